This design comes from an exercise in tuning for small area and a short achievable clock period on the open sky130 flow, not from production work. Where RTL was checked, it was by simulation tests only, not by an equivalence proof against the original. Order is by start time. A run may have started before the one above it ended, and the first run may already hold edits. The series may have gaps, and a smaller design here may also do less where the tests do not look. For runs 2 to 4, 11 to 19, 25 and 26, only the layout was checked, not whether the RTL still works.

===== flow/constraint.sdc =====
create_clock -name core_clock -period 8.5 [get_ports {PCLK}]
set_input_delay 1.7000 -clock core_clock [delete_from_list [all_inputs] [get_ports {PCLK}]]
set_output_delay 1.7000 -clock core_clock [all_outputs]
set_load 0.01 [all_outputs]

===== flow/config.mk =====
export PLATFORM = sky130hd
export DESIGN_NAME = APB_Square
export DESIGN_NICKNAME = APB_Square
export VERILOG_FILES = /design/flow/design.v
export SDC_FILE = /design/flow/constraint.sdc
export NUM_CORES = 4
export LEC_CHECK = 0
export CAP_MARGIN = 20
export CORE_MARGIN = 2
export CORE_UTILIZATION = 40
export SLEW_MARGIN = 20

===== flow/design.v =====
module APB_Square
#(parameter storona_a_ADDR = 4'h0,   
  parameter storona_b_ADDR = 4'h4,   
  parameter output_reg_ADDR = 4'h8)  
(
    input wire PWRITE,             
    input wire PCLK,               
    input wire PSEL,               
    input wire [31:0] PADDR,       
    input wire [31:0] PWDATA,      
    output reg [31:0] PRDATA,      
    input wire PENABLE,            
    output reg PREADY,             
	  input PRESET                   
);
reg  [31:0] storona_a;    
reg  [31:0] storona_b;    
reg  [31:0] output_reg;   
always @(posedge PCLK) 
begin
    if(PRESET)  
	  begin
	    storona_a <= 0;
      storona_b <= 0;
      PRDATA    <= 0;
      PREADY    <= 0;
	  end
    else if (PSEL && !PWRITE && PENABLE)  
     begin
        case(PADDR)
         storona_a_ADDR  : PRDATA <= storona_a;
         storona_b_ADDR  : PRDATA <= storona_b;
         output_reg_ADDR : PRDATA <= output_reg;
        endcase
        PREADY <= 1'd1;
     end
     else if(PSEL && PWRITE && PENABLE)  
     begin
      case(PADDR)
         storona_a_ADDR : storona_a <= PWDATA;
         storona_b_ADDR : storona_b <= PWDATA;
      endcase
        PREADY <= 1'd1;
     end
   if (PREADY)  
    begin
      PREADY <= !PREADY;
    end
  end
always @(*) begin  
    if(PRESET)
	  begin
	    output_reg = 0;
	  end
    else begin
      output_reg = storona_a * storona_b;
    end
end
endmodule

===== flow/run.sh =====
#!/bin/bash
# synth_recipe.tcl (not shown) runs the flow's synth.tcl, then flattens the netlist and writes it again
# the make line also repeats each setting of config.mk as NAME=value (left out here)
make -C /OpenROAD-flow-scripts/flow DESIGN_CONFIG=/design/flow/config.mk WORK_HOME=/design/flow/orfs CLKGATE_MAP_FILE= SYNTH_SCRIPT=/design/flow/synth_recipe.tcl finish

==> reports/metrics.cfg, run 1 <==
[critical_path]
critPathCaptureType = register
critPathMostFrequentCell = fa_1
startpoint_type = register
r2r_cells = 20
path_cells = and2_1, fa_1, fa_1, inv_1, fa_1, fa_1, inv_1, fa_1, fa_1, fa_1, fa_1, ha_1, and3_1, and3_1, a211o_1, a221oi_1, o21ai_1, xnor2_1, nand2_1, a211oi_1
crit_fanout = 18
critPathKind = reg -> reg
worst_ep_arrival_time_ps = 7890
timing.rr.end = PRDATA[31]
crit_required_ps = 8780
worst_path_max_delay_cell = dfxtp_1
cp_slowest_stage_delay_ps = 1060
worstReg2RegStart = storona_a[10]
reg2reg_setup_slack_ps = 890

[layout]
syn_to_final_growth_pct = 10.3
diodes = 0
final_common_cell = fa_1
layout_common_cells = 408 x fa_1, 385 x inv_1, 369 x nand2_1
postLayoutCoreUtil_pct = 44.5
fillers = 4830
nNetsFinal = 2867
drive_gt1_share_pct = 3.61
instances_no_fill = 2935

[synth]
synth_area_per_cell_um2 = 8.79
synth_edf_count = 0
ys_ff_latch = 97
synth_top_flop_cell = dfxtp_1
synth_warnings = 1
synth_cell_types = 58
syn_area_um2 = 19700
synthArstFlopShare_pct = 0
syn-instance-count = 2240
ys_seq_area_share_pct = 9.86

[cts]
cts_hold_buf = 0
path_clk_slew_ps = 80
max-clock-path-buffers = 2
clock-root-buffer = clkbuf_16
h-tree-depth = 3
cts-resized-gates = 0
insertion_delay_ps = 360
cts_sinks = 97
postCtsSetupBuffers = 0
cts_buffers = 9
tritoncts = yes

[floorplan]
ios = 102
placementRows = 81
core_region_area_um2 = 48700
start_util_pct = 40.4
die_h_um = 226
die_w_um = 226
die-area_um2 = 51000

[min_path]
min_path_cells = 1
worstHoldPathType = reg -> reg
min_to = PREADY
hp-start = PREADY

[sta]
tightestPinTransition_ps = 1130
drv_slew = 0
fin_crit_sh_pct = 89.5
finalClockSkew_ps = 12.9
grt_setup_unrepaired = false
period_needed_ps = 7610
setup_violations = 0
fin_hold_ws_ps = 425
tns_ps = 0
final_hold_viol_count = 0
fmax_mhz = 131
slew_headroom_pct = 24.8

[placed_design]
place.gp.congestion = 0.908
placed_cells = 2920
port_buffers = 101
place_hpwl_mm = 47.3

[global_route]
antenna_found_initial = 2
grt_pass1_wl_mm = 96.2
globalRouteTotalUtil_pct = 25.1
grt_overflow_total = 0
grt_max_degree = 82
grt_pass1_vias = 16700

[routing]
vias = 15400
drtAntennaViolNets = 0
vias_per_cell = 5.25
wl_per_cell_um = 20.7
drc = 0
first_iter_violations = 1087
wl_mm = 60.7
dr.pass1.iters = 5

[job]
cap_violations = 0

[run_status]
status = no timing/DRC/antenna violations

## cell usage after synthesis, drive strengths merged (3+ instances only)
cell type	instances	area [um^2]
buf	13	70.1
a221oi	10	93.8
a211o	3	26.3
nor3	25	125
and3	6	37.5
ha	123	1540
xnor2	60	526
nand3	6	30.0
o21bai	4	30.0
a21o	15	113
nor4	11	75.1
clkbuf	127	477
dfxtp	97	1940
inv	386	1450
o21ai	19	95.1
fa	408	8170
a21oi	108	541
and2	309	1930
a211oi	7	57.6
o211ai	4	30.0
nor2	48	180
nor3b	3	56.3
xor2	20	175
o21a	3	22.5
nand2b	5	31.3
nand3b	3	22.5
nand2	369	1390
a311oi	3	26.3
a221o	17	170
## layout make-up
type                            count  area [um^2]  share of cell area, %
Clock inverter                      6         62.6                  0.288
Clock buffer                        9          225                   1.04
Inverter                          386         1450                   6.67
Timing Repair Buffer              156         1440                   6.65
Sequential cell                    97         1940                   8.95
Tap cell                          664          831                   3.83
Multi-Input combinational cell   1617        15800                   72.6
## registers in the layout, summed over array words and instances (netlist names)
name       count
PRDATA        32
PREADY         1
storona_a     32
storona_b     32
## metal layers
metal	global-route usage, %	routed length [um]	vias up
met3	4.31	4280	134
met1	33.1	25200	7928
met5	0	10	-
li1	-	-	6794
met2	41.5	28700	551
met4	8.74	2470	2
## metrics by stage
step           area, um^2  setup slack, ps
4_1_cts             21700              960
2_1_floorplan       19700             1670
5_1_grt             21700              578
6_report            21700              894
3_5_place_dp        21400              984
3_3_place_gp        21400             1000
## worst max path at each step
| stage | startpoint | end | slack (ps) | depth (start not counted) |
|---|---|---|---|---|
| detailed placement | storona_a[10] | PRDATA[31] | 980 | 20 |
| global placement | storona_a[10] | PRDATA[31] | 1000 | 20 |
| global route | storona_a[10] | PRDATA[31] | 580 | 20 |
| floorplan | storona_b[3] | PRDATA[31] | 1670 | 23 |
| finish | storona_a[10] | PRDATA[31] | 890 | 20 |
| CTS | storona_a[10] | PRDATA[31] | 960 | 20 |
## kinds of logic (layout without fill, tap and decap cells)
logic type	after synthesis	in the layout	share of synthesized area (%)
compound gates	209	209	6.88
xor+xnor	81	81	3.67
fa+ha+maj	531	531	49.3
buf+inv	526	557	10.1
flops	97	97	9.86
simple gates	796	796	20.1
## worst max-delay path: cells and delay by family, from the launching register on
family | cells | cell delay [ps]
compound gates | 4 | 1130
fa+ha+maj | 9 | 4280
buf+inv | 2 | 100
xor+xnor | 1 | 160
flops | 1 | 1060
simple gates | 4 | 770
Power of run 1 is not shown: the default activity estimate is doubtful for this run.
==> inputs of run 2 (changes only) <==
==> flow/design.v (replaced) <==
module APB_Square
(
    input wire PWRITE,
    input wire PCLK,
    input wire PSEL,
    input wire [31:0] PADDR,
    input wire [31:0] PWDATA,
    output reg [31:0] PRDATA,
    input wire PENABLE,
    output reg PREADY,
    input PRESET
);
  reg [31:0] a;
  reg [31:0] b;
  reg        rst_d;    
  wire acc   = PSEL & PENABLE;
  wire hi0   = (PADDR[31:4] == 28'd0) & (PADDR[1:0] == 2'd0);
  wire sel0  = hi0 & (PADDR[3:2] == 2'd0);
  wire sel4  = hi0 & (PADDR[3:2] == 2'd1);
  wire sel8  = hi0 & (PADDR[3:2] == 2'd2);
  always @(posedge PCLK) rst_d <= PRESET;
  always @(posedge PCLK) begin
    if (PRESET) begin
      a      <= 32'd0;
      b      <= 32'd0;
      PRDATA <= 32'd0;
      PREADY <= 1'b0;
    end else begin
      PREADY <= acc & ~PREADY;
      if (acc & PWRITE & sel0) a <= PWDATA;
      if (acc & PWRITE & sel4) b <= PWDATA;
      if (acc & ~PWRITE) begin
        if (sel0)      PRDATA <= a;
        else if (sel4) PRDATA <= b;
        else if (sel8) PRDATA <= rst_d ? 32'd0 : prod;
      end
    end
  end
  wire one0 = b[0] ^ 1'b0;
  wire two0 = (b[1] & ~b[0] & ~1'b0) | (~b[1] & b[0] & 1'b0);
  wire neg0 = b[1];
  wire pp0_0;
  apb_bsel u_pp0_0 (.one(one0), .two(two0), .neg(neg0), .x(1'b0), .y(a[0]), .p(pp0_0));
  wire pp0_1;
  apb_bsel u_pp0_1 (.one(one0), .two(two0), .neg(neg0), .x(a[0]), .y(a[1]), .p(pp0_1));
  wire pp0_2;
  apb_bsel u_pp0_2 (.one(one0), .two(two0), .neg(neg0), .x(a[1]), .y(a[2]), .p(pp0_2));
  wire pp0_3;
  apb_bsel u_pp0_3 (.one(one0), .two(two0), .neg(neg0), .x(a[2]), .y(a[3]), .p(pp0_3));
  wire pp0_4;
  apb_bsel u_pp0_4 (.one(one0), .two(two0), .neg(neg0), .x(a[3]), .y(a[4]), .p(pp0_4));
  wire pp0_5;
  apb_bsel u_pp0_5 (.one(one0), .two(two0), .neg(neg0), .x(a[4]), .y(a[5]), .p(pp0_5));
  wire pp0_6;
  apb_bsel u_pp0_6 (.one(one0), .two(two0), .neg(neg0), .x(a[5]), .y(a[6]), .p(pp0_6));
  wire pp0_7;
  apb_bsel u_pp0_7 (.one(one0), .two(two0), .neg(neg0), .x(a[6]), .y(a[7]), .p(pp0_7));
  wire pp0_8;
  apb_bsel u_pp0_8 (.one(one0), .two(two0), .neg(neg0), .x(a[7]), .y(a[8]), .p(pp0_8));
  wire pp0_9;
  apb_bsel u_pp0_9 (.one(one0), .two(two0), .neg(neg0), .x(a[8]), .y(a[9]), .p(pp0_9));
  wire pp0_10;
  apb_bsel u_pp0_10 (.one(one0), .two(two0), .neg(neg0), .x(a[9]), .y(a[10]), .p(pp0_10));
  wire pp0_11;
  apb_bsel u_pp0_11 (.one(one0), .two(two0), .neg(neg0), .x(a[10]), .y(a[11]), .p(pp0_11));
  wire pp0_12;
  apb_bsel u_pp0_12 (.one(one0), .two(two0), .neg(neg0), .x(a[11]), .y(a[12]), .p(pp0_12));
  wire pp0_13;
  apb_bsel u_pp0_13 (.one(one0), .two(two0), .neg(neg0), .x(a[12]), .y(a[13]), .p(pp0_13));
  wire pp0_14;
  apb_bsel u_pp0_14 (.one(one0), .two(two0), .neg(neg0), .x(a[13]), .y(a[14]), .p(pp0_14));
  wire pp0_15;
  apb_bsel u_pp0_15 (.one(one0), .two(two0), .neg(neg0), .x(a[14]), .y(a[15]), .p(pp0_15));
  wire pp0_16;
  apb_bsel u_pp0_16 (.one(one0), .two(two0), .neg(neg0), .x(a[15]), .y(a[16]), .p(pp0_16));
  wire pp0_17;
  apb_bsel u_pp0_17 (.one(one0), .two(two0), .neg(neg0), .x(a[16]), .y(a[17]), .p(pp0_17));
  wire pp0_18;
  apb_bsel u_pp0_18 (.one(one0), .two(two0), .neg(neg0), .x(a[17]), .y(a[18]), .p(pp0_18));
  wire pp0_19;
  apb_bsel u_pp0_19 (.one(one0), .two(two0), .neg(neg0), .x(a[18]), .y(a[19]), .p(pp0_19));
  wire pp0_20;
  apb_bsel u_pp0_20 (.one(one0), .two(two0), .neg(neg0), .x(a[19]), .y(a[20]), .p(pp0_20));
  wire pp0_21;
  apb_bsel u_pp0_21 (.one(one0), .two(two0), .neg(neg0), .x(a[20]), .y(a[21]), .p(pp0_21));
  wire pp0_22;
  apb_bsel u_pp0_22 (.one(one0), .two(two0), .neg(neg0), .x(a[21]), .y(a[22]), .p(pp0_22));
  wire pp0_23;
  apb_bsel u_pp0_23 (.one(one0), .two(two0), .neg(neg0), .x(a[22]), .y(a[23]), .p(pp0_23));
  wire pp0_24;
  apb_bsel u_pp0_24 (.one(one0), .two(two0), .neg(neg0), .x(a[23]), .y(a[24]), .p(pp0_24));
  wire pp0_25;
  apb_bsel u_pp0_25 (.one(one0), .two(two0), .neg(neg0), .x(a[24]), .y(a[25]), .p(pp0_25));
  wire pp0_26;
  apb_bsel u_pp0_26 (.one(one0), .two(two0), .neg(neg0), .x(a[25]), .y(a[26]), .p(pp0_26));
  wire pp0_27;
  apb_bsel u_pp0_27 (.one(one0), .two(two0), .neg(neg0), .x(a[26]), .y(a[27]), .p(pp0_27));
  wire pp0_28;
  apb_bsel u_pp0_28 (.one(one0), .two(two0), .neg(neg0), .x(a[27]), .y(a[28]), .p(pp0_28));
  wire pp0_29;
  apb_bsel u_pp0_29 (.one(one0), .two(two0), .neg(neg0), .x(a[28]), .y(a[29]), .p(pp0_29));
  wire pp0_30;
  apb_bsel u_pp0_30 (.one(one0), .two(two0), .neg(neg0), .x(a[29]), .y(a[30]), .p(pp0_30));
  wire pp0_31;
  apb_bsel u_pp0_31 (.one(one0), .two(two0), .neg(neg0), .x(a[30]), .y(a[31]), .p(pp0_31));
  wire one1 = b[2] ^ b[1];
  wire two1 = (b[3] & ~b[2] & ~b[1]) | (~b[3] & b[2] & b[1]);
  wire neg1 = b[3];
  wire pp1_0;
  apb_bsel u_pp1_0 (.one(one1), .two(two1), .neg(neg1), .x(1'b0), .y(a[0]), .p(pp1_0));
  wire pp1_1;
  apb_bsel u_pp1_1 (.one(one1), .two(two1), .neg(neg1), .x(a[0]), .y(a[1]), .p(pp1_1));
  wire pp1_2;
  apb_bsel u_pp1_2 (.one(one1), .two(two1), .neg(neg1), .x(a[1]), .y(a[2]), .p(pp1_2));
  wire pp1_3;
  apb_bsel u_pp1_3 (.one(one1), .two(two1), .neg(neg1), .x(a[2]), .y(a[3]), .p(pp1_3));
  wire pp1_4;
  apb_bsel u_pp1_4 (.one(one1), .two(two1), .neg(neg1), .x(a[3]), .y(a[4]), .p(pp1_4));
  wire pp1_5;
  apb_bsel u_pp1_5 (.one(one1), .two(two1), .neg(neg1), .x(a[4]), .y(a[5]), .p(pp1_5));
  wire pp1_6;
  apb_bsel u_pp1_6 (.one(one1), .two(two1), .neg(neg1), .x(a[5]), .y(a[6]), .p(pp1_6));
  wire pp1_7;
  apb_bsel u_pp1_7 (.one(one1), .two(two1), .neg(neg1), .x(a[6]), .y(a[7]), .p(pp1_7));
  wire pp1_8;
  apb_bsel u_pp1_8 (.one(one1), .two(two1), .neg(neg1), .x(a[7]), .y(a[8]), .p(pp1_8));
  wire pp1_9;
  apb_bsel u_pp1_9 (.one(one1), .two(two1), .neg(neg1), .x(a[8]), .y(a[9]), .p(pp1_9));
  wire pp1_10;
  apb_bsel u_pp1_10 (.one(one1), .two(two1), .neg(neg1), .x(a[9]), .y(a[10]), .p(pp1_10));
  wire pp1_11;
  apb_bsel u_pp1_11 (.one(one1), .two(two1), .neg(neg1), .x(a[10]), .y(a[11]), .p(pp1_11));
  wire pp1_12;
  apb_bsel u_pp1_12 (.one(one1), .two(two1), .neg(neg1), .x(a[11]), .y(a[12]), .p(pp1_12));
  wire pp1_13;
  apb_bsel u_pp1_13 (.one(one1), .two(two1), .neg(neg1), .x(a[12]), .y(a[13]), .p(pp1_13));
  wire pp1_14;
  apb_bsel u_pp1_14 (.one(one1), .two(two1), .neg(neg1), .x(a[13]), .y(a[14]), .p(pp1_14));
  wire pp1_15;
  apb_bsel u_pp1_15 (.one(one1), .two(two1), .neg(neg1), .x(a[14]), .y(a[15]), .p(pp1_15));
  wire pp1_16;
  apb_bsel u_pp1_16 (.one(one1), .two(two1), .neg(neg1), .x(a[15]), .y(a[16]), .p(pp1_16));
  wire pp1_17;
  apb_bsel u_pp1_17 (.one(one1), .two(two1), .neg(neg1), .x(a[16]), .y(a[17]), .p(pp1_17));
  wire pp1_18;
  apb_bsel u_pp1_18 (.one(one1), .two(two1), .neg(neg1), .x(a[17]), .y(a[18]), .p(pp1_18));
  wire pp1_19;
  apb_bsel u_pp1_19 (.one(one1), .two(two1), .neg(neg1), .x(a[18]), .y(a[19]), .p(pp1_19));
  wire pp1_20;
  apb_bsel u_pp1_20 (.one(one1), .two(two1), .neg(neg1), .x(a[19]), .y(a[20]), .p(pp1_20));
  wire pp1_21;
  apb_bsel u_pp1_21 (.one(one1), .two(two1), .neg(neg1), .x(a[20]), .y(a[21]), .p(pp1_21));
  wire pp1_22;
  apb_bsel u_pp1_22 (.one(one1), .two(two1), .neg(neg1), .x(a[21]), .y(a[22]), .p(pp1_22));
  wire pp1_23;
  apb_bsel u_pp1_23 (.one(one1), .two(two1), .neg(neg1), .x(a[22]), .y(a[23]), .p(pp1_23));
  wire pp1_24;
  apb_bsel u_pp1_24 (.one(one1), .two(two1), .neg(neg1), .x(a[23]), .y(a[24]), .p(pp1_24));
  wire pp1_25;
  apb_bsel u_pp1_25 (.one(one1), .two(two1), .neg(neg1), .x(a[24]), .y(a[25]), .p(pp1_25));
  wire pp1_26;
  apb_bsel u_pp1_26 (.one(one1), .two(two1), .neg(neg1), .x(a[25]), .y(a[26]), .p(pp1_26));
  wire pp1_27;
  apb_bsel u_pp1_27 (.one(one1), .two(two1), .neg(neg1), .x(a[26]), .y(a[27]), .p(pp1_27));
  wire pp1_28;
  apb_bsel u_pp1_28 (.one(one1), .two(two1), .neg(neg1), .x(a[27]), .y(a[28]), .p(pp1_28));
  wire pp1_29;
  apb_bsel u_pp1_29 (.one(one1), .two(two1), .neg(neg1), .x(a[28]), .y(a[29]), .p(pp1_29));
  wire one2 = b[4] ^ b[3];
  wire two2 = (b[5] & ~b[4] & ~b[3]) | (~b[5] & b[4] & b[3]);
  wire neg2 = b[5];
  wire pp2_0;
  apb_bsel u_pp2_0 (.one(one2), .two(two2), .neg(neg2), .x(1'b0), .y(a[0]), .p(pp2_0));
  wire pp2_1;
  apb_bsel u_pp2_1 (.one(one2), .two(two2), .neg(neg2), .x(a[0]), .y(a[1]), .p(pp2_1));
  wire pp2_2;
  apb_bsel u_pp2_2 (.one(one2), .two(two2), .neg(neg2), .x(a[1]), .y(a[2]), .p(pp2_2));
  wire pp2_3;
  apb_bsel u_pp2_3 (.one(one2), .two(two2), .neg(neg2), .x(a[2]), .y(a[3]), .p(pp2_3));
  wire pp2_4;
  apb_bsel u_pp2_4 (.one(one2), .two(two2), .neg(neg2), .x(a[3]), .y(a[4]), .p(pp2_4));
  wire pp2_5;
  apb_bsel u_pp2_5 (.one(one2), .two(two2), .neg(neg2), .x(a[4]), .y(a[5]), .p(pp2_5));
  wire pp2_6;
  apb_bsel u_pp2_6 (.one(one2), .two(two2), .neg(neg2), .x(a[5]), .y(a[6]), .p(pp2_6));
  wire pp2_7;
  apb_bsel u_pp2_7 (.one(one2), .two(two2), .neg(neg2), .x(a[6]), .y(a[7]), .p(pp2_7));
  wire pp2_8;
  apb_bsel u_pp2_8 (.one(one2), .two(two2), .neg(neg2), .x(a[7]), .y(a[8]), .p(pp2_8));
  wire pp2_9;
  apb_bsel u_pp2_9 (.one(one2), .two(two2), .neg(neg2), .x(a[8]), .y(a[9]), .p(pp2_9));
  wire pp2_10;
  apb_bsel u_pp2_10 (.one(one2), .two(two2), .neg(neg2), .x(a[9]), .y(a[10]), .p(pp2_10));
  wire pp2_11;
  apb_bsel u_pp2_11 (.one(one2), .two(two2), .neg(neg2), .x(a[10]), .y(a[11]), .p(pp2_11));
  wire pp2_12;
  apb_bsel u_pp2_12 (.one(one2), .two(two2), .neg(neg2), .x(a[11]), .y(a[12]), .p(pp2_12));
  wire pp2_13;
  apb_bsel u_pp2_13 (.one(one2), .two(two2), .neg(neg2), .x(a[12]), .y(a[13]), .p(pp2_13));
  wire pp2_14;
  apb_bsel u_pp2_14 (.one(one2), .two(two2), .neg(neg2), .x(a[13]), .y(a[14]), .p(pp2_14));
  wire pp2_15;
  apb_bsel u_pp2_15 (.one(one2), .two(two2), .neg(neg2), .x(a[14]), .y(a[15]), .p(pp2_15));
  wire pp2_16;
  apb_bsel u_pp2_16 (.one(one2), .two(two2), .neg(neg2), .x(a[15]), .y(a[16]), .p(pp2_16));
  wire pp2_17;
  apb_bsel u_pp2_17 (.one(one2), .two(two2), .neg(neg2), .x(a[16]), .y(a[17]), .p(pp2_17));
  wire pp2_18;
  apb_bsel u_pp2_18 (.one(one2), .two(two2), .neg(neg2), .x(a[17]), .y(a[18]), .p(pp2_18));
  wire pp2_19;
  apb_bsel u_pp2_19 (.one(one2), .two(two2), .neg(neg2), .x(a[18]), .y(a[19]), .p(pp2_19));
  wire pp2_20;
  apb_bsel u_pp2_20 (.one(one2), .two(two2), .neg(neg2), .x(a[19]), .y(a[20]), .p(pp2_20));
  wire pp2_21;
  apb_bsel u_pp2_21 (.one(one2), .two(two2), .neg(neg2), .x(a[20]), .y(a[21]), .p(pp2_21));
  wire pp2_22;
  apb_bsel u_pp2_22 (.one(one2), .two(two2), .neg(neg2), .x(a[21]), .y(a[22]), .p(pp2_22));
  wire pp2_23;
  apb_bsel u_pp2_23 (.one(one2), .two(two2), .neg(neg2), .x(a[22]), .y(a[23]), .p(pp2_23));
  wire pp2_24;
  apb_bsel u_pp2_24 (.one(one2), .two(two2), .neg(neg2), .x(a[23]), .y(a[24]), .p(pp2_24));
  wire pp2_25;
  apb_bsel u_pp2_25 (.one(one2), .two(two2), .neg(neg2), .x(a[24]), .y(a[25]), .p(pp2_25));
  wire pp2_26;
  apb_bsel u_pp2_26 (.one(one2), .two(two2), .neg(neg2), .x(a[25]), .y(a[26]), .p(pp2_26));
  wire pp2_27;
  apb_bsel u_pp2_27 (.one(one2), .two(two2), .neg(neg2), .x(a[26]), .y(a[27]), .p(pp2_27));
  wire one3 = b[6] ^ b[5];
  wire two3 = (b[7] & ~b[6] & ~b[5]) | (~b[7] & b[6] & b[5]);
  wire neg3 = b[7];
  wire pp3_0;
  apb_bsel u_pp3_0 (.one(one3), .two(two3), .neg(neg3), .x(1'b0), .y(a[0]), .p(pp3_0));
  wire pp3_1;
  apb_bsel u_pp3_1 (.one(one3), .two(two3), .neg(neg3), .x(a[0]), .y(a[1]), .p(pp3_1));
  wire pp3_2;
  apb_bsel u_pp3_2 (.one(one3), .two(two3), .neg(neg3), .x(a[1]), .y(a[2]), .p(pp3_2));
  wire pp3_3;
  apb_bsel u_pp3_3 (.one(one3), .two(two3), .neg(neg3), .x(a[2]), .y(a[3]), .p(pp3_3));
  wire pp3_4;
  apb_bsel u_pp3_4 (.one(one3), .two(two3), .neg(neg3), .x(a[3]), .y(a[4]), .p(pp3_4));
  wire pp3_5;
  apb_bsel u_pp3_5 (.one(one3), .two(two3), .neg(neg3), .x(a[4]), .y(a[5]), .p(pp3_5));
  wire pp3_6;
  apb_bsel u_pp3_6 (.one(one3), .two(two3), .neg(neg3), .x(a[5]), .y(a[6]), .p(pp3_6));
  wire pp3_7;
  apb_bsel u_pp3_7 (.one(one3), .two(two3), .neg(neg3), .x(a[6]), .y(a[7]), .p(pp3_7));
  wire pp3_8;
  apb_bsel u_pp3_8 (.one(one3), .two(two3), .neg(neg3), .x(a[7]), .y(a[8]), .p(pp3_8));
  wire pp3_9;
  apb_bsel u_pp3_9 (.one(one3), .two(two3), .neg(neg3), .x(a[8]), .y(a[9]), .p(pp3_9));
  wire pp3_10;
  apb_bsel u_pp3_10 (.one(one3), .two(two3), .neg(neg3), .x(a[9]), .y(a[10]), .p(pp3_10));
  wire pp3_11;
  apb_bsel u_pp3_11 (.one(one3), .two(two3), .neg(neg3), .x(a[10]), .y(a[11]), .p(pp3_11));
  wire pp3_12;
  apb_bsel u_pp3_12 (.one(one3), .two(two3), .neg(neg3), .x(a[11]), .y(a[12]), .p(pp3_12));
  wire pp3_13;
  apb_bsel u_pp3_13 (.one(one3), .two(two3), .neg(neg3), .x(a[12]), .y(a[13]), .p(pp3_13));
  wire pp3_14;
  apb_bsel u_pp3_14 (.one(one3), .two(two3), .neg(neg3), .x(a[13]), .y(a[14]), .p(pp3_14));
  wire pp3_15;
  apb_bsel u_pp3_15 (.one(one3), .two(two3), .neg(neg3), .x(a[14]), .y(a[15]), .p(pp3_15));
  wire pp3_16;
  apb_bsel u_pp3_16 (.one(one3), .two(two3), .neg(neg3), .x(a[15]), .y(a[16]), .p(pp3_16));
  wire pp3_17;
  apb_bsel u_pp3_17 (.one(one3), .two(two3), .neg(neg3), .x(a[16]), .y(a[17]), .p(pp3_17));
  wire pp3_18;
  apb_bsel u_pp3_18 (.one(one3), .two(two3), .neg(neg3), .x(a[17]), .y(a[18]), .p(pp3_18));
  wire pp3_19;
  apb_bsel u_pp3_19 (.one(one3), .two(two3), .neg(neg3), .x(a[18]), .y(a[19]), .p(pp3_19));
  wire pp3_20;
  apb_bsel u_pp3_20 (.one(one3), .two(two3), .neg(neg3), .x(a[19]), .y(a[20]), .p(pp3_20));
  wire pp3_21;
  apb_bsel u_pp3_21 (.one(one3), .two(two3), .neg(neg3), .x(a[20]), .y(a[21]), .p(pp3_21));
  wire pp3_22;
  apb_bsel u_pp3_22 (.one(one3), .two(two3), .neg(neg3), .x(a[21]), .y(a[22]), .p(pp3_22));
  wire pp3_23;
  apb_bsel u_pp3_23 (.one(one3), .two(two3), .neg(neg3), .x(a[22]), .y(a[23]), .p(pp3_23));
  wire pp3_24;
  apb_bsel u_pp3_24 (.one(one3), .two(two3), .neg(neg3), .x(a[23]), .y(a[24]), .p(pp3_24));
  wire pp3_25;
  apb_bsel u_pp3_25 (.one(one3), .two(two3), .neg(neg3), .x(a[24]), .y(a[25]), .p(pp3_25));
  wire one4 = b[8] ^ b[7];
  wire two4 = (b[9] & ~b[8] & ~b[7]) | (~b[9] & b[8] & b[7]);
  wire neg4 = b[9];
  wire pp4_0;
  apb_bsel u_pp4_0 (.one(one4), .two(two4), .neg(neg4), .x(1'b0), .y(a[0]), .p(pp4_0));
  wire pp4_1;
  apb_bsel u_pp4_1 (.one(one4), .two(two4), .neg(neg4), .x(a[0]), .y(a[1]), .p(pp4_1));
  wire pp4_2;
  apb_bsel u_pp4_2 (.one(one4), .two(two4), .neg(neg4), .x(a[1]), .y(a[2]), .p(pp4_2));
  wire pp4_3;
  apb_bsel u_pp4_3 (.one(one4), .two(two4), .neg(neg4), .x(a[2]), .y(a[3]), .p(pp4_3));
  wire pp4_4;
  apb_bsel u_pp4_4 (.one(one4), .two(two4), .neg(neg4), .x(a[3]), .y(a[4]), .p(pp4_4));
  wire pp4_5;
  apb_bsel u_pp4_5 (.one(one4), .two(two4), .neg(neg4), .x(a[4]), .y(a[5]), .p(pp4_5));
  wire pp4_6;
  apb_bsel u_pp4_6 (.one(one4), .two(two4), .neg(neg4), .x(a[5]), .y(a[6]), .p(pp4_6));
  wire pp4_7;
  apb_bsel u_pp4_7 (.one(one4), .two(two4), .neg(neg4), .x(a[6]), .y(a[7]), .p(pp4_7));
  wire pp4_8;
  apb_bsel u_pp4_8 (.one(one4), .two(two4), .neg(neg4), .x(a[7]), .y(a[8]), .p(pp4_8));
  wire pp4_9;
  apb_bsel u_pp4_9 (.one(one4), .two(two4), .neg(neg4), .x(a[8]), .y(a[9]), .p(pp4_9));
  wire pp4_10;
  apb_bsel u_pp4_10 (.one(one4), .two(two4), .neg(neg4), .x(a[9]), .y(a[10]), .p(pp4_10));
  wire pp4_11;
  apb_bsel u_pp4_11 (.one(one4), .two(two4), .neg(neg4), .x(a[10]), .y(a[11]), .p(pp4_11));
  wire pp4_12;
  apb_bsel u_pp4_12 (.one(one4), .two(two4), .neg(neg4), .x(a[11]), .y(a[12]), .p(pp4_12));
  wire pp4_13;
  apb_bsel u_pp4_13 (.one(one4), .two(two4), .neg(neg4), .x(a[12]), .y(a[13]), .p(pp4_13));
  wire pp4_14;
  apb_bsel u_pp4_14 (.one(one4), .two(two4), .neg(neg4), .x(a[13]), .y(a[14]), .p(pp4_14));
  wire pp4_15;
  apb_bsel u_pp4_15 (.one(one4), .two(two4), .neg(neg4), .x(a[14]), .y(a[15]), .p(pp4_15));
  wire pp4_16;
  apb_bsel u_pp4_16 (.one(one4), .two(two4), .neg(neg4), .x(a[15]), .y(a[16]), .p(pp4_16));
  wire pp4_17;
  apb_bsel u_pp4_17 (.one(one4), .two(two4), .neg(neg4), .x(a[16]), .y(a[17]), .p(pp4_17));
  wire pp4_18;
  apb_bsel u_pp4_18 (.one(one4), .two(two4), .neg(neg4), .x(a[17]), .y(a[18]), .p(pp4_18));
  wire pp4_19;
  apb_bsel u_pp4_19 (.one(one4), .two(two4), .neg(neg4), .x(a[18]), .y(a[19]), .p(pp4_19));
  wire pp4_20;
  apb_bsel u_pp4_20 (.one(one4), .two(two4), .neg(neg4), .x(a[19]), .y(a[20]), .p(pp4_20));
  wire pp4_21;
  apb_bsel u_pp4_21 (.one(one4), .two(two4), .neg(neg4), .x(a[20]), .y(a[21]), .p(pp4_21));
  wire pp4_22;
  apb_bsel u_pp4_22 (.one(one4), .two(two4), .neg(neg4), .x(a[21]), .y(a[22]), .p(pp4_22));
  wire pp4_23;
  apb_bsel u_pp4_23 (.one(one4), .two(two4), .neg(neg4), .x(a[22]), .y(a[23]), .p(pp4_23));
  wire one5 = b[10] ^ b[9];
  wire two5 = (b[11] & ~b[10] & ~b[9]) | (~b[11] & b[10] & b[9]);
  wire neg5 = b[11];
  wire pp5_0;
  apb_bsel u_pp5_0 (.one(one5), .two(two5), .neg(neg5), .x(1'b0), .y(a[0]), .p(pp5_0));
  wire pp5_1;
  apb_bsel u_pp5_1 (.one(one5), .two(two5), .neg(neg5), .x(a[0]), .y(a[1]), .p(pp5_1));
  wire pp5_2;
  apb_bsel u_pp5_2 (.one(one5), .two(two5), .neg(neg5), .x(a[1]), .y(a[2]), .p(pp5_2));
  wire pp5_3;
  apb_bsel u_pp5_3 (.one(one5), .two(two5), .neg(neg5), .x(a[2]), .y(a[3]), .p(pp5_3));
  wire pp5_4;
  apb_bsel u_pp5_4 (.one(one5), .two(two5), .neg(neg5), .x(a[3]), .y(a[4]), .p(pp5_4));
  wire pp5_5;
  apb_bsel u_pp5_5 (.one(one5), .two(two5), .neg(neg5), .x(a[4]), .y(a[5]), .p(pp5_5));
  wire pp5_6;
  apb_bsel u_pp5_6 (.one(one5), .two(two5), .neg(neg5), .x(a[5]), .y(a[6]), .p(pp5_6));
  wire pp5_7;
  apb_bsel u_pp5_7 (.one(one5), .two(two5), .neg(neg5), .x(a[6]), .y(a[7]), .p(pp5_7));
  wire pp5_8;
  apb_bsel u_pp5_8 (.one(one5), .two(two5), .neg(neg5), .x(a[7]), .y(a[8]), .p(pp5_8));
  wire pp5_9;
  apb_bsel u_pp5_9 (.one(one5), .two(two5), .neg(neg5), .x(a[8]), .y(a[9]), .p(pp5_9));
  wire pp5_10;
  apb_bsel u_pp5_10 (.one(one5), .two(two5), .neg(neg5), .x(a[9]), .y(a[10]), .p(pp5_10));
  wire pp5_11;
  apb_bsel u_pp5_11 (.one(one5), .two(two5), .neg(neg5), .x(a[10]), .y(a[11]), .p(pp5_11));
  wire pp5_12;
  apb_bsel u_pp5_12 (.one(one5), .two(two5), .neg(neg5), .x(a[11]), .y(a[12]), .p(pp5_12));
  wire pp5_13;
  apb_bsel u_pp5_13 (.one(one5), .two(two5), .neg(neg5), .x(a[12]), .y(a[13]), .p(pp5_13));
  wire pp5_14;
  apb_bsel u_pp5_14 (.one(one5), .two(two5), .neg(neg5), .x(a[13]), .y(a[14]), .p(pp5_14));
  wire pp5_15;
  apb_bsel u_pp5_15 (.one(one5), .two(two5), .neg(neg5), .x(a[14]), .y(a[15]), .p(pp5_15));
  wire pp5_16;
  apb_bsel u_pp5_16 (.one(one5), .two(two5), .neg(neg5), .x(a[15]), .y(a[16]), .p(pp5_16));
  wire pp5_17;
  apb_bsel u_pp5_17 (.one(one5), .two(two5), .neg(neg5), .x(a[16]), .y(a[17]), .p(pp5_17));
  wire pp5_18;
  apb_bsel u_pp5_18 (.one(one5), .two(two5), .neg(neg5), .x(a[17]), .y(a[18]), .p(pp5_18));
  wire pp5_19;
  apb_bsel u_pp5_19 (.one(one5), .two(two5), .neg(neg5), .x(a[18]), .y(a[19]), .p(pp5_19));
  wire pp5_20;
  apb_bsel u_pp5_20 (.one(one5), .two(two5), .neg(neg5), .x(a[19]), .y(a[20]), .p(pp5_20));
  wire pp5_21;
  apb_bsel u_pp5_21 (.one(one5), .two(two5), .neg(neg5), .x(a[20]), .y(a[21]), .p(pp5_21));
  wire one6 = b[12] ^ b[11];
  wire two6 = (b[13] & ~b[12] & ~b[11]) | (~b[13] & b[12] & b[11]);
  wire neg6 = b[13];
  wire pp6_0;
  apb_bsel u_pp6_0 (.one(one6), .two(two6), .neg(neg6), .x(1'b0), .y(a[0]), .p(pp6_0));
  wire pp6_1;
  apb_bsel u_pp6_1 (.one(one6), .two(two6), .neg(neg6), .x(a[0]), .y(a[1]), .p(pp6_1));
  wire pp6_2;
  apb_bsel u_pp6_2 (.one(one6), .two(two6), .neg(neg6), .x(a[1]), .y(a[2]), .p(pp6_2));
  wire pp6_3;
  apb_bsel u_pp6_3 (.one(one6), .two(two6), .neg(neg6), .x(a[2]), .y(a[3]), .p(pp6_3));
  wire pp6_4;
  apb_bsel u_pp6_4 (.one(one6), .two(two6), .neg(neg6), .x(a[3]), .y(a[4]), .p(pp6_4));
  wire pp6_5;
  apb_bsel u_pp6_5 (.one(one6), .two(two6), .neg(neg6), .x(a[4]), .y(a[5]), .p(pp6_5));
  wire pp6_6;
  apb_bsel u_pp6_6 (.one(one6), .two(two6), .neg(neg6), .x(a[5]), .y(a[6]), .p(pp6_6));
  wire pp6_7;
  apb_bsel u_pp6_7 (.one(one6), .two(two6), .neg(neg6), .x(a[6]), .y(a[7]), .p(pp6_7));
  wire pp6_8;
  apb_bsel u_pp6_8 (.one(one6), .two(two6), .neg(neg6), .x(a[7]), .y(a[8]), .p(pp6_8));
  wire pp6_9;
  apb_bsel u_pp6_9 (.one(one6), .two(two6), .neg(neg6), .x(a[8]), .y(a[9]), .p(pp6_9));
  wire pp6_10;
  apb_bsel u_pp6_10 (.one(one6), .two(two6), .neg(neg6), .x(a[9]), .y(a[10]), .p(pp6_10));
  wire pp6_11;
  apb_bsel u_pp6_11 (.one(one6), .two(two6), .neg(neg6), .x(a[10]), .y(a[11]), .p(pp6_11));
  wire pp6_12;
  apb_bsel u_pp6_12 (.one(one6), .two(two6), .neg(neg6), .x(a[11]), .y(a[12]), .p(pp6_12));
  wire pp6_13;
  apb_bsel u_pp6_13 (.one(one6), .two(two6), .neg(neg6), .x(a[12]), .y(a[13]), .p(pp6_13));
  wire pp6_14;
  apb_bsel u_pp6_14 (.one(one6), .two(two6), .neg(neg6), .x(a[13]), .y(a[14]), .p(pp6_14));
  wire pp6_15;
  apb_bsel u_pp6_15 (.one(one6), .two(two6), .neg(neg6), .x(a[14]), .y(a[15]), .p(pp6_15));
  wire pp6_16;
  apb_bsel u_pp6_16 (.one(one6), .two(two6), .neg(neg6), .x(a[15]), .y(a[16]), .p(pp6_16));
  wire pp6_17;
  apb_bsel u_pp6_17 (.one(one6), .two(two6), .neg(neg6), .x(a[16]), .y(a[17]), .p(pp6_17));
  wire pp6_18;
  apb_bsel u_pp6_18 (.one(one6), .two(two6), .neg(neg6), .x(a[17]), .y(a[18]), .p(pp6_18));
  wire pp6_19;
  apb_bsel u_pp6_19 (.one(one6), .two(two6), .neg(neg6), .x(a[18]), .y(a[19]), .p(pp6_19));
  wire one7 = b[14] ^ b[13];
  wire two7 = (b[15] & ~b[14] & ~b[13]) | (~b[15] & b[14] & b[13]);
  wire neg7 = b[15];
  wire pp7_0;
  apb_bsel u_pp7_0 (.one(one7), .two(two7), .neg(neg7), .x(1'b0), .y(a[0]), .p(pp7_0));
  wire pp7_1;
  apb_bsel u_pp7_1 (.one(one7), .two(two7), .neg(neg7), .x(a[0]), .y(a[1]), .p(pp7_1));
  wire pp7_2;
  apb_bsel u_pp7_2 (.one(one7), .two(two7), .neg(neg7), .x(a[1]), .y(a[2]), .p(pp7_2));
  wire pp7_3;
  apb_bsel u_pp7_3 (.one(one7), .two(two7), .neg(neg7), .x(a[2]), .y(a[3]), .p(pp7_3));
  wire pp7_4;
  apb_bsel u_pp7_4 (.one(one7), .two(two7), .neg(neg7), .x(a[3]), .y(a[4]), .p(pp7_4));
  wire pp7_5;
  apb_bsel u_pp7_5 (.one(one7), .two(two7), .neg(neg7), .x(a[4]), .y(a[5]), .p(pp7_5));
  wire pp7_6;
  apb_bsel u_pp7_6 (.one(one7), .two(two7), .neg(neg7), .x(a[5]), .y(a[6]), .p(pp7_6));
  wire pp7_7;
  apb_bsel u_pp7_7 (.one(one7), .two(two7), .neg(neg7), .x(a[6]), .y(a[7]), .p(pp7_7));
  wire pp7_8;
  apb_bsel u_pp7_8 (.one(one7), .two(two7), .neg(neg7), .x(a[7]), .y(a[8]), .p(pp7_8));
  wire pp7_9;
  apb_bsel u_pp7_9 (.one(one7), .two(two7), .neg(neg7), .x(a[8]), .y(a[9]), .p(pp7_9));
  wire pp7_10;
  apb_bsel u_pp7_10 (.one(one7), .two(two7), .neg(neg7), .x(a[9]), .y(a[10]), .p(pp7_10));
  wire pp7_11;
  apb_bsel u_pp7_11 (.one(one7), .two(two7), .neg(neg7), .x(a[10]), .y(a[11]), .p(pp7_11));
  wire pp7_12;
  apb_bsel u_pp7_12 (.one(one7), .two(two7), .neg(neg7), .x(a[11]), .y(a[12]), .p(pp7_12));
  wire pp7_13;
  apb_bsel u_pp7_13 (.one(one7), .two(two7), .neg(neg7), .x(a[12]), .y(a[13]), .p(pp7_13));
  wire pp7_14;
  apb_bsel u_pp7_14 (.one(one7), .two(two7), .neg(neg7), .x(a[13]), .y(a[14]), .p(pp7_14));
  wire pp7_15;
  apb_bsel u_pp7_15 (.one(one7), .two(two7), .neg(neg7), .x(a[14]), .y(a[15]), .p(pp7_15));
  wire pp7_16;
  apb_bsel u_pp7_16 (.one(one7), .two(two7), .neg(neg7), .x(a[15]), .y(a[16]), .p(pp7_16));
  wire pp7_17;
  apb_bsel u_pp7_17 (.one(one7), .two(two7), .neg(neg7), .x(a[16]), .y(a[17]), .p(pp7_17));
  wire one8 = b[16] ^ b[15];
  wire two8 = (b[17] & ~b[16] & ~b[15]) | (~b[17] & b[16] & b[15]);
  wire neg8 = b[17];
  wire pp8_0;
  apb_bsel u_pp8_0 (.one(one8), .two(two8), .neg(neg8), .x(1'b0), .y(a[0]), .p(pp8_0));
  wire pp8_1;
  apb_bsel u_pp8_1 (.one(one8), .two(two8), .neg(neg8), .x(a[0]), .y(a[1]), .p(pp8_1));
  wire pp8_2;
  apb_bsel u_pp8_2 (.one(one8), .two(two8), .neg(neg8), .x(a[1]), .y(a[2]), .p(pp8_2));
  wire pp8_3;
  apb_bsel u_pp8_3 (.one(one8), .two(two8), .neg(neg8), .x(a[2]), .y(a[3]), .p(pp8_3));
  wire pp8_4;
  apb_bsel u_pp8_4 (.one(one8), .two(two8), .neg(neg8), .x(a[3]), .y(a[4]), .p(pp8_4));
  wire pp8_5;
  apb_bsel u_pp8_5 (.one(one8), .two(two8), .neg(neg8), .x(a[4]), .y(a[5]), .p(pp8_5));
  wire pp8_6;
  apb_bsel u_pp8_6 (.one(one8), .two(two8), .neg(neg8), .x(a[5]), .y(a[6]), .p(pp8_6));
  wire pp8_7;
  apb_bsel u_pp8_7 (.one(one8), .two(two8), .neg(neg8), .x(a[6]), .y(a[7]), .p(pp8_7));
  wire pp8_8;
  apb_bsel u_pp8_8 (.one(one8), .two(two8), .neg(neg8), .x(a[7]), .y(a[8]), .p(pp8_8));
  wire pp8_9;
  apb_bsel u_pp8_9 (.one(one8), .two(two8), .neg(neg8), .x(a[8]), .y(a[9]), .p(pp8_9));
  wire pp8_10;
  apb_bsel u_pp8_10 (.one(one8), .two(two8), .neg(neg8), .x(a[9]), .y(a[10]), .p(pp8_10));
  wire pp8_11;
  apb_bsel u_pp8_11 (.one(one8), .two(two8), .neg(neg8), .x(a[10]), .y(a[11]), .p(pp8_11));
  wire pp8_12;
  apb_bsel u_pp8_12 (.one(one8), .two(two8), .neg(neg8), .x(a[11]), .y(a[12]), .p(pp8_12));
  wire pp8_13;
  apb_bsel u_pp8_13 (.one(one8), .two(two8), .neg(neg8), .x(a[12]), .y(a[13]), .p(pp8_13));
  wire pp8_14;
  apb_bsel u_pp8_14 (.one(one8), .two(two8), .neg(neg8), .x(a[13]), .y(a[14]), .p(pp8_14));
  wire pp8_15;
  apb_bsel u_pp8_15 (.one(one8), .two(two8), .neg(neg8), .x(a[14]), .y(a[15]), .p(pp8_15));
  wire one9 = b[18] ^ b[17];
  wire two9 = (b[19] & ~b[18] & ~b[17]) | (~b[19] & b[18] & b[17]);
  wire neg9 = b[19];
  wire pp9_0;
  apb_bsel u_pp9_0 (.one(one9), .two(two9), .neg(neg9), .x(1'b0), .y(a[0]), .p(pp9_0));
  wire pp9_1;
  apb_bsel u_pp9_1 (.one(one9), .two(two9), .neg(neg9), .x(a[0]), .y(a[1]), .p(pp9_1));
  wire pp9_2;
  apb_bsel u_pp9_2 (.one(one9), .two(two9), .neg(neg9), .x(a[1]), .y(a[2]), .p(pp9_2));
  wire pp9_3;
  apb_bsel u_pp9_3 (.one(one9), .two(two9), .neg(neg9), .x(a[2]), .y(a[3]), .p(pp9_3));
  wire pp9_4;
  apb_bsel u_pp9_4 (.one(one9), .two(two9), .neg(neg9), .x(a[3]), .y(a[4]), .p(pp9_4));
  wire pp9_5;
  apb_bsel u_pp9_5 (.one(one9), .two(two9), .neg(neg9), .x(a[4]), .y(a[5]), .p(pp9_5));
  wire pp9_6;
  apb_bsel u_pp9_6 (.one(one9), .two(two9), .neg(neg9), .x(a[5]), .y(a[6]), .p(pp9_6));
  wire pp9_7;
  apb_bsel u_pp9_7 (.one(one9), .two(two9), .neg(neg9), .x(a[6]), .y(a[7]), .p(pp9_7));
  wire pp9_8;
  apb_bsel u_pp9_8 (.one(one9), .two(two9), .neg(neg9), .x(a[7]), .y(a[8]), .p(pp9_8));
  wire pp9_9;
  apb_bsel u_pp9_9 (.one(one9), .two(two9), .neg(neg9), .x(a[8]), .y(a[9]), .p(pp9_9));
  wire pp9_10;
  apb_bsel u_pp9_10 (.one(one9), .two(two9), .neg(neg9), .x(a[9]), .y(a[10]), .p(pp9_10));
  wire pp9_11;
  apb_bsel u_pp9_11 (.one(one9), .two(two9), .neg(neg9), .x(a[10]), .y(a[11]), .p(pp9_11));
  wire pp9_12;
  apb_bsel u_pp9_12 (.one(one9), .two(two9), .neg(neg9), .x(a[11]), .y(a[12]), .p(pp9_12));
  wire pp9_13;
  apb_bsel u_pp9_13 (.one(one9), .two(two9), .neg(neg9), .x(a[12]), .y(a[13]), .p(pp9_13));
  wire one10 = b[20] ^ b[19];
  wire two10 = (b[21] & ~b[20] & ~b[19]) | (~b[21] & b[20] & b[19]);
  wire neg10 = b[21];
  wire pp10_0;
  apb_bsel u_pp10_0 (.one(one10), .two(two10), .neg(neg10), .x(1'b0), .y(a[0]), .p(pp10_0));
  wire pp10_1;
  apb_bsel u_pp10_1 (.one(one10), .two(two10), .neg(neg10), .x(a[0]), .y(a[1]), .p(pp10_1));
  wire pp10_2;
  apb_bsel u_pp10_2 (.one(one10), .two(two10), .neg(neg10), .x(a[1]), .y(a[2]), .p(pp10_2));
  wire pp10_3;
  apb_bsel u_pp10_3 (.one(one10), .two(two10), .neg(neg10), .x(a[2]), .y(a[3]), .p(pp10_3));
  wire pp10_4;
  apb_bsel u_pp10_4 (.one(one10), .two(two10), .neg(neg10), .x(a[3]), .y(a[4]), .p(pp10_4));
  wire pp10_5;
  apb_bsel u_pp10_5 (.one(one10), .two(two10), .neg(neg10), .x(a[4]), .y(a[5]), .p(pp10_5));
  wire pp10_6;
  apb_bsel u_pp10_6 (.one(one10), .two(two10), .neg(neg10), .x(a[5]), .y(a[6]), .p(pp10_6));
  wire pp10_7;
  apb_bsel u_pp10_7 (.one(one10), .two(two10), .neg(neg10), .x(a[6]), .y(a[7]), .p(pp10_7));
  wire pp10_8;
  apb_bsel u_pp10_8 (.one(one10), .two(two10), .neg(neg10), .x(a[7]), .y(a[8]), .p(pp10_8));
  wire pp10_9;
  apb_bsel u_pp10_9 (.one(one10), .two(two10), .neg(neg10), .x(a[8]), .y(a[9]), .p(pp10_9));
  wire pp10_10;
  apb_bsel u_pp10_10 (.one(one10), .two(two10), .neg(neg10), .x(a[9]), .y(a[10]), .p(pp10_10));
  wire pp10_11;
  apb_bsel u_pp10_11 (.one(one10), .two(two10), .neg(neg10), .x(a[10]), .y(a[11]), .p(pp10_11));
  wire one11 = b[22] ^ b[21];
  wire two11 = (b[23] & ~b[22] & ~b[21]) | (~b[23] & b[22] & b[21]);
  wire neg11 = b[23];
  wire pp11_0;
  apb_bsel u_pp11_0 (.one(one11), .two(two11), .neg(neg11), .x(1'b0), .y(a[0]), .p(pp11_0));
  wire pp11_1;
  apb_bsel u_pp11_1 (.one(one11), .two(two11), .neg(neg11), .x(a[0]), .y(a[1]), .p(pp11_1));
  wire pp11_2;
  apb_bsel u_pp11_2 (.one(one11), .two(two11), .neg(neg11), .x(a[1]), .y(a[2]), .p(pp11_2));
  wire pp11_3;
  apb_bsel u_pp11_3 (.one(one11), .two(two11), .neg(neg11), .x(a[2]), .y(a[3]), .p(pp11_3));
  wire pp11_4;
  apb_bsel u_pp11_4 (.one(one11), .two(two11), .neg(neg11), .x(a[3]), .y(a[4]), .p(pp11_4));
  wire pp11_5;
  apb_bsel u_pp11_5 (.one(one11), .two(two11), .neg(neg11), .x(a[4]), .y(a[5]), .p(pp11_5));
  wire pp11_6;
  apb_bsel u_pp11_6 (.one(one11), .two(two11), .neg(neg11), .x(a[5]), .y(a[6]), .p(pp11_6));
  wire pp11_7;
  apb_bsel u_pp11_7 (.one(one11), .two(two11), .neg(neg11), .x(a[6]), .y(a[7]), .p(pp11_7));
  wire pp11_8;
  apb_bsel u_pp11_8 (.one(one11), .two(two11), .neg(neg11), .x(a[7]), .y(a[8]), .p(pp11_8));
  wire pp11_9;
  apb_bsel u_pp11_9 (.one(one11), .two(two11), .neg(neg11), .x(a[8]), .y(a[9]), .p(pp11_9));
  wire one12 = b[24] ^ b[23];
  wire two12 = (b[25] & ~b[24] & ~b[23]) | (~b[25] & b[24] & b[23]);
  wire neg12 = b[25];
  wire pp12_0;
  apb_bsel u_pp12_0 (.one(one12), .two(two12), .neg(neg12), .x(1'b0), .y(a[0]), .p(pp12_0));
  wire pp12_1;
  apb_bsel u_pp12_1 (.one(one12), .two(two12), .neg(neg12), .x(a[0]), .y(a[1]), .p(pp12_1));
  wire pp12_2;
  apb_bsel u_pp12_2 (.one(one12), .two(two12), .neg(neg12), .x(a[1]), .y(a[2]), .p(pp12_2));
  wire pp12_3;
  apb_bsel u_pp12_3 (.one(one12), .two(two12), .neg(neg12), .x(a[2]), .y(a[3]), .p(pp12_3));
  wire pp12_4;
  apb_bsel u_pp12_4 (.one(one12), .two(two12), .neg(neg12), .x(a[3]), .y(a[4]), .p(pp12_4));
  wire pp12_5;
  apb_bsel u_pp12_5 (.one(one12), .two(two12), .neg(neg12), .x(a[4]), .y(a[5]), .p(pp12_5));
  wire pp12_6;
  apb_bsel u_pp12_6 (.one(one12), .two(two12), .neg(neg12), .x(a[5]), .y(a[6]), .p(pp12_6));
  wire pp12_7;
  apb_bsel u_pp12_7 (.one(one12), .two(two12), .neg(neg12), .x(a[6]), .y(a[7]), .p(pp12_7));
  wire one13 = b[26] ^ b[25];
  wire two13 = (b[27] & ~b[26] & ~b[25]) | (~b[27] & b[26] & b[25]);
  wire neg13 = b[27];
  wire pp13_0;
  apb_bsel u_pp13_0 (.one(one13), .two(two13), .neg(neg13), .x(1'b0), .y(a[0]), .p(pp13_0));
  wire pp13_1;
  apb_bsel u_pp13_1 (.one(one13), .two(two13), .neg(neg13), .x(a[0]), .y(a[1]), .p(pp13_1));
  wire pp13_2;
  apb_bsel u_pp13_2 (.one(one13), .two(two13), .neg(neg13), .x(a[1]), .y(a[2]), .p(pp13_2));
  wire pp13_3;
  apb_bsel u_pp13_3 (.one(one13), .two(two13), .neg(neg13), .x(a[2]), .y(a[3]), .p(pp13_3));
  wire pp13_4;
  apb_bsel u_pp13_4 (.one(one13), .two(two13), .neg(neg13), .x(a[3]), .y(a[4]), .p(pp13_4));
  wire pp13_5;
  apb_bsel u_pp13_5 (.one(one13), .two(two13), .neg(neg13), .x(a[4]), .y(a[5]), .p(pp13_5));
  wire one14 = b[28] ^ b[27];
  wire two14 = (b[29] & ~b[28] & ~b[27]) | (~b[29] & b[28] & b[27]);
  wire neg14 = b[29];
  wire pp14_0;
  apb_bsel u_pp14_0 (.one(one14), .two(two14), .neg(neg14), .x(1'b0), .y(a[0]), .p(pp14_0));
  wire pp14_1;
  apb_bsel u_pp14_1 (.one(one14), .two(two14), .neg(neg14), .x(a[0]), .y(a[1]), .p(pp14_1));
  wire pp14_2;
  apb_bsel u_pp14_2 (.one(one14), .two(two14), .neg(neg14), .x(a[1]), .y(a[2]), .p(pp14_2));
  wire pp14_3;
  apb_bsel u_pp14_3 (.one(one14), .two(two14), .neg(neg14), .x(a[2]), .y(a[3]), .p(pp14_3));
  wire one15 = b[30] ^ b[29];
  wire two15 = (b[31] & ~b[30] & ~b[29]) | (~b[31] & b[30] & b[29]);
  wire neg15 = b[31];
  wire pp15_0;
  apb_bsel u_pp15_0 (.one(one15), .two(two15), .neg(neg15), .x(1'b0), .y(a[0]), .p(pp15_0));
  wire pp15_1;
  apb_bsel u_pp15_1 (.one(one15), .two(two15), .neg(neg15), .x(a[0]), .y(a[1]), .p(pp15_1));
  wire s1, k2;
  apb_ha u_s1 (.x(pp0_24), .y(pp1_22), .s(s1), .c(k2));
  wire s3, k4;
  apb_ha u_s3 (.x(pp0_25), .y(pp1_23), .s(s3), .c(k4));
  wire s5, k6;
  apb_fa u_s5 (.x(pp0_26), .y(pp1_24), .z(pp2_22), .s(s5), .c(k6));
  wire s7, k8;
  apb_ha u_s7 (.x(pp3_20), .y(pp4_18), .s(s7), .c(k8));
  wire s9, k10;
  apb_fa u_s9 (.x(pp0_27), .y(pp1_25), .z(pp2_23), .s(s9), .c(k10));
  wire s11, k12;
  apb_ha u_s11 (.x(pp3_21), .y(pp4_19), .s(s11), .c(k12));
  wire s13, k14;
  apb_fa u_s13 (.x(pp0_28), .y(pp1_26), .z(pp2_24), .s(s13), .c(k14));
  wire s15, k16;
  apb_fa u_s15 (.x(pp3_22), .y(pp4_20), .z(pp5_18), .s(s15), .c(k16));
  wire s17, k18;
  apb_ha u_s17 (.x(pp6_16), .y(pp7_14), .s(s17), .c(k18));
  wire s19, k20;
  apb_fa u_s19 (.x(pp0_29), .y(pp1_27), .z(pp2_25), .s(s19), .c(k20));
  wire s21, k22;
  apb_fa u_s21 (.x(pp3_23), .y(pp4_21), .z(pp5_19), .s(s21), .c(k22));
  wire s23, k24;
  apb_ha u_s23 (.x(pp6_17), .y(pp7_15), .s(s23), .c(k24));
  wire s25, k26;
  apb_fa u_s25 (.x(pp0_30), .y(pp1_28), .z(pp2_26), .s(s25), .c(k26));
  wire s27, k28;
  apb_fa u_s27 (.x(pp3_24), .y(pp4_22), .z(pp5_20), .s(s27), .c(k28));
  wire s29, k30;
  apb_fa u_s29 (.x(pp6_18), .y(pp7_16), .z(pp8_14), .s(s29), .c(k30));
  wire s31, k32;
  apb_ha u_s31 (.x(pp9_12), .y(pp10_10), .s(s31), .c(k32));
  wire s33 = pp0_31 ^ pp1_29;
  wire s34 = pp2_27 ^ pp3_25;
  wire s35 = pp4_23 ^ pp5_21;
  wire s36 = pp6_19 ^ pp7_17;
  wire s37 = pp8_15 ^ pp9_13;
  wire s38 = pp10_11 ^ pp11_9;
  wire s39 = pp12_7 ^ pp13_5;
  wire s40, k41;
  apb_ha u_s40 (.x(pp0_16), .y(pp1_14), .s(s40), .c(k41));
  wire s42, k43;
  apb_ha u_s42 (.x(pp0_17), .y(pp1_15), .s(s42), .c(k43));
  wire s44, k45;
  apb_fa u_s44 (.x(pp0_18), .y(pp1_16), .z(pp2_14), .s(s44), .c(k45));
  wire s46, k47;
  apb_ha u_s46 (.x(pp3_12), .y(pp4_10), .s(s46), .c(k47));
  wire s48, k49;
  apb_fa u_s48 (.x(pp0_19), .y(pp1_17), .z(pp2_15), .s(s48), .c(k49));
  wire s50, k51;
  apb_ha u_s50 (.x(pp3_13), .y(pp4_11), .s(s50), .c(k51));
  wire s52, k53;
  apb_fa u_s52 (.x(pp0_20), .y(pp1_18), .z(pp2_16), .s(s52), .c(k53));
  wire s54, k55;
  apb_fa u_s54 (.x(pp3_14), .y(pp4_12), .z(pp5_10), .s(s54), .c(k55));
  wire s56, k57;
  apb_ha u_s56 (.x(pp6_8), .y(pp7_6), .s(s56), .c(k57));
  wire s58, k59;
  apb_fa u_s58 (.x(pp0_21), .y(pp1_19), .z(pp2_17), .s(s58), .c(k59));
  wire s60, k61;
  apb_fa u_s60 (.x(pp3_15), .y(pp4_13), .z(pp5_11), .s(s60), .c(k61));
  wire s62, k63;
  apb_ha u_s62 (.x(pp6_9), .y(pp7_7), .s(s62), .c(k63));
  wire s64, k65;
  apb_fa u_s64 (.x(pp0_22), .y(pp1_20), .z(pp2_18), .s(s64), .c(k65));
  wire s66, k67;
  apb_fa u_s66 (.x(pp3_16), .y(pp4_14), .z(pp5_12), .s(s66), .c(k67));
  wire s68, k69;
  apb_fa u_s68 (.x(pp6_10), .y(pp7_8), .z(pp8_6), .s(s68), .c(k69));
  wire s70, k71;
  apb_ha u_s70 (.x(pp9_4), .y(pp10_2), .s(s70), .c(k71));
  wire s72, k73;
  apb_fa u_s72 (.x(pp0_23), .y(pp1_21), .z(pp2_19), .s(s72), .c(k73));
  wire s74, k75;
  apb_fa u_s74 (.x(pp3_17), .y(pp4_15), .z(pp5_13), .s(s74), .c(k75));
  wire s76, k77;
  apb_fa u_s76 (.x(pp6_11), .y(pp7_9), .z(pp8_7), .s(s76), .c(k77));
  wire s78, k79;
  apb_ha u_s78 (.x(pp9_5), .y(pp10_3), .s(s78), .c(k79));
  wire s80, k81;
  apb_fa u_s80 (.x(pp2_20), .y(pp3_18), .z(pp4_16), .s(s80), .c(k81));
  wire s82, k83;
  apb_fa u_s82 (.x(pp5_14), .y(pp6_12), .z(pp7_10), .s(s82), .c(k83));
  wire s84, k85;
  apb_fa u_s84 (.x(pp8_8), .y(pp9_6), .z(pp10_4), .s(s84), .c(k85));
  wire s86, k87;
  apb_fa u_s86 (.x(pp11_2), .y(pp12_0), .z(neg12), .s(s86), .c(k87));
  wire s88, k89;
  apb_fa u_s88 (.x(pp2_21), .y(pp3_19), .z(pp4_17), .s(s88), .c(k89));
  wire s90, k91;
  apb_fa u_s90 (.x(pp5_15), .y(pp6_13), .z(pp7_11), .s(s90), .c(k91));
  wire s92, k93;
  apb_fa u_s92 (.x(pp8_9), .y(pp9_7), .z(pp10_5), .s(s92), .c(k93));
  wire s94, k95;
  apb_fa u_s94 (.x(pp11_3), .y(pp12_1), .z(s3), .s(s94), .c(k95));
  wire s96, k97;
  apb_fa u_s96 (.x(pp5_16), .y(pp6_14), .z(pp7_12), .s(s96), .c(k97));
  wire s98, k99;
  apb_fa u_s98 (.x(pp8_10), .y(pp9_8), .z(pp10_6), .s(s98), .c(k99));
  wire s100, k101;
  apb_fa u_s100 (.x(pp11_4), .y(pp12_2), .z(pp13_0), .s(s100), .c(k101));
  wire s102, k103;
  apb_fa u_s102 (.x(neg13), .y(s5), .z(s7), .s(s102), .c(k103));
  wire s104, k105;
  apb_fa u_s104 (.x(pp5_17), .y(pp6_15), .z(pp7_13), .s(s104), .c(k105));
  wire s106, k107;
  apb_fa u_s106 (.x(pp8_11), .y(pp9_9), .z(pp10_7), .s(s106), .c(k107));
  wire s108, k109;
  apb_fa u_s108 (.x(pp11_5), .y(pp12_3), .z(pp13_1), .s(s108), .c(k109));
  wire s110, k111;
  apb_fa u_s110 (.x(s9), .y(s11), .z(k6), .s(s110), .c(k111));
  wire s112, k113;
  apb_fa u_s112 (.x(pp8_12), .y(pp9_10), .z(pp10_8), .s(s112), .c(k113));
  wire s114, k115;
  apb_fa u_s114 (.x(pp11_6), .y(pp12_4), .z(pp13_2), .s(s114), .c(k115));
  wire s116, k117;
  apb_fa u_s116 (.x(pp14_0), .y(neg14), .z(s13), .s(s116), .c(k117));
  wire s118, k119;
  apb_fa u_s118 (.x(s15), .y(s17), .z(k10), .s(s118), .c(k119));
  wire s120, k121;
  apb_fa u_s120 (.x(pp8_13), .y(pp9_11), .z(pp10_9), .s(s120), .c(k121));
  wire s122, k123;
  apb_fa u_s122 (.x(pp11_7), .y(pp12_5), .z(pp13_3), .s(s122), .c(k123));
  wire s124, k125;
  apb_fa u_s124 (.x(pp14_1), .y(s19), .z(s21), .s(s124), .c(k125));
  wire s126, k127;
  apb_fa u_s126 (.x(s23), .y(k14), .z(k16), .s(s126), .c(k127));
  wire s128, k129;
  apb_fa u_s128 (.x(pp11_8), .y(pp12_6), .z(pp13_4), .s(s128), .c(k129));
  wire s130, k131;
  apb_fa u_s130 (.x(pp14_2), .y(pp15_0), .z(neg15), .s(s130), .c(k131));
  wire s132, k133;
  apb_fa u_s132 (.x(s25), .y(s27), .z(s29), .s(s132), .c(k133));
  wire s134, k135;
  apb_fa u_s134 (.x(s31), .y(k20), .z(k22), .s(s134), .c(k135));
  wire s136 = pp14_3 ^ pp15_1;
  wire s137 = s33 ^ s34;
  wire s138 = s35 ^ s36;
  wire s139 = s37 ^ s38;
  wire s140 = s39 ^ k26;
  wire s141 = k28 ^ k30;
  wire s142 = k32 ^ s136;
  wire s143 = s137 ^ s138;
  wire s144, k145;
  apb_ha u_s144 (.x(pp0_10), .y(pp1_8), .s(s144), .c(k145));
  wire s146, k147;
  apb_ha u_s146 (.x(pp0_11), .y(pp1_9), .s(s146), .c(k147));
  wire s148, k149;
  apb_fa u_s148 (.x(pp0_12), .y(pp1_10), .z(pp2_8), .s(s148), .c(k149));
  wire s150, k151;
  apb_ha u_s150 (.x(pp3_6), .y(pp4_4), .s(s150), .c(k151));
  wire s152, k153;
  apb_fa u_s152 (.x(pp0_13), .y(pp1_11), .z(pp2_9), .s(s152), .c(k153));
  wire s154, k155;
  apb_ha u_s154 (.x(pp3_7), .y(pp4_5), .s(s154), .c(k155));
  wire s156, k157;
  apb_fa u_s156 (.x(pp0_14), .y(pp1_12), .z(pp2_10), .s(s156), .c(k157));
  wire s158, k159;
  apb_fa u_s158 (.x(pp3_8), .y(pp4_6), .z(pp5_4), .s(s158), .c(k159));
  wire s160, k161;
  apb_ha u_s160 (.x(pp6_2), .y(pp7_0), .s(s160), .c(k161));
  wire s162, k163;
  apb_fa u_s162 (.x(pp0_15), .y(pp1_13), .z(pp2_11), .s(s162), .c(k163));
  wire s164, k165;
  apb_fa u_s164 (.x(pp3_9), .y(pp4_7), .z(pp5_5), .s(s164), .c(k165));
  wire s166, k167;
  apb_ha u_s166 (.x(pp6_3), .y(pp7_1), .s(s166), .c(k167));
  wire s168, k169;
  apb_fa u_s168 (.x(pp2_12), .y(pp3_10), .z(pp4_8), .s(s168), .c(k169));
  wire s170, k171;
  apb_fa u_s170 (.x(pp5_6), .y(pp6_4), .z(pp7_2), .s(s170), .c(k171));
  wire s172, k173;
  apb_fa u_s172 (.x(pp8_0), .y(neg8), .z(s40), .s(s172), .c(k173));
  wire s174, k175;
  apb_fa u_s174 (.x(pp2_13), .y(pp3_11), .z(pp4_9), .s(s174), .c(k175));
  wire s176, k177;
  apb_fa u_s176 (.x(pp5_7), .y(pp6_5), .z(pp7_3), .s(s176), .c(k177));
  wire s178, k179;
  apb_fa u_s178 (.x(pp8_1), .y(s42), .z(k41), .s(s178), .c(k179));
  wire s180, k181;
  apb_fa u_s180 (.x(pp5_8), .y(pp6_6), .z(pp7_4), .s(s180), .c(k181));
  wire s182, k183;
  apb_fa u_s182 (.x(pp8_2), .y(pp9_0), .z(neg9), .s(s182), .c(k183));
  wire s184, k185;
  apb_fa u_s184 (.x(s44), .y(s46), .z(k43), .s(s184), .c(k185));
  wire s186, k187;
  apb_fa u_s186 (.x(pp5_9), .y(pp6_7), .z(pp7_5), .s(s186), .c(k187));
  wire s188, k189;
  apb_fa u_s188 (.x(pp8_3), .y(pp9_1), .z(s48), .s(s188), .c(k189));
  wire s190, k191;
  apb_fa u_s190 (.x(s50), .y(k45), .z(k47), .s(s190), .c(k191));
  wire s192, k193;
  apb_fa u_s192 (.x(pp8_4), .y(pp9_2), .z(pp10_0), .s(s192), .c(k193));
  wire s194, k195;
  apb_fa u_s194 (.x(neg10), .y(s52), .z(s54), .s(s194), .c(k195));
  wire s196, k197;
  apb_fa u_s196 (.x(s56), .y(k49), .z(k51), .s(s196), .c(k197));
  wire s198, k199;
  apb_fa u_s198 (.x(pp8_5), .y(pp9_3), .z(pp10_1), .s(s198), .c(k199));
  wire s200, k201;
  apb_fa u_s200 (.x(s58), .y(s60), .z(s62), .s(s200), .c(k201));
  wire s202, k203;
  apb_fa u_s202 (.x(k53), .y(k55), .z(k57), .s(s202), .c(k203));
  wire s204, k205;
  apb_fa u_s204 (.x(pp11_0), .y(neg11), .z(s64), .s(s204), .c(k205));
  wire s206, k207;
  apb_fa u_s206 (.x(s66), .y(s68), .z(s70), .s(s206), .c(k207));
  wire s208, k209;
  apb_fa u_s208 (.x(k59), .y(k61), .z(k63), .s(s208), .c(k209));
  wire s210, k211;
  apb_fa u_s210 (.x(pp11_1), .y(s72), .z(s74), .s(s210), .c(k211));
  wire s212, k213;
  apb_fa u_s212 (.x(s76), .y(s78), .z(k65), .s(s212), .c(k213));
  wire s214, k215;
  apb_fa u_s214 (.x(k67), .y(k69), .z(k71), .s(s214), .c(k215));
  wire s216, k217;
  apb_fa u_s216 (.x(s1), .y(s80), .z(s82), .s(s216), .c(k217));
  wire s218, k219;
  apb_fa u_s218 (.x(s84), .y(s86), .z(k73), .s(s218), .c(k219));
  wire s220, k221;
  apb_fa u_s220 (.x(k75), .y(k77), .z(k79), .s(s220), .c(k221));
  wire s222, k223;
  apb_fa u_s222 (.x(k2), .y(s88), .z(s90), .s(s222), .c(k223));
  wire s224, k225;
  apb_fa u_s224 (.x(s92), .y(s94), .z(k81), .s(s224), .c(k225));
  wire s226, k227;
  apb_fa u_s226 (.x(k83), .y(k85), .z(k87), .s(s226), .c(k227));
  wire s228, k229;
  apb_fa u_s228 (.x(k4), .y(s96), .z(s98), .s(s228), .c(k229));
  wire s230, k231;
  apb_fa u_s230 (.x(s100), .y(s102), .z(k89), .s(s230), .c(k231));
  wire s232, k233;
  apb_fa u_s232 (.x(k91), .y(k93), .z(k95), .s(s232), .c(k233));
  wire s234, k235;
  apb_fa u_s234 (.x(k8), .y(s104), .z(s106), .s(s234), .c(k235));
  wire s236, k237;
  apb_fa u_s236 (.x(s108), .y(s110), .z(k97), .s(s236), .c(k237));
  wire s238, k239;
  apb_fa u_s238 (.x(k99), .y(k101), .z(k103), .s(s238), .c(k239));
  wire s240, k241;
  apb_fa u_s240 (.x(k12), .y(s112), .z(s114), .s(s240), .c(k241));
  wire s242, k243;
  apb_fa u_s242 (.x(s116), .y(s118), .z(k105), .s(s242), .c(k243));
  wire s244, k245;
  apb_fa u_s244 (.x(k107), .y(k109), .z(k111), .s(s244), .c(k245));
  wire s246, k247;
  apb_fa u_s246 (.x(k18), .y(s120), .z(s122), .s(s246), .c(k247));
  wire s248, k249;
  apb_fa u_s248 (.x(s124), .y(s126), .z(k113), .s(s248), .c(k249));
  wire s250, k251;
  apb_fa u_s250 (.x(k115), .y(k117), .z(k119), .s(s250), .c(k251));
  wire s252, k253;
  apb_fa u_s252 (.x(k24), .y(s128), .z(s130), .s(s252), .c(k253));
  wire s254, k255;
  apb_fa u_s254 (.x(s132), .y(s134), .z(k121), .s(s254), .c(k255));
  wire s256, k257;
  apb_fa u_s256 (.x(k123), .y(k125), .z(k127), .s(s256), .c(k257));
  wire s258 = s139 ^ s140;
  wire s259 = s141 ^ s142;
  wire s260 = s143 ^ k129;
  wire s261 = k131 ^ k133;
  wire s262 = k135 ^ s258;
  wire s263 = s259 ^ s260;
  wire s264, k265;
  apb_ha u_s264 (.x(pp0_6), .y(pp1_4), .s(s264), .c(k265));
  wire s266, k267;
  apb_ha u_s266 (.x(pp0_7), .y(pp1_5), .s(s266), .c(k267));
  wire s268, k269;
  apb_fa u_s268 (.x(pp0_8), .y(pp1_6), .z(pp2_4), .s(s268), .c(k269));
  wire s270, k271;
  apb_ha u_s270 (.x(pp3_2), .y(pp4_0), .s(s270), .c(k271));
  wire s272, k273;
  apb_fa u_s272 (.x(pp0_9), .y(pp1_7), .z(pp2_5), .s(s272), .c(k273));
  wire s274, k275;
  apb_ha u_s274 (.x(pp3_3), .y(pp4_1), .s(s274), .c(k275));
  wire s276, k277;
  apb_fa u_s276 (.x(pp2_6), .y(pp3_4), .z(pp4_2), .s(s276), .c(k277));
  wire s278, k279;
  apb_fa u_s278 (.x(pp5_0), .y(neg5), .z(s144), .s(s278), .c(k279));
  wire s280, k281;
  apb_fa u_s280 (.x(pp2_7), .y(pp3_5), .z(pp4_3), .s(s280), .c(k281));
  wire s282, k283;
  apb_fa u_s282 (.x(pp5_1), .y(s146), .z(k145), .s(s282), .c(k283));
  wire s284, k285;
  apb_fa u_s284 (.x(pp5_2), .y(pp6_0), .z(neg6), .s(s284), .c(k285));
  wire s286, k287;
  apb_fa u_s286 (.x(s148), .y(s150), .z(k147), .s(s286), .c(k287));
  wire s288, k289;
  apb_fa u_s288 (.x(pp5_3), .y(pp6_1), .z(s152), .s(s288), .c(k289));
  wire s290, k291;
  apb_fa u_s290 (.x(s154), .y(k149), .z(k151), .s(s290), .c(k291));
  wire s292, k293;
  apb_fa u_s292 (.x(neg7), .y(s156), .z(s158), .s(s292), .c(k293));
  wire s294, k295;
  apb_fa u_s294 (.x(s160), .y(k153), .z(k155), .s(s294), .c(k295));
  wire s296, k297;
  apb_fa u_s296 (.x(s162), .y(s164), .z(s166), .s(s296), .c(k297));
  wire s298, k299;
  apb_fa u_s298 (.x(k157), .y(k159), .z(k161), .s(s298), .c(k299));
  wire s300, k301;
  apb_fa u_s300 (.x(s168), .y(s170), .z(s172), .s(s300), .c(k301));
  wire s302, k303;
  apb_fa u_s302 (.x(k163), .y(k165), .z(k167), .s(s302), .c(k303));
  wire s304, k305;
  apb_fa u_s304 (.x(s174), .y(s176), .z(s178), .s(s304), .c(k305));
  wire s306, k307;
  apb_fa u_s306 (.x(k169), .y(k171), .z(k173), .s(s306), .c(k307));
  wire s308, k309;
  apb_fa u_s308 (.x(s180), .y(s182), .z(s184), .s(s308), .c(k309));
  wire s310, k311;
  apb_fa u_s310 (.x(k175), .y(k177), .z(k179), .s(s310), .c(k311));
  wire s312, k313;
  apb_fa u_s312 (.x(s186), .y(s188), .z(s190), .s(s312), .c(k313));
  wire s314, k315;
  apb_fa u_s314 (.x(k181), .y(k183), .z(k185), .s(s314), .c(k315));
  wire s316, k317;
  apb_fa u_s316 (.x(s192), .y(s194), .z(s196), .s(s316), .c(k317));
  wire s318, k319;
  apb_fa u_s318 (.x(k187), .y(k189), .z(k191), .s(s318), .c(k319));
  wire s320, k321;
  apb_fa u_s320 (.x(s198), .y(s200), .z(s202), .s(s320), .c(k321));
  wire s322, k323;
  apb_fa u_s322 (.x(k193), .y(k195), .z(k197), .s(s322), .c(k323));
  wire s324, k325;
  apb_fa u_s324 (.x(s204), .y(s206), .z(s208), .s(s324), .c(k325));
  wire s326, k327;
  apb_fa u_s326 (.x(k199), .y(k201), .z(k203), .s(s326), .c(k327));
  wire s328, k329;
  apb_fa u_s328 (.x(s210), .y(s212), .z(s214), .s(s328), .c(k329));
  wire s330, k331;
  apb_fa u_s330 (.x(k205), .y(k207), .z(k209), .s(s330), .c(k331));
  wire s332, k333;
  apb_fa u_s332 (.x(s216), .y(s218), .z(s220), .s(s332), .c(k333));
  wire s334, k335;
  apb_fa u_s334 (.x(k211), .y(k213), .z(k215), .s(s334), .c(k335));
  wire s336, k337;
  apb_fa u_s336 (.x(s222), .y(s224), .z(s226), .s(s336), .c(k337));
  wire s338, k339;
  apb_fa u_s338 (.x(k217), .y(k219), .z(k221), .s(s338), .c(k339));
  wire s340, k341;
  apb_fa u_s340 (.x(s228), .y(s230), .z(s232), .s(s340), .c(k341));
  wire s342, k343;
  apb_fa u_s342 (.x(k223), .y(k225), .z(k227), .s(s342), .c(k343));
  wire s344, k345;
  apb_fa u_s344 (.x(s234), .y(s236), .z(s238), .s(s344), .c(k345));
  wire s346, k347;
  apb_fa u_s346 (.x(k229), .y(k231), .z(k233), .s(s346), .c(k347));
  wire s348, k349;
  apb_fa u_s348 (.x(s240), .y(s242), .z(s244), .s(s348), .c(k349));
  wire s350, k351;
  apb_fa u_s350 (.x(k235), .y(k237), .z(k239), .s(s350), .c(k351));
  wire s352, k353;
  apb_fa u_s352 (.x(s246), .y(s248), .z(s250), .s(s352), .c(k353));
  wire s354, k355;
  apb_fa u_s354 (.x(k241), .y(k243), .z(k245), .s(s354), .c(k355));
  wire s356, k357;
  apb_fa u_s356 (.x(s252), .y(s254), .z(s256), .s(s356), .c(k357));
  wire s358, k359;
  apb_fa u_s358 (.x(k247), .y(k249), .z(k251), .s(s358), .c(k359));
  wire s360 = s261 ^ s262;
  wire s361 = s263 ^ k253;
  wire s362 = k255 ^ k257;
  wire s363 = s360 ^ s361;
  wire s364, k365;
  apb_ha u_s364 (.x(pp0_4), .y(pp1_2), .s(s364), .c(k365));
  wire s366, k367;
  apb_ha u_s366 (.x(pp0_5), .y(pp1_3), .s(s366), .c(k367));
  wire s368, k369;
  apb_fa u_s368 (.x(pp2_2), .y(pp3_0), .z(neg3), .s(s368), .c(k369));
  wire s370, k371;
  apb_fa u_s370 (.x(pp2_3), .y(pp3_1), .z(s266), .s(s370), .c(k371));
  wire s372, k373;
  apb_fa u_s372 (.x(neg4), .y(s268), .z(s270), .s(s372), .c(k373));
  wire s374, k375;
  apb_fa u_s374 (.x(s272), .y(s274), .z(k269), .s(s374), .c(k375));
  wire s376, k377;
  apb_fa u_s376 (.x(s276), .y(s278), .z(k273), .s(s376), .c(k377));
  wire s378, k379;
  apb_fa u_s378 (.x(s280), .y(s282), .z(k277), .s(s378), .c(k379));
  wire s380, k381;
  apb_fa u_s380 (.x(s284), .y(s286), .z(k281), .s(s380), .c(k381));
  wire s382, k383;
  apb_fa u_s382 (.x(s288), .y(s290), .z(k285), .s(s382), .c(k383));
  wire s384, k385;
  apb_fa u_s384 (.x(s292), .y(s294), .z(k289), .s(s384), .c(k385));
  wire s386, k387;
  apb_fa u_s386 (.x(s296), .y(s298), .z(k293), .s(s386), .c(k387));
  wire s388, k389;
  apb_fa u_s388 (.x(s300), .y(s302), .z(k297), .s(s388), .c(k389));
  wire s390, k391;
  apb_fa u_s390 (.x(s304), .y(s306), .z(k301), .s(s390), .c(k391));
  wire s392, k393;
  apb_fa u_s392 (.x(s308), .y(s310), .z(k305), .s(s392), .c(k393));
  wire s394, k395;
  apb_fa u_s394 (.x(s312), .y(s314), .z(k309), .s(s394), .c(k395));
  wire s396, k397;
  apb_fa u_s396 (.x(s316), .y(s318), .z(k313), .s(s396), .c(k397));
  wire s398, k399;
  apb_fa u_s398 (.x(s320), .y(s322), .z(k317), .s(s398), .c(k399));
  wire s400, k401;
  apb_fa u_s400 (.x(s324), .y(s326), .z(k321), .s(s400), .c(k401));
  wire s402, k403;
  apb_fa u_s402 (.x(s328), .y(s330), .z(k325), .s(s402), .c(k403));
  wire s404, k405;
  apb_fa u_s404 (.x(s332), .y(s334), .z(k329), .s(s404), .c(k405));
  wire s406, k407;
  apb_fa u_s406 (.x(s336), .y(s338), .z(k333), .s(s406), .c(k407));
  wire s408, k409;
  apb_fa u_s408 (.x(s340), .y(s342), .z(k337), .s(s408), .c(k409));
  wire s410, k411;
  apb_fa u_s410 (.x(s344), .y(s346), .z(k341), .s(s410), .c(k411));
  wire s412, k413;
  apb_fa u_s412 (.x(s348), .y(s350), .z(k345), .s(s412), .c(k413));
  wire s414, k415;
  apb_fa u_s414 (.x(s352), .y(s354), .z(k349), .s(s414), .c(k415));
  wire s416, k417;
  apb_fa u_s416 (.x(s356), .y(s358), .z(k353), .s(s416), .c(k417));
  wire s418 = s362 ^ s363;
  wire s419 = k357 ^ k359;
  wire s420, k421;
  apb_ha u_s420 (.x(pp0_2), .y(pp1_0), .s(s420), .c(k421));
  wire s422, k423;
  apb_ha u_s422 (.x(pp0_3), .y(pp1_1), .s(s422), .c(k423));
  wire s424, k425;
  apb_fa u_s424 (.x(pp2_0), .y(neg2), .z(s364), .s(s424), .c(k425));
  wire s426, k427;
  apb_fa u_s426 (.x(pp2_1), .y(s366), .z(k365), .s(s426), .c(k427));
  wire s428, k429;
  apb_fa u_s428 (.x(s264), .y(s368), .z(k367), .s(s428), .c(k429));
  wire s430, k431;
  apb_fa u_s430 (.x(k265), .y(s370), .z(k369), .s(s430), .c(k431));
  wire s432, k433;
  apb_fa u_s432 (.x(k267), .y(s372), .z(k371), .s(s432), .c(k433));
  wire s434, k435;
  apb_fa u_s434 (.x(k271), .y(s374), .z(k373), .s(s434), .c(k435));
  wire s436, k437;
  apb_fa u_s436 (.x(k275), .y(s376), .z(k375), .s(s436), .c(k437));
  wire s438, k439;
  apb_fa u_s438 (.x(k279), .y(s378), .z(k377), .s(s438), .c(k439));
  wire s440, k441;
  apb_fa u_s440 (.x(k283), .y(s380), .z(k379), .s(s440), .c(k441));
  wire s442, k443;
  apb_fa u_s442 (.x(k287), .y(s382), .z(k381), .s(s442), .c(k443));
  wire s444, k445;
  apb_fa u_s444 (.x(k291), .y(s384), .z(k383), .s(s444), .c(k445));
  wire s446, k447;
  apb_fa u_s446 (.x(k295), .y(s386), .z(k385), .s(s446), .c(k447));
  wire s448, k449;
  apb_fa u_s448 (.x(k299), .y(s388), .z(k387), .s(s448), .c(k449));
  wire s450, k451;
  apb_fa u_s450 (.x(k303), .y(s390), .z(k389), .s(s450), .c(k451));
  wire s452, k453;
  apb_fa u_s452 (.x(k307), .y(s392), .z(k391), .s(s452), .c(k453));
  wire s454, k455;
  apb_fa u_s454 (.x(k311), .y(s394), .z(k393), .s(s454), .c(k455));
  wire s456, k457;
  apb_fa u_s456 (.x(k315), .y(s396), .z(k395), .s(s456), .c(k457));
  wire s458, k459;
  apb_fa u_s458 (.x(k319), .y(s398), .z(k397), .s(s458), .c(k459));
  wire s460, k461;
  apb_fa u_s460 (.x(k323), .y(s400), .z(k399), .s(s460), .c(k461));
  wire s462, k463;
  apb_fa u_s462 (.x(k327), .y(s402), .z(k401), .s(s462), .c(k463));
  wire s464, k465;
  apb_fa u_s464 (.x(k331), .y(s404), .z(k403), .s(s464), .c(k465));
  wire s466, k467;
  apb_fa u_s466 (.x(k335), .y(s406), .z(k405), .s(s466), .c(k467));
  wire s468, k469;
  apb_fa u_s468 (.x(k339), .y(s408), .z(k407), .s(s468), .c(k469));
  wire s470, k471;
  apb_fa u_s470 (.x(k343), .y(s410), .z(k409), .s(s470), .c(k471));
  wire s472, k473;
  apb_fa u_s472 (.x(k347), .y(s412), .z(k411), .s(s472), .c(k473));
  wire s474, k475;
  apb_fa u_s474 (.x(k351), .y(s414), .z(k413), .s(s474), .c(k475));
  wire s476, k477;
  apb_fa u_s476 (.x(k355), .y(s416), .z(k415), .s(s476), .c(k477));
  wire s478 = s418 ^ s419;
  wire s479 = k417 ^ s478;
  reg [62:0] cs_r;
  always @(posedge PCLK) begin
    cs_r[0] <= pp0_0;
    cs_r[1] <= neg0;
    cs_r[2] <= pp0_1;
    cs_r[3] <= neg1;
    cs_r[4] <= s420;
    cs_r[5] <= s422;
    cs_r[6] <= k421;
    cs_r[7] <= s424;
    cs_r[8] <= k423;
    cs_r[9] <= s426;
    cs_r[10] <= k425;
    cs_r[11] <= s428;
    cs_r[12] <= k427;
    cs_r[13] <= s430;
    cs_r[14] <= k429;
    cs_r[15] <= s432;
    cs_r[16] <= k431;
    cs_r[17] <= s434;
    cs_r[18] <= k433;
    cs_r[19] <= s436;
    cs_r[20] <= k435;
    cs_r[21] <= s438;
    cs_r[22] <= k437;
    cs_r[23] <= s440;
    cs_r[24] <= k439;
    cs_r[25] <= s442;
    cs_r[26] <= k441;
    cs_r[27] <= s444;
    cs_r[28] <= k443;
    cs_r[29] <= s446;
    cs_r[30] <= k445;
    cs_r[31] <= s448;
    cs_r[32] <= k447;
    cs_r[33] <= s450;
    cs_r[34] <= k449;
    cs_r[35] <= s452;
    cs_r[36] <= k451;
    cs_r[37] <= s454;
    cs_r[38] <= k453;
    cs_r[39] <= s456;
    cs_r[40] <= k455;
    cs_r[41] <= s458;
    cs_r[42] <= k457;
    cs_r[43] <= s460;
    cs_r[44] <= k459;
    cs_r[45] <= s462;
    cs_r[46] <= k461;
    cs_r[47] <= s464;
    cs_r[48] <= k463;
    cs_r[49] <= s466;
    cs_r[50] <= k465;
    cs_r[51] <= s468;
    cs_r[52] <= k467;
    cs_r[53] <= s470;
    cs_r[54] <= k469;
    cs_r[55] <= s472;
    cs_r[56] <= k471;
    cs_r[57] <= s474;
    cs_r[58] <= k473;
    cs_r[59] <= s476;
    cs_r[60] <= k475;
    cs_r[61] <= s479;
    cs_r[62] <= k477;
  end
  wire [31:0] prod = {cs_r[61], cs_r[59], cs_r[57], cs_r[55], cs_r[53], cs_r[51], cs_r[49], cs_r[47], cs_r[45], cs_r[43], cs_r[41], cs_r[39], cs_r[37], cs_r[35], cs_r[33], cs_r[31], cs_r[29], cs_r[27], cs_r[25], cs_r[23], cs_r[21], cs_r[19], cs_r[17], cs_r[15], cs_r[13], cs_r[11], cs_r[9], cs_r[7], cs_r[5], cs_r[3], cs_r[2], cs_r[0]} + {cs_r[62], cs_r[60], cs_r[58], cs_r[56], cs_r[54], cs_r[52], cs_r[50], cs_r[48], cs_r[46], cs_r[44], cs_r[42], cs_r[40], cs_r[38], cs_r[36], cs_r[34], cs_r[32], cs_r[30], cs_r[28], cs_r[26], cs_r[24], cs_r[22], cs_r[20], cs_r[18], cs_r[16], cs_r[14], cs_r[12], cs_r[10], cs_r[8], cs_r[6], cs_r[4], 1'b0, cs_r[1]};
endmodule
module apb_fa (input wire x, input wire y, input wire z, output wire s, output wire c);
  assign s = x ^ y ^ z;
  assign c = (x & y) | (x & z) | (y & z);
endmodule
module apb_ha (input wire x, input wire y, output wire s, output wire c);
  assign s = x ^ y;
  assign c = x & y;
endmodule
module apb_bsel (input wire one, input wire two, input wire neg, input wire x, input wire y, output wire p);
  assign p = ((one & y) | (two & x)) ^ neg;
endmodule
--- a/flow/config.mk
+++ b/flow/config.mk
@@ -10,2 +10,4 @@
 export CORE_UTILIZATION = 40
+export SETUP_SLACK_MARGIN = 5
 export SLEW_MARGIN = 20
+export SYNTH_HIERARCHICAL = 1
==> run 2 against run 1 <==
Against the previous run:
- still clean on timing, DRC and antenna
- via count rose by 1.7%
- clock skew rose by 2.8 ps
- highest routed layer unchanged
- non-clock buffer count rose by 143
- critical endpoint is now cs_r[61]
- largest cell class unchanged
- critical path depth fell by 5
- synthesized cell count fell by 23%
- critical path type unchanged
- sequential cell count rose by 64
==> reports/metrics.cfg, run 2 <==
[routing]
first_iter_violations = 1499  ; +38%
dr.pass1.iters = 5  ; unchanged
vias = 15700  ; +1.7%
wl_mm = 70.1  ; +15%
wl_per_cell_um = 26.9  ; +30%
drtAntennaViolNets = 0  ; unchanged
vias_per_cell = 6.00  ; +14%
drc = 0  ; unchanged

[placed_design]
place.gp.congestion = 0.894  ; -1.6%
port_buffers = 101  ; unchanged
place_hpwl_mm = 45.7  ; -3.3%

[synth]
synthArstFlopShare_pct = 0  ; unchanged
synth_cell_types = 69  ; +19%
synth_area_per_cell_um2 = 10.4  ; +19%
synth_top_flop_cell = dfxtp_1
synth_warnings = 7  ; +6
ys_ff_latch = 161  ; +66%
syn_area_um2 = 18000  ; -8.7%
synth_most_common_cell = xnor2_1
synth_area_leaders = fa_1 22%, a22oi_2 19%, dfxtp_1 18%
synth_top_area_share_pct = 21.8  ; -20 points
syn-instance-count = 1721  ; -23%
synth_edf_count = 0  ; unchanged
ys_seq_area_share_pct = 17.9  ; +8.1 points
ys_top_cells_by_count = 312 x xnor2_1, 272 x a22oi_2, 197 x nand2_1
synth_top_cell_by_area = fa_1

[sta]
period_needed_ps = 4470  ; -3140 ps
grt_setup_unrepaired = true
slew_headroom_pct = 46.4  ; +22 points
finalClockSkew_ps = 15.6  ; +2.75 ps
drv_slew = 0  ; unchanged
tns_ps = 0  ; unchanged
fin_crit_sh_pct = 52.5  ; -37 points
final_hold_viol_count = 0  ; unchanged
setup_violations = 0  ; unchanged
tightestPinTransition_ps = 802  ; -324 ps
fmax_mhz = 224  ; +70%

[cts]
clock-root-buffer = clkbuf_16
insertion_delay_ps = 480  ; +120 ps
h-tree-depth = 4  ; +1
cts_sinks = 161  ; +66%
cts_buffers = 17  ; +8
path_clk_slew_ps = 80  ; about the same
max-clock-path-buffers = 2  ; unchanged
tritoncts = yes

[job]
cap_violations = 0  ; unchanged

[min_path]
worstHoldPathType = reg -> reg
min_to = PREADY
min_path_cells = 1  ; unchanged
hp-start = PREADY

[layout]
drive_gt1_share_pct = 35.0  ; +31 points
layout_common_cells = 284 x xnor2_1, 272 x a22oi_2, 189 x nand2_1
top_register = cs_r
final_common_cell = xnor2_1
syn_to_final_growth_pct = 30.8
fillers = 3867  ; -20%
largest_reg_flops = 63
diodes = 0  ; unchanged
nNetsFinal = 2331  ; -19%

[floorplan]
start_util_pct = 40.6  ; +0.17 points
die_w_um = 216  ; -4.4%
ios = 102  ; unchanged
core_region_area_um2 = 44300  ; -9.1%
die-area_um2 = 46600  ; -8.5%
die_h_um = 216  ; -4.4%
placementRows = 77  ; -4.9%

[critical_path]
critPathCaptureType = register
crit_fanout = 6  ; -12
timing.rr.end = cs_r[61]
critPathKind = reg -> reg
worst_ep_arrival_time_ps = 4830  ; -3060 ps
reg2reg_setup_slack_ps = 4030  ; +3140 ps
crit_required_ps = 8860  ; +80 ps
worstReg2RegStart = b[12]
r2r_cells = 15  ; -25%
startpoint_type = register

[global_route]
grt_overflow_total = 0  ; unchanged
grt_max_degree = 54  ; -34%
globalRouteTotalUtil_pct = 30.2  ; +5.1 points
antenna_found_initial = 1  ; -1
grt_pass1_vias = 16100  ; -3.7%
grt_pass1_wl_mm = 105  ; +8.8%

[run_status]
status = no timing/DRC/antenna violations

[run 2: logic make-up (layout without fill, tap and decap cells)]
family | Yosys count | in the layout | share of synthesized area [%]
other cells | 1 | 16 | 0.0209
mux | 32 | 32 | 1.84
fa+ha+maj | 256 | 256 | 26.0
xor+xnor | 336 | 338 | 16.4
simple gates | 343 | 346 | 8.43
buf+inv | 69 | 344 | 1.61
flops | 161 | 161 | 17.9
compound gates | 523 | 525 | 27.8
[run 2: layout make-up]
type | count | area [um^2] | area share (%)
repair buffers | 299 | 3310 | 14.1
clock buffers | 17 | 425 | 1.81
clock inverters | 14 | 170 | 0.724
well taps | 592 | 741 | 3.15
flip-flops and latches | 161 | 3320 | 14.1
inverters | 14 | 52.6 | 0.223
multi-input cells | 1513 | 15500 | 65.9
[run 2: critical path: stages (launching register included)]
cell and delay (ps):
dfxtp_4 470, nor2_1 60, nand2_1 210, o21ai_4 100
a22oi_2 210, xnor2_2 160, fa_2 520, fa_1 580
fa_1 460, fa_1 470, fa_2 370, xor2_2 170
xnor2_2 150, xnor2_1 150, xnor2_1 200, xnor2_1 90
[run 2: worst max path at each step]
stage	startpoint	endpoint	slack [ps]	depth (start not counted)
6_report	b[12]	cs_r[61]	4030	15
5_1_grt	b[3]	cs_r[61]	3920	16
4_1_cts	b[1]	cs_r[61]	4100	15
3_5_place_dp	b[13]	cs_r[61]	3050	14
3_3_place_gp	b[1]	cs_r[61]	3060	14
2_1_floorplan	b[3]	cs_r[61]	3490	14
[run 2: what timing repair did]
action | in CTS | in global routing
cloned | 17 | 1
buffers inserted | 139 | 7
hold buffers | 0 | 0
setup endpoints to repair | 145 | 126
gates resized for setup | 167 | 83
pin swaps | 67 | 67
[run 2: modules after synthesis (local to each module, per instance)]
module	flops+latches	copies in the design	area, um^2
apb_ha	0	29	12.5
apb_fa	0	196	20.0
APB_Square	161	1	7900
apb_bsel	0	272	21.3
[run 2: stage by stage]
stage	area [um^2]	worst slack [ps]	utilization [%]	std cells	hold WS, ps
after floorplan	18500	3490	-	1736	456
after global placement	20300	3060	45.8	2415	419
after detailed placement	20300	3050	45.8	2415	409
after CTS	23100	4100	52.2	2602	428
after global routing	23500	3920	53.1	2610	446
final	23500	4030	53.1	2610	428
[run 2: per-layer routing]
layer	vias to the layer above	share of wire (%)	GRT usage, %
li1	6791	-	-
met1	7886	41	40.1
met2	818	46	47.5
met3	176	9.6	7.50
met4	2	3.8	11.1
met5	-	0.017	0
Power of run 2 is not shown: the default activity estimate is doubtful for this run.
==> inputs of run 3 (changes only) <==
--- a/flow/config.mk
+++ b/flow/config.mk
@@ -10,3 +10,2 @@
 export CORE_UTILIZATION = 40
-export SETUP_SLACK_MARGIN = 5
 export SLEW_MARGIN = 20
==> run 3 against run 2 <==
Against the previous run:
- wire length shrank 11%
- cell count shrank 5.4%
- core utilization shrank 6.2 points
- register-to-register slack lost 980 ps
- die area is the same
- sequential cell count is the same
- worst hold slack gained 6.9 ps
- setup slack lost 980 ps
- clock-buffer cell count grew 1
- global-route usage shrank 3.0 points
- via count shrank 7.0%
- critical path depth is the same
- largest cell class unchanged
- highest routed layer is now met4
==> reports/metrics.cfg, run 3 <==
[cts]
path_clk_slew_ps = 80  ; about the same
clock-root-buffer = clkbuf_16
cts_buffers = 17  ; unchanged
cts_sinks = 161  ; unchanged
h-tree-depth = 4  ; unchanged
insertion_delay_ps = 480  ; about the same
tritoncts = yes
cts_hold_buf = 0  ; unchanged
max-clock-path-buffers = 2  ; unchanged
postCtsSetupBuffers = 0  ; -100%
cts-resized-gates = 0  ; -100%

[min_path]
worstHoldPathType = reg -> reg
min_to = PREADY
min_path_cells = 1  ; unchanged
hp-start = PREADY

[layout]
register_area_um2 = 3240  ; -2.4%
fillers = 4188  ; +8.3%
nNetsFinal = 2189  ; -6.1%
diodes = 0  ; unchanged
top_register = cs_r
largest_reg_flops = 63  ; unchanged
layout_common_cells = 312 x xnor2_1, 272 x a22oi_2, 197 x nand2_1
multi_input_area_um2 = 14700  ; -5.2%
final_common_cell = xnor2_1
syn_to_final_growth_pct = 15.6
drive_gt1_share_pct = 22.7  ; -12 points

[routing]
vias = 14600  ; -7.0%
vias_per_cell = 5.90  ; -1.7%
drtAntennaViolNets = 0  ; unchanged
wl_mm = 62.7  ; -11%
first_iter_violations = 1347  ; -10%
dr.pass1.iters = 5  ; unchanged
drc = 0  ; unchanged
wl_per_cell_um = 25.4  ; -5.5%

[synth]
synth_edf_count = 0  ; unchanged
synth_area_leaders = fa_1 22%, a22oi_2 19%, dfxtp_1 18%
ys_ff_latch = 161  ; unchanged
syn-instance-count = 1721  ; unchanged
synth_top_flop_cell = dfxtp_1
synth_warnings = 7  ; unchanged
synthArstFlopShare_pct = 0  ; unchanged
syn_area_um2 = 18000  ; unchanged
synth_top_area_share_pct = 21.8  ; unchanged
synth_top_cell_by_area = fa_1
synth_area_per_cell_um2 = 10.4  ; unchanged
ys_seq_area_share_pct = 17.9  ; unchanged
ys_top_cells_by_count = 312 x xnor2_1, 272 x a22oi_2, 197 x nand2_1
synth_cell_types = 69  ; unchanged
synth_most_common_cell = xnor2_1

[critical_path]
worstReg2RegStart = b[1]
crit_required_ps = 8860  ; about the same
r2r_cells = 15  ; unchanged
worst_path_max_delay_cell = dfxtp_2
startpoint_type = register
cp_slowest_stage_delay_ps = 690  ; +110 ps
worst_ep_arrival_time_ps = 5810  ; +980 ps
critPathCaptureType = register
path_cells = buf_4, nor2b_4, buf_4, a22oi_2, xnor2_1, fa_1, fa_1, fa_1, fa_1, fa_1, xor2_1, xnor2_1, xnor2_1, xnor2_1, xnor2_1
path_delay_family = adder cells
critPathKind = reg -> reg
worst-path-buf-inv = 2  ; +2
reg2reg_setup_slack_ps = 3050  ; -980 ps
timing.rr.end = cs_r[61]
crit_fanout = 32  ; +26

[placed_design]
port_buffers = 101  ; unchanged
place.gp.congestion = 0.914  ; +2.2%
place_hpwl_mm = 45.6  ; -0.29%

[sta]
finalClockSkew_ps = 14.0  ; -1.65 ps
tightestPinTransition_ps = 1150  ; +347 ps
period_needed_ps = 5450  ; +984 ps
setup_violations = 0  ; unchanged
grt_setup_unrepaired = false
fin_crit_sh_pct = 64.1  ; +12 points
final_hold_viol_count = 0  ; unchanged
fmax_mhz = 184  ; -18%
tns_ps = 0  ; unchanged
drv_slew = 0  ; unchanged
slew_headroom_pct = 23.2  ; -23 points

[floorplan]
die-area_um2 = 46600  ; unchanged
die_h_um = 216  ; unchanged
start_util_pct = 40.6  ; unchanged
ios = 102  ; unchanged
core_region_area_um2 = 44300  ; unchanged
placementRows = 77  ; unchanged
die_w_um = 216  ; unchanged

[global_route]
grt_overflow_total = 0  ; unchanged
grt_pass1_vias = 14900  ; -7.5%
grt_max_degree = 60  ; +11%
grt_pass1_wl_mm = 95.2  ; -9.0%
globalRouteTotalUtil_pct = 27.2  ; -3.0 points
antenna_found_initial = 0  ; -1

[run_status]
status = no timing/DRC/antenna violations

[job]
cap_violations = 0  ; unchanged

## run 3: cell type report
class                   instances  area share (%)
multi-input cells            1506            70.7
flip-flops and latches        161            15.6
repair buffers                164            7.09
well taps                     592            3.57
clock buffers                  18            2.07
clock inverters                14           0.681
inverters                      14           0.253
## run 3: logic make-up after synthesis
family / count (synthesis) / synth area share, %
xor gates and xnor gates: 336 / 16.4
buffers and inverters: 69 / 1.61
DFF: 161 / 17.9
AOI/OAI and AO/OA: 523 / 27.8
adders and majority gates: 256 / 26.0
other: 1 / 0.0209
and+or+nand+nor: 343 / 8.43
muxes: 32 / 1.84
## run 3: how the worst max path moves through the flow
| stage | slack, ps | startpoint | depth (start not counted) | endpoint |
|---|---|---|---|---|
| after global routing | 2830 | b[1] | 15 | cs_r[61] |
| final | 3050 | b[1] | 15 | cs_r[61] |
| after global placement | 3140 | b[1] | 14 | cs_r[61] |
| after detailed placement | 3080 | b[1] | 14 | cs_r[61] |
| after floorplan | 540 | b[1] | 14 | cs_r[61] |
| after CTS | 3060 | b[1] | 14 | cs_r[61] |
## run 3: stage by stage
| stage | setup slack (ps) | util, % | hold slack [ps] | area, um^2 | instances |
|---|---|---|---|---|---|
| after CTS | 3060 | 46.9 | 435 | 20800 | 2469 |
| after floorplan | 543 | - | 456 | 18000 | 1736 |
| after global placement | 3140 | 45.5 | 413 | 20200 | 2437 |
| after global routing | 2830 | 46.9 | 466 | 20800 | 2469 |
| final | 3050 | 46.9 | 435 | 20800 | 2469 |
| after detailed placement | 3080 | 45.6 | 416 | 20200 | 2437 |
## run 3: Yosys stat by module, one instance, submodules excluded
module      area, um^2  cells  times used
apb_bsel          21.3      2         272
apb_fa            20.0      1         196
APB_Square        7900    952           1
apb_ha            12.5      1          29
## run 3: routing by layer
metal,share of wire (%),up-vias,track usage (%)
li1,-,6473,-
met1,43,7402,36.9
met2,46,602,44.1
met3,7.9,99,5.61
met4,2.4,0,7.31
met5,0,-,0
Power of run 3 is not shown: the default activity estimate is doubtful for this run.
## Run 4: large edit since run 3, in outline
flow/design.v: 1188 -> 1437 lines; modules unchanged: 2
  APB_Square: edited, 1177 -> 1423 lines, shown in part
  apb_sel: new, 3 lines
  apb_xor: new, 3 lines
  removed: apb_bsel
==> module APB_Square as of run 4, first 56 of 1423 lines <==
module APB_Square
(
    input wire PWRITE,
    input wire PCLK,
    input wire PSEL,
    input wire [31:0] PADDR,
    input wire [31:0] PWDATA,
    output reg [31:0] PRDATA,
    input wire PENABLE,
    output reg PREADY,
    input PRESET
);
  reg [31:0] a;
  reg [31:0] b;
  reg        rst_d;    
  wire acc   = PSEL & PENABLE;
  wire hi0   = (PADDR[31:4] == 28'd0) & (PADDR[1:0] == 2'd0);
  wire sel0  = hi0 & (PADDR[3:2] == 2'd0);
  wire sel4  = hi0 & (PADDR[3:2] == 2'd1);
  wire sel8  = hi0 & (PADDR[3:2] == 2'd2);
  always @(posedge PCLK) rst_d <= PRESET;
  always @(posedge PCLK) begin
    if (PRESET) begin
      a      <= 32'd0;
      b      <= 32'd0;
      PRDATA <= 32'd0;
      PREADY <= 1'b0;
    end else begin
      PREADY <= acc & ~PREADY;
      if (acc & PWRITE & sel0) a <= PWDATA;
      if (acc & PWRITE & sel4) b <= PWDATA;
      if (acc & ~PWRITE) begin
        if (sel0)      PRDATA <= a;
        else if (sel4) PRDATA <= b;
        else if (sel8) PRDATA <= rst_d ? 32'd0 : prod;
      end
    end
  end
  wire [31:0] na = ~a;
  wire one0 = b[0] ^ 1'b0;
  wire two0 = (b[1] & ~b[0] & ~1'b0) | (~b[1] & b[0] & 1'b0);
  wire none0 = ~one0;
  wire ntwo0 = ~two0;
  wire neg0 = b[1];
  wire pp0_0 = one0 & a[0];
  wire nc0 = neg0 & ~pp0_0;
  wire t0_1, pp0_1;
  apb_sel u_t0_1 (.none(none0), .ntwo(ntwo0), .nx(na[0]), .ny(na[1]), .t(t0_1));
  apb_xor u_pp0_1 (.t(t0_1), .neg(neg0), .p(pp0_1));
  wire t0_2, pp0_2;
  apb_sel u_t0_2 (.none(none0), .ntwo(ntwo0), .nx(na[1]), .ny(na[2]), .t(t0_2));
  apb_xor u_pp0_2 (.t(t0_2), .neg(neg0), .p(pp0_2));
  wire t0_3, pp0_3;
  apb_sel u_t0_3 (.none(none0), .ntwo(ntwo0), .nx(na[2]), .ny(na[3]), .t(t0_3));
  apb_xor u_pp0_3 (.t(t0_3), .neg(neg0), .p(pp0_3));
  wire t0_4, pp0_4;
==> module apb_sel as of run 4 <==
module apb_sel (input wire none, input wire ntwo, input wire nx, input wire ny, output wire t);
  assign t = ~((none | ny) & (ntwo | nx));
endmodule
==> module apb_xor as of run 4 <==
module apb_xor (input wire t, input wire neg, output wire p);
  assign p = t ^ neg;
endmodule
--- a/flow/config.mk
+++ b/flow/config.mk
@@ -10,2 +10,3 @@
 export CORE_UTILIZATION = 40
+export SETUP_SLACK_MARGIN = 4
 export SLEW_MARGIN = 20
==> run 4 against run 3 <==
Against the previous run:
- still clean on timing, DRC and antenna
- via count shrank 0.61%
- die area decreased by 12%
- clock-buffer cell count grew 1
- cell area is 6.7% lower
- first-iteration DRC count is 25% higher
- critical path depth rose by 1
- sequential cell count stayed put
- clock skew hardly changed
- synthesized cell count grew 0.76%
- core utilization grew 3.1 points
- fmax is 19% higher
- critical path type unchanged
==> reports/metrics.cfg, run 4 <==
[run_status]
status = no timing/DRC/antenna violations

[floorplan]
placementRows = 72  ; -6.5%
die_h_um = 202  ; -6.3%
start_util_pct = 40.6  ; +0.060 points
die-area_um2 = 40900  ; -12%
die_w_um = 202  ; -6.3%
core_region_area_um2 = 38700  ; -13%
ios = 102  ; unchanged

[layout]
drive_gt1_share_pct = 12.9  ; -9.8 points
syn_to_final_growth_pct = 23.2
final_common_cell = xor2_1
layout_common_cells = 276 x xor2_1, 255 x o22ai_1, 192 x nand2_1
nNetsFinal = 2223  ; +1.6%
diodes = 0  ; unchanged
postLayoutCoreUtil_pct = 50.0  ; +3.1 points
largest_reg_flops = 63  ; unchanged
fillers = 3619  ; -14%
top_register = cs_r

[sta]
slew_headroom_pct = 22.4  ; -0.87 points
finalClockSkew_ps = 14.4  ; +0.489 ps
fin_crit_sh_pct = 53.7  ; -10 points
tightestPinTransition_ps = 1160  ; +10.7 ps
setup_violations = 0  ; unchanged
period_needed_ps = 4570  ; -882 ps
fmax_mhz = 219  ; +19%
grt_setup_unrepaired = true
tns_ps = 0  ; unchanged
drv_slew = 0  ; unchanged
final_hold_viol_count = 0  ; unchanged

[global_route]
globalRouteTotalUtil_pct = 28.3  ; +1.1 points
grt_pass1_wl_mm = 88.0  ; -7.6%
antenna_found_initial = 1  ; +1
grt_overflow_total = 0  ; unchanged
grt_pass1_vias = 14500  ; -2.4%
grt_max_degree = 64  ; +6.7%

[routing]
vias = 14500  ; -0.61%
drc = 0  ; unchanged
vias_per_cell = 5.93  ; +0.41%
dr.pass1.iters = 6  ; +1
wl_per_cell_um = 23.5  ; -7.6%
wl_mm = 57.3  ; -8.5%
drtAntennaViolNets = 0  ; unchanged
first_iter_violations = 1685  ; +25%

[cts]
cts_sinks = 161  ; unchanged
insertion_delay_ps = 470  ; about the same
path_clk_slew_ps = 70  ; about the same
clock-root-buffer = clkbuf_16
cts_buffers = 17  ; unchanged
max-clock-path-buffers = 2  ; unchanged
h-tree-depth = 4  ; unchanged
cts_hold_buf = 0  ; unchanged
tritoncts = yes

[critical_path]
worstReg2RegStart = b[13]
critPathKind = reg -> reg
critPathCaptureType = register
startpoint_type = register
worst_ep_arrival_time_ps = 4960  ; -850 ps
critPathLaunch = b[13]
crit_required_ps = 8900  ; +40 ps
crit_fanout = 19  ; -41%

[synth]
synth_top_flop_cell = dfxtp_1
synth_edf_count = 0  ; unchanged
synth_area_leaders = fa_1 25%, dfxtp_1 20%, xor2_1 16%
ys_ff_latch = 161  ; unchanged
synth_cell_types = 48  ; -30%
syn-instance-count = 1734  ; +0.76%
ys_top_cells_by_count = 286 x xor2_1, 267 x o22ai_1, 197 x fa_1
synth_area_per_cell_um2 = 9.07  ; -13%
synth_top_cell_by_area = fa_1
ys_seq_area_share_pct = 20.5  ; +2.6 points
syn_area_um2 = 15700  ; -12%
synth_top_area_share_pct = 25.1  ; +3.2 points
synth_most_common_cell = xor2_1
synthArstFlopShare_pct = 0  ; unchanged
synth_warnings = 7  ; unchanged

[placed_design]
place.gp.congestion = 0.883  ; -3.4%
place_hpwl_mm = 39.5  ; -13%
port_buffers = 101  ; unchanged

[job]
cap_violations = 0  ; unchanged

[min_path]
worstHoldPathType = reg -> reg
hp-start = PREADY

run 4: cell count changes after synthesis, sizes merged, moves of 10 or more:
| cell | before | now |
|---|---|---|
| o22ai | 1 | 267 |
| a22oi | 273 | 0 |
| nand3 | 18 | 7 |
| ha | 60 | 44 |
| buf | 13 | 3 |
| nor2 | 65 | 100 |
| xnor2 | 312 | 39 |
| a21oi | 109 | 131 |
| mux2i | 24 | 6 |
| xor2 | 24 | 286 |
| nor2b | 3 | 15 |
| clkbuf | 42 | 58 |
| nor3 | 14 | 25 |
| inv | 14 | 54 |
run 4: kinds of logic (layout without fill, tap and decap cells):
kind of cell,after synthesis,in the layout,synth area share [%]
buf+inv,116,304,2.78
xor+xnor,325,325,18.1
compound gates,510,514,19.6
mux,6,6,0.382
fa+ha+maj,241,241,28.6
flops,161,161,20.5
simple gates,375,375,10.1
run 4: critical path: stages (launching register included):
cell and delay (ps):
dfxtp_4 390, buf_4 150, a21oi_4 120, buf_8 190, o22ai_2 90, xor2_1 190, fa_1 600, fa_1 450
fa_1 570, fa_1 440, fa_2 370, xor2_2 170, xnor2_2 140, xnor2_1 170, xnor2_1 150, xnor2_1 160
xnor2_1 140
run 4: through the flow:
stage | setup slack [ps] | cells | cell area, um^2 | hold WS (ps)
after CTS | 3870 | 2417 | 18900 | 435
after global routing | 3730 | 2444 | 19400 | 447
final | 3930 | 2444 | 19400 | 434
after floorplan | 3630 | 1734 | 15900 | 432
after detailed placement | 3090 | 2323 | 17600 | 416
after global placement | 3190 | 2323 | 17600 | 411
run 4: path summary, 6_finish.rpt:
| check | endpoint | slack, ps | cells past startpoint |
|---|---|---|---|
| setup / recovery | cs_r[61] | 3930 | 16 |
| hold / removal | PREADY | 430 | 1 |
| setup reg to reg | cs_r[61] | 3930 | 16 |
| hold reg to reg | PREADY | 430 | 1 |
run 4: routing by layer:
layer  vias to the layer above  part of all wire (%)  track usage, %
met1                      7169                    41            37.5
met2                       683                    46            45.2
met4                         0                   4.8            12.8
met3                       151                   7.6            4.71
li1                       6484                     -               -
met5                         -                     0               0
run 4: cell type report:
cell class / instances / area (um^2) / share of cell area [%]
inverter: 55 / 249 / 1.29
tap: 518 / 648 / 3.35
sequential: 161 / 3280 / 16.9
clock inverter: 13 / 118 / 0.607
multi-input combinational: 1461 / 12600 / 64.8
timing repair inverter: 5 / 25.0 / 0.129
timing repair buffer: 212 / 2050 / 10.6
clock buffer: 19 / 443 / 2.29
run 4: what timing repair did:
item	4_1_cts	5_1_grt
resized for setup	47	51
buffers inserted	54	25
endpoints found under the hold margin	0	0
gates cloned	8	2
setup endpoints to repair	61	25
pin swaps	7	35
run 4: modules after synthesis (local to each module, per instance):
| module | area (um^2) | cells | copies in the design | flip-flops and latches |
|---|---|---|---|---|
| apb_ha | 12.5 | 1 | 14 | 0 |
| apb_sel | 6.26 | 1 | 256 | 0 |
| APB_Square | 7790 | 1012 | 1 | 161 |
| apb_fa | 20.0 | 1 | 196 | 0 |
| apb_xor | 8.76 | 1 | 256 | 0 |
Power of run 4 is not shown: the default activity estimate is doubtful for this run.
==> inputs of run 5 (changes only) <==
--- a/flow/design.v
+++ b/flow/design.v
@@ -1244,180 +1244,236 @@
   wire s325 = k224 ^ k226 ^ k228;
+  reg [118:0] cs_r;
+  always @(posedge PCLK) begin
+    cs_r[0] <= pp0_0;
+    cs_r[1] <= nc0;
+    cs_r[2] <= pp0_1;
+    cs_r[3] <= pp0_2;
+    cs_r[4] <= pp1_0;
+    cs_r[5] <= pp0_3;
+    cs_r[6] <= nc1;
+    cs_r[7] <= pp1_1;
+    cs_r[8] <= pp0_4;
+    cs_r[9] <= pp1_2;
+    cs_r[10] <= pp2_0;
+    cs_r[11] <= pp0_5;
+    cs_r[12] <= pp1_3;
+    cs_r[13] <= nc2;
+    cs_r[14] <= pp2_1;
+    cs_r[15] <= pp0_6;
+    cs_r[16] <= pp1_4;
+    cs_r[17] <= pp2_2;
+    cs_r[18] <= pp3_0;
+    cs_r[19] <= pp2_3;
+    cs_r[20] <= nc3;
+    cs_r[21] <= pp3_1;
+    cs_r[22] <= s232;
+    cs_r[23] <= pp3_2;
+    cs_r[24] <= pp4_0;
+    cs_r[25] <= s234;
+    cs_r[26] <= k233;
+    cs_r[27] <= pp4_1;
+    cs_r[28] <= s236;
+    cs_r[29] <= s238;
+    cs_r[30] <= k235;
+    cs_r[31] <= s240;
+    cs_r[32] <= s242;
+    cs_r[33] <= k237;
+    cs_r[34] <= k239;
+    cs_r[35] <= s244;
+    cs_r[36] <= s246;
+    cs_r[37] <= k241;
+    cs_r[38] <= k243;
+    cs_r[39] <= s248;
+    cs_r[40] <= s250;
+    cs_r[41] <= k245;
+    cs_r[42] <= k247;
+    cs_r[43] <= s252;
+    cs_r[44] <= s254;
+    cs_r[45] <= k249;
+    cs_r[46] <= k251;
+    cs_r[47] <= s256;
+    cs_r[48] <= s258;
+    cs_r[49] <= k253;
+    cs_r[50] <= k255;
+    cs_r[51] <= s260;
+    cs_r[52] <= s262;
+    cs_r[53] <= k257;
+    cs_r[54] <= k259;
+    cs_r[55] <= s264;
+    cs_r[56] <= s266;
+    cs_r[57] <= k261;
+    cs_r[58] <= k263;
+    cs_r[59] <= s268;
+    cs_r[60] <= s270;
+    cs_r[61] <= k265;
+    cs_r[62] <= k267;
+    cs_r[63] <= s272;
+    cs_r[64] <= s274;
+    cs_r[65] <= k269;
+    cs_r[66] <= k271;
+    cs_r[67] <= s276;
+    cs_r[68] <= s278;
+    cs_r[69] <= k273;
+    cs_r[70] <= k275;
+    cs_r[71] <= s280;
+    cs_r[72] <= s282;
+    cs_r[73] <= k277;
+    cs_r[74] <= k279;
+    cs_r[75] <= s284;
+    cs_r[76] <= s286;
+    cs_r[77] <= k281;
+    cs_r[78] <= k283;
+    cs_r[79] <= s288;
+    cs_r[80] <= s290;
+    cs_r[81] <= k285;
+    cs_r[82] <= k287;
+    cs_r[83] <= s292;
+    cs_r[84] <= s294;
+    cs_r[85] <= k289;
+    cs_r[86] <= k291;
+    cs_r[87] <= s296;
+    cs_r[88] <= s298;
+    cs_r[89] <= k293;
+    cs_r[90] <= k295;
+    cs_r[91] <= s300;
+    cs_r[92] <= s302;
+    cs_r[93] <= k297;
+    cs_r[94] <= k299;
+    cs_r[95] <= s304;
+    cs_r[96] <= s306;
+    cs_r[97] <= k301;
+    cs_r[98] <= k303;
+    cs_r[99] <= s308;
+    cs_r[100] <= s310;
+    cs_r[101] <= k305;
+    cs_r[102] <= k307;
+    cs_r[103] <= s312;
+    cs_r[104] <= s314;
+    cs_r[105] <= k309;
+    cs_r[106] <= k311;
+    cs_r[107] <= s316;
+    cs_r[108] <= s318;
+    cs_r[109] <= k313;
+    cs_r[110] <= k315;
+    cs_r[111] <= s320;
+    cs_r[112] <= s322;
+    cs_r[113] <= k317;
+    cs_r[114] <= k319;
+    cs_r[115] <= s324;
+    cs_r[116] <= s325;
+    cs_r[117] <= k321;
+    cs_r[118] <= k323;
+  end
   wire s326, k327;
-  apb_ha u_s326 (.x(pp0_5), .y(pp1_3), .s(s326), .c(k327));
+  apb_ha u_s326 (.x(cs_r[11]), .y(cs_r[12]), .s(s326), .c(k327));
   wire s328, k329;
-  apb_fa u_s328 (.x(pp0_6), .y(pp1_4), .z(pp2_2), .s(s328), .c(k329));
+  apb_fa u_s328 (.x(cs_r[15]), .y(cs_r[16]), .z(cs_r[17]), .s(s328), .c(k329));
   wire s330, k331;
-  apb_fa u_s330 (.x(pp2_3), .y(nc3), .z(pp3_1), .s(s330), .c(k331));
+  apb_fa u_s330 (.x(cs_r[19]), .y(cs_r[20]), .z(cs_r[21]), .s(s330), .c(k331));
   wire s332, k333;
-  apb_fa u_s332 (.x(pp3_2), .y(pp4_0), .z(s234), .s(s332), .c(k333));
+  apb_fa u_s332 (.x(cs_r[23]), .y(cs_r[24]), .z(cs_r[25]), .s(s332), .c(k333));
   wire s334, k335;
-  apb_fa u_s334 (.x(pp4_1), .y(s236), .z(s238), .s(s334), .c(k335));
+  apb_fa u_s334 (.x(cs_r[27]), .y(cs_r[28]), .z(cs_r[29]), .s(s334), .c(k335));
   wire s336, k337;
-  apb_fa u_s336 (.x(s240), .y(s242), .z(k237), .s(s336), .c(k337));
+  apb_fa u_s336 (.x(cs_r[31]), .y(cs_r[32]), .z(cs_r[33]), .s(s336), .c(k337));
   wire s338, k339;
-  apb_fa u_s338 (.x(s244), .y(s246), .z(k241), .s(s338), .c(k339));
+  apb_fa u_s338 (.x(cs_r[35]), .y(cs_r[36]), .z(cs_r[37]), .s(s338), .c(k339));
   wire s340, k341;
-  apb_fa u_s340 (.x(s248), .y(s250), .z(k245), .s(s340), .c(k341));
+  apb_fa u_s340 (.x(cs_r[39]), .y(cs_r[40]), .z(cs_r[41]), .s(s340), .c(k341));
   wire s342, k343;
-  apb_fa u_s342 (.x(s252), .y(s254), .z(k249), .s(s342), .c(k343));
+  apb_fa u_s342 (.x(cs_r[43]), .y(cs_r[44]), .z(cs_r[45]), .s(s342), .c(k343));
   wire s344, k345;
-  apb_fa u_s344 (.x(s256), .y(s258), .z(k253), .s(s344), .c(k345));
+  apb_fa u_s344 (.x(cs_r[47]), .y(cs_r[48]), .z(cs_r[49]), .s(s344), .c(k345));
   wire s346, k347;
-  apb_fa u_s346 (.x(s260), .y(s262), .z(k257), .s(s346), .c(k347));
+  apb_fa u_s346 (.x(cs_r[51]), .y(cs_r[52]), .z(cs_r[53]), .s(s346), .c(k347));
   wire s348, k349;
-  apb_fa u_s348 (.x(s264), .y(s266), .z(k261), .s(s348), .c(k349));
+  apb_fa u_s348 (.x(cs_r[55]), .y(cs_r[56]), .z(cs_r[57]), .s(s348), .c(k349));
   wire s350, k351;
-  apb_fa u_s350 (.x(s268), .y(s270), .z(k265), .s(s350), .c(k351));
+  apb_fa u_s350 (.x(cs_r[59]), .y(cs_r[60]), .z(cs_r[61]), .s(s350), .c(k351));
   wire s352, k353;
-  apb_fa u_s352 (.x(s272), .y(s274), .z(k269), .s(s352), .c(k353));
+  apb_fa u_s352 (.x(cs_r[63]), .y(cs_r[64]), .z(cs_r[65]), .s(s352), .c(k353));
   wire s354, k355;
-  apb_fa u_s354 (.x(s276), .y(s278), .z(k273), .s(s354), .c(k355));
+  apb_fa u_s354 (.x(cs_r[67]), .y(cs_r[68]), .z(cs_r[69]), .s(s354), .c(k355));
   wire s356, k357;
-  apb_fa u_s356 (.x(s280), .y(s282), .z(k277), .s(s356), .c(k357));
+  apb_fa u_s356 (.x(cs_r[71]), .y(cs_r[72]), .z(cs_r[73]), .s(s356), .c(k357));
   wire s358, k359;
-  apb_fa u_s358 (.x(s284), .y(s286), .z(k281), .s(s358), .c(k359));
+  apb_fa u_s358 (.x(cs_r[75]), .y(cs_r[76]), .z(cs_r[77]), .s(s358), .c(k359));
   wire s360, k361;
-  apb_fa u_s360 (.x(s288), .y(s290), .z(k285), .s(s360), .c(k361));
+  apb_fa u_s360 (.x(cs_r[79]), .y(cs_r[80]), .z(cs_r[81]), .s(s360), .c(k361));
   wire s362, k363;
-  apb_fa u_s362 (.x(s292), .y(s294), .z(k289), .s(s362), .c(k363));
+  apb_fa u_s362 (.x(cs_r[83]), .y(cs_r[84]), .z(cs_r[85]), .s(s362), .c(k363));
   wire s364, k365;
-  apb_fa u_s364 (.x(s296), .y(s298), .z(k293), .s(s364), .c(k365));
+  apb_fa u_s364 (.x(cs_r[87]), .y(cs_r[88]), .z(cs_r[89]), .s(s364), .c(k365));
   wire s366, k367;
-  apb_fa u_s366 (.x(s300), .y(s302), .z(k297), .s(s366), .c(k367));
+  apb_fa u_s366 (.x(cs_r[91]), .y(cs_r[92]), .z(cs_r[93]), .s(s366), .c(k367));
   wire s368, k369;
-  apb_fa u_s368 (.x(s304), .y(s306), .z(k301), .s(s368), .c(k369));
+  apb_fa u_s368 (.x(cs_r[95]), .y(cs_r[96]), .z(cs_r[97]), .s(s368), .c(k369));
   wire s370, k371;
-  apb_fa u_s370 (.x(s308), .y(s310), .z(k305), .s(s370), .c(k371));
+  apb_fa u_s370 (.x(cs_r[99]), .y(cs_r[100]), .z(cs_r[101]), .s(s370), .c(k371));
   wire s372, k373;
-  apb_fa u_s372 (.x(s312), .y(s314), .z(k309), .s(s372), .c(k373));
+  apb_fa u_s372 (.x(cs_r[103]), .y(cs_r[104]), .z(cs_r[105]), .s(s372), .c(k373));
   wire s374, k375;
-  apb_fa u_s374 (.x(s316), .y(s318), .z(k313), .s(s374), .c(k375));
+  apb_fa u_s374 (.x(cs_r[107]), .y(cs_r[108]), .z(cs_r[109]), .s(s374), .c(k375));
   wire s376, k377;
-  apb_fa u_s376 (.x(s320), .y(s322), .z(k317), .s(s376), .c(k377));
-  wire s378 = s324 ^ s325 ^ k321;
+  apb_fa u_s376 (.x(cs_r[111]), .y(cs_r[112]), .z(cs_r[113]), .s(s376), .c(k377));
+  wire s378 = cs_r[115] ^ cs_r[116] ^ cs_r[117];
   wire s379, k380;
-  apb_ha u_s379 (.x(pp0_3), .y(nc1), .s(s379), .c(k380));
+  apb_ha u_s379 (.x(cs_r[5]), .y(cs_r[6]), .s(s379), .c(k380));
   wire s381, k382;
-  apb_fa u_s381 (.x(pp0_4), .y(pp1_2), .z(pp2_0), .s(s381), .c(k382));
+  apb_fa u_s381 (.x(cs_r[8]), .y(cs_r[9]), .z(cs_r[10]), .s(s381), .c(k382));
   wire s383, k384;
-  apb_fa u_s383 (.x(nc2), .y(pp2_1), .z(s326), .s(s383), .c(k384));
+  apb_fa u_s383 (.x(cs_r[13]), .y(cs_r[14]), .z(s326), .s(s383), .c(k384));
   wire s385, k386;
-  apb_fa u_s385 (.x(pp3_0), .y(s328), .z(k327), .s(s385), .c(k386));
+  apb_fa u_s385 (.x(cs_r[18]), .y(s328), .z(k327), .s(s385), .c(k386));
   wire s387, k388;
-  apb_fa u_s387 (.x(s232), .y(s330), .z(k329), .s(s387), .c(k388));
+  apb_fa u_s387 (.x(cs_r[22]), .y(s330), .z(k329), .s(s387), .c(k388));
   wire s389, k390;
-  apb_fa u_s389 (.x(k233), .y(s332), .z(k331), .s(s389), .c(k390));
+  apb_fa u_s389 (.x(cs_r[26]), .y(s332), .z(k331), .s(s389), .c(k390));
   wire s391, k392;
-  apb_fa u_s391 (.x(k235), .y(s334), .z(k333), .s(s391), .c(k392));
+  apb_fa u_s391 (.x(cs_r[30]), .y(s334), .z(k333), .s(s391), .c(k392));
   wire s393, k394;
-  apb_fa u_s393 (.x(k239), .y(s336), .z(k335), .s(s393), .c(k394));
+  apb_fa u_s393 (.x(cs_r[34]), .y(s336), .z(k335), .s(s393), .c(k394));
   wire s395, k396;
-  apb_fa u_s395 (.x(k243), .y(s338), .z(k337), .s(s395), .c(k396));
+  apb_fa u_s395 (.x(cs_r[38]), .y(s338), .z(k337), .s(s395), .c(k396));
   wire s397, k398;
-  apb_fa u_s397 (.x(k247), .y(s340), .z(k339), .s(s397), .c(k398));
+  apb_fa u_s397 (.x(cs_r[42]), .y(s340), .z(k339), .s(s397), .c(k398));
   wire s399, k400;
-  apb_fa u_s399 (.x(k251), .y(s342), .z(k341), .s(s399), .c(k400));
+  apb_fa u_s399 (.x(cs_r[46]), .y(s342), .z(k341), .s(s399), .c(k400));
   wire s401, k402;
-  apb_fa u_s401 (.x(k255), .y(s344), .z(k343), .s(s401), .c(k402));
+  apb_fa u_s401 (.x(cs_r[50]), .y(s344), .z(k343), .s(s401), .c(k402));
   wire s403, k404;
-  apb_fa u_s403 (.x(k259), .y(s346), .z(k345), .s(s403), .c(k404));
+  apb_fa u_s403 (.x(cs_r[54]), .y(s346), .z(k345), .s(s403), .c(k404));
   wire s405, k406;
-  apb_fa u_s405 (.x(k263), .y(s348), .z(k347), .s(s405), .c(k406));
+  apb_fa u_s405 (.x(cs_r[58]), .y(s348), .z(k347), .s(s405), .c(k406));
   wire s407, k408;
-  apb_fa u_s407 (.x(k267), .y(s350), .z(k349), .s(s407), .c(k408));
+  apb_fa u_s407 (.x(cs_r[62]), .y(s350), .z(k349), .s(s407), .c(k408));
   wire s409, k410;
-  apb_fa u_s409 (.x(k271), .y(s352), .z(k351), .s(s409), .c(k410));
+  apb_fa u_s409 (.x(cs_r[66]), .y(s352), .z(k351), .s(s409), .c(k410));
   wire s411, k412;
-  apb_fa u_s411 (.x(k275), .y(s354), .z(k353), .s(s411), .c(k412));
+  apb_fa u_s411 (.x(cs_r[70]), .y(s354), .z(k353), .s(s411), .c(k412));
   wire s413, k414;
-  apb_fa u_s413 (.x(k279), .y(s356), .z(k355), .s(s413), .c(k414));
+  apb_fa u_s413 (.x(cs_r[74]), .y(s356), .z(k355), .s(s413), .c(k414));
   wire s415, k416;
-  apb_fa u_s415 (.x(k283), .y(s358), .z(k357), .s(s415), .c(k416));
+  apb_fa u_s415 (.x(cs_r[78]), .y(s358), .z(k357), .s(s415), .c(k416));
   wire s417, k418;
-  apb_fa u_s417 (.x(k287), .y(s360), .z(k359), .s(s417), .c(k418));
+  apb_fa u_s417 (.x(cs_r[82]), .y(s360), .z(k359), .s(s417), .c(k418));
   wire s419, k420;
-  apb_fa u_s419 (.x(k291), .y(s362), .z(k361), .s(s419), .c(k420));
+  apb_fa u_s419 (.x(cs_r[86]), .y(s362), .z(k361), .s(s419), .c(k420));
   wire s421, k422;
-  apb_fa u_s421 (.x(k295), .y(s364), .z(k363), .s(s421), .c(k422));
+  apb_fa u_s421 (.x(cs_r[90]), .y(s364), .z(k363), .s(s421), .c(k422));
   wire s423, k424;
-  apb_fa u_s423 (.x(k299), .y(s366), .z(k365), .s(s423), .c(k424));
+  apb_fa u_s423 (.x(cs_r[94]), .y(s366), .z(k365), .s(s423), .c(k424));
   wire s425, k426;
-  apb_fa u_s425 (.x(k303), .y(s368), .z(k367), .s(s425), .c(k426));
+  apb_fa u_s425 (.x(cs_r[98]), .y(s368), .z(k367), .s(s425), .c(k426));
   wire s427, k428;
-  apb_fa u_s427 (.x(k307), .y(s370), .z(k369), .s(s427), .c(k428));
+  apb_fa u_s427 (.x(cs_r[102]), .y(s370), .z(k369), .s(s427), .c(k428));
   wire s429, k430;
-  apb_fa u_s429 (.x(k311), .y(s372), .z(k371), .s(s429), .c(k430));
+  apb_fa u_s429 (.x(cs_r[106]), .y(s372), .z(k371), .s(s429), .c(k430));
   wire s431, k432;
-  apb_fa u_s431 (.x(k315), .y(s374), .z(k373), .s(s431), .c(k432));
+  apb_fa u_s431 (.x(cs_r[110]), .y(s374), .z(k373), .s(s431), .c(k432));
   wire s433, k434;
-  apb_fa u_s433 (.x(k319), .y(s376), .z(k375), .s(s433), .c(k434));
-  wire s435 = k323 ^ s378 ^ k377;
-  reg [62:0] cs_r;
-  always @(posedge PCLK) begin
-    cs_r[0] <= pp0_0;
-    cs_r[1] <= nc0;
-    cs_r[2] <= pp0_1;
-    cs_r[3] <= pp0_2;
-    cs_r[4] <= pp1_0;
-    cs_r[5] <= pp1_1;
-    cs_r[6] <= s379;
-    cs_r[7] <= s381;
-    cs_r[8] <= k380;
-    cs_r[9] <= s383;
-    cs_r[10] <= k382;
-    cs_r[11] <= s385;
-    cs_r[12] <= k384;
-    cs_r[13] <= s387;
-    cs_r[14] <= k386;
-    cs_r[15] <= s389;
-    cs_r[16] <= k388;
-    cs_r[17] <= s391;
-    cs_r[18] <= k390;
-    cs_r[19] <= s393;
-    cs_r[20] <= k392;
-    cs_r[21] <= s395;
-    cs_r[22] <= k394;
-    cs_r[23] <= s397;
-    cs_r[24] <= k396;
-    cs_r[25] <= s399;
-    cs_r[26] <= k398;
-    cs_r[27] <= s401;
-    cs_r[28] <= k400;
-    cs_r[29] <= s403;
-    cs_r[30] <= k402;
-    cs_r[31] <= s405;
-    cs_r[32] <= k404;
-    cs_r[33] <= s407;
-    cs_r[34] <= k406;
-    cs_r[35] <= s409;
-    cs_r[36] <= k408;
-    cs_r[37] <= s411;
-    cs_r[38] <= k410;
-    cs_r[39] <= s413;
-    cs_r[40] <= k412;
-    cs_r[41] <= s415;
-    cs_r[42] <= k414;
-    cs_r[43] <= s417;
-    cs_r[44] <= k416;
-    cs_r[45] <= s419;
-    cs_r[46] <= k418;
-    cs_r[47] <= s421;
-    cs_r[48] <= k420;
-    cs_r[49] <= s423;
-    cs_r[50] <= k422;
-    cs_r[51] <= s425;
-    cs_r[52] <= k424;
-    cs_r[53] <= s427;
-    cs_r[54] <= k426;
-    cs_r[55] <= s429;
-    cs_r[56] <= k428;
-    cs_r[57] <= s431;
-    cs_r[58] <= k430;
-    cs_r[59] <= s433;
-    cs_r[60] <= k432;
-    cs_r[61] <= s435;
-    cs_r[62] <= k434;
-  end
-  wire s436 = cs_r[61] ^ cs_r[62];
-  wire [31:0] prod = {s436, cs_r[59], cs_r[57], cs_r[55], cs_r[53], cs_r[51], cs_r[49], cs_r[47], cs_r[45], cs_r[43], cs_r[41], cs_r[39], cs_r[37], cs_r[35], cs_r[33], cs_r[31], cs_r[29], cs_r[27], cs_r[25], cs_r[23], cs_r[21], cs_r[19], cs_r[17], cs_r[15], cs_r[13], cs_r[11], cs_r[9], cs_r[7], cs_r[5], cs_r[3], cs_r[1], cs_r[0]} + {1'b0, cs_r[60], cs_r[58], cs_r[56], cs_r[54], cs_r[52], cs_r[50], cs_r[48], cs_r[46], cs_r[44], cs_r[42], cs_r[40], cs_r[38], cs_r[36], cs_r[34], cs_r[32], cs_r[30], cs_r[28], cs_r[26], cs_r[24], cs_r[22], cs_r[20], cs_r[18], cs_r[16], cs_r[14], cs_r[12], cs_r[10], cs_r[8], cs_r[6], cs_r[4], cs_r[2], 1'b0};
+  apb_fa u_s433 (.x(cs_r[114]), .y(s376), .z(k375), .s(s433), .c(k434));
+  wire s435 = cs_r[118] ^ s378 ^ k377;
+  wire s436 = s435 ^ k434;
+  wire [31:0] prod = {s436, s433, s431, s429, s427, s425, s423, s421, s419, s417, s415, s413, s411, s409, s407, s405, s403, s401, s399, s397, s395, s393, s391, s389, s387, s385, s383, s381, cs_r[7], cs_r[3], cs_r[1], cs_r[0]} + {1'b0, k432, k430, k428, k426, k424, k422, k420, k418, k416, k414, k412, k410, k408, k406, k404, k402, k400, k398, k396, k394, k392, k390, k388, k386, k384, k382, k380, s379, cs_r[4], cs_r[2], 1'b0};
 endmodule
--- a/flow/config.mk
+++ b/flow/config.mk
@@ -10,3 +10,3 @@
 export CORE_UTILIZATION = 40
-export SETUP_SLACK_MARGIN = 4
+export SETUP_SLACK_MARGIN = 5
 export SLEW_MARGIN = 20
==> run 5 against run 4 <==
Against the previous run:
- clock skew decreased by 3.6 ps
- via count increased by 7.9%
- clock-buffer cell count increased by 18
- core utilization increased by 1.6 points
- synthesized area increased by 7.6%
- non-clock buffer count increased by 12
- sequential cell count increased by 56
- die area increased by 7.5%
- cell count increased by 3.7%
- global-route usage increased by 0.92 points
- wire length increased by 14%
- largest cell class unchanged
- critical endpoint is now cs_r[111]
- register-to-register slack improved by 1000 ps
==> reports/metrics.cfg, run 5 <==
[synth]
ys_ff_latch = 217  ; +35%
synth_most_common_cell = xor2_1
synth_top_area_share_pct = 25.7  ; +0.59 points
syn_area_um2 = 16900  ; +7.6%
synth_top_flop_cell = dfxtp_1
synth_edf_count = 0  ; unchanged
synth_warnings = 7  ; unchanged
synth_area_leaders = dfxtp_1 26%, fa_1 23%, xor2_1 15%
synthArstFlopShare_pct = 0  ; unchanged
ys_top_cells_by_count = 287 x xor2_1, 258 x o22ai_1, 217 x dfxtp_1
synth_cell_types = 59  ; +23%
synth_top_cell_by_area = dfxtp_1
syn-instance-count = 1773  ; +2.2%
synth_area_per_cell_um2 = 9.55  ; +5.3%
ys_seq_area_share_pct = 25.7  ; +5.2 points

[routing]
drtAntennaViolNets = 0  ; unchanged
wl_mm = 65.5  ; +14%
wl_per_cell_um = 25.8  ; +10%
first_iter_violations = 1952  ; +16%
dr.pass1.iters = 6  ; unchanged
vias_per_cell = 6.17  ; +4.1%
drc = 0  ; unchanged
vias = 15600  ; +7.9%

[cts]
cts_buffers = 25  ; +8
path_clk_slew_ps = 60  ; about the same
cts_sinks = 217  ; +35%
h-tree-depth = 1  ; -3
cts_hold_buf = 0  ; unchanged
clock-root-buffer = clkbuf_16
max-clock-path-buffers = 3  ; +1
insertion_delay_ps = 570  ; +100 ps
tritoncts = yes

[placed_design]
port_buffers = 101  ; unchanged
place.gp.congestion = 0.914  ; +3.5%
place_hpwl_mm = 40.3  ; +2.1%

[floorplan]
start_util_pct = 40.5  ; -0.16 points
die_h_um = 210  ; +3.7%
ios = 102  ; unchanged
core_region_area_um2 = 41900  ; +8.0%
die-area_um2 = 44000  ; +7.5%
placementRows = 75  ; +4.2%
die_w_um = 210  ; +3.7%

[sta]
drv_slew = 0  ; unchanged
period_needed_ps = 3520  ; -1050 ps
fmax_mhz = 284  ; +30%
finalClockSkew_ps = 10.8  ; -3.61 ps
fin_crit_sh_pct = 41.4  ; -12 points
slew_headroom_pct = 26.4  ; +4.1 points
tightestPinTransition_ps = 1100  ; -57.0 ps
final_hold_viol_count = 0  ; unchanged
tns_ps = 0  ; unchanged
grt_setup_unrepaired = true
setup_violations = 0  ; unchanged

[global_route]
grt_overflow_total = 0  ; unchanged
globalRouteTotalUtil_pct = 29.2  ; +0.92 points
antenna_found_initial = 0  ; -1
grt_pass1_vias = 15600  ; +7.9%
grt_pass1_wl_mm = 96.9  ; +10%
grt_max_degree = 59  ; -7.8%

[layout]
layout_common_cells = 276 x xor2_1, 249 x o22ai_1, 196 x dfxtp_1
final_common_cell = xor2_1
largest_reg_flops = 119  ; +89%
nNetsFinal = 2286  ; +2.8%
top_register = cs_r
fillers = 3747  ; +3.5%
drive_gt1_share_pct = 17.1  ; +4.2 points
syn_to_final_growth_pct = 27.7
diodes = 0  ; unchanged

[critical_path]
startpoint_type = register
crit_required_ps = 8920  ; +20 ps
cp_slowest_stage_delay_ps = 600  ; about the same
critPathKind = reg -> reg
reg2reg_setup_slack_ps = 4980  ; +1050 ps
worst_path_max_delay_cell = fa_1
worst_ep_arrival_time_ps = 3940  ; -1020 ps
path_cells = inv_1, o22ai_1, xor2_1, fa_1, fa_1, fa_1, fa_1
crit_fanout = 17  ; -2
critPathCaptureType = register
critPathMostFrequentCell = fa_1

[run_status]
status = no timing/DRC/antenna violations

[min_path]
worstHoldPathType = reg -> reg

[job]
cap_violations = 0  ; unchanged

==> run 5: changes by cell type after synthesis, moves of 9 or more <==
cell	previous run	this run
a211oi_1	16	2
a221oi_1	10	0
buf_2	1	13
clkbuf_1	58	40
dfxtp_1	161	217
mux2i_1	6	21
nand2_1	193	182
nand3_1	6	15
nor3_1	25	16
o22ai_1	267	258
==> run 5: per-stage QoR <==
| stage | hold WS [ps] | utilization (%) | cells | setup slack (ps) | instance area (um^2) |
|---|---|---|---|---|---|
| floorplan | 432 | - | 1773 | 4830 | 17200 |
| global placement | 420 | 44.9 | 2382 | 3560 | 18800 |
| detailed placement | 421 | 45.0 | 2383 | 3610 | 18800 |
| CTS | 430 | 50.3 | 2505 | 4980 | 21000 |
| global route | 471 | 51.7 | 2534 | 4930 | 21600 |
| finish | 425 | 51.7 | 2534 | 4980 | 21600 |
==> run 5: final timing paths <==
check          from   endpoint  cells past startpoint
min reg2reg  PREADY     PREADY                      1
min          PREADY     PREADY                      1
max           a[15]  cs_r[111]                      7
max reg2reg   a[15]  cs_r[111]                      7
==> run 5: layer usage <==
metal | global-route usage [%] | up-vias | share of wire (%)
li1 | - | 6656 | -
met3 | 6.34 | 214 | 11
met5 | 0 | - | 0
met4 | 13.6 | 0 | 5.2
met1 | 37.9 | 7711 | 39
met2 | 46.5 | 1052 | 45
==> run 5: final cells by class <==
class	count	area, um^2	share of cell area [%]
inverter	55	241	1.12
sequential	217	4400	20.3
clock buffer	37	741	3.43
tap	539	674	3.12
timing repair buffer	224	2250	10.4
multi-input combinational	1452	13200	61.0
timing repair inverter	1	5.00	0.0231
clock inverter	9	111	0.515
==> run 5: worst max-delay path, delay by kind of cell, from the launching register on <==
family | cells | cell delay (ps)
adder cells (fa/ha/maj) | 4 | 2110
buffers and inverters | 1 | 490
flip-flops | 1 | 320
AO/OA/AOI/OAI | 1 | 230
XOR/XNOR | 1 | 210
==> run 5: kinds of logic (layout without fill, tap and decap cells) <==
kind of cell | Yosys count | count (layout) | share of synthesized area, %
AOI/OAI and AO/OA | 496 | 499 | 17.9
and+or+nand+nor | 358 | 364 | 9.06
xor gates and xnor gates | 327 | 327 | 16.9
adders and majority gates | 241 | 241 | 26.5
DFF | 217 | 217 | 25.7
buffers and inverters | 113 | 326 | 2.65
muxes | 21 | 21 | 1.24
==> run 5: modules after synthesis (local to each module, per instance) <==
module,cells,cell area (um^2),flip-flops and latches
apb_ha,1,12.5,0
APB_Square,1051,8990,217
apb_sel,1,6.26,0
apb_fa,1,20.0,0
apb_xor,1,8.76,0
==> run 5: repair_timing <==
action	CTS	global route
buffers inserted	67	26
pin swaps	51	60
gates resized for setup	152	78
gates cloned	9	3
setup endpoints to repair	147	122
Power of run 5 is not shown: the default activity estimate is doubtful for this run.
==> inputs of run 6 (changes only) <==
==> flow/flow/run.sh (new file) <==
#!/bin/bash
# The standard layout (standard.sh: standard synthesis through finish), with the
# port buffers that buffer_ports inserts made the smallest buffer cell.
set -euo pipefail
export BUFFER_PORTS_ARGS="-buffer_cell sky130_fd_sc_hd__buf_1"
bash standard.sh > standard.log 2>&1
==> flow/standard.sh (new file) <==
#!/bin/bash
# synth_recipe.tcl (not shown) runs the flow's synth.tcl, then flattens the netlist and writes it again
# the make line also repeats each setting of config.mk as NAME=value (left out here)
make -C /OpenROAD-flow-scripts/flow DESIGN_CONFIG=/design/flow/config.mk WORK_HOME=/design/flow/orfs CLKGATE_MAP_FILE= SYNTH_SCRIPT=/design/flow/synth_recipe.tcl "${@:-finish}"
removed: flow/run.sh
==> run 6 against run 5 <==
Against the previous run:
- global-route usage fell by 0.72 points
- clock-buffer cell count fell by 6
- synthesized area did not move
- cell area fell by 4.7%
- worst hold slack improved by 4.2 ps
- cell count fell by 0.91%
- critical endpoint is now PRDATA[29]
- fmax rose by 0.81%
- still clean on timing, DRC and antenna
- wire length fell by 3.3%
- sequential cell count did not move
- sequential share of layout area rose by 0.97 points
- first-iteration DRC count fell by 13%
==> reports/metrics.cfg, run 6 <==
[critical_path]
r2r_cells = 11  ; +4
reg2reg_setup_slack_ps = 5050  ; +70 ps
worst_ep_arrival_time_ps = 3980  ; +40 ps
path_delay_family = simple AND/OR/NAND/NOR gates
crit_fanout = 36  ; +19
critPathCaptureType = register
cp_slowest_stage_delay_ps = 590  ; about the same
crit_required_ps = 8990  ; +70 ps
critPathKind = in -> reg
worstReg2RegStart = cs_r[51]
startpoint_type = primary input
worst-path-buf-inv = 2  ; +1
timing.rr.end = PRDATA[24]
path_cells = buf_1, nor4_4, nand4_1, or3_1, buf_4, or4_4, nor2_2, a21oi_1, o21ai_0
worst_path_max_delay_cell = or4_4

[cts]
tritoncts = yes
h-tree-depth = 1  ; unchanged
clock-root-buffer = clkbuf_16
max-clock-path-buffers = 3  ; unchanged
insertion_delay_ps = 580  ; about the same
path_clk_slew_ps = 60  ; about the same
cts_hold_buf = 0  ; unchanged
cts_buffers = 26  ; +4.0%
cts_sinks = 217  ; unchanged

[routing]
drc = 0  ; unchanged
dr.pass1.iters = 5  ; -1
vias_per_cell = 6.15  ; -0.36%
first_iter_violations = 1691  ; -13%
wl_per_cell_um = 25.2  ; -2.4%
wl_mm = 63.4  ; -3.3%
drtAntennaViolNets = 0  ; unchanged
vias = 15400  ; -1.3%

[sta]
tightestPinTransition_ps = 971  ; -131 ps
period_needed_ps = 3490  ; -28.3 ps
setup_slack_ps = 5010  ; +28.3 ps
setup_violations = 0  ; unchanged
drv_slew = 0  ; unchanged
fmax_mhz = 286  ; +0.81%
fin_crit_sh_pct = 41.1  ; -0.33 points
final_hold_viol_count = 0  ; unchanged
slew_headroom_pct = 35.2  ; +8.8 points
finalClockSkew_ps = 23.1  ; +12.2 ps
tns_ps = 0  ; unchanged
grt_setup_unrepaired = true

[synth]
synth_top_area_share_pct = 25.7  ; unchanged
synth_area_per_cell_um2 = 9.55  ; unchanged
synth_warnings = 7  ; unchanged
ys_ff_latch = 217  ; unchanged
synth_cell_types = 59  ; unchanged
ys_top_cells_by_count = 287 x xor2_1, 258 x o22ai_1, 217 x dfxtp_1
syn-instance-count = 1773  ; unchanged
synth_top_cell_by_area = dfxtp_1
synth_most_common_cell = xor2_1
synth_area_leaders = dfxtp_1 26%, fa_1 23%, xor2_1 15%
synth_edf_count = 0  ; unchanged
ys_seq_area_share_pct = 25.7  ; unchanged
syn_area_um2 = 16900  ; unchanged
synthArstFlopShare_pct = 0  ; unchanged
synth_top_flop_cell = dfxtp_1

[job]
cap_violations = 0  ; unchanged

[global_route]
antenna_found_initial = 0  ; unchanged
globalRouteTotalUtil_pct = 28.4  ; -0.72 points
grt_overflow_total = 0  ; unchanged
grt_pass1_wl_mm = 94.6  ; -2.4%
grt_max_degree = 85  ; +44%
grt_pass1_vias = 15400  ; -1.4%

[floorplan]
placementRows = 75  ; unchanged
die_h_um = 210  ; unchanged
ios = 102  ; unchanged
core_region_area_um2 = 41900  ; unchanged
die-area_um2 = 44000  ; unchanged
die_w_um = 210  ; unchanged
start_util_pct = 40.5  ; unchanged

[min_path]
min_path_cells = 1  ; unchanged
min_to = PREADY
worstHoldPathType = reg -> reg
hp-start = PREADY

[layout]
final_common_cell = xor2_1
diodes = 0  ; unchanged
final_area_um2 = 20600  ; -4.7%
top_register = cs_r
layout_common_cells = 276 x xor2_1, 248 x o22ai_1, 202 x dfxtp_1
largest_reg_flops = 119  ; unchanged
postLayoutCoreUtil_pct = 49.3  ; -2.4 points
drive_gt1_share_pct = 14.4  ; -2.7 points
syn_to_final_growth_pct = 21.7
nNetsFinal = 2262  ; -1.0%
fillers = 3881  ; +3.6%

[placed_design]
place_hpwl_mm = 39.5  ; -1.9%
dpl_worst_slack_ps = 3450  ; -155 ps
port_buffers = 101  ; unchanged
place.gp.congestion = 0.893  ; -2.3%
placed_area_um2 = 18200  ; -3.4%

[run_status]
status = no timing/DRC/antenna violations

==> run 6: cell counts after synthesis <==
Identical to the previous run, type by type.
==> run 6: worst max path at each step <==
stage	start	cells past startpoint	end	slack, ps
3_5_place_dp	PADDR[15]	10	b[5]	3450
5_1_grt	cs_r[51]	11	PRDATA[24]	4890
2_1_floorplan	b[3]	9	cs_r[107]	4830
4_1_cts	cs_r[52]	12	PRDATA[30]	4960
6_report	PADDR[15]	9	PRDATA[29]	5010
3_3_place_gp	PADDR[15]	10	b[5]	3530
==> run 6: cell families after synthesis <==
| kind of cell | after synthesis | share of synthesized area [%] |
|---|---|---|
| adders and majority gates | 241 | 26.5 |
| xor gates and xnor gates | 327 | 16.9 |
| DFF | 217 | 25.7 |
| and+or+nand+nor | 358 | 9.06 |
| buffers and inverters | 113 | 2.65 |
| muxes | 21 | 1.24 |
| AOI/OAI and AO/OA | 496 | 17.9 |
==> run 6: metrics by stage <==
step | instances | hold WS, ps
2_1_floorplan | 1773 | 432
3_3_place_gp | 2384 | 411
3_5_place_dp | 2384 | 419
4_1_cts | 2494 | 428
5_1_grt | 2511 | 450
6_report | 2511 | 429
==> run 6: per-module statistics from Yosys (local to each module, per instance) <==
module,flops+latches,cells,times used,area [um^2]
APB_Square,217,1051,1,8990
apb_fa,0,1,196,20.0
apb_ha,0,1,14,12.5
apb_sel,0,1,256,6.26
apb_xor,0,1,256,8.76
==> run 6: area by class of cell <==
cell class	instances	area, um^2	share of cell area (%)
Timing Repair inverter	1	5.00	0.0243
Tap cell	539	674	3.27
Clock inverter	17	163	0.789
Inverter	55	253	1.23
Sequential cell	217	4390	21.3
Clock buffer	31	689	3.34
Multi-Input combinational cell	1450	13000	63.2
Timing Repair Buffer	201	1410	6.85
==> run 6: layer usage <==
| metal | global-route usage [%] | up-vias | share of wire, % |
|---|---|---|---|
| met1 | 37.9 | 7693 | 40 |
| li1 | - | 6588 | - |
| met3 | 5.49 | 177 | 10 |
| met5 | 0 | - | 0 |
| met2 | 45.1 | 978 | 46 |
| met4 | 12.6 | 0 | 4.3 |
==> run 6: timing repair <==
item / 4_1_cts / 5_1_grt
endpoints found under the hold margin: 0 / 0
buffers inserted: 55 / 15
resized for setup: 95 / 54
endpoints found under the setup margin: 148 / 102
pin swaps: 31 / 33
cloned: 7 / 1
Power of run 6 is not shown: the default activity estimate is doubtful for this run.
==> inputs of run 7 (changes only) <==
--- a/flow/flow/run.sh
+++ b/flow/flow/run.sh
@@ -5,2 +5,3 @@
 export BUFFER_PORTS_ARGS="-buffer_cell sky130_fd_sc_hd__buf_1"
+export SETUP_SLACK_MARGIN=6
 bash standard.sh > standard.log 2>&1
--- a/flow/config.mk
+++ b/flow/config.mk
@@ -10,3 +10,2 @@
 export CORE_UTILIZATION = 40
-export SETUP_SLACK_MARGIN = 5
 export SLEW_MARGIN = 20
==> run 7 against run 6 <==
Against the previous run:
- core utilization grew 12 points
- via count grew 15%
- largest cell class unchanged
- non-clock buffer count grew 165
- fmax shrank 5.2%
==> reports/metrics.cfg, run 7 <==
[synth]
synth_edf_count = 0  ; unchanged
synthArstFlopShare_pct = 0  ; unchanged
synth_area_leaders = dfxtp_1 26%, fa_1 23%, xor2_1 15%
ys_top_cells_by_count = 287 x xor2_1, 258 x o22ai_1, 217 x dfxtp_1
synth_warnings = 7  ; unchanged
synth_top_area_share_pct = 25.7  ; unchanged
synth_area_per_cell_um2 = 9.55  ; unchanged
syn_area_um2 = 16900  ; unchanged
syn-instance-count = 1773  ; unchanged
synth_top_cell_by_area = dfxtp_1
synth_cell_types = 59  ; unchanged
synth_top_flop_cell = dfxtp_1
ys_ff_latch = 217  ; unchanged
ys_seq_area_share_pct = 25.7  ; unchanged
synth_most_common_cell = xor2_1

[global_route]
grt_pass1_wl_mm = 106  ; +12%
grt_pass1_vias = 17000  ; +10%
grt_max_degree = 96  ; +13%
globalRouteTotalUtil_pct = 32.1  ; +3.6 points
antenna_found_initial = 1  ; +1
grt_overflow_total = 0  ; unchanged

[sta]
fmax_mhz = 272  ; -5.2%
tns_ps = 0  ; unchanged
period_needed_ps = 3680  ; +191 ps
finalClockSkew_ps = 16.2  ; -6.83 ps
tightestPinTransition_ps = 1370  ; +394 ps
fin_crit_sh_pct = 43.3  ; +2.2 points
fin_hold_ws_ps = 480  ; +50.7 ps
grt_setup_unrepaired = true
drv_slew = 0  ; unchanged
slew_headroom_pct = 8.63  ; -27 points
final_hold_viol_count = 0  ; unchanged
setup_violations = 0  ; unchanged

[layout]
drive_gt1_share_pct = 43.5  ; +29 points
largest_reg_flops = 119  ; unchanged
top_register = cs_r
layout_common_cells = 251 x xor2_1, 203 x o22ai_1, 149 x dfxtp_1
nNetsFinal = 2431  ; +7.5%
fillers = 3062  ; -21%
instances_no_fill = 2679  ; +6.7%
syn_to_final_growth_pct = 50.5
final_area_um2 = 25500  ; +24%
final_common_cell = xor2_1

[critical_path]
startpoint_type = register
r2r_cells = 12  ; +1
path_delay_family = adder cells
crit_fanout = 4  ; -89%
worstReg2RegStart = cs_r[23]
worst-path-buf-inv = 1  ; -1
critPathKind = reg -> reg
worst_path_max_delay_cell = fa_1
crit_required_ps = 8960  ; -30 ps
cp_slowest_stage_delay_ps = 610  ; +20 ps
critPathCaptureType = register
worst_ep_arrival_time_ps = 4140  ; +160 ps
path_cells = fa_1, fa_1, ha_4, and3_4, nand2_2, a211oi_4, o211ai_1, buf_4, nand3b_1, a21oi_2, xor2_2, o221ai_2
critPathMostFrequentCell = fa_1
reg2reg_setup_slack_ps = 4820  ; -230 ps
timing.rr.end = PRDATA[24]

[floorplan]
die_w_um = 210  ; unchanged
placementRows = 75  ; unchanged
ios = 102  ; unchanged
start_util_pct = 40.5  ; unchanged
core_region_area_um2 = 41900  ; unchanged
die-area_um2 = 44000  ; unchanged
die_h_um = 210  ; unchanged

[routing]
wl_per_cell_um = 29.6  ; +17%
wl_mm = 79.2  ; +25%
dr.pass1.iters = 7  ; +2
drc = 0  ; unchanged
drtAntennaViolNets = 0  ; unchanged
vias = 17800  ; +15%
vias_per_cell = 6.63  ; +7.8%
first_iter_violations = 2801  ; +66%

[cts]
cts_buffers = 25  ; -3.8%
cts_sinks = 217  ; unchanged
h-tree-depth = 1  ; unchanged
tritoncts = yes
insertion_delay_ps = 590  ; about the same
path_clk_slew_ps = 70  ; about the same
max-clock-path-buffers = 3  ; unchanged
clock-root-buffer = clkbuf_16

[min_path]
min_to = a[3]
worstHoldPathType = reg -> reg
min_path_cells = 2  ; +1
hp-start = a[3]

[placed_design]
placed_area_um2 = 18300  ; +0.61%
placed_cells = 2380  ; -0.17%
place_hpwl_mm = 39.2  ; -0.84%
place.gp.congestion = 0.894  ; about the same
port_buffers = 101  ; unchanged

[job]
cap_violations = 0  ; unchanged

[run_status]
status = no timing/DRC/antenna violations

## run 7: cell count changes in the layout (fill, tap and decap cells not counted), sizes merged
cell / change
clkinv: -8
clkbuf: +12
bufinv: -2
nor2b: +1
diode: +2
or4: +1
bufbuf: +1
buf: +159
a21oi: -1
clkinvlp: +12
inv: -9
## run 7: per-module statistics from Yosys (local to each module, per instance)
module	copies in the design	area [um^2]	flip-flops and latches
apb_sel	256	6.26	0
apb_xor	256	8.76	0
apb_ha	14	12.5	0
apb_fa	196	20.0	0
APB_Square	1	8990	217
## run 7: worst max-delay path by stage
stage,startpoint,endpoint,cells past startpoint
global placement,PADDR[28],PRDATA[23],8
CTS,cs_r[59],PRDATA[30],11
finish,cs_r[23],PRDATA[24],12
global route,cs_r[23],PRDATA[24],12
floorplan,b[3],cs_r[107],9
detailed placement,PADDR[28],PRDATA[22],8
## run 7: cell families (layout without fill, tap and decap cells)
logic type | after synthesis | count (layout) | synth area share [%]
AOI/OAI and AO/OA | 496 | 498 | 17.9
xor gates and xnor gates | 327 | 327 | 16.9
adders and majority gates | 241 | 241 | 26.5
buffers and inverters | 113 | 470 | 2.65
DFF | 217 | 217 | 25.7
muxes | 21 | 21 | 1.24
other | 0 | 2 | 0
and+or+nand+nor | 358 | 364 | 9.06
## run 7: timing repair
item                       in CTS  in global routing
setup endpoints to repair     218                202
pin swaps                     144                177
hold buffers                    0                  0
resized for setup             512                381
gates cloned                   29                  5
buffers inserted              157                 61
## run 7: worst min-delay path, delay by kind of cell (launching register included)
family          cells  cell delay (ps)
flops               1              310
compound gates      1               50
simple gates        1               80
## run 7: through the flow
stage                     worst slack [ps]  utilization (%)
final                                 4820             60.9
after global routing                  4750             60.9
after CTS                             5030             55.5
after detailed placement              3960             43.7
after global placement                3960             43.7
after floorplan                       4830                -
## run 7: cell type report
| cell class | count | area [um^2] | share of cell area, % |
|---|---|---|---|
| timing repair inverter | 5 | 37.5 | 0.147 |
| clock inverter | 6 | 95.1 | 0.373 |
| timing repair buffer | 366 | 3840 | 15.1 |
| clock buffer | 38 | 756 | 2.97 |
| inverter | 55 | 295 | 1.16 |
| sequential | 217 | 4500 | 17.7 |
| tap | 539 | 674 | 2.65 |
| antenna | 2 | 5.00 | 0.0196 |
| multi-input combinational | 1451 | 15300 | 60.0 |
## run 7: metal layers
metal,vias up,wire length (um),GRT usage [%]
li1,6956,-,-
met1,8562,27600,39.5
met2,1658,34400,50.8
met3,576,10100,8.38
met4,0,7130,18.9
met5,-,0,0
Power of run 7 is not shown: the default activity estimate is doubtful for this run.
==> inputs of run 8 (changes only) <==
--- a/flow/flow/run.sh
+++ b/flow/flow/run.sh
@@ -5,3 +5,3 @@
 export BUFFER_PORTS_ARGS="-buffer_cell sky130_fd_sc_hd__buf_1"
-export SETUP_SLACK_MARGIN=6
+export SETUP_SLACK_MARGIN=5.3
 bash standard.sh > standard.log 2>&1
--- a/flow/config.mk
+++ b/flow/config.mk
@@ -9,3 +9,4 @@
 export CORE_MARGIN = 2
-export CORE_UTILIZATION = 40
+export CORE_UTILIZATION = 60
+export CTS_BUF_LIST = sky130_fd_sc_hd__clkbuf_4
 export SLEW_MARGIN = 20
==> run 8 against run 7 <==
Against the previous run:
- still clean
- clock skew is 31 ps higher
- global-route usage is 12 points higher
- die area is 33% lower
- sequential cell count stayed put
- core utilization is 16 points higher
- critical path depth is 1 lower
- synthesized area stayed put
- non-clock buffer count is 115 lower
- worst hold slack worse by 51 ps
- via count is 7.6% lower
- first-iteration DRC count is 16% lower
- wire length is 17% lower
- critical path type unchanged
- highest routed layer unchanged
==> reports/metrics.cfg, run 8 <==
[critical_path]
path_cells = buf_6, nor2_4, a21oi_4, buf_12, buf_12, o22ai_4, xor2_2, fa_2, fa_2, fa_2, fa_2
worst_path_max_delay_cell = fa_2
critPathCaptureType = register
critPathLaunch = b[3]
worst_ep_arrival_time_ps = 4050  ; -90 ps
worstReg2RegStart = b[3]
crit_required_ps = 9110  ; +150 ps
critPathKind = reg -> reg
cp_slowest_stage_delay_ps = 560  ; -50 ps
startpoint_type = register
critPathMostFrequentCell = fa_2
crit_fanout = 6  ; +2

[sta]
setup_violations = 0  ; unchanged
slew_headroom_pct = 30.4  ; +22 points
fmax_mhz = 290  ; +6.9%
tightestPinTransition_ps = 1040  ; -321 ps
period_needed_ps = 3440  ; -238 ps
grt_setup_unrepaired = true
fin_crit_sh_pct = 40.5  ; -2.8 points
drv_slew = 0  ; unchanged
tns_ps = 0  ; unchanged
final_hold_viol_count = 0  ; unchanged
finalClockSkew_ps = 46.9  ; +30.7 ps

[routing]
vias_per_cell = 6.68  ; +0.84%
drtAntennaViolNets = 0  ; unchanged
vias = 16400  ; -7.6%
wl_per_cell_um = 26.9  ; -9.0%
drc = 0  ; unchanged
dr.pass1.iters = 9  ; +2
wl_mm = 66.0  ; -17%
first_iter_violations = 2358  ; -16%

[placed_design]
place_hpwl_mm = 37.1  ; -5.2%
place.gp.congestion = 0.900  ; +0.72%
placed_cells = 2217  ; -6.8%
port_buffers = 101  ; unchanged

[cts]
clock-root-buffer = clkbuf_4
cts_hold_buf = 0  ; unchanged
tritoncts = yes
cts_sinks = 217  ; unchanged
path_clk_slew_ps = 70  ; about the same
h-tree-depth = 2  ; +1
insertion_delay_ps = 760  ; +170 ps
cts_buffers = 57  ; +130%
max-clock-path-buffers = 3  ; unchanged

[synth]
syn_area_um2 = 16900  ; unchanged
synth_most_common_cell = xor2_1
synth_top_flop_cell = dfxtp_1
synth_warnings = 7  ; unchanged
ys_top_cells_by_count = 287 x xor2_1, 258 x o22ai_1, 217 x dfxtp_1
ys_ff_latch = 217  ; unchanged
synth_xor_area_share_pct = 16.9  ; unchanged
synth_top_area_share_pct = 25.7  ; unchanged
synth_compound_area_share_pct = 17.9  ; unchanged
synth_area_per_cell_um2 = 9.55  ; unchanged
synth_mux_area_share_pct = 1.24  ; unchanged
synth_cell_types = 59  ; unchanged
synth_edf_count = 0  ; unchanged
ys_seq_area_share_pct = 25.7  ; unchanged
synthSimpleGateAreaFrac_pct = 9.06  ; unchanged
synthArstFlopShare_pct = 0  ; unchanged
syn-instance-count = 1773  ; unchanged
synth_top_cell_by_area = dfxtp_1
synth_top_family_by_area = adder cells
synth_area_leaders = dfxtp_1 26%, fa_1 23%, xor2_1 15%
synthAdderAreaFrac_pct = 26.5  ; unchanged

[global_route]
globalRouteTotalUtil_pct = 44.3  ; +12 points
grt_max_degree = 95  ; -1.0%
grt_overflow_total = 0  ; unchanged
antenna_found_initial = 1  ; unchanged
grt_pass1_wl_mm = 97.1  ; -8.3%
grt_pass1_vias = 16300  ; -4.6%

[layout]
postLayoutCoreUtil_pct = 77.4  ; +16 points
instances_no_fill = 2454  ; -8.4%
largest_reg_flops = 119  ; unchanged
final_common_cell = xor2_1
syn_to_final_growth_pct = 27.0
fillers = 1911  ; -38%
top_register = cs_r
nNetsFinal = 2348  ; -3.4%
layout_common_cells = 265 x xor2_1, 228 x o22ai_1, 192 x dfxtp_1
drive_gt1_share_pct = 23.1  ; -20 points

[floorplan]
start_util_pct = 60.9  ; +20 points
placementRows = 61  ; -19%
die-area_um2 = 29600  ; -33%
ios = 102  ; unchanged
die_h_um = 172  ; -18%
core_region_area_um2 = 27800  ; -34%
die_w_um = 172  ; -18%

[min_path]
worstHoldPathType = reg -> reg
hp-start = PREADY

[job]
cap_violations = 0  ; unchanged

[run_status]
status = no timing/DRC/antenna violations

-- run 8: cell counts after synthesis --
No cell type changed its count.
-- run 8: logic make-up (layout without fill, tap and decap cells) --
family | Yosys count | count (layout)
buffers and inverters | 113 | 408
muxes | 21 | 21
xor gates and xnor gates | 327 | 327
AOI/OAI and AO/OA | 496 | 498
DFF | 217 | 217
and+or+nand+nor | 358 | 362
adders and majority gates | 241 | 241
other | 0 | 2
-- run 8: per-layer routing --
layer	vias up	share of wire [%]	global-route usage, %
met3	366	15	15.7
met1	7771	36	56.9
met4	0	7.4	25.9
met2	1451	42	64.6
met5	-	0	0.522
li1	6809	-	-
-- run 8: critical path, delay by kind of cell (launching register included) --
family | cells | cell delay (ps)
AO/OA/AOI/OAI | 2 | 230
XOR/XNOR | 1 | 220
adder cells (fa/ha/maj) | 4 | 1980
buffers and inverters | 3 | 390
flip-flops | 1 | 430
AND/OR/NAND/NOR | 1 | 40
-- run 8: timing repair --
action / CTS / global route
setup buffers: 93 / 28
gates cloned: 15 / 4
pin swaps: 77 / 90
hold endpoints to repair: 0 / 0
gates resized for setup: 189 / 83
endpoints found under the setup margin: 156 / 132
-- run 8: final cells by class --
type,count,area [um^2],area share [%]
multi-input cells,1449,13600,63.2
flip-flops and latches,217,4420,20.6
repair buffers,251,1980,9.22
clock buffers,83,623,2.90
well taps,378,473,2.20
inverters,55,280,1.30
clock inverters,12,83.8,0.390
repair inverters,7,37.5,0.175
diodes,2,5.00,0.0233
-- run 8: worst paths after layout --
kind	depth (start not counted)	slack, ps	to
setup / recovery	11	5060	cs_r[99]
hold / removal	1	430	PREADY
setup reg to reg	11	5060	cs_r[99]
hold reg to reg	1	430	PREADY
-- run 8: through the flow --
| step | setup WS, ps | instance area [um^2] | hold slack [ps] |
|---|---|---|---|
| global route | 5000 | 21500 | 465 |
| global placement | 3980 | 18100 | 416 |
| detailed placement | 3940 | 18100 | 411 |
| finish | 5060 | 21500 | 428 |
| CTS | 5120 | 20800 | 427 |
| floorplan | 4830 | 17400 | 439 |
-- run 8: per-module statistics from Yosys (local to each module, per instance) --
module,flip-flops and latches,cells,area (um^2),times used
APB_Square,217,1051,8990,1
apb_fa,0,1,20.0,196
apb_ha,0,1,12.5,14
apb_xor,0,1,8.76,256
apb_sel,0,1,6.26,256
Power of run 8 is not shown: the default activity estimate is doubtful for this run.
==> inputs of run 9 (changes only) <==
--- a/flow/flow/run.sh
+++ b/flow/flow/run.sh
@@ -5,3 +5,2 @@
 export BUFFER_PORTS_ARGS="-buffer_cell sky130_fd_sc_hd__buf_1"
-export SETUP_SLACK_MARGIN=5.3
 bash standard.sh > standard.log 2>&1
--- a/flow/config.mk
+++ b/flow/config.mk
@@ -11,2 +11,3 @@
 export CTS_BUF_LIST = sky130_fd_sc_hd__clkbuf_4
+export SETUP_SLACK_MARGIN = 5
 export SLEW_MARGIN = 20
==> run 9 against run 8 <==
Against the previous run:
- first-iteration DRC count shrank 22%
- worst hold slack gained 9.1 ps
- synthesized cell count unchanged
- clock skew up 15 ps
- critical path type unchanged
==> reports/metrics.cfg, run 9 <==
[synth]
synth_top_area_share_pct = 25.7  ; unchanged
ys_ff_latch = 217  ; unchanged
synth_edf_count = 0  ; unchanged
syn_area_um2 = 16900  ; unchanged
synth_most_common_cell = xor2_1
synth_top_flop_cell = dfxtp_1
ys_top_cells_by_count = 287 x xor2_1, 258 x o22ai_1, 217 x dfxtp_1
syn-instance-count = 1773  ; unchanged
synth_area_per_cell_um2 = 9.55  ; unchanged
synth_area_leaders = dfxtp_1 26%, fa_1 23%, xor2_1 15%
synthArstFlopShare_pct = 0  ; unchanged
synth_top_cell_by_area = dfxtp_1
ys_seq_area_share_pct = 25.7  ; unchanged
synth_cell_types = 59  ; unchanged
synth_warnings = 7  ; unchanged

[min_path]
hp-start = PREADY
worstHoldPathType = reg -> reg

[cts]
h-tree-depth = 2  ; unchanged
cts_hold_buf = 0  ; unchanged
path_clk_slew_ps = 70  ; about the same
insertion_delay_ps = 770  ; about the same
cts_buffers = 57  ; unchanged
clock-root-buffer = clkbuf_4
max-clock-path-buffers = 3  ; unchanged
cts_sinks = 217  ; unchanged
tritoncts = yes

[sta]
fin_crit_sh_pct = 40.8  ; +0.30 points
finalClockSkew_ps = 62.2  ; +15.3 ps
setup_slack_ps = 5030  ; -25.9 ps
slew_headroom_pct = 29.9  ; -0.45 points
setup_violations = 0  ; unchanged
final_hold_viol_count = 0  ; unchanged
period_needed_ps = 3470  ; +25.9 ps
fmax_mhz = 288  ; -0.75%
grt_setup_unrepaired = true
tightestPinTransition_ps = 1050  ; +6.74 ps
tns_ps = 0  ; unchanged
drv_slew = 0  ; unchanged

[critical_path]
worst_ep_arrival_time_ps = 4120  ; +70 ps
critPathLaunch = cs_r[40]
reg2reg_setup_slack_ps = 5030  ; -30 ps
crit_fanout = 6  ; unchanged
worstReg2RegStart = cs_r[40]
critPathCaptureType = register
r2r_cells = 11  ; unchanged
startpoint_type = register
crit_required_ps = 9150  ; +40 ps
critPathKind = reg -> reg
endpoint = PRDATA[30]
timing.rr.end = PRDATA[30]

[floorplan]
die_w_um = 172  ; unchanged
die_h_um = 172  ; unchanged
ios = 102  ; unchanged
placementRows = 61  ; unchanged
core_region_area_um2 = 27800  ; unchanged
die-area_um2 = 29600  ; unchanged
start_util_pct = 60.9  ; unchanged

[placed_design]
dpl_worst_slack_ps = 4160  ; +222 ps
port_buffers = 101  ; unchanged
place.gp.congestion = 0.890  ; -1.1%
place_hpwl_mm = 38.0  ; +2.4%

[layout]
drive_gt1_share_pct = 15.9  ; -7.2 points
final_common_cell = xor2_1
largest_reg_flops = 119  ; unchanged
nNetsFinal = 2277  ; -3.0%
register_area_um2 = 4390  ; -0.68%
multi_input_area_um2 = 13000  ; -4.7%
layout_common_cells = 276 x xor2_1, 248 x o22ai_1, 200 x dfxtp_1
top_register = cs_r
fillers = 2208  ; +16%
syn_to_final_growth_pct = 18.4

[job]
cap_violations = 0  ; unchanged

[routing]
drtAntennaViolNets = 0  ; unchanged
drc = 0  ; unchanged
vias_per_cell = 6.51  ; -2.5%
wl_per_cell_um = 25.1  ; -6.6%
dr.pass1.iters = 8  ; -1
vias = 15600  ; -5.1%
first_iter_violations = 1828  ; -22%
wl_mm = 60.1  ; -9.0%

[run_status]
status = no timing/DRC/antenna violations

[global_route]
grt_pass1_wl_mm = 90.0  ; -7.3%
antenna_found_initial = 3  ; +2
grt_max_degree = 95  ; unchanged
globalRouteTotalUtil_pct = 40.8  ; -3.5 points
grt_pass1_vias = 15300  ; -5.7%
grt_overflow_total = 0  ; unchanged

## run 9: cell counts after synthesis
Identical to the previous run, type by type.
## run 9: cells by family (layout without fill, tap and decap cells)
kind of cell	Yosys count	count (layout)	synth area share [%]
other	0	3	0
adders and majority gates	241	241	26.5
AOI/OAI and AO/OA	496	499	17.9
buffers and inverters	113	345	2.65
and+or+nand+nor	358	358	9.06
muxes	21	21	1.24
DFF	217	217	25.7
xor gates and xnor gates	327	327	16.9
## run 9: layer usage
| metal | vias to the layer above | share of wire (%) | GRT usage (%) |
|---|---|---|---|
| li1 | 6666 | - | - |
| met1 | 7521 | 38 | 53.5 |
| met2 | 1126 | 44 | 62.4 |
| met3 | 243 | 12 | 11.9 |
| met4 | 0 | 5.1 | 19.0 |
| met5 | - | 0 | 0 |
## run 9: repair_timing
item,CTS,global route
endpoints found under the setup margin,94,99
pin swaps,14,30
buffers inserted,36,21
gates resized for setup,73,73
cloned,5,1
## run 9: per-module statistics from Yosys, one instance, submodules excluded
module | flip-flops and latches | cells inside | times used | area [um^2]
apb_ha | 0 | 1 | 14 | 12.5
apb_fa | 0 | 1 | 196 | 20.0
apb_xor | 0 | 1 | 256 | 8.76
apb_sel | 0 | 1 | 256 | 6.26
APB_Square | 217 | 1051 | 1 | 8990
## run 9: worst min path at each step
stage	end	cells after the start	slack [ps]
after floorplan	a[14]	2	430
after global placement	PREADY	1	430
after detailed placement	PREADY	1	430
after CTS	PREADY	1	440
after global routing	PREADY	1	460
final	PREADY	1	440
## run 9: worst max-delay path, cell delays in order, from the launching register on
cell and delay [ps]:
dfxtp_1 320, fa_1 540, fa_1 550, ha_4 320, and3_1 220, nand3_2 130
a211oi_4 290, o211ai_1 180, nand2_2 270, a41oi_2 180, xor2_2 310, o21ai_2 70
## run 9: cell type report
type	count	area share, %
timing repair inverter	1	0.0250
antenna	3	0.0375
multi-input combinational	1446	64.7
inverter	55	1.14
timing repair buffer	189	6.34
clock buffer	83	3.11
sequential	217	21.9
clock inverter	17	0.418
tap	378	2.36
## run 9: metrics by stage
stage | util [%] | cell area (um^2) | std cells | hold slack [ps]
5_1_grt | 72.1 | 20000 | 2389 | 463
4_1_cts | 70.2 | 19500 | 2364 | 440
6_report | 72.1 | 20000 | 2389 | 438
3_3_place_gp | 64.7 | 18000 | 2223 | 429
3_5_place_dp | 64.7 | 18000 | 2223 | 430
2_1_floorplan | - | 17200 | 1773 | 432
Power of run 9 is not shown: the default activity estimate is doubtful for this run.
==> inputs of run 10 (changes only) <==
--- a/flow/config.mk
+++ b/flow/config.mk
@@ -14 +14,2 @@
 export SYNTH_HIERARCHICAL = 1
+export TNS_END_PERCENT = 5
==> run 10 against run 9 <==
Against the previous run:
- still clean on timing, DRC and antenna
- clock skew decreased by 5.5 ps
- fmax decreased by 4.6%
- register-to-register slack got worse by 170 ps
- sequential share of layout area increased by 0.27 points
- setup slack got worse by 170 ps
- critical path depth decreased by 4
- core utilization decreased by 0.99 points
- critical path type unchanged
- highest routed layer unchanged
==> reports/metrics.cfg, run 10 <==
[synth]
synth_top_cell_by_area = dfxtp_1
synth_area_leaders = dfxtp_1 26%, fa_1 23%, xor2_1 15%
synth_warnings = 7  ; unchanged
ys_seq_area_share_pct = 25.7  ; unchanged
synth_edf_count = 0  ; unchanged
syn-instance-count = 1773  ; unchanged
synth_top_area_share_pct = 25.7  ; unchanged
syn_area_um2 = 16900  ; unchanged
ys_ff_latch = 217  ; unchanged
synth_area_per_cell_um2 = 9.55  ; unchanged
ys_top_cells_by_count = 287 x xor2_1, 258 x o22ai_1, 217 x dfxtp_1
synthArstFlopShare_pct = 0  ; unchanged
synth_cell_types = 59  ; unchanged
synth_top_flop_cell = dfxtp_1
synth_most_common_cell = xor2_1

[critical_path]
crit_required_ps = 9090  ; -60 ps
startpoint_type = register
r2r_cells = 7  ; -4
worst_ep_arrival_time_ps = 4230  ; +110 ps
critPathKind = reg -> reg
critPathCaptureType = register
crit_fanout = 17  ; +11

[cts]
max-clock-path-buffers = 3  ; unchanged
cts_sinks = 217  ; unchanged
clock-root-buffer = clkbuf_4
tritoncts = yes
path_clk_slew_ps = 70  ; about the same
h-tree-depth = 2  ; unchanged
cts_hold_buf = 0  ; unchanged
cts_buffers = 60  ; +5.3%
insertion_delay_ps = 770  ; about the same

[min_path]
min_path_cells = 1  ; unchanged
worstHoldPathType = reg -> reg

[routing]
dr_wl_met3_mm = 8.04  ; +7.2%
vias_per_cell = 6.50  ; -0.14%
wl_met1_mm = 23.4  ; +1.9%
drtAntennaViolNets = 0  ; unchanged
first_iter_violations = 2067  ; +13%
drc = 0  ; unchanged
vias = 15500  ; -0.39%
wl_mm = 61.5  ; +2.3%
dr.max_layer_used = met4
wl_per_cell_um = 25.8  ; +2.6%
dr.pass1.iters = 8  ; unchanged
wl_met2_mm = 26.7  ; +0.39%

[sta]
finalClockSkew_ps = 56.7  ; -5.49 ps
setup_violations = 0  ; unchanged
fin_crit_sh_pct = 42.8  ; +2.0 points
fmax_mhz = 275  ; -4.6%
grt_setup_unrepaired = true
drv_slew = 0  ; unchanged
tns_ps = 0  ; unchanged
slew_headroom_pct = 25.9  ; -4.1 points
tightestPinTransition_ps = 1110  ; +59.6 ps
final_hold_viol_count = 0  ; unchanged
period_needed_ps = 3640  ; +168 ps

[layout]
syn_to_final_growth_pct = 16.7
largest_reg_flops = 119  ; unchanged
postLayoutCoreUtil_pct = 71.1  ; -0.99 points
layout_common_cells = 280 x xor2_1, 250 x o22ai_1, 202 x dfxtp_1
final_area_um2 = 19800  ; -1.4%
drive_gt1_share_pct = 14.6  ; -1.4 points
top_register = cs_r
multi_input_area_um2 = 12700  ; -1.7%
fillers = 2262  ; +2.4%
nNetsFinal = 2266  ; -0.48%
register_area_um2 = 4390  ; -0.17%
final_common_cell = xor2_1

[global_route]
antenna_found_initial = 1  ; -2
grt_overflow_total = 0  ; unchanged
grt_max_degree = 94  ; -1.1%
grt_pass1_vias = 15400  ; +0.42%
grt_pass1_wl_mm = 91.7  ; +1.9%
globalRouteTotalUtil_pct = 41.8  ; +1.0 points

[floorplan]
die-area_um2 = 29600  ; unchanged
ios = 102  ; unchanged
die_h_um = 172  ; unchanged
placementRows = 61  ; unchanged
core_region_area_um2 = 27800  ; unchanged
start_util_pct = 60.9  ; unchanged
die_w_um = 172  ; unchanged

[job]
cap_violations = 0  ; unchanged

[run_status]
status = no timing/DRC/antenna violations

[placed_design]
place.gp.congestion = 0.926  ; +4.0%
placed_area_um2 = 17900  ; -0.13%
port_buffers = 101  ; unchanged
place_hpwl_mm = 38.2  ; +0.54%

run 10: timing repair:
item | CTS | global route
gates resized for setup | 78 | 19
gates cloned | 4 | 0
buffers inserted | 40 | 7
endpoints found under the setup margin | 104 | 98
pin swaps | 15 | 5
run 10: through the flow:
stage / setup WS, ps / cells / hold slack [ps]
finish: 4860 / 2383 / 425
global route: 4800 / 2382 / 447
CTS: 4870 / 2374 / 429
detailed placement: 4110 / 2221 / 421
global placement: 4130 / 2221 / 415
floorplan: 4830 / 1773 / 432
run 10: cell type report:
cell class              instances  area share [%]
repair inverters                2          0.0506
clock inverters                13           0.443
well taps                     378            2.39
diodes                          2          0.0253
flip-flops and latches        217            22.2
repair buffers                175            5.67
inverters                      55            1.16
multi-input cells            1445            64.4
clock buffers                  96            3.65
run 10: final timing paths:
path / from / endpoint / slack (ps)
worst max-delay path: a[15] / cs_r[111] / 4860
worst min register to register: PREADY / PREADY / 420
worst max register to register: a[15] / cs_r[111] / 4860
worst min-delay path: PREADY / PREADY / 420
run 10: Yosys stat by module (local to each module, per instance):
module	area [um^2]	times used	cells	flops+latches
APB_Square	8990	1	1051	217
apb_ha	12.5	14	1	0
apb_fa	20.0	196	1	0
apb_sel	6.26	256	1	0
apb_xor	8.76	256	1	0
run 10: cells by family after synthesis:
logic type      Yosys count  synth area share, %
buf+inv                 113                 2.65
fa+ha+maj               241                 26.5
simple gates            358                 9.06
mux                      21                 1.24
compound gates          496                 17.9
flops                   217                 25.7
xor+xnor                327                 16.9
run 10: per-layer routing:
layer	vias up	GRT usage [%]
met5	-	0
met4	0	20.5
met3	249	13.5
met2	1206	62.9
met1	7399	54.5
li1	6641	-
run 10: worst max-delay path, cell delays in order (launching register included):
cell and delay (ps):
dfxtp_1 320, inv_1 540, o22ai_1 220, xor2_1 210
fa_1 640, fa_1 470, fa_1 630, fa_1 430
Power of run 10 is not shown: the default activity estimate is doubtful for this run.
==> inputs of run 11 (changes only) <==
--- a/flow/design.v
+++ b/flow/design.v
@@ -920,327 +920,415 @@
   wire s1, k2;
-  apb_ha u_s1 (.x(pp0_25), .y(pp1_23), .s(s1), .c(k2));
+  apb_ha u_s1 (.x(pp0_3), .y(nc1), .s(s1), .c(k2));
   wire s3, k4;
-  apb_fa u_s3 (.x(pp0_26), .y(pp1_24), .z(pp2_22), .s(s3), .c(k4));
+  apb_fa u_s3 (.x(pp0_4), .y(pp1_2), .z(pp2_0), .s(s3), .c(k4));
   wire s5, k6;
-  apb_fa u_s5 (.x(pp0_27), .y(pp1_25), .z(pp2_23), .s(s5), .c(k6));
+  apb_fa u_s5 (.x(pp0_5), .y(pp1_3), .z(nc2), .s(s5), .c(k6));
   wire s7, k8;
-  apb_ha u_s7 (.x(pp3_21), .y(pp4_19), .s(s7), .c(k8));
+  apb_ha u_s7 (.x(pp2_1), .y(k4), .s(s7), .c(k8));
   wire s9, k10;
-  apb_fa u_s9 (.x(pp0_28), .y(pp1_26), .z(pp2_24), .s(s9), .c(k10));
+  apb_fa u_s9 (.x(pp0_6), .y(pp1_4), .z(pp2_2), .s(s9), .c(k10));
   wire s11, k12;
-  apb_fa u_s11 (.x(pp3_22), .y(pp4_20), .z(pp5_18), .s(s11), .c(k12));
+  apb_fa u_s11 (.x(pp3_0), .y(k6), .z(s9), .s(s11), .c(k12));
   wire s13, k14;
-  apb_fa u_s13 (.x(pp0_29), .y(pp1_27), .z(pp2_25), .s(s13), .c(k14));
+  apb_fa u_s13 (.x(pp0_7), .y(pp1_5), .z(pp2_3), .s(s13), .c(k14));
   wire s15, k16;
-  apb_fa u_s15 (.x(pp3_23), .y(pp4_21), .z(pp5_19), .s(s15), .c(k16));
+  apb_fa u_s15 (.x(nc3), .y(pp3_1), .z(k10), .s(s15), .c(k16));
   wire s17, k18;
-  apb_ha u_s17 (.x(pp6_17), .y(pp7_15), .s(s17), .c(k18));
+  apb_ha u_s17 (.x(s13), .y(k12), .s(s17), .c(k18));
   wire s19, k20;
-  apb_fa u_s19 (.x(pp0_30), .y(pp1_28), .z(pp2_26), .s(s19), .c(k20));
+  apb_fa u_s19 (.x(pp0_8), .y(pp1_6), .z(pp2_4), .s(s19), .c(k20));
   wire s21, k22;
-  apb_fa u_s21 (.x(pp3_24), .y(pp4_22), .z(pp5_20), .s(s21), .c(k22));
+  apb_fa u_s21 (.x(pp3_2), .y(pp4_0), .z(k14), .s(s21), .c(k22));
   wire s23, k24;
-  apb_fa u_s23 (.x(pp6_18), .y(pp7_16), .z(pp8_14), .s(s23), .c(k24));
-  wire s25 = pp0_31 ^ pp1_29 ^ pp2_27;
-  wire s26 = pp3_25 ^ pp4_23 ^ pp5_21;
-  wire s27 = pp6_19 ^ pp7_17 ^ pp8_15;
-  wire s28 = pp9_13 ^ pp10_11;
+  apb_fa u_s23 (.x(s19), .y(k16), .z(s21), .s(s23), .c(k24));
+  wire s25, k26;
+  apb_fa u_s25 (.x(pp0_9), .y(pp1_7), .z(pp2_5), .s(s25), .c(k26));
+  wire s27, k28;
+  apb_fa u_s27 (.x(pp3_3), .y(nc4), .z(pp4_1), .s(s27), .c(k28));
   wire s29, k30;
-  apb_ha u_s29 (.x(pp0_17), .y(pp1_15), .s(s29), .c(k30));
+  apb_fa u_s29 (.x(k20), .y(s25), .z(s27), .s(s29), .c(k30));
   wire s31, k32;
-  apb_fa u_s31 (.x(pp0_18), .y(pp1_16), .z(pp2_14), .s(s31), .c(k32));
+  apb_ha u_s31 (.x(k22), .y(s29), .s(s31), .c(k32));
   wire s33, k34;
-  apb_fa u_s33 (.x(pp0_19), .y(pp1_17), .z(pp2_15), .s(s33), .c(k34));
+  apb_fa u_s33 (.x(pp0_10), .y(pp1_8), .z(pp2_6), .s(s33), .c(k34));
   wire s35, k36;
-  apb_ha u_s35 (.x(pp3_13), .y(pp4_11), .s(s35), .c(k36));
+  apb_fa u_s35 (.x(pp3_4), .y(pp4_2), .z(pp5_0), .s(s35), .c(k36));
   wire s37, k38;
-  apb_fa u_s37 (.x(pp0_20), .y(pp1_18), .z(pp2_16), .s(s37), .c(k38));
+  apb_fa u_s37 (.x(k26), .y(k28), .z(s33), .s(s37), .c(k38));
   wire s39, k40;
-  apb_fa u_s39 (.x(pp3_14), .y(pp4_12), .z(pp5_10), .s(s39), .c(k40));
+  apb_fa u_s39 (.x(s35), .y(k30), .z(s37), .s(s39), .c(k40));
   wire s41, k42;
-  apb_fa u_s41 (.x(pp0_21), .y(pp1_19), .z(pp2_17), .s(s41), .c(k42));
+  apb_fa u_s41 (.x(pp0_11), .y(pp1_9), .z(pp2_7), .s(s41), .c(k42));
   wire s43, k44;
-  apb_fa u_s43 (.x(pp3_15), .y(pp4_13), .z(pp5_11), .s(s43), .c(k44));
+  apb_fa u_s43 (.x(pp3_5), .y(pp4_3), .z(nc5), .s(s43), .c(k44));
   wire s45, k46;
-  apb_ha u_s45 (.x(pp6_9), .y(pp7_7), .s(s45), .c(k46));
+  apb_fa u_s45 (.x(pp5_1), .y(k34), .z(k36), .s(s45), .c(k46));
   wire s47, k48;
-  apb_fa u_s47 (.x(pp0_22), .y(pp1_20), .z(pp2_18), .s(s47), .c(k48));
+  apb_fa u_s47 (.x(s41), .y(s43), .z(k38), .s(s47), .c(k48));
   wire s49, k50;
-  apb_fa u_s49 (.x(pp3_16), .y(pp4_14), .z(pp5_12), .s(s49), .c(k50));
+  apb_ha u_s49 (.x(s45), .y(k40), .s(s49), .c(k50));
   wire s51, k52;
-  apb_fa u_s51 (.x(pp6_10), .y(pp7_8), .z(pp8_6), .s(s51), .c(k52));
+  apb_fa u_s51 (.x(pp0_12), .y(pp1_10), .z(pp2_8), .s(s51), .c(k52));
   wire s53, k54;
-  apb_fa u_s53 (.x(pp0_23), .y(pp1_21), .z(pp2_19), .s(s53), .c(k54));
+  apb_fa u_s53 (.x(pp3_6), .y(pp4_4), .z(pp5_2), .s(s53), .c(k54));
   wire s55, k56;
-  apb_fa u_s55 (.x(pp3_17), .y(pp4_15), .z(pp5_13), .s(s55), .c(k56));
+  apb_fa u_s55 (.x(pp6_0), .y(k42), .z(k44), .s(s55), .c(k56));
   wire s57, k58;
-  apb_fa u_s57 (.x(pp6_11), .y(pp7_9), .z(pp8_7), .s(s57), .c(k58));
+  apb_fa u_s57 (.x(s51), .y(s53), .z(k46), .s(s57), .c(k58));
   wire s59, k60;
-  apb_ha u_s59 (.x(pp9_5), .y(pp10_3), .s(s59), .c(k60));
+  apb_fa u_s59 (.x(s55), .y(k48), .z(s57), .s(s59), .c(k60));
   wire s61, k62;
-  apb_fa u_s61 (.x(pp0_24), .y(pp1_22), .z(pp2_20), .s(s61), .c(k62));
+  apb_fa u_s61 (.x(pp0_13), .y(pp1_11), .z(pp2_9), .s(s61), .c(k62));
   wire s63, k64;
-  apb_fa u_s63 (.x(pp3_18), .y(pp4_16), .z(pp5_14), .s(s63), .c(k64));
+  apb_fa u_s63 (.x(pp3_7), .y(pp4_5), .z(pp5_3), .s(s63), .c(k64));
   wire s65, k66;
-  apb_fa u_s65 (.x(pp6_12), .y(pp7_10), .z(pp8_8), .s(s65), .c(k66));
+  apb_fa u_s65 (.x(nc6), .y(pp6_1), .z(k52), .s(s65), .c(k66));
   wire s67, k68;
-  apb_fa u_s67 (.x(pp9_6), .y(pp10_4), .z(pp11_2), .s(s67), .c(k68));
+  apb_fa u_s67 (.x(k54), .y(s61), .z(s63), .s(s67), .c(k68));
   wire s69, k70;
-  apb_fa u_s69 (.x(pp2_21), .y(pp3_19), .z(pp4_17), .s(s69), .c(k70));
+  apb_fa u_s69 (.x(k56), .y(s65), .z(s67), .s(s69), .c(k70));
   wire s71, k72;
-  apb_fa u_s71 (.x(pp5_15), .y(pp6_13), .z(pp7_11), .s(s71), .c(k72));
+  apb_ha u_s71 (.x(k58), .y(s69), .s(s71), .c(k72));
   wire s73, k74;
-  apb_fa u_s73 (.x(pp8_9), .y(pp9_7), .z(pp10_5), .s(s73), .c(k74));
+  apb_fa u_s73 (.x(pp0_14), .y(pp1_12), .z(pp2_10), .s(s73), .c(k74));
   wire s75, k76;
-  apb_fa u_s75 (.x(pp11_3), .y(nc12), .z(pp12_1), .s(s75), .c(k76));
+  apb_fa u_s75 (.x(pp3_8), .y(pp4_6), .z(pp5_4), .s(s75), .c(k76));
   wire s77, k78;
-  apb_fa u_s77 (.x(pp3_20), .y(pp4_18), .z(pp5_16), .s(s77), .c(k78));
+  apb_fa u_s77 (.x(pp6_2), .y(pp7_0), .z(k62), .s(s77), .c(k78));
   wire s79, k80;
-  apb_fa u_s79 (.x(pp6_14), .y(pp7_12), .z(pp8_10), .s(s79), .c(k80));
+  apb_fa u_s79 (.x(k64), .y(s73), .z(s75), .s(s79), .c(k80));
   wire s81, k82;
-  apb_fa u_s81 (.x(pp9_8), .y(pp10_6), .z(pp11_4), .s(s81), .c(k82));
+  apb_fa u_s81 (.x(k66), .y(k68), .z(s77), .s(s81), .c(k82));
   wire s83, k84;
-  apb_fa u_s83 (.x(pp12_2), .y(pp13_0), .z(s3), .s(s83), .c(k84));
+  apb_fa u_s83 (.x(s79), .y(k70), .z(s81), .s(s83), .c(k84));
   wire s85, k86;
-  apb_fa u_s85 (.x(pp5_17), .y(pp6_15), .z(pp7_13), .s(s85), .c(k86));
+  apb_fa u_s85 (.x(pp0_15), .y(pp1_13), .z(pp2_11), .s(s85), .c(k86));
   wire s87, k88;
-  apb_fa u_s87 (.x(pp8_11), .y(pp9_9), .z(pp10_7), .s(s87), .c(k88));
+  apb_fa u_s87 (.x(pp3_9), .y(pp4_7), .z(pp5_5), .s(s87), .c(k88));
   wire s89, k90;
-  apb_fa u_s89 (.x(pp11_5), .y(pp12_3), .z(nc13), .s(s89), .c(k90));
+  apb_fa u_s89 (.x(pp6_3), .y(nc7), .z(pp7_1), .s(s89), .c(k90));
   wire s91, k92;
-  apb_fa u_s91 (.x(pp13_1), .y(s5), .z(s7), .s(s91), .c(k92));
+  apb_fa u_s91 (.x(k74), .y(k76), .z(s85), .s(s91), .c(k92));
   wire s93, k94;
-  apb_fa u_s93 (.x(pp6_16), .y(pp7_14), .z(pp8_12), .s(s93), .c(k94));
+  apb_fa u_s93 (.x(s87), .y(s89), .z(k78), .s(s93), .c(k94));
   wire s95, k96;
-  apb_fa u_s95 (.x(pp9_10), .y(pp10_8), .z(pp11_6), .s(s95), .c(k96));
+  apb_fa u_s95 (.x(k80), .y(s91), .z(k82), .s(s95), .c(k96));
   wire s97, k98;
-  apb_fa u_s97 (.x(pp12_4), .y(pp13_2), .z(pp14_0), .s(s97), .c(k98));
+  apb_fa u_s97 (.x(pp0_16), .y(pp1_14), .z(pp2_12), .s(s97), .c(k98));
   wire s99, k100;
-  apb_fa u_s99 (.x(s9), .y(s11), .z(k6), .s(s99), .c(k100));
+  apb_fa u_s99 (.x(pp3_10), .y(pp4_8), .z(pp5_6), .s(s99), .c(k100));
   wire s101, k102;
-  apb_fa u_s101 (.x(pp8_13), .y(pp9_11), .z(pp10_9), .s(s101), .c(k102));
+  apb_fa u_s101 (.x(pp6_4), .y(pp7_2), .z(pp8_0), .s(s101), .c(k102));
   wire s103, k104;
-  apb_fa u_s103 (.x(pp11_7), .y(pp12_5), .z(pp13_3), .s(s103), .c(k104));
+  apb_fa u_s103 (.x(k86), .y(k88), .z(k90), .s(s103), .c(k104));
   wire s105, k106;
-  apb_fa u_s105 (.x(nc14), .y(pp14_1), .z(s13), .s(s105), .c(k106));
+  apb_fa u_s105 (.x(s97), .y(s99), .z(s101), .s(s105), .c(k106));
   wire s107, k108;
-  apb_fa u_s107 (.x(s15), .y(s17), .z(k10), .s(s107), .c(k108));
+  apb_fa u_s107 (.x(k92), .y(s103), .z(s105), .s(s107), .c(k108));
   wire s109, k110;
-  apb_fa u_s109 (.x(pp9_12), .y(pp10_10), .z(pp11_8), .s(s109), .c(k110));
+  apb_ha u_s109 (.x(k94), .y(s107), .s(s109), .c(k110));
   wire s111, k112;
-  apb_fa u_s111 (.x(pp12_6), .y(pp13_4), .z(pp14_2), .s(s111), .c(k112));
+  apb_fa u_s111 (.x(pp0_17), .y(pp1_15), .z(pp2_13), .s(s111), .c(k112));
   wire s113, k114;
-  apb_fa u_s113 (.x(pp15_0), .y(s19), .z(s21), .s(s113), .c(k114));
+  apb_fa u_s113 (.x(pp3_11), .y(pp4_9), .z(pp5_7), .s(s113), .c(k114));
   wire s115, k116;
-  apb_fa u_s115 (.x(s23), .y(k14), .z(k16), .s(s115), .c(k116));
-  wire s117 = pp11_9 ^ pp12_7 ^ pp13_5;
-  wire s118 = pp14_3 ^ nc15 ^ pp15_1;
-  wire s119 = s25 ^ s26 ^ s27;
-  wire s120 = s28 ^ k20 ^ k22;
+  apb_fa u_s115 (.x(pp6_5), .y(pp7_3), .z(nc8), .s(s115), .c(k116));
+  wire s117, k118;
+  apb_fa u_s117 (.x(pp8_1), .y(k98), .z(k100), .s(s117), .c(k118));
+  wire s119, k120;
+  apb_fa u_s119 (.x(k102), .y(s111), .z(s113), .s(s119), .c(k120));
   wire s121, k122;
-  apb_ha u_s121 (.x(pp0_11), .y(pp1_9), .s(s121), .c(k122));
+  apb_fa u_s121 (.x(s115), .y(k104), .z(k106), .s(s121), .c(k122));
   wire s123, k124;
-  apb_fa u_s123 (.x(pp0_12), .y(pp1_10), .z(pp2_8), .s(s123), .c(k124));
+  apb_fa u_s123 (.x(s117), .y(s119), .z(k108), .s(s123), .c(k124));
   wire s125, k126;
-  apb_fa u_s125 (.x(pp0_13), .y(pp1_11), .z(pp2_9), .s(s125), .c(k126));
+  apb_fa u_s125 (.x(pp0_18), .y(pp1_16), .z(pp2_14), .s(s125), .c(k126));
   wire s127, k128;
-  apb_ha u_s127 (.x(pp3_7), .y(pp4_5), .s(s127), .c(k128));
+  apb_fa u_s127 (.x(pp3_12), .y(pp4_10), .z(pp5_8), .s(s127), .c(k128));
   wire s129, k130;
-  apb_fa u_s129 (.x(pp0_14), .y(pp1_12), .z(pp2_10), .s(s129), .c(k130));
+  apb_fa u_s129 (.x(pp6_6), .y(pp7_4), .z(pp8_2), .s(s129), .c(k130));
   wire s131, k132;
-  apb_fa u_s131 (.x(pp3_8), .y(pp4_6), .z(pp5_4), .s(s131), .c(k132));
+  apb_fa u_s131 (.x(pp9_0), .y(k112), .z(k114), .s(s131), .c(k132));
   wire s133, k134;
-  apb_fa u_s133 (.x(pp0_15), .y(pp1_13), .z(pp2_11), .s(s133), .c(k134));
+  apb_fa u_s133 (.x(k116), .y(s125), .z(s127), .s(s133), .c(k134));
   wire s135, k136;
-  apb_fa u_s135 (.x(pp3_9), .y(pp4_7), .z(pp5_5), .s(s135), .c(k136));
+  apb_fa u_s135 (.x(s129), .y(k118), .z(k120), .s(s135), .c(k136));
   wire s137, k138;
-  apb_ha u_s137 (.x(pp6_3), .y(nc7), .s(s137), .c(k138));
+  apb_fa u_s137 (.x(s131), .y(s133), .z(k122), .s(s137), .c(k138));
   wire s139, k140;
-  apb_fa u_s139 (.x(pp0_16), .y(pp1_14), .z(pp2_12), .s(s139), .c(k140));
+  apb_fa u_s139 (.x(pp0_19), .y(pp1_17), .z(pp2_15), .s(s139), .c(k140));
   wire s141, k142;
-  apb_fa u_s141 (.x(pp3_10), .y(pp4_8), .z(pp5_6), .s(s141), .c(k142));
+  apb_fa u_s141 (.x(pp3_13), .y(pp4_11), .z(pp5_9), .s(s141), .c(k142));
   wire s143, k144;
-  apb_fa u_s143 (.x(pp6_4), .y(pp7_2), .z(pp8_0), .s(s143), .c(k144));
+  apb_fa u_s143 (.x(pp6_7), .y(pp7_5), .z(pp8_3), .s(s143), .c(k144));
   wire s145, k146;
-  apb_fa u_s145 (.x(pp2_13), .y(pp3_11), .z(pp4_9), .s(s145), .c(k146));
+  apb_fa u_s145 (.x(nc9), .y(pp9_1), .z(k126), .s(s145), .c(k146));
   wire s147, k148;
-  apb_fa u_s147 (.x(pp5_7), .y(pp6_5), .z(pp7_3), .s(s147), .c(k148));
+  apb_fa u_s147 (.x(k128), .y(k130), .z(s139), .s(s147), .c(k148));
   wire s149, k150;
-  apb_fa u_s149 (.x(nc8), .y(pp8_1), .z(s29), .s(s149), .c(k150));
+  apb_fa u_s149 (.x(s141), .y(s143), .z(k132), .s(s149), .c(k150));
   wire s151, k152;
-  apb_fa u_s151 (.x(pp3_12), .y(pp4_10), .z(pp5_8), .s(s151), .c(k152));
+  apb_fa u_s151 (.x(k134), .y(s145), .z(s147), .s(s151), .c(k152));
   wire s153, k154;
-  apb_fa u_s153 (.x(pp6_6), .y(pp7_4), .z(pp8_2), .s(s153), .c(k154));
+  apb_fa u_s153 (.x(k136), .y(s149), .z(s151), .s(s153), .c(k154));
   wire s155, k156;
-  apb_fa u_s155 (.x(pp9_0), .y(s31), .z(k30), .s(s155), .c(k156));
+  apb_fa u_s155 (.x(pp0_20), .y(pp1_18), .z(pp2_16), .s(s155), .c(k156));
   wire s157, k158;
-  apb_fa u_s157 (.x(pp5_9), .y(pp6_7), .z(pp7_5), .s(s157), .c(k158));
+  apb_fa u_s157 (.x(pp3_14), .y(pp4_12), .z(pp5_10), .s(s157), .c(k158));
   wire s159, k160;
-  apb_fa u_s159 (.x(pp8_3), .y(nc9), .z(pp9_1), .s(s159), .c(k160));
+  apb_fa u_s159 (.x(pp6_8), .y(pp7_6), .z(pp8_4), .s(s159), .c(k160));
   wire s161, k162;
-  apb_fa u_s161 (.x(s33), .y(s35), .z(k32), .s(s161), .c(k162));
+  apb_fa u_s161 (.x(pp9_2), .y(pp10_0), .z(k140), .s(s161), .c(k162));
   wire s163, k164;
-  apb_fa u_s163 (.x(pp6_8), .y(pp7_6), .z(pp8_4), .s(s163), .c(k164));
+  apb_fa u_s163 (.x(k142), .y(k144), .z(s155), .s(s163), .c(k164));
   wire s165, k166;
-  apb_fa u_s165 (.x(pp9_2), .y(pp10_0), .z(s37), .s(s165), .c(k166));
+  apb_fa u_s165 (.x(s157), .y(s159), .z(k146), .s(s165), .c(k166));
   wire s167, k168;
-  apb_fa u_s167 (.x(s39), .y(k34), .z(k36), .s(s167), .c(k168));
+  apb_fa u_s167 (.x(k148), .y(s161), .z(s163), .s(s167), .c(k168));
   wire s169, k170;
-  apb_fa u_s169 (.x(pp8_5), .y(pp9_3), .z(nc10), .s(s169), .c(k170));
+  apb_fa u_s169 (.x(k150), .y(k152), .z(s165), .s(s169), .c(k170));
   wire s171, k172;
-  apb_fa u_s171 (.x(pp10_1), .y(s41), .z(s43), .s(s171), .c(k172));
+  apb_fa u_s171 (.x(pp0_21), .y(pp1_19), .z(pp2_17), .s(s171), .c(k172));
   wire s173, k174;
-  apb_fa u_s173 (.x(s45), .y(k38), .z(k40), .s(s173), .c(k174));
+  apb_fa u_s173 (.x(pp3_15), .y(pp4_13), .z(pp5_11), .s(s173), .c(k174));
   wire s175, k176;
-  apb_fa u_s175 (.x(pp9_4), .y(pp10_2), .z(pp11_0), .s(s175), .c(k176));
+  apb_fa u_s175 (.x(pp6_9), .y(pp7_7), .z(pp8_5), .s(s175), .c(k176));
   wire s177, k178;
-  apb_fa u_s177 (.x(s47), .y(s49), .z(s51), .s(s177), .c(k178));
+  apb_fa u_s177 (.x(pp9_3), .y(nc10), .z(pp10_1), .s(s177), .c(k178));
   wire s179, k180;
-  apb_fa u_s179 (.x(k42), .y(k44), .z(k46), .s(s179), .c(k180));
+  apb_fa u_s179 (.x(k156), .y(k158), .z(k160), .s(s179), .c(k180));
   wire s181, k182;
-  apb_fa u_s181 (.x(nc11), .y(pp11_1), .z(s53), .s(s181), .c(k182));
+  apb_fa u_s181 (.x(s171), .y(s173), .z(s175), .s(s181), .c(k182));
   wire s183, k184;
-  apb_fa u_s183 (.x(s55), .y(s57), .z(s59), .s(s183), .c(k184));
+  apb_fa u_s183 (.x(s177), .y(k162), .z(k164), .s(s183), .c(k184));
   wire s185, k186;
-  apb_fa u_s185 (.x(k48), .y(k50), .z(k52), .s(s185), .c(k186));
+  apb_fa u_s185 (.x(s179), .y(s181), .z(k166), .s(s185), .c(k186));
   wire s187, k188;
-  apb_fa u_s187 (.x(pp12_0), .y(s61), .z(s63), .s(s187), .c(k188));
+  apb_ha u_s187 (.x(k168), .y(s183), .s(s187), .c(k188));
   wire s189, k190;
-  apb_fa u_s189 (.x(s65), .y(s67), .z(k54), .s(s189), .c(k190));
+  apb_fa u_s189 (.x(pp0_22), .y(pp1_20), .z(pp2_18), .s(s189), .c(k190));
   wire s191, k192;
-  apb_fa u_s191 (.x(k56), .y(k58), .z(k60), .s(s191), .c(k192));
+  apb_fa u_s191 (.x(pp3_16), .y(pp4_14), .z(pp5_12), .s(s191), .c(k192));
   wire s193, k194;
-  apb_fa u_s193 (.x(s1), .y(s69), .z(s71), .s(s193), .c(k194));
+  apb_fa u_s193 (.x(pp6_10), .y(pp7_8), .z(pp8_6), .s(s193), .c(k194));
   wire s195, k196;
-  apb_fa u_s195 (.x(s73), .y(s75), .z(k62), .s(s195), .c(k196));
+  apb_fa u_s195 (.x(pp9_4), .y(pp10_2), .z(pp11_0), .s(s195), .c(k196));
   wire s197, k198;
-  apb_fa u_s197 (.x(k64), .y(k66), .z(k68), .s(s197), .c(k198));
+  apb_fa u_s197 (.x(k172), .y(k174), .z(k176), .s(s197), .c(k198));
   wire s199, k200;
-  apb_fa u_s199 (.x(k2), .y(s77), .z(s79), .s(s199), .c(k200));
+  apb_fa u_s199 (.x(k178), .y(s189), .z(s191), .s(s199), .c(k200));
   wire s201, k202;
-  apb_fa u_s201 (.x(s81), .y(s83), .z(k70), .s(s201), .c(k202));
+  apb_fa u_s201 (.x(s193), .y(s195), .z(k180), .s(s201), .c(k202));
   wire s203, k204;
-  apb_fa u_s203 (.x(k72), .y(k74), .z(k76), .s(s203), .c(k204));
+  apb_fa u_s203 (.x(k182), .y(s197), .z(s199), .s(s203), .c(k204));
   wire s205, k206;
-  apb_fa u_s205 (.x(k4), .y(s85), .z(s87), .s(s205), .c(k206));
+  apb_fa u_s205 (.x(k184), .y(s201), .z(s203), .s(s205), .c(k206));
   wire s207, k208;
-  apb_fa u_s207 (.x(s89), .y(s91), .z(k78), .s(s207), .c(k208));
+  apb_fa u_s207 (.x(pp0_23), .y(pp1_21), .z(pp2_19), .s(s207), .c(k208));
   wire s209, k210;
-  apb_fa u_s209 (.x(k80), .y(k82), .z(k84), .s(s209), .c(k210));
+  apb_fa u_s209 (.x(pp3_17), .y(pp4_15), .z(pp5_13), .s(s209), .c(k210));
   wire s211, k212;
-  apb_fa u_s211 (.x(k8), .y(s93), .z(s95), .s(s211), .c(k212));
+  apb_fa u_s211 (.x(pp6_11), .y(pp7_9), .z(pp8_7), .s(s211), .c(k212));
   wire s213, k214;
-  apb_fa u_s213 (.x(s97), .y(s99), .z(k86), .s(s213), .c(k214));
+  apb_fa u_s213 (.x(pp9_5), .y(pp10_3), .z(nc11), .s(s213), .c(k214));
   wire s215, k216;
-  apb_fa u_s215 (.x(k88), .y(k90), .z(k92), .s(s215), .c(k216));
+  apb_fa u_s215 (.x(pp11_1), .y(k190), .z(k192), .s(s215), .c(k216));
   wire s217, k218;
-  apb_fa u_s217 (.x(k12), .y(s101), .z(s103), .s(s217), .c(k218));
+  apb_fa u_s217 (.x(k194), .y(k196), .z(s207), .s(s217), .c(k218));
   wire s219, k220;
-  apb_fa u_s219 (.x(s105), .y(s107), .z(k94), .s(s219), .c(k220));
+  apb_fa u_s219 (.x(s209), .y(s211), .z(s213), .s(s219), .c(k220));
   wire s221, k222;
-  apb_fa u_s221 (.x(k96), .y(k98), .z(k100), .s(s221), .c(k222));
+  apb_fa u_s221 (.x(k198), .y(k200), .z(s215), .s(s221), .c(k222));
   wire s223, k224;
-  apb_fa u_s223 (.x(k18), .y(s109), .z(s111), .s(s223), .c(k224));
+  apb_fa u_s223 (.x(s217), .y(s219), .z(k202), .s(s223), .c(k224));
   wire s225, k226;
-  apb_fa u_s225 (.x(s113), .y(s115), .z(k102), .s(s225), .c(k226));
+  apb_ha u_s225 (.x(k204), .y(s221), .s(s225), .c(k226));
   wire s227, k228;
-  apb_fa u_s227 (.x(k104), .y(k106), .z(k108), .s(s227), .c(k228));
-  wire s229 = k24 ^ s117 ^ s118;
-  wire s230 = s119 ^ s120 ^ k110;
-  wire s231 = k112 ^ k114 ^ k116;
-  wire s232, k233;
-  apb_ha u_s232 (.x(pp0_7), .y(pp1_5), .s(s232), .c(k233));
-  wire s234, k235;
-  apb_fa u_s234 (.x(pp0_8), .y(pp1_6), .z(pp2_4), .s(s234), .c(k235));
-  wire s236, k237;
-  apb_fa u_s236 (.x(pp0_9), .y(pp1_7), .z(pp2_5), .s(s236), .c(k237));
-  wire s238, k239;
-  apb_ha u_s238 (.x(pp3_3), .y(nc4), .s(s238), .c(k239));
-  wire s240, k241;
-  apb_fa u_s240 (.x(pp0_10), .y(pp1_8), .z(pp2_6), .s(s240), .c(k241));
-  wire s242, k243;
-  apb_fa u_s242 (.x(pp3_4), .y(pp4_2), .z(pp5_0), .s(s242), .c(k243));
-  wire s244, k245;
-  apb_fa u_s244 (.x(pp2_7), .y(pp3_5), .z(pp4_3), .s(s244), .c(k245));
-  wire s246, k247;
-  apb_fa u_s246 (.x(nc5), .y(pp5_1), .z(s121), .s(s246), .c(k247));
-  wire s248, k249;
-  apb_fa u_s248 (.x(pp3_6), .y(pp4_4), .z(pp5_2), .s(s248), .c(k249));
-  wire s250, k251;
-  apb_fa u_s250 (.x(pp6_0), .y(s123), .z(k122), .s(s250), .c(k251));
-  wire s252, k253;
-  apb_fa u_s252 (.x(pp5_3), .y(nc6), .z(pp6_1), .s(s252), .c(k253));
-  wire s254, k255;
-  apb_fa u_s254 (.x(s125), .y(s127), .z(k124), .s(s254), .c(k255));
-  wire s256, k257;
-  apb_fa u_s256 (.x(pp6_2), .y(pp7_0), .z(s129), .s(s256), .c(k257));
-  wire s258, k259;
-  apb_fa u_s258 (.x(s131), .y(k126), .z(k128), .s(s258), .c(k259));
-  wire s260, k261;
-  apb_fa u_s260 (.x(pp7_1), .y(s133), .z(s135), .s(s260), .c(k261));
-  wire s262, k263;
-  apb_fa u_s262 (.x(s137), .y(k130), .z(k132), .s(s262), .c(k263));
-  wire s264, k265;
-  apb_fa u_s264 (.x(s139), .y(s141), .z(s143), .s(s264), .c(k265));
-  wire s266, k267;
-  apb_fa u_s266 (.x(k134), .y(k136), .z(k138), .s(s266), .c(k267));
-  wire s268, k269;
-  apb_fa u_s268 (.x(s145), .y(s147), .z(s149), .s(s268), .c(k269));
-  wire s270, k271;
-  apb_fa u_s270 (.x(k140), .y(k142), .z(k144), .s(s270), .c(k271));
-  wire s272, k273;
-  apb_fa u_s272 (.x(s151), .y(s153), .z(s155), .s(s272), .c(k273));
-  wire s274, k275;
-  apb_fa u_s274 (.x(k146), .y(k148), .z(k150), .s(s274), .c(k275));
-  wire s276, k277;
-  apb_fa u_s276 (.x(s157), .y(s159), .z(s161), .s(s276), .c(k277));
-  wire s278, k279;
-  apb_fa u_s278 (.x(k152), .y(k154), .z(k156), .s(s278), .c(k279));
-  wire s280, k281;
-  apb_fa u_s280 (.x(s163), .y(s165), .z(s167), .s(s280), .c(k281));
-  wire s282, k283;
-  apb_fa u_s282 (.x(k158), .y(k160), .z(k162), .s(s282), .c(k283));
-  wire s284, k285;
-  apb_fa u_s284 (.x(s169), .y(s171), .z(s173), .s(s284), .c(k285));
-  wire s286, k287;
-  apb_fa u_s286 (.x(k164), .y(k166), .z(k168), .s(s286), .c(k287));
-  wire s288, k289;
-  apb_fa u_s288 (.x(s175), .y(s177), .z(s179), .s(s288), .c(k289));
-  wire s290, k291;
-  apb_fa u_s290 (.x(k170), .y(k172), .z(k174), .s(s290), .c(k291));
-  wire s292, k293;
-  apb_fa u_s292 (.x(s181), .y(s183), .z(s185), .s(s292), .c(k293));
-  wire s294, k295;
-  apb_fa u_s294 (.x(k176), .y(k178), .z(k180), .s(s294), .c(k295));
-  wire s296, k297;
-  apb_fa u_s296 (.x(s187), .y(s189), .z(s191), .s(s296), .c(k297));
-  wire s298, k299;
-  apb_fa u_s298 (.x(k182), .y(k184), .z(k186), .s(s298), .c(k299));
-  wire s300, k301;
-  apb_fa u_s300 (.x(s193), .y(s195), .z(s197), .s(s300), .c(k301));
-  wire s302, k303;
-  apb_fa u_s302 (.x(k188), .y(k190), .z(k192), .s(s302), .c(k303));
-  wire s304, k305;
-  apb_fa u_s304 (.x(s199), .y(s201), .z(s203), .s(s304), .c(k305));
-  wire s306, k307;
-  apb_fa u_s306 (.x(k194), .y(k196), .z(k198), .s(s306), .c(k307));
-  wire s308, k309;
-  apb_fa u_s308 (.x(s205), .y(s207), .z(s209), .s(s308), .c(k309));
-  wire s310, k311;
-  apb_fa u_s310 (.x(k200), .y(k202), .z(k204), .s(s310), .c(k311));
-  wire s312, k313;
-  apb_fa u_s312 (.x(s211), .y(s213), .z(s215), .s(s312), .c(k313));
-  wire s314, k315;
-  apb_fa u_s314 (.x(k206), .y(k208), .z(k210), .s(s314), .c(k315));
-  wire s316, k317;
-  apb_fa u_s316 (.x(s217), .y(s219), .z(s221), .s(s316), .c(k317));
-  wire s318, k319;
-  apb_fa u_s318 (.x(k212), .y(k214), .z(k216), .s(s318), .c(k319));
-  wire s320, k321;
-  apb_fa u_s320 (.x(s223), .y(s225), .z(s227), .s(s320), .c(k321));
-  wire s322, k323;
-  apb_fa u_s322 (.x(k218), .y(k220), .z(k222), .s(s322), .c(k323));
-  wire s324 = s229 ^ s230 ^ s231;
-  wire s325 = k224 ^ k226 ^ k228;
-  reg [118:0] cs_r;
+  apb_fa u_s227 (.x(pp0_24), .y(pp1_22), .z(pp2_20), .s(s227), .c(k228));
+  wire s229, k230;
+  apb_fa u_s229 (.x(pp3_18), .y(pp4_16), .z(pp5_14), .s(s229), .c(k230));
+  wire s231, k232;
+  apb_fa u_s231 (.x(pp6_12), .y(pp7_10), .z(pp8_8), .s(s231), .c(k232));
+  wire s233, k234;
+  apb_fa u_s233 (.x(pp9_6), .y(pp10_4), .z(pp11_2), .s(s233), .c(k234));
+  wire s235, k236;
+  apb_fa u_s235 (.x(pp12_0), .y(k208), .z(k210), .s(s235), .c(k236));
+  wire s237, k238;
+  apb_fa u_s237 (.x(k212), .y(k214), .z(s227), .s(s237), .c(k238));
+  wire s239, k240;
+  apb_fa u_s239 (.x(s229), .y(s231), .z(s233), .s(s239), .c(k240));
+  wire s241, k242;
+  apb_fa u_s241 (.x(k216), .y(k218), .z(k220), .s(s241), .c(k242));
+  wire s243, k244;
+  apb_fa u_s243 (.x(s235), .y(s237), .z(s239), .s(s243), .c(k244));
+  wire s245, k246;
+  apb_fa u_s245 (.x(k222), .y(s241), .z(s243), .s(s245), .c(k246));
+  wire s247, k248;
+  apb_fa u_s247 (.x(pp0_25), .y(pp1_23), .z(pp2_21), .s(s247), .c(k248));
+  wire s249, k250;
+  apb_fa u_s249 (.x(pp3_19), .y(pp4_17), .z(pp5_15), .s(s249), .c(k250));
+  wire s251, k252;
+  apb_fa u_s251 (.x(pp6_13), .y(pp7_11), .z(pp8_9), .s(s251), .c(k252));
+  wire s253, k254;
+  apb_fa u_s253 (.x(pp9_7), .y(pp10_5), .z(pp11_3), .s(s253), .c(k254));
+  wire s255, k256;
+  apb_fa u_s255 (.x(nc12), .y(pp12_1), .z(k228), .s(s255), .c(k256));
+  wire s257, k258;
+  apb_fa u_s257 (.x(k230), .y(k232), .z(k234), .s(s257), .c(k258));
+  wire s259, k260;
+  apb_fa u_s259 (.x(s247), .y(s249), .z(s251), .s(s259), .c(k260));
+  wire s261, k262;
+  apb_fa u_s261 (.x(s253), .y(k236), .z(k238), .s(s261), .c(k262));
+  wire s263, k264;
+  apb_fa u_s263 (.x(k240), .y(s255), .z(s257), .s(s263), .c(k264));
+  wire s265, k266;
+  apb_fa u_s265 (.x(s259), .y(k242), .z(k244), .s(s265), .c(k266));
+  wire s267, k268;
+  apb_ha u_s267 (.x(s261), .y(s263), .s(s267), .c(k268));
+  wire s269, k270;
+  apb_fa u_s269 (.x(pp0_26), .y(pp1_24), .z(pp2_22), .s(s269), .c(k270));
+  wire s271, k272;
+  apb_fa u_s271 (.x(pp3_20), .y(pp4_18), .z(pp5_16), .s(s271), .c(k272));
+  wire s273, k274;
+  apb_fa u_s273 (.x(pp6_14), .y(pp7_12), .z(pp8_10), .s(s273), .c(k274));
+  wire s275, k276;
+  apb_fa u_s275 (.x(pp9_8), .y(pp10_6), .z(pp11_4), .s(s275), .c(k276));
+  wire s277, k278;
+  apb_fa u_s277 (.x(pp12_2), .y(pp13_0), .z(k248), .s(s277), .c(k278));
+  wire s279, k280;
+  apb_fa u_s279 (.x(k250), .y(k252), .z(k254), .s(s279), .c(k280));
+  wire s281, k282;
+  apb_fa u_s281 (.x(s269), .y(s271), .z(s273), .s(s281), .c(k282));
+  wire s283, k284;
+  apb_fa u_s283 (.x(s275), .y(k256), .z(k258), .s(s283), .c(k284));
+  wire s285, k286;
+  apb_fa u_s285 (.x(k260), .y(s277), .z(s279), .s(s285), .c(k286));
+  wire s287, k288;
+  apb_fa u_s287 (.x(s281), .y(k262), .z(k264), .s(s287), .c(k288));
+  wire s289, k290;
+  apb_ha u_s289 (.x(s283), .y(s285), .s(s289), .c(k290));
+  wire s291, k292;
+  apb_fa u_s291 (.x(pp0_27), .y(pp1_25), .z(pp2_23), .s(s291), .c(k292));
+  wire s293, k294;
+  apb_fa u_s293 (.x(pp3_21), .y(pp4_19), .z(pp5_17), .s(s293), .c(k294));
+  wire s295, k296;
+  apb_fa u_s295 (.x(pp6_15), .y(pp7_13), .z(pp8_11), .s(s295), .c(k296));
+  wire s297, k298;
+  apb_fa u_s297 (.x(pp9_9), .y(pp10_7), .z(pp11_5), .s(s297), .c(k298));
+  wire s299, k300;
+  apb_fa u_s299 (.x(pp12_3), .y(nc13), .z(pp13_1), .s(s299), .c(k300));
+  wire s301, k302;
+  apb_fa u_s301 (.x(k270), .y(k272), .z(k274), .s(s301), .c(k302));
+  wire s303, k304;
+  apb_fa u_s303 (.x(k276), .y(s291), .z(s293), .s(s303), .c(k304));
+  wire s305, k306;
+  apb_fa u_s305 (.x(s295), .y(s297), .z(s299), .s(s305), .c(k306));
+  wire s307, k308;
+  apb_fa u_s307 (.x(k278), .y(k280), .z(k282), .s(s307), .c(k308));
+  wire s309, k310;
+  apb_fa u_s309 (.x(s301), .y(s303), .z(s305), .s(s309), .c(k310));
+  wire s311, k312;
+  apb_fa u_s311 (.x(k284), .y(k286), .z(s307), .s(s311), .c(k312));
+  wire s313, k314;
+  apb_fa u_s313 (.x(pp0_28), .y(pp1_26), .z(pp2_24), .s(s313), .c(k314));
+  wire s315, k316;
+  apb_fa u_s315 (.x(pp3_22), .y(pp4_20), .z(pp5_18), .s(s315), .c(k316));
+  wire s317, k318;
+  apb_fa u_s317 (.x(pp6_16), .y(pp7_14), .z(pp8_12), .s(s317), .c(k318));
+  wire s319, k320;
+  apb_fa u_s319 (.x(pp9_10), .y(pp10_8), .z(pp11_6), .s(s319), .c(k320));
+  wire s321, k322;
+  apb_fa u_s321 (.x(pp12_4), .y(pp13_2), .z(pp14_0), .s(s321), .c(k322));
+  wire s323, k324;
+  apb_fa u_s323 (.x(k292), .y(k294), .z(k296), .s(s323), .c(k324));
+  wire s325, k326;
+  apb_fa u_s325 (.x(k298), .y(k300), .z(s313), .s(s325), .c(k326));
+  wire s327, k328;
+  apb_fa u_s327 (.x(s315), .y(s317), .z(s319), .s(s327), .c(k328));
+  wire s329, k330;
+  apb_fa u_s329 (.x(s321), .y(k302), .z(k304), .s(s329), .c(k330));
+  wire s331, k332;
+  apb_fa u_s331 (.x(k306), .y(s323), .z(s325), .s(s331), .c(k332));
+  wire s333, k334;
+  apb_fa u_s333 (.x(s327), .y(k308), .z(k310), .s(s333), .c(k334));
+  wire s335, k336;
+  apb_ha u_s335 (.x(s329), .y(s331), .s(s335), .c(k336));
+  wire s337, k338;
+  apb_fa u_s337 (.x(pp0_29), .y(pp1_27), .z(pp2_25), .s(s337), .c(k338));
+  wire s339, k340;
+  apb_fa u_s339 (.x(pp3_23), .y(pp4_21), .z(pp5_19), .s(s339), .c(k340));
+  wire s341, k342;
+  apb_fa u_s341 (.x(pp6_17), .y(pp7_15), .z(pp8_13), .s(s341), .c(k342));
+  wire s343, k344;
+  apb_fa u_s343 (.x(pp9_11), .y(pp10_9), .z(pp11_7), .s(s343), .c(k344));
+  wire s345, k346;
+  apb_fa u_s345 (.x(pp12_5), .y(pp13_3), .z(nc14), .s(s345), .c(k346));
+  wire s347, k348;
+  apb_fa u_s347 (.x(pp14_1), .y(k314), .z(k316), .s(s347), .c(k348));
+  wire s349, k350;
+  apb_fa u_s349 (.x(k318), .y(k320), .z(k322), .s(s349), .c(k350));
+  wire s351, k352;
+  apb_fa u_s351 (.x(s337), .y(s339), .z(s341), .s(s351), .c(k352));
+  wire s353, k354;
+  apb_fa u_s353 (.x(s343), .y(s345), .z(k324), .s(s353), .c(k354));
+  wire s355, k356;
+  apb_fa u_s355 (.x(k326), .y(k328), .z(s347), .s(s355), .c(k356));
+  wire s357, k358;
+  apb_fa u_s357 (.x(s349), .y(s351), .z(k330), .s(s357), .c(k358));
+  wire s359, k360;
+  apb_fa u_s359 (.x(k332), .y(s353), .z(s355), .s(s359), .c(k360));
+  wire s361, k362;
+  apb_fa u_s361 (.x(pp0_30), .y(pp1_28), .z(pp2_26), .s(s361), .c(k362));
+  wire s363, k364;
+  apb_fa u_s363 (.x(pp3_24), .y(pp4_22), .z(pp5_20), .s(s363), .c(k364));
+  wire s365, k366;
+  apb_fa u_s365 (.x(pp6_18), .y(pp7_16), .z(pp8_14), .s(s365), .c(k366));
+  wire s367, k368;
+  apb_fa u_s367 (.x(pp9_12), .y(pp10_10), .z(pp11_8), .s(s367), .c(k368));
+  wire s369, k370;
+  apb_fa u_s369 (.x(pp12_6), .y(pp13_4), .z(pp14_2), .s(s369), .c(k370));
+  wire s371, k372;
+  apb_fa u_s371 (.x(pp15_0), .y(k338), .z(k340), .s(s371), .c(k372));
+  wire s373, k374;
+  apb_fa u_s373 (.x(k342), .y(k344), .z(k346), .s(s373), .c(k374));
+  wire s375, k376;
+  apb_fa u_s375 (.x(s361), .y(s363), .z(s365), .s(s375), .c(k376));
+  wire s377, k378;
+  apb_fa u_s377 (.x(s367), .y(s369), .z(k348), .s(s377), .c(k378));
+  wire s379, k380;
+  apb_fa u_s379 (.x(k350), .y(k352), .z(s371), .s(s379), .c(k380));
+  wire s381, k382;
+  apb_fa u_s381 (.x(s373), .y(s375), .z(k354), .s(s381), .c(k382));
+  wire s383, k384;
+  apb_fa u_s383 (.x(k356), .y(s377), .z(s379), .s(s383), .c(k384));
+  wire s385;
+  apb_x3 u_s385 (.x(pp0_31), .y(pp1_29), .z(pp2_27), .s(s385));
+  wire s386;
+  apb_x3 u_s386 (.x(pp3_25), .y(pp4_23), .z(pp5_21), .s(s386));
+  wire s387;
+  apb_x3 u_s387 (.x(pp6_19), .y(pp7_17), .z(pp8_15), .s(s387));
+  wire s388;
+  apb_x3 u_s388 (.x(pp9_13), .y(pp10_11), .z(pp11_9), .s(s388));
+  wire s389;
+  apb_x3 u_s389 (.x(pp12_7), .y(pp13_5), .z(pp14_3), .s(s389));
+  wire s390;
+  apb_x3 u_s390 (.x(nc15), .y(pp15_1), .z(k362), .s(s390));
+  wire s391;
+  apb_x3 u_s391 (.x(k364), .y(k366), .z(k368), .s(s391));
+  wire s392;
+  apb_x3 u_s392 (.x(k370), .y(s385), .z(s386), .s(s392));
+  wire s393;
+  apb_x3 u_s393 (.x(s387), .y(s388), .z(s389), .s(s393));
+  wire s394;
+  apb_x3 u_s394 (.x(k372), .y(k374), .z(k376), .s(s394));
+  wire s395;
+  apb_x3 u_s395 (.x(s390), .y(s391), .z(s392), .s(s395));
+  wire s396;
+  apb_x3 u_s396 (.x(s393), .y(k378), .z(k380), .s(s396));
+  wire s397;
+  apb_xor u_s397 (.t(s394), .neg(s395), .p(s397));
+  wire s398 = k382 ^ k384;
+  wire s399 = s396 ^ s397;
+  wire s400 = s398 ^ s399;
+  reg [79:0] cs_r;
   always @(posedge PCLK) begin
@@ -1251,229 +1339,125 @@
     cs_r[4] <= pp1_0;
-    cs_r[5] <= pp0_3;
-    cs_r[6] <= nc1;
-    cs_r[7] <= pp1_1;
-    cs_r[8] <= pp0_4;
-    cs_r[9] <= pp1_2;
-    cs_r[10] <= pp2_0;
-    cs_r[11] <= pp0_5;
-    cs_r[12] <= pp1_3;
-    cs_r[13] <= nc2;
-    cs_r[14] <= pp2_1;
-    cs_r[15] <= pp0_6;
-    cs_r[16] <= pp1_4;
-    cs_r[17] <= pp2_2;
-    cs_r[18] <= pp3_0;
-    cs_r[19] <= pp2_3;
-    cs_r[20] <= nc3;
-    cs_r[21] <= pp3_1;
-    cs_r[22] <= s232;
-    cs_r[23] <= pp3_2;
-    cs_r[24] <= pp4_0;
-    cs_r[25] <= s234;
-    cs_r[26] <= k233;
-    cs_r[27] <= pp4_1;
-    cs_r[28] <= s236;
-    cs_r[29] <= s238;
-    cs_r[30] <= k235;
-    cs_r[31] <= s240;
-    cs_r[32] <= s242;
-    cs_r[33] <= k237;
-    cs_r[34] <= k239;
-    cs_r[35] <= s244;
-    cs_r[36] <= s246;
-    cs_r[37] <= k241;
-    cs_r[38] <= k243;
-    cs_r[39] <= s248;
-    cs_r[40] <= s250;
-    cs_r[41] <= k245;
-    cs_r[42] <= k247;
-    cs_r[43] <= s252;
-    cs_r[44] <= s254;
-    cs_r[45] <= k249;
-    cs_r[46] <= k251;
-    cs_r[47] <= s256;
-    cs_r[48] <= s258;
-    cs_r[49] <= k253;
-    cs_r[50] <= k255;
-    cs_r[51] <= s260;
-    cs_r[52] <= s262;
-    cs_r[53] <= k257;
-    cs_r[54] <= k259;
-    cs_r[55] <= s264;
-    cs_r[56] <= s266;
-    cs_r[57] <= k261;
-    cs_r[58] <= k263;
-    cs_r[59] <= s268;
-    cs_r[60] <= s270;
-    cs_r[61] <= k265;
-    cs_r[62] <= k267;
-    cs_r[63] <= s272;
-    cs_r[64] <= s274;
-    cs_r[65] <= k269;
-    cs_r[66] <= k271;
-    cs_r[67] <= s276;
-    cs_r[68] <= s278;
-    cs_r[69] <= k273;
-    cs_r[70] <= k275;
-    cs_r[71] <= s280;
-    cs_r[72] <= s282;
-    cs_r[73] <= k277;
-    cs_r[74] <= k279;
-    cs_r[75] <= s284;
-    cs_r[76] <= s286;
-    cs_r[77] <= k281;
-    cs_r[78] <= k283;
-    cs_r[79] <= s288;
-    cs_r[80] <= s290;
-    cs_r[81] <= k285;
-    cs_r[82] <= k287;
-    cs_r[83] <= s292;
-    cs_r[84] <= s294;
-    cs_r[85] <= k289;
-    cs_r[86] <= k291;
-    cs_r[87] <= s296;
-    cs_r[88] <= s298;
-    cs_r[89] <= k293;
-    cs_r[90] <= k295;
-    cs_r[91] <= s300;
-    cs_r[92] <= s302;
-    cs_r[93] <= k297;
-    cs_r[94] <= k299;
-    cs_r[95] <= s304;
-    cs_r[96] <= s306;
-    cs_r[97] <= k301;
-    cs_r[98] <= k303;
-    cs_r[99] <= s308;
-    cs_r[100] <= s310;
-    cs_r[101] <= k305;
-    cs_r[102] <= k307;
-    cs_r[103] <= s312;
-    cs_r[104] <= s314;
-    cs_r[105] <= k309;
-    cs_r[106] <= k311;
-    cs_r[107] <= s316;
-    cs_r[108] <= s318;
-    cs_r[109] <= k313;
-    cs_r[110] <= k315;
-    cs_r[111] <= s320;
-    cs_r[112] <= s322;
-    cs_r[113] <= k317;
-    cs_r[114] <= k319;
-    cs_r[115] <= s324;
-    cs_r[116] <= s325;
-    cs_r[117] <= k321;
-    cs_r[118] <= k323;
+    cs_r[5] <= pp1_1;
+    cs_r[6] <= s1;
+    cs_r[7] <= k2;
+    cs_r[8] <= s3;
+    cs_r[9] <= s5;
+    cs_r[10] <= s7;
+    cs_r[11] <= k8;
+    cs_r[12] <= s11;
+    cs_r[13] <= s15;
+    cs_r[14] <= s17;
+    cs_r[15] <= k18;
+    cs_r[16] <= s23;
+    cs_r[17] <= k24;
+    cs_r[18] <= s31;
+    cs_r[19] <= k32;
+    cs_r[20] <= s39;
+    cs_r[21] <= s47;
+    cs_r[22] <= s49;
+    cs_r[23] <= k50;
+    cs_r[24] <= s59;
+    cs_r[25] <= k60;
+    cs_r[26] <= s71;
+    cs_r[27] <= k72;
+    cs_r[28] <= s83;
+    cs_r[29] <= s93;
+    cs_r[30] <= k84;
+    cs_r[31] <= s95;
+    cs_r[32] <= k96;
+    cs_r[33] <= s109;
+    cs_r[34] <= s121;
+    cs_r[35] <= k110;
+    cs_r[36] <= s123;
+    cs_r[37] <= s135;
+    cs_r[38] <= k124;
+    cs_r[39] <= s137;
+    cs_r[40] <= k138;
+    cs_r[41] <= s153;
+    cs_r[42] <= s167;
+    cs_r[43] <= k154;
+    cs_r[44] <= s169;
+    cs_r[45] <= k170;
+    cs_r[46] <= s185;
+    cs_r[47] <= s187;
+    cs_r[48] <= k186;
+    cs_r[49] <= k188;
+    cs_r[50] <= s205;
+    cs_r[51] <= k206;
+    cs_r[52] <= s223;
+    cs_r[53] <= s225;
+    cs_r[54] <= k224;
+    cs_r[55] <= k226;
+    cs_r[56] <= s245;
+    cs_r[57] <= k246;
+    cs_r[58] <= s265;
+    cs_r[59] <= s267;
+    cs_r[60] <= k266;
+    cs_r[61] <= k268;
+    cs_r[62] <= s287;
+    cs_r[63] <= s289;
+    cs_r[64] <= s309;
+    cs_r[65] <= k288;
+    cs_r[66] <= k290;
+    cs_r[67] <= s311;
+    cs_r[68] <= k312;
+    cs_r[69] <= s333;
+    cs_r[70] <= s335;
+    cs_r[71] <= k334;
+    cs_r[72] <= k336;
+    cs_r[73] <= s357;
+    cs_r[74] <= s359;
+    cs_r[75] <= k358;
+    cs_r[76] <= k360;
+    cs_r[77] <= s381;
+    cs_r[78] <= s383;
+    cs_r[79] <= s400;
   end
-  wire s326, k327;
-  apb_ha u_s326 (.x(cs_r[11]), .y(cs_r[12]), .s(s326), .c(k327));
-  wire s328, k329;
-  apb_fa u_s328 (.x(cs_r[15]), .y(cs_r[16]), .z(cs_r[17]), .s(s328), .c(k329));
-  wire s330, k331;
-  apb_fa u_s330 (.x(cs_r[19]), .y(cs_r[20]), .z(cs_r[21]), .s(s330), .c(k331));
-  wire s332, k333;
-  apb_fa u_s332 (.x(cs_r[23]), .y(cs_r[24]), .z(cs_r[25]), .s(s332), .c(k333));
-  wire s334, k335;
-  apb_fa u_s334 (.x(cs_r[27]), .y(cs_r[28]), .z(cs_r[29]), .s(s334), .c(k335));
-  wire s336, k337;
-  apb_fa u_s336 (.x(cs_r[31]), .y(cs_r[32]), .z(cs_r[33]), .s(s336), .c(k337));
-  wire s338, k339;
-  apb_fa u_s338 (.x(cs_r[35]), .y(cs_r[36]), .z(cs_r[37]), .s(s338), .c(k339));
-  wire s340, k341;
-  apb_fa u_s340 (.x(cs_r[39]), .y(cs_r[40]), .z(cs_r[41]), .s(s340), .c(k341));
-  wire s342, k343;
-  apb_fa u_s342 (.x(cs_r[43]), .y(cs_r[44]), .z(cs_r[45]), .s(s342), .c(k343));
-  wire s344, k345;
-  apb_fa u_s344 (.x(cs_r[47]), .y(cs_r[48]), .z(cs_r[49]), .s(s344), .c(k345));
-  wire s346, k347;
-  apb_fa u_s346 (.x(cs_r[51]), .y(cs_r[52]), .z(cs_r[53]), .s(s346), .c(k347));
-  wire s348, k349;
-  apb_fa u_s348 (.x(cs_r[55]), .y(cs_r[56]), .z(cs_r[57]), .s(s348), .c(k349));
-  wire s350, k351;
-  apb_fa u_s350 (.x(cs_r[59]), .y(cs_r[60]), .z(cs_r[61]), .s(s350), .c(k351));
-  wire s352, k353;
-  apb_fa u_s352 (.x(cs_r[63]), .y(cs_r[64]), .z(cs_r[65]), .s(s352), .c(k353));
-  wire s354, k355;
-  apb_fa u_s354 (.x(cs_r[67]), .y(cs_r[68]), .z(cs_r[69]), .s(s354), .c(k355));
-  wire s356, k357;
-  apb_fa u_s356 (.x(cs_r[71]), .y(cs_r[72]), .z(cs_r[73]), .s(s356), .c(k357));
-  wire s358, k359;
-  apb_fa u_s358 (.x(cs_r[75]), .y(cs_r[76]), .z(cs_r[77]), .s(s358), .c(k359));
-  wire s360, k361;
-  apb_fa u_s360 (.x(cs_r[79]), .y(cs_r[80]), .z(cs_r[81]), .s(s360), .c(k361));
-  wire s362, k363;
-  apb_fa u_s362 (.x(cs_r[83]), .y(cs_r[84]), .z(cs_r[85]), .s(s362), .c(k363));
-  wire s364, k365;
-  apb_fa u_s364 (.x(cs_r[87]), .y(cs_r[88]), .z(cs_r[89]), .s(s364), .c(k365));
-  wire s366, k367;
-  apb_fa u_s366 (.x(cs_r[91]), .y(cs_r[92]), .z(cs_r[93]), .s(s366), .c(k367));
-  wire s368, k369;
-  apb_fa u_s368 (.x(cs_r[95]), .y(cs_r[96]), .z(cs_r[97]), .s(s368), .c(k369));
-  wire s370, k371;
-  apb_fa u_s370 (.x(cs_r[99]), .y(cs_r[100]), .z(cs_r[101]), .s(s370), .c(k371));
-  wire s372, k373;
-  apb_fa u_s372 (.x(cs_r[103]), .y(cs_r[104]), .z(cs_r[105]), .s(s372), .c(k373));
-  wire s374, k375;
-  apb_fa u_s374 (.x(cs_r[107]), .y(cs_r[108]), .z(cs_r[109]), .s(s374), .c(k375));
-  wire s376, k377;
-  apb_fa u_s376 (.x(cs_r[111]), .y(cs_r[112]), .z(cs_r[113]), .s(s376), .c(k377));
-  wire s378 = cs_r[115] ^ cs_r[116] ^ cs_r[117];
-  wire s379, k380;
-  apb_ha u_s379 (.x(cs_r[5]), .y(cs_r[6]), .s(s379), .c(k380));
-  wire s381, k382;
-  apb_fa u_s381 (.x(cs_r[8]), .y(cs_r[9]), .z(cs_r[10]), .s(s381), .c(k382));
-  wire s383, k384;
-  apb_fa u_s383 (.x(cs_r[13]), .y(cs_r[14]), .z(s326), .s(s383), .c(k384));
-  wire s385, k386;
-  apb_fa u_s385 (.x(cs_r[18]), .y(s328), .z(k327), .s(s385), .c(k386));
-  wire s387, k388;
-  apb_fa u_s387 (.x(cs_r[22]), .y(s330), .z(k329), .s(s387), .c(k388));
-  wire s389, k390;
-  apb_fa u_s389 (.x(cs_r[26]), .y(s332), .z(k331), .s(s389), .c(k390));
-  wire s391, k392;
-  apb_fa u_s391 (.x(cs_r[30]), .y(s334), .z(k333), .s(s391), .c(k392));
-  wire s393, k394;
-  apb_fa u_s393 (.x(cs_r[34]), .y(s336), .z(k335), .s(s393), .c(k394));
-  wire s395, k396;
-  apb_fa u_s395 (.x(cs_r[38]), .y(s338), .z(k337), .s(s395), .c(k396));
-  wire s397, k398;
-  apb_fa u_s397 (.x(cs_r[42]), .y(s340), .z(k339), .s(s397), .c(k398));
-  wire s399, k400;
-  apb_fa u_s399 (.x(cs_r[46]), .y(s342), .z(k341), .s(s399), .c(k400));
   wire s401, k402;
-  apb_fa u_s401 (.x(cs_r[50]), .y(s344), .z(k343), .s(s401), .c(k402));
+  apb_ha u_s401 (.x(cs_r[29]), .y(cs_r[30]), .s(s401), .c(k402));
   wire s403, k404;
-  apb_fa u_s403 (.x(cs_r[54]), .y(s346), .z(k345), .s(s403), .c(k404));
+  apb_ha u_s403 (.x(cs_r[32]), .y(cs_r[33]), .s(s403), .c(k404));
   wire s405, k406;
-  apb_fa u_s405 (.x(cs_r[58]), .y(s348), .z(k347), .s(s405), .c(k406));
+  apb_fa u_s405 (.x(cs_r[34]), .y(cs_r[35]), .z(cs_r[36]), .s(s405), .c(k406));
   wire s407, k408;
-  apb_fa u_s407 (.x(cs_r[62]), .y(s350), .z(k349), .s(s407), .c(k408));
+  apb_fa u_s407 (.x(cs_r[37]), .y(cs_r[38]), .z(cs_r[39]), .s(s407), .c(k408));
   wire s409, k410;
-  apb_fa u_s409 (.x(cs_r[66]), .y(s352), .z(k351), .s(s409), .c(k410));
+  apb_ha u_s409 (.x(cs_r[40]), .y(cs_r[41]), .s(s409), .c(k410));
   wire s411, k412;
-  apb_fa u_s411 (.x(cs_r[70]), .y(s354), .z(k353), .s(s411), .c(k412));
+  apb_fa u_s411 (.x(cs_r[42]), .y(cs_r[43]), .z(cs_r[44]), .s(s411), .c(k412));
   wire s413, k414;
-  apb_fa u_s413 (.x(cs_r[74]), .y(s356), .z(k355), .s(s413), .c(k414));
+  apb_fa u_s413 (.x(cs_r[45]), .y(cs_r[46]), .z(cs_r[47]), .s(s413), .c(k414));
   wire s415, k416;
-  apb_fa u_s415 (.x(cs_r[78]), .y(s358), .z(k357), .s(s415), .c(k416));
+  apb_fa u_s415 (.x(cs_r[48]), .y(cs_r[49]), .z(cs_r[50]), .s(s415), .c(k416));
   wire s417, k418;
-  apb_fa u_s417 (.x(cs_r[82]), .y(s360), .z(k359), .s(s417), .c(k418));
+  apb_fa u_s417 (.x(cs_r[51]), .y(cs_r[52]), .z(cs_r[53]), .s(s417), .c(k418));
   wire s419, k420;
-  apb_fa u_s419 (.x(cs_r[86]), .y(s362), .z(k361), .s(s419), .c(k420));
+  apb_fa u_s419 (.x(cs_r[54]), .y(cs_r[55]), .z(cs_r[56]), .s(s419), .c(k420));
   wire s421, k422;
-  apb_fa u_s421 (.x(cs_r[90]), .y(s364), .z(k363), .s(s421), .c(k422));
+  apb_fa u_s421 (.x(cs_r[57]), .y(cs_r[58]), .z(cs_r[59]), .s(s421), .c(k422));
   wire s423, k424;
-  apb_fa u_s423 (.x(cs_r[94]), .y(s366), .z(k365), .s(s423), .c(k424));
+  apb_fa u_s423 (.x(cs_r[60]), .y(cs_r[61]), .z(cs_r[62]), .s(s423), .c(k424));
   wire s425, k426;
-  apb_fa u_s425 (.x(cs_r[98]), .y(s368), .z(k367), .s(s425), .c(k426));
+  apb_ha u_s425 (.x(cs_r[63]), .y(k422), .s(s425), .c(k426));
   wire s427, k428;
-  apb_fa u_s427 (.x(cs_r[102]), .y(s370), .z(k369), .s(s427), .c(k428));
+  apb_fa u_s427 (.x(cs_r[64]), .y(cs_r[65]), .z(cs_r[66]), .s(s427), .c(k428));
   wire s429, k430;
-  apb_fa u_s429 (.x(cs_r[106]), .y(s372), .z(k371), .s(s429), .c(k430));
+  apb_fa u_s429 (.x(cs_r[67]), .y(k424), .z(s427), .s(s429), .c(k430));
   wire s431, k432;
-  apb_fa u_s431 (.x(cs_r[110]), .y(s374), .z(k373), .s(s431), .c(k432));
+  apb_fa u_s431 (.x(cs_r[68]), .y(cs_r[69]), .z(cs_r[70]), .s(s431), .c(k432));
   wire s433, k434;
-  apb_fa u_s433 (.x(cs_r[114]), .y(s376), .z(k375), .s(s433), .c(k434));
-  wire s435 = cs_r[118] ^ s378 ^ k377;
-  wire s436 = s435 ^ k434;
-  wire [31:0] prod = {s436, s433, s431, s429, s427, s425, s423, s421, s419, s417, s415, s413, s411, s409, s407, s405, s403, s401, s399, s397, s395, s393, s391, s389, s387, s385, s383, s381, cs_r[7], cs_r[3], cs_r[1], cs_r[0]} + {1'b0, k432, k430, k428, k426, k424, k422, k420, k418, k416, k414, k412, k410, k408, k406, k404, k402, k400, k398, k396, k394, k392, k390, k388, k386, k384, k382, k380, s379, cs_r[4], cs_r[2], 1'b0};
+  apb_ha u_s433 (.x(k428), .y(s431), .s(s433), .c(k434));
+  wire s435, k436;
+  apb_fa u_s435 (.x(cs_r[71]), .y(cs_r[72]), .z(cs_r[73]), .s(s435), .c(k436));
+  wire s437, k438;
+  apb_fa u_s437 (.x(cs_r[74]), .y(k432), .z(s435), .s(s437), .c(k438));
+  wire s439, k440;
+  apb_fa u_s439 (.x(cs_r[75]), .y(cs_r[76]), .z(cs_r[77]), .s(s439), .c(k440));
+  wire s441, k442;
+  apb_fa u_s441 (.x(cs_r[78]), .y(k436), .z(s439), .s(s441), .c(k442));
+  wire s443;
+  apb_x3 u_s443 (.x(cs_r[79]), .y(k440), .z(k442), .s(s443));
+  wire [31:0] r0 = {s443, k438, k434, k430, k426, s423, k420, k418, k416, k414, k412, k410, k408, k406, k404, k402, cs_r[31], cs_r[27], cs_r[25], cs_r[23], cs_r[21], cs_r[19], cs_r[17], cs_r[15], cs_r[13], cs_r[11], cs_r[9], cs_r[7], cs_r[5], cs_r[3], cs_r[1], cs_r[0]};
+  wire [31:0] r1 = {1'b0, s441, s437, s433, s429, s425, s421, s419, s417, s415, s413, s411, s409, s407, s405, s403, s401, cs_r[28], cs_r[26], cs_r[24], cs_r[22], cs_r[20], cs_r[18], cs_r[16], cs_r[14], cs_r[12], cs_r[10], cs_r[8], cs_r[6], cs_r[4], cs_r[2], 1'b0};
+  wire [31:0] prod = r0 + r1;
 endmodule
@@ -1490,2 +1474,5 @@
 endmodule
+module apb_x3 (input wire x, input wire y, input wire z, output wire s);
+  assign s = x ^ y ^ z;
+endmodule
 module apb_xor (input wire t, input wire neg, output wire p);
--- a/flow/config.mk
+++ b/flow/config.mk
@@ -9,4 +9,4 @@
 export CORE_MARGIN = 2
-export CORE_UTILIZATION = 60
-export CTS_BUF_LIST = sky130_fd_sc_hd__clkbuf_4
+export CORE_UTILIZATION = 50
+export CTS_BUF_LIST = sky130_fd_sc_hd__clkbuf_8
 export SETUP_SLACK_MARGIN = 5
@@ -14,2 +14 @@
 export SYNTH_HIERARCHICAL = 1
-export TNS_END_PERCENT = 5
==> run 11 against run 10 <==
Against the previous run:
- critical path depth grew 3
- critical endpoint is now cs_r[41]
- cell count grew 1.4%
- non-clock buffer count grew 76
- synthesized area shrank 3.1%
- setup slack gained 82 ps
- highest routed layer unchanged
- core utilization shrank 9.1 points
- via count grew 3.7%
==> reports/metrics.cfg, run 11 <==
[run_status]
status = no timing/DRC/antenna violations

[layout]
layout_common_cells = 267 x xor2_1, 236 x o22ai_1, 174 x nand2_1
diodes = 0  ; -2
largest_reg_flops = 80  ; -33%
final_common_cell = xor2_1
top_register = cs_r
final_area_um2 = 20100  ; +1.9%
nNetsFinal = 2275  ; +0.40%
drive_gt1_share_pct = 18.8  ; +4.2 points
fillers = 2766  ; +22%
syn_to_final_growth_pct = 22.8

[floorplan]
die-area_um2 = 34300  ; +16%
die_w_um = 185  ; +7.6%
die_h_um = 185  ; +7.6%
placementRows = 66  ; +8.2%
ios = 102  ; unchanged
start_util_pct = 50.5  ; -10 points
core_region_area_um2 = 32500  ; +17%

[synth]
syn_area_um2 = 16400  ; -3.1%
synth_edf_count = 0  ; unchanged
syn-instance-count = 1737  ; -2.0%
ys_ff_latch = 178  ; -18%
synth_area_per_cell_um2 = 9.44  ; -1.1%
synth_top_cell_by_area = fa_1
synth_cell_types = 71  ; +20%
synth_top_flop_cell = dfxtp_1
synth_most_common_cell = xor2_1
ys_seq_area_share_pct = 21.7  ; -3.9 points
ys_top_cells_by_count = 279 x xor2_1, 257 x o22ai_1, 197 x fa_1
synth_top_area_share_pct = 24.0  ; -1.6 points
synthArstFlopShare_pct = 0  ; unchanged
synth_area_leaders = fa_1 24%, dfxtp_1 22%, xor2_1 15%
synth_warnings = 7  ; unchanged

[sta]
drv_slew = 0  ; unchanged
finalClockSkew_ps = 21.1  ; -35.7 ps
slew_headroom_pct = 25.5  ; -0.36 points
tns_ps = 0  ; unchanged
period_needed_ps = 3560  ; -82.4 ps
grt_setup_unrepaired = true
fmax_mhz = 281  ; +2.3%
setup_slack_ps = 4940  ; +82.4 ps
tightestPinTransition_ps = 1120  ; +6.56 ps
fin_crit_sh_pct = 41.8  ; -0.97 points
final_hold_viol_count = 0  ; unchanged
setup_violations = 0  ; unchanged

[routing]
drtAntennaViolNets = 0  ; unchanged
vias_per_cell = 6.65  ; +2.2%
drc = 0  ; unchanged
vias = 16100  ; +3.7%
wl_per_cell_um = 27.9  ; +8.0%
wl_mm = 67.3  ; +9.5%
first_iter_violations = 2365  ; +14%
dr.pass1.iters = 12  ; +4

[cts]
cts_sinks = 178  ; -18%
insertion_delay_ps = 550  ; -220 ps
path_clk_slew_ps = 120  ; +50 ps
h-tree-depth = 4  ; +2
clock-root-buffer = clkbuf_8
tritoncts = yes
max-clock-path-buffers = 2  ; -1
cts_buffers = 17  ; -72%

[critical_path]
timing.rr.end = cs_r[41]
endpoint = cs_r[41]
critPathCaptureType = register
worst_ep_arrival_time_ps = 3980  ; -250 ps
r2r_cells = 10  ; +3
critPathMostFrequentCell = fa_1
startpoint_type = register
worstReg2RegStart = b[4]
path_cells = nand2_1, nor2_4, a21oi_4, buf_12, o22ai_1, xor2_1, fa_1, fa_1, fa_1, fa_1
worst_path_max_delay_cell = fa_1
critPathKind = reg -> reg
reg2reg_setup_slack_ps = 4940  ; +80 ps
crit_fanout = 14  ; -3
crit_required_ps = 8920  ; -170 ps
cp.depth = 10  ; +3
path_delay_family = adder cells
worst-path-buf-inv = 1  ; unchanged
critPathLaunch = b[4]
cp_slowest_stage_delay_ps = 520  ; -120 ps

[global_route]
grt_max_degree = 100  ; +6.4%
grt_overflow_total = 0  ; unchanged
antenna_found_initial = 0  ; -1
globalRouteTotalUtil_pct = 38.7  ; -3.1 points
grt_pass1_wl_mm = 96.7  ; +5.4%
grt_pass1_vias = 15500  ; +0.90%

[placed_design]
placed_area_um2 = 17500  ; -2.8%
place_hpwl_mm = 38.5  ; +0.62%
port_buffers = 101  ; unchanged
place.gp.congestion = 0.949  ; +2.5%
dpl_worst_slack_ps = 4020  ; -91.4 ps

[job]
cap_violations = 0  ; unchanged

[min_path]
worstHoldPathType = reg -> reg

==> run 11: changes by cell type in the layout (fill, tap and decap cells not counted), moves of 25 or more <==
cell      before  now
buf_4         58  101
dfxtp_1      202  152
fa_2           4   37
fa_1         193  160
buf_12         6   31
clkbuf_4      97    1
==> run 11: worst min path at each step <==
stage | start | end | cells after the start
global placement | PREADY | PREADY | 1
global route | PREADY | PREADY | 1
finish | PREADY | PREADY | 1
CTS | PREADY | PREADY | 1
detailed placement | PREADY | PREADY | 1
floorplan | a[20] | a[20] | 2
==> run 11: Yosys stat by module (local to each module, per instance) <==
| module | area [um^2] | cells | flops+latches |
|---|---|---|---|
| APB_Square | 8110 | 998 | 178 |
| apb_x3 | 23.8 | 1 | 0 |
| apb_fa | 20.0 | 1 | 0 |
| apb_ha | 12.5 | 1 | 0 |
| apb_xor | 8.76 | 1 | 0 |
| apb_sel | 6.26 | 1 | 0 |
==> run 11: what timing repair did <==
| action | in CTS | in global routing |
|---|---|---|
| buffers inserted | 94 | 36 |
| hold endpoints to repair | 0 | 0 |
| gates resized for setup | 82 | 97 |
| setup endpoints to repair | 145 | 125 |
| pin swaps | 18 | 60 |
| gates cloned | 12 | 3 |
| hold buffers | 0 | 0 |
==> run 11: layer usage <==
layer | global-route usage, % | share of wire (%) | up-vias
met1 | 49.1 | 37 | 7782
met3 | 10.6 | 12 | 381
li1 | - | - | 6620
met2 | 58.8 | 43 | 1279
met5 | 0 | 0 | -
met4 | 24.1 | 7.9 | 0
==> run 11: per-stage QoR <==
step,util [%],instances,hold WS (ps)
floorplan,-,1737,432
global placement,53.8,2240,404
detailed placement,53.8,2240,412
CTS,59.7,2378,429
global route,62.1,2417,456
finish,62.1,2417,429
==> run 11: layout make-up <==
cell class                 count  area (um^2)  area share (%)
multi-input combinational   1447        13100            65.1
sequential                   178         3640            18.1
timing repair buffer         251         2030            10.1
tap                          442          553            2.74
inverter                      60          319            1.58
clock buffer                  17          234            1.16
clock inverter                15          194           0.963
timing repair inverter         7         52.6           0.261
==> run 11: cell families (layout without fill, tap and decap cells) <==
| group | Yosys count | count (layout) | synth area share [%] |
|---|---|---|---|
| adders and majority gates | 244 | 244 | 27.6 |
| AOI/OAI and AO/OA | 492 | 498 | 18.3 |
| and+or+nand+nor | 367 | 369 | 9.86 |
| xor gates and xnor gates | 308 | 308 | 17.6 |
| DFF | 178 | 178 | 21.7 |
| buffers and inverters | 120 | 350 | 3.10 |
| muxes | 28 | 28 | 1.71 |
Power of run 11 is not shown: the default activity estimate is doubtful for this run.
--- run 12: outline of the changes from run 11 ---
flow/design.v: 1480 -> 1524 lines; modules unchanged: 4
  APB_Square: edited, 1463 -> 1507 lines, shown in part
  apb_xnor: new, 3 lines
  removed: apb_x3
==> module APB_Square, changes in run 12, first 37 of 1755 lines <==
@@ -38,3 +38,2 @@
   end
-  wire [31:0] na = ~a;
   wire one0 = b[0] ^ 1'b0;
@@ -43,98 +42,100 @@
   wire ntwo0 = ~two0;
-  wire neg0 = b[1];
+  wire neg0 = b[1] & ~(b[0] & 1'b0);
+  wire [31:0] ny0;
+  apb_xnor u_ny0_0 (.x(a[0]), .n(neg0), .y(ny0[0]));
+  apb_xnor u_ny0_1 (.x(a[1]), .n(neg0), .y(ny0[1]));
+  apb_xnor u_ny0_2 (.x(a[2]), .n(neg0), .y(ny0[2]));
+  apb_xnor u_ny0_3 (.x(a[3]), .n(neg0), .y(ny0[3]));
+  apb_xnor u_ny0_4 (.x(a[4]), .n(neg0), .y(ny0[4]));
+  apb_xnor u_ny0_5 (.x(a[5]), .n(neg0), .y(ny0[5]));
+  apb_xnor u_ny0_6 (.x(a[6]), .n(neg0), .y(ny0[6]));
+  apb_xnor u_ny0_7 (.x(a[7]), .n(neg0), .y(ny0[7]));
+  apb_xnor u_ny0_8 (.x(a[8]), .n(neg0), .y(ny0[8]));
+  apb_xnor u_ny0_9 (.x(a[9]), .n(neg0), .y(ny0[9]));
+  apb_xnor u_ny0_10 (.x(a[10]), .n(neg0), .y(ny0[10]));
+  apb_xnor u_ny0_11 (.x(a[11]), .n(neg0), .y(ny0[11]));
+  apb_xnor u_ny0_12 (.x(a[12]), .n(neg0), .y(ny0[12]));
+  apb_xnor u_ny0_13 (.x(a[13]), .n(neg0), .y(ny0[13]));
+  apb_xnor u_ny0_14 (.x(a[14]), .n(neg0), .y(ny0[14]));
+  apb_xnor u_ny0_15 (.x(a[15]), .n(neg0), .y(ny0[15]));
+  apb_xnor u_ny0_16 (.x(a[16]), .n(neg0), .y(ny0[16]));
+  apb_xnor u_ny0_17 (.x(a[17]), .n(neg0), .y(ny0[17]));
+  apb_xnor u_ny0_18 (.x(a[18]), .n(neg0), .y(ny0[18]));
+  apb_xnor u_ny0_19 (.x(a[19]), .n(neg0), .y(ny0[19]));
+  apb_xnor u_ny0_20 (.x(a[20]), .n(neg0), .y(ny0[20]));
+  apb_xnor u_ny0_21 (.x(a[21]), .n(neg0), .y(ny0[21]));
+  apb_xnor u_ny0_22 (.x(a[22]), .n(neg0), .y(ny0[22]));
+  apb_xnor u_ny0_23 (.x(a[23]), .n(neg0), .y(ny0[23]));
+  apb_xnor u_ny0_24 (.x(a[24]), .n(neg0), .y(ny0[24]));
+  apb_xnor u_ny0_25 (.x(a[25]), .n(neg0), .y(ny0[25]));
+  apb_xnor u_ny0_26 (.x(a[26]), .n(neg0), .y(ny0[26]));
+  apb_xnor u_ny0_27 (.x(a[27]), .n(neg0), .y(ny0[27]));
==> module apb_xnor as of run 12 <==
module apb_xnor (input wire x, input wire n, output wire y);
  assign y = ~(x ^ n);
endmodule
--- a/flow/config.mk
+++ b/flow/config.mk
@@ -11,2 +11,4 @@
 export CTS_BUF_LIST = sky130_fd_sc_hd__clkbuf_8
+export CTS_CLUSTER_DIAMETER = 50
+export CTS_CLUSTER_SIZE = 16
 export SETUP_SLACK_MARGIN = 5
==> run 12 against run 11 <==
Against the previous run:
- sequential share of layout area is essentially flat
- wire length fell by 8.6%
- global-route usage fell by 2.3 points
- non-clock buffer count is 18 lower
- still clean on timing, DRC and antenna
- critical path type unchanged
- clock skew grew 4.0 ps
- synthesized area is 0.59% higher
- worst hold slack gained 8.8 ps
- critical endpoint is now cs_r[56]
==> reports/metrics.cfg, run 12 <==
[run_status]
status = no timing/DRC/antenna violations

[routing]
vias_per_cell = 6.40  ; -3.7%
wl_mm = 61.5  ; -8.6%
dr_wl_met3_mm = 5.81  ; -31%
first_iter_violations = 1998  ; -16%
drc = 0  ; unchanged
vias = 15400  ; -4.4%
dr.pass1.iters = 6  ; -6
wl_per_cell_um = 25.6  ; -8.0%
wl_met1_mm = 24.0  ; -2.5%
drtAntennaViolNets = 0  ; unchanged
wl_met2_mm = 28.5  ; -1.7%
dr.max_layer_used = met4

[global_route]
antenna_found_initial = 0  ; unchanged
grt_overflow_total = 0  ; unchanged
grt_pass1_vias = 15100  ; -3.1%
grt_pass1_wl_mm = 91.1  ; -5.8%
grt_max_degree = 61  ; -39%
globalRouteTotalUtil_pct = 36.4  ; -2.3 points

[synth]
synth_warnings = 7  ; unchanged
synth_top_flop_cell = dfxtp_1
synthArstFlopShare_pct = 0  ; unchanged
synth_edf_count = 0  ; unchanged
synth_area_per_cell_um2 = 9.51  ; +0.71%
synthSimpleGateAreaFrac_pct = 9.91  ; +0.055 points
syn-instance-count = 1735  ; -0.12%
synth_cell_types = 65  ; -8.5%
ys_top_cells_by_count = 284 x xnor2_1, 258 x o22ai_1, 197 x fa_1
synth_mux_area_share_pct = 1.83  ; +0.12 points
ys_seq_area_share_pct = 21.6  ; -0.13 points
synth_top_area_share_pct = 23.9  ; -0.14 points
synth_top_family_by_area = adder cells
syn_area_um2 = 16500  ; +0.59%
synth_top_cell_by_area = fa_1
synth_compound_area_share_pct = 19.0  ; +0.66 points
synth_area_leaders = fa_1 24%, dfxtp_1 22%, xnor2_1 15%
ys_ff_latch = 178  ; unchanged
synth_xor_area_share_pct = 17.1  ; -0.49 points
synth_most_common_cell = xnor2_1
synthAdderAreaFrac_pct = 28.6  ; +0.97 points

[layout]
nNetsFinal = 2273  ; -0.088%
top_register = cs_r
layout_common_cells = 243 x xnor2_1, 229 x o22ai_1, 181 x nand2_1
largest_reg_flops = 80  ; unchanged
diodes = 0  ; unchanged
final_common_cell = xnor2_1
drive_gt1_share_pct = 18.4  ; -0.40 points
syn_to_final_growth_pct = 21.6

[cts]
cts_sinks = 178  ; unchanged
h-tree-depth = 4  ; unchanged
path_clk_slew_ps = 100  ; -20 ps
insertion_delay_ps = 540  ; about the same
cts_buffers = 17  ; unchanged
clock-root-buffer = clkbuf_8
tritoncts = yes
max-clock-path-buffers = 2  ; unchanged

[critical_path]
critPathKind = reg -> reg
startpoint_type = register
worstReg2RegStart = b[8]
reg2reg_setup_slack_ps = 4980  ; +40 ps
critPathLaunch = b[8]
critPathCaptureType = register
crit_fanout = 5  ; -9
worst_ep_arrival_time_ps = 3920  ; -60 ps
crit_required_ps = 8910  ; about the same

[min_path]
hp-start = PREADY
worstHoldPathType = reg -> reg

[floorplan]
placementRows = 66  ; unchanged
die-area_um2 = 34500  ; +0.58%
core_region_area_um2 = 32500  ; +0.25%
ios = 102  ; unchanged
start_util_pct = 50.7  ; +0.17 points
die_h_um = 186  ; +0.29%
die_w_um = 186  ; +0.29%

[placed_design]
port_buffers = 101  ; unchanged
place_hpwl_mm = 41.3  ; +7.5%
place.gp.congestion = 0.935  ; -1.4%

[sta]
drv_slew = 0  ; unchanged
setup_violations = 0  ; unchanged
final_hold_viol_count = 0  ; unchanged
finalClockSkew_ps = 25.1  ; +4.04 ps
grt_setup_unrepaired = true
fin_crit_sh_pct = 41.4  ; -0.48 points
tns_ps = 0  ; unchanged
tightestPinTransition_ps = 830  ; -287 ps
slew_headroom_pct = 44.6  ; +19 points
period_needed_ps = 3520  ; -40.7 ps
fmax_mhz = 284  ; +1.2%

[job]
cap_violations = 0  ; unchanged

## run 12: cell types whose count changed after synthesis, sizes merged, moves of 11 or more
cell	before	now
nor3	19	8
and2	2	21
xnor2	16	284
clkbuf	47	36
nor2b	19	32
xor2	279	39
inv	59	26
xor3	13	0
nor2	92	68
ha	47	62
## run 12: routing by layer
layer / track usage (%) / vias up
met5: 0 / -
met4: 17.7 / 0
met3: 10.5 / 206
met2: 57.4 / 891
met1: 45.8 / 7574
li1: - / 6682
## run 12: what timing repair did
action / CTS / global route
hold buffers: 0 / 0
pin swaps: 34 / 48
setup endpoints to repair: 120 / 82
setup buffers: 68 / 10
gates resized for setup: 130 / 89
cloned: 12 / 2
## run 12: cell type report
cell class	count	area, um^2
well taps	442	553
multi-input cells	1485	13500
inverters	26	116
clock buffers	18	248
flip-flops and latches	178	3620
fillers	2912	12500
repair buffers	233	1820
clock inverters	14	155
repair inverters	4	27.5
## run 12: worst paths after layout
check / end / cells past startpoint
max reg2reg: cs_r[56] / 12
max: cs_r[56] / 12
min: PREADY / 1
min reg2reg: PREADY / 1
## run 12: cell families after synthesis
family,Yosys count
compound gates,506
mux,30
simple gates,365
fa+ha+maj,259
buf+inv,74
flops,178
xor+xnor,323
## run 12: critical path, cell delays in order (launching register included)
cell,delay (ps)
dfxtp_4,380
ha_4,160
nor2b_4,170
buf_12,130
buf_12,90
buf_16,130
buf_6,110
xnor2_4,120
o22ai_2,100
fa_1,580
fa_1,460
fa_2,560
fa_1,400
## run 12: per-module statistics from Yosys (local to each module, per instance)
module,flops+latches,cell area [um^2],cells inside,copies in the design
APB_Square,178,8140,967,1
apb_fa,0,20.0,1,196
apb_ha,0,12.5,1,17
apb_sel,0,6.26,1,256
apb_xnor,0,8.76,1,272
apb_xor,0,8.76,1,27
## run 12: through the flow
step / area, um^2 / utilization [%] / instances / setup WS [ps] / hold WS, ps
final: 20100 / 61.7 / 2400 / 4980 / 438
after floorplan: 16600 / - / 1735 / 4590 / 457
after CTS: 19400 / 59.8 / 2388 / 5000 / 438
after global routing: 20100 / 61.7 / 2400 / 4910 / 445
after global placement: 17700 / 54.4 / 2276 / 3770 / 415
after detailed placement: 17700 / 54.4 / 2276 / 3650 / 423
Power of run 12 is not shown: the default activity estimate is doubtful for this run.
==> inputs of run 13 (changes only) <==
--- a/flow/config.mk
+++ b/flow/config.mk
@@ -10,5 +10,2 @@
 export CORE_UTILIZATION = 50
-export CTS_BUF_LIST = sky130_fd_sc_hd__clkbuf_8
-export CTS_CLUSTER_DIAMETER = 50
-export CTS_CLUSTER_SIZE = 16
 export SETUP_SLACK_MARGIN = 5
==> run 13 against run 12 <==
Against the previous run:
- critical endpoint is now cs_r[50]
- cell area rose by 1.8%
- clock-buffer cell count grew 1
- critical path type unchanged
- global-route usage is 0.39 points lower
- clock skew shrank 5.7 ps
- sequential cell count unchanged
==> reports/metrics.cfg, run 13 <==
[run_status]
status = no timing/DRC/antenna violations

[synth]
synth_top_flop_cell = dfxtp_1
synth_edf_count = 0  ; unchanged
synth_top_area_share_pct = 23.9  ; unchanged
synth_area_per_cell_um2 = 9.51  ; unchanged
synthArstFlopShare_pct = 0  ; unchanged
synth_top_cell_by_area = fa_1
ys_ff_latch = 178  ; unchanged
syn_area_um2 = 16500  ; unchanged
ys_seq_area_share_pct = 21.6  ; unchanged
syn-instance-count = 1735  ; unchanged
synth_cell_types = 65  ; unchanged
synth_area_leaders = fa_1 24%, dfxtp_1 22%, xnor2_1 15%
synth_warnings = 7  ; unchanged
ys_top_cells_by_count = 284 x xnor2_1, 258 x o22ai_1, 197 x fa_1
synth_most_common_cell = xnor2_1

[routing]
wl_per_cell_um = 25.6  ; about the same
first_iter_violations = 1960  ; -1.9%
dr.pass1.iters = 6  ; unchanged
drc = 0  ; unchanged
wl_mm = 61.8  ; +0.45%
vias = 15300  ; -0.18%
vias_per_cell = 6.36  ; -0.55%
drtAntennaViolNets = 0  ; unchanged

[cts]
path_clk_slew_ps = 70  ; -30 ps
clock-root-buffer = clkbuf_16
h-tree-depth = 4  ; unchanged
insertion_delay_ps = 480  ; -60 ps
cts_sinks = 178  ; unchanged
tritoncts = yes
cts_hold_buf = 0  ; unchanged
max-clock-path-buffers = 2  ; unchanged
cts_buffers = 17  ; unchanged

[floorplan]
die_w_um = 186  ; unchanged
ios = 102  ; unchanged
die_h_um = 186  ; unchanged
placementRows = 66  ; unchanged
core_region_area_um2 = 32500  ; unchanged
start_util_pct = 50.7  ; unchanged
die-area_um2 = 34500  ; unchanged

[layout]
layout_common_cells = 241 x xnor2_1, 225 x o22ai_1, 181 x nand2_1
largest_reg_flops = 80  ; unchanged
syn_to_final_growth_pct = 23.7
postLayoutCoreUtil_pct = 62.8  ; +1.1 points
final_common_cell = xnor2_1
diodes = 0  ; unchanged
top_register = cs_r
nNetsFinal = 2282  ; +0.40%
drive_gt1_share_pct = 18.7  ; +0.27 points

[critical_path]
crit_fanout = 8  ; +3
critPathKind = reg -> reg
worst_ep_arrival_time_ps = 3860  ; -60 ps
critPathCaptureType = register
reg2reg_setup_slack_ps = 4980  ; about the same
startpoint_type = register
crit_required_ps = 8840  ; -70 ps

[global_route]
grt_max_degree = 61  ; unchanged
grt_pass1_wl_mm = 90.3  ; -0.87%
antenna_found_initial = 0  ; unchanged
grt_overflow_total = 0  ; unchanged
globalRouteTotalUtil_pct = 36.0  ; -0.39 points
grt_pass1_vias = 15000  ; -0.55%

[sta]
tightestPinTransition_ps = 780  ; -49.4 ps
setup_violations = 0  ; unchanged
final_hold_viol_count = 0  ; unchanged
drv_slew = 0  ; unchanged
finalClockSkew_ps = 19.4  ; -5.69 ps
period_needed_ps = 3520  ; +5.92 ps
slew_headroom_pct = 47.9  ; +3.3 points
tns_ps = 0  ; unchanged
fmax_mhz = 284  ; -0.17%
fin_crit_sh_pct = 41.4  ; +0.070 points
grt_setup_unrepaired = true

[placed_design]
place.gp.congestion = 0.935  ; unchanged
port_buffers = 101  ; unchanged
place_hpwl_mm = 41.3  ; unchanged

[min_path]
worstHoldPathType = reg -> reg

[job]
cap_violations = 0  ; unchanged

[run 13: cell counts after synthesis]
No cell type changed its count.
[run 13: kinds of logic (layout without fill, tap and decap cells)]
| group | Yosys count | in the layout | share of synthesized area [%] |
|---|---|---|---|
| adder cells (fa/ha/maj) | 259 | 259 | 28.6 |
| buffers and inverters | 74 | 304 | 1.92 |
| AND/OR/NAND/NOR | 365 | 367 | 9.91 |
| multiplexers | 30 | 30 | 1.83 |
| XOR/XNOR | 323 | 323 | 17.1 |
| flip-flops | 178 | 178 | 21.6 |
| AO/OA/AOI/OAI | 506 | 506 | 19.0 |
[run 13: worst max-delay path, stage by stage (launching register included)]
cell and delay [ps]:
dfxtp_4 390, ha_2 200, nor2b_4 180, buf_12 170
buf_6 150, xnor2_1 210, o22ai_2 170, fa_2 520
fa_1 450, fa_1 530, fa_1 400
[run 13: final cells by class]
cell class | count | area [um^2]
timing repair buffer | 242 | 1960
tap | 442 | 553
multi-input combinational | 1485 | 13500
fill | 2832 | 12100
clock inverter | 13 | 151
sequential | 178 | 3620
clock buffer | 19 | 443
timing repair inverter | 4 | 27.5
inverter | 26 | 120
[run 13: final timing paths]
check	endpoint	depth (start not counted)	from
hold / removal	PREADY	1	PREADY
setup reg to reg	cs_r[50]	10	b[5]
setup / recovery	cs_r[50]	10	b[5]
hold reg to reg	PREADY	1	PREADY
[run 13: metal layers]
metal  vias up  share of wire [%]  global-route usage, %
met1      7489                 38                   45.0
met3       209                 10                   10.3
met4         2                4.9                   15.6
met5         -               0.10                   1.33
met2       916                 47                   58.1
li1       6710                  -                      -
[run 13: what timing repair did]
action / 4_1_cts / 5_1_grt
gates resized for setup: 108 / 118
cloned: 11 / 4
setup endpoints to repair: 120 / 89
pin swaps: 32 / 44
buffers inserted: 60 / 26
[run 13: stage by stage]
stage          setup WS [ps]  instances  area, um^2  hold WS, ps
2_1_floorplan           4590       1735       16600          457
3_3_place_gp            3770       2276       17700          415
3_5_place_dp            3650       2276       17700          423
4_1_cts                 4950       2379       19400          434
5_1_grt                 4910       2409       20400          441
6_report                4980       2409       20400          434
[run 13: modules after synthesis, one instance, submodules excluded]
module,flip-flops and latches,copies in the design,cells
apb_fa,0,196,1
APB_Square,178,1,967
apb_ha,0,17,1
apb_sel,0,256,1
apb_xor,0,27,1
apb_xnor,0,272,1
Power of run 13 is not shown: the default activity estimate is doubtful for this run.
==> inputs of run 14 (changes only) <==
==> flow/flow/run.sh (replaced) <==
#!/bin/bash
# The standard layout (standard.sh), in two calls: synthesis, floorplan and placement
# with no setup margin, then clock tree, routing and finish with the repair aiming 5 ns
# below the clock period. buffer_ports uses the smallest buffer cell.
set -euo pipefail
export BUFFER_PORTS_ARGS="-buffer_cell sky130_fd_sc_hd__buf_1"
bash standard.sh synth floorplan place > standard_1.log 2>&1
export SETUP_SLACK_MARGIN=5
bash standard.sh > standard_2.log 2>&1
--- a/flow/config.mk
+++ b/flow/config.mk
@@ -10,3 +10,2 @@
 export CORE_UTILIZATION = 50
-export SETUP_SLACK_MARGIN = 5
 export SLEW_MARGIN = 20
==> run 14 against run 13 <==
Against the previous run:
- wire length up 2.0%
- clock-buffer cell count fell by 1
- non-clock buffer count grew 7
- synthesized area did not move
- die area unchanged
- clock skew decreased by 3.8 ps
- register-to-register slack about the same
- highest routed layer is now met4
==> reports/metrics.cfg, run 14 <==
[critical_path]
critPathLaunch = b[13]
path_cells = ha_1, nor2b_2, buf_12, buf_4, xnor2_1, o22ai_1, fa_1, fa_1, fa_1, fa_1
critPathMostFrequentCell = fa_1
path_delay_family = adder cells
crit_fanout = 17  ; +9
crit_required_ps = 8840  ; about the same
worst_ep_arrival_time_ps = 3860  ; about the same
worst_path_max_delay_cell = fa_1
worstReg2RegStart = b[13]
worst-path-buf-inv = 2  ; unchanged
reg2reg_setup_slack_ps = 4980  ; about the same
critPathCaptureType = register
cp_slowest_stage_delay_ps = 590  ; +60 ps
endpoint = cs_r[50]
r2r_cells = 10  ; unchanged
startpoint_type = register
cp.depth = 10  ; unchanged
timing.rr.end = cs_r[50]
critPathKind = reg -> reg

[floorplan]
die_w_um = 186  ; unchanged
start_util_pct = 50.7  ; unchanged
placementRows = 66  ; unchanged
die_h_um = 186  ; unchanged
die-area_um2 = 34500  ; unchanged
core_region_area_um2 = 32500  ; unchanged
ios = 102  ; unchanged

[synth]
synth_most_common_cell = xnor2_1
synth_area_per_cell_um2 = 9.51  ; unchanged
synthArstFlopShare_pct = 0  ; unchanged
ys_seq_area_share_pct = 21.6  ; unchanged
syn_area_um2 = 16500  ; unchanged
synth_area_leaders = fa_1 24%, dfxtp_1 22%, xnor2_1 15%
ys_top_cells_by_count = 284 x xnor2_1, 258 x o22ai_1, 197 x fa_1
synth_top_area_share_pct = 23.9  ; unchanged
syn-instance-count = 1735  ; unchanged
synth_warnings = 7  ; unchanged
ys_ff_latch = 178  ; unchanged
synth_edf_count = 0  ; unchanged
synth_cell_types = 65  ; unchanged
synth_top_flop_cell = dfxtp_1
synth_top_cell_by_area = fa_1

[job]
cap_violations = 0  ; unchanged

[min_path]
hp-start = PREADY
worstHoldPathType = reg -> reg

[global_route]
grt_pass1_vias = 15200  ; +1.4%
grt_overflow_total = 0  ; unchanged
grt_pass1_wl_mm = 91.5  ; +1.3%
grt_max_degree = 90  ; +48%
antenna_found_initial = 0  ; unchanged
globalRouteTotalUtil_pct = 36.2  ; +0.17 points

[layout]
fillers = 2827  ; -0.18%
multi_input_area_um2 = 13400  ; -0.91%
nNetsFinal = 2287  ; +0.22%
drive_gt1_share_pct = 18.3  ; -0.39 points
syn_to_final_growth_pct = 22.6
register_area_um2 = 3610  ; -0.35%
top_register = cs_r
postLayoutCoreUtil_pct = 62.2  ; -0.60 points
final_common_cell = xnor2_1
instances_no_fill = 2413  ; +0.17%
layout_common_cells = 254 x xnor2_1, 226 x o22ai_1, 183 x nand2_1
largest_reg_flops = 80  ; unchanged
diodes = 0  ; unchanged

[placed_design]
place_hpwl_mm = 42.1  ; +1.9%
placed_cells = 2281  ; +0.22%
place.gp.congestion = 0.917  ; -1.9%
port_buffers = 101  ; unchanged
dpl_worst_slack_ps = 4140  ; +486 ps

[routing]
drc = 0  ; unchanged
wl_per_cell_um = 26.1  ; +1.9%
first_iter_violations = 1841  ; -6.1%
wl_mm = 63.0  ; +2.0%
dr.pass1.iters = 8  ; +2
vias_per_cell = 6.44  ; +1.2%
vias = 15500  ; +1.3%
drtAntennaViolNets = 0  ; unchanged

[cts]
max-clock-path-buffers = 2  ; unchanged
tritoncts = yes
insertion_delay_ps = 460  ; -20 ps
clock-root-buffer = clkbuf_16
h-tree-depth = 4  ; unchanged
cts_buffers = 17  ; unchanged
cts_sinks = 178  ; unchanged
path_clk_slew_ps = 80  ; about the same

[sta]
tns_ps = 0  ; unchanged
setup_slack_ps = 4980  ; +1.62 ps
fmax_mhz = 284  ; about the same
finalClockSkew_ps = 15.7  ; -3.76 ps
tightestPinTransition_ps = 998  ; +217 ps
fin_crit_sh_pct = 41.4  ; about the same
slew_headroom_pct = 33.5  ; -14 points
final_hold_viol_count = 0  ; unchanged
setup_violations = 0  ; unchanged
period_needed_ps = 3520  ; -1.62 ps
drv_slew = 0  ; unchanged
grt_setup_unrepaired = true

[run_status]
status = no timing/DRC/antenna violations

-- run 14: cell counts after synthesis --
No cell type changed its count.
-- run 14: logic make-up after synthesis --
logic type               after synthesis  share of synthesized area (%)
buffers and inverters                 74                           1.92
flip-flops                           178                           21.6
multiplexers                          30                           1.83
AND/OR/NAND/NOR                      365                           9.91
adder cells (fa/ha/maj)              259                           28.6
XOR/XNOR                             323                           17.1
AO/OA/AOI/OAI                        506                           19.0
-- run 14: worst min path at each step --
stage / cells past startpoint / slack (ps) / end
detailed placement: 1 / 420 / PREADY
floorplan: 2 / 460 / b[0]
global route: 1 / 450 / PREADY
CTS: 1 / 430 / PREADY
finish: 1 / 430 / PREADY
global placement: 1 / 410 / PREADY
-- run 14: final cells by class --
| type | count | share of cell area [%] |
|---|---|---|
| Clock buffer | 18 | 2.17 |
| Clock inverter | 13 | 0.681 |
| Inverter | 26 | 0.575 |
| Multi-Input combinational cell | 1486 | 66.4 |
| Sequential cell | 178 | 17.9 |
| Tap cell | 442 | 2.73 |
| Timing Repair Buffer | 249 | 9.58 |
| Timing Repair inverter | 1 | 0.0371 |
-- run 14: timing repair --
action / 4_1_cts / 5_1_grt
setup buffers: 53 / 35
endpoints found under the setup margin: 125 / 105
hold buffers: 0 / 0
pin swaps: 33 / 43
gates resized for setup: 127 / 101
cloned: 10 / 3
-- run 14: modules after synthesis, one instance, submodules excluded --
module / cell area (um^2) / copies in the design
apb_xor: 8.76 / 27
apb_sel: 6.26 / 256
APB_Square: 8140 / 1
apb_ha: 12.5 / 17
apb_fa: 20.0 / 196
apb_xnor: 8.76 / 272
-- run 14: layer usage --
metal / track usage (%) / up-vias / part of all wire, % / wire [um]
met2: 59.8 / 974 / 47 / 29800
li1: - / 6702 / - / -
met3: 8.82 / 166 / 9.7 / 6120
met5: 0 / - / 0 / 0
met4: 14.8 / 0 / 4.5 / 2870
met1: 45.4 / 7690 / 38 / 24200
-- run 14: stage by stage --
stage               hold WS (ps)  area (um^2)
finish                       433        20200
global route                 451        20200
CTS                          432        19400
detailed placement           422        17700
global placement             410        17700
floorplan                    457        16500
Power of run 14 is not shown: the default activity estimate is doubtful for this run.
==> inputs of run 15 (changes only) <==
==> flow/flow/run.sh (replaced) <==
#!/bin/bash
# The standard layout (standard.sh: standard synthesis through finish), with the
# port buffers that buffer_ports inserts made the smallest buffer cell.
set -euo pipefail
export BUFFER_PORTS_ARGS="-buffer_cell sky130_fd_sc_hd__buf_1"
bash standard.sh > standard.log 2>&1
--- a/flow/config.mk
+++ b/flow/config.mk
@@ -10,2 +10,3 @@
 export CORE_UTILIZATION = 50
+export SETUP_SLACK_MARGIN = 4.5
 export SLEW_MARGIN = 20
==> run 15 against run 14 <==
Against the previous run:
- still clean on timing, DRC and antenna
- first-iteration DRC count shrank 6.0%
- synthesized area is the same
- clock-buffer cell count grew 1
- synthesized cell count is the same
- via count shrank 4.7%
- cell area shrank 8.6%
- critical path type unchanged
- largest cell class unchanged
==> reports/metrics.cfg, run 15 <==
[sta]
setup_violations = 0  ; unchanged
tightestPinTransition_ps = 1040  ; +40.2 ps
grt_setup_unrepaired = true
slew_headroom_pct = 30.7  ; -2.8 points
drv_slew = 0  ; unchanged
finalClockSkew_ps = 20.3  ; +4.66 ps
tns_ps = 0  ; unchanged
fin_hold_ws_ps = 436  ; +3.10 ps
period_needed_ps = 3880  ; +358 ps
final_hold_viol_count = 0  ; unchanged
fmax_mhz = 258  ; -9.2%
setup_slack_ps = 4620  ; -358 ps
fin_crit_sh_pct = 45.6  ; +4.2 points

[placed_design]
dpl_worst_slack_ps = 4170  ; +31.6 ps
place_hpwl_mm = 42.6  ; +1.2%
port_buffers = 101  ; unchanged
place.gp.congestion = 0.959  ; +4.5%

[routing]
drtAntennaViolNets = 0  ; unchanged
vias_per_cell = 6.38  ; -0.95%
wl_per_cell_um = 25.1  ; -3.9%
wl_mm = 58.2  ; -7.6%
first_iter_violations = 1731  ; -6.0%
drc = 0  ; unchanged
dr.pass1.iters = 8  ; unchanged
vias = 14800  ; -4.7%

[min_path]
worstHoldPathType = reg -> reg

[synth]
synthArstFlopShare_pct = 0  ; unchanged
synth_mux_area_share_pct = 1.83  ; unchanged
synth_top_family_by_area = adder cells
synth_area_leaders = fa_1 24%, dfxtp_1 22%, xnor2_1 15%
synth_xor_area_share_pct = 17.1  ; unchanged
synth_edf_count = 0  ; unchanged
synth_cell_types = 65  ; unchanged
synth_top_flop_cell = dfxtp_1
ys_ff_latch = 178  ; unchanged
synth_warnings = 7  ; unchanged
syn_area_um2 = 16500  ; unchanged
synth_compound_area_share_pct = 19.0  ; unchanged
synth_most_common_cell = xnor2_1
synthSimpleGateAreaFrac_pct = 9.91  ; unchanged
synth_top_cell_by_area = fa_1
synth_top_area_share_pct = 23.9  ; unchanged
ys_seq_area_share_pct = 21.6  ; unchanged
synth_area_per_cell_um2 = 9.51  ; unchanged
syn-instance-count = 1735  ; unchanged
ys_top_cells_by_count = 284 x xnor2_1, 258 x o22ai_1, 197 x fa_1
synthAdderAreaFrac_pct = 28.6  ; unchanged

[cts]
h-tree-depth = 4  ; unchanged
insertion_delay_ps = 470  ; about the same
clock-root-buffer = clkbuf_16
cts_sinks = 178  ; unchanged
cts_buffers = 17  ; unchanged
max-clock-path-buffers = 2  ; unchanged
tritoncts = yes
path_clk_slew_ps = 80  ; about the same

[critical_path]
crit_fanout = 15  ; -2
crit_required_ps = 8900  ; +60 ps
startpoint_type = register
critPathKind = reg -> reg
critPathCaptureType = register
worst_ep_arrival_time_ps = 4280  ; +420 ps
reg2reg_setup_slack_ps = 4620  ; -360 ps

[global_route]
grt_max_degree = 62  ; -31%
antenna_found_initial = 0  ; unchanged
globalRouteTotalUtil_pct = 34.1  ; -2.1 points
grt_overflow_total = 0  ; unchanged
grt_pass1_vias = 14600  ; -4.0%
grt_pass1_wl_mm = 86.9  ; -5.0%

[floorplan]
ios = 102  ; unchanged
core_region_area_um2 = 32500  ; unchanged
die_h_um = 186  ; unchanged
die_w_um = 186  ; unchanged
placementRows = 66  ; unchanged
start_util_pct = 50.7  ; unchanged
die-area_um2 = 34500  ; unchanged

[layout]
drive_gt1_share_pct = 7.45  ; -11 points
diodes = 0  ; unchanged
top_register = cs_r
layout_common_cells = 281 x xnor2_1, 256 x o22ai_1, 195 x fa_1
largest_reg_flops = 80  ; unchanged
final_common_cell = xnor2_1
nNetsFinal = 2194  ; -4.1%
syn_to_final_growth_pct = 12.0
fillers = 3040  ; +7.5%

[run_status]
status = no timing/DRC/antenna violations

[job]
cap_violations = 0  ; unchanged

==> run 15: changes by cell type in the layout (fill, tap and decap cells not counted), moves of 26 or more <==
cell	change
buf_4	-61
fa_1	+30
fa_2	-30
o22ai_1	+30
o22ai_2	-30
xnor2_1	+27
xnor2_2	-26
==> run 15: per-module statistics from Yosys (local to each module, per instance) <==
module / flops+latches / cells
APB_Square: 178 / 967
apb_fa: 0 / 1
apb_ha: 0 / 1
apb_sel: 0 / 1
apb_xnor: 0 / 1
apb_xor: 0 / 1
==> run 15: repair_timing <==
action	CTS	global route
buffers inserted	1	12
resized for setup	8	22
hold buffers	0	0
setup endpoints to repair	25	39
pin swaps	0	0
gates cloned	1	3
==> run 15: through the flow <==
step / area, um^2 / std cells / util [%]
3_5_place_dp: 17600 / 2272 / 54.2
4_1_cts: 18300 / 2306 / 56.2
2_1_floorplan: 16600 / 1735 / -
5_1_grt: 18500 / 2321 / 56.8
6_report: 18500 / 2321 / 56.8
3_3_place_gp: 17600 / 2272 / 54.2
==> run 15: final timing paths <==
check	from	endpoint	cells after the start
worst min register to register	PREADY	PREADY	1
worst min-delay path	PREADY	PREADY	1
worst max-delay path	b[15]	cs_r[79]	9
worst max register to register	b[15]	cs_r[79]	9
==> run 15: cell families after synthesis <==
| kind of cell | count (synthesis) |
|---|---|
| adders and majority gates | 259 |
| buffers and inverters | 74 |
| AOI/OAI and AO/OA | 506 |
| muxes | 30 |
| xor gates and xnor gates | 323 |
| DFF | 178 |
| and+or+nand+nor | 365 |
==> run 15: routing by layer <==
layer	track usage, %	share of wire [%]	vias up
met1	44.5	40	7313
li1	-	-	6518
met4	15.2	4.7	0
met2	55.4	46	817
met5	0	0	-
met3	6.03	8.7	150
==> run 15: worst max-delay path: stages, from the launching register on <==
cell and delay [ps]:
dfxtp_1 500, ha_1 310, inv_1 470, o22ai_1 220, fa_1 560, fa_1 440, fa_1 540, fa_1 430
xnor2_1 190, xnor2_1 130
==> run 15: area by class of cell <==
type / count / area, um^2 / share of cell area, %
clock buffer: 19 / 443 / 2.40
timing repair inverter: 3 / 22.5 / 0.122
clock inverter: 13 / 135 / 0.731
tap: 442 / 553 / 2.99
timing repair buffer: 156 / 857 / 4.64
inverter: 26 / 116 / 0.630
sequential: 178 / 3570 / 19.3
multi-input combinational: 1484 / 12800 / 69.2
Power of run 15 is not shown: the default activity estimate is doubtful for this run.
==> inputs of run 16 (changes only) <==
--- a/flow/design.v
+++ b/flow/design.v
@@ -38,7 +38,5 @@
   end
-  wire one0 = b[0] ^ 1'b0;
-  wire two0 = (b[1] & ~b[0] & ~1'b0) | (~b[1] & b[0] & 1'b0);
-  wire none0 = ~one0;
-  wire ntwo0 = ~two0;
-  wire neg0 = b[1] & ~(b[0] & 1'b0);
+  wire none0, ntwo0, neg0;
+  apb_xnor u_none0 (.x(b[0]), .n(1'b0), .y(none0));
+  apb_benc u_benc0 (.b2(b[1]), .b1(b[0]), .b0(1'b0), .ntwo(ntwo0), .neg(neg0));
   wire [31:0] ny0;
@@ -76,3 +74,3 @@
   apb_xnor u_ny0_31 (.x(a[31]), .n(neg0), .y(ny0[31]));
-  wire pp0_0 = one0 & a[0];
+  wire pp0_0 = ~none0 & a[0];
   wire nc0 = neg0 & ~pp0_0;
@@ -140,7 +138,5 @@
   apb_sel u_pp0_31 (.none(none0), .ntwo(ntwo0), .nx(ny0[30]), .ny(ny0[31]), .t(pp0_31));
-  wire one1 = b[2] ^ b[1];
-  wire two1 = (b[3] & ~b[2] & ~b[1]) | (~b[3] & b[2] & b[1]);
-  wire none1 = ~one1;
-  wire ntwo1 = ~two1;
-  wire neg1 = b[3] & ~(b[2] & b[1]);
+  wire none1, ntwo1, neg1;
+  apb_xnor u_none1 (.x(b[2]), .n(b[1]), .y(none1));
+  apb_benc u_benc1 (.b2(b[3]), .b1(b[2]), .b0(b[1]), .ntwo(ntwo1), .neg(neg1));
   wire [29:0] ny1;
@@ -176,3 +172,3 @@
   apb_xnor u_ny1_29 (.x(a[29]), .n(neg1), .y(ny1[29]));
-  wire pp1_0 = one1 & a[0];
+  wire pp1_0 = ~none1 & a[0];
   wire nc1 = neg1 & ~pp1_0;
@@ -236,7 +232,5 @@
   apb_sel u_pp1_29 (.none(none1), .ntwo(ntwo1), .nx(ny1[28]), .ny(ny1[29]), .t(pp1_29));
-  wire one2 = b[4] ^ b[3];
-  wire two2 = (b[5] & ~b[4] & ~b[3]) | (~b[5] & b[4] & b[3]);
-  wire none2 = ~one2;
-  wire ntwo2 = ~two2;
-  wire neg2 = b[5] & ~(b[4] & b[3]);
+  wire none2, ntwo2, neg2;
+  apb_xnor u_none2 (.x(b[4]), .n(b[3]), .y(none2));
+  apb_benc u_benc2 (.b2(b[5]), .b1(b[4]), .b0(b[3]), .ntwo(ntwo2), .neg(neg2));
   wire [27:0] ny2;
@@ -270,3 +264,3 @@
   apb_xnor u_ny2_27 (.x(a[27]), .n(neg2), .y(ny2[27]));
-  wire pp2_0 = one2 & a[0];
+  wire pp2_0 = ~none2 & a[0];
   wire nc2 = neg2 & ~pp2_0;
@@ -326,7 +320,5 @@
   apb_sel u_pp2_27 (.none(none2), .ntwo(ntwo2), .nx(ny2[26]), .ny(ny2[27]), .t(pp2_27));
-  wire one3 = b[6] ^ b[5];
-  wire two3 = (b[7] & ~b[6] & ~b[5]) | (~b[7] & b[6] & b[5]);
-  wire none3 = ~one3;
-  wire ntwo3 = ~two3;
-  wire neg3 = b[7] & ~(b[6] & b[5]);
+  wire none3, ntwo3, neg3;
+  apb_xnor u_none3 (.x(b[6]), .n(b[5]), .y(none3));
+  apb_benc u_benc3 (.b2(b[7]), .b1(b[6]), .b0(b[5]), .ntwo(ntwo3), .neg(neg3));
   wire [25:0] ny3;
@@ -358,3 +350,3 @@
   apb_xnor u_ny3_25 (.x(a[25]), .n(neg3), .y(ny3[25]));
-  wire pp3_0 = one3 & a[0];
+  wire pp3_0 = ~none3 & a[0];
   wire nc3 = neg3 & ~pp3_0;
@@ -410,7 +402,5 @@
   apb_sel u_pp3_25 (.none(none3), .ntwo(ntwo3), .nx(ny3[24]), .ny(ny3[25]), .t(pp3_25));
-  wire one4 = b[8] ^ b[7];
-  wire two4 = (b[9] & ~b[8] & ~b[7]) | (~b[9] & b[8] & b[7]);
-  wire none4 = ~one4;
-  wire ntwo4 = ~two4;
-  wire neg4 = b[9] & ~(b[8] & b[7]);
+  wire none4, ntwo4, neg4;
+  apb_xnor u_none4 (.x(b[8]), .n(b[7]), .y(none4));
+  apb_benc u_benc4 (.b2(b[9]), .b1(b[8]), .b0(b[7]), .ntwo(ntwo4), .neg(neg4));
   wire [23:0] ny4;
@@ -440,3 +430,3 @@
   apb_xnor u_ny4_23 (.x(a[23]), .n(neg4), .y(ny4[23]));
-  wire pp4_0 = one4 & a[0];
+  wire pp4_0 = ~none4 & a[0];
   wire nc4 = neg4 & ~pp4_0;
@@ -488,7 +478,5 @@
   apb_sel u_pp4_23 (.none(none4), .ntwo(ntwo4), .nx(ny4[22]), .ny(ny4[23]), .t(pp4_23));
-  wire one5 = b[10] ^ b[9];
-  wire two5 = (b[11] & ~b[10] & ~b[9]) | (~b[11] & b[10] & b[9]);
-  wire none5 = ~one5;
-  wire ntwo5 = ~two5;
-  wire neg5 = b[11] & ~(b[10] & b[9]);
+  wire none5, ntwo5, neg5;
+  apb_xnor u_none5 (.x(b[10]), .n(b[9]), .y(none5));
+  apb_benc u_benc5 (.b2(b[11]), .b1(b[10]), .b0(b[9]), .ntwo(ntwo5), .neg(neg5));
   wire [21:0] ny5;
@@ -516,3 +504,3 @@
   apb_xnor u_ny5_21 (.x(a[21]), .n(neg5), .y(ny5[21]));
-  wire pp5_0 = one5 & a[0];
+  wire pp5_0 = ~none5 & a[0];
   wire nc5 = neg5 & ~pp5_0;
@@ -560,7 +548,5 @@
   apb_sel u_pp5_21 (.none(none5), .ntwo(ntwo5), .nx(ny5[20]), .ny(ny5[21]), .t(pp5_21));
-  wire one6 = b[12] ^ b[11];
-  wire two6 = (b[13] & ~b[12] & ~b[11]) | (~b[13] & b[12] & b[11]);
-  wire none6 = ~one6;
-  wire ntwo6 = ~two6;
-  wire neg6 = b[13] & ~(b[12] & b[11]);
+  wire none6, ntwo6, neg6;
+  apb_xnor u_none6 (.x(b[12]), .n(b[11]), .y(none6));
+  apb_benc u_benc6 (.b2(b[13]), .b1(b[12]), .b0(b[11]), .ntwo(ntwo6), .neg(neg6));
   wire [19:0] ny6;
@@ -586,3 +572,3 @@
   apb_xnor u_ny6_19 (.x(a[19]), .n(neg6), .y(ny6[19]));
-  wire pp6_0 = one6 & a[0];
+  wire pp6_0 = ~none6 & a[0];
   wire nc6 = neg6 & ~pp6_0;
@@ -626,7 +612,5 @@
   apb_sel u_pp6_19 (.none(none6), .ntwo(ntwo6), .nx(ny6[18]), .ny(ny6[19]), .t(pp6_19));
-  wire one7 = b[14] ^ b[13];
-  wire two7 = (b[15] & ~b[14] & ~b[13]) | (~b[15] & b[14] & b[13]);
-  wire none7 = ~one7;
-  wire ntwo7 = ~two7;
-  wire neg7 = b[15] & ~(b[14] & b[13]);
+  wire none7, ntwo7, neg7;
+  apb_xnor u_none7 (.x(b[14]), .n(b[13]), .y(none7));
+  apb_benc u_benc7 (.b2(b[15]), .b1(b[14]), .b0(b[13]), .ntwo(ntwo7), .neg(neg7));
   wire [17:0] ny7;
@@ -650,3 +634,3 @@
   apb_xnor u_ny7_17 (.x(a[17]), .n(neg7), .y(ny7[17]));
-  wire pp7_0 = one7 & a[0];
+  wire pp7_0 = ~none7 & a[0];
   wire nc7 = neg7 & ~pp7_0;
@@ -686,7 +670,5 @@
   apb_sel u_pp7_17 (.none(none7), .ntwo(ntwo7), .nx(ny7[16]), .ny(ny7[17]), .t(pp7_17));
-  wire one8 = b[16] ^ b[15];
-  wire two8 = (b[17] & ~b[16] & ~b[15]) | (~b[17] & b[16] & b[15]);
-  wire none8 = ~one8;
-  wire ntwo8 = ~two8;
-  wire neg8 = b[17] & ~(b[16] & b[15]);
+  wire none8, ntwo8, neg8;
+  apb_xnor u_none8 (.x(b[16]), .n(b[15]), .y(none8));
+  apb_benc u_benc8 (.b2(b[17]), .b1(b[16]), .b0(b[15]), .ntwo(ntwo8), .neg(neg8));
   wire [15:0] ny8;
@@ -708,3 +690,3 @@
   apb_xnor u_ny8_15 (.x(a[15]), .n(neg8), .y(ny8[15]));
-  wire pp8_0 = one8 & a[0];
+  wire pp8_0 = ~none8 & a[0];
   wire nc8 = neg8 & ~pp8_0;
@@ -740,7 +722,5 @@
   apb_sel u_pp8_15 (.none(none8), .ntwo(ntwo8), .nx(ny8[14]), .ny(ny8[15]), .t(pp8_15));
-  wire one9 = b[18] ^ b[17];
-  wire two9 = (b[19] & ~b[18] & ~b[17]) | (~b[19] & b[18] & b[17]);
-  wire none9 = ~one9;
-  wire ntwo9 = ~two9;
-  wire neg9 = b[19] & ~(b[18] & b[17]);
+  wire none9, ntwo9, neg9;
+  apb_xnor u_none9 (.x(b[18]), .n(b[17]), .y(none9));
+  apb_benc u_benc9 (.b2(b[19]), .b1(b[18]), .b0(b[17]), .ntwo(ntwo9), .neg(neg9));
   wire [13:0] ny9;
@@ -760,3 +740,3 @@
   apb_xnor u_ny9_13 (.x(a[13]), .n(neg9), .y(ny9[13]));
-  wire pp9_0 = one9 & a[0];
+  wire pp9_0 = ~none9 & a[0];
   wire nc9 = neg9 & ~pp9_0;
@@ -788,7 +768,5 @@
   apb_sel u_pp9_13 (.none(none9), .ntwo(ntwo9), .nx(ny9[12]), .ny(ny9[13]), .t(pp9_13));
-  wire one10 = b[20] ^ b[19];
-  wire two10 = (b[21] & ~b[20] & ~b[19]) | (~b[21] & b[20] & b[19]);
-  wire none10 = ~one10;
-  wire ntwo10 = ~two10;
-  wire neg10 = b[21] & ~(b[20] & b[19]);
+  wire none10, ntwo10, neg10;
+  apb_xnor u_none10 (.x(b[20]), .n(b[19]), .y(none10));
+  apb_benc u_benc10 (.b2(b[21]), .b1(b[20]), .b0(b[19]), .ntwo(ntwo10), .neg(neg10));
   wire [11:0] ny10;
@@ -806,3 +784,3 @@
   apb_xnor u_ny10_11 (.x(a[11]), .n(neg10), .y(ny10[11]));
-  wire pp10_0 = one10 & a[0];
+  wire pp10_0 = ~none10 & a[0];
   wire nc10 = neg10 & ~pp10_0;
@@ -830,7 +808,5 @@
   apb_sel u_pp10_11 (.none(none10), .ntwo(ntwo10), .nx(ny10[10]), .ny(ny10[11]), .t(pp10_11));
-  wire one11 = b[22] ^ b[21];
-  wire two11 = (b[23] & ~b[22] & ~b[21]) | (~b[23] & b[22] & b[21]);
-  wire none11 = ~one11;
-  wire ntwo11 = ~two11;
-  wire neg11 = b[23] & ~(b[22] & b[21]);
+  wire none11, ntwo11, neg11;
+  apb_xnor u_none11 (.x(b[22]), .n(b[21]), .y(none11));
+  apb_benc u_benc11 (.b2(b[23]), .b1(b[22]), .b0(b[21]), .ntwo(ntwo11), .neg(neg11));
   wire [9:0] ny11;
@@ -846,3 +822,3 @@
   apb_xnor u_ny11_9 (.x(a[9]), .n(neg11), .y(ny11[9]));
-  wire pp11_0 = one11 & a[0];
+  wire pp11_0 = ~none11 & a[0];
   wire nc11 = neg11 & ~pp11_0;
@@ -866,7 +842,5 @@
   apb_sel u_pp11_9 (.none(none11), .ntwo(ntwo11), .nx(ny11[8]), .ny(ny11[9]), .t(pp11_9));
-  wire one12 = b[24] ^ b[23];
-  wire two12 = (b[25] & ~b[24] & ~b[23]) | (~b[25] & b[24] & b[23]);
-  wire none12 = ~one12;
-  wire ntwo12 = ~two12;
-  wire neg12 = b[25] & ~(b[24] & b[23]);
+  wire none12, ntwo12, neg12;
+  apb_xnor u_none12 (.x(b[24]), .n(b[23]), .y(none12));
+  apb_benc u_benc12 (.b2(b[25]), .b1(b[24]), .b0(b[23]), .ntwo(ntwo12), .neg(neg12));
   wire [7:0] ny12;
@@ -880,3 +854,3 @@
   apb_xnor u_ny12_7 (.x(a[7]), .n(neg12), .y(ny12[7]));
-  wire pp12_0 = one12 & a[0];
+  wire pp12_0 = ~none12 & a[0];
   wire nc12 = neg12 & ~pp12_0;
@@ -896,7 +870,5 @@
   apb_sel u_pp12_7 (.none(none12), .ntwo(ntwo12), .nx(ny12[6]), .ny(ny12[7]), .t(pp12_7));
-  wire one13 = b[26] ^ b[25];
-  wire two13 = (b[27] & ~b[26] & ~b[25]) | (~b[27] & b[26] & b[25]);
-  wire none13 = ~one13;
-  wire ntwo13 = ~two13;
-  wire neg13 = b[27] & ~(b[26] & b[25]);
+  wire none13, ntwo13, neg13;
+  apb_xnor u_none13 (.x(b[26]), .n(b[25]), .y(none13));
+  apb_benc u_benc13 (.b2(b[27]), .b1(b[26]), .b0(b[25]), .ntwo(ntwo13), .neg(neg13));
   wire [5:0] ny13;
@@ -908,3 +880,3 @@
   apb_xnor u_ny13_5 (.x(a[5]), .n(neg13), .y(ny13[5]));
-  wire pp13_0 = one13 & a[0];
+  wire pp13_0 = ~none13 & a[0];
   wire nc13 = neg13 & ~pp13_0;
@@ -920,7 +892,5 @@
   apb_sel u_pp13_5 (.none(none13), .ntwo(ntwo13), .nx(ny13[4]), .ny(ny13[5]), .t(pp13_5));
-  wire one14 = b[28] ^ b[27];
-  wire two14 = (b[29] & ~b[28] & ~b[27]) | (~b[29] & b[28] & b[27]);
-  wire none14 = ~one14;
-  wire ntwo14 = ~two14;
-  wire neg14 = b[29] & ~(b[28] & b[27]);
+  wire none14, ntwo14, neg14;
+  apb_xnor u_none14 (.x(b[28]), .n(b[27]), .y(none14));
+  apb_benc u_benc14 (.b2(b[29]), .b1(b[28]), .b0(b[27]), .ntwo(ntwo14), .neg(neg14));
   wire [3:0] ny14;
@@ -930,3 +900,3 @@
   apb_xnor u_ny14_3 (.x(a[3]), .n(neg14), .y(ny14[3]));
-  wire pp14_0 = one14 & a[0];
+  wire pp14_0 = ~none14 & a[0];
   wire nc14 = neg14 & ~pp14_0;
@@ -938,7 +908,5 @@
   apb_sel u_pp14_3 (.none(none14), .ntwo(ntwo14), .nx(ny14[2]), .ny(ny14[3]), .t(pp14_3));
-  wire one15 = b[30] ^ b[29];
-  wire two15 = (b[31] & ~b[30] & ~b[29]) | (~b[31] & b[30] & b[29]);
-  wire none15 = ~one15;
-  wire ntwo15 = ~two15;
-  wire neg15 = b[31] & ~(b[30] & b[29]);
+  wire none15, ntwo15, neg15;
+  apb_xnor u_none15 (.x(b[30]), .n(b[29]), .y(none15));
+  apb_benc u_benc15 (.b2(b[31]), .b1(b[30]), .b0(b[29]), .ntwo(ntwo15), .neg(neg15));
   wire [1:0] ny15;
@@ -946,3 +914,3 @@
   apb_xnor u_ny15_1 (.x(a[1]), .n(neg15), .y(ny15[1]));
-  wire pp15_0 = one15 & a[0];
+  wire pp15_0 = ~none15 & a[0];
   wire nc15 = neg15 & ~pp15_0;
@@ -1372,6 +1340,3 @@
   apb_xor u_s397 (.t(s394), .neg(s395), .p(s397));
-  wire s398 = k382 ^ k384;
-  wire s399 = s396 ^ s397;
-  wire s400 = s398 ^ s399;
-  reg [79:0] cs_r;
+  reg [82:0] cs_r;
   always @(posedge PCLK) begin
@@ -1456,51 +1421,59 @@
     cs_r[78] <= s383;
-    cs_r[79] <= s400;
+    cs_r[79] <= k382;
+    cs_r[80] <= k384;
+    cs_r[81] <= s396;
+    cs_r[82] <= s397;
   end
-  wire s401, k402;
-  apb_ha u_s401 (.x(cs_r[29]), .y(cs_r[30]), .s(s401), .c(k402));
-  wire s403, k404;
-  apb_ha u_s403 (.x(cs_r[32]), .y(cs_r[33]), .s(s403), .c(k404));
-  wire s405, k406;
-  apb_fa u_s405 (.x(cs_r[34]), .y(cs_r[35]), .z(cs_r[36]), .s(s405), .c(k406));
-  wire s407, k408;
-  apb_fa u_s407 (.x(cs_r[37]), .y(cs_r[38]), .z(cs_r[39]), .s(s407), .c(k408));
-  wire s409, k410;
-  apb_ha u_s409 (.x(cs_r[40]), .y(cs_r[41]), .s(s409), .c(k410));
-  wire s411, k412;
-  apb_fa u_s411 (.x(cs_r[42]), .y(cs_r[43]), .z(cs_r[44]), .s(s411), .c(k412));
-  wire s413, k414;
-  apb_fa u_s413 (.x(cs_r[45]), .y(cs_r[46]), .z(cs_r[47]), .s(s413), .c(k414));
-  wire s415, k416;
-  apb_fa u_s415 (.x(cs_r[48]), .y(cs_r[49]), .z(cs_r[50]), .s(s415), .c(k416));
-  wire s417, k418;
-  apb_fa u_s417 (.x(cs_r[51]), .y(cs_r[52]), .z(cs_r[53]), .s(s417), .c(k418));
-  wire s419, k420;
-  apb_fa u_s419 (.x(cs_r[54]), .y(cs_r[55]), .z(cs_r[56]), .s(s419), .c(k420));
-  wire s421, k422;
-  apb_fa u_s421 (.x(cs_r[57]), .y(cs_r[58]), .z(cs_r[59]), .s(s421), .c(k422));
-  wire s423, k424;
-  apb_fa u_s423 (.x(cs_r[60]), .y(cs_r[61]), .z(cs_r[62]), .s(s423), .c(k424));
-  wire s425, k426;
-  apb_ha u_s425 (.x(cs_r[63]), .y(k422), .s(s425), .c(k426));
-  wire s427, k428;
-  apb_fa u_s427 (.x(cs_r[64]), .y(cs_r[65]), .z(cs_r[66]), .s(s427), .c(k428));
-  wire s429, k430;
-  apb_fa u_s429 (.x(cs_r[67]), .y(k424), .z(s427), .s(s429), .c(k430));
-  wire s431, k432;
-  apb_fa u_s431 (.x(cs_r[68]), .y(cs_r[69]), .z(cs_r[70]), .s(s431), .c(k432));
-  wire s433, k434;
-  apb_ha u_s433 (.x(k428), .y(s431), .s(s433), .c(k434));
-  wire s435, k436;
-  apb_fa u_s435 (.x(cs_r[71]), .y(cs_r[72]), .z(cs_r[73]), .s(s435), .c(k436));
-  wire s437, k438;
-  apb_fa u_s437 (.x(cs_r[74]), .y(k432), .z(s435), .s(s437), .c(k438));
-  wire s439, k440;
-  apb_fa u_s439 (.x(cs_r[75]), .y(cs_r[76]), .z(cs_r[77]), .s(s439), .c(k440));
-  wire s441, k442;
-  apb_fa u_s441 (.x(cs_r[78]), .y(k436), .z(s439), .s(s441), .c(k442));
-  wire s443_h, s443;
-  apb_xor u_s443_h (.t(cs_r[79]), .neg(k440), .p(s443_h));
-  apb_xor u_s443 (.t(s443_h), .neg(k442), .p(s443));
-  wire [31:0] r0 = {s443, k438, k434, k430, k426, s423, k420, k418, k416, k414, k412, k410, k408, k406, k404, k402, cs_r[31], cs_r[27], cs_r[25], cs_r[23], cs_r[21], cs_r[19], cs_r[17], cs_r[15], cs_r[13], cs_r[11], cs_r[9], cs_r[7], cs_r[5], cs_r[3], cs_r[1], cs_r[0]};
-  wire [31:0] r1 = {1'b0, s441, s437, s433, s429, s425, s421, s419, s417, s415, s413, s411, s409, s407, s405, s403, s401, cs_r[28], cs_r[26], cs_r[24], cs_r[22], cs_r[20], cs_r[18], cs_r[16], cs_r[14], cs_r[12], cs_r[10], cs_r[8], cs_r[6], cs_r[4], cs_r[2], 1'b0};
+  wire s398, k399;
+  apb_ha u_s398 (.x(cs_r[29]), .y(cs_r[30]), .s(s398), .c(k399));
+  wire s400, k401;
+  apb_ha u_s400 (.x(cs_r[32]), .y(cs_r[33]), .s(s400), .c(k401));
+  wire s402, k403;
+  apb_fa u_s402 (.x(cs_r[34]), .y(cs_r[35]), .z(cs_r[36]), .s(s402), .c(k403));
+  wire s404, k405;
+  apb_fa u_s404 (.x(cs_r[37]), .y(cs_r[38]), .z(cs_r[39]), .s(s404), .c(k405));
+  wire s406, k407;
+  apb_ha u_s406 (.x(cs_r[40]), .y(cs_r[41]), .s(s406), .c(k407));
+  wire s408, k409;
+  apb_fa u_s408 (.x(cs_r[42]), .y(cs_r[43]), .z(cs_r[44]), .s(s408), .c(k409));
+  wire s410, k411;
+  apb_fa u_s410 (.x(cs_r[45]), .y(cs_r[46]), .z(cs_r[47]), .s(s410), .c(k411));
+  wire s412, k413;
+  apb_fa u_s412 (.x(cs_r[48]), .y(cs_r[49]), .z(cs_r[50]), .s(s412), .c(k413));
+  wire s414, k415;
+  apb_fa u_s414 (.x(cs_r[51]), .y(cs_r[52]), .z(cs_r[53]), .s(s414), .c(k415));
+  wire s416, k417;
+  apb_fa u_s416 (.x(cs_r[54]), .y(cs_r[55]), .z(cs_r[56]), .s(s416), .c(k417));
+  wire s418, k419;
+  apb_fa u_s418 (.x(cs_r[57]), .y(cs_r[58]), .z(cs_r[59]), .s(s418), .c(k419));
+  wire s420, k421;
+  apb_fa u_s420 (.x(cs_r[60]), .y(cs_r[61]), .z(cs_r[62]), .s(s420), .c(k421));
+  wire s422, k423;
+  apb_ha u_s422 (.x(cs_r[63]), .y(k419), .s(s422), .c(k423));
+  wire s424, k425;
+  apb_fa u_s424 (.x(cs_r[64]), .y(cs_r[65]), .z(cs_r[66]), .s(s424), .c(k425));
+  wire s426, k427;
+  apb_fa u_s426 (.x(cs_r[67]), .y(k421), .z(s424), .s(s426), .c(k427));
+  wire s428, k429;
+  apb_fa u_s428 (.x(cs_r[68]), .y(cs_r[69]), .z(cs_r[70]), .s(s428), .c(k429));
+  wire s430, k431;
+  apb_ha u_s430 (.x(k425), .y(s428), .s(s430), .c(k431));
+  wire s432, k433;
+  apb_fa u_s432 (.x(cs_r[71]), .y(cs_r[72]), .z(cs_r[73]), .s(s432), .c(k433));
+  wire s434, k435;
+  apb_fa u_s434 (.x(cs_r[74]), .y(k429), .z(s432), .s(s434), .c(k435));
+  wire s436, k437;
+  apb_fa u_s436 (.x(cs_r[75]), .y(cs_r[76]), .z(cs_r[77]), .s(s436), .c(k437));
+  wire s438, k439;
+  apb_fa u_s438 (.x(cs_r[78]), .y(k433), .z(s436), .s(s438), .c(k439));
+  wire s440_h, s440;
+  apb_xor u_s440_h (.t(cs_r[79]), .neg(cs_r[80]), .p(s440_h));
+  apb_xor u_s440 (.t(s440_h), .neg(cs_r[81]), .p(s440));
+  wire s441_h, s441;
+  apb_xor u_s441_h (.t(cs_r[82]), .neg(k437), .p(s441_h));
+  apb_xor u_s441 (.t(s441_h), .neg(s440), .p(s441));
+  wire s442;
+  apb_xor u_s442 (.t(k439), .neg(s441), .p(s442));
+  wire [31:0] r0 = {s442, k435, k431, k427, k423, s420, k417, k415, k413, k411, k409, k407, k405, k403, k401, k399, cs_r[31], cs_r[27], cs_r[25], cs_r[23], cs_r[21], cs_r[19], cs_r[17], cs_r[15], cs_r[13], cs_r[11], cs_r[9], cs_r[7], cs_r[5], cs_r[3], cs_r[1], cs_r[0]};
+  wire [31:0] r1 = {1'b0, s438, s434, s430, s426, s422, s418, s416, s414, s412, s410, s408, s406, s404, s402, s400, s398, cs_r[28], cs_r[26], cs_r[24], cs_r[22], cs_r[20], cs_r[18], cs_r[16], cs_r[14], cs_r[12], cs_r[10], cs_r[8], cs_r[6], cs_r[4], cs_r[2], 1'b0};
   wire [31:0] prod = r0 + r1;
@@ -1518,2 +1491,6 @@
 endmodule
+module apb_benc (input wire b2, input wire b1, input wire b0, output wire ntwo, output wire neg);
+  assign ntwo = ~((b2 & ~b1 & ~b0) | (~b2 & b1 & b0));
+  assign neg = b2 & ~(b1 & b0);
+endmodule
 module apb_xnor (input wire x, input wire n, output wire y);
==> flow/flow/run.sh (replaced) <==
#!/bin/bash
# The standard layout (standard.sh), in two calls: synthesis, floorplan and placement
# with no setup margin, then clock tree, routing and finish with the repair aiming 5 ns
# below the clock period. buffer_ports uses the smallest buffer cell.
set -euo pipefail
export BUFFER_PORTS_ARGS="-buffer_cell sky130_fd_sc_hd__buf_1"
bash standard.sh synth floorplan place > standard_1.log 2>&1
export SETUP_SLACK_MARGIN=5
bash standard.sh > standard_2.log 2>&1
--- a/flow/config.mk
+++ b/flow/config.mk
@@ -10,3 +10,2 @@
 export CORE_UTILIZATION = 50
-export SETUP_SLACK_MARGIN = 4.5
 export SLEW_MARGIN = 20
==> run 16 against run 15 <==
Against the previous run:
- cell area grew 7.9%
- clock-buffer cell count increased by 1
- die area increased by 0.93%
- via count is 4.1% higher
- sequential share of layout area shrank 0.83 points
- critical endpoint is now cs_r[24]
- synthesized area up 0.96%
- still clean
- critical path depth grew 2
- sequential cell count grew 3
- largest cell class unchanged
- fmax up 8.8%
- first-iteration DRC count is 27% higher
- critical path type unchanged
- worst hold slack got worse by 7.0 ps
- wire length grew 6.5%
==> reports/metrics.cfg, run 16 <==
[run_status]
status = no timing/DRC/antenna violations

[cts]
cts_buffers = 17  ; unchanged
clock-root-buffer = clkbuf_16
cts_sinks = 181  ; +1.7%
tritoncts = yes
path_clk_slew_ps = 70  ; about the same
h-tree-depth = 4  ; unchanged
insertion_delay_ps = 460  ; about the same
max-clock-path-buffers = 2  ; unchanged

[global_route]
grt_pass1_wl_mm = 89.7  ; +3.2%
antenna_found_initial = 0  ; unchanged
globalRouteTotalUtil_pct = 34.2  ; +0.17 points
grt_overflow_total = 0  ; unchanged
grt_pass1_vias = 14800  ; +1.4%
grt_max_degree = 88  ; +42%

[routing]
vias = 15400  ; +4.1%
vias_per_cell = 6.50  ; +2.0%
drtAntennaViolNets = 0  ; unchanged
dr.pass1.iters = 6  ; -2
wl_mm = 62.0  ; +6.5%
drc = 0  ; unchanged
wl_per_cell_um = 26.2  ; +4.3%
first_iter_violations = 2191  ; +27%

[synth]
synthSimpleGateAreaFrac_pct = 9.93  ; +0.019 points
synthArstFlopShare_pct = 0  ; unchanged
synth_most_common_cell = xnor2_1
synth_area_leaders = fa_1 24%, dfxtp_1 22%, xnor2_1 16%
synth_edf_count = 0  ; unchanged
ys_ff_latch = 181  ; +1.7%
synth_mux_area_share_pct = 1.58  ; -0.25 points
ys_top_cells_by_count = 303 x xnor2_1, 258 x o22ai_1, 197 x fa_1
synthAdderAreaFrac_pct = 27.2  ; -1.4 points
synth_compound_area_share_pct = 20.0  ; +1.0 points
synth_top_area_share_pct = 23.7  ; -0.23 points
synth_xor_area_share_pct = 17.6  ; +0.47 points
synth_area_per_cell_um2 = 9.62  ; +1.1%
syn_area_um2 = 16700  ; +0.96%
synth_warnings = 7  ; unchanged
synth_top_cell_by_area = fa_1
synth_top_family_by_area = adder cells
syn-instance-count = 1732  ; -0.17%
ys_seq_area_share_pct = 21.8  ; +0.16 points
synth_cell_types = 65  ; unchanged
synth_top_flop_cell = dfxtp_1

[layout]
final_common_cell = xnor2_1
largest_reg_flops = 83  ; +3.8%
fillers = 2825  ; -7.1%
final_area_um2 = 19900  ; +7.9%
diodes = 0  ; unchanged
instances_no_fill = 2369  ; +2.1%
drive_gt1_share_pct = 13.0  ; +5.6 points
layout_common_cells = 285 x xnor2_1, 252 x o22ai_1, 190 x fa_1
top_register = cs_r
syn_to_final_growth_pct = 19.7
multi_input_area_um2 = 13300  ; +4.1%
register_area_um2 = 3690  ; +3.3%
nNetsFinal = 2228  ; +1.5%

[critical_path]
startpoint_type = register
worst_path_max_delay_cell = fa_1
path_cells = buf_12, a21boi_4, buf_12, buf_12, clkbuf_16, xnor2_1, o22ai_1, fa_1, fa_1, fa_1, fa_1
critPathKind = reg -> reg
path_delay_family = adder cells
cp_slowest_stage_delay_ps = 560  ; about the same
worst-path-buf-inv = 4  ; +3
worst_ep_arrival_time_ps = 3900  ; -380 ps
crit_required_ps = 8840  ; -60 ps
critPathCaptureType = register
crit_fanout = 11  ; -4
critPathMostFrequentCell = fa_1

[placed_design]
port_buffers = 101  ; unchanged
place_hpwl_mm = 42.7  ; +0.15%
dpl_worst_slack_ps = 4150  ; -20.3 ps
place.gp.congestion = 0.955  ; -0.41%
placed_area_um2 = 17900  ; +1.2%
placed_cells = 2271  ; -0.044%

[job]
cap_violations = 0  ; unchanged

[floorplan]
die-area_um2 = 34800  ; +0.93%
start_util_pct = 50.9  ; +0.23 points
die_h_um = 187  ; +0.47%
core_region_area_um2 = 32700  ; +0.51%
die_w_um = 187  ; +0.47%
placementRows = 66  ; unchanged
ios = 102  ; unchanged

[sta]
tns_ps = 0  ; unchanged
slew_headroom_pct = 35.3  ; +4.6 points
tightestPinTransition_ps = 970  ; -68.0 ps
setup_violations = 0  ; unchanged
fmax_mhz = 281  ; +8.8%
grt_setup_unrepaired = true
finalClockSkew_ps = 15.5  ; -4.79 ps
drv_slew = 0  ; unchanged
fin_crit_sh_pct = 41.9  ; -3.7 points
setup_slack_ps = 4940  ; +312 ps
period_needed_ps = 3560  ; -312 ps
final_hold_viol_count = 0  ; unchanged

[min_path]
worstHoldPathType = reg -> reg

-- run 16: path summary, 6_finish.rpt --
path / startpoint / end / slack, ps / depth (start not counted)
min reg2reg: PREADY / PREADY / 430 / 1
max reg2reg: b[3] / cs_r[24] / 4940 / 11
max: b[3] / cs_r[24] / 4940 / 11
min: PREADY / PREADY / 430 / 1
-- run 16: area by class of cell --
class | instances | area share [%]
clock buffer | 20 | 2.24
multi-input combinational | 1496 | 66.7
sequential | 181 | 18.5
clock inverter | 11 | 0.828
tap | 442 | 2.77
timing repair buffer | 207 | 8.71
inverter | 12 | 0.226
-- run 16: cell families after synthesis --
| kind of cell | after synthesis |
|---|---|
| flip-flops | 181 |
| multiplexers | 26 |
| other | 1 |
| buffers and inverters | 62 |
| XOR/XNOR | 335 |
| AND/OR/NAND/NOR | 349 |
| adder cells (fa/ha/maj) | 244 |
| AO/OA/AOI/OAI | 534 |
-- run 16: layer usage --
| metal | GRT usage (%) | share of wire [%] | up-vias |
|---|---|---|---|
| met5 | 0 | 0 | - |
| met4 | 14.2 | 3.8 | 0 |
| met1 | 47.0 | 40 | 7548 |
| met3 | 8.65 | 12 | 162 |
| li1 | - | - | 6648 |
| met2 | 51.7 | 44 | 1043 |
-- run 16: per-stage QoR --
step,util (%),hold WS [ps]
after floorplan,-,462
after global placement,54.6,411
after detailed placement,54.6,412
after CTS,58.4,431
after global routing,61.0,452
final,61.0,429
-- run 16: Yosys stat by module, one instance, submodules excluded --
| module | times used | flops+latches | cells inside |
|---|---|---|---|
| APB_Square | 1 | 181 | 881 |
| apb_benc | 16 | 0 | 4 |
| apb_fa | 196 | 0 | 1 |
| apb_ha | 17 | 0 | 1 |
| apb_sel | 256 | 0 | 1 |
| apb_xnor | 288 | 0 | 1 |
| apb_xor | 30 | 0 | 1 |
-- run 16: what timing repair did --
action                                  CTS  global route
pin swaps                                 6            21
gates resized for setup                  67            81
endpoints found under the setup margin  124           104
gates cloned                              5            11
hold buffers                              0             0
buffers inserted                         24            27
Power of run 16 is not shown: the default activity estimate is doubtful for this run.
==> inputs of run 17 (changes only) <==
==> flow/flow/run.sh (replaced) <==
#!/bin/bash
# The standard layout (standard.sh), in two calls: synthesis, floorplan and placement
# with no setup margin, then clock tree, routing and finish with the repair aiming 4.75 ns
# below the clock period. buffer_ports uses the smallest buffer cell.
set -euo pipefail
export BUFFER_PORTS_ARGS="-buffer_cell sky130_fd_sc_hd__buf_1"
bash standard.sh synth floorplan place > standard_1.log 2>&1
export SETUP_SLACK_MARGIN=4.75
bash standard.sh > standard_2.log 2>&1
==> run 17 against run 16 <==
Against the previous run:
- clock skew about the same
- non-clock buffer count decreased by 51
- clock-buffer cell count unchanged
- cell area fell by 5.7%
- wire length fell by 5.1%
- via count shrank 3.3%
- critical path depth fell by 4
- core utilization down 3.5 points
- fmax is 3.5% lower
- synthesized cell count unchanged
- synthesized area is the same
- critical endpoint is now cs_r[56]
==> reports/metrics.cfg, run 17 <==
[sta]
tightestPinTransition_ps = 1100  ; +126 ps
period_needed_ps = 3690  ; +129 ps
setup_violations = 0  ; unchanged
fmax_mhz = 271  ; -3.5%
grt_setup_unrepaired = true
fin_hold_ws_ps = 431  ; +1.91 ps
finalClockSkew_ps = 15.6  ; +0.0452 ps
tns_ps = 0  ; unchanged
final_hold_viol_count = 0  ; unchanged
fin_crit_sh_pct = 43.5  ; +1.5 points
slew_headroom_pct = 26.9  ; -8.5 points
drv_slew = 0  ; unchanged

[synth]
synth_cell_types = 65  ; unchanged
ys_ff_latch = 181  ; unchanged
syn-instance-count = 1732  ; unchanged
synth_top_area_share_pct = 23.7  ; unchanged
ys_seq_area_share_pct = 21.8  ; unchanged
synth_warnings = 7  ; unchanged
syn_area_um2 = 16700  ; unchanged
synth_edf_count = 0  ; unchanged
synth_most_common_cell = xnor2_1
synth_area_leaders = fa_1 24%, dfxtp_1 22%, xnor2_1 16%
ys_top_cells_by_count = 303 x xnor2_1, 258 x o22ai_1, 197 x fa_1
synth_area_per_cell_um2 = 9.62  ; unchanged
synth_top_cell_by_area = fa_1
synth_top_flop_cell = dfxtp_1
synthArstFlopShare_pct = 0  ; unchanged

[layout]
final_common_cell = xnor2_1
layout_common_cells = 292 x xnor2_1, 258 x o22ai_1, 197 x fa_1
top_register = cs_r
drive_gt1_share_pct = 8.06  ; -5.0 points
fillers = 2975  ; +5.3%
largest_reg_flops = 83  ; unchanged
diodes = 0  ; unchanged
nNetsFinal = 2175  ; -2.4%
syn_to_final_growth_pct = 12.9

[cts]
cts_sinks = 181  ; unchanged
path_clk_slew_ps = 70  ; about the same
tritoncts = yes
cts_hold_buf = 0  ; unchanged
clock-root-buffer = clkbuf_16
cts_buffers = 17  ; unchanged
max-clock-path-buffers = 2  ; unchanged
h-tree-depth = 4  ; unchanged
insertion_delay_ps = 460  ; about the same

[routing]
vias_per_cell = 6.43  ; -1.1%
wl_per_cell_um = 25.4  ; -3.0%
vias = 14900  ; -3.3%
first_iter_violations = 1796  ; -18%
drtAntennaViolNets = 0  ; unchanged
wl_mm = 58.8  ; -5.1%
dr.pass1.iters = 8  ; +2
drc = 0  ; unchanged

[placed_design]
port_buffers = 101  ; unchanged
place.gp.congestion = 0.955  ; unchanged
place_hpwl_mm = 42.7  ; unchanged

[critical_path]
worst_ep_arrival_time_ps = 4020  ; +120 ps
critPathLaunch = a[0]
crit_fanout = 25  ; +14
cp_slowest_stage_delay_ps = 630  ; +70 ps
critPathMostFrequentCell = fa_1
worst_path_max_delay_cell = dfxtp_1
crit_required_ps = 8830  ; about the same
critPathCaptureType = register
path_cells = buf_4, nor2b_1, nor2b_1, fa_1, fa_1, fa_1, fa_1
worstReg2RegStart = a[0]
startpoint_type = register
critPathKind = reg -> reg

[floorplan]
placementRows = 66  ; unchanged
start_util_pct = 50.9  ; unchanged
die_h_um = 187  ; unchanged
die_w_um = 187  ; unchanged
die-area_um2 = 34800  ; unchanged
core_region_area_um2 = 32700  ; unchanged
ios = 102  ; unchanged

[min_path]
hp-start = PREADY
worstHoldPathType = reg -> reg

[global_route]
grt_pass1_vias = 14700  ; -0.77%
grt_pass1_wl_mm = 88.1  ; -1.8%
grt_overflow_total = 0  ; unchanged
grt_max_degree = 88  ; unchanged
globalRouteTotalUtil_pct = 33.5  ; -0.71 points
antenna_found_initial = 0  ; unchanged

[run_status]
status = no timing/DRC/antenna violations

[job]
cap_violations = 0  ; unchanged

run 17: cell counts after synthesis:
Identical to the previous run, type by type.
run 17: worst paths after layout:
check	end	slack [ps]	depth (start not counted)
min	PREADY	430	1
max reg2reg	cs_r[56]	4810	7
min reg2reg	PREADY	430	1
max	cs_r[56]	4810	7
run 17: area by class of cell:
cell class                 count  area, um^2  share of cell area (%)
multi-input combinational   1494       13100                    69.5
sequential                   181        3640                    19.4
timing repair buffer         156         890                    4.73
tap                          442         553                    2.94
clock buffer                  20         447                    2.38
clock inverter                11         165                   0.879
inverter                      12        45.0                   0.240
run 17: cell families (layout without fill, tap and decap cells):
kind of cell,Yosys count,in the layout,synth area share [%]
xor gates and xnor gates,335,335,17.6
DFF,181,181,21.8
buffers and inverters,62,199,1.88
and+or+nand+nor,349,349,9.93
muxes,26,26,1.58
other,1,4,0.0225
adders and majority gates,244,244,27.2
AOI/OAI and AO/OA,534,536,20.0
run 17: timing repair:
action                                  in CTS  in global routing
resized for setup                           23                 26
pin swaps                                    2                  2
cloned                                       2                  0
buffers inserted                            10                  2
endpoints found under the setup margin      84                 86
run 17: Yosys stat by module, one instance, submodules excluded:
module      cell area [um^2]  cells inside
apb_sel                 6.26             1
apb_xor                 8.76             1
apb_benc                25.0             4
apb_ha                  12.5             1
apb_fa                  20.0             1
APB_Square              7730           881
apb_xnor                8.76             1
run 17: critical path, delay by kind of cell, from the launching register on:
| kind | cells | cell delay, ps |
|---|---|---|
| DFF | 1 | 630 |
| buffers and inverters | 1 | 480 |
| and+or+nand+nor | 2 | 460 |
| adders and majority gates | 4 | 1950 |
run 17: per-stage QoR:
stage	instances	util (%)	setup WS [ps]	instance area, um^2
after global routing	2316	57.5	4710	18800
after global placement	2271	54.6	4210	17900
after detailed placement	2271	54.6	4150	17900
after floorplan	1735	-	2060	16700
after CTS	2314	57.2	4730	18700
final	2316	57.5	4810	18800
run 17: per-layer routing:
metal / vias up / GRT usage (%) / share of wire, %
met2: 931 / 50.2 / 43
met1: 7264 / 45.1 / 40
li1: 6552 / - / -
met3: 141 / 10.2 / 12
met4: 0 / 14.2 / 3.9
met5: - / 0 / 0
Power of run 17 is not shown: the default activity estimate is doubtful for this run.
==> inputs of run 18 (changes only) <==
==> flow/flow/run.sh (replaced) <==
#!/bin/bash
# The standard layout (standard.sh), in two calls: synthesis, floorplan and placement
# with no setup margin, then clock tree, routing and finish with the repair aiming 4.5 ns
# below the clock period. buffer_ports uses the smallest buffer cell.
set -euo pipefail
export BUFFER_PORTS_ARGS="-buffer_cell sky130_fd_sc_hd__buf_1"
bash standard.sh synth floorplan place > standard_1.log 2>&1
export SETUP_SLACK_MARGIN=4.5
bash standard.sh > standard_2.log 2>&1
==> run 18 against run 17 <==
Against the previous run:
- critical path depth up 1
- synthesized cell count unchanged
- via count down 0.97%
- critical path type unchanged
- synthesized area unchanged
- global-route usage down 0.30 points
- sequential share of layout area up 0.17 points
- fmax down 7.3%
==> reports/metrics.cfg, run 18 <==
[critical_path]
worst_ep_arrival_time_ps = 4310  ; +290 ps
crit_fanout = 31  ; +24%
reg2reg_setup_slack_ps = 4520  ; -290 ps
startpoint_type = register
crit_required_ps = 8830  ; about the same
critPathCaptureType = register
critPathKind = reg -> reg

[global_route]
antenna_found_initial = 0  ; unchanged
globalRouteTotalUtil_pct = 33.2  ; -0.30 points
grt_pass1_vias = 14500  ; -0.86%
grt_max_degree = 88  ; unchanged
grt_pass1_wl_mm = 87.3  ; -0.85%
grt_overflow_total = 0  ; unchanged

[cts]
insertion_delay_ps = 460  ; about the same
clock-root-buffer = clkbuf_16
max-clock-path-buffers = 2  ; unchanged
path_clk_slew_ps = 70  ; about the same
h-tree-depth = 4  ; unchanged
tritoncts = yes
cts_buffers = 17  ; unchanged
cts_sinks = 181  ; unchanged

[sta]
finalClockSkew_ps = 15.6  ; +0.0612 ps
setup_slack_ps = 4520  ; -290 ps
setup_violations = 0  ; unchanged
drv_slew = 0  ; unchanged
fin_crit_sh_pct = 46.9  ; +3.4 points
fmax_mhz = 251  ; -7.3%
tns_ps = 0  ; unchanged
period_needed_ps = 3980  ; +290 ps
final_hold_viol_count = 0  ; unchanged
slew_headroom_pct = 25.9  ; -0.98 points
grt_setup_unrepaired = true
tightestPinTransition_ps = 1110  ; +14.6 ps

[synth]
ys_seq_area_share_pct = 21.8  ; unchanged
synth_area_per_cell_um2 = 9.62  ; unchanged
synth_warnings = 7  ; unchanged
synth_edf_count = 0  ; unchanged
syn_area_um2 = 16700  ; unchanged
synth_top_flop_cell = dfxtp_1
synth_top_cell_by_area = fa_1
synth_most_common_cell = xnor2_1
ys_top_cells_by_count = 303 x xnor2_1, 258 x o22ai_1, 197 x fa_1
synth_area_leaders = fa_1 24%, dfxtp_1 22%, xnor2_1 16%
ys_ff_latch = 181  ; unchanged
syn-instance-count = 1732  ; unchanged
synth_top_area_share_pct = 23.7  ; unchanged
synthArstFlopShare_pct = 0  ; unchanged
synth_cell_types = 65  ; unchanged

[routing]
vias_per_cell = 6.40  ; -0.49%
wl_per_cell_um = 25.4  ; -0.11%
drc = 0  ; unchanged
wl_mm = 58.5  ; -0.59%
vias = 14700  ; -0.97%
first_iter_violations = 1797  ; +0.056%
dr.pass1.iters = 6  ; -2
drtAntennaViolNets = 0  ; unchanged

[job]
cap_violations = 0  ; unchanged

[layout]
diodes = 0  ; unchanged
final_area_um2 = 18600  ; -1.3%
layout_common_cells = 293 x xnor2_1, 258 x o22ai_1, 197 x fa_1
instances_no_fill = 2305  ; -0.47%
drive_gt1_share_pct = 6.66  ; -1.4 points
largest_reg_flops = 83  ; unchanged
top_register = cs_r
final_common_cell = xnor2_1
nNetsFinal = 2164  ; -0.51%
syn_to_final_growth_pct = 11.4

[floorplan]
die-area_um2 = 34800  ; unchanged
core_region_area_um2 = 32700  ; unchanged
ios = 102  ; unchanged
placementRows = 66  ; unchanged
start_util_pct = 50.9  ; unchanged
die_w_um = 187  ; unchanged
die_h_um = 187  ; unchanged

[placed_design]
port_buffers = 101  ; unchanged
dpl_worst_slack_ps = 4150  ; unchanged
placed_cells = 2271  ; unchanged
place_hpwl_mm = 42.7  ; unchanged
place.gp.congestion = 0.955  ; unchanged
placed_area_um2 = 17900  ; unchanged

[run_status]
status = no timing/DRC/antenna violations

[min_path]
worstHoldPathType = reg -> reg

-- run 18: cell counts after synthesis --
No cell type changed its count.
-- run 18: final cells by class --
type | instances | area, um^2
tap | 442 | 553
timing repair buffer | 145 | 723
sequential | 181 | 3630
multi-input combinational | 1494 | 13000
clock buffer | 20 | 447
clock inverter | 11 | 165
fill | 3002 | 14100
inverter | 12 | 45.0
-- run 18: path summary, 6_finish.rpt --
check                             from        to  cells after the start
worst min register to register  PREADY    PREADY                      1
worst max register to register    b[3]  cs_r[56]                      8
worst max-delay path              b[3]  cs_r[56]                      8
worst min-delay path            PREADY    PREADY                      1
-- run 18: logic make-up after synthesis --
family                     Yosys count  synth area share [%]
buffers and inverters               62                  1.88
and+or+nand+nor                    349                  9.93
xor gates and xnor gates           335                  17.6
adders and majority gates          244                  27.2
AOI/OAI and AO/OA                  534                  20.0
DFF                                181                  21.8
other                                1                0.0225
muxes                               26                  1.58
-- run 18: what timing repair did --
item | 4_1_cts | 5_1_grt
setup buffers | 0 | 1
setup endpoints to repair | 18 | 26
pin swaps | 0 | 1
gates resized for setup | 3 | 9
hold buffers | 0 | 0
cloned | 1 | 1
-- run 18: per-module statistics from Yosys (local to each module, per instance) --
module	flip-flops and latches	cell area, um^2	copies in the design
apb_sel	0	6.26	256
apb_benc	0	25.0	16
apb_xnor	0	8.76	288
apb_ha	0	12.5	17
APB_Square	181	7730	1
apb_xor	0	8.76	30
apb_fa	0	20.0	196
-- run 18: stage by stage --
stage | util [%] | hold WS, ps
after floorplan | - | 462
after global placement | 54.6 | 411
after detailed placement | 54.6 | 412
after CTS | 56.5 | 431
after global routing | 56.8 | 452
final | 56.8 | 430
-- run 18: worst max-delay path, stage by stage, from the launching register on --
cell and delay (ps):
dfxtp_2 540, a21boi_4 230, buf_4 470, xnor2_1 240, o22ai_1 170, fa_1 670
fa_1 470, fa_1 570, fa_1 430
-- run 18: layer usage --
metal / global-route usage, % / vias up / part of all wire, %
met5: 0 / - / 0
met4: 13.7 / 0 / 3.7
met3: 9.12 / 126 / 12
met2: 49.7 / 885 / 44
met1: 45.5 / 7190 / 41
li1: - / 6543 / -
Power of run 18 is not shown: the default activity estimate is doubtful for this run.
==> inputs of run 19 (changes only) <==
==> flow/flow/run.sh (replaced) <==
#!/bin/bash
# The standard layout (standard.sh), in two calls: synthesis, floorplan and placement
# with no setup margin, then clock tree, routing and finish with the repair aiming 4.25 ns
# below the clock period. buffer_ports uses the smallest buffer cell.
set -euo pipefail
export BUFFER_PORTS_ARGS="-buffer_cell sky130_fd_sc_hd__buf_1"
bash standard.sh synth floorplan place > standard_1.log 2>&1
export SETUP_SLACK_MARGIN=4.25
bash standard.sh > standard_2.log 2>&1
==> run 19 against run 18 <==
Against the previous run:
- worst hold slack got worse by 1.6 ps
- via count hardly changed
- register-to-register slack worse by 90 ps
- die area is the same
- synthesized area did not move
- fmax shrank 2.2%
- first-iteration DRC count is 0.50% lower
- clock skew barely moved
- synthesized cell count stayed put
- largest cell class unchanged
==> reports/metrics.cfg, run 19 <==
[sta]
final_hold_viol_count = 0  ; unchanged
fin_hold_ws_ps = 429  ; -1.61 ps
period_needed_ps = 4070  ; +87.6 ps
fin_crit_sh_pct = 47.9  ; +1.0 points
finalClockSkew_ps = 15.7  ; +0.0196 ps
grt_setup_unrepaired = false
tightestPinTransition_ps = 1080  ; -33.1 ps
fmax_mhz = 246  ; -2.2%
slew_headroom_pct = 28.1  ; +2.2 points
drv_slew = 0  ; unchanged
setup_violations = 0  ; unchanged
tns_ps = 0  ; unchanged

[routing]
vias = 14700  ; -0.041%
drtAntennaViolNets = 0  ; unchanged
first_iter_violations = 1788  ; -0.50%
vias_per_cell = 6.40  ; about the same
wl_per_cell_um = 25.2  ; -0.84%
dr.pass1.iters = 6  ; unchanged
wl_mm = 57.9  ; -0.93%
drc = 0  ; unchanged

[global_route]
grt_pass1_vias = 14500  ; -0.25%
antenna_found_initial = 0  ; unchanged
globalRouteTotalUtil_pct = 33.0  ; -0.25 points
grt_max_degree = 88  ; unchanged
grt_overflow_total = 0  ; unchanged
grt_pass1_wl_mm = 86.8  ; -0.60%

[floorplan]
core_region_area_um2 = 32700  ; unchanged
die-area_um2 = 34800  ; unchanged
ios = 102  ; unchanged
start_util_pct = 50.9  ; unchanged
die_h_um = 187  ; unchanged
die_w_um = 187  ; unchanged
placementRows = 66  ; unchanged

[synth]
synth_area_leaders = fa_1 24%, dfxtp_1 22%, xnor2_1 16%
syn_area_um2 = 16700  ; unchanged
synth_edf_count = 0  ; unchanged
ys_ff_latch = 181  ; unchanged
synth_top_area_share_pct = 23.7  ; unchanged
synth_top_flop_cell = dfxtp_1
syn-instance-count = 1732  ; unchanged
synthArstFlopShare_pct = 0  ; unchanged
synth_top_cell_by_area = fa_1
synth_cell_types = 65  ; unchanged
synth_area_per_cell_um2 = 9.62  ; unchanged
ys_top_cells_by_count = 303 x xnor2_1, 258 x o22ai_1, 197 x fa_1
synth_warnings = 7  ; unchanged
ys_seq_area_share_pct = 21.8  ; unchanged
synth_most_common_cell = xnor2_1

[layout]
instances_no_fill = 2303  ; -0.087%
top_register = cs_r
drive_gt1_share_pct = 6.39  ; -0.26 points
final_common_cell = xnor2_1
layout_common_cells = 293 x xnor2_1, 258 x o22ai_1, 197 x fa_1
nNetsFinal = 2162  ; -0.092%
diodes = 0  ; unchanged
largest_reg_flops = 83  ; unchanged
syn_to_final_growth_pct = 11.1
fillers = 3009  ; +0.23%

[critical_path]
crit_fanout = 13  ; -58%
path_cells = a21boi_2, buf_4, xnor2_1, o22ai_1, fa_1, fa_1, fa_1, fa_1
worstReg2RegStart = b[15]
reg2reg_setup_slack_ps = 4430  ; -90 ps
r2r_cells = 8  ; unchanged
worst_ep_arrival_time_ps = 4400  ; +90 ps
critPathMostFrequentCell = fa_1
crit_required_ps = 8830  ; about the same
critPathCaptureType = register
timing.rr.end = cs_r[56]
cp_slowest_stage_delay_ps = 580  ; -90 ps
critPathKind = reg -> reg
worst_path_max_delay_cell = fa_1
startpoint_type = register

[cts]
path_clk_slew_ps = 70  ; about the same
tritoncts = yes
cts_buffers = 17  ; unchanged
h-tree-depth = 4  ; unchanged
cts_sinks = 181  ; unchanged
insertion_delay_ps = 460  ; about the same
postCtsSetupBuffers = 0  ; unchanged
max-clock-path-buffers = 2  ; unchanged
cts_hold_buf = 0  ; unchanged
clock-root-buffer = clkbuf_16

[min_path]
min_path_cells = 1  ; unchanged
hp-start = PREADY
worstHoldPathType = reg -> reg
min_to = PREADY

[placed_design]
port_buffers = 101  ; unchanged
place.gp.congestion = 0.955  ; unchanged
place_hpwl_mm = 42.7  ; unchanged
placed_cells = 2271  ; unchanged

[run_status]
status = no timing/DRC/antenna violations

[job]
cap_violations = 0  ; unchanged

run 19: final cells by class:
class                           count  area [um^2]  share of cell area (%)
Multi-Input combinational cell   1493        13000                    70.1
Sequential cell                   181         3630                    19.6
Timing Repair Buffer              144          704                    3.81
Tap cell                          442          553                    2.99
Clock buffer                       20          447                    2.41
Clock inverter                     11          165                   0.892
Inverter                           12         45.0                   0.243
run 19: repair_timing:
| action | CTS | global route |
|---|---|---|
| resized for setup | 0 | 3 |
| endpoints found under the hold margin | 0 | 0 |
| endpoints found under the setup margin | 0 | 5 |
run 19: routing by layer:
metal | vias to the layer above | global-route usage, % | routed length [um]
met5 | - | 0 | 0
met4 | 0 | 13.7 | 2150
met3 | 121 | 9.23 | 6470
met2 | 837 | 49.0 | 25100
met1 | 7249 | 45.2 | 24200
li1 | 6531 | - | -
run 19: worst max path at each step:
stage	from	cells after the start	end	slack [ps]
floorplan	b[1]	7	cs_r[56]	2060
global placement	PADDR[28]	8	a[25]	4210
detailed placement	PADDR[28]	8	a[4]	4150
CTS	b[3]	7	cs_r[56]	4330
global route	b[15]	8	cs_r[56]	4290
finish	b[15]	8	cs_r[56]	4430
run 19: metrics by stage:
step / setup slack, ps / area, um^2 / utilization [%]
6_report: 4430 / 18500 / 56.6
5_1_grt: 4290 / 18500 / 56.6
4_1_cts: 4330 / 18500 / 56.5
3_5_place_dp: 4150 / 17900 / 54.6
3_3_place_gp: 4210 / 17900 / 54.6
2_1_floorplan: 2060 / 16700 / -
run 19: critical path: cells and delay by family, from the launching register on:
family,cells,cell delay [ps]
AO/OA/AOI/OAI,2,730
adder cells (fa/ha/maj),4,2060
buffers and inverters,1,380
flip-flops,1,550
XOR/XNOR,1,210
run 19: cells by family after synthesis:
family          synth area share (%)
mux                             1.58
fa+ha+maj                       27.2
other cells                   0.0225
flops                           21.8
compound gates                  20.0
simple gates                    9.93
xor+xnor                        17.6
buf+inv                         1.88
run 19: Yosys stat by module (local to each module, per instance):
module	area (um^2)	times used	cells	flops+latches
APB_Square	7730	1	881	181
apb_benc	25.0	16	4	0
apb_fa	20.0	196	1	0
apb_ha	12.5	17	1	0
apb_sel	6.26	256	1	0
apb_xnor	8.76	288	1	0
apb_xor	8.76	30	1	0
Power of run 19 is not shown: the default activity estimate is doubtful for this run.
==> inputs of run 20 (changes only) <==
--- a/flow/design.v
+++ b/flow/design.v
@@ -75,3 +75,3 @@
   wire pp0_0 = ~none0 & a[0];
-  wire nc0 = neg0 & ~pp0_0;
+  wire nc0 = neg0 & (none0 | ~a[0]);
   wire pp0_1;
@@ -173,3 +173,3 @@
   wire pp1_0 = ~none1 & a[0];
-  wire nc1 = neg1 & ~pp1_0;
+  wire nc1 = neg1 & (none1 | ~a[0]);
   wire pp1_1;
@@ -265,3 +265,3 @@
   wire pp2_0 = ~none2 & a[0];
-  wire nc2 = neg2 & ~pp2_0;
+  wire nc2 = neg2 & (none2 | ~a[0]);
   wire pp2_1;
@@ -351,3 +351,3 @@
   wire pp3_0 = ~none3 & a[0];
-  wire nc3 = neg3 & ~pp3_0;
+  wire nc3 = neg3 & (none3 | ~a[0]);
   wire pp3_1;
@@ -431,3 +431,3 @@
   wire pp4_0 = ~none4 & a[0];
-  wire nc4 = neg4 & ~pp4_0;
+  wire nc4 = neg4 & (none4 | ~a[0]);
   wire pp4_1;
@@ -505,3 +505,3 @@
   wire pp5_0 = ~none5 & a[0];
-  wire nc5 = neg5 & ~pp5_0;
+  wire nc5 = neg5 & (none5 | ~a[0]);
   wire pp5_1;
@@ -573,3 +573,3 @@
   wire pp6_0 = ~none6 & a[0];
-  wire nc6 = neg6 & ~pp6_0;
+  wire nc6 = neg6 & (none6 | ~a[0]);
   wire pp6_1;
@@ -635,3 +635,3 @@
   wire pp7_0 = ~none7 & a[0];
-  wire nc7 = neg7 & ~pp7_0;
+  wire nc7 = neg7 & (none7 | ~a[0]);
   wire pp7_1;
@@ -691,3 +691,3 @@
   wire pp8_0 = ~none8 & a[0];
-  wire nc8 = neg8 & ~pp8_0;
+  wire nc8 = neg8 & (none8 | ~a[0]);
   wire pp8_1;
@@ -741,3 +741,3 @@
   wire pp9_0 = ~none9 & a[0];
-  wire nc9 = neg9 & ~pp9_0;
+  wire nc9 = neg9 & (none9 | ~a[0]);
   wire pp9_1;
@@ -785,3 +785,3 @@
   wire pp10_0 = ~none10 & a[0];
-  wire nc10 = neg10 & ~pp10_0;
+  wire nc10 = neg10 & (none10 | ~a[0]);
   wire pp10_1;
@@ -823,3 +823,3 @@
   wire pp11_0 = ~none11 & a[0];
-  wire nc11 = neg11 & ~pp11_0;
+  wire nc11 = neg11 & (none11 | ~a[0]);
   wire pp11_1;
@@ -855,3 +855,3 @@
   wire pp12_0 = ~none12 & a[0];
-  wire nc12 = neg12 & ~pp12_0;
+  wire nc12 = neg12 & (none12 | ~a[0]);
   wire pp12_1;
@@ -881,3 +881,3 @@
   wire pp13_0 = ~none13 & a[0];
-  wire nc13 = neg13 & ~pp13_0;
+  wire nc13 = neg13 & (none13 | ~a[0]);
   wire pp13_1;
@@ -901,3 +901,3 @@
   wire pp14_0 = ~none14 & a[0];
-  wire nc14 = neg14 & ~pp14_0;
+  wire nc14 = neg14 & (none14 | ~a[0]);
   wire pp14_1;
@@ -915,3 +915,3 @@
   wire pp15_0 = ~none15 & a[0];
-  wire nc15 = neg15 & ~pp15_0;
+  wire nc15 = neg15 & (none15 | ~a[0]);
   wire pp15_1;
==> flow/flow/run.sh (replaced) <==
#!/bin/bash
# The standard layout (standard.sh), in two calls: synthesis, floorplan and placement
# with no setup margin, then clock tree, routing and finish with the repair aiming 4.75 ns
# below the clock period. buffer_ports uses the smallest buffer cell.
set -euo pipefail
export BUFFER_PORTS_ARGS="-buffer_cell sky130_fd_sc_hd__buf_1"
bash standard.sh synth floorplan place > standard_1.log 2>&1
export SETUP_SLACK_MARGIN=4.75
bash standard.sh > standard_2.log 2>&1
==> run 20 against run 19 <==
Against the previous run:
- still clean
- setup slack gained 400 ps
- fmax rose by 11%
- cell count rose by 0.61%
- worst hold slack better by 4.1 ps
- cell area rose by 1.3%
- wire length is 3.0% higher
- highest routed layer unchanged
==> reports/metrics.cfg, run 20 <==
[run_status]
status = no timing/DRC/antenna violations

[routing]
vias_per_cell = 6.52  ; +1.9%
vias = 15100  ; +2.5%
dr.pass1.iters = 7  ; +1
first_iter_violations = 1733  ; -3.1%
drtAntennaViolNets = 0  ; unchanged
drc = 0  ; unchanged
wl_mm = 59.7  ; +3.0%
wl_per_cell_um = 25.8  ; +2.4%

[sta]
tightestPinTransition_ps = 1110  ; +36.6 ps
grt_setup_unrepaired = true
final_hold_viol_count = 0  ; unchanged
period_needed_ps = 3680  ; -396 ps
setup_violations = 0  ; unchanged
slew_headroom_pct = 25.7  ; -2.4 points
fin_hold_ws_ps = 433  ; +4.10 ps
tns_ps = 0  ; unchanged
fin_crit_sh_pct = 43.2  ; -4.7 points
fmax_mhz = 272  ; +11%
drv_slew = 0  ; unchanged
finalClockSkew_ps = 23.7  ; +8.04 ps

[critical_path]
critPathKind = reg -> reg
startpoint_type = register
critPathLaunch = a[11]
path_cells = xnor2_1, o22ai_1, fa_1, fa_1, fa_1, fa_1
cp_slowest_stage_delay_ps = 1060  ; +480 ps
worst_path_max_delay_cell = dfxtp_1
crit_fanout = 13  ; unchanged
critPathMostFrequentCell = fa_1
worstReg2RegStart = a[11]
critPathCaptureType = register
worst_ep_arrival_time_ps = 4010  ; -390 ps
crit_required_ps = 8830  ; about the same

[layout]
fillers = 3057  ; +1.6%
drive_gt1_share_pct = 7.68  ; +1.3 points
instances_no_fill = 2317  ; +0.61%
final_common_cell = xnor2_1
layout_common_cells = 295 x xnor2_1, 258 x o22ai_1, 197 x fa_1
diodes = 0  ; unchanged
top_register = cs_r
nNetsFinal = 2175  ; +0.60%
largest_reg_flops = 83  ; unchanged
syn_to_final_growth_pct = 12.6

[synth]
synth_top_flop_cell = dfxtp_1
synth_cell_types = 65  ; unchanged
synth_area_leaders = fa_1 24%, dfxtp_1 22%, xnor2_1 16%
syn-instance-count = 1732  ; unchanged
synth_edf_count = 0  ; unchanged
synthArstFlopShare_pct = 0  ; unchanged
ys_seq_area_share_pct = 21.8  ; unchanged
syn_area_um2 = 16700  ; unchanged
ys_ff_latch = 181  ; unchanged
synth_most_common_cell = xnor2_1
synth_top_cell_by_area = fa_1
synth_top_area_share_pct = 23.7  ; unchanged
ys_top_cells_by_count = 303 x xnor2_1, 258 x o22ai_1, 197 x fa_1
synth_warnings = 7  ; unchanged
synth_area_per_cell_um2 = 9.62  ; unchanged

[min_path]
hp-start = PREADY
worstHoldPathType = reg -> reg

[cts]
clock-root-buffer = clkbuf_16
cts_sinks = 181  ; unchanged
h-tree-depth = 4  ; unchanged
cts_hold_buf = 0  ; unchanged
max-clock-path-buffers = 2  ; unchanged
cts_buffers = 17  ; unchanged
path_clk_slew_ps = 70  ; about the same
insertion_delay_ps = 470  ; about the same
tritoncts = yes

[global_route]
antenna_found_initial = 1  ; +1
grt_max_degree = 88  ; unchanged
globalRouteTotalUtil_pct = 34.2  ; +1.2 points
grt_overflow_total = 0  ; unchanged
grt_pass1_vias = 14900  ; +3.1%
grt_pass1_wl_mm = 89.6  ; +3.2%

[floorplan]
die_h_um = 187  ; unchanged
core_region_area_um2 = 32700  ; unchanged
ios = 102  ; unchanged
die_w_um = 187  ; unchanged
placementRows = 66  ; unchanged
start_util_pct = 50.9  ; unchanged
die-area_um2 = 34800  ; unchanged

[job]
cap_violations = 0  ; unchanged

[placed_design]
place_hpwl_mm = 42.6  ; -0.30%
placed_cells = 2272  ; +0.044%
port_buffers = 101  ; unchanged
place.gp.congestion = 0.936  ; -2.0%

## run 20: cell counts after synthesis
No cell type changed its count.
## run 20: logic make-up (layout without fill, tap and decap cells)
group / after synthesis / count (layout) / synth area share (%)
other cells: 1 / 4 / 0.0225
flops: 181 / 181 / 21.8
buf+inv: 62 / 199 / 1.88
xor+xnor: 335 / 336 / 17.6
fa+ha+maj: 244 / 244 / 27.2
mux: 26 / 26 / 1.58
simple gates: 349 / 349 / 9.93
compound gates: 534 / 536 / 20.0
## run 20: path summary, 6_finish.rpt
kind,endpoint,cells after the start,slack [ps]
max,cs_r[50],6,4820
min,PREADY,1,430
max reg2reg,cs_r[50],6,4820
min reg2reg,PREADY,1,430
## run 20: worst max-delay path, delay by kind of cell (launching register included)
kind            cells  cell delay [ps]
fa+ha+maj           4             1970
flops               1             1060
compound gates      1              270
xor+xnor            1              230
## run 20: per-stage QoR
| stage | util (%) | setup WS [ps] | area [um^2] |
|---|---|---|---|
| after floorplan | - | 2060 | 16700 |
| after detailed placement | 54.6 | 4130 | 17900 |
| final | 57.3 | 4820 | 18800 |
| after global routing | 57.3 | 4690 | 18800 |
| after CTS | 57.0 | 4720 | 18600 |
| after global placement | 54.6 | 4210 | 17900 |
## run 20: layout make-up
type | instances | area (um^2) | area share, %
clock buffer | 19 | 453 | 2.42
clock inverter | 13 | 158 | 0.841
inverter | 12 | 45.0 | 0.240
multi-input combinational | 1495 | 13000 | 69.5
sequential | 181 | 3640 | 19.4
tap | 442 | 553 | 2.95
timing repair buffer | 155 | 863 | 4.60
## run 20: what timing repair did
| action | CTS | global route |
|---|---|---|
| pin swaps | 0 | 3 |
| setup endpoints to repair | 83 | 62 |
| setup buffers | 5 | 5 |
| resized for setup | 18 | 17 |
| cloned | 2 | 1 |
## run 20: Yosys stat by module (local to each module, per instance)
module / flops+latches / cells / cell area [um^2]
APB_Square: 181 / 881 / 7730
apb_benc: 0 / 4 / 25.0
apb_fa: 0 / 1 / 20.0
apb_ha: 0 / 1 / 12.5
apb_xnor: 0 / 1 / 8.76
apb_xor: 0 / 1 / 8.76
apb_sel: 0 / 1 / 6.26
## run 20: routing by layer
layer	global-route usage, %	share of wire (%)
met5	0	0
met4	18.2	5.5
met3	8.60	11
met2	50.7	44
met1	46.0	40
Power of run 20 is not shown: the default activity estimate is doubtful for this run.
==> inputs of run 21 (changes only) <==
==> flow/flow/run.sh (replaced) <==
#!/bin/bash
# The standard layout (standard.sh), in two calls: synthesis, floorplan and placement
# with no setup margin, then clock tree, routing and finish with the repair aiming 5 ns
# below the clock period. buffer_ports uses the smallest buffer cell.
set -euo pipefail
export BUFFER_PORTS_ARGS="-buffer_cell sky130_fd_sc_hd__buf_1"
bash standard.sh synth floorplan place > standard_1.log 2>&1
export SETUP_SLACK_MARGIN=5
bash standard.sh > standard_2.log 2>&1
==> run 21 against run 20 <==
Against the previous run:
- still clean on timing, DRC and antenna
- cell area increased by 4.0%
- clock skew down 1.1 ps
- clock-buffer cell count is the same
- register-to-register slack better by 180 ps
- synthesized cell count stayed put
- cell count grew 1.3%
- via count rose by 1.7%
- non-clock buffer count increased by 30
- die area is the same
- core utilization up 2.3 points
- sequential share of layout area is 0.52 points lower
- highest routed layer unchanged
==> reports/metrics.cfg, run 21 <==
[layout]
top_register = cs_r
instances_no_fill = 2348  ; +1.3%
largest_reg_flops = 83  ; unchanged
diodes = 0  ; unchanged
final_common_cell = xnor2_1
fillers = 2930  ; -4.2%
postLayoutCoreUtil_pct = 59.6  ; +2.3 points
layout_common_cells = 291 x xnor2_1, 254 x o22ai_1, 195 x fa_1
nNetsFinal = 2206  ; +1.4%
syn_to_final_growth_pct = 17.1
drive_gt1_share_pct = 11.4  ; +3.7 points

[cts]
cts_buffers = 17  ; unchanged
cts_hold_buf = 0  ; unchanged
cts_sinks = 181  ; unchanged
clock-root-buffer = clkbuf_16
tritoncts = yes
path_clk_slew_ps = 70  ; about the same
max-clock-path-buffers = 2  ; unchanged
h-tree-depth = 4  ; unchanged
insertion_delay_ps = 470  ; about the same

[synth]
synth_area_per_cell_um2 = 9.62  ; unchanged
ys_seq_area_share_pct = 21.8  ; unchanged
synth_warnings = 7  ; unchanged
synth_top_area_share_pct = 23.7  ; unchanged
ys_top_cells_by_count = 303 x xnor2_1, 258 x o22ai_1, 197 x fa_1
synthArstFlopShare_pct = 0  ; unchanged
synth_top_flop_cell = dfxtp_1
synth_most_common_cell = xnor2_1
ys_ff_latch = 181  ; unchanged
synth_top_cell_by_area = fa_1
syn-instance-count = 1732  ; unchanged
synth_area_leaders = fa_1 24%, dfxtp_1 22%, xnor2_1 16%
synth_cell_types = 65  ; unchanged
synth_edf_count = 0  ; unchanged
syn_area_um2 = 16700  ; unchanged

[sta]
tns_ps = 0  ; unchanged
slew_headroom_pct = 35.1  ; +9.5 points
grt_setup_unrepaired = true
finalClockSkew_ps = 22.6  ; -1.10 ps
fin_crit_sh_pct = 41.2  ; -2.1 points
drv_slew = 0  ; unchanged
final_hold_viol_count = 0  ; unchanged
fmax_mhz = 286  ; +5.1%
tightestPinTransition_ps = 973  ; -140 ps
setup_violations = 0  ; unchanged
period_needed_ps = 3500  ; -178 ps

[routing]
dr.pass1.iters = 6  ; -1
drc = 0  ; unchanged
wl_mm = 62.1  ; +4.0%
vias = 15400  ; +1.7%
vias_per_cell = 6.54  ; +0.31%
first_iter_violations = 1936  ; +12%
wl_per_cell_um = 26.4  ; +2.7%
drtAntennaViolNets = 0  ; unchanged

[floorplan]
ios = 102  ; unchanged
placementRows = 66  ; unchanged
die_w_um = 187  ; unchanged
die-area_um2 = 34800  ; unchanged
core_region_area_um2 = 32700  ; unchanged
die_h_um = 187  ; unchanged
start_util_pct = 50.9  ; unchanged

[critical_path]
crit_fanout = 14  ; +1
worstReg2RegStart = b[3]
path_cells = buf_4, xnor2_4, o22ai_1, fa_1, fa_1, fa_1, fa_1
critPathMostFrequentCell = fa_1
critPathKind = reg -> reg
worst_path_max_delay_cell = fa_1
crit_required_ps = 8840  ; about the same
critPathCaptureType = register
worst_ep_arrival_time_ps = 3840  ; -170 ps
cp_slowest_stage_delay_ps = 590  ; -470 ps
critPathLaunch = b[3]
startpoint_type = register

[global_route]
grt_pass1_vias = 15100  ; +1.0%
antenna_found_initial = 1  ; unchanged
grt_max_degree = 88  ; unchanged
grt_pass1_wl_mm = 91.1  ; +1.6%
globalRouteTotalUtil_pct = 34.9  ; +0.70 points
grt_overflow_total = 0  ; unchanged

[placed_design]
port_buffers = 101  ; unchanged
placed_cells = 2272  ; unchanged
place_hpwl_mm = 42.6  ; unchanged
place.gp.congestion = 0.936  ; unchanged

[min_path]
hp-start = PREADY
worstHoldPathType = reg -> reg

[run_status]
status = no timing/DRC/antenna violations

[job]
cap_violations = 0  ; unchanged

[run 21: cell type report]
class / count / area [um^2] / area share [%]
Timing Repair Buffer: 185 / 1370 / 7.04
Multi-Input combinational cell: 1496 / 13200 / 67.9
Tap cell: 442 / 553 / 2.84
Clock inverter: 13 / 158 / 0.808
Inverter: 12 / 45.0 / 0.231
Clock buffer: 19 / 453 / 2.32
Sequential cell: 181 / 3680 / 18.9
[run 21: path summary, 6_finish.rpt]
| check | depth (start not counted) | to | slack, ps |
|---|---|---|---|
| hold reg to reg | 1 | PREADY | 430 |
| setup / recovery | 7 | cs_r[56] | 5000 |
| hold / removal | 1 | PREADY | 430 |
| setup reg to reg | 7 | cs_r[56] | 5000 |
[run 21: kinds of logic (layout without fill, tap and decap cells)]
kind of cell	count (synthesis)	after routing	share of synthesized area, %
AO/OA/AOI/OAI	534	536	20.0
XOR/XNOR	335	337	17.6
adder cells (fa/ha/maj)	244	244	27.2
buffers and inverters	62	229	1.88
flip-flops	181	181	21.8
multiplexers	26	26	1.58
other	1	4	0.0225
AND/OR/NAND/NOR	349	349	9.93
[run 21: routing by layer]
metal / share of wire [%] / track usage [%] / up-vias
met2: 44 / 51.6 / 1009
met1: 39 / 46.1 / 7514
li1: - / - / 6631
met3: 12 / 9.70 / 200
met4: 5.7 / 19.6 / 0
met5: 0 / 0 / -
[run 21: worst max-delay path, delay by kind of cell (launching register included)]
kind,cells,cell delay (ps)
flops,1,380
fa+ha+maj,4,2050
xor+xnor,1,530
buf+inv,1,170
compound gates,1,220
[run 21: repair_timing]
action,4_1_cts,5_1_grt
setup buffers,18,16
hold endpoints to repair,0,0
resized for setup,62,55
pin swaps,5,10
endpoints found under the setup margin,126,106
cloned,5,5
[run 21: modules after synthesis, one instance, submodules excluded]
module      cells inside  cell area (um^2)  copies in the design
APB_Square           881              7730                     1
apb_benc               4              25.0                    16
apb_ha                 1              12.5                    17
apb_xor                1              8.76                    30
apb_sel                1              6.26                   256
apb_xnor               1              8.76                   288
apb_fa                 1              20.0                   196
[run 21: stage by stage]
stage / setup WS (ps) / hold WS [ps] / area [um^2]
2_1_floorplan: 2060 / 462 / 16700
3_3_place_gp: 4210 / 415 / 17900
3_5_place_dp: 4130 / 418 / 17900
4_1_cts: 4980 / 431 / 19000
5_1_grt: 4930 / 441 / 19500
6_report: 5000 / 426 / 19500
Power of run 21 is not shown: the default activity estimate is doubtful for this run.
==> inputs of run 22 (changes only) <==
==> flow/flow/run.sh (replaced) <==
#!/bin/bash
# The standard layout (standard.sh), in two calls: synthesis, floorplan and placement
# with no setup margin, then clock tree, routing and finish with the repair aiming 5.25 ns
# below the clock period. buffer_ports uses the smallest buffer cell.
set -euo pipefail
export BUFFER_PORTS_ARGS="-buffer_cell sky130_fd_sc_hd__buf_1"
bash standard.sh synth floorplan place > standard_1.log 2>&1
export SETUP_SLACK_MARGIN=5.25
bash standard.sh > standard_2.log 2>&1
==> run 22 against run 21 <==
Against the previous run:
- still clean
- wire length increased by 15%
- core utilization increased by 9.8 points
- cell count increased by 4.9%
- critical path depth increased by 6
- global-route usage increased by 1.6 points
- non-clock buffer count increased by 111
- register-to-register slack improved by 80 ps
- critical endpoint is now a[11]
- largest cell class unchanged
==> reports/metrics.cfg, run 22 <==
[floorplan]
die_w_um = 187  ; unchanged
start_util_pct = 50.9  ; unchanged
core_region_area_um2 = 32700  ; unchanged
die_h_um = 187  ; unchanged
die-area_um2 = 34800  ; unchanged
placementRows = 66  ; unchanged
ios = 102  ; unchanged

[cts]
cts_hold_buf = 0  ; unchanged
clock-root-buffer = clkbuf_16
cts_sinks = 181  ; unchanged
path_clk_slew_ps = 80  ; about the same
cts_buffers = 17  ; unchanged
max-clock-path-buffers = 2  ; unchanged
insertion_delay_ps = 480  ; about the same
tritoncts = yes
h-tree-depth = 4  ; unchanged

[routing]
vias = 16800  ; +9.7%
vias_per_cell = 6.83  ; +4.5%
drtAntennaViolNets = 0  ; unchanged
dr.pass1.iters = 7  ; +1
wl_mm = 71.1  ; +15%
first_iter_violations = 2679  ; +38%
drc = 0  ; unchanged
wl_per_cell_um = 28.9  ; +9.2%

[global_route]
globalRouteTotalUtil_pct = 36.5  ; +1.6 points
antenna_found_initial = 1  ; unchanged
grt_overflow_total = 0  ; unchanged
grt_pass1_vias = 15500  ; +2.8%
grt_pass1_wl_mm = 95.1  ; +4.4%
grt_max_degree = 88  ; unchanged

[job]
cap_violations = 0  ; unchanged

[critical_path]
crit_required_ps = 8870  ; +30 ps
startpoint_type = primary input
reg2reg_setup_slack_ps = 5080  ; +80 ps
timing.rr.end = cs_r[56]
critPathCaptureType = register
r2r_cells = 8  ; +1
critPathKind = in -> reg
worstReg2RegStart = b[7]
crit_fanout = 16  ; +2
worst_ep_arrival_time_ps = 3930  ; +90 ps

[min_path]
worstHoldPathType = reg -> reg
hp-start = PREADY
min_path_cells = 1  ; unchanged
min_to = PREADY

[synth]
syn-instance-count = 1732  ; unchanged
synth_top_flop_cell = dfxtp_1
synth_warnings = 7  ; unchanged
synth_top_area_share_pct = 23.7  ; unchanged
synth_area_per_cell_um2 = 9.62  ; unchanged
syn_area_um2 = 16700  ; unchanged
synth_top_cell_by_area = fa_1
ys_seq_area_share_pct = 21.8  ; unchanged
synth_most_common_cell = xnor2_1
synth_area_leaders = fa_1 24%, dfxtp_1 22%, xnor2_1 16%
ys_top_cells_by_count = 303 x xnor2_1, 258 x o22ai_1, 197 x fa_1
synthArstFlopShare_pct = 0  ; unchanged
ys_ff_latch = 181  ; unchanged
synth_cell_types = 65  ; unchanged
synth_edf_count = 0  ; unchanged

[sta]
fmax_mhz = 281  ; -1.8%
fin_crit_sh_pct = 41.9  ; +0.74 points
period_needed_ps = 3560  ; +63.3 ps
finalClockSkew_ps = 24.7  ; +2.15 ps
tns_ps = 0  ; unchanged
final_hold_viol_count = 0  ; unchanged
grt_setup_unrepaired = true
setup_violations = 0  ; unchanged
slew_headroom_pct = 41.7  ; +6.6 points
tightestPinTransition_ps = 875  ; -98.5 ps
drv_slew = 0  ; unchanged

[layout]
layout_common_cells = 241 x xnor2_1, 221 x o22ai_1, 142 x dfxtp_1
diodes = 0  ; unchanged
syn_to_final_growth_pct = 36.2
top_register = cs_r
final_common_cell = xnor2_1
largest_reg_flops = 83  ; unchanged
drive_gt1_share_pct = 29.4  ; +18 points
nNetsFinal = 2322  ; +5.3%

[placed_design]
place.gp.congestion = 0.936  ; unchanged
place_hpwl_mm = 42.6  ; unchanged
port_buffers = 101  ; unchanged

[run_status]
status = no timing/DRC/antenna violations

## run 22: cell counts after synthesis
No cell type changed its count.
## run 22: layout make-up
type,instances,area (um^2)
Clock buffer,19,453
Fill cell,2421,10000
Multi-Input combinational cell,1501,14900
Timing Repair Buffer,296,2890
Clock inverter,13,158
Inverter,12,45.0
Sequential cell,181,3730
Tap cell,442,553
## run 22: per-stage QoR
step	instances	instance area, um^2	hold WS, ps	setup WS [ps]	util [%]
3_5_place_dp	2272	17900	418	4130	54.6
5_1_grt	2464	22700	441	4910	69.4
6_report	2464	22700	428	4940	69.4
4_1_cts	2379	20200	431	5130	61.8
3_3_place_gp	2272	17900	415	4210	54.6
2_1_floorplan	1735	16700	462	2060	-
## run 22: logic make-up (layout without fill, tap and decap cells)
| family | after synthesis | after routing | synth area share [%] |
|---|---|---|---|
| compound gates | 534 | 536 | 20.0 |
| simple gates | 349 | 354 | 9.93 |
| xor+xnor | 335 | 337 | 17.6 |
| fa+ha+maj | 244 | 244 | 27.2 |
| flops | 181 | 181 | 21.8 |
| buf+inv | 62 | 340 | 1.88 |
| mux | 26 | 26 | 1.58 |
| other cells | 1 | 4 | 0.0225 |
## run 22: how the worst max path moves through the flow
stage                          from  endpoint  slack [ps]
after global placement    PADDR[27]     a[23]        4210
final                     PADDR[16]     a[11]        4940
after global routing      PADDR[13]     a[11]        4910
after detailed placement  PADDR[20]     a[30]        4130
after floorplan                b[1]  cs_r[56]        2060
after CTS                      b[1]  cs_r[56]        5130
## run 22: routing by layer
metal | vias up | GRT usage [%] | part of all wire [%] | wire, um
met3 | 374 | 10.1 | 14 | 9990
li1 | 6876 | - | - | -
met1 | 8113 | 47.3 | 36 | 25500
met2 | 1476 | 54.6 | 43 | 30400
met4 | 0 | 21.8 | 7.3 | 5230
met5 | - | 0 | 0 | 0
## run 22: Yosys stat by module, one instance, submodules excluded
module / cells / copies in the design / flops+latches / cell area [um^2]
APB_Square: 881 / 1 / 181 / 7730
apb_benc: 4 / 16 / 0 / 25.0
apb_fa: 1 / 196 / 0 / 20.0
apb_ha: 1 / 17 / 0 / 12.5
apb_xnor: 1 / 288 / 0 / 8.76
apb_xor: 1 / 30 / 0 / 8.76
apb_sel: 1 / 256 / 0 / 6.26
## run 22: what timing repair did
| action | CTS | global route |
|---|---|---|
| gates resized for setup | 203 | 333 |
| setup endpoints to repair | 156 | 143 |
| setup buffers | 62 | 64 |
| endpoints found under the hold margin | 0 | 0 |
| pin swaps | 66 | 115 |
| gates cloned | 13 | 21 |
## run 22: worst max-delay path, cell delays in order
cell	delay [ps]
buf_1	100
nor4_2	280
nand4_1	240
buf_4	220
buf_6	110
nor3_4	230
buf_6	150
buf_6	120
nand2_8	60
nor2_4	250
clkbuf_16	250
nand2_1	60
a21oi_1	160
Power of run 22 is not shown: the default activity estimate is doubtful for this run.
==> inputs of run 23 (changes only) <==
==> flow/flow/run.sh (replaced) <==
#!/bin/bash
# The standard layout (standard.sh), in two calls: synthesis, floorplan and placement
# with no setup margin, then clock tree, routing and finish with the repair aiming 5 ns
# below the clock period. buffer_ports uses the smallest buffer cell.
set -euo pipefail
export BUFFER_PORTS_ARGS="-buffer_cell sky130_fd_sc_hd__buf_1"
bash standard.sh synth floorplan place > standard_1.log 2>&1
export SETUP_SLACK_MARGIN=5
bash standard.sh > standard_2.log 2>&1
--- a/flow/config.mk
+++ b/flow/config.mk
@@ -9,3 +9,3 @@
 export CORE_MARGIN = 2
-export CORE_UTILIZATION = 50
+export CORE_UTILIZATION = 60
 export SLEW_MARGIN = 20
==> run 23 against run 22 <==
Against the previous run:
- still clean
- global-route usage increased by 5.4 points
- critical path depth fell by 4
- die area fell by 16%
- register-to-register slack lost 100 ps
- first-iteration DRC count shrank 18%
- cell area is 13% lower
- setup slack improved by 37 ps
- core utilization up 3.3 points
- worst hold slack better by 3.0 ps
- synthesized cell count unchanged
- clock-buffer cell count decreased by 2
- highest routed layer is now met5
==> reports/metrics.cfg, run 23 <==
[cts]
path_clk_slew_ps = 100  ; +20 ps
clock-root-buffer = clkbuf_16
h-tree-depth = 4  ; unchanged
tritoncts = yes
max-clock-path-buffers = 2  ; unchanged
cts_sinks = 181  ; unchanged
cts_hold_buf = 0  ; unchanged
insertion_delay_ps = 460  ; -20 ps
cts_buffers = 17  ; unchanged

[synth]
synth_top_cell_by_area = fa_1
synth_top_area_share_pct = 23.7  ; unchanged
syn_area_um2 = 16700  ; unchanged
synth_warnings = 7  ; unchanged
synth_area_per_cell_um2 = 9.62  ; unchanged
ys_seq_area_share_pct = 21.8  ; unchanged
syn-instance-count = 1732  ; unchanged
synth_cell_types = 65  ; unchanged
synth_edf_count = 0  ; unchanged
ys_ff_latch = 181  ; unchanged
synthArstFlopShare_pct = 0  ; unchanged
ys_top_cells_by_count = 303 x xnor2_1, 258 x o22ai_1, 197 x fa_1
synth_most_common_cell = xnor2_1
synth_area_leaders = fa_1 24%, dfxtp_1 22%, xnor2_1 16%
synth_top_flop_cell = dfxtp_1

[global_route]
globalRouteTotalUtil_pct = 41.9  ; +5.4 points
antenna_found_initial = 1  ; unchanged
grt_pass1_wl_mm = 90.2  ; -5.2%
grt_overflow_total = 0  ; unchanged
grt_max_degree = 88  ; unchanged
grt_pass1_vias = 15100  ; -2.9%

[placed_design]
place_hpwl_mm = 41.7  ; -2.0%
port_buffers = 101  ; unchanged
place.gp.congestion = 0.972  ; +3.9%
dpl_worst_slack_ps = 4140  ; +13.3 ps
placed_cells = 2203  ; -3.0%

[min_path]
hp-start = PREADY
worstHoldPathType = reg -> reg

[critical_path]
critPathLaunch = b[9]
worst_ep_arrival_time_ps = 3870  ; -60 ps
crit_fanout = 12  ; -4
critPathKind = reg -> reg
startpoint_type = register
crit_required_ps = 8840  ; -30 ps
worstReg2RegStart = b[9]
reg2reg_setup_slack_ps = 4980  ; -100 ps
critPathCaptureType = register

[routing]
first_iter_violations = 2197  ; -18%
dr.pass1.iters = 8  ; +1
wl_per_cell_um = 27.4  ; -5.1%
drc = 0  ; unchanged
drtAntennaViolNets = 0  ; unchanged
vias = 15800  ; -6.2%
wl_mm = 62.7  ; -12%
vias_per_cell = 6.91  ; +1.1%

[layout]
drive_gt1_share_pct = 12.8  ; -17 points
instances_no_fill = 2286  ; -7.2%
top_register = cs_r
nNetsFinal = 2213  ; -4.7%
postLayoutCoreUtil_pct = 72.7  ; +3.3 points
fillers = 2013  ; -17%
layout_common_cells = 282 x xnor2_1, 243 x o22ai_1, 193 x fa_1
final_common_cell = xnor2_1
largest_reg_flops = 83  ; unchanged
syn_to_final_growth_pct = 18.3

[floorplan]
die_h_um = 171  ; -8.5%
start_util_pct = 61.5  ; +11 points
die_w_um = 171  ; -8.5%
core_region_area_um2 = 27100  ; -17%
die-area_um2 = 29100  ; -16%
ios = 102  ; unchanged
placementRows = 60  ; -9.1%

[sta]
grt_setup_unrepaired = true
setup_slack_ps = 4980  ; +37.3 ps
tns_ps = 0  ; unchanged
fmax_mhz = 284  ; +1.1%
final_hold_viol_count = 0  ; unchanged
drv_slew = 0  ; unchanged
finalClockSkew_ps = 20.4  ; -4.37 ps
tightestPinTransition_ps = 941  ; +66.1 ps
fin_crit_sh_pct = 41.5  ; -0.44 points
slew_headroom_pct = 37.3  ; -4.4 points
period_needed_ps = 3520  ; -37.3 ps
setup_violations = 0  ; unchanged

[run_status]
status = no timing/DRC/antenna violations

[job]
cap_violations = 0  ; unchanged

==> run 23: final cells by class <==
type / count / area (um^2) / share of cell area (%)
Clock inverter: 15 / 204 / 1.03
Tap cell: 372 / 465 / 2.36
Sequential cell: 181 / 3690 / 18.7
Antenna cell: 1 / 2.50 / 0.0127
Multi-Input combinational cell: 1499 / 13400 / 68.1
Timing Repair Buffer: 189 / 1460 / 7.40
Inverter: 12 / 45.0 / 0.229
Clock buffer: 17 / 425 / 2.16
==> run 23: worst max-delay path, cell delays in order (launching register included) <==
cell       delay (ps)
dfxtp_4           440
a21boi_4          260
buf_12            140
clkbuf_16         180
xnor2_1           210
o22ai_1           200
fa_1              560
fa_2              400
fa_1              580
fa_1              420
==> run 23: Yosys stat by module, one instance, submodules excluded <==
module,cell area [um^2],flops+latches
APB_Square,7730,181
apb_benc,25.0,0
apb_fa,20.0,0
apb_ha,12.5,0
apb_sel,6.26,0
apb_xnor,8.76,0
apb_xor,8.76,0
==> run 23: kinds of logic (layout without fill, tap and decap cells) <==
group / after synthesis / in the layout / synth area share [%]
other cells: 1 / 5 / 0.0225
buf+inv: 62 / 233 / 1.88
fa+ha+maj: 244 / 244 / 27.2
compound gates: 534 / 536 / 20.0
xor+xnor: 335 / 338 / 17.6
simple gates: 349 / 351 / 9.93
flops: 181 / 181 / 21.8
mux: 26 / 26 / 1.58
==> run 23: final timing paths <==
check,endpoint,depth (start not counted)
hold / removal,PREADY,1
setup reg to reg,cs_r[28],9
setup / recovery,cs_r[28],9
hold reg to reg,PREADY,1
==> run 23: metrics by stage <==
stage	hold slack (ps)	area, um^2
detailed placement	418	17800
global route	453	19700
finish	431	19700
global placement	417	17800
floorplan	462	16700
CTS	432	18900
==> run 23: what timing repair did <==
action / 4_1_cts / 5_1_grt
setup buffers: 16 / 21
gates resized for setup: 72 / 78
endpoints found under the setup margin: 135 / 99
gates cloned: 5 / 8
pin swaps: 6 / 10
==> run 23: routing by layer <==
layer  vias up  GRT usage (%)  share of wire (%)
met1      7522           54.9                 37
met3       294           12.4                 14
li1       6648              -                  -
met4         2           19.3                5.9
met2      1322           63.9                 43
met5         -           2.09               0.13
Power of run 23 is not shown: the default activity estimate is doubtful for this run.
==> inputs of run 24 (changes only) <==
--- a/flow/config.mk
+++ b/flow/config.mk
@@ -9,3 +9,3 @@
 export CORE_MARGIN = 2
-export CORE_UTILIZATION = 60
+export CORE_UTILIZATION = 55
 export SLEW_MARGIN = 20
==> run 24 against run 23 <==
Against the previous run:
- synthesized area stayed put
- fmax increased by 0.67%
- largest cell class unchanged
- synthesized cell count unchanged
- sequential cell count unchanged
- core utilization fell by 6.7 points
- setup slack gained 23 ps
- first-iteration DRC count is 11% lower
- cell count is 0.79% higher
- wire length is 1.1% lower
- via count down 2.0%
==> reports/metrics.cfg, run 24 <==
[min_path]
min_path_cells = 1  ; unchanged
min_to = PREADY
worstHoldPathType = reg -> reg
hp-start = PREADY

[layout]
fillers = 2433  ; +21%
largest_reg_flops = 83  ; unchanged
drive_gt1_share_pct = 12.9  ; +0.15 points
layout_common_cells = 290 x xnor2_1, 249 x o22ai_1, 181 x fa_1
nNetsFinal = 2214  ; +0.045%
diodes = 0  ; -1
final_common_cell = xnor2_1
top_register = cs_r
syn_to_final_growth_pct = 17.8

[sta]
setup_slack_ps = 5000  ; +23.4 ps
period_needed_ps = 3500  ; -23.4 ps
drv_slew = 0  ; unchanged
fmax_mhz = 286  ; +0.67%
tns_ps = 0  ; unchanged
setup_violations = 0  ; unchanged
grt_setup_unrepaired = true
finalClockSkew_ps = 18.3  ; -2.08 ps
fin_crit_sh_pct = 41.2  ; -0.27 points
final_hold_viol_count = 0  ; unchanged
slew_headroom_pct = 38.4  ; +1.2 points
tightestPinTransition_ps = 923  ; -17.4 ps

[synth]
synth_cell_types = 65  ; unchanged
synth_top_area_share_pct = 23.7  ; unchanged
synth_warnings = 7  ; unchanged
synth_area_per_cell_um2 = 9.62  ; unchanged
synth_top_cell_by_area = fa_1
synth_top_flop_cell = dfxtp_1
synth_most_common_cell = xnor2_1
syn-instance-count = 1732  ; unchanged
syn_area_um2 = 16700  ; unchanged
ys_ff_latch = 181  ; unchanged
synth_area_leaders = fa_1 24%, dfxtp_1 22%, xnor2_1 16%
synth_edf_count = 0  ; unchanged
ys_top_cells_by_count = 303 x xnor2_1, 258 x o22ai_1, 197 x fa_1
ys_seq_area_share_pct = 21.8  ; unchanged
synthArstFlopShare_pct = 0  ; unchanged

[global_route]
globalRouteTotalUtil_pct = 38.6  ; -3.3 points
grt_overflow_total = 0  ; unchanged
grt_pass1_vias = 14800  ; -1.8%
grt_pass1_wl_mm = 89.4  ; -0.90%
grt_max_degree = 88  ; unchanged
antenna_found_initial = 0  ; -1

[routing]
wl_mm = 61.9  ; -1.1%
vias = 15500  ; -2.0%
drc = 0  ; unchanged
wl_per_cell_um = 26.9  ; -1.9%
first_iter_violations = 1950  ; -11%
drtAntennaViolNets = 0  ; unchanged
dr.pass1.iters = 9  ; +1
vias_per_cell = 6.72  ; -2.8%

[critical_path]
worst-path-buf-inv = 3  ; +1
timing.rr.end = cs_r[41]
worst_path_max_delay_cell = fa_1
cp_slowest_stage_delay_ps = 520  ; -60 ps
crit_fanout = 15  ; +3
reg2reg_setup_slack_ps = 5000  ; +20 ps
critPathMostFrequentCell = fa_1
r2r_cells = 10  ; +1
critPathCaptureType = register
critPathKind = reg -> reg
path_cells = buf_4, a21boi_4, buf_4, clkbuf_16, xnor2_1, o22ai_1, fa_1, fa_1, fa_1, fa_1
worst_ep_arrival_time_ps = 3850  ; -20 ps
path_delay_family = adder cells
crit_required_ps = 8850  ; about the same
startpoint_type = register
worstReg2RegStart = b[1]

[placed_design]
place.gp.congestion = 0.948  ; -2.5%
place_hpwl_mm = 42.9  ; +2.8%
port_buffers = 101  ; unchanged
dpl_worst_slack_ps = 4080  ; -61.0 ps

[run_status]
status = no timing/DRC/antenna violations

[cts]
max-clock-path-buffers = 2  ; unchanged
clock-root-buffer = clkbuf_16
cts_sinks = 181  ; unchanged
h-tree-depth = 4  ; unchanged
cts_buffers = 17  ; unchanged
path_clk_slew_ps = 80  ; -20 ps
insertion_delay_ps = 480  ; +20 ps
tritoncts = yes

[floorplan]
core_region_area_um2 = 29700  ; +9.7%
die_w_um = 178  ; +4.3%
die-area_um2 = 31700  ; +8.9%
placementRows = 63  ; +5.0%
die_h_um = 178  ; +4.3%
start_util_pct = 56.1  ; -5.4 points
ios = 102  ; unchanged

[job]
cap_violations = 0  ; unchanged

==> run 24: kinds of logic (layout without fill, tap and decap cells) <==
kind of cell | after synthesis | in the layout | share of synthesized area [%]
compound gates | 534 | 535 | 20.0
xor+xnor | 335 | 337 | 17.6
fa+ha+maj | 244 | 244 | 27.2
buf+inv | 62 | 236 | 1.88
flops | 181 | 181 | 21.8
mux | 26 | 26 | 1.58
other cells | 1 | 4 | 0.0225
simple gates | 349 | 351 | 9.93
==> run 24: what timing repair did <==
item / 4_1_cts / 5_1_grt
hold endpoints to repair: 0 / 0
hold buffers: 0 / 0
buffers inserted: 23 / 16
gates cloned: 5 / 7
resized for setup: 68 / 91
pin swaps: 8 / 20
setup endpoints to repair: 133 / 99
==> run 24: how the worst max path moves through the flow <==
stage / startpoint / to / slack, ps / cells after the start
final: b[1] / cs_r[41] / 5000 / 10
after detailed placement: PADDR[28] / b[25] / 4080 / 8
after global routing: b[1] / cs_r[56] / 4950 / 9
after CTS: b[23] / cs_r[56] / 4930 / 8
after floorplan: b[1] / cs_r[56] / 2060 / 7
after global placement: PADDR[28] / b[26] / 4160 / 8
==> run 24: final cells by class <==
type                       count  area (um^2)  area share, %
clock buffer                  18          429           2.19
multi-input combinational   1497        13300           67.9
inverter                      12         45.0          0.230
sequential                   181         3700           18.9
tap                          390          488           2.49
clock inverter                14          154          0.784
timing repair buffer         192         1490           7.59
==> run 24: routing by layer <==
metal | up-vias | GRT usage, % | share of wire [%]
li1 | 6657 | - | -
met1 | 7559 | 51.7 | 40
met4 | 0 | 16.4 | 4.2
met3 | 179 | 11.8 | 12
met5 | - | 0 | 0
met2 | 1077 | 57.9 | 44
==> run 24: metrics by stage <==
step / hold WS [ps] / std cells / utilization [%] / cell area (um^2)
4_1_cts: 435 / 2281 / 63.8 / 19000
6_report: 447 / 2304 / 66.0 / 19600
3_3_place_gp: 414 / 2221 / 59.9 / 17800
3_5_place_dp: 415 / 2221 / 59.9 / 17800
2_1_floorplan: 462 / 1735 / - / 16700
5_1_grt: 452 / 2304 / 66.0 / 19600
==> run 24: Yosys stat by module, one instance, submodules excluded <==
module      times used  flops+latches
apb_benc            16              0
APB_Square           1            181
apb_ha              17              0
apb_sel            256              0
apb_fa             196              0
apb_xor             30              0
apb_xnor           288              0
Power of run 24 is not shown: the default activity estimate is doubtful for this run.
==> inputs of run 25 (changes only) <==
--- a/flow/design.v
+++ b/flow/design.v
@@ -41,2 +41,5 @@
   apb_benc u_benc0 (.b2(b[1]), .b1(b[0]), .b0(1'b0), .ntwo(ntwo0), .neg(neg0));
+  wire none0_u, ntwo0_u, neg0_u;
+  apb_xnor u_none0_u (.x(b[0]), .n(1'b0), .y(none0_u));
+  apb_benc u_benc0_u (.b2(b[1]), .b1(b[0]), .b0(1'b0), .ntwo(ntwo0_u), .neg(neg0_u));
   wire [31:0] ny0;
@@ -58,18 +61,18 @@
   apb_xnor u_ny0_15 (.x(a[15]), .n(neg0), .y(ny0[15]));
-  apb_xnor u_ny0_16 (.x(a[16]), .n(neg0), .y(ny0[16]));
-  apb_xnor u_ny0_17 (.x(a[17]), .n(neg0), .y(ny0[17]));
-  apb_xnor u_ny0_18 (.x(a[18]), .n(neg0), .y(ny0[18]));
-  apb_xnor u_ny0_19 (.x(a[19]), .n(neg0), .y(ny0[19]));
-  apb_xnor u_ny0_20 (.x(a[20]), .n(neg0), .y(ny0[20]));
-  apb_xnor u_ny0_21 (.x(a[21]), .n(neg0), .y(ny0[21]));
-  apb_xnor u_ny0_22 (.x(a[22]), .n(neg0), .y(ny0[22]));
-  apb_xnor u_ny0_23 (.x(a[23]), .n(neg0), .y(ny0[23]));
-  apb_xnor u_ny0_24 (.x(a[24]), .n(neg0), .y(ny0[24]));
-  apb_xnor u_ny0_25 (.x(a[25]), .n(neg0), .y(ny0[25]));
-  apb_xnor u_ny0_26 (.x(a[26]), .n(neg0), .y(ny0[26]));
-  apb_xnor u_ny0_27 (.x(a[27]), .n(neg0), .y(ny0[27]));
-  apb_xnor u_ny0_28 (.x(a[28]), .n(neg0), .y(ny0[28]));
-  apb_xnor u_ny0_29 (.x(a[29]), .n(neg0), .y(ny0[29]));
-  apb_xnor u_ny0_30 (.x(a[30]), .n(neg0), .y(ny0[30]));
-  apb_xnor u_ny0_31 (.x(a[31]), .n(neg0), .y(ny0[31]));
+  apb_xnor u_ny0_16 (.x(a[16]), .n(neg0_u), .y(ny0[16]));
+  apb_xnor u_ny0_17 (.x(a[17]), .n(neg0_u), .y(ny0[17]));
+  apb_xnor u_ny0_18 (.x(a[18]), .n(neg0_u), .y(ny0[18]));
+  apb_xnor u_ny0_19 (.x(a[19]), .n(neg0_u), .y(ny0[19]));
+  apb_xnor u_ny0_20 (.x(a[20]), .n(neg0_u), .y(ny0[20]));
+  apb_xnor u_ny0_21 (.x(a[21]), .n(neg0_u), .y(ny0[21]));
+  apb_xnor u_ny0_22 (.x(a[22]), .n(neg0_u), .y(ny0[22]));
+  apb_xnor u_ny0_23 (.x(a[23]), .n(neg0_u), .y(ny0[23]));
+  apb_xnor u_ny0_24 (.x(a[24]), .n(neg0_u), .y(ny0[24]));
+  apb_xnor u_ny0_25 (.x(a[25]), .n(neg0_u), .y(ny0[25]));
+  apb_xnor u_ny0_26 (.x(a[26]), .n(neg0_u), .y(ny0[26]));
+  apb_xnor u_ny0_27 (.x(a[27]), .n(neg0_u), .y(ny0[27]));
+  apb_xnor u_ny0_28 (.x(a[28]), .n(neg0_u), .y(ny0[28]));
+  apb_xnor u_ny0_29 (.x(a[29]), .n(neg0_u), .y(ny0[29]));
+  apb_xnor u_ny0_30 (.x(a[30]), .n(neg0_u), .y(ny0[30]));
+  apb_xnor u_ny0_31 (.x(a[31]), .n(neg0_u), .y(ny0[31]));
   wire pp0_0 = ~none0 & a[0];
@@ -107,33 +110,33 @@
   wire pp0_16;
-  apb_sel u_pp0_16 (.none(none0), .ntwo(ntwo0), .nx(ny0[15]), .ny(ny0[16]), .t(pp0_16));
+  apb_sel u_pp0_16 (.none(none0_u), .ntwo(ntwo0_u), .nx(ny0[15]), .ny(ny0[16]), .t(pp0_16));
   wire pp0_17;
-  apb_sel u_pp0_17 (.none(none0), .ntwo(ntwo0), .nx(ny0[16]), .ny(ny0[17]), .t(pp0_17));
+  apb_sel u_pp0_17 (.none(none0_u), .ntwo(ntwo0_u), .nx(ny0[16]), .ny(ny0[17]), .t(pp0_17));
   wire pp0_18;
-  apb_sel u_pp0_18 (.none(none0), .ntwo(ntwo0), .nx(ny0[17]), .ny(ny0[18]), .t(pp0_18));
+  apb_sel u_pp0_18 (.none(none0_u), .ntwo(ntwo0_u), .nx(ny0[17]), .ny(ny0[18]), .t(pp0_18));
   wire pp0_19;
-  apb_sel u_pp0_19 (.none(none0), .ntwo(ntwo0), .nx(ny0[18]), .ny(ny0[19]), .t(pp0_19));
+  apb_sel u_pp0_19 (.none(none0_u), .ntwo(ntwo0_u), .nx(ny0[18]), .ny(ny0[19]), .t(pp0_19));
   wire pp0_20;
-  apb_sel u_pp0_20 (.none(none0), .ntwo(ntwo0), .nx(ny0[19]), .ny(ny0[20]), .t(pp0_20));
+  apb_sel u_pp0_20 (.none(none0_u), .ntwo(ntwo0_u), .nx(ny0[19]), .ny(ny0[20]), .t(pp0_20));
   wire pp0_21;
-  apb_sel u_pp0_21 (.none(none0), .ntwo(ntwo0), .nx(ny0[20]), .ny(ny0[21]), .t(pp0_21));
+  apb_sel u_pp0_21 (.none(none0_u), .ntwo(ntwo0_u), .nx(ny0[20]), .ny(ny0[21]), .t(pp0_21));
   wire pp0_22;
-  apb_sel u_pp0_22 (.none(none0), .ntwo(ntwo0), .nx(ny0[21]), .ny(ny0[22]), .t(pp0_22));
+  apb_sel u_pp0_22 (.none(none0_u), .ntwo(ntwo0_u), .nx(ny0[21]), .ny(ny0[22]), .t(pp0_22));
   wire pp0_23;
-  apb_sel u_pp0_23 (.none(none0), .ntwo(ntwo0), .nx(ny0[22]), .ny(ny0[23]), .t(pp0_23));
+  apb_sel u_pp0_23 (.none(none0_u), .ntwo(ntwo0_u), .nx(ny0[22]), .ny(ny0[23]), .t(pp0_23));
   wire pp0_24;
-  apb_sel u_pp0_24 (.none(none0), .ntwo(ntwo0), .nx(ny0[23]), .ny(ny0[24]), .t(pp0_24));
+  apb_sel u_pp0_24 (.none(none0_u), .ntwo(ntwo0_u), .nx(ny0[23]), .ny(ny0[24]), .t(pp0_24));
   wire pp0_25;
-  apb_sel u_pp0_25 (.none(none0), .ntwo(ntwo0), .nx(ny0[24]), .ny(ny0[25]), .t(pp0_25));
+  apb_sel u_pp0_25 (.none(none0_u), .ntwo(ntwo0_u), .nx(ny0[24]), .ny(ny0[25]), .t(pp0_25));
   wire pp0_26;
-  apb_sel u_pp0_26 (.none(none0), .ntwo(ntwo0), .nx(ny0[25]), .ny(ny0[26]), .t(pp0_26));
+  apb_sel u_pp0_26 (.none(none0_u), .ntwo(ntwo0_u), .nx(ny0[25]), .ny(ny0[26]), .t(pp0_26));
   wire pp0_27;
-  apb_sel u_pp0_27 (.none(none0), .ntwo(ntwo0), .nx(ny0[26]), .ny(ny0[27]), .t(pp0_27));
+  apb_sel u_pp0_27 (.none(none0_u), .ntwo(ntwo0_u), .nx(ny0[26]), .ny(ny0[27]), .t(pp0_27));
   wire pp0_28;
-  apb_sel u_pp0_28 (.none(none0), .ntwo(ntwo0), .nx(ny0[27]), .ny(ny0[28]), .t(pp0_28));
+  apb_sel u_pp0_28 (.none(none0_u), .ntwo(ntwo0_u), .nx(ny0[27]), .ny(ny0[28]), .t(pp0_28));
   wire pp0_29;
-  apb_sel u_pp0_29 (.none(none0), .ntwo(ntwo0), .nx(ny0[28]), .ny(ny0[29]), .t(pp0_29));
+  apb_sel u_pp0_29 (.none(none0_u), .ntwo(ntwo0_u), .nx(ny0[28]), .ny(ny0[29]), .t(pp0_29));
   wire pp0_30;
-  apb_sel u_pp0_30 (.none(none0), .ntwo(ntwo0), .nx(ny0[29]), .ny(ny0[30]), .t(pp0_30));
+  apb_sel u_pp0_30 (.none(none0_u), .ntwo(ntwo0_u), .nx(ny0[29]), .ny(ny0[30]), .t(pp0_30));
   wire pp0_31;
-  apb_sel u_pp0_31 (.none(none0), .ntwo(ntwo0), .nx(ny0[30]), .ny(ny0[31]), .t(pp0_31));
+  apb_sel u_pp0_31 (.none(none0_u), .ntwo(ntwo0_u), .nx(ny0[30]), .ny(ny0[31]), .t(pp0_31));
   wire none1, ntwo1, neg1;
@@ -141,2 +144,5 @@
   apb_benc u_benc1 (.b2(b[3]), .b1(b[2]), .b0(b[1]), .ntwo(ntwo1), .neg(neg1));
+  wire none1_u, ntwo1_u, neg1_u;
+  apb_xnor u_none1_u (.x(b[2]), .n(b[1]), .y(none1_u));
+  apb_benc u_benc1_u (.b2(b[3]), .b1(b[2]), .b0(b[1]), .ntwo(ntwo1_u), .neg(neg1_u));
   wire [29:0] ny1;
@@ -157,17 +163,17 @@
   apb_xnor u_ny1_14 (.x(a[14]), .n(neg1), .y(ny1[14]));
-  apb_xnor u_ny1_15 (.x(a[15]), .n(neg1), .y(ny1[15]));
-  apb_xnor u_ny1_16 (.x(a[16]), .n(neg1), .y(ny1[16]));
-  apb_xnor u_ny1_17 (.x(a[17]), .n(neg1), .y(ny1[17]));
-  apb_xnor u_ny1_18 (.x(a[18]), .n(neg1), .y(ny1[18]));
-  apb_xnor u_ny1_19 (.x(a[19]), .n(neg1), .y(ny1[19]));
-  apb_xnor u_ny1_20 (.x(a[20]), .n(neg1), .y(ny1[20]));
-  apb_xnor u_ny1_21 (.x(a[21]), .n(neg1), .y(ny1[21]));
-  apb_xnor u_ny1_22 (.x(a[22]), .n(neg1), .y(ny1[22]));
-  apb_xnor u_ny1_23 (.x(a[23]), .n(neg1), .y(ny1[23]));
-  apb_xnor u_ny1_24 (.x(a[24]), .n(neg1), .y(ny1[24]));
-  apb_xnor u_ny1_25 (.x(a[25]), .n(neg1), .y(ny1[25]));
-  apb_xnor u_ny1_26 (.x(a[26]), .n(neg1), .y(ny1[26]));
-  apb_xnor u_ny1_27 (.x(a[27]), .n(neg1), .y(ny1[27]));
-  apb_xnor u_ny1_28 (.x(a[28]), .n(neg1), .y(ny1[28]));
-  apb_xnor u_ny1_29 (.x(a[29]), .n(neg1), .y(ny1[29]));
+  apb_xnor u_ny1_15 (.x(a[15]), .n(neg1_u), .y(ny1[15]));
+  apb_xnor u_ny1_16 (.x(a[16]), .n(neg1_u), .y(ny1[16]));
+  apb_xnor u_ny1_17 (.x(a[17]), .n(neg1_u), .y(ny1[17]));
+  apb_xnor u_ny1_18 (.x(a[18]), .n(neg1_u), .y(ny1[18]));
+  apb_xnor u_ny1_19 (.x(a[19]), .n(neg1_u), .y(ny1[19]));
+  apb_xnor u_ny1_20 (.x(a[20]), .n(neg1_u), .y(ny1[20]));
+  apb_xnor u_ny1_21 (.x(a[21]), .n(neg1_u), .y(ny1[21]));
+  apb_xnor u_ny1_22 (.x(a[22]), .n(neg1_u), .y(ny1[22]));
+  apb_xnor u_ny1_23 (.x(a[23]), .n(neg1_u), .y(ny1[23]));
+  apb_xnor u_ny1_24 (.x(a[24]), .n(neg1_u), .y(ny1[24]));
+  apb_xnor u_ny1_25 (.x(a[25]), .n(neg1_u), .y(ny1[25]));
+  apb_xnor u_ny1_26 (.x(a[26]), .n(neg1_u), .y(ny1[26]));
+  apb_xnor u_ny1_27 (.x(a[27]), .n(neg1_u), .y(ny1[27]));
+  apb_xnor u_ny1_28 (.x(a[28]), .n(neg1_u), .y(ny1[28]));
+  apb_xnor u_ny1_29 (.x(a[29]), .n(neg1_u), .y(ny1[29]));
   wire pp1_0 = ~none1 & a[0];
@@ -203,31 +209,31 @@
   wire pp1_15;
-  apb_sel u_pp1_15 (.none(none1), .ntwo(ntwo1), .nx(ny1[14]), .ny(ny1[15]), .t(pp1_15));
+  apb_sel u_pp1_15 (.none(none1_u), .ntwo(ntwo1_u), .nx(ny1[14]), .ny(ny1[15]), .t(pp1_15));
   wire pp1_16;
-  apb_sel u_pp1_16 (.none(none1), .ntwo(ntwo1), .nx(ny1[15]), .ny(ny1[16]), .t(pp1_16));
+  apb_sel u_pp1_16 (.none(none1_u), .ntwo(ntwo1_u), .nx(ny1[15]), .ny(ny1[16]), .t(pp1_16));
   wire pp1_17;
-  apb_sel u_pp1_17 (.none(none1), .ntwo(ntwo1), .nx(ny1[16]), .ny(ny1[17]), .t(pp1_17));
+  apb_sel u_pp1_17 (.none(none1_u), .ntwo(ntwo1_u), .nx(ny1[16]), .ny(ny1[17]), .t(pp1_17));
   wire pp1_18;
-  apb_sel u_pp1_18 (.none(none1), .ntwo(ntwo1), .nx(ny1[17]), .ny(ny1[18]), .t(pp1_18));
+  apb_sel u_pp1_18 (.none(none1_u), .ntwo(ntwo1_u), .nx(ny1[17]), .ny(ny1[18]), .t(pp1_18));
   wire pp1_19;
-  apb_sel u_pp1_19 (.none(none1), .ntwo(ntwo1), .nx(ny1[18]), .ny(ny1[19]), .t(pp1_19));
+  apb_sel u_pp1_19 (.none(none1_u), .ntwo(ntwo1_u), .nx(ny1[18]), .ny(ny1[19]), .t(pp1_19));
   wire pp1_20;
-  apb_sel u_pp1_20 (.none(none1), .ntwo(ntwo1), .nx(ny1[19]), .ny(ny1[20]), .t(pp1_20));
+  apb_sel u_pp1_20 (.none(none1_u), .ntwo(ntwo1_u), .nx(ny1[19]), .ny(ny1[20]), .t(pp1_20));
   wire pp1_21;
-  apb_sel u_pp1_21 (.none(none1), .ntwo(ntwo1), .nx(ny1[20]), .ny(ny1[21]), .t(pp1_21));
+  apb_sel u_pp1_21 (.none(none1_u), .ntwo(ntwo1_u), .nx(ny1[20]), .ny(ny1[21]), .t(pp1_21));
   wire pp1_22;
-  apb_sel u_pp1_22 (.none(none1), .ntwo(ntwo1), .nx(ny1[21]), .ny(ny1[22]), .t(pp1_22));
+  apb_sel u_pp1_22 (.none(none1_u), .ntwo(ntwo1_u), .nx(ny1[21]), .ny(ny1[22]), .t(pp1_22));
   wire pp1_23;
-  apb_sel u_pp1_23 (.none(none1), .ntwo(ntwo1), .nx(ny1[22]), .ny(ny1[23]), .t(pp1_23));
+  apb_sel u_pp1_23 (.none(none1_u), .ntwo(ntwo1_u), .nx(ny1[22]), .ny(ny1[23]), .t(pp1_23));
   wire pp1_24;
-  apb_sel u_pp1_24 (.none(none1), .ntwo(ntwo1), .nx(ny1[23]), .ny(ny1[24]), .t(pp1_24));
+  apb_sel u_pp1_24 (.none(none1_u), .ntwo(ntwo1_u), .nx(ny1[23]), .ny(ny1[24]), .t(pp1_24));
   wire pp1_25;
-  apb_sel u_pp1_25 (.none(none1), .ntwo(ntwo1), .nx(ny1[24]), .ny(ny1[25]), .t(pp1_25));
+  apb_sel u_pp1_25 (.none(none1_u), .ntwo(ntwo1_u), .nx(ny1[24]), .ny(ny1[25]), .t(pp1_25));
   wire pp1_26;
-  apb_sel u_pp1_26 (.none(none1), .ntwo(ntwo1), .nx(ny1[25]), .ny(ny1[26]), .t(pp1_26));
+  apb_sel u_pp1_26 (.none(none1_u), .ntwo(ntwo1_u), .nx(ny1[25]), .ny(ny1[26]), .t(pp1_26));
   wire pp1_27;
-  apb_sel u_pp1_27 (.none(none1), .ntwo(ntwo1), .nx(ny1[26]), .ny(ny1[27]), .t(pp1_27));
+  apb_sel u_pp1_27 (.none(none1_u), .ntwo(ntwo1_u), .nx(ny1[26]), .ny(ny1[27]), .t(pp1_27));
   wire pp1_28;
-  apb_sel u_pp1_28 (.none(none1), .ntwo(ntwo1), .nx(ny1[27]), .ny(ny1[28]), .t(pp1_28));
+  apb_sel u_pp1_28 (.none(none1_u), .ntwo(ntwo1_u), .nx(ny1[27]), .ny(ny1[28]), .t(pp1_28));
   wire pp1_29;
-  apb_sel u_pp1_29 (.none(none1), .ntwo(ntwo1), .nx(ny1[28]), .ny(ny1[29]), .t(pp1_29));
+  apb_sel u_pp1_29 (.none(none1_u), .ntwo(ntwo1_u), .nx(ny1[28]), .ny(ny1[29]), .t(pp1_29));
   wire none2, ntwo2, neg2;
@@ -235,2 +241,5 @@
   apb_benc u_benc2 (.b2(b[5]), .b1(b[4]), .b0(b[3]), .ntwo(ntwo2), .neg(neg2));
+  wire none2_u, ntwo2_u, neg2_u;
+  apb_xnor u_none2_u (.x(b[4]), .n(b[3]), .y(none2_u));
+  apb_benc u_benc2_u (.b2(b[5]), .b1(b[4]), .b0(b[3]), .ntwo(ntwo2_u), .neg(neg2_u));
   wire [27:0] ny2;
@@ -250,16 +259,16 @@
   apb_xnor u_ny2_13 (.x(a[13]), .n(neg2), .y(ny2[13]));
-  apb_xnor u_ny2_14 (.x(a[14]), .n(neg2), .y(ny2[14]));
-  apb_xnor u_ny2_15 (.x(a[15]), .n(neg2), .y(ny2[15]));
-  apb_xnor u_ny2_16 (.x(a[16]), .n(neg2), .y(ny2[16]));
-  apb_xnor u_ny2_17 (.x(a[17]), .n(neg2), .y(ny2[17]));
-  apb_xnor u_ny2_18 (.x(a[18]), .n(neg2), .y(ny2[18]));
-  apb_xnor u_ny2_19 (.x(a[19]), .n(neg2), .y(ny2[19]));
-  apb_xnor u_ny2_20 (.x(a[20]), .n(neg2), .y(ny2[20]));
-  apb_xnor u_ny2_21 (.x(a[21]), .n(neg2), .y(ny2[21]));
-  apb_xnor u_ny2_22 (.x(a[22]), .n(neg2), .y(ny2[22]));
-  apb_xnor u_ny2_23 (.x(a[23]), .n(neg2), .y(ny2[23]));
-  apb_xnor u_ny2_24 (.x(a[24]), .n(neg2), .y(ny2[24]));
-  apb_xnor u_ny2_25 (.x(a[25]), .n(neg2), .y(ny2[25]));
-  apb_xnor u_ny2_26 (.x(a[26]), .n(neg2), .y(ny2[26]));
-  apb_xnor u_ny2_27 (.x(a[27]), .n(neg2), .y(ny2[27]));
+  apb_xnor u_ny2_14 (.x(a[14]), .n(neg2_u), .y(ny2[14]));
+  apb_xnor u_ny2_15 (.x(a[15]), .n(neg2_u), .y(ny2[15]));
+  apb_xnor u_ny2_16 (.x(a[16]), .n(neg2_u), .y(ny2[16]));
+  apb_xnor u_ny2_17 (.x(a[17]), .n(neg2_u), .y(ny2[17]));
+  apb_xnor u_ny2_18 (.x(a[18]), .n(neg2_u), .y(ny2[18]));
+  apb_xnor u_ny2_19 (.x(a[19]), .n(neg2_u), .y(ny2[19]));
+  apb_xnor u_ny2_20 (.x(a[20]), .n(neg2_u), .y(ny2[20]));
+  apb_xnor u_ny2_21 (.x(a[21]), .n(neg2_u), .y(ny2[21]));
+  apb_xnor u_ny2_22 (.x(a[22]), .n(neg2_u), .y(ny2[22]));
+  apb_xnor u_ny2_23 (.x(a[23]), .n(neg2_u), .y(ny2[23]));
+  apb_xnor u_ny2_24 (.x(a[24]), .n(neg2_u), .y(ny2[24]));
+  apb_xnor u_ny2_25 (.x(a[25]), .n(neg2_u), .y(ny2[25]));
+  apb_xnor u_ny2_26 (.x(a[26]), .n(neg2_u), .y(ny2[26]));
+  apb_xnor u_ny2_27 (.x(a[27]), .n(neg2_u), .y(ny2[27]));
   wire pp2_0 = ~none2 & a[0];
@@ -293,29 +302,29 @@
   wire pp2_14;
-  apb_sel u_pp2_14 (.none(none2), .ntwo(ntwo2), .nx(ny2[13]), .ny(ny2[14]), .t(pp2_14));
+  apb_sel u_pp2_14 (.none(none2_u), .ntwo(ntwo2_u), .nx(ny2[13]), .ny(ny2[14]), .t(pp2_14));
   wire pp2_15;
-  apb_sel u_pp2_15 (.none(none2), .ntwo(ntwo2), .nx(ny2[14]), .ny(ny2[15]), .t(pp2_15));
+  apb_sel u_pp2_15 (.none(none2_u), .ntwo(ntwo2_u), .nx(ny2[14]), .ny(ny2[15]), .t(pp2_15));
   wire pp2_16;
-  apb_sel u_pp2_16 (.none(none2), .ntwo(ntwo2), .nx(ny2[15]), .ny(ny2[16]), .t(pp2_16));
+  apb_sel u_pp2_16 (.none(none2_u), .ntwo(ntwo2_u), .nx(ny2[15]), .ny(ny2[16]), .t(pp2_16));
   wire pp2_17;
-  apb_sel u_pp2_17 (.none(none2), .ntwo(ntwo2), .nx(ny2[16]), .ny(ny2[17]), .t(pp2_17));
+  apb_sel u_pp2_17 (.none(none2_u), .ntwo(ntwo2_u), .nx(ny2[16]), .ny(ny2[17]), .t(pp2_17));
   wire pp2_18;
-  apb_sel u_pp2_18 (.none(none2), .ntwo(ntwo2), .nx(ny2[17]), .ny(ny2[18]), .t(pp2_18));
+  apb_sel u_pp2_18 (.none(none2_u), .ntwo(ntwo2_u), .nx(ny2[17]), .ny(ny2[18]), .t(pp2_18));
   wire pp2_19;
-  apb_sel u_pp2_19 (.none(none2), .ntwo(ntwo2), .nx(ny2[18]), .ny(ny2[19]), .t(pp2_19));
+  apb_sel u_pp2_19 (.none(none2_u), .ntwo(ntwo2_u), .nx(ny2[18]), .ny(ny2[19]), .t(pp2_19));
   wire pp2_20;
-  apb_sel u_pp2_20 (.none(none2), .ntwo(ntwo2), .nx(ny2[19]), .ny(ny2[20]), .t(pp2_20));
+  apb_sel u_pp2_20 (.none(none2_u), .ntwo(ntwo2_u), .nx(ny2[19]), .ny(ny2[20]), .t(pp2_20));
   wire pp2_21;
-  apb_sel u_pp2_21 (.none(none2), .ntwo(ntwo2), .nx(ny2[20]), .ny(ny2[21]), .t(pp2_21));
+  apb_sel u_pp2_21 (.none(none2_u), .ntwo(ntwo2_u), .nx(ny2[20]), .ny(ny2[21]), .t(pp2_21));
   wire pp2_22;
-  apb_sel u_pp2_22 (.none(none2), .ntwo(ntwo2), .nx(ny2[21]), .ny(ny2[22]), .t(pp2_22));
+  apb_sel u_pp2_22 (.none(none2_u), .ntwo(ntwo2_u), .nx(ny2[21]), .ny(ny2[22]), .t(pp2_22));
   wire pp2_23;
-  apb_sel u_pp2_23 (.none(none2), .ntwo(ntwo2), .nx(ny2[22]), .ny(ny2[23]), .t(pp2_23));
+  apb_sel u_pp2_23 (.none(none2_u), .ntwo(ntwo2_u), .nx(ny2[22]), .ny(ny2[23]), .t(pp2_23));
   wire pp2_24;
-  apb_sel u_pp2_24 (.none(none2), .ntwo(ntwo2), .nx(ny2[23]), .ny(ny2[24]), .t(pp2_24));
+  apb_sel u_pp2_24 (.none(none2_u), .ntwo(ntwo2_u), .nx(ny2[23]), .ny(ny2[24]), .t(pp2_24));
   wire pp2_25;
-  apb_sel u_pp2_25 (.none(none2), .ntwo(ntwo2), .nx(ny2[24]), .ny(ny2[25]), .t(pp2_25));
+  apb_sel u_pp2_25 (.none(none2_u), .ntwo(ntwo2_u), .nx(ny2[24]), .ny(ny2[25]), .t(pp2_25));
   wire pp2_26;
-  apb_sel u_pp2_26 (.none(none2), .ntwo(ntwo2), .nx(ny2[25]), .ny(ny2[26]), .t(pp2_26));
+  apb_sel u_pp2_26 (.none(none2_u), .ntwo(ntwo2_u), .nx(ny2[25]), .ny(ny2[26]), .t(pp2_26));
   wire pp2_27;
-  apb_sel u_pp2_27 (.none(none2), .ntwo(ntwo2), .nx(ny2[26]), .ny(ny2[27]), .t(pp2_27));
+  apb_sel u_pp2_27 (.none(none2_u), .ntwo(ntwo2_u), .nx(ny2[26]), .ny(ny2[27]), .t(pp2_27));
   wire none3, ntwo3, neg3;
@@ -323,2 +332,5 @@
   apb_benc u_benc3 (.b2(b[7]), .b1(b[6]), .b0(b[5]), .ntwo(ntwo3), .neg(neg3));
+  wire none3_u, ntwo3_u, neg3_u;
+  apb_xnor u_none3_u (.x(b[6]), .n(b[5]), .y(none3_u));
+  apb_benc u_benc3_u (.b2(b[7]), .b1(b[6]), .b0(b[5]), .ntwo(ntwo3_u), .neg(neg3_u));
   wire [25:0] ny3;
@@ -337,15 +349,15 @@
   apb_xnor u_ny3_12 (.x(a[12]), .n(neg3), .y(ny3[12]));
-  apb_xnor u_ny3_13 (.x(a[13]), .n(neg3), .y(ny3[13]));
-  apb_xnor u_ny3_14 (.x(a[14]), .n(neg3), .y(ny3[14]));
-  apb_xnor u_ny3_15 (.x(a[15]), .n(neg3), .y(ny3[15]));
-  apb_xnor u_ny3_16 (.x(a[16]), .n(neg3), .y(ny3[16]));
-  apb_xnor u_ny3_17 (.x(a[17]), .n(neg3), .y(ny3[17]));
-  apb_xnor u_ny3_18 (.x(a[18]), .n(neg3), .y(ny3[18]));
-  apb_xnor u_ny3_19 (.x(a[19]), .n(neg3), .y(ny3[19]));
-  apb_xnor u_ny3_20 (.x(a[20]), .n(neg3), .y(ny3[20]));
-  apb_xnor u_ny3_21 (.x(a[21]), .n(neg3), .y(ny3[21]));
-  apb_xnor u_ny3_22 (.x(a[22]), .n(neg3), .y(ny3[22]));
-  apb_xnor u_ny3_23 (.x(a[23]), .n(neg3), .y(ny3[23]));
-  apb_xnor u_ny3_24 (.x(a[24]), .n(neg3), .y(ny3[24]));
-  apb_xnor u_ny3_25 (.x(a[25]), .n(neg3), .y(ny3[25]));
+  apb_xnor u_ny3_13 (.x(a[13]), .n(neg3_u), .y(ny3[13]));
+  apb_xnor u_ny3_14 (.x(a[14]), .n(neg3_u), .y(ny3[14]));
+  apb_xnor u_ny3_15 (.x(a[15]), .n(neg3_u), .y(ny3[15]));
+  apb_xnor u_ny3_16 (.x(a[16]), .n(neg3_u), .y(ny3[16]));
+  apb_xnor u_ny3_17 (.x(a[17]), .n(neg3_u), .y(ny3[17]));
+  apb_xnor u_ny3_18 (.x(a[18]), .n(neg3_u), .y(ny3[18]));
+  apb_xnor u_ny3_19 (.x(a[19]), .n(neg3_u), .y(ny3[19]));
+  apb_xnor u_ny3_20 (.x(a[20]), .n(neg3_u), .y(ny3[20]));
+  apb_xnor u_ny3_21 (.x(a[21]), .n(neg3_u), .y(ny3[21]));
+  apb_xnor u_ny3_22 (.x(a[22]), .n(neg3_u), .y(ny3[22]));
+  apb_xnor u_ny3_23 (.x(a[23]), .n(neg3_u), .y(ny3[23]));
+  apb_xnor u_ny3_24 (.x(a[24]), .n(neg3_u), .y(ny3[24]));
+  apb_xnor u_ny3_25 (.x(a[25]), .n(neg3_u), .y(ny3[25]));
   wire pp3_0 = ~none3 & a[0];
@@ -377,27 +389,27 @@
   wire pp3_13;
-  apb_sel u_pp3_13 (.none(none3), .ntwo(ntwo3), .nx(ny3[12]), .ny(ny3[13]), .t(pp3_13));
+  apb_sel u_pp3_13 (.none(none3_u), .ntwo(ntwo3_u), .nx(ny3[12]), .ny(ny3[13]), .t(pp3_13));
   wire pp3_14;
-  apb_sel u_pp3_14 (.none(none3), .ntwo(ntwo3), .nx(ny3[13]), .ny(ny3[14]), .t(pp3_14));
+  apb_sel u_pp3_14 (.none(none3_u), .ntwo(ntwo3_u), .nx(ny3[13]), .ny(ny3[14]), .t(pp3_14));
   wire pp3_15;
-  apb_sel u_pp3_15 (.none(none3), .ntwo(ntwo3), .nx(ny3[14]), .ny(ny3[15]), .t(pp3_15));
+  apb_sel u_pp3_15 (.none(none3_u), .ntwo(ntwo3_u), .nx(ny3[14]), .ny(ny3[15]), .t(pp3_15));
   wire pp3_16;
-  apb_sel u_pp3_16 (.none(none3), .ntwo(ntwo3), .nx(ny3[15]), .ny(ny3[16]), .t(pp3_16));
+  apb_sel u_pp3_16 (.none(none3_u), .ntwo(ntwo3_u), .nx(ny3[15]), .ny(ny3[16]), .t(pp3_16));
   wire pp3_17;
-  apb_sel u_pp3_17 (.none(none3), .ntwo(ntwo3), .nx(ny3[16]), .ny(ny3[17]), .t(pp3_17));
+  apb_sel u_pp3_17 (.none(none3_u), .ntwo(ntwo3_u), .nx(ny3[16]), .ny(ny3[17]), .t(pp3_17));
   wire pp3_18;
-  apb_sel u_pp3_18 (.none(none3), .ntwo(ntwo3), .nx(ny3[17]), .ny(ny3[18]), .t(pp3_18));
+  apb_sel u_pp3_18 (.none(none3_u), .ntwo(ntwo3_u), .nx(ny3[17]), .ny(ny3[18]), .t(pp3_18));
   wire pp3_19;
-  apb_sel u_pp3_19 (.none(none3), .ntwo(ntwo3), .nx(ny3[18]), .ny(ny3[19]), .t(pp3_19));
+  apb_sel u_pp3_19 (.none(none3_u), .ntwo(ntwo3_u), .nx(ny3[18]), .ny(ny3[19]), .t(pp3_19));
   wire pp3_20;
-  apb_sel u_pp3_20 (.none(none3), .ntwo(ntwo3), .nx(ny3[19]), .ny(ny3[20]), .t(pp3_20));
+  apb_sel u_pp3_20 (.none(none3_u), .ntwo(ntwo3_u), .nx(ny3[19]), .ny(ny3[20]), .t(pp3_20));
   wire pp3_21;
-  apb_sel u_pp3_21 (.none(none3), .ntwo(ntwo3), .nx(ny3[20]), .ny(ny3[21]), .t(pp3_21));
+  apb_sel u_pp3_21 (.none(none3_u), .ntwo(ntwo3_u), .nx(ny3[20]), .ny(ny3[21]), .t(pp3_21));
   wire pp3_22;
-  apb_sel u_pp3_22 (.none(none3), .ntwo(ntwo3), .nx(ny3[21]), .ny(ny3[22]), .t(pp3_22));
+  apb_sel u_pp3_22 (.none(none3_u), .ntwo(ntwo3_u), .nx(ny3[21]), .ny(ny3[22]), .t(pp3_22));
   wire pp3_23;
-  apb_sel u_pp3_23 (.none(none3), .ntwo(ntwo3), .nx(ny3[22]), .ny(ny3[23]), .t(pp3_23));
+  apb_sel u_pp3_23 (.none(none3_u), .ntwo(ntwo3_u), .nx(ny3[22]), .ny(ny3[23]), .t(pp3_23));
   wire pp3_24;
-  apb_sel u_pp3_24 (.none(none3), .ntwo(ntwo3), .nx(ny3[23]), .ny(ny3[24]), .t(pp3_24));
+  apb_sel u_pp3_24 (.none(none3_u), .ntwo(ntwo3_u), .nx(ny3[23]), .ny(ny3[24]), .t(pp3_24));
   wire pp3_25;
-  apb_sel u_pp3_25 (.none(none3), .ntwo(ntwo3), .nx(ny3[24]), .ny(ny3[25]), .t(pp3_25));
+  apb_sel u_pp3_25 (.none(none3_u), .ntwo(ntwo3_u), .nx(ny3[24]), .ny(ny3[25]), .t(pp3_25));
   wire none4, ntwo4, neg4;
@@ -405,2 +417,5 @@
   apb_benc u_benc4 (.b2(b[9]), .b1(b[8]), .b0(b[7]), .ntwo(ntwo4), .neg(neg4));
+  wire none4_u, ntwo4_u, neg4_u;
+  apb_xnor u_none4_u (.x(b[8]), .n(b[7]), .y(none4_u));
+  apb_benc u_benc4_u (.b2(b[9]), .b1(b[8]), .b0(b[7]), .ntwo(ntwo4_u), .neg(neg4_u));
   wire [23:0] ny4;
@@ -418,14 +433,14 @@
   apb_xnor u_ny4_11 (.x(a[11]), .n(neg4), .y(ny4[11]));
-  apb_xnor u_ny4_12 (.x(a[12]), .n(neg4), .y(ny4[12]));
-  apb_xnor u_ny4_13 (.x(a[13]), .n(neg4), .y(ny4[13]));
-  apb_xnor u_ny4_14 (.x(a[14]), .n(neg4), .y(ny4[14]));
-  apb_xnor u_ny4_15 (.x(a[15]), .n(neg4), .y(ny4[15]));
-  apb_xnor u_ny4_16 (.x(a[16]), .n(neg4), .y(ny4[16]));
-  apb_xnor u_ny4_17 (.x(a[17]), .n(neg4), .y(ny4[17]));
-  apb_xnor u_ny4_18 (.x(a[18]), .n(neg4), .y(ny4[18]));
-  apb_xnor u_ny4_19 (.x(a[19]), .n(neg4), .y(ny4[19]));
-  apb_xnor u_ny4_20 (.x(a[20]), .n(neg4), .y(ny4[20]));
-  apb_xnor u_ny4_21 (.x(a[21]), .n(neg4), .y(ny4[21]));
-  apb_xnor u_ny4_22 (.x(a[22]), .n(neg4), .y(ny4[22]));
-  apb_xnor u_ny4_23 (.x(a[23]), .n(neg4), .y(ny4[23]));
+  apb_xnor u_ny4_12 (.x(a[12]), .n(neg4_u), .y(ny4[12]));
+  apb_xnor u_ny4_13 (.x(a[13]), .n(neg4_u), .y(ny4[13]));
+  apb_xnor u_ny4_14 (.x(a[14]), .n(neg4_u), .y(ny4[14]));
+  apb_xnor u_ny4_15 (.x(a[15]), .n(neg4_u), .y(ny4[15]));
+  apb_xnor u_ny4_16 (.x(a[16]), .n(neg4_u), .y(ny4[16]));
+  apb_xnor u_ny4_17 (.x(a[17]), .n(neg4_u), .y(ny4[17]));
+  apb_xnor u_ny4_18 (.x(a[18]), .n(neg4_u), .y(ny4[18]));
+  apb_xnor u_ny4_19 (.x(a[19]), .n(neg4_u), .y(ny4[19]));
+  apb_xnor u_ny4_20 (.x(a[20]), .n(neg4_u), .y(ny4[20]));
+  apb_xnor u_ny4_21 (.x(a[21]), .n(neg4_u), .y(ny4[21]));
+  apb_xnor u_ny4_22 (.x(a[22]), .n(neg4_u), .y(ny4[22]));
+  apb_xnor u_ny4_23 (.x(a[23]), .n(neg4_u), .y(ny4[23]));
   wire pp4_0 = ~none4 & a[0];
@@ -455,25 +470,25 @@
   wire pp4_12;
-  apb_sel u_pp4_12 (.none(none4), .ntwo(ntwo4), .nx(ny4[11]), .ny(ny4[12]), .t(pp4_12));
+  apb_sel u_pp4_12 (.none(none4_u), .ntwo(ntwo4_u), .nx(ny4[11]), .ny(ny4[12]), .t(pp4_12));
   wire pp4_13;
-  apb_sel u_pp4_13 (.none(none4), .ntwo(ntwo4), .nx(ny4[12]), .ny(ny4[13]), .t(pp4_13));
+  apb_sel u_pp4_13 (.none(none4_u), .ntwo(ntwo4_u), .nx(ny4[12]), .ny(ny4[13]), .t(pp4_13));
   wire pp4_14;
-  apb_sel u_pp4_14 (.none(none4), .ntwo(ntwo4), .nx(ny4[13]), .ny(ny4[14]), .t(pp4_14));
+  apb_sel u_pp4_14 (.none(none4_u), .ntwo(ntwo4_u), .nx(ny4[13]), .ny(ny4[14]), .t(pp4_14));
   wire pp4_15;
-  apb_sel u_pp4_15 (.none(none4), .ntwo(ntwo4), .nx(ny4[14]), .ny(ny4[15]), .t(pp4_15));
+  apb_sel u_pp4_15 (.none(none4_u), .ntwo(ntwo4_u), .nx(ny4[14]), .ny(ny4[15]), .t(pp4_15));
   wire pp4_16;
-  apb_sel u_pp4_16 (.none(none4), .ntwo(ntwo4), .nx(ny4[15]), .ny(ny4[16]), .t(pp4_16));
+  apb_sel u_pp4_16 (.none(none4_u), .ntwo(ntwo4_u), .nx(ny4[15]), .ny(ny4[16]), .t(pp4_16));
   wire pp4_17;
-  apb_sel u_pp4_17 (.none(none4), .ntwo(ntwo4), .nx(ny4[16]), .ny(ny4[17]), .t(pp4_17));
+  apb_sel u_pp4_17 (.none(none4_u), .ntwo(ntwo4_u), .nx(ny4[16]), .ny(ny4[17]), .t(pp4_17));
   wire pp4_18;
-  apb_sel u_pp4_18 (.none(none4), .ntwo(ntwo4), .nx(ny4[17]), .ny(ny4[18]), .t(pp4_18));
+  apb_sel u_pp4_18 (.none(none4_u), .ntwo(ntwo4_u), .nx(ny4[17]), .ny(ny4[18]), .t(pp4_18));
   wire pp4_19;
-  apb_sel u_pp4_19 (.none(none4), .ntwo(ntwo4), .nx(ny4[18]), .ny(ny4[19]), .t(pp4_19));
+  apb_sel u_pp4_19 (.none(none4_u), .ntwo(ntwo4_u), .nx(ny4[18]), .ny(ny4[19]), .t(pp4_19));
   wire pp4_20;
-  apb_sel u_pp4_20 (.none(none4), .ntwo(ntwo4), .nx(ny4[19]), .ny(ny4[20]), .t(pp4_20));
+  apb_sel u_pp4_20 (.none(none4_u), .ntwo(ntwo4_u), .nx(ny4[19]), .ny(ny4[20]), .t(pp4_20));
   wire pp4_21;
-  apb_sel u_pp4_21 (.none(none4), .ntwo(ntwo4), .nx(ny4[20]), .ny(ny4[21]), .t(pp4_21));
+  apb_sel u_pp4_21 (.none(none4_u), .ntwo(ntwo4_u), .nx(ny4[20]), .ny(ny4[21]), .t(pp4_21));
   wire pp4_22;
-  apb_sel u_pp4_22 (.none(none4), .ntwo(ntwo4), .nx(ny4[21]), .ny(ny4[22]), .t(pp4_22));
+  apb_sel u_pp4_22 (.none(none4_u), .ntwo(ntwo4_u), .nx(ny4[21]), .ny(ny4[22]), .t(pp4_22));
   wire pp4_23;
-  apb_sel u_pp4_23 (.none(none4), .ntwo(ntwo4), .nx(ny4[22]), .ny(ny4[23]), .t(pp4_23));
+  apb_sel u_pp4_23 (.none(none4_u), .ntwo(ntwo4_u), .nx(ny4[22]), .ny(ny4[23]), .t(pp4_23));
   wire none5, ntwo5, neg5;
@@ -481,2 +496,5 @@
   apb_benc u_benc5 (.b2(b[11]), .b1(b[10]), .b0(b[9]), .ntwo(ntwo5), .neg(neg5));
+  wire none5_u, ntwo5_u, neg5_u;
+  apb_xnor u_none5_u (.x(b[10]), .n(b[9]), .y(none5_u));
+  apb_benc u_benc5_u (.b2(b[11]), .b1(b[10]), .b0(b[9]), .ntwo(ntwo5_u), .neg(neg5_u));
   wire [21:0] ny5;
@@ -493,13 +511,13 @@
   apb_xnor u_ny5_10 (.x(a[10]), .n(neg5), .y(ny5[10]));
-  apb_xnor u_ny5_11 (.x(a[11]), .n(neg5), .y(ny5[11]));
-  apb_xnor u_ny5_12 (.x(a[12]), .n(neg5), .y(ny5[12]));
-  apb_xnor u_ny5_13 (.x(a[13]), .n(neg5), .y(ny5[13]));
-  apb_xnor u_ny5_14 (.x(a[14]), .n(neg5), .y(ny5[14]));
-  apb_xnor u_ny5_15 (.x(a[15]), .n(neg5), .y(ny5[15]));
-  apb_xnor u_ny5_16 (.x(a[16]), .n(neg5), .y(ny5[16]));
-  apb_xnor u_ny5_17 (.x(a[17]), .n(neg5), .y(ny5[17]));
-  apb_xnor u_ny5_18 (.x(a[18]), .n(neg5), .y(ny5[18]));
-  apb_xnor u_ny5_19 (.x(a[19]), .n(neg5), .y(ny5[19]));
-  apb_xnor u_ny5_20 (.x(a[20]), .n(neg5), .y(ny5[20]));
-  apb_xnor u_ny5_21 (.x(a[21]), .n(neg5), .y(ny5[21]));
+  apb_xnor u_ny5_11 (.x(a[11]), .n(neg5_u), .y(ny5[11]));
+  apb_xnor u_ny5_12 (.x(a[12]), .n(neg5_u), .y(ny5[12]));
+  apb_xnor u_ny5_13 (.x(a[13]), .n(neg5_u), .y(ny5[13]));
+  apb_xnor u_ny5_14 (.x(a[14]), .n(neg5_u), .y(ny5[14]));
+  apb_xnor u_ny5_15 (.x(a[15]), .n(neg5_u), .y(ny5[15]));
+  apb_xnor u_ny5_16 (.x(a[16]), .n(neg5_u), .y(ny5[16]));
+  apb_xnor u_ny5_17 (.x(a[17]), .n(neg5_u), .y(ny5[17]));
+  apb_xnor u_ny5_18 (.x(a[18]), .n(neg5_u), .y(ny5[18]));
+  apb_xnor u_ny5_19 (.x(a[19]), .n(neg5_u), .y(ny5[19]));
+  apb_xnor u_ny5_20 (.x(a[20]), .n(neg5_u), .y(ny5[20]));
+  apb_xnor u_ny5_21 (.x(a[21]), .n(neg5_u), .y(ny5[21]));
   wire pp5_0 = ~none5 & a[0];
@@ -527,23 +545,23 @@
   wire pp5_11;
-  apb_sel u_pp5_11 (.none(none5), .ntwo(ntwo5), .nx(ny5[10]), .ny(ny5[11]), .t(pp5_11));
+  apb_sel u_pp5_11 (.none(none5_u), .ntwo(ntwo5_u), .nx(ny5[10]), .ny(ny5[11]), .t(pp5_11));
   wire pp5_12;
-  apb_sel u_pp5_12 (.none(none5), .ntwo(ntwo5), .nx(ny5[11]), .ny(ny5[12]), .t(pp5_12));
+  apb_sel u_pp5_12 (.none(none5_u), .ntwo(ntwo5_u), .nx(ny5[11]), .ny(ny5[12]), .t(pp5_12));
   wire pp5_13;
-  apb_sel u_pp5_13 (.none(none5), .ntwo(ntwo5), .nx(ny5[12]), .ny(ny5[13]), .t(pp5_13));
+  apb_sel u_pp5_13 (.none(none5_u), .ntwo(ntwo5_u), .nx(ny5[12]), .ny(ny5[13]), .t(pp5_13));
   wire pp5_14;
-  apb_sel u_pp5_14 (.none(none5), .ntwo(ntwo5), .nx(ny5[13]), .ny(ny5[14]), .t(pp5_14));
+  apb_sel u_pp5_14 (.none(none5_u), .ntwo(ntwo5_u), .nx(ny5[13]), .ny(ny5[14]), .t(pp5_14));
   wire pp5_15;
-  apb_sel u_pp5_15 (.none(none5), .ntwo(ntwo5), .nx(ny5[14]), .ny(ny5[15]), .t(pp5_15));
+  apb_sel u_pp5_15 (.none(none5_u), .ntwo(ntwo5_u), .nx(ny5[14]), .ny(ny5[15]), .t(pp5_15));
   wire pp5_16;
-  apb_sel u_pp5_16 (.none(none5), .ntwo(ntwo5), .nx(ny5[15]), .ny(ny5[16]), .t(pp5_16));
+  apb_sel u_pp5_16 (.none(none5_u), .ntwo(ntwo5_u), .nx(ny5[15]), .ny(ny5[16]), .t(pp5_16));
   wire pp5_17;
-  apb_sel u_pp5_17 (.none(none5), .ntwo(ntwo5), .nx(ny5[16]), .ny(ny5[17]), .t(pp5_17));
+  apb_sel u_pp5_17 (.none(none5_u), .ntwo(ntwo5_u), .nx(ny5[16]), .ny(ny5[17]), .t(pp5_17));
   wire pp5_18;
-  apb_sel u_pp5_18 (.none(none5), .ntwo(ntwo5), .nx(ny5[17]), .ny(ny5[18]), .t(pp5_18));
+  apb_sel u_pp5_18 (.none(none5_u), .ntwo(ntwo5_u), .nx(ny5[17]), .ny(ny5[18]), .t(pp5_18));
   wire pp5_19;
-  apb_sel u_pp5_19 (.none(none5), .ntwo(ntwo5), .nx(ny5[18]), .ny(ny5[19]), .t(pp5_19));
+  apb_sel u_pp5_19 (.none(none5_u), .ntwo(ntwo5_u), .nx(ny5[18]), .ny(ny5[19]), .t(pp5_19));
   wire pp5_20;
-  apb_sel u_pp5_20 (.none(none5), .ntwo(ntwo5), .nx(ny5[19]), .ny(ny5[20]), .t(pp5_20));
+  apb_sel u_pp5_20 (.none(none5_u), .ntwo(ntwo5_u), .nx(ny5[19]), .ny(ny5[20]), .t(pp5_20));
   wire pp5_21;
-  apb_sel u_pp5_21 (.none(none5), .ntwo(ntwo5), .nx(ny5[20]), .ny(ny5[21]), .t(pp5_21));
+  apb_sel u_pp5_21 (.none(none5_u), .ntwo(ntwo5_u), .nx(ny5[20]), .ny(ny5[21]), .t(pp5_21));
   wire none6, ntwo6, neg6;
@@ -551,2 +569,5 @@
   apb_benc u_benc6 (.b2(b[13]), .b1(b[12]), .b0(b[11]), .ntwo(ntwo6), .neg(neg6));
+  wire none6_u, ntwo6_u, neg6_u;
+  apb_xnor u_none6_u (.x(b[12]), .n(b[11]), .y(none6_u));
+  apb_benc u_benc6_u (.b2(b[13]), .b1(b[12]), .b0(b[11]), .ntwo(ntwo6_u), .neg(neg6_u));
   wire [19:0] ny6;
@@ -562,12 +583,12 @@
   apb_xnor u_ny6_9 (.x(a[9]), .n(neg6), .y(ny6[9]));
-  apb_xnor u_ny6_10 (.x(a[10]), .n(neg6), .y(ny6[10]));
-  apb_xnor u_ny6_11 (.x(a[11]), .n(neg6), .y(ny6[11]));
-  apb_xnor u_ny6_12 (.x(a[12]), .n(neg6), .y(ny6[12]));
-  apb_xnor u_ny6_13 (.x(a[13]), .n(neg6), .y(ny6[13]));
-  apb_xnor u_ny6_14 (.x(a[14]), .n(neg6), .y(ny6[14]));
-  apb_xnor u_ny6_15 (.x(a[15]), .n(neg6), .y(ny6[15]));
-  apb_xnor u_ny6_16 (.x(a[16]), .n(neg6), .y(ny6[16]));
-  apb_xnor u_ny6_17 (.x(a[17]), .n(neg6), .y(ny6[17]));
-  apb_xnor u_ny6_18 (.x(a[18]), .n(neg6), .y(ny6[18]));
-  apb_xnor u_ny6_19 (.x(a[19]), .n(neg6), .y(ny6[19]));
+  apb_xnor u_ny6_10 (.x(a[10]), .n(neg6_u), .y(ny6[10]));
+  apb_xnor u_ny6_11 (.x(a[11]), .n(neg6_u), .y(ny6[11]));
+  apb_xnor u_ny6_12 (.x(a[12]), .n(neg6_u), .y(ny6[12]));
+  apb_xnor u_ny6_13 (.x(a[13]), .n(neg6_u), .y(ny6[13]));
+  apb_xnor u_ny6_14 (.x(a[14]), .n(neg6_u), .y(ny6[14]));
+  apb_xnor u_ny6_15 (.x(a[15]), .n(neg6_u), .y(ny6[15]));
+  apb_xnor u_ny6_16 (.x(a[16]), .n(neg6_u), .y(ny6[16]));
+  apb_xnor u_ny6_17 (.x(a[17]), .n(neg6_u), .y(ny6[17]));
+  apb_xnor u_ny6_18 (.x(a[18]), .n(neg6_u), .y(ny6[18]));
+  apb_xnor u_ny6_19 (.x(a[19]), .n(neg6_u), .y(ny6[19]));
   wire pp6_0 = ~none6 & a[0];
@@ -593,21 +614,21 @@
   wire pp6_10;
-  apb_sel u_pp6_10 (.none(none6), .ntwo(ntwo6), .nx(ny6[9]), .ny(ny6[10]), .t(pp6_10));
+  apb_sel u_pp6_10 (.none(none6_u), .ntwo(ntwo6_u), .nx(ny6[9]), .ny(ny6[10]), .t(pp6_10));
   wire pp6_11;
-  apb_sel u_pp6_11 (.none(none6), .ntwo(ntwo6), .nx(ny6[10]), .ny(ny6[11]), .t(pp6_11));
+  apb_sel u_pp6_11 (.none(none6_u), .ntwo(ntwo6_u), .nx(ny6[10]), .ny(ny6[11]), .t(pp6_11));
   wire pp6_12;
-  apb_sel u_pp6_12 (.none(none6), .ntwo(ntwo6), .nx(ny6[11]), .ny(ny6[12]), .t(pp6_12));
+  apb_sel u_pp6_12 (.none(none6_u), .ntwo(ntwo6_u), .nx(ny6[11]), .ny(ny6[12]), .t(pp6_12));
   wire pp6_13;
-  apb_sel u_pp6_13 (.none(none6), .ntwo(ntwo6), .nx(ny6[12]), .ny(ny6[13]), .t(pp6_13));
+  apb_sel u_pp6_13 (.none(none6_u), .ntwo(ntwo6_u), .nx(ny6[12]), .ny(ny6[13]), .t(pp6_13));
   wire pp6_14;
-  apb_sel u_pp6_14 (.none(none6), .ntwo(ntwo6), .nx(ny6[13]), .ny(ny6[14]), .t(pp6_14));
+  apb_sel u_pp6_14 (.none(none6_u), .ntwo(ntwo6_u), .nx(ny6[13]), .ny(ny6[14]), .t(pp6_14));
   wire pp6_15;
-  apb_sel u_pp6_15 (.none(none6), .ntwo(ntwo6), .nx(ny6[14]), .ny(ny6[15]), .t(pp6_15));
+  apb_sel u_pp6_15 (.none(none6_u), .ntwo(ntwo6_u), .nx(ny6[14]), .ny(ny6[15]), .t(pp6_15));
   wire pp6_16;
-  apb_sel u_pp6_16 (.none(none6), .ntwo(ntwo6), .nx(ny6[15]), .ny(ny6[16]), .t(pp6_16));
+  apb_sel u_pp6_16 (.none(none6_u), .ntwo(ntwo6_u), .nx(ny6[15]), .ny(ny6[16]), .t(pp6_16));
   wire pp6_17;
-  apb_sel u_pp6_17 (.none(none6), .ntwo(ntwo6), .nx(ny6[16]), .ny(ny6[17]), .t(pp6_17));
+  apb_sel u_pp6_17 (.none(none6_u), .ntwo(ntwo6_u), .nx(ny6[16]), .ny(ny6[17]), .t(pp6_17));
   wire pp6_18;
-  apb_sel u_pp6_18 (.none(none6), .ntwo(ntwo6), .nx(ny6[17]), .ny(ny6[18]), .t(pp6_18));
+  apb_sel u_pp6_18 (.none(none6_u), .ntwo(ntwo6_u), .nx(ny6[17]), .ny(ny6[18]), .t(pp6_18));
   wire pp6_19;
-  apb_sel u_pp6_19 (.none(none6), .ntwo(ntwo6), .nx(ny6[18]), .ny(ny6[19]), .t(pp6_19));
+  apb_sel u_pp6_19 (.none(none6_u), .ntwo(ntwo6_u), .nx(ny6[18]), .ny(ny6[19]), .t(pp6_19));
   wire none7, ntwo7, neg7;
@@ -615,2 +636,5 @@
   apb_benc u_benc7 (.b2(b[15]), .b1(b[14]), .b0(b[13]), .ntwo(ntwo7), .neg(neg7));
+  wire none7_u, ntwo7_u, neg7_u;
+  apb_xnor u_none7_u (.x(b[14]), .n(b[13]), .y(none7_u));
+  apb_benc u_benc7_u (.b2(b[15]), .b1(b[14]), .b0(b[13]), .ntwo(ntwo7_u), .neg(neg7_u));
   wire [17:0] ny7;
@@ -625,11 +649,11 @@
   apb_xnor u_ny7_8 (.x(a[8]), .n(neg7), .y(ny7[8]));
-  apb_xnor u_ny7_9 (.x(a[9]), .n(neg7), .y(ny7[9]));
-  apb_xnor u_ny7_10 (.x(a[10]), .n(neg7), .y(ny7[10]));
-  apb_xnor u_ny7_11 (.x(a[11]), .n(neg7), .y(ny7[11]));
-  apb_xnor u_ny7_12 (.x(a[12]), .n(neg7), .y(ny7[12]));
-  apb_xnor u_ny7_13 (.x(a[13]), .n(neg7), .y(ny7[13]));
-  apb_xnor u_ny7_14 (.x(a[14]), .n(neg7), .y(ny7[14]));
-  apb_xnor u_ny7_15 (.x(a[15]), .n(neg7), .y(ny7[15]));
-  apb_xnor u_ny7_16 (.x(a[16]), .n(neg7), .y(ny7[16]));
-  apb_xnor u_ny7_17 (.x(a[17]), .n(neg7), .y(ny7[17]));
+  apb_xnor u_ny7_9 (.x(a[9]), .n(neg7_u), .y(ny7[9]));
+  apb_xnor u_ny7_10 (.x(a[10]), .n(neg7_u), .y(ny7[10]));
+  apb_xnor u_ny7_11 (.x(a[11]), .n(neg7_u), .y(ny7[11]));
+  apb_xnor u_ny7_12 (.x(a[12]), .n(neg7_u), .y(ny7[12]));
+  apb_xnor u_ny7_13 (.x(a[13]), .n(neg7_u), .y(ny7[13]));
+  apb_xnor u_ny7_14 (.x(a[14]), .n(neg7_u), .y(ny7[14]));
+  apb_xnor u_ny7_15 (.x(a[15]), .n(neg7_u), .y(ny7[15]));
+  apb_xnor u_ny7_16 (.x(a[16]), .n(neg7_u), .y(ny7[16]));
+  apb_xnor u_ny7_17 (.x(a[17]), .n(neg7_u), .y(ny7[17]));
   wire pp7_0 = ~none7 & a[0];
@@ -653,19 +677,19 @@
   wire pp7_9;
-  apb_sel u_pp7_9 (.none(none7), .ntwo(ntwo7), .nx(ny7[8]), .ny(ny7[9]), .t(pp7_9));
+  apb_sel u_pp7_9 (.none(none7_u), .ntwo(ntwo7_u), .nx(ny7[8]), .ny(ny7[9]), .t(pp7_9));
   wire pp7_10;
-  apb_sel u_pp7_10 (.none(none7), .ntwo(ntwo7), .nx(ny7[9]), .ny(ny7[10]), .t(pp7_10));
+  apb_sel u_pp7_10 (.none(none7_u), .ntwo(ntwo7_u), .nx(ny7[9]), .ny(ny7[10]), .t(pp7_10));
   wire pp7_11;
-  apb_sel u_pp7_11 (.none(none7), .ntwo(ntwo7), .nx(ny7[10]), .ny(ny7[11]), .t(pp7_11));
+  apb_sel u_pp7_11 (.none(none7_u), .ntwo(ntwo7_u), .nx(ny7[10]), .ny(ny7[11]), .t(pp7_11));
   wire pp7_12;
-  apb_sel u_pp7_12 (.none(none7), .ntwo(ntwo7), .nx(ny7[11]), .ny(ny7[12]), .t(pp7_12));
+  apb_sel u_pp7_12 (.none(none7_u), .ntwo(ntwo7_u), .nx(ny7[11]), .ny(ny7[12]), .t(pp7_12));
   wire pp7_13;
-  apb_sel u_pp7_13 (.none(none7), .ntwo(ntwo7), .nx(ny7[12]), .ny(ny7[13]), .t(pp7_13));
+  apb_sel u_pp7_13 (.none(none7_u), .ntwo(ntwo7_u), .nx(ny7[12]), .ny(ny7[13]), .t(pp7_13));
   wire pp7_14;
-  apb_sel u_pp7_14 (.none(none7), .ntwo(ntwo7), .nx(ny7[13]), .ny(ny7[14]), .t(pp7_14));
+  apb_sel u_pp7_14 (.none(none7_u), .ntwo(ntwo7_u), .nx(ny7[13]), .ny(ny7[14]), .t(pp7_14));
   wire pp7_15;
-  apb_sel u_pp7_15 (.none(none7), .ntwo(ntwo7), .nx(ny7[14]), .ny(ny7[15]), .t(pp7_15));
+  apb_sel u_pp7_15 (.none(none7_u), .ntwo(ntwo7_u), .nx(ny7[14]), .ny(ny7[15]), .t(pp7_15));
   wire pp7_16;
-  apb_sel u_pp7_16 (.none(none7), .ntwo(ntwo7), .nx(ny7[15]), .ny(ny7[16]), .t(pp7_16));
+  apb_sel u_pp7_16 (.none(none7_u), .ntwo(ntwo7_u), .nx(ny7[15]), .ny(ny7[16]), .t(pp7_16));
   wire pp7_17;
-  apb_sel u_pp7_17 (.none(none7), .ntwo(ntwo7), .nx(ny7[16]), .ny(ny7[17]), .t(pp7_17));
+  apb_sel u_pp7_17 (.none(none7_u), .ntwo(ntwo7_u), .nx(ny7[16]), .ny(ny7[17]), .t(pp7_17));
   wire none8, ntwo8, neg8;
--- a/flow/config.mk
+++ b/flow/config.mk
@@ -9,3 +9,3 @@
 export CORE_MARGIN = 2
-export CORE_UTILIZATION = 55
+export CORE_UTILIZATION = 50
 export SLEW_MARGIN = 20
==> run 25 against run 24 <==
Against the previous run:
- register-to-register slack better by 20 ps
- clock-buffer cell count stayed put
- fmax up 0.51%
- die area grew 12%
- non-clock buffer count is 28 higher
- global-route usage is 4.7 points lower
- cell area increased by 2.1%
- clock skew is 1.6 ps lower
- synthesized cell count rose by 2.3%
- critical path type unchanged
- critical endpoint is now cs_r[78]
==> reports/metrics.cfg, run 25 <==
[layout]
diodes = 0  ; unchanged
final_common_cell = xnor2_1
nNetsFinal = 2283  ; +3.1%
register_area_um2 = 3690  ; -0.27%
fillers = 2879  ; +18%
layout_common_cells = 295 x xnor2_1, 253 x o22ai_1, 192 x fa_1
drive_gt1_share_pct = 12.9  ; about the same
syn_to_final_growth_pct = 18.4
multi_input_area_um2 = 13600  ; +1.9%
largest_reg_flops = 83  ; unchanged
top_register = cs_r

[global_route]
grt_pass1_vias = 14900  ; +0.47%
grt_max_degree = 88  ; unchanged
antenna_found_initial = 0  ; unchanged
grt_pass1_wl_mm = 89.8  ; +0.46%
globalRouteTotalUtil_pct = 33.8  ; -4.7 points
grt_overflow_total = 0  ; unchanged

[floorplan]
die_h_um = 188  ; +5.6%
placementRows = 67  ; +6.3%
core_region_area_um2 = 33400  ; +13%
ios = 102  ; unchanged
die_w_um = 188  ; +5.6%
start_util_pct = 50.6  ; -5.4 points
die-area_um2 = 35300  ; +12%

[cts]
cts_buffers = 17  ; unchanged
cts_sinks = 181  ; unchanged
tritoncts = yes
clock-root-buffer = clkbuf_16
insertion_delay_ps = 460  ; -20 ps
path_clk_slew_ps = 80  ; about the same
cts_hold_buf = 0  ; unchanged
max-clock-path-buffers = 2  ; unchanged
h-tree-depth = 4  ; unchanged

[critical_path]
critPathCaptureType = register
worst-path-buf-inv = 1  ; -2
crit_fanout = 12  ; -3
critPathMostFrequentCell = fa_1
crit_required_ps = 8830  ; -20 ps
cp_slowest_stage_delay_ps = 580  ; +60 ps
startpoint_type = register
worst_ep_arrival_time_ps = 3810  ; -40 ps
path_cells = a21boi_1, buf_6, xnor2_1, o22ai_1, fa_1, fa_1, fa_1, fa_1
worst_path_max_delay_cell = fa_1
path_delay_family = adder cells
critPathKind = reg -> reg

[sta]
grt_setup_unrepaired = true
period_needed_ps = 3480  ; -17.6 ps
final_hold_viol_count = 0  ; unchanged
fmax_mhz = 287  ; +0.51%
tightestPinTransition_ps = 943  ; +19.3 ps
drv_slew = 0  ; unchanged
fin_crit_sh_pct = 41.0  ; -0.21 points
setup_violations = 0  ; unchanged
slew_headroom_pct = 37.2  ; -1.3 points
finalClockSkew_ps = 16.7  ; -1.57 ps
tns_ps = 0  ; unchanged

[synth]
ys_seq_area_share_pct = 21.4  ; -0.35 points
synth_top_area_share_pct = 23.3  ; -0.38 points
syn-instance-count = 1772  ; +2.3%
synth_area_leaders = fa_1 23%, dfxtp_1 21%, xnor2_1 16%
synth_warnings = 7  ; unchanged
synth_cell_types = 65  ; unchanged
synth_top_flop_cell = dfxtp_1
synth_area_per_cell_um2 = 9.55  ; -0.67%
synthArstFlopShare_pct = 0  ; unchanged
syn_area_um2 = 16900  ; +1.6%
synth_most_common_cell = xnor2_1
ys_ff_latch = 181  ; unchanged
synth_top_cell_by_area = fa_1
ys_top_cells_by_count = 311 x xnor2_1, 258 x o22ai_1, 197 x fa_1
synth_edf_count = 0  ; unchanged

[routing]
wl_mm = 61.2  ; -1.2%
vias = 15500  ; -0.045%
vias_per_cell = 6.36  ; -5.3%
dr.pass1.iters = 6  ; -3
drc = 0  ; unchanged
drtAntennaViolNets = 0  ; unchanged
first_iter_violations = 2052  ; +5.2%
wl_per_cell_um = 25.2  ; -6.4%

[placed_design]
place_hpwl_mm = 44.0  ; +2.7%
place.gp.congestion = 0.965  ; +1.8%
port_buffers = 101  ; unchanged

[run_status]
status = no timing/DRC/antenna violations

[min_path]
worstHoldPathType = reg -> reg

[job]
cap_violations = 0  ; unchanged

==> run 25: changes by cell type in the layout (fill, tap and decap cells not counted), sizes merged, moves of 2 or more <==
cell	before	now
nor2	64	72
conb	4	8
and3b	16	24
a21boi	16	24
buf	184	218
a21oi	121	128
xnor2	305	311
clkbuf	25	20
bufinv	0	2
==> run 25: final timing paths <==
| kind | from | endpoint | slack, ps | cells past startpoint |
|---|---|---|---|---|
| max | b[9] | cs_r[78] | 5020 | 8 |
| min | PREADY | PREADY | 460 | 1 |
| max reg2reg | b[9] | cs_r[78] | 5020 | 8 |
| min reg2reg | PREADY | PREADY | 460 | 1 |
==> run 25: metal layers <==
| layer | vias up | track usage (%) | share of wire, % |
|---|---|---|---|
| li1 | 6842 | - | - |
| met1 | 7501 | 44.9 | 40 |
| met2 | 960 | 52.4 | 46 |
| met3 | 162 | 7.19 | 9.3 |
| met4 | 0 | 17.1 | 5.4 |
| met5 | - | 0 | 0 |
==> run 25: area by class of cell <==
class	count	share of cell area [%]
multi-input combinational	1538	67.8
sequential	181	18.4
timing repair buffer	220	7.61
tap	448	2.80
clock buffer	18	2.19
clock inverter	14	0.999
inverter	12	0.225
==> run 25: kinds of logic (layout without fill, tap and decap cells) <==
logic type | count (synthesis) | in the layout | share of synthesized area (%)
buffers and inverters | 62 | 264 | 1.85
XOR/XNOR | 343 | 343 | 17.7
other | 1 | 8 | 0.0222
multiplexers | 26 | 26 | 1.55
adder cells (fa/ha/maj) | 244 | 244 | 26.8
AO/OA/AOI/OAI | 550 | 550 | 20.3
AND/OR/NAND/NOR | 365 | 367 | 10.4
flip-flops | 181 | 181 | 21.4
==> run 25: what timing repair did <==
item                       in CTS  in global routing
setup endpoints to repair     130                101
buffers inserted               32                 37
cloned                          1                  3
resized for setup              85                 64
pin swaps                       2                 16
==> run 25: Yosys stat by module (local to each module, per instance) <==
module      flip-flops and latches  times used  cells inside  cell area, um^2
apb_benc                         0          24             4             25.0
apb_fa                           0         196             1             20.0
apb_xor                          0          30             1             8.76
APB_Square                     181           1           881             7730
apb_xnor                         0         296             1             8.76
apb_ha                           0          17             1             12.5
apb_sel                          0         256             1             6.26
==> run 25: per-stage QoR <==
| step | util, % | cells | worst slack [ps] | cell area (um^2) | hold WS [ps] |
|---|---|---|---|---|---|
| 2_1_floorplan | - | 1779 | 3710 | 17000 | 462 |
| 3_3_place_gp | 53.9 | 2326 | 4160 | 18000 | 412 |
| 3_5_place_dp | 53.9 | 2326 | 4170 | 18000 | 451 |
| 4_1_cts | 57.9 | 2391 | 5000 | 19400 | 461 |
| 5_1_grt | 59.9 | 2431 | 4920 | 20000 | 465 |
| 6_report | 59.9 | 2431 | 5020 | 20000 | 460 |
==> run 25: worst reg2reg max path: stages (launching register included) <==
cell,delay (ps)
dfxtp_4,470
a21boi_1,220
buf_6,210
xnor2_1,120
o22ai_1,350
fa_1,490
fa_1,480
fa_1,580
fa_1,440
Power of run 25 is not shown: the default activity estimate is doubtful for this run.
==> inputs of run 26 (changes only) <==
==> flow/flow/run.sh (replaced) <==
#!/bin/bash
# The standard layout (standard.sh), in two calls: synthesis, floorplan and placement
# with no setup margin, then clock tree, routing and finish with the repair aiming 4.75 ns
# below the clock period. buffer_ports uses the smallest buffer cell.
set -euo pipefail
export BUFFER_PORTS_ARGS="-buffer_cell sky130_fd_sc_hd__buf_1"
bash standard.sh synth floorplan place > standard_1.log 2>&1
export SETUP_SLACK_MARGIN=4.75
bash standard.sh > standard_2.log 2>&1
==> run 26 against run 25 <==
Against the previous run:
- sequential share of layout area grew 0.54 points
- core utilization is 2.4 points lower
- global-route usage fell by 0.20 points
- setup slack got worse by 260 ps
- first-iteration DRC count down 9.6%
- sequential cell count unchanged
- fmax is 7.0% lower
- still clean
==> reports/metrics.cfg, run 26 <==
[run_status]
status = no timing/DRC/antenna violations

[global_route]
grt_pass1_vias = 14700  ; -1.3%
grt_max_degree = 88  ; unchanged
antenna_found_initial = 0  ; unchanged
globalRouteTotalUtil_pct = 33.7  ; -0.20 points
grt_pass1_wl_mm = 89.3  ; -0.61%
grt_overflow_total = 0  ; unchanged

[synth]
syn_area_um2 = 16900  ; unchanged
synthSimpleGateAreaFrac_pct = 10.4  ; unchanged
ys_top_cells_by_count = 311 x xnor2_1, 258 x o22ai_1, 197 x fa_1
synth_top_family_by_area = adder cells
synth_cell_types = 65  ; unchanged
synth_area_per_cell_um2 = 9.55  ; unchanged
synth_most_common_cell = xnor2_1
synthAdderAreaFrac_pct = 26.8  ; unchanged
synth_top_cell_by_area = fa_1
synth_area_leaders = fa_1 23%, dfxtp_1 21%, xnor2_1 16%
syn-instance-count = 1772  ; unchanged
synth_compound_area_share_pct = 20.3  ; unchanged
synth_top_area_share_pct = 23.3  ; unchanged
synth_warnings = 7  ; unchanged
synth_edf_count = 0  ; unchanged
synth_xor_area_share_pct = 17.7  ; unchanged
ys_seq_area_share_pct = 21.4  ; unchanged
synth_top_flop_cell = dfxtp_1
synth_mux_area_share_pct = 1.55  ; unchanged
synthArstFlopShare_pct = 0  ; unchanged
ys_ff_latch = 181  ; unchanged

[floorplan]
start_util_pct = 50.6  ; unchanged
die_w_um = 188  ; unchanged
die_h_um = 188  ; unchanged
placementRows = 67  ; unchanged
die-area_um2 = 35300  ; unchanged
ios = 102  ; unchanged
core_region_area_um2 = 33400  ; unchanged

[layout]
largest_reg_flops = 83  ; unchanged
top_register = cs_r
diodes = 0  ; unchanged
drive_gt1_share_pct = 8.88  ; -4.0 points
syn_to_final_growth_pct = 13.7
nNetsFinal = 2238  ; -2.0%
layout_common_cells = 304 x xnor2_1, 258 x o22ai_1, 197 x fa_1
final_common_cell = xnor2_1

[sta]
tns_ps = 0  ; unchanged
drv_slew = 0  ; unchanged
tightestPinTransition_ps = 1020  ; +73.6 ps
finalClockSkew_ps = 18.5  ; +1.76 ps
slew_headroom_pct = 32.2  ; -5.0 points
final_hold_viol_count = 0  ; unchanged
setup_violations = 0  ; unchanged
grt_setup_unrepaired = true
fin_crit_sh_pct = 44.0  ; +3.1 points
fmax_mhz = 267  ; -7.0%
period_needed_ps = 3740  ; +261 ps

[cts]
clock-root-buffer = clkbuf_16
cts_hold_buf = 0  ; unchanged
cts_sinks = 181  ; unchanged
tritoncts = yes
max-clock-path-buffers = 2  ; unchanged
path_clk_slew_ps = 80  ; about the same
insertion_delay_ps = 460  ; about the same
h-tree-depth = 4  ; unchanged
cts_buffers = 17  ; unchanged

[critical_path]
worst_ep_arrival_time_ps = 4070  ; +260 ps
critPathKind = reg -> reg
critPathMostFrequentCell = fa_1
cp_slowest_stage_delay_ps = 820  ; +240 ps
worstReg2RegStart = b[10]
crit_required_ps = 8830  ; about the same
path_cells = xnor2_1, o22ai_1, fa_1, fa_1, fa_1, fa_1
critPathCaptureType = register
worst_path_max_delay_cell = xnor2_1
critPathLaunch = b[10]
crit_fanout = 11  ; -1
r2r_cells = 6  ; -2
startpoint_type = register

[job]
cap_violations = 0  ; unchanged

[routing]
wl_per_cell_um = 24.8  ; -1.6%
vias = 15000  ; -2.9%
dr.pass1.iters = 8  ; +2
vias_per_cell = 6.29  ; -1.1%
wl_mm = 59.1  ; -3.4%
drtAntennaViolNets = 0  ; unchanged
drc = 0  ; unchanged
first_iter_violations = 1856  ; -9.6%

[min_path]
hp-start = PREADY
min_path_cells = 1  ; unchanged
worstHoldPathType = reg -> reg

[placed_design]
port_buffers = 101  ; unchanged
place_hpwl_mm = 44.0  ; unchanged
place.gp.congestion = 0.965  ; unchanged

run 26: cell counts after synthesis:
No cell type changed its count.
run 26: what timing repair did:
| action | in CTS | in global routing |
|---|---|---|
| cloned | 0 | 0 |
| setup buffers | 18 | 10 |
| endpoints found under the setup margin | 92 | 100 |
| pin swaps | 0 | 1 |
| resized for setup | 36 | 28 |
run 26: worst paths after layout:
| kind | end | slack (ps) |
|---|---|---|
| setup / recovery | cs_r[78] | 4760 |
| hold / removal | PREADY | 460 |
| setup reg to reg | cs_r[78] | 4760 |
| hold reg to reg | PREADY | 460 |
run 26: modules after synthesis, one instance, submodules excluded:
module	flip-flops and latches	times used	cells	area (um^2)
APB_Square	181	1	881	7730
apb_benc	0	24	4	25.0
apb_fa	0	196	1	20.0
apb_ha	0	17	1	12.5
apb_sel	0	256	1	6.26
apb_xnor	0	296	1	8.76
apb_xor	0	30	1	8.76
run 26: layout make-up:
| type | instances | area, um^2 |
|---|---|---|
| Fill cell | 2977 | 14200 |
| Multi-Input combinational cell | 1536 | 13300 |
| Sequential cell | 181 | 3650 |
| Timing Repair Buffer | 177 | 1050 |
| Tap cell | 448 | 561 |
| Clock buffer | 18 | 439 |
| Clock inverter | 14 | 200 |
| Inverter | 12 | 45.0 |
run 26: worst max-delay path, delay by kind of cell (launching register included):
family	cells	cell delay, ps
fa+ha+maj	4	2050
xor+xnor	1	820
flops	1	480
compound gates	1	260
run 26: routing by layer:
| layer | share of wire, % | vias to the layer above | GRT usage [%] |
|---|---|---|---|
| met3 | 8.9 | 152 | 6.79 |
| met2 | 46 | 863 | 52.6 |
| li1 | - | 6750 | - |
| met1 | 40 | 7250 | 44.6 |
| met5 | 0 | - | 0 |
| met4 | 5.4 | 0 | 16.5 |
run 26: logic make-up after synthesis:
family,after synthesis
AOI/OAI and AO/OA,550
adders and majority gates,244
DFF,181
and+or+nand+nor,365
buffers and inverters,62
muxes,26
other,1
xor gates and xnor gates,343
run 26: per-stage QoR:
step	hold WS [ps]	util (%)	setup slack (ps)	instances	instance area, um^2
CTS	461	56.9	4700	2376	19000
floorplan	462	-	3710	1779	17000
global placement	412	53.9	4160	2326	18000
finish	462	57.5	4760	2386	19200
global route	465	57.5	4730	2386	19200
detailed placement	451	53.9	4170	2326	18000
Power of run 26 is not shown: the default activity estimate is doubtful for this run.
==> inputs of run 27 (changes only) <==
==> flow/design.v: back to that of run 20 <==
==> flow/flow/run.sh (replaced) <==
#!/bin/bash
# The standard layout (standard.sh), in two calls: synthesis, floorplan and placement
# with no setup margin, then clock tree, routing and finish with the repair aiming 5 ns
# below the clock period. buffer_ports uses the smallest buffer cell.
set -euo pipefail
export BUFFER_PORTS_ARGS="-buffer_cell sky130_fd_sc_hd__buf_1"
bash standard.sh synth floorplan place > standard_1.log 2>&1
export SETUP_SLACK_MARGIN=5
bash standard.sh > standard_2.log 2>&1
--- a/flow/config.mk
+++ b/flow/config.mk
@@ -10,2 +10,3 @@
 export CORE_UTILIZATION = 50
+export GPL_ROUTABILITY_DRIVEN = 0
 export SLEW_MARGIN = 20
==> run 27 against run 26 <==
Against the previous run:
- synthesized area down 1.6%
- global-route usage grew 0.71 points
- critical endpoint is now cs_r[69]
- highest routed layer unchanged
- wire length grew 4.7%
- critical path type unchanged
- sequential share of layout area fell by 0.33 points
==> reports/metrics.cfg, run 27 <==
[critical_path]
crit_required_ps = 8840  ; about the same
worst_path_max_delay_cell = fa_1
critPathCaptureType = register
cp_slowest_stage_delay_ps = 590  ; -230 ps
critPathKind = reg -> reg
startpoint_type = register
worst_ep_arrival_time_ps = 3860  ; -210 ps
critPathMostFrequentCell = fa_1
path_cells = buf_4, a21boi_4, buf_4, buf_12, xnor2_1, o22ai_1, fa_1, fa_1, fa_1, fa_1
reg2reg_setup_slack_ps = 4980  ; +230 ps
crit_fanout = 8  ; -3
worst-path-buf-inv = 3  ; +3
path_delay_family = adder cells

[cts]
h-tree-depth = 4  ; unchanged
cts_sinks = 181  ; unchanged
insertion_delay_ps = 470  ; about the same
path_clk_slew_ps = 70  ; about the same
tritoncts = yes
cts_buffers = 17  ; unchanged
clock-root-buffer = clkbuf_16
cts_hold_buf = 0  ; unchanged
max-clock-path-buffers = 2  ; unchanged

[sta]
finalClockSkew_ps = 25.1  ; +6.63 ps
tightestPinTransition_ps = 980  ; -36.0 ps
tns_ps = 0  ; unchanged
slew_headroom_pct = 34.6  ; +2.5 points
final_hold_viol_count = 0  ; unchanged
grt_setup_unrepaired = true
setup_violations = 0  ; unchanged
fin_crit_sh_pct = 41.4  ; -2.7 points
drv_slew = 0  ; unchanged
period_needed_ps = 3520  ; -225 ps
fmax_mhz = 284  ; +6.4%

[layout]
diodes = 0  ; unchanged
drive_gt1_share_pct = 13.5  ; +4.6 points
fillers = 2820  ; -5.3%
nNetsFinal = 2217  ; -0.94%
largest_reg_flops = 83  ; unchanged
syn_to_final_growth_pct = 18.8
layout_common_cells = 281 x xnor2_1, 250 x o22ai_1, 181 x fa_1
top_register = cs_r
final_common_cell = xnor2_1

[global_route]
globalRouteTotalUtil_pct = 34.4  ; +0.71 points
grt_pass1_vias = 14900  ; +1.6%
grt_max_degree = 88  ; unchanged
grt_pass1_wl_mm = 90.4  ; +1.3%
grt_overflow_total = 0  ; unchanged
antenna_found_initial = 0  ; unchanged

[floorplan]
placementRows = 66  ; -1.5%
die-area_um2 = 34800  ; -1.6%
core_region_area_um2 = 32700  ; -2.2%
ios = 102  ; unchanged
start_util_pct = 50.9  ; +0.33 points
die_h_um = 187  ; -0.78%
die_w_um = 187  ; -0.78%

[routing]
first_iter_violations = 2022  ; +8.9%
drtAntennaViolNets = 0  ; unchanged
wl_mm = 61.9  ; +4.7%
drc = 0  ; unchanged
vias_per_cell = 6.51  ; +3.5%
vias = 15400  ; +2.3%
wl_per_cell_um = 26.2  ; +5.9%
dr.pass1.iters = 7  ; -1

[synth]
synth_edf_count = 0  ; unchanged
ys_ff_latch = 181  ; unchanged
synth_top_flop_cell = dfxtp_1
synthArstFlopShare_pct = 0  ; unchanged
ys_seq_area_share_pct = 21.8  ; +0.35 points
synth_cell_types = 65  ; unchanged
ys_top_cells_by_count = 303 x xnor2_1, 258 x o22ai_1, 197 x fa_1
synth_top_cell_by_area = fa_1
synth_area_leaders = fa_1 24%, dfxtp_1 22%, xnor2_1 16%
synth_area_per_cell_um2 = 9.62  ; +0.68%
synth_warnings = 7  ; unchanged
synth_top_area_share_pct = 23.7  ; +0.38 points
syn_area_um2 = 16700  ; -1.6%
syn-instance-count = 1732  ; -2.3%
synth_most_common_cell = xnor2_1

[placed_design]
place_hpwl_mm = 41.8  ; -5.0%
port_buffers = 101  ; unchanged

[min_path]
worstHoldPathType = reg -> reg

[job]
cap_violations = 0  ; unchanged

[run_status]
status = no timing/DRC/antenna violations

## run 27: changes by cell type in the layout (fill, tap and decap cells not counted), sizes merged, moves of 4 or more
cell | previous run | this run
a21oi | 128 | 122
conb | 8 | 4
xnor2 | 311 | 305
and3b | 24 | 16
a21boi | 24 | 16
nor2 | 72 | 64
buf | 176 | 186
## run 27: layout make-up
type / instances / area (um^2) / share of cell area, %
timing repair buffer: 193 / 1460 / 7.35
multi-input combinational: 1499 / 13400 / 67.8
inverter: 12 / 45.0 / 0.228
clock inverter: 15 / 208 / 1.05
sequential: 181 / 3690 / 18.6
clock buffer: 17 / 425 / 2.15
tap: 442 / 553 / 2.79
## run 27: per-layer routing
| layer | track usage [%] | vias up | wire, um |
|---|---|---|---|
| li1 | - | 6653 | - |
| met1 | 47.2 | 7528 | 25100 |
| met2 | 52.9 | 1006 | 27300 |
| met3 | 7.39 | 172 | 6900 |
| met4 | 14.2 | 0 | 2630 |
| met5 | 0 | - | 0 |
## run 27: logic make-up after synthesis
| family | Yosys count | synth area share (%) |
|---|---|---|
| AO/OA/AOI/OAI | 534 | 20.0 |
| AND/OR/NAND/NOR | 349 | 9.93 |
| XOR/XNOR | 335 | 17.6 |
| adder cells (fa/ha/maj) | 244 | 27.2 |
| flip-flops | 181 | 21.8 |
| buffers and inverters | 62 | 1.88 |
| multiplexers | 26 | 1.58 |
| other | 1 | 0.0225 |
## run 27: final timing paths
path	startpoint	end	cells past startpoint
worst max-delay path	b[3]	cs_r[69]	10
worst min-delay path	PREADY	PREADY	1
worst max register to register	b[3]	cs_r[69]	10
worst min register to register	PREADY	PREADY	1
## run 27: metrics by stage
stage,hold slack [ps],setup slack (ps),util [%],cell area [um^2],std cells
after CTS,430,4880,58.4,19100,2333
final,427,4980,60.5,19800,2359
after floorplan,462,2060,-,16700,1735
after global routing,460,4930,60.5,19800,2359
after detailed placement,419,4060,54.6,17900,2271
after global placement,412,4190,54.6,17900,2271
## run 27: modules after synthesis (local to each module, per instance)
module | copies in the design | cell area [um^2] | cells inside | flops+latches
APB_Square | 1 | 7730 | 881 | 181
apb_benc | 16 | 25.0 | 4 | 0
apb_fa | 196 | 20.0 | 1 | 0
apb_ha | 17 | 12.5 | 1 | 0
apb_xnor | 288 | 8.76 | 1 | 0
apb_xor | 30 | 8.76 | 1 | 0
apb_sel | 256 | 6.26 | 1 | 0
## run 27: what timing repair did
action / in CTS / in global routing
setup buffers: 24 / 20
pin swaps: 7 / 24
resized for setup: 64 / 91
endpoints found under the setup margin: 131 / 105
cloned: 6 / 6
Power of run 27 is not shown: the default activity estimate is doubtful for this run.

re-timing with driven ports:
No port has a modelled driver above. Below, the same layouts with a new extraction and two added sets of constraints. Step 1 assumes that a clkbuf_16 drives the clock port and a buf_2 every other input. Step 2, shift: input delay + t, output delay - t, t = (earliest + latest rising clock arrival at the registers) / 2. This alone moves slack from input paths to output paths. a / b / c = ideal ports / drivers / drivers and shift; a / b = the first two.
run | t, ns | setup WS [ns] | worst setup path at the end | slew at the worst register clock pin (ns)
run 1 | 0.397 | 0.894 / 0.894 / 0.894 | register to register | 0.08 / 0.08
run 2 | 0.522 | 4.034 / 4.034 / 4.034 | register to register | 0.08 / 0.08
run 3 | 0.528 | 3.050 / 3.050 / 3.050 | register to register | 0.08 / 0.08
run 4 | 0.520 | 3.932 / 3.932 / 3.706 | input to register | 0.08 / 0.08
run 5 | 0.619 | 4.980 / 4.980 / 4.401 | input to register | 0.06 / 0.06
run 6 | 0.627 | 5.009 / 5.041 / 4.414 | input to register | 0.07 / 0.07
run 7 | 0.637 | 4.818 / 4.818 / 4.478 | input to register | 0.07 / 0.07
run 8 | 0.784 | 5.055 / 5.055 / 4.630 | input to register | 0.08 / 0.08
run 9 | 0.787 | 5.030 / 5.030 / 4.426 | input to register | 0.09 / 0.09
run 10 | 0.780 | 4.862 / 4.862 / 4.292 | input to register | 0.08 / 0.08
run 11 | 0.585 | 4.944 / 4.944 / 4.560 | input to register | 0.12 / 0.12
run 12 | 0.577 | 4.985 / 4.985 / 4.560 | input to register | 0.12 / 0.12
run 13 | 0.520 | 4.979 / 4.979 / 4.628 | input to register | 0.09 / 0.09
run 14 | 0.504 | 4.981 / 4.981 / 4.620 | input to register | 0.08 / 0.08
run 15 | 0.513 | 4.623 / 4.623 / 4.291 | input to register | 0.08 / 0.08
run 16 | 0.509 | 4.935 / 4.935 / 4.582 | input to register | 0.08 / 0.08
run 17 | 0.507 | 4.807 / 4.807 / 4.406 | input to register | 0.08 / 0.08
run 18 | 0.504 | 4.516 / 4.516 / 4.236 | input to register | 0.08 / 0.08
run 19 | 0.502 | 4.429 / 4.429 / 4.249 | input to register | 0.08 / 0.08
run 20 | 0.519 | 4.825 / 4.825 / 4.447 | input to register | 0.08 / 0.08
run 21 | 0.518 | 5.002 / 5.002 / 4.564 | input to register | 0.08 / 0.08
run 22 | 0.520 | 4.939 / 4.948 / 4.428 | input to register | 0.09 / 0.09
run 23 | 0.500 | 4.976 / 4.976 / 4.539 | input to register | 0.10 / 0.10
run 24 | 0.524 | 4.999 / 4.999 / 4.525 | input to register | 0.08 / 0.08
run 25 | 0.506 | 5.017 / 5.017 / 4.601 | input to register | 0.08 / 0.08
run 26 | 0.511 | 4.756 / 4.756 / 4.468 | input to register | 0.08 / 0.08
run 27 | 0.512 | 4.981 / 4.981 / 4.547 | input to register | 0.09 / 0.09
After both steps every run listed still meets setup and hold. The setup slack of run 9, which loses most, moves by 0.000 ns with the drivers and by -0.604 ns with both steps.
